Background: an optimization exercise with open tools, aiming at small area and a short achievable clock period. Do not read the settings as production practice. Where RTL was checked, it was by simulation tests only, not by an equivalence proof against the original. Runs are listed by start time; runs that overlapped did not see each other's results, and the first one shown may already differ from the original design. Not every run is shown, and edits may drop behaviour that the tests do not exercise. No functional check of the RTL was part of runs 17, 20, 21 and 28 to 30. No driver is modelled on the clock port, so clocking that relies on it looks cheaper here than on a real chip. Power is estimated from default activity; no workload was simulated.

==> design.v <==
module fairArb (
	input logic [15:0] bids,
	output logic [15:0] wins,
	input logic get_next_win,
	input logic clk,
	input logic rst
		);
	parameter SIZE = 3;
	parameter S0=3'b000, S1=3'b001, S2=3'b010, S3=3'b011, S4=3'b100, S5=3'b101, S6=3'b110;
	logic [SIZE-1:0] state;
	logic [SIZE-1:0] next_state;
	logic [3:0] dec1;
	logic [3:0] dec2;
	logic [15:0] bid1;
	logic [15:0] bid2;
	logic [15:0] b [15:0];
	logic [15:0] d [15:0];
	logic [15:0] out_check;
	logic [3:0] new_priority;
	logic [3:0] pr_in;
	logic [15:0] bids_cycle_f;
	logic [3:0] priority_f;
	logic [3:0] priority_d;
	logic [15:0] wins_d;
	logic sB, sD;
	logic [1:0] sC;
	always @ (*) begin
		case (sC)
			2'b00: priority_d = dec2;
			2'b01: priority_d = priority_f;
			2'b10: priority_d = pr_in;
			2'b11: priority_d = 0;
		endcase
	end
	always @ (*) begin
		case (sB)
			1'b0: wins_d = bid1;
			1'b1: wins_d = bid2;
		endcase
	end
	always @ (*) begin
		case (sD)
			1'b0: begin
				bid2 = out_check;
				pr_in = new_priority + 1;
			end
			1'b1: begin
				bid2 = d[priority_f];
				pr_in = priority_f + 1;
			end
		endcase
	end
	always @ (*) begin
		bids_cycle_f = bids;
		next_state = S0;
		new_priority = 4'd0;
		out_check = 16'd0;
		if ((bids_cycle_f & 16'd1) != 16'b0) begin
			bid1 = 16'd1;
		end
		else if ((bids_cycle_f & 16'd2) != 16'b0) begin
			bid1 = 16'd2;
		end
		else if ((bids_cycle_f & 16'd4) != 16'b0) begin
			bid1 = 16'd4;
		end
		else if ((bids_cycle_f & 16'd8) != 16'b0) begin
			bid1 = 16'd8;
		end
		else if ((bids_cycle_f & 16'd16) != 16'b0) begin
			bid1 = 16'd16;
		end
		else if ((bids_cycle_f & 16'd32) != 16'b0) begin
			bid1 = 16'd32;
		end
		else if ((bids_cycle_f & 16'd64) != 16'b0) begin
			bid1 = 16'd64;
		end
		else if ((bids_cycle_f & 16'd128) != 16'b0) begin
			bid1 = 16'd128;
		end
		else if ((bids_cycle_f & 16'd256) != 16'b0) begin
			bid1 = 16'd256;
		end
		else if ((bids_cycle_f & 16'd512) != 16'b0) begin
			bid1 = 16'd512;
		end
		else if ((bids_cycle_f & 16'd1024) != 16'b0) begin
			bid1 = 16'd1024;
		end
		else if ((bids_cycle_f & 16'd2048) != 16'b0) begin
			bid1 = 16'd2048;
		end
		else if ((bids_cycle_f & 16'd4096) != 16'b0) begin
			bid1 = 16'd4096;
		end
		else if ((bids_cycle_f & 16'd8192) != 16'b0) begin
			bid1 = 16'd8192;
		end
		else if ((bids_cycle_f & 16'd16384) != 16'b0) begin
			bid1 = 16'd16384;
		end
		else if ((bids_cycle_f & 16'd32768) != 16'b0) begin
			bid1 = 16'd32768;
		end
		else begin
			bid1 = 0;
		end
		d[0] = bids_cycle_f & 16'd1;
		b[0] = (bids_cycle_f & 16'd1) >> 0;
		d[1] = bids_cycle_f & 16'd2;
		b[1] = (bids_cycle_f & 16'd2) >> 1;
		d[2] = bids_cycle_f & 16'd4;
		b[2] = (bids_cycle_f & 16'd4) >> 2;
		d[3] = bids_cycle_f & 16'd8;
		b[3] = (bids_cycle_f & 16'd8) >> 3;
		d[4] = bids_cycle_f & 16'd16;
		b[4] = (bids_cycle_f & 16'd16) >> 4;
		d[5] = bids_cycle_f & 16'd32;
		b[5] = (bids_cycle_f & 16'd32) >> 5;
		d[6] = bids_cycle_f & 16'd64;
		b[6] = (bids_cycle_f & 16'd64) >> 6;
		d[7] = bids_cycle_f & 16'd128;
		b[7] = (bids_cycle_f & 16'd128) >> 7;
		d[8] = bids_cycle_f & 16'd256;
		b[8] = (bids_cycle_f & 16'd256) >> 8;
		d[9] = bids_cycle_f & 16'd512;
		b[9] = (bids_cycle_f & 16'd512) >> 9;
		d[10] = bids_cycle_f & 16'd1024;
		b[10] = (bids_cycle_f & 16'd1024) >> 10;
		d[11] = bids_cycle_f & 16'd2048;
		b[11] = (bids_cycle_f & 16'd2048) >> 11;
		d[12] = bids_cycle_f & 16'd4096;
		b[12] = (bids_cycle_f & 16'd4096) >> 12;
		d[13] = bids_cycle_f & 16'd8192;
		b[13] = (bids_cycle_f & 16'd8192) >> 13;
		d[14] = bids_cycle_f & 16'd16384;
		b[14] = (bids_cycle_f & 16'd16384) >> 14;
		d[15] = bids_cycle_f & 16'd32768;
		b[15] = (bids_cycle_f & 16'd32768) >> 15;
                case (wins_d)
                16'd1: begin
                        dec1 = 0;
                end
                16'd2: begin
                        dec1 = 1;
                end
                16'd4: begin
                        dec1 = 2;
                end
                16'd8: begin
                        dec1 = 3;
                end
                16'd16: begin
                        dec1 = 4;
                end
                16'd32: begin
                        dec1 = 5;
                end
                16'd64: begin
                        dec1 = 6;
                end
                16'd128: begin
                        dec1 = 7;
                end
                16'd256: begin
                        dec1 = 8;
                end
                16'd512: begin
                        dec1 = 9;
                end
                16'd1024: begin
                        dec1 = 10;
                end
                16'd2048: begin
                        dec1 = 11;
                end
                16'd4096: begin
                        dec1 = 12;
                end
                16'd8192: begin
                        dec1 = 13;
                end
                16'd16384: begin
                        dec1 = 14;
                end
                16'd32768: begin
                        dec1 = 15;
                end
                default: begin
                        dec1 = 0;
                end
                endcase
		dec2 = dec1 + 1'b1;
		sD = b[priority_f] & 1'b1;
		if (bids_cycle_f == 16'b0) begin
			out_check = 16'b0;
			new_priority = new_priority;
		end
		else begin
			case (priority_f)
			5'd0: begin
			case (1'b1)
			b[1]: begin
			  new_priority = 1;
			  out_check = d[1];
			end
			b[2]: begin
			  new_priority = 2;
			  out_check = d[2];
			end
			b[3]: begin
			  new_priority = 3;
			  out_check = d[3];
			end
			b[4]: begin
			  new_priority = 4;
			  out_check = d[4];
			end
			b[5]: begin
			  new_priority = 5;
			  out_check = d[5];
			end
			b[6]: begin
			  new_priority = 6;
			  out_check = d[6];
			end
			b[7]: begin
			  new_priority = 7;
			  out_check = d[7];
			end
			b[8]: begin
			  new_priority = 8;
			  out_check = d[8];
			end
			b[9]: begin
			  new_priority = 9;
			  out_check = d[9];
			end
			b[10]: begin
			  new_priority = 10;
			  out_check = d[10];
			end
			b[11]: begin
			  new_priority = 11;
			  out_check = d[11];
			end
			b[12]: begin
			  new_priority = 12;
			  out_check = d[12];
			end
			b[13]: begin
			  new_priority = 13;
			  out_check = d[13];
			end
			b[14]: begin
			  new_priority = 14;
			  out_check = d[14];
			end
			b[15]: begin
			  new_priority = 15;
			  out_check = d[15];
			end
			endcase
			end
			5'd1: begin
			case (1'b1)
			b[2]: begin
			  new_priority = 2;
			  out_check = d[2];
			end
			b[3]: begin
			  new_priority = 3;
			  out_check = d[3];
			end
			b[4]: begin
			  new_priority = 4;
			  out_check = d[4];
			end
			b[5]: begin
			  new_priority = 5;
			  out_check = d[5];
			end
			b[6]: begin
			  new_priority = 6;
			  out_check = d[6];
			end
			b[7]: begin
			  new_priority = 7;
			  out_check = d[7];
			end
			b[8]: begin
			  new_priority = 8;
			  out_check = d[8];
			end
			b[9]: begin
			  new_priority = 9;
			  out_check = d[9];
			end
			b[10]: begin
			  new_priority = 10;
			  out_check = d[10];
			end
			b[11]: begin
			  new_priority = 11;
			  out_check = d[11];
			end
			b[12]: begin
			  new_priority = 12;
			  out_check = d[12];
			end
			b[13]: begin
			  new_priority = 13;
			  out_check = d[13];
			end
			b[14]: begin
			  new_priority = 14;
			  out_check = d[14];
			end
			b[15]: begin
			  new_priority = 15;
			  out_check = d[15];
			end
			b[0]: begin
			  new_priority = 0;
			  out_check = d[0];
			end
			endcase
			end
			5'd2: begin
			case (1'b1)
			b[3]: begin
			  new_priority = 3;
			  out_check = d[3];
			end
			b[4]: begin
			  new_priority = 4;
			  out_check = d[4];
			end
			b[5]: begin
			  new_priority = 5;
			  out_check = d[5];
			end
			b[6]: begin
			  new_priority = 6;
			  out_check = d[6];
			end
			b[7]: begin
			  new_priority = 7;
			  out_check = d[7];
			end
			b[8]: begin
			  new_priority = 8;
			  out_check = d[8];
			end
			b[9]: begin
			  new_priority = 9;
			  out_check = d[9];
			end
			b[10]: begin
			  new_priority = 10;
			  out_check = d[10];
			end
			b[11]: begin
			  new_priority = 11;
			  out_check = d[11];
			end
			b[12]: begin
			  new_priority = 12;
			  out_check = d[12];
			end
			b[13]: begin
			  new_priority = 13;
			  out_check = d[13];
			end
			b[14]: begin
			  new_priority = 14;
			  out_check = d[14];
			end
			b[15]: begin
			  new_priority = 15;
			  out_check = d[15];
			end
			b[0]: begin
			  new_priority = 0;
			  out_check = d[0];
			end
			b[1]: begin
			  new_priority = 1;
			  out_check = d[1];
			end
			endcase
			end
			5'd3: begin
			case (1'b1)
			b[4]: begin
			  new_priority = 4;
			  out_check = d[4];
			end
			b[5]: begin
			  new_priority = 5;
			  out_check = d[5];
			end
			b[6]: begin
			  new_priority = 6;
			  out_check = d[6];
			end
			b[7]: begin
			  new_priority = 7;
			  out_check = d[7];
			end
			b[8]: begin
			  new_priority = 8;
			  out_check = d[8];
			end
			b[9]: begin
			  new_priority = 9;
			  out_check = d[9];
			end
			b[10]: begin
			  new_priority = 10;
			  out_check = d[10];
			end
			b[11]: begin
			  new_priority = 11;
			  out_check = d[11];
			end
			b[12]: begin
			  new_priority = 12;
			  out_check = d[12];
			end
			b[13]: begin
			  new_priority = 13;
			  out_check = d[13];
			end
			b[14]: begin
			  new_priority = 14;
			  out_check = d[14];
			end
			b[15]: begin
			  new_priority = 15;
			  out_check = d[15];
			end
			b[0]: begin
			  new_priority = 0;
			  out_check = d[0];
			end
			b[1]: begin
			  new_priority = 1;
			  out_check = d[1];
			end
			b[2]: begin
			  new_priority = 2;
			  out_check = d[2];
			end
			endcase
			end
			5'd4: begin
			case (1'b1)
			b[5]: begin
			  new_priority = 5;
			  out_check = d[5];
			end
			b[6]: begin
			  new_priority = 6;
			  out_check = d[6];
			end
			b[7]: begin
			  new_priority = 7;
			  out_check = d[7];
			end
			b[8]: begin
			  new_priority = 8;
			  out_check = d[8];
			end
			b[9]: begin
			  new_priority = 9;
			  out_check = d[9];
			end
			b[10]: begin
			  new_priority = 10;
			  out_check = d[10];
			end
			b[11]: begin
			  new_priority = 11;
			  out_check = d[11];
			end
			b[12]: begin
			  new_priority = 12;
			  out_check = d[12];
			end
			b[13]: begin
			  new_priority = 13;
			  out_check = d[13];
			end
			b[14]: begin
			  new_priority = 14;
			  out_check = d[14];
			end
			b[15]: begin
			  new_priority = 15;
			  out_check = d[15];
			end
			b[0]: begin
			  new_priority = 0;
			  out_check = d[0];
			end
			b[1]: begin
			  new_priority = 1;
			  out_check = d[1];
			end
			b[2]: begin
			  new_priority = 2;
			  out_check = d[2];
			end
			b[3]: begin
			  new_priority = 3;
			  out_check = d[3];
			end
			endcase
			end
			5'd5: begin
			case (1'b1)
			b[6]: begin
			  new_priority = 6;
			  out_check = d[6];
			end
			b[7]: begin
			  new_priority = 7;
			  out_check = d[7];
			end
			b[8]: begin
			  new_priority = 8;
			  out_check = d[8];
			end
			b[9]: begin
			  new_priority = 9;
			  out_check = d[9];
			end
			b[10]: begin
			  new_priority = 10;
			  out_check = d[10];
			end
			b[11]: begin
			  new_priority = 11;
			  out_check = d[11];
			end
			b[12]: begin
			  new_priority = 12;
			  out_check = d[12];
			end
			b[13]: begin
			  new_priority = 13;
			  out_check = d[13];
			end
			b[14]: begin
			  new_priority = 14;
			  out_check = d[14];
			end
			b[15]: begin
			  new_priority = 15;
			  out_check = d[15];
			end
			b[0]: begin
			  new_priority = 0;
			  out_check = d[0];
			end
			b[1]: begin
			  new_priority = 1;
			  out_check = d[1];
			end
			b[2]: begin
			  new_priority = 2;
			  out_check = d[2];
			end
			b[3]: begin
			  new_priority = 3;
			  out_check = d[3];
			end
			b[4]: begin
			  new_priority = 4;
			  out_check = d[4];
			end
			endcase
			end
			5'd6: begin
			case (1'b1)
			b[7]: begin
			  new_priority = 7;
			  out_check = d[7];
			end
			b[8]: begin
			  new_priority = 8;
			  out_check = d[8];
			end
			b[9]: begin
			  new_priority = 9;
			  out_check = d[9];
			end
			b[10]: begin
			  new_priority = 10;
			  out_check = d[10];
			end
			b[11]: begin
			  new_priority = 11;
			  out_check = d[11];
			end
			b[12]: begin
			  new_priority = 12;
			  out_check = d[12];
			end
			b[13]: begin
			  new_priority = 13;
			  out_check = d[13];
			end
			b[14]: begin
			  new_priority = 14;
			  out_check = d[14];
			end
			b[15]: begin
			  new_priority = 15;
			  out_check = d[15];
			end
			b[0]: begin
			  new_priority = 0;
			  out_check = d[0];
			end
			b[1]: begin
			  new_priority = 1;
			  out_check = d[1];
			end
			b[2]: begin
			  new_priority = 2;
			  out_check = d[2];
			end
			b[3]: begin
			  new_priority = 3;
			  out_check = d[3];
			end
			b[4]: begin
			  new_priority = 4;
			  out_check = d[4];
			end
			b[5]: begin
			  new_priority = 5;
			  out_check = d[5];
			end
			endcase
			end
			5'd7: begin
			case (1'b1)
			b[8]: begin
			  new_priority = 8;
			  out_check = d[8];
			end
			b[9]: begin
			  new_priority = 9;
			  out_check = d[9];
			end
			b[10]: begin
			  new_priority = 10;
			  out_check = d[10];
			end
			b[11]: begin
			  new_priority = 11;
			  out_check = d[11];
			end
			b[12]: begin
			  new_priority = 12;
			  out_check = d[12];
			end
			b[13]: begin
			  new_priority = 13;
			  out_check = d[13];
			end
			b[14]: begin
			  new_priority = 14;
			  out_check = d[14];
			end
			b[15]: begin
			  new_priority = 15;
			  out_check = d[15];
			end
			b[0]: begin
			  new_priority = 0;
			  out_check = d[0];
			end
			b[1]: begin
			  new_priority = 1;
			  out_check = d[1];
			end
			b[2]: begin
			  new_priority = 2;
			  out_check = d[2];
			end
			b[3]: begin
			  new_priority = 3;
			  out_check = d[3];
			end
			b[4]: begin
			  new_priority = 4;
			  out_check = d[4];
			end
			b[5]: begin
			  new_priority = 5;
			  out_check = d[5];
			end
			b[6]: begin
			  new_priority = 6;
			  out_check = d[6];
			end
			endcase
			end
			5'd8: begin
			case (1'b1)
			b[9]: begin
			  new_priority = 9;
			  out_check = d[9];
			end
			b[10]: begin
			  new_priority = 10;
			  out_check = d[10];
			end
			b[11]: begin
			  new_priority = 11;
			  out_check = d[11];
			end
			b[12]: begin
			  new_priority = 12;
			  out_check = d[12];
			end
			b[13]: begin
			  new_priority = 13;
			  out_check = d[13];
			end
			b[14]: begin
			  new_priority = 14;
			  out_check = d[14];
			end
			b[15]: begin
			  new_priority = 15;
			  out_check = d[15];
			end
			b[0]: begin
			  new_priority = 0;
			  out_check = d[0];
			end
			b[1]: begin
			  new_priority = 1;
			  out_check = d[1];
			end
			b[2]: begin
			  new_priority = 2;
			  out_check = d[2];
			end
			b[3]: begin
			  new_priority = 3;
			  out_check = d[3];
			end
			b[4]: begin
			  new_priority = 4;
			  out_check = d[4];
			end
			b[5]: begin
			  new_priority = 5;
			  out_check = d[5];
			end
			b[6]: begin
			  new_priority = 6;
			  out_check = d[6];
			end
			b[7]: begin
			  new_priority = 7;
			  out_check = d[7];
			end
			endcase
			end
			5'd9: begin
			case (1'b1)
			b[10]: begin
			  new_priority = 10;
			  out_check = d[10];
			end
			b[11]: begin
			  new_priority = 11;
			  out_check = d[11];
			end
			b[12]: begin
			  new_priority = 12;
			  out_check = d[12];
			end
			b[13]: begin
			  new_priority = 13;
			  out_check = d[13];
			end
			b[14]: begin
			  new_priority = 14;
			  out_check = d[14];
			end
			b[15]: begin
			  new_priority = 15;
			  out_check = d[15];
			end
			b[0]: begin
			  new_priority = 0;
			  out_check = d[0];
			end
			b[1]: begin
			  new_priority = 1;
			  out_check = d[1];
			end
			b[2]: begin
			  new_priority = 2;
			  out_check = d[2];
			end
			b[3]: begin
			  new_priority = 3;
			  out_check = d[3];
			end
			b[4]: begin
			  new_priority = 4;
			  out_check = d[4];
			end
			b[5]: begin
			  new_priority = 5;
			  out_check = d[5];
			end
			b[6]: begin
			  new_priority = 6;
			  out_check = d[6];
			end
			b[7]: begin
			  new_priority = 7;
			  out_check = d[7];
			end
			b[8]: begin
			  new_priority = 8;
			  out_check = d[8];
			end
			endcase
			end
			5'd10: begin
			case (1'b1)
			b[11]: begin
			  new_priority = 11;
			  out_check = d[11];
			end
			b[12]: begin
			  new_priority = 12;
			  out_check = d[12];
			end
			b[13]: begin
			  new_priority = 13;
			  out_check = d[13];
			end
			b[14]: begin
			  new_priority = 14;
			  out_check = d[14];
			end
			b[15]: begin
			  new_priority = 15;
			  out_check = d[15];
			end
			b[0]: begin
			  new_priority = 0;
			  out_check = d[0];
			end
			b[1]: begin
			  new_priority = 1;
			  out_check = d[1];
			end
			b[2]: begin
			  new_priority = 2;
			  out_check = d[2];
			end
			b[3]: begin
			  new_priority = 3;
			  out_check = d[3];
			end
			b[4]: begin
			  new_priority = 4;
			  out_check = d[4];
			end
			b[5]: begin
			  new_priority = 5;
			  out_check = d[5];
			end
			b[6]: begin
			  new_priority = 6;
			  out_check = d[6];
			end
			b[7]: begin
			  new_priority = 7;
			  out_check = d[7];
			end
			b[8]: begin
			  new_priority = 8;
			  out_check = d[8];
			end
			b[9]: begin
			  new_priority = 9;
			  out_check = d[9];
			end
			endcase
			end
			5'd11: begin
			case (1'b1)
			b[12]: begin
			  new_priority = 12;
			  out_check = d[12];
			end
			b[13]: begin
			  new_priority = 13;
			  out_check = d[13];
			end
			b[14]: begin
			  new_priority = 14;
			  out_check = d[14];
			end
			b[15]: begin
			  new_priority = 15;
			  out_check = d[15];
			end
			b[0]: begin
			  new_priority = 0;
			  out_check = d[0];
			end
			b[1]: begin
			  new_priority = 1;
			  out_check = d[1];
			end
			b[2]: begin
			  new_priority = 2;
			  out_check = d[2];
			end
			b[3]: begin
			  new_priority = 3;
			  out_check = d[3];
			end
			b[4]: begin
			  new_priority = 4;
			  out_check = d[4];
			end
			b[5]: begin
			  new_priority = 5;
			  out_check = d[5];
			end
			b[6]: begin
			  new_priority = 6;
			  out_check = d[6];
			end
			b[7]: begin
			  new_priority = 7;
			  out_check = d[7];
			end
			b[8]: begin
			  new_priority = 8;
			  out_check = d[8];
			end
			b[9]: begin
			  new_priority = 9;
			  out_check = d[9];
			end
			b[10]: begin
			  new_priority = 10;
			  out_check = d[10];
			end
			endcase
			end
			5'd12: begin
			case (1'b1)
			b[13]: begin
			  new_priority = 13;
			  out_check = d[13];
			end
			b[14]: begin
			  new_priority = 14;
			  out_check = d[14];
			end
			b[15]: begin
			  new_priority = 15;
			  out_check = d[15];
			end
			b[0]: begin
			  new_priority = 0;
			  out_check = d[0];
			end
			b[1]: begin
			  new_priority = 1;
			  out_check = d[1];
			end
			b[2]: begin
			  new_priority = 2;
			  out_check = d[2];
			end
			b[3]: begin
			  new_priority = 3;
			  out_check = d[3];
			end
			b[4]: begin
			  new_priority = 4;
			  out_check = d[4];
			end
			b[5]: begin
			  new_priority = 5;
			  out_check = d[5];
			end
			b[6]: begin
			  new_priority = 6;
			  out_check = d[6];
			end
			b[7]: begin
			  new_priority = 7;
			  out_check = d[7];
			end
			b[8]: begin
			  new_priority = 8;
			  out_check = d[8];
			end
			b[9]: begin
			  new_priority = 9;
			  out_check = d[9];
			end
			b[10]: begin
			  new_priority = 10;
			  out_check = d[10];
			end
			b[11]: begin
			  new_priority = 11;
			  out_check = d[11];
			end
			endcase
			end
			5'd13: begin
			case (1'b1)
			b[14]: begin
			  new_priority = 14;
			  out_check = d[14];
			end
			b[15]: begin
			  new_priority = 15;
			  out_check = d[15];
			end
			b[0]: begin
			  new_priority = 0;
			  out_check = d[0];
			end
			b[1]: begin
			  new_priority = 1;
			  out_check = d[1];
			end
			b[2]: begin
			  new_priority = 2;
			  out_check = d[2];
			end
			b[3]: begin
			  new_priority = 3;
			  out_check = d[3];
			end
			b[4]: begin
			  new_priority = 4;
			  out_check = d[4];
			end
			b[5]: begin
			  new_priority = 5;
			  out_check = d[5];
			end
			b[6]: begin
			  new_priority = 6;
			  out_check = d[6];
			end
			b[7]: begin
			  new_priority = 7;
			  out_check = d[7];
			end
			b[8]: begin
			  new_priority = 8;
			  out_check = d[8];
			end
			b[9]: begin
			  new_priority = 9;
			  out_check = d[9];
			end
			b[10]: begin
			  new_priority = 10;
			  out_check = d[10];
			end
			b[11]: begin
			  new_priority = 11;
			  out_check = d[11];
			end
			b[12]: begin
			  new_priority = 12;
			  out_check = d[12];
			end
			endcase
			end
			5'd14: begin
			case (1'b1)
			b[15]: begin
			  new_priority = 15;
			  out_check = d[15];
			end
			b[0]: begin
			  new_priority = 0;
			  out_check = d[0];
			end
			b[1]: begin
			  new_priority = 1;
			  out_check = d[1];
			end
			b[2]: begin
			  new_priority = 2;
			  out_check = d[2];
			end
			b[3]: begin
			  new_priority = 3;
			  out_check = d[3];
			end
			b[4]: begin
			  new_priority = 4;
			  out_check = d[4];
			end
			b[5]: begin
			  new_priority = 5;
			  out_check = d[5];
			end
			b[6]: begin
			  new_priority = 6;
			  out_check = d[6];
			end
			b[7]: begin
			  new_priority = 7;
			  out_check = d[7];
			end
			b[8]: begin
			  new_priority = 8;
			  out_check = d[8];
			end
			b[9]: begin
			  new_priority = 9;
			  out_check = d[9];
			end
			b[10]: begin
			  new_priority = 10;
			  out_check = d[10];
			end
			b[11]: begin
			  new_priority = 11;
			  out_check = d[11];
			end
			b[12]: begin
			  new_priority = 12;
			  out_check = d[12];
			end
			b[13]: begin
			  new_priority = 13;
			  out_check = d[13];
			end
			endcase
			end
			5'd15: begin
			case (1'b1)
			b[0]: begin
			  new_priority = 0;
			  out_check = d[0];
			end
			b[1]: begin
			  new_priority = 1;
			  out_check = d[1];
			end
			b[2]: begin
			  new_priority = 2;
			  out_check = d[2];
			end
			b[3]: begin
			  new_priority = 3;
			  out_check = d[3];
			end
			b[4]: begin
			  new_priority = 4;
			  out_check = d[4];
			end
			b[5]: begin
			  new_priority = 5;
			  out_check = d[5];
			end
			b[6]: begin
			  new_priority = 6;
			  out_check = d[6];
			end
			b[7]: begin
			  new_priority = 7;
			  out_check = d[7];
			end
			b[8]: begin
			  new_priority = 8;
			  out_check = d[8];
			end
			b[9]: begin
			  new_priority = 9;
			  out_check = d[9];
			end
			b[10]: begin
			  new_priority = 10;
			  out_check = d[10];
			end
			b[11]: begin
			  new_priority = 11;
			  out_check = d[11];
			end
			b[12]: begin
			  new_priority = 12;
			  out_check = d[12];
			end
			b[13]: begin
			  new_priority = 13;
			  out_check = d[13];
			end
			b[14]: begin
			  new_priority = 14;
			  out_check = d[14];
			end
			endcase
			end
			endcase
		end
        case (state)
        S0: begin
			sB = 0;
			sC = 2'b11;
			next_state = S1;
        end
        S1: begin
			sB = 0;
			sC = 2'b00;
			next_state = S2;
		end
		S2: begin
			sB = 1;
			if (get_next_win == 1)  begin
				if (bids_cycle_f == 16'b0) begin
					sC = 2'b01;
				end
				else begin
					sC = 2'b10;
				end
			end
			else begin
				sC = 2'b01;
			end
			next_state = S2;
		end
		default: begin
			sC = 2'b11;
			sB = 0;
		end
		endcase
	end
	always @ (posedge clk) begin
		if (~rst) begin
			wins <= 0;
		end
		else begin
			wins <= wins_d;
		end
	end
	always @ (posedge clk) begin
		if (~rst) begin
			priority_f <= 0;
		end
		else begin
			priority_f <= priority_d;
		end
	end
	always @ (posedge clk) begin
		if (~rst) begin
			state <= S0;
		end
		else begin
			state <= next_state;
		end
	end
endmodule
==> run.sh <==
#!/bin/bash
# synth_recipe.tcl (not shown) runs the flow's synth.tcl, then flattens the netlist and writes it again
# the make line also repeats each setting of config.mk as NAME=value (left out here)
make -C /OpenROAD-flow-scripts/flow DESIGN_CONFIG=/design/flow/config.mk WORK_HOME=/design/flow/orfs CLKGATE_MAP_FILE= SYNTH_SCRIPT=/design/flow/synth_recipe.tcl finish
==> config.mk <==
export PLATFORM = sky130hd
export DESIGN_NAME = fairArb
export DESIGN_NICKNAME = fairArb
export VERILOG_FILES = /design/flow/design.v
export SDC_FILE = /design/flow/constraint.sdc
export NUM_CORES = 4
export LEC_CHECK = 0
export CAP_MARGIN = 20
export CORE_MARGIN = 2
export CORE_UTILIZATION = 40
export SLEW_MARGIN = 20
==> constraint.sdc <==
create_clock -name core_clock -period 4.0 [get_ports {clk}]
set_input_delay 0.8000 -clock core_clock [delete_from_list [all_inputs] [get_ports {clk}]]
set_output_delay 0.8000 -clock core_clock [all_outputs]
set_load 0.01 [all_outputs]
==> out/results.tsv, run 1 <==
stage	metric	value	unit
sta	Tcrit/Tclk final	0.9667	
logic_synthesis	synthesized flop and latch total	22	
logic_synthesis	most frequent cell after synthesis	nor2_1	
logic_synthesis	Ys Warns	3	
power	worst vdd ir	162.6	uV
final_layout	fin nets	560	
logic_synthesis	post-synth top area cell	dfxtp_1	
worst_hold_path	hold depth	3	
placement	# port buffers	34	
placement	GPL Wtd Cong	1.072	
clock_network	depth of the CTS H-tree	1	
worst_setup_path	r2r endpoint	priority_f[1]$_SDFFE_PN0P_	
global_routing	first-pass GRT wire length	22760	um
power	PwrDens	273.1	nW/um^2
global_routing	vias in the first global route	4077	
detailed_routing	WL met2	6291	um
detailed_routing	antenna-violating nets left	0	
worst_setup_path	Crit path depth	12	
detailed_routing	met3 wire length	1713	um
worst_setup_path	CP delay by family, top	simple AND/OR/NAND/NOR gates	
final_layout	area delta synth->final	38.02	%
worst_setup_path	CP Capture Type	flop	
worst_setup_path	Setup Crit Path Kind	input pin to flop	
final_layout	final instance area	4210	um^2
detailed_routing	Pre-Repair DR Iteration Count	5	
sta	RSZ-0062 raised after global routing	false	
sta	worst hold margin	661.4	ps
logic_synthesis	share of flip-flops with an asynchronous set or reset	0	
placement	placed wire-length estimate	11420	um
logic_synthesis	most frequent cells after synthesis	nor2_1, nand2_1, a21oi_1	
clock_network	clock slew at reported path FFs	80	ps
placement	dpl cell area	4124	um^2
logic_synthesis	Mapped Avg Cell Area	7.144	um^2
logic_synthesis	Syn Std Cell Area	3050	um^2
clock_network	clk sinks	22	
detailed_routing	DR iter-0 viols	498	
detailed_routing	vias per cell	6.587	
sta	Slew Limit Fails	0	
worst_setup_path	Worst EP required	4150	ps
global_routing	gr usage total	0.3495	
detailed_routing	Post-Route WL	14440	um
global_routing	largest net degree at the start of global routing	23	
sta	worst-margin pin slew	1067	ps
worst_setup_path	worst reg2reg startpoint	priority_f[1]$_SDFFE_PN0P_	
placement	Setup WS pre-CTS	-79.63	ps
clock_network	Clock Tree Buf Depth	2	
worst_hold_path	Hold Path Class	flop to flop	
final_layout	Ant. Diodes	0	
logic_synthesis	Synth cell types	84	
worst_setup_path	CP max stage delay	680	ps
power	LEAKAGE	1.638	nW
worst_setup_path	type of origin of the critical path	input pin	
worst_setup_path	Critical Path AT	4020	ps
die	Core Area	7331	um^2
detailed_routing	wire length per cell	22.74	um
final_layout	layout cells sized above 1	0.2575	
die	Die Height	91.33	um
sta	setup slack after layout	133.3	ps
placement	# placed instances	631	
logic_synthesis	ys flop type	dfxtp_1	
worst_setup_path	worst path bufs/invs	2	
worst_hold_path	WHS Endpoint	state[1]$_SDFF_PN0_	
die	DIE AREA	8340	um^2
die	initial core utilization	0.4161	
logic_synthesis	post-synthesis sequential area ratio	0.1444	
die	I/O pin count	35	
final_layout	non-filler cells, final	635	
logic_synthesis	largest cells by area after synthesis	dfxtp_1, nor2_1, a21oi_1, nand2_1, o21ai_0	
clock_network	CTS tree	built	
status	outcome	finished clean	
sta	Final Hold Vio Count	0	
detailed_routing	vias	4183	
worst_setup_path	Worst path slowest cell	or4_1	
clock_network	Root Buffer	clkbuf_8	
detailed_routing	Routed met1 length	5739	um
worst_setup_path	Worst Path Max Fanout	7	
clock_network	clock latency on the worst-skew pair	260	ps
global_routing	initial antenna violation count	0	
worst_hold_path	Hold Startpoint	state[1]$_SDFF_PN0_	
logic_synthesis	Post-synth EDFFs	0	
sta	Final setup violation count	0	
logic_synthesis	share of the synthesized area in the top cell type	0.1444	
power	total power	0.001150	W
die	Cell Rows	31	
detailed_routing	uppermost layer routed	met4	
detailed_routing	Post-route DRC	0	
worst_setup_path	Reg2Reg Setup Slack	240	ps
logic_synthesis	instance count of the mapped netlist	427	
global_routing	Overflow after GRT	0	
sta	Tmin final	3867	ps
sta	Setup Skew	0.7895	ps
sta	Rel. slew slack	0.2878	
die	Die W	91.33	um
clock_network	TritonCTS buffer count	3	
job	Max-Cap Viols	0	
sta	fmax	258.6	MHz
worst_setup_path	worst path cell trace	clkdlybuf4s50_1, buf_4, or4_1, or3_4, o22ai_1, nor2_1, and3_1, a22oi_1, or3_1, ha_1, a22oi_1, nor2_1	
clock_network	Hold Buf Count CTS	0	
worst_setup_path	R2R cell count	11	
-- area by class of cell --
class	count	area, um^2
Fill cell	696	3120
Multi-Input combinational cell	356	2351
Timing Repair Buffer	142	1179
Sequential cell	22	440.4
Tap cell	99	123.9
Inverter	12	45.04
Clock buffer	3	41.29
Clock inverter	1	30.03
-- power by group --
group	internal [W]	switching (W)	leakage (nW)
Sequential	0.000232	0.0000355	0.179
Combinational	0.000295	0.000383	1.42
Clock	0.000134	0.0000700	0.0357
Total	0.000661	0.000489	1.64
-- routing by layer --
layer,up-vias,GRT usage
met2,309,0.5469
met1,1957,0.4540
met5,-,0
li1,1853,-
met3,64,0.08465
met4,0,0.1553
-- kinds of logic after synthesis --
group,after synthesis,synth area share
muxes,4,0.01477
adders and majority gates,4,0.01641
buffers and inverters,49,0.08901
xor gates and xnor gates,1,0.002872
DFF,22,0.1444
AOI/OAI and AO/OA,145,0.3482
and+or+nand+nor,202,0.3843
-- sequential cells by signal (all words and copies together), names as in the netlist --
register    flops
state           2
priority_f      4
wins           16
-- per-stage QoR --
stage	TNS, ps	util
2_1_floorplan	0	-
3_3_place_gp	-85.17	0.5626
3_5_place_dp	-151.3	0.5626
4_1_cts	0	0.5723
5_1_grt	0	0.5743
6_report	0	0.5743
-- placed cells by master (no fill, tap or decap), drive strengths merged, types with 3 or more instances in the layout --
| master | synthesis | layout |
|---|---|---|
| o21bai | 3 | 3 |
| o22ai | 5 | 5 |
| nor4b | 4 | 4 |
| a31oi | 11 | 11 |
| a221oi | 3 | 3 |
| o311ai | 4 | 4 |
| clkbuf | 10 | 3 |
| or4 | 3 | 3 |
| a21oi | 29 | 29 |
| dfxtp | 22 | 22 |
| o2111ai | 3 | 3 |
| nor3b | 6 | 6 |
| nand3b | 5 | 5 |
| o32ai | 5 | 5 |
| nor2b | 12 | 12 |
| mux2i | 3 | 3 |
| nand2 | 39 | 39 |
| nor4 | 11 | 11 |
| clkdlybuf4s50 | 0 | 33 |
| nand4 | 7 | 7 |
| o211ai | 6 | 6 |
| a211oi | 6 | 6 |
| and2 | 13 | 13 |
| o31ai | 9 | 9 |
| o21ai | 23 | 23 |
| nand3 | 12 | 12 |
| nand2b | 8 | 8 |
| ha | 4 | 4 |
| nor3 | 12 | 12 |
| nor2 | 46 | 46 |
| inv | 11 | 11 |
| a22oi | 3 | 3 |
| or3 | 6 | 6 |
| a32oi | 7 | 7 |
| and3 | 10 | 10 |
| a2111oi | 4 | 4 |
| buf | 27 | 108 |
-- what timing repair did --
item	CTS	global route
buffers inserted	0	0
endpoints found under the setup margin	0	3
gates resized for setup	0	3
-- worst min-delay path: cells and delay by family (launching register included) --
kind / cells / cell delay [ps]
adders and majority gates: 1 / 120
buffers and inverters: 1 / 80
DFF: 1 / 330
and+or+nand+nor: 1 / 110
-- worst max-delay path by stage --
stage                 start                         end
CTS                 bids[1]  priority_f[3]$_SDFFE_PN0P_
finish              bids[7]  priority_f[1]$_SDFFE_PN0P_
detailed placement  bids[1]  priority_f[3]$_SDFFE_PN0P_
floorplan           bids[3]  priority_f[1]$_SDFFE_PN0P_
global placement    bids[1]  priority_f[3]$_SDFFE_PN0P_
global route        bids[5]  priority_f[1]$_SDFFE_PN0P_
==> run 2: changes to the inputs <==
==> design.v (replaced) <==
module fairArb (
	input  logic [15:0] bids,
	output logic [15:0] wins,
	input  logic        get_next_win,
	input  logic        clk,
	input  logic        rst
);
	logic [3:0]  p;
	logic        a, b;
	logic [15:0] m;       
	logic [15:0] bm;      
	logic [15:0] g;       
	logic [3:0]  pn;      
	always_comb begin
		for (int i = 0; i < 16; i++)
			m[i] = (i[3:0] >= p);
	end
	assign bm = bids & m;
	assign g  = (|bm) ? (bm & (~bm + 16'd1)) : (bids & (~bids + 16'd1));
	always_comb begin
		pn = 4'd0;
		for (int i = 0; i < 16; i++)
			if (g[i]) pn = pn | (i[3:0] + 4'd1);
		if (g == 16'd0) pn = 4'd1;
	end
	always_ff @(posedge clk) begin
		if (~rst) begin
			wins <= 16'd0;
			p    <= 4'd0;
			a    <= 1'b0;
			b    <= 1'b0;
		end else begin
			wins <= g;
			a    <= 1'b1;
			b    <= a;
			if ((a & ~b) | (b & get_next_win & (|bids)))
				p <= pn;
		end
	end
endmodule
==> run 2 against run 1 <==
Net effect:
- still clean
- global-route usage shrank 15 points
- clock skew grew 4.5 ps
- setup slack gained 830 ps
- sequential share of layout area grew 12 points
- non-clock buffer count shrank 107
- synthesized cell count shrank 56%
- count of clock-buffer cells in the layout is the same
- combinational power shrank 78%
- critical endpoint is now p[0]$_SDFFE_PN0P_
- largest power group is now sequential cells
- highest routed layer unchanged
==> out/results.tsv, run 2 <==
stage	metric	value	unit	change
logic_synthesis	instance count of the mapped netlist	190		was 427
final_layout	Ant. Diodes	0		unchanged
sta	Final setup violation count	0		unchanged
global_routing	vias in the first global route	1408		was 4077
detailed_routing	wire length per cell	15.74	um	was 22.74 um
sta	Rel. slew slack	0.5472		was 0.2878
power	worst vdd ir	116.3	uV	was 162.6 uV
logic_synthesis	Post-synth EDFFs	0		unchanged
die	Cell Rows	22		was 31
clock_network	clock latency on the worst-skew pair	260	ps	about the same
clock_network	Hold Buf Count CTS	0		unchanged
detailed_routing	Post-Route WL	4218	um	was 14440 um
sta	RSZ-0062 raised after global routing	false		unchanged
logic_synthesis	Synth cell types	53		was 84
power	LEAKAGE	0.6521	nW	was 1.638 nW
die	initial core utilization	0.4156		was 0.4161
worst_setup_path	Worst EP required	4190	ps	was 4150 ps
sta	Final Hold Vio Count	0		unchanged
die	Die Height	65.68	um	was 91.33 um
clock_network	depth of the CTS H-tree	1		unchanged
worst_setup_path	Critical Path AT	3230	ps	was 4020 ps
worst_setup_path	CP Capture Type	flop		unchanged
detailed_routing	DR iter-0 viols	118		was 498
logic_synthesis	Syn Std Cell Area	1521	um^2	was 3050 um^2
worst_setup_path	Worst Path Max Fanout	11		was 7
final_layout	commonest non-fill, non-tap cell in the layout	clkdlybuf4s50_1		was buf_4
clock_network	clk sinks	22		unchanged
global_routing	largest net degree at the start of global routing	19		was 23
sta	Setup Skew	5.272	ps	was 0.7895 ps
power	PwrDens	309.1	nW/um^2	was 273.1 nW/um^2
placement	# port buffers	34		unchanged
logic_synthesis	largest cells by area after synthesis	dfxtp_1, nor2_1, and2_1, o21ai_0, nand3_1		was dfxtp_1, nor2_1, a21oi_1, nand2_1, o21ai_0
clock_network	post_cts resized	0		unchanged
logic_synthesis	synthesized flop and latch total	22		unchanged
clock_network	Clock Tree Buf Depth	2		unchanged
logic_synthesis	most frequent cell after synthesis	nor2_1		unchanged
detailed_routing	vias	1603		was 4183
global_routing	first-pass GRT wire length	6796	um	was 22760 um
logic_synthesis	post-synth top area cell	dfxtp_1		unchanged
status	outcome	finished clean		unchanged
final_layout	most frequent cells in the layout	clkdlybuf4s50_1, nor2_1, dfxtp_1		was buf_4, nor2_1, nand2_1
logic_synthesis	most frequent cells after synthesis	nor2_1, dfxtp_1, nand2_1		was nor2_1, nand2_1, a21oi_1
logic_synthesis	Mapped Avg Cell Area	8.008	um^2	was 7.144 um^2
sta	Slew Limit Fails	0		unchanged
final_layout	Final Util	0.5335		was 0.5743
global_routing	initial antenna violation count	0		unchanged
final_layout	Largest regs	wins (16), p (4)		was wins (16), priority_f (4), state (2)
detailed_routing	Pre-Repair DR Iteration Count	4		was 5
logic_synthesis	share of the synthesized area in the top cell type	0.2895		was 0.1444
logic_synthesis	Ys Warns	1		was 3
clock_network	clock slew at reported path FFs	80	ps	about the same
worst_setup_path	type of origin of the critical path	input pin		unchanged
sta	worst-margin pin slew	678.2	ps	was 1067 ps
clock_network	CTS tree	built		unchanged
sta	Tcrit/Tclk final	0.7603		was 0.9667
sta	Tmin final	3041	ps	was 3867 ps
clock_network	TritonCTS buffer count	3		unchanged
placement	GPL Wtd Cong	0.8535		was 1.072
worst_setup_path	Setup Crit Path Kind	input pin to flop		unchanged
worst_setup_path	Worst path slowest cell	o31ai_1		was or4_1
global_routing	gr usage total	0.2015		was 0.3495
logic_synthesis	ys flop type	dfxtp_1		unchanged
placement	placed wire-length estimate	3178	um	was 11420 um
worst_setup_path	worst path cell trace	clkdlybuf4s50_1, a21boi_1, o21ai_1, nand4_1, o31ai_1, nor2_1, a41oi_2		was clkdlybuf4s50_1, buf_4, or4_1, or3_4, o22ai_1, nor2_1, and3_1, a22oi_1, or3_1, ha_1, a22oi_1, nor2_1
final_layout	area delta synth->final	28.37	%	was 38.02%
sta	fmax	328.8	MHz	was 258.6 MHz
job	Max-Cap Viols	0		unchanged
die	Die W	65.68	um	was 91.33 um
final_layout	max reg flops	16		unchanged
clock_network	Root Buffer	clkbuf_8		unchanged
die	I/O pin count	35		unchanged
logic_synthesis	share of flip-flops with an asynchronous set or reset	0		unchanged
final_layout	layout cells sized above 1	0.1136		was 0.2575
final_layout	fin nets	240		was 560
global_routing	Overflow after GRT	0		unchanged
final_layout	non-filler cells, final	268		was 635
detailed_routing	antenna-violating nets left	0		unchanged
die	DIE AREA	4313	um^2	was 8340 um^2
detailed_routing	Post-route DRC	0		unchanged
final_layout	Reg with most FFs	wins		unchanged
logic_synthesis	post-synthesis sequential area ratio	0.2895		was 0.1444
placement	# placed instances	264		was 631
worst_hold_path	Hold Path Class	flop to flop		unchanged
detailed_routing	vias per cell	5.981		was 6.587
worst_setup_path	CP max stage delay	590	ps	was 680 ps
sta	final setup TNS	0	ps	unchanged
clock_network	Post-CTS Setup Inserts	0		unchanged
die	Core Area	3661	um^2	was 7331 um^2
## run 2: routing by layer
layer  global-route usage  part of all wire  wire length, um
met3              0.01541             0.068              288
met1               0.2742              0.43             1827
met4              0.09896             0.025              106
met2               0.3194              0.47             1995
met5                    0                 0                0
## run 2: path summary, 6_finish.rpt
kind,cells after the start,slack (ps),startpoint,endpoint
worst max-delay path,7,960,bids[2],p[0]$_SDFFE_PN0P_
worst min-delay path,2,480,a$_DFF_P_,b$_SDFF_PN0_
worst max register to register,6,1240,p[1]$_SDFFE_PN0P_,p[0]$_SDFFE_PN0P_
worst min register to register,2,480,a$_DFF_P_,b$_SDFF_PN0_
## run 2: worst max-delay path: cells and delay by family
| family | cells | cell delay, ps |
|---|---|---|
| simple gates | 2 | 570 |
| buf+inv | 1 | 500 |
| compound gates | 4 | 1360 |
## run 2: kinds of logic after synthesis
| family | after synthesis | synth area share |
|---|---|---|
| fa+ha+maj | 1 | 0.006579 |
| buf+inv | 17 | 0.05098 |
| flops | 22 | 0.2895 |
| mux | 1 | 0.007401 |
| compound gates | 49 | 0.2533 |
| simple gates | 100 | 0.3923 |
## run 2: layout make-up
type / count / area, um^2
clock buffer: 3 / 41.29
clock inverter: 1 / 30.03
fill: 351 / 1708
inverter: 8 / 30.03
multi-input combinational: 151 / 1003
sequential: 22 / 440.4
tap: 48 / 60.06
timing repair buffer: 35 / 347.8
## run 2: power breakdown
group	switching [W]	total (W)	internal, W	leakage (nW)
registers	0.0000247	0.000254	0.000229	0.179
logic	0.0000826	0.000149	0.0000661	0.437
clock network	0.0000675	0.000201	0.000134	0.0357
total	0.000175	0.000604	0.000429	0.652
## run 2: through the flow
stage	cell area (um^2)	hold WS (ps)	setup slack (ps)	power, W
detailed placement	1882	473.9	695.8	0.0004055
floorplan	1521	434.2	1613	0.0003478
global placement	1882	454.6	785.8	0.0004023
CTS	1953	485.6	980.5	0.0006043
global route	1953	496.4	669.1	0.0006303
finish	1953	481.1	958.9	0.0006037
==> run 3: changes to the inputs <==
--- a/config.mk
+++ b/config.mk
@@ -5,7 +5,9 @@
 export SDC_FILE = /design/flow/constraint.sdc
 export NUM_CORES = 4
 export LEC_CHECK = 0
+export ABC_CLOCK_PERIOD_IN_PS = 1500
 export CAP_MARGIN = 20
 export CORE_MARGIN = 2
 export CORE_UTILIZATION = 40
+export SETUP_SLACK_MARGIN = 2.2
 export SLEW_MARGIN = 20
==> run 3 against run 2 <==
Net effect:
- combinational power rose by 75%
- highest routed layer unchanged
- via count rose by 22%
- sequential power rose by 3%
- setup slack improved by 600 ps
- sequential cell count did not move
- count of clock-buffer cells in the layout did not move
- design area rose by 40%
- non-clock buffer count rose by 42
==> out/results.tsv, run 3 <==
stage	metric	value	unit	change
detailed_routing	vias	1955		was 1603
clock_network	Root Buffer	clkbuf_8		unchanged
detailed_routing	vias per cell	6.306		was 5.981
logic_synthesis	share of the synthesized area in the top cell type	0.2895		unchanged
sta	Final setup violation count	0		unchanged
worst_setup_path	cell repeated most along the worst path	buf_4		
power	clock share of power	0.284		was 0.333
power	Gate power share	0.358		was 0.246
worst_setup_path	r2r endpoint	p[1]$_SDFFE_PN0P_		was p[0]$_SDFFE_PN0P_
logic_synthesis	most frequent cell after synthesis	nor2_1		unchanged
die	Die W	65.68	um	unchanged
global_routing	gr usage total	0.2876		was 0.2015
worst_setup_path	CP Capture Type	flop		unchanged
power	worst vdd ir	160.9	uV	was 116.3 uV
logic_synthesis	Ys Warns	1		unchanged
final_layout	most frequent cells in the layout	buf_4, nor2_1, dfxtp_1		was clkdlybuf4s50_1, nor2_1, dfxtp_1
power	total power	0.0007293	W	was 0.0006037 W
final_layout	max reg flops	16		unchanged
clock_network	clock slew at reported path FFs	80	ps	about the same
worst_hold_path	Hold Path Class	flop to flop		unchanged
worst_setup_path	CP max stage delay	260	ps	was 590 ps
logic_synthesis	most frequent cells after synthesis	nor2_1, dfxtp_1, nand2_1		unchanged
logic_synthesis	Synth cell types	53		unchanged
power	Internal	0.0004855	W	was 0.0004288 W
detailed_routing	wire length per cell	20.68	um	was 15.74 um
clock_network	Hold Buf Count CTS	0		unchanged
die	Die Height	65.68	um	unchanged
job	Max-Cap Viols	0		unchanged
detailed_routing	Pre-Repair DR Iteration Count	7		was 4
logic_synthesis	Post-synth EDFFs	0		unchanged
worst_setup_path	worst path bufs/invs	6		was 1
worst_setup_path	Setup Crit Path Kind	input pin to flop		unchanged
placement	Setup WS pre-CTS	668.9	ps	was 695.8 ps
placement	GPL Wtd Cong	0.9798		was 0.8535
detailed_routing	antenna-violating nets left	0		unchanged
die	DIE AREA	4313	um^2	unchanged
sta	setup slack after layout	1561	ps	was 958.9 ps
worst_setup_path	type of origin of the critical path	input pin		unchanged
final_layout	layout cells sized above 1	0.4847		was 0.1136
logic_synthesis	Syn Std Cell Area	1521	um^2	unchanged
final_layout	Ant. Diodes	0		unchanged
logic_synthesis	ys flop type	dfxtp_1		unchanged
detailed_routing	Post-route DRC	0		unchanged
power	switching pwr	0.0002438	W	was 0.0001748 W
detailed_routing	DR iter-0 viols	135		was 118
sta	RSZ-0062 raised after global routing	true		was false
logic_synthesis	instance count of the mapped netlist	190		unchanged
sta	Final Hold Vio Count	0		unchanged
final_layout	Reg with most FFs	wins		unchanged
worst_setup_path	worst path cell trace	buf_8, buf_4, buf_6, nor2b_4, o211ai_4, nand4_1, buf_4, buf_4, buf_6, o31ai_4, nor2_1, a31oi_1		was clkdlybuf4s50_1, a21boi_1, o21ai_1, nand4_1, o31ai_1, nor2_1, a41oi_2
final_layout	fin nets	282		was 240
worst_setup_path	worst reg2reg startpoint	p[0]$_SDFFE_PN0P_		was p[1]$_SDFFE_PN0P_
final_layout	non-filler cells, final	310		was 268
final_layout	Fillers	233		was 351
die	Cell Rows	22		unchanged
clock_network	CTS tree	built		unchanged
sta	Slew Limit Fails	0		unchanged
die	initial core utilization	0.4156		unchanged
worst_setup_path	Worst path slowest cell	o31ai_4		was o31ai_1
sta	fmax	410.1	MHz	was 328.8 MHz
logic_synthesis	post-synth top area cell	dfxtp_1		unchanged
logic_synthesis	Mapped Avg Cell Area	8.008	um^2	unchanged
worst_setup_path	R2R cell count	9		was 6
global_routing	first-pass GRT wire length	9480	um	was 6796 um
final_layout	area delta synth->final	79.11	%	was 28.37%
clock_network	clk sinks	22		unchanged
detailed_routing	Post-Route WL	6410	um	was 4218 um
logic_synthesis	share of flip-flops with an asynchronous set or reset	0		unchanged
placement	placed wire-length estimate	3413	um	was 3178 um
final_layout	Final Util	0.7444		was 0.5335
worst_setup_path	Reg2Reg Setup Slack	1730	ps	was 1240 ps
logic_synthesis	largest cells by area after synthesis	dfxtp_1, nor2_1, and2_1, o21ai_0, nand3_1		unchanged
global_routing	vias in the first global route	1929		was 1408
global_routing	initial antenna violation count	0		unchanged
clock_network	Clock Tree Buf Depth	2		unchanged
worst_setup_path	Worst EP required	4190	ps	about the same
sta	Rel. slew slack	0.6739		was 0.5472
worst_hold_path	WHS Endpoint	b$_SDFF_PN0_		unchanged
worst_setup_path	Critical Path AT	2630	ps	was 3230 ps
clock_network	clock latency on the worst-skew pair	270	ps	was 260 ps
power	LEAKAGE	1.084	nW	was 0.6521 nW
die	I/O pin count	35		unchanged
worst_setup_path	Worst Path Max Fanout	3		was 11
power	PwrDens	267.6	nW/um^2	was 309.1 nW/um^2
final_layout	Largest regs	wins (16), p (4)		unchanged
final_layout	multi-input logic area	1424	um^2	was 1003 um^2
global_routing	largest net degree at the start of global routing	19		unchanged
placement	# placed instances	265		was 264
placement	# port buffers	34		unchanged
clock_network	depth of the CTS H-tree	1		unchanged
power	sw frac	0.3343		was 0.2896
worst_setup_path	CP delay by family, top	buffers and inverters		was compound AO/OA/AOI/OAI gates
final_layout	commonest non-fill, non-tap cell in the layout	buf_4		was clkdlybuf4s50_1
sta	final setup TNS	0	ps	unchanged
die	Core Area	3661	um^2	unchanged
global_routing	Overflow after GRT	0		unchanged
worst_hold_path	hold depth	2		unchanged
worst_hold_path	Hold Startpoint	a$_DFF_P_		unchanged
sta	Tmin final	2439	ps	was 3041 ps
power	Sequential Power Share	0.358		was 0.420
final_layout	Seq. cell area	445.4	um^2	was 440.4 um^2
clock_network	TritonCTS buffer count	3		unchanged
sta	worst-margin pin slew	484.6	ps	was 678.2 ps
sta	Setup Skew	2.291	ps	was 5.272 ps
sta	Tcrit/Tclk final	0.6096		was 0.7603
logic_synthesis	post-synthesis sequential area ratio	0.2895		unchanged
logic_synthesis	synthesized flop and latch total	22		unchanged
status	outcome	finished clean		unchanged
## run 3: cell counts after synthesis
No cell type changed its count.
## run 3: timing repair
item,CTS,global route
resized for setup,151,20
gates cloned,2,0
setup buffers,25,14
endpoints found under the hold margin,0,0
setup endpoints to repair,36,20
pin swaps,38,22
## run 3: stage by stage
step	hold WS (ps)	instance area, um^2
after floorplan	434.2	1603
after global placement	464.8	1964
after detailed placement	459.4	1964
after CTS	470.8	2534
after global routing	510.8	2725
final	470.4	2725
## run 3: how the worst max path moves through the flow
stage	from	to	slack (ps)	depth (start not counted)
floorplan	bids[0]	p[0]$_SDFFE_PN0P_	1610	6
global placement	bids[2]	p[0]$_SDFFE_PN0P_	560	7
detailed placement	bids[2]	p[0]$_SDFFE_PN0P_	670	7
CTS	bids[0]	p[0]$_SDFFE_PN0P_	1620	8
global route	bids[0]	p[2]$_SDFFE_PN0P_	1510	11
finish	bids[0]	p[1]$_SDFFE_PN0P_	1560	12
## run 3: worst reg2reg max path: cells and delay by family (launching register included)
kind                   cells  cell delay [ps]
AOI/OAI and AO/OA          4              870
DFF                        1              630
buffers and inverters      3              420
and+or+nand+nor            2              280
## run 3: layer usage
| layer | wire (um) | track usage |
|---|---|---|
| met3 | 496 | 0.04281 |
| met4 | 343 | 0.1276 |
| met1 | 2428 | 0.3463 |
| met2 | 3142 | 0.5013 |
| met5 | 0 | 0 |
## run 3: kinds of logic after synthesis
| logic type | after synthesis | share of synthesized area |
|---|---|---|
| buffers and inverters | 17 | 0.05098 |
| DFF | 22 | 0.2895 |
| and+or+nand+nor | 100 | 0.3923 |
| AOI/OAI and AO/OA | 49 | 0.2533 |
| adders and majority gates | 1 | 0.006579 |
| muxes | 1 | 0.007401 |
## run 3: layout make-up
class | count | share of cell area
clock buffer | 3 | 0.01515
multi-input combinational | 151 | 0.5225
clock inverter | 1 | 0.01102
timing repair buffer | 77 | 0.2548
inverter | 8 | 0.01102
sequential | 22 | 0.1635
tap | 48 | 0.02204
## run 3: power by group through the flow
stage	registers, W	clock network (W)	logic (W)
after global routing	0.000262	0.000219	0.000275
after global placement	0.000259	0	0.000162
final	0.000261	0.000207	0.000261
after detailed placement	0.000260	0	0.000164
after CTS	0.000259	0.000207	0.000224
after floorplan	0.000242	0	0.000119
==> run 4: changes to the inputs <==
--- a/config.mk
+++ b/config.mk
@@ -5,7 +5,6 @@
 export SDC_FILE = /design/flow/constraint.sdc
 export NUM_CORES = 4
 export LEC_CHECK = 0
-export ABC_CLOCK_PERIOD_IN_PS = 1500
 export CAP_MARGIN = 20
 export CORE_MARGIN = 2
 export CORE_UTILIZATION = 40
==> run 4 against run 3 <==
Net effect:
- clock power hardly changed
- combinational power about the same
- sequential share of layout area unchanged
- first-iteration DRC count did not move
- die area did not move
- critical endpoint unchanged
- largest cell class unchanged
- largest power group unchanged
==> out/results.tsv, run 4 <==
stage	metric	value	unit	change
logic_synthesis	instance count of the mapped netlist	190		unchanged
clock_network	clock latency on the worst-skew pair	270	ps	about the same
clock_network	clock slew at reported path FFs	80	ps	about the same
final_layout	Ant. Diodes	0		unchanged
clock_network	Clock Tree Buf Depth	2		unchanged
final_layout	Fillers	233		unchanged
worst_hold_path	Hold Path Class	flop to flop		unchanged
logic_synthesis	Mapped Avg Cell Area	8.008	um^2	unchanged
detailed_routing	DR iter-0 viols	135		unchanged
sta	Slew Limit Fails	0		unchanged
worst_setup_path	Setup crit start	bids[0]		unchanged
clock_network	clk sinks	22		unchanged
final_layout	commonest non-fill, non-tap cell in the layout	buf_4		unchanged
logic_synthesis	largest cells by area after synthesis	dfxtp_1, nor2_1, and2_1, o21ai_0, nand3_1		unchanged
logic_synthesis	Syn Std Cell Area	1521	um^2	unchanged
global_routing	first-pass GRT wire length	9480	um	unchanged
die	Die W	65.68	um	unchanged
logic_synthesis	post-synth top area cell	dfxtp_1		unchanged
logic_synthesis	most frequent cells after synthesis	nor2_1, dfxtp_1, nand2_1		unchanged
final_layout	Largest regs	wins (16), p (4)		unchanged
detailed_routing	Pre-Repair DR Iteration Count	7		unchanged
die	Core Area	3661	um^2	unchanged
final_layout	layout cells sized above 1	0.4847		unchanged
worst_setup_path	R2R cell count	9		unchanged
worst_hold_path	hold depth	2		unchanged
final_layout	fin nets	282		unchanged
worst_setup_path	CP Capture Type	flop		unchanged
clock_network	depth of the CTS H-tree	1		unchanged
logic_synthesis	share of the synthesized area in the top cell type	0.2895		unchanged
logic_synthesis	synthesized flop and latch total	22		unchanged
final_layout	area delta synth->final	79.11	%	unchanged
logic_synthesis	Post-synth EDFFs	0		unchanged
global_routing	gr usage total	0.2876		unchanged
sta	Tmin final	2439	ps	unchanged
worst_setup_path	Reg2Reg Setup Slack	1730	ps	about the same
worst_setup_path	Critical Path AT	2630	ps	about the same
logic_synthesis	Synth cell types	53		unchanged
final_layout	Seq. cell area	445.4	um^2	unchanged
sta	Tcrit/Tclk final	0.6096		unchanged
logic_synthesis	ys flop type	dfxtp_1		unchanged
worst_setup_path	r2r endpoint	p[1]$_SDFFE_PN0P_		unchanged
sta	final setup TNS	0	ps	unchanged
global_routing	initial antenna violation count	0		unchanged
placement	placed wire-length estimate	3413	um	unchanged
worst_setup_path	Worst EP required	4190	ps	about the same
sta	Setup Skew	2.291	ps	unchanged
final_layout	Reg with most FFs	wins		unchanged
logic_synthesis	share of flip-flops with an asynchronous set or reset	0		unchanged
worst_hold_path	Hold Startpoint	a$_DFF_P_		unchanged
global_routing	Overflow after GRT	0		unchanged
final_layout	max reg flops	16		unchanged
logic_synthesis	post-synthesis sequential area ratio	0.2895		unchanged
sta	worst-margin pin slew	484.6	ps	unchanged
detailed_routing	vias	1955		unchanged
global_routing	largest net degree at the start of global routing	19		unchanged
placement	GPL Wtd Cong	0.9798		unchanged
worst_hold_path	WHS Endpoint	b$_SDFF_PN0_		unchanged
die	DIE AREA	4313	um^2	unchanged
sta	Final setup violation count	0		unchanged
clock_network	TritonCTS buffer count	3		unchanged
final_layout	multi-input logic area	1424	um^2	unchanged
power	LEAKAGE	1.084	nW	unchanged
status	outcome	finished clean		unchanged
die	initial core utilization	0.4156		unchanged
final_layout	most frequent cells in the layout	buf_4, nor2_1, dfxtp_1		unchanged
die	I/O pin count	35		unchanged
clock_network	Hold Buf Count CTS	0		unchanged
worst_setup_path	Worst Path Max Fanout	3		unchanged
logic_synthesis	most frequent cell after synthesis	nor2_1		unchanged
die	Cell Rows	22		unchanged
job	Max-Cap Viols	0		unchanged
detailed_routing	Post-Route WL	6410	um	unchanged
detailed_routing	antenna-violating nets left	0		unchanged
placement	dpl cell area	1964	um^2	unchanged
detailed_routing	Post-route DRC	0		unchanged
sta	Final Hold Vio Count	0		unchanged
logic_synthesis	Ys Warns	1		unchanged
sta	RSZ-0062 raised after global routing	true		unchanged
global_routing	vias in the first global route	1929		unchanged
worst_setup_path	Setup Crit Path Kind	input pin to flop		unchanged
clock_network	CTS tree	built		unchanged
die	Die Height	65.68	um	unchanged
detailed_routing	wire length per cell	20.68	um	unchanged
power	worst vdd ir	160.9	uV	unchanged
final_layout	final instance area	2725	um^2	unchanged
sta	Rel. slew slack	0.6739		unchanged
power	PwrDens	267.6	nW/um^2	unchanged
worst_setup_path	worst reg2reg startpoint	p[0]$_SDFFE_PN0P_		unchanged
placement	# port buffers	34		unchanged
clock_network	Root Buffer	clkbuf_8		unchanged
detailed_routing	vias per cell	6.306		unchanged
sta	fmax	410.1	MHz	unchanged
worst_setup_path	type of origin of the critical path	input pin		unchanged
## run 4: metrics by stage
step                hold slack, ps    util  setup slack (ps)  power [W]  instances
finish                       470.4  0.7444              1561  0.0007293        310
global route                 510.8  0.7444              1506  0.0007557        310
CTS                          470.8  0.6921              1620  0.0006890        296
detailed placement           459.4  0.5366             668.9  0.0004241        265
global placement             464.8  0.5366             558.3  0.0004216        265
floorplan                    434.2       -              1615  0.0003616        190
## run 4: what timing repair did
action	CTS	global route
resized for setup	151	20
pin swaps	38	22
setup endpoints to repair	36	20
setup buffers	25	14
gates cloned	2	0
## run 4: logic make-up (layout without fill, tap and decap cells)
family | Yosys count | count (layout) | synth area share
muxes | 1 | 1 | 0.007401
DFF | 22 | 22 | 0.2895
AOI/OAI and AO/OA | 49 | 49 | 0.2533
adders and majority gates | 1 | 1 | 0.006579
and+or+nand+nor | 100 | 100 | 0.3923
buffers and inverters | 17 | 89 | 0.05098
## run 4: worst max path at each step
stage,to,slack (ps),cells after the start
2_1_floorplan,p[0]$_SDFFE_PN0P_,1610,6
3_3_place_gp,p[0]$_SDFFE_PN0P_,560,7
3_5_place_dp,p[0]$_SDFFE_PN0P_,670,7
4_1_cts,p[0]$_SDFFE_PN0P_,1620,8
5_1_grt,p[2]$_SDFFE_PN0P_,1510,11
6_report,p[1]$_SDFFE_PN0P_,1560,12
## run 4: report_power, final
part	total [W]	leakage, nW	switching [W]	internal (W)
sequential	0.000261	0.181	0.0000313	0.000230
clock	0.000207	0.0357	0.0000733	0.000134
combinational	0.000261	0.867	0.000139	0.000122
## run 4: worst max-delay path, stage by stage
cell and delay [ps]:
buf_8 90, buf_4 120, buf_6 110, nor2b_4 120, o211ai_4 240, nand4_1 160, buf_4 180, buf_4 130
buf_6 110, o31ai_4 260, nor2_1 120, a31oi_1 180
## run 4: final cells by class
cell class | count | share of cell area
tap | 48 | 0.02204
timing repair buffer | 77 | 0.2548
inverter | 8 | 0.01102
clock inverter | 1 | 0.01102
clock buffer | 3 | 0.01515
multi-input combinational | 151 | 0.5225
sequential | 22 | 0.1635
## run 4: layer usage
| metal | global-route usage | vias to the layer above | share of wire |
|---|---|---|---|
| met5 | 0 | - | 0 |
| met4 | 0.1276 | 0 | 0.054 |
| met3 | 0.04281 | 34 | 0.077 |
| met2 | 0.5013 | 129 | 0.49 |
| met1 | 0.3463 | 926 | 0.38 |
| li1 | - | 866 | - |
==> run 5: changes to the inputs <==
==> flow/run.sh (new file) <==
#!/bin/bash
# Layout flow: the standard synthesis unchanged, then the standard ORFS
# steps with buf_2 port buffers and the timing-repair settings in vars.sh.
set -euo pipefail
here=$(cd "$(dirname "$0")" && pwd)
source "$here/vars.sh"
bash standard.sh synth > synth.log 2>&1
bash standard.sh "${EXTRA[@]}" finish > layout.log 2>&1
==> flow/vars.sh (new file) <==
EXTRA=(BUFFER_PORTS_ARGS="-buffer_cell sky130_fd_sc_hd__buf_2")
==> standard.sh (new file) <==
#!/bin/bash
# synth_recipe.tcl (not shown) runs the flow's synth.tcl, then flattens the netlist and writes it again
# the make line also repeats each setting of config.mk as NAME=value (left out here)
make -C /OpenROAD-flow-scripts/flow DESIGN_CONFIG=/design/flow/config.mk WORK_HOME=/design/flow/orfs CLKGATE_MAP_FILE= SYNTH_SCRIPT=/design/flow/synth_recipe.tcl "${@:-finish}"
--- a/config.mk
+++ b/config.mk
@@ -8,5 +8,4 @@
 export CAP_MARGIN = 20
 export CORE_MARGIN = 2
 export CORE_UTILIZATION = 40
-export SETUP_SLACK_MARGIN = 2.2
 export SLEW_MARGIN = 20
removed: run.sh
==> run 5 against run 4 <==
Net effect:
- sequential power shrank 3%
- register-to-register slack lost 620 ps
- die area is the same
- first-iteration DRC count grew 0.74%
- hold slack lost 15 ps
- global-route usage shrank 10 points
==> out/results.tsv, run 5 <==
stage	metric	value	unit	change
status	outcome	finished clean		unchanged
detailed_routing	uppermost layer routed	met4		unchanged
placement	dpl cell area	1712	um^2	was 1964 um^2
clock_network	Hold Buf Count CTS	0		unchanged
detailed_routing	met3 wire length	254	um	was 496 um
clock_network	clk sinks	22		unchanged
logic_synthesis	instance count of the mapped netlist	190		unchanged
detailed_routing	WL met2	1746	um	was 3142 um
logic_synthesis	Syn Std Cell Area	1521	um^2	unchanged
worst_setup_path	CP Capture Type	flop		unchanged
sta	worst-margin pin slew	690.8	ps	was 484.6 ps
logic_synthesis	Synth cell types	53		unchanged
sta	RSZ-0062 raised after global routing	false		was true
sta	Tcrit/Tclk final	0.7225		was 0.6096
final_layout	Reg with most FFs	wins		unchanged
logic_synthesis	Ys Warns	1		unchanged
final_layout	Seq. cell area	440.4	um^2	was 445.4 um^2
job	Max-Cap Viols	0		unchanged
worst_hold_path	WHS Endpoint	b$_SDFF_PN0_		unchanged
die	Core Area	3661	um^2	unchanged
global_routing	initial antenna violation count	0		unchanged
worst_setup_path	Setup Crit Path Kind	flop to flop		was input pin to flop
final_layout	layout cells sized above 1	0.2682		was 0.4847
worst_setup_path	worst path cell trace	a21boi_1, o21ai_1, nand4_1, o31ai_1, nor2_1, a41oi_2		was buf_8, buf_4, buf_6, nor2b_4, o211ai_4, nand4_1, buf_4, buf_4, buf_6, o31ai_4, nor2_1, a31oi_1
logic_synthesis	post-synth top area cell	dfxtp_1		unchanged
clock_network	clock slew at reported path FFs	70	ps	was 80 ps
clock_network	Root Buffer	clkbuf_8		unchanged
final_layout	multi-input logic area	1003	um^2	was 1424 um^2
clock_network	post_cts resized	0		was 151
worst_setup_path	Worst EP required	4190	ps	about the same
final_layout	most frequent cells in the layout	buf_2, nor2_1, dfxtp_1		was buf_4, nor2_1, dfxtp_1
final_layout	Ant. Diodes	0		unchanged
placement	# placed instances	264		was 265
logic_synthesis	most frequent cells after synthesis	nor2_1, dfxtp_1, nand2_1		unchanged
die	Die Height	65.68	um	unchanged
detailed_routing	wire length per cell	14.82	um	was 20.68 um
die	Cell Rows	22		unchanged
detailed_routing	Pre-Repair DR Iteration Count	4		was 7
final_layout	Largest regs	wins (16), p (4)		unchanged
final_layout	Fillers	392		was 233
final_layout	fin nets	240		was 282
sta	Slew Limit Fails	0		unchanged
final_layout	Final Util	0.4826		was 0.7444
logic_synthesis	share of the synthesized area in the top cell type	0.2895		unchanged
final_layout	max reg flops	16		unchanged
worst_setup_path	R2R cell count	6		was 9
sta	setup slack after layout	1110	ps	was 1561 ps
placement	GPL Wtd Cong	0.8900		was 0.9798
logic_synthesis	largest cells by area after synthesis	dfxtp_1, nor2_1, and2_1, o21ai_0, nand3_1		unchanged
final_layout	non-filler cells, final	268		was 310
global_routing	largest net degree at the start of global routing	19		unchanged
placement	# port buffers	34		unchanged
clock_network	depth of the CTS H-tree	1		unchanged
worst_setup_path	type of origin of the critical path	flop		was input pin
sta	final setup TNS	0	ps	unchanged
detailed_routing	vias per cell	5.769		was 6.306
worst_hold_path	Hold Path Class	flop to flop		unchanged
placement	placed wire-length estimate	2952	um	was 3413 um
detailed_routing	DR iter-0 viols	136		was 135
logic_synthesis	Mapped Avg Cell Area	8.008	um^2	unchanged
detailed_routing	Post-route DRC	0		unchanged
global_routing	vias in the first global route	1288		was 1929
clock_network	Post-CTS Setup Inserts	0		was 25
global_routing	first-pass GRT wire length	6299	um	was 9480 um
logic_synthesis	share of flip-flops with an asynchronous set or reset	0		unchanged
worst_setup_path	worst reg2reg startpoint	p[1]$_SDFFE_PN0P_		was p[0]$_SDFFE_PN0P_
clock_network	CTS tree	built		unchanged
global_routing	gr usage total	0.1860		was 0.2876
final_layout	commonest non-fill, non-tap cell in the layout	buf_2		was buf_4
logic_synthesis	most frequent cell after synthesis	nor2_1		unchanged
global_routing	Overflow after GRT	0		unchanged
logic_synthesis	synthesized flop and latch total	22		unchanged
die	initial core utilization	0.4156		unchanged
logic_synthesis	post-synthesis sequential area ratio	0.2895		unchanged
worst_setup_path	Worst path slowest cell	dfxtp_1		was o31ai_4
die	Die W	65.68	um	unchanged
worst_setup_path	Reg2Reg Setup Slack	1110	ps	was 1730 ps
sta	Setup Skew	0.6113	ps	was 2.291 ps
sta	fmax	346.0	MHz	was 410.1 MHz
final_layout	final instance area	1767	um^2	was 2725 um^2
clock_network	clock latency on the worst-skew pair	260	ps	was 270 ps
worst_hold_path	hold depth	2		unchanged
detailed_routing	antenna-violating nets left	0		unchanged
final_layout	area delta synth->final	16.12	%	was 79.11%
power	worst vdd ir	112.4	uV	was 160.9 uV
power	PwrDens	307.2	nW/um^2	was 267.6 nW/um^2
worst_setup_path	Critical Path AT	3080	ps	was 2630 ps
power	LEAKAGE	0.6787	nW	was 1.084 nW
die	DIE AREA	4313	um^2	unchanged
sta	Tmin final	2890	ps	was 2439 ps
sta	Final Hold Vio Count	0		unchanged
detailed_routing	Post-Route WL	3972	um	was 6410 um
die	I/O pin count	35		unchanged
placement	Setup WS pre-CTS	1061	ps	was 668.9 ps
worst_setup_path	r2r endpoint	p[0]$_SDFFE_PN0P_		was p[1]$_SDFFE_PN0P_
detailed_routing	vias	1546		was 1955
clock_network	TritonCTS buffer count	3		unchanged
worst_setup_path	Worst Path Max Fanout	18		was 3
worst_setup_path	CP max stage delay	770	ps	was 260 ps
detailed_routing	Routed met1 length	1923	um	was 2428 um
sta	Final setup violation count	0		unchanged
clock_network	Clock Tree Buf Depth	2		unchanged
logic_synthesis	ys flop type	dfxtp_1		unchanged
logic_synthesis	Post-synth EDFFs	0		unchanged
sta	Rel. slew slack	0.5388		was 0.6739
worst_hold_path	Hold Startpoint	a$_DFF_P_		unchanged
-- run 5: area by class of cell --
| type | instances | area share |
|---|---|---|
| sequential | 22 | 0.2493 |
| multi-input combinational | 151 | 0.5680 |
| clock buffer | 4 | 0.03116 |
| inverter | 8 | 0.01700 |
| timing repair buffer | 35 | 0.1006 |
| tap | 48 | 0.03399 |
-- run 5: how the worst max path moves through the flow --
stage	start	end	slack (ps)	depth (start not counted)
global route	p[1]$_SDFFE_PN0P_	p[0]$_SDFFE_PN0P_	910	6
floorplan	bids[0]	p[0]$_SDFFE_PN0P_	1610	6
finish	p[1]$_SDFFE_PN0P_	p[0]$_SDFFE_PN0P_	1110	6
CTS	p[1]$_SDFFE_PN0P_	p[0]$_SDFFE_PN0P_	1230	6
detailed placement	bids[2]	p[0]$_SDFFE_PN0P_	1060	7
global placement	bids[2]	p[0]$_SDFFE_PN0P_	1100	7
-- run 5: per-layer routing --
| layer | global-route usage | up-vias |
|---|---|---|
| li1 | - | 773 |
| met1 | 0.2760 | 713 |
| met2 | 0.2727 | 56 |
| met3 | 0.01370 | 4 |
| met4 | 0.08073 | 0 |
| met5 | 0 | - |
-- run 5: kinds of logic (layout without fill, tap and decap cells) --
family / Yosys count / count (layout) / share of synthesized area
buffers and inverters: 17 / 47 / 0.05098
multiplexers: 1 / 1 / 0.007401
AO/OA/AOI/OAI: 49 / 49 / 0.2533
flip-flops: 22 / 22 / 0.2895
adder cells (fa/ha/maj): 1 / 1 / 0.006579
AND/OR/NAND/NOR: 100 / 100 / 0.3923
-- run 5: report_power, final --
group	internal (W)	total [W]	switching [W]
sequential	0.000229	0.000253	0.0000240
clock	0.0000877	0.000156	0.0000679
combinational	0.0000525	0.000134	0.0000817
-- run 5: stage by stage --
step	hold WS [ps]	total power [W]
final	454.9	0.0005428
after global placement	453.0	0.0003911
after global routing	477.7	0.0005688
after detailed placement	443.1	0.0003904
after CTS	456.2	0.0005408
after floorplan	434.2	0.0003478
-- run 5: worst max-delay path: cells and delay by family, from the launching register on --
family | cells | cell delay (ps)
compound gates | 4 | 1430
flops | 1 | 770
simple gates | 2 | 620
==> run 6: changes to the inputs <==
==> flow/vars.sh (replaced) <==
EXTRA=(BUFFER_PORTS_ARGS="-buffer_cell sky130_fd_sc_hd__buf_2" SETUP_SLACK_MARGIN=2.4 SETUP_MOVE_SEQUENCE=sizeup,swap SKIP_GATE_CLONING=1)
==> run 6 against run 5 <==
Net effect:
- synthesized cell count did not move
- design area rose by 15%
- clock power fell by 3%
- register-to-register slack improved by 240 ps
- area after synthesis did not move
==> out/results.tsv, run 6 <==
stage	metric	value	unit	change
status	outcome	finished clean		unchanged
clock_network	Hold Buf Count CTS	0		unchanged
sta	fmax	368.4	MHz	was 346.0 MHz
global_routing	vias in the first global route	1537		was 1288
logic_synthesis	instance count of the mapped netlist	190		unchanged
clock_network	TritonCTS buffer count	3		unchanged
detailed_routing	wire length per cell	16.81	um	was 14.82 um
final_layout	Fillers	359		was 392
final_layout	commonest non-fill, non-tap cell in the layout	buf_2		unchanged
die	Core Area	3661	um^2	unchanged
sta	worst-margin pin slew	893.3	ps	was 690.8 ps
die	Cell Rows	22		unchanged
final_layout	final instance area	2029	um^2	was 1767 um^2
final_layout	multi-input logic area	1235	um^2	was 1003 um^2
logic_synthesis	share of flip-flops with an asynchronous set or reset	0		unchanged
global_routing	initial antenna violation count	0		unchanged
placement	dpl cell area	1787	um^2	was 1712 um^2
placement	GPL Wtd Cong	0.9042		was 0.8900
die	DIE AREA	4313	um^2	unchanged
worst_setup_path	worst path bufs/invs	1		was 0
worst_setup_path	Worst EP required	4180	ps	was 4190 ps
sta	worst hold margin	462.8	ps	was 454.9 ps
worst_setup_path	Setup Crit Path Kind	input pin to flop		was flop to flop
final_layout	Final Util	0.5543		was 0.4826
detailed_routing	DR iter-0 viols	58		was 136
worst_setup_path	type of origin of the critical path	input pin		was flop
sta	Rel. slew slack	0.4027		was 0.5388
worst_hold_path	hold depth	2		unchanged
final_layout	most frequent cells in the layout	buf_2, nor2_1, dfxtp_1		unchanged
sta	Final Hold Vio Count	0		unchanged
sta	Setup Skew	3.808	ps	was 0.6113 ps
clock_network	Clock Tree Buf Depth	2		unchanged
placement	# placed instances	264		unchanged
logic_synthesis	ys flop type	dfxtp_1		unchanged
power	LEAKAGE	0.7486	nW	was 0.6787 nW
clock_network	Root Buffer	clkbuf_8		unchanged
worst_setup_path	Critical Path AT	2900	ps	was 3080 ps
logic_synthesis	synthesized flop and latch total	22		unchanged
worst_setup_path	r2r endpoint	wins[11]$_SDFF_PN0_		was p[0]$_SDFFE_PN0P_
sta	Tmin final	2714	ps	was 2890 ps
detailed_routing	Post-Route WL	4506	um	was 3972 um
final_layout	Reg with most FFs	wins		unchanged
worst_hold_path	Hold Path Class	flop to flop		unchanged
logic_synthesis	share of the synthesized area in the top cell type	0.2895		unchanged
worst_setup_path	Worst path slowest cell	nand4_1		was dfxtp_1
sta	RSZ-0062 raised after global routing	true		was false
clock_network	clock latency on the worst-skew pair	260	ps	about the same
logic_synthesis	post-synthesis sequential area ratio	0.2895		unchanged
global_routing	first-pass GRT wire length	7355	um	was 6299 um
global_routing	Overflow after GRT	0		unchanged
final_layout	Largest regs	wins (16), p (4)		unchanged
worst_setup_path	CP delay by family, top	simple AND/OR/NAND/NOR gates		was compound AO/OA/AOI/OAI gates
clock_network	clock slew at reported path FFs	70	ps	about the same
sta	Slew Limit Fails	0		unchanged
logic_synthesis	Mapped Avg Cell Area	8.008	um^2	unchanged
global_routing	gr usage total	0.2199		was 0.1860
worst_setup_path	CP Capture Type	flop		unchanged
logic_synthesis	largest cells by area after synthesis	dfxtp_1, nor2_1, and2_1, o21ai_0, nand3_1		unchanged
clock_network	depth of the CTS H-tree	1		unchanged
final_layout	layout cells sized above 1	0.3864		was 0.2682
logic_synthesis	Synth cell types	53		unchanged
detailed_routing	vias per cell	5.981		was 5.769
detailed_routing	vias	1603		was 1546
die	I/O pin count	35		unchanged
worst_setup_path	Reg2Reg Setup Slack	1350	ps	was 1110 ps
final_layout	Ant. Diodes	0		unchanged
logic_synthesis	Post-synth EDFFs	0		unchanged
worst_setup_path	worst reg2reg startpoint	p[1]$_SDFFE_PN0P_		unchanged
final_layout	area delta synth->final	33.39	%	was 16.12%
final_layout	max reg flops	16		unchanged
power	worst vdd ir	173.7	uV	was 112.4 uV
final_layout	fin nets	240		unchanged
clock_network	CTS tree	built		unchanged
detailed_routing	Pre-Repair DR Iteration Count	4		unchanged
die	initial core utilization	0.4156		unchanged
global_routing	largest net degree at the start of global routing	19		unchanged
placement	placed wire-length estimate	3276	um	was 2952 um
worst_hold_path	WHS Endpoint	b$_SDFF_PN0_		unchanged
die	Die W	65.68	um	unchanged
logic_synthesis	most frequent cells after synthesis	nor2_1, dfxtp_1, nand2_1		unchanged
sta	Final setup violation count	0		unchanged
detailed_routing	antenna-violating nets left	0		unchanged
worst_setup_path	CP max stage delay	750	ps	was 770 ps
worst_setup_path	Worst Path Max Fanout	11		was 18
job	Max-Cap Viols	0		unchanged
logic_synthesis	Syn Std Cell Area	1521	um^2	unchanged
logic_synthesis	post-synth top area cell	dfxtp_1		unchanged
final_layout	Seq. cell area	450.4	um^2	was 440.4 um^2
sta	Tcrit/Tclk final	0.6786		was 0.7225
worst_setup_path	worst path cell trace	buf_8, nor2b_4, o211ai_4, nand4_1, or3_4, nor3b_2		was a21boi_1, o21ai_1, nand4_1, o31ai_1, nor2_1, a41oi_2
sta	final setup TNS	0	ps	unchanged
worst_hold_path	Hold Startpoint	a$_DFF_P_		unchanged
power	PwrDens	285.1	nW/um^2	was 307.2 nW/um^2
final_layout	non-filler cells, final	268		unchanged
logic_synthesis	most frequent cell after synthesis	nor2_1		unchanged
logic_synthesis	Ys Warns	1		unchanged
clock_network	clk sinks	22		unchanged
placement	# port buffers	34		unchanged
worst_setup_path	Crit path depth	6		unchanged
die	Die Height	65.68	um	unchanged
detailed_routing	Post-route DRC	0		unchanged
worst_setup_path	R2R cell count	5		was 6
## run 6: area by class of cell
| type | count | share of cell area |
|---|---|---|
| clock buffers | 4 | 0.02713 |
| repair buffers | 35 | 0.09803 |
| multi-input cells | 151 | 0.6085 |
| flip-flops and latches | 22 | 0.2219 |
| inverters | 8 | 0.01480 |
| well taps | 48 | 0.02959 |
## run 6: what timing repair did
item,in CTS,in global routing
setup endpoints to repair,20,20
pin swaps,27,5
gates cloned,0,0
setup buffers,0,0
gates resized for setup,32,6
## run 6: worst register-to-register path: cells and delay by family (launching register included)
family / cells / cell delay (ps)
and+or+nand+nor: 4 / 1730
DFF: 1 / 600
AOI/OAI and AO/OA: 1 / 250
## run 6: cell families after synthesis
| family | Yosys count | synth area share |
|---|---|---|
| compound gates | 49 | 0.2533 |
| mux | 1 | 0.007401 |
| flops | 22 | 0.2895 |
| simple gates | 100 | 0.3923 |
| fa+ha+maj | 1 | 0.006579 |
| buf+inv | 17 | 0.05098 |
## run 6: how the worst max path moves through the flow
stage,from,slack (ps),end
2_1_floorplan,bids[0],1610,p[0]$_SDFFE_PN0P_
5_1_grt,bids[0],1180,p[3]$_SDFFE_PN0P_
3_5_place_dp,bids[4],1000,p[0]$_SDFFE_PN0P_
4_1_cts,bids[0],1400,wins[11]$_SDFF_PN0_
6_report,bids[0],1290,wins[11]$_SDFF_PN0_
3_3_place_gp,bids[4],1080,p[0]$_SDFFE_PN0P_
## run 6: power breakdown
part	switching [W]	internal [W]
clock	0.0000634	0.0000875
sequential	0.0000290	0.000230
combinational	0.000101	0.0000676
## run 6: routing by layer
metal | track usage | wire length, um | up-vias
li1 | - | - | 774
met4 | 0.08594 | 47 | 0
met1 | 0.2854 | 1950 | 758
met5 | 0 | 0 | -
met2 | 0.3611 | 2206 | 63
met3 | 0.03767 | 301 | 8
## run 6: per-stage QoR
| stage | power (W) | setup WS, ps |
|---|---|---|
| floorplan | 0.0003616 | 1615 |
| global placement | 0.0004039 | 1081 |
| detailed placement | 0.0004083 | 1005 |
| CTS | 0.0005778 | 1403 |
| global route | 0.0006076 | 1178 |
| finish | 0.0005786 | 1286 |
==> run 7: changes to the inputs <==
==> flow/vars.sh (replaced) <==
EXTRA=(BUFFER_PORTS_ARGS="-buffer_cell sky130_fd_sc_hd__buf_2")
--- a/config.mk
+++ b/config.mk
@@ -5,6 +5,7 @@
 export SDC_FILE = /design/flow/constraint.sdc
 export NUM_CORES = 4
 export LEC_CHECK = 0
+export ABC_AREA = 1
 export CAP_MARGIN = 20
 export CORE_MARGIN = 2
 export CORE_UTILIZATION = 40
==> run 7 against run 6 <==
Net effect:
- critical path depth rose by 7
- count of clock-buffer cells in the layout did not move
- setup slack improved by 140 ps
- critical path type is now flop to flop
- critical endpoint is now p[2]$_SDFFE_PN0P_
- highest routed layer unchanged
==> out/results.tsv, run 7 <==
stage	metric	value	unit	change
status	outcome	finished clean		unchanged
placement	Setup WS pre-CTS	1307	ps	was 1005 ps
worst_setup_path	Critical Path AT	2730	ps	was 2900 ps
logic_synthesis	synthesized flop and latch total	22		unchanged
logic_synthesis	post-synth top area cell	dfxtp_1		unchanged
logic_synthesis	most frequent cells after synthesis	nand2_1, nor2_1, inv_1		was nor2_1, dfxtp_1, nand2_1
die	Cell Rows	23		was 22
final_layout	Reg with most FFs	wins		unchanged
logic_synthesis	largest cells by area after synthesis	dfxtp_1, nand2_1, nor2_1, inv_1, nand3_1		was dfxtp_1, nor2_1, and2_1, o21ai_0, nand3_1
detailed_routing	vias per cell	4.913		was 5.981
final_layout	area delta synth->final	13.05	%	was 33.39%
sta	worst hold margin	427.9	ps	was 462.8 ps
job	Max-Cap Viols	0		unchanged
sta	setup slack after layout	1423	ps	was 1286 ps
final_layout	Seq. cell area	440.4	um^2	was 450.4 um^2
clock_network	Clock Tree Buf Depth	2		unchanged
clock_network	depth of the CTS H-tree	1		unchanged
worst_setup_path	type of origin of the critical path	flop		was input pin
worst_setup_path	Setup Crit Path Kind	flop to flop		was input pin to flop
clock_network	post_cts resized	0		was 32
final_layout	layout cells sized above 1	0.2226		was 0.3864
sta	RSZ-0062 raised after global routing	false		was true
final_layout	commonest non-fill, non-tap cell in the layout	nand2_1		was buf_2
logic_synthesis	Post-synth EDFFs	0		unchanged
logic_synthesis	share of flip-flops with an asynchronous set or reset	0		unchanged
die	initial core utilization	0.4222		was 0.4156
worst_setup_path	Worst EP required	4160	ps	was 4180 ps
final_layout	multi-input logic area	1065	um^2	was 1235 um^2
worst_hold_path	hold depth	2		unchanged
sta	Rel. slew slack	0.6414		was 0.4027
logic_synthesis	ys flop type	dfxtp_1		unchanged
global_routing	Overflow after GRT	0		unchanged
worst_setup_path	R2R cell count	13		was 5
logic_synthesis	share of the synthesized area in the top cell type	0.2553		was 0.2895
worst_setup_path	r2r endpoint	p[2]$_SDFFE_PN0P_		was wins[11]$_SDFF_PN0_
die	Core Area	4086	um^2	was 3661 um^2
placement	GPL Wtd Cong	0.8903		was 0.9042
clock_network	Root Buffer	clkbuf_8		unchanged
detailed_routing	vias	1813		was 1603
global_routing	largest net degree at the start of global routing	17		was 19
die	I/O pin count	35		unchanged
final_layout	fin nets	339		was 240
logic_synthesis	Ys Warns	1		unchanged
global_routing	vias in the first global route	1665		was 1537
placement	# port buffers	34		unchanged
logic_synthesis	Syn Std Cell Area	1725	um^2	was 1521 um^2
sta	Final setup violation count	0		unchanged
clock_network	Hold Buf Count CTS	0		unchanged
global_routing	first-pass GRT wire length	7748	um	was 7355 um
final_layout	Largest regs	wins (16), p (4)		unchanged
detailed_routing	Post-Route WL	4531	um	was 4506 um
worst_setup_path	CP Capture Type	flop		unchanged
detailed_routing	Post-route DRC	0		unchanged
worst_hold_path	Hold Startpoint	a$_DFF_P_		unchanged
sta	worst-margin pin slew	537.1	ps	was 893.3 ps
detailed_routing	DR iter-0 viols	113		was 58
detailed_routing	antenna-violating nets left	0		unchanged
power	PwrDens	281.6	nW/um^2	was 285.1 nW/um^2
sta	Final Hold Vio Count	0		unchanged
die	DIE AREA	4855	um^2	was 4313 um^2
sta	final setup TNS	0	ps	unchanged
global_routing	initial antenna violation count	0		unchanged
logic_synthesis	Synth cell types	31		was 53
logic_synthesis	most frequent cell after synthesis	nand2_1		was nor2_1
die	Die W	69.68	um	was 65.68 um
sta	Tmin final	2577	ps	was 2714 ps
logic_synthesis	Mapped Avg Cell Area	6.012	um^2	was 8.008 um^2
sta	Slew Limit Fails	0		unchanged
clock_network	clock latency on the worst-skew pair	250	ps	was 260 ps
clock_network	TritonCTS buffer count	3		unchanged
worst_hold_path	WHS Endpoint	b$_SDFF_PN0_		unchanged
worst_setup_path	Reg2Reg Setup Slack	1420	ps	was 1350 ps
global_routing	gr usage total	0.1945		was 0.2199
final_layout	Fillers	467		was 359
logic_synthesis	post-synthesis sequential area ratio	0.2553		was 0.2895
power	worst vdd ir	157.8	uV	was 173.7 uV
detailed_routing	wire length per cell	12.28	um	was 16.81 um
detailed_routing	Pre-Repair DR Iteration Count	4		unchanged
sta	Tcrit/Tclk final	0.6441		was 0.6786
sta	fmax	388.1	MHz	was 368.4 MHz
clock_network	clk sinks	22		unchanged
clock_network	CTS tree	built		unchanged
clock_network	clock slew at reported path FFs	70	ps	about the same
sta	Setup Skew	2.786	ps	was 3.808 ps
worst_setup_path	worst reg2reg startpoint	p[1]$_SDFFE_PN0P_		unchanged
placement	placed wire-length estimate	3754	um	was 3276 um
die	Die Height	69.68	um	was 65.68 um
logic_synthesis	instance count of the mapped netlist	287		was 190
worst_hold_path	Hold Path Class	flop to flop		unchanged
power	LEAKAGE	1.136	nW	was 0.7486 nW
worst_setup_path	Worst Path Max Fanout	14		was 11
final_layout	max reg flops	16		unchanged
clock_network	Post-CTS Setup Inserts	0		unchanged
final_layout	Ant. Diodes	0		unchanged
final_layout	most frequent cells in the layout	nand2_1, nor2_1, inv_1		was buf_2, nor2_1, dfxtp_1
## run 7: worst max-delay path by stage
stage | start | endpoint | slack [ps] | cells after the start
floorplan | bids[6] | p[2]$_SDFFE_PN0P_ | 1940 | 16
global placement | bids[6] | p[2]$_SDFFE_PN0P_ | 1280 | 15
detailed placement | bids[6] | p[2]$_SDFFE_PN0P_ | 1310 | 15
CTS | p[1]$_SDFFE_PN0P_ | p[2]$_SDFFE_PN0P_ | 1460 | 13
global route | p[1]$_SDFFE_PN0P_ | p[2]$_SDFFE_PN0P_ | 1180 | 13
finish | p[1]$_SDFFE_PN0P_ | p[2]$_SDFFE_PN0P_ | 1420 | 13
## run 7: cell type report
class / instances / area share
repair buffers: 34 / 0.08724
multi-input cells: 217 / 0.5459
well taps: 50 / 0.03207
clock buffers: 4 / 0.02822
inverters: 42 / 0.08082
flip-flops and latches: 22 / 0.2258
## run 7: report_power, final
part	total, W	internal [W]	switching [W]
combinational	0.000151	0.0000507	0.000101
clock	0.000152	0.0000875	0.0000649
sequential	0.000245	0.000230	0.0000160
## run 7: logic make-up after synthesis
group	Yosys count	share of synthesized area
flops	22	0.2553
simple gates	204	0.5685
buf+inv	48	0.1276
compound gates	13	0.04859
## run 7: critical path, cell delays in order (launching register included)
cell and delay [ps]:
dfxtp_1 570, nand2_1 230, o21ai_2 260, nand2_1 120, clkinv_1 60, nand2_1 70, nor2_4 360, nand2_4 190
o21ai_1 280, nand2_1 80, nor2_1 100, nand3_1 70, nand2_1 60, inv_1 30
## run 7: layer usage
layer  GRT usage  wire length, um
met1      0.2716             2082
met5           0                0
met3     0.03779              288
met2      0.3162             2082
met4     0.03205               78
## run 7: metrics by stage
stage          total power (W)  area [um^2]  utilization  instances
3_5_place_dp         0.0004001         1896       0.4639        365
3_3_place_gp         0.0004008         1896       0.4639        365
5_1_grt              0.0005825         1951       0.4773        369
4_1_cts              0.0005526         1951       0.4773        369
6_report             0.0005492         1951       0.4773        369
2_1_floorplan        0.0003555         1725            -        287
==> run 8: changes to the inputs <==
==> flow/vars.sh (replaced) <==
EXTRA=(BUFFER_PORTS_ARGS="-buffer_cell sky130_fd_sc_hd__buf_2" MATCH_CELL_FOOTPRINT=0 SETUP_SLACK_MARGIN=2.3)
--- a/config.mk
+++ b/config.mk
@@ -5,7 +5,6 @@
 export SDC_FILE = /design/flow/constraint.sdc
 export NUM_CORES = 4
 export LEC_CHECK = 0
-export ABC_AREA = 1
 export CAP_MARGIN = 20
 export CORE_MARGIN = 2
 export CORE_UTILIZATION = 40
==> run 8 against run 7 <==
Net effect:
- hold slack better by 35 ps
- sequential share of layout area is 4.4 points lower
- largest power group unchanged
- highest routed layer unchanged
- sequential power rose by 7%
==> out/results.tsv, run 8 <==
stage	metric	value	unit	change
logic_synthesis	Synth cell types	53		was 31
job	Max-Cap Viols	0		unchanged
sta	RSZ-0062 raised after global routing	true		was false
power	Gate power share	0.356		was 0.276
logic_synthesis	share of the synthesized area in the top cell type	0.2895		was 0.2553
placement	placed wire-length estimate	3276	um	was 3754 um
worst_setup_path	Critical Path AT	2590	ps	was 2730 ps
detailed_routing	vias per cell	5.940		was 4.913
sta	Tcrit/Tclk final	0.6040		was 0.6441
worst_setup_path	Worst Path Max Fanout	5		was 14
clock_network	CTS tree	built		unchanged
placement	GPL Wtd Cong	0.9042		was 0.8903
worst_setup_path	CP Capture Type	flop		unchanged
final_layout	layout cells sized above 1	0.5276		was 0.2226
logic_synthesis	ys flop type	dfxtp_1		unchanged
final_layout	area delta synth->final	63.40	%	was 13.05%
clock_network	clock latency on the worst-skew pair	260	ps	was 250 ps
final_layout	Largest regs	wins (16), p (4)		unchanged
power	LEAKAGE	0.9919	nW	was 1.136 nW
sta	Final Hold Vio Count	0		unchanged
sta	Final setup violation count	0		unchanged
logic_synthesis	Ys Warns	1		unchanged
worst_hold_path	Hold Path Class	flop to flop		unchanged
placement	Setup WS pre-CTS	1005	ps	was 1307 ps
logic_synthesis	most frequent cell after synthesis	nor2_1		was nand2_1
final_layout	commonest non-fill, non-tap cell in the layout	buf_4		was nand2_1
final_layout	Reg with most FFs	wins		unchanged
global_routing	first-pass GRT wire length	8238	um	was 7748 um
logic_synthesis	Mapped Avg Cell Area	8.008	um^2	was 6.012 um^2
sta	worst-margin pin slew	610.0	ps	was 537.1 ps
logic_synthesis	Post-synth EDFFs	0		unchanged
final_layout	Final Util	0.6791		was 0.4773
clock_network	Clock Tree Buf Depth	2		unchanged
logic_synthesis	most frequent cells after synthesis	nor2_1, dfxtp_1, nand2_1		was nand2_1, nor2_1, inv_1
sta	final setup TNS	0	ps	unchanged
global_routing	largest net degree at the start of global routing	19		was 17
die	Die W	65.68	um	was 69.68 um
logic_synthesis	instance count of the mapped netlist	190		was 287
sta	setup slack after layout	1584	ps	was 1423 ps
die	Cell Rows	22		was 23
global_routing	gr usage total	0.2461		was 0.1945
clock_network	clk sinks	22		unchanged
worst_setup_path	Worst path slowest cell	or4_4		was dfxtp_1
power	Sequential Power Share	0.405		was 0.447
final_layout	fin nets	274		was 339
detailed_routing	Pre-Repair DR Iteration Count	5		was 4
global_routing	Overflow after GRT	0		unchanged
die	Core Area	3661	um^2	was 4086 um^2
sta	Setup Skew	5.399	ps	was 2.786 ps
detailed_routing	wire length per cell	17.35	um	was 12.28 um
power	clock share of power	0.238		was 0.277
placement	# port buffers	34		unchanged
worst_setup_path	type of origin of the critical path	input pin		was flop
logic_synthesis	share of flip-flops with an asynchronous set or reset	0		unchanged
detailed_routing	Post-Route WL	5240	um	was 4531 um
die	initial core utilization	0.4156		was 0.4222
worst_hold_path	Hold Startpoint	a$_DFF_P_		unchanged
worst_setup_path	Worst EP required	4180	ps	was 4160 ps
global_routing	initial antenna violation count	0		unchanged
sta	Rel. slew slack	0.5896		was 0.6414
sta	fmax	413.9	MHz	was 388.1 MHz
final_layout	most frequent cells in the layout	buf_4, buf_2, nor2_1		was nand2_1, nor2_1, inv_1
clock_network	clock slew at reported path FFs	70	ps	about the same
worst_setup_path	Setup crit start	bids[0]		was p[1]$_SDFFE_PN0P_
worst_setup_path	Setup Crit Path Kind	input pin to flop		was flop to flop
die	Die Height	65.68	um	was 69.68 um
worst_setup_path	worst path cell trace	buf_8, or4_4, nor4_4, nand4_2, a211oi_2, a311oi_1, a31oi_1		was nand2_1, o21ai_2, nand2_1, clkinv_1, nand2_1, nor2_4, nand2_4, o21ai_1, nand2_1, nor2_1, nand3_1, nand2_1, inv_1
power	sw frac	0.3405		was 0.3305
detailed_routing	vias	1794		was 1813
global_routing	vias in the first global route	1724		was 1665
clock_network	Hold Buf Count CTS	0		unchanged
worst_setup_path	CP max stage delay	600	ps	was 570 ps
power	PwrDens	260.1	nW/um^2	was 281.6 nW/um^2
power	worst vdd ir	183.6	uV	was 157.8 uV
detailed_routing	DR iter-0 viols	141		was 113
clock_network	depth of the CTS H-tree	1		unchanged
detailed_routing	antenna-violating nets left	0		unchanged
clock_network	TritonCTS buffer count	3		unchanged
detailed_routing	Post-route DRC	0		unchanged
logic_synthesis	synthesized flop and latch total	22		unchanged
status	outcome	finished clean		unchanged
final_layout	max reg flops	16		unchanged
sta	Slew Limit Fails	0		unchanged
logic_synthesis	largest cells by area after synthesis	dfxtp_1, nor2_1, and2_1, o21ai_0, nand3_1		was dfxtp_1, nand2_1, nor2_1, inv_1, nand3_1
logic_synthesis	Syn Std Cell Area	1521	um^2	was 1725 um^2
sta	Tmin final	2416	ps	was 2577 ps
worst_setup_path	worst reg2reg startpoint	p[3]$_SDFFE_PN0P_		was p[1]$_SDFFE_PN0P_
die	I/O pin count	35		unchanged
final_layout	Ant. Diodes	0		unchanged
power	Internal	0.0004264	W	was 0.0003677 W
logic_synthesis	post-synthesis sequential area ratio	0.2895		was 0.2553
clock_network	Root Buffer	clkbuf_8		unchanged
power	switching pwr	0.0002202	W	was 0.0001815 W
logic_synthesis	post-synth top area cell	dfxtp_1		unchanged
die	DIE AREA	4313	um^2	was 4855 um^2
[run 8: cell types whose count changed after synthesis, moves of 5 or more]
| cell | previous run | this run |
|---|---|---|
| nand2_2 | 13 | 0 |
| nor2b_1 | 0 | 5 |
| nand2_1 | 81 | 11 |
| and2_1 | 1 | 10 |
| or3_1 | 0 | 6 |
| nand3_1 | 21 | 9 |
| nor2_1 | 53 | 25 |
| a21oi_1 | 1 | 7 |
| nand3_2 | 7 | 1 |
| inv_1 | 39 | 8 |
[run 8: kinds of logic after synthesis]
group | synth area share
AOI/OAI and AO/OA | 0.2533
adders and majority gates | 0.006579
buffers and inverters | 0.05098
DFF | 0.2895
muxes | 0.007401
and+or+nand+nor | 0.3923
[run 8: layout make-up]
cell class,count,area (um^2)
sequential,22,452.9
clock buffer,4,55.05
inverter,8,30.03
tap,48,60.06
timing repair buffer,69,499.2
fill,279,1175
multi-input combinational,151,1389
[run 8: worst max-delay path: cells and delay by family]
family          cells  cell delay [ps]
simple gates        3             1050
compound gates      3              650
buf+inv             1               90
[run 8: path summary, 6_finish.rpt]
check	depth (start not counted)	slack, ps	end
min reg2reg	2	460	b$_SDFF_PN0_
max reg2reg	7	1780	p[3]$_SDFFE_PN0P_
min	2	460	b$_SDFF_PN0_
max	7	1580	p[3]$_SDFFE_PN0P_
[run 8: per-layer routing]
layer,share of wire,vias up,global-route usage
met4,0.031,0,0.1146
met3,0.076,20,0.03253
li1,-,845,-
met5,0,-,0
met2,0.49,93,0.4066
met1,0.40,836,0.3160
[run 8: power by group through the flow]
stage                     clock network, W  logic, W  registers, W
after global routing              0.000164  0.000246      0.000264
final                             0.000154  0.000230      0.000262
after floorplan                          0  0.000119      0.000242
after detailed placement                 0  0.000148      0.000260
after global placement                   0  0.000145      0.000259
after CTS                         0.000154  0.000206      0.000261
[run 8: through the flow]
step | cell area [um^2] | instances | power [W] | hold WS, ps
after floorplan | 1603 | 190 | 0.0003616 | 434.2
after global placement | 1787 | 264 | 0.0004039 | 443.0
after detailed placement | 1787 | 264 | 0.0004083 | 457.6
after CTS | 2349 | 296 | 0.0006221 | 468.3
after global routing | 2486 | 302 | 0.0006732 | 493.4
final | 2486 | 302 | 0.0006466 | 462.8
[run 8: timing repair]
action | 4_1_cts | 5_1_grt
resized for setup | 66 | 15
setup buffers | 28 | 6
pin swaps | 27 | 18
endpoints found under the setup margin | 20 | 20
==> run 9: changes to the inputs <==
==> design.v (replaced) <==
module fairArb (
	input  logic [15:0] bids,
	output logic [15:0] wins,
	input  logic        get_next_win,
	input  logic        clk,
	input  logic        rst
);
	logic [3:0]  p;
	logic        a, b;
	logic [15:0] m, nm, g;
	logic [3:0]  pn;
	logic        anyb, upd;
	logic nbm_1;
	logic nbm_2;
	logic nbm_3;
	logic nbm_4;
	logic nbm_5;
	logic nbm_6;
	logic nbm_7;
	logic nbm_8;
	logic nbm_9;
	logic nbm_10;
	logic nbm_11;
	logic nbm_12;
	logic nbm_13;
	logic nbm_14;
	logic nbm_15;
	logic nbm_16;
	logic n_17;
	logic n_18;
	logic n_19;
	logic n_20;
	logic n_21;
	logic n_22;
	logic n_23;
	logic n_24;
	logic n_25;
	logic n_26;
	logic n_27;
	logic n_28;
	logic n_29;
	logic n_30;
	logic n_31;
	logic n_32;
	logic n_33;
	logic n_34;
	logic n_35;
	logic n_36;
	logic n_37;
	logic n_38;
	logic n_39;
	logic n_40;
	logic n_41;
	logic n_42;
	logic n_43;
	logic n_44;
	logic n_45;
	logic n_46;
	logic n_47;
	logic n_48;
	logic n_49;
	logic n_50;
	logic n_51;
	logic n_52;
	logic n_53;
	logic n_54;
	logic n_55;
	logic n_56;
	logic n_57;
	logic n_58;
	logic n_59;
	logic n_60;
	logic n_61;
	logic n_62;
	logic n_63;
	logic n_64;
	logic n_65;
	logic n_66;
	logic n_67;
	logic n_68;
	logic n_69;
	logic n_70;
	logic n_71;
	logic n_72;
	logic n_73;
	logic n_74;
	logic n_75;
	logic n_76;
	logic n_77;
	logic n_78;
	logic n_79;
	logic n_80;
	logic nrb_81;
	logic n_82;
	logic nrb_83;
	logic n_84;
	logic n_85;
	logic nrb_86;
	logic n_87;
	logic nrb_88;
	logic n_89;
	logic n_90;
	logic nrb_91;
	logic n_92;
	logic n_93;
	logic nrb_94;
	logic n_95;
	logic nrb_96;
	logic n_97;
	logic nrb_98;
	logic n_99;
	logic nrb_100;
	logic n_101;
	logic nrb_102;
	logic n_103;
	logic n_104;
	logic nrb_105;
	logic n_106;
	logic n_107;
	logic nrb_108;
	logic n_109;
	logic n_110;
	logic nrb_111;
	logic n_112;
	logic n_113;
	logic nrb_114;
	logic n_115;
	logic n_116;
	logic nrb_117;
	logic n_118;
	logic n_119;
	logic nrb_120;
	logic n_121;
	logic n_122;
	always @(*) begin
		for (int i = 0; i < 16; i++) begin
			m[i]  = (i[3:0] >= p);
			nm[i] = ~(i[3:0] >= p);
		end
	end
	g_nand2 u_nbm_1 (.a(bids[0]), .b(m[0]), .y(nbm_1));
	g_nand2 u_nbm_2 (.a(bids[1]), .b(m[1]), .y(nbm_2));
	g_nand2 u_nbm_3 (.a(bids[2]), .b(m[2]), .y(nbm_3));
	g_nand2 u_nbm_4 (.a(bids[3]), .b(m[3]), .y(nbm_4));
	g_nand2 u_nbm_5 (.a(bids[4]), .b(m[4]), .y(nbm_5));
	g_nand2 u_nbm_6 (.a(bids[5]), .b(m[5]), .y(nbm_6));
	g_nand2 u_nbm_7 (.a(bids[6]), .b(m[6]), .y(nbm_7));
	g_nand2 u_nbm_8 (.a(bids[7]), .b(m[7]), .y(nbm_8));
	g_nand2 u_nbm_9 (.a(bids[8]), .b(m[8]), .y(nbm_9));
	g_nand2 u_nbm_10 (.a(bids[9]), .b(m[9]), .y(nbm_10));
	g_nand2 u_nbm_11 (.a(bids[10]), .b(m[10]), .y(nbm_11));
	g_nand2 u_nbm_12 (.a(bids[11]), .b(m[11]), .y(nbm_12));
	g_nand2 u_nbm_13 (.a(bids[12]), .b(m[12]), .y(nbm_13));
	g_nand2 u_nbm_14 (.a(bids[13]), .b(m[13]), .y(nbm_14));
	g_nand2 u_nbm_15 (.a(bids[14]), .b(m[14]), .y(nbm_15));
	g_nand2 u_nbm_16 (.a(bids[15]), .b(m[15]), .y(nbm_16));
	g_nand2 u_n_17 (.a(nbm_2), .b(nbm_1), .y(n_17));
	g_nand2 u_n_18 (.a(nbm_4), .b(nbm_3), .y(n_18));
	g_nand2 u_n_19 (.a(nbm_6), .b(nbm_5), .y(n_19));
	g_nand2 u_n_20 (.a(nbm_8), .b(nbm_7), .y(n_20));
	g_nand2 u_n_21 (.a(nbm_10), .b(nbm_9), .y(n_21));
	g_nand2 u_n_22 (.a(nbm_12), .b(nbm_11), .y(n_22));
	g_nand2 u_n_23 (.a(nbm_14), .b(nbm_13), .y(n_23));
	g_nand2 u_n_24 (.a(nbm_16), .b(nbm_15), .y(n_24));
	g_nor2b u_n_25 (.a(n_17), .bn(nbm_3), .y(n_25));
	g_nor2 u_n_26 (.a(n_18), .b(n_17), .y(n_26));
	g_nor2b u_n_27 (.a(n_19), .bn(nbm_7), .y(n_27));
	g_nor2 u_n_28 (.a(n_20), .b(n_19), .y(n_28));
	g_nor2b u_n_29 (.a(n_21), .bn(nbm_11), .y(n_29));
	g_nor2 u_n_30 (.a(n_22), .b(n_21), .y(n_30));
	g_nor2b u_n_31 (.a(n_23), .bn(nbm_15), .y(n_31));
	g_nor2 u_n_32 (.a(n_24), .b(n_23), .y(n_32));
	g_nand2 u_n_33 (.a(nbm_5), .b(n_26), .y(n_33));
	g_nand2b u_n_34 (.an(n_19), .b(n_26), .y(n_34));
	g_nand2 u_n_35 (.a(n_27), .b(n_26), .y(n_35));
	g_nand2 u_n_36 (.a(n_28), .b(n_26), .y(n_36));
	g_nand2 u_n_37 (.a(nbm_13), .b(n_30), .y(n_37));
	g_nand2b u_n_38 (.an(n_23), .b(n_30), .y(n_38));
	g_nand2 u_n_39 (.a(n_31), .b(n_30), .y(n_39));
	g_nand2 u_n_40 (.a(n_32), .b(n_30), .y(n_40));
	g_nor2b u_n_41 (.a(n_36), .bn(nbm_9), .y(n_41));
	g_nor2 u_n_42 (.a(n_21), .b(n_36), .y(n_42));
	g_nor2b u_n_43 (.a(n_36), .bn(n_29), .y(n_43));
	g_nor2b u_n_44 (.a(n_36), .bn(n_30), .y(n_44));
	g_nor2 u_n_45 (.a(n_37), .b(n_36), .y(n_45));
	g_nor2 u_n_46 (.a(n_38), .b(n_36), .y(n_46));
	g_nor2 u_n_47 (.a(n_39), .b(n_36), .y(n_47));
	g_nor2 u_n_48 (.a(n_40), .b(n_36), .y(n_48));
	g_nor2 u_n_49 (.a(bids[1]), .b(bids[0]), .y(n_49));
	g_nor2 u_n_50 (.a(bids[3]), .b(bids[2]), .y(n_50));
	g_nor2 u_n_51 (.a(bids[5]), .b(bids[4]), .y(n_51));
	g_nor2 u_n_52 (.a(bids[7]), .b(bids[6]), .y(n_52));
	g_nor2 u_n_53 (.a(bids[9]), .b(bids[8]), .y(n_53));
	g_nor2 u_n_54 (.a(bids[11]), .b(bids[10]), .y(n_54));
	g_nor2 u_n_55 (.a(bids[13]), .b(bids[12]), .y(n_55));
	g_nor2 u_n_56 (.a(bids[15]), .b(bids[14]), .y(n_56));
	g_nand2b u_n_57 (.an(bids[2]), .b(n_49), .y(n_57));
	g_nand2 u_n_58 (.a(n_50), .b(n_49), .y(n_58));
	g_nand2b u_n_59 (.an(bids[6]), .b(n_51), .y(n_59));
	g_nand2 u_n_60 (.a(n_52), .b(n_51), .y(n_60));
	g_nand2b u_n_61 (.an(bids[10]), .b(n_53), .y(n_61));
	g_nand2 u_n_62 (.a(n_54), .b(n_53), .y(n_62));
	g_nand2b u_n_63 (.an(bids[14]), .b(n_55), .y(n_63));
	g_nand2 u_n_64 (.a(n_56), .b(n_55), .y(n_64));
	g_nor2 u_n_65 (.a(bids[4]), .b(n_58), .y(n_65));
	g_nor2b u_n_66 (.a(n_58), .bn(n_51), .y(n_66));
	g_nor2 u_n_67 (.a(n_59), .b(n_58), .y(n_67));
	g_nor2 u_n_68 (.a(n_60), .b(n_58), .y(n_68));
	g_nor2 u_n_69 (.a(bids[12]), .b(n_62), .y(n_69));
	g_nor2b u_n_70 (.a(n_62), .bn(n_55), .y(n_70));
	g_nor2 u_n_71 (.a(n_63), .b(n_62), .y(n_71));
	g_nor2 u_n_72 (.a(n_64), .b(n_62), .y(n_72));
	g_nand2b u_n_73 (.an(bids[8]), .b(n_68), .y(n_73));
	g_nand2 u_n_74 (.a(n_53), .b(n_68), .y(n_74));
	g_nand2b u_n_75 (.an(n_61), .b(n_68), .y(n_75));
	g_nand2b u_n_76 (.an(n_62), .b(n_68), .y(n_76));
	g_nand2 u_n_77 (.a(n_69), .b(n_68), .y(n_77));
	g_nand2 u_n_78 (.a(n_70), .b(n_68), .y(n_78));
	g_nand2 u_n_79 (.a(n_71), .b(n_68), .y(n_79));
	g_nand2 u_n_80 (.a(n_72), .b(n_68), .y(n_80));
	g_nand2 u_nrb_81 (.a(bids[0]), .b(rst), .y(nrb_81));
	g_inv u_n_82 (.a(n_48), .y(n_82));
	g_a211oi u_g0 (.a1(nm[0]), .a2(n_82), .b1(1'b0), .c1(nrb_81), .y(g[0]));
	g_nand2 u_nrb_83 (.a(bids[1]), .b(rst), .y(nrb_83));
	g_nand2b u_n_84 (.an(bids[0]), .b(n_48), .y(n_84));
	g_inv u_n_85 (.a(nbm_1), .y(n_85));
	g_a211oi u_g1 (.a1(nm[1]), .a2(n_84), .b1(n_85), .c1(nrb_83), .y(g[1]));
	g_nand2 u_nrb_86 (.a(bids[2]), .b(rst), .y(nrb_86));
	g_nand2 u_n_87 (.a(n_48), .b(n_49), .y(n_87));
	g_a211oi u_g2 (.a1(nm[2]), .a2(n_87), .b1(n_17), .c1(nrb_86), .y(g[2]));
	g_nand2 u_nrb_88 (.a(bids[3]), .b(rst), .y(nrb_88));
	g_nand2b u_n_89 (.an(n_57), .b(n_48), .y(n_89));
	g_inv u_n_90 (.a(n_25), .y(n_90));
	g_a211oi u_g3 (.a1(nm[3]), .a2(n_89), .b1(n_90), .c1(nrb_88), .y(g[3]));
	g_nand2 u_nrb_91 (.a(bids[4]), .b(rst), .y(nrb_91));
	g_nand2b u_n_92 (.an(n_58), .b(n_48), .y(n_92));
	g_inv u_n_93 (.a(n_26), .y(n_93));
	g_a211oi u_g4 (.a1(nm[4]), .a2(n_92), .b1(n_93), .c1(nrb_91), .y(g[4]));
	g_nand2 u_nrb_94 (.a(bids[5]), .b(rst), .y(nrb_94));
	g_nand2 u_n_95 (.a(n_48), .b(n_65), .y(n_95));
	g_a211oi u_g5 (.a1(nm[5]), .a2(n_95), .b1(n_33), .c1(nrb_94), .y(g[5]));
	g_nand2 u_nrb_96 (.a(bids[6]), .b(rst), .y(nrb_96));
	g_nand2 u_n_97 (.a(n_48), .b(n_66), .y(n_97));
	g_a211oi u_g6 (.a1(nm[6]), .a2(n_97), .b1(n_34), .c1(nrb_96), .y(g[6]));
	g_nand2 u_nrb_98 (.a(bids[7]), .b(rst), .y(nrb_98));
	g_nand2 u_n_99 (.a(n_48), .b(n_67), .y(n_99));
	g_a211oi u_g7 (.a1(nm[7]), .a2(n_99), .b1(n_35), .c1(nrb_98), .y(g[7]));
	g_nand2 u_nrb_100 (.a(bids[8]), .b(rst), .y(nrb_100));
	g_nand2 u_n_101 (.a(n_48), .b(n_68), .y(n_101));
	g_a211oi u_g8 (.a1(nm[8]), .a2(n_101), .b1(n_36), .c1(nrb_100), .y(g[8]));
	g_nand2 u_nrb_102 (.a(bids[9]), .b(rst), .y(nrb_102));
	g_nand2b u_n_103 (.an(n_73), .b(n_48), .y(n_103));
	g_inv u_n_104 (.a(n_41), .y(n_104));
	g_a211oi u_g9 (.a1(nm[9]), .a2(n_103), .b1(n_104), .c1(nrb_102), .y(g[9]));
	g_nand2 u_nrb_105 (.a(bids[10]), .b(rst), .y(nrb_105));
	g_nand2b u_n_106 (.an(n_74), .b(n_48), .y(n_106));
	g_inv u_n_107 (.a(n_42), .y(n_107));
	g_a211oi u_g10 (.a1(nm[10]), .a2(n_106), .b1(n_107), .c1(nrb_105), .y(g[10]));
	g_nand2 u_nrb_108 (.a(bids[11]), .b(rst), .y(nrb_108));
	g_nand2b u_n_109 (.an(n_75), .b(n_48), .y(n_109));
	g_inv u_n_110 (.a(n_43), .y(n_110));
	g_a211oi u_g11 (.a1(nm[11]), .a2(n_109), .b1(n_110), .c1(nrb_108), .y(g[11]));
	g_nand2 u_nrb_111 (.a(bids[12]), .b(rst), .y(nrb_111));
	g_nand2b u_n_112 (.an(n_76), .b(n_48), .y(n_112));
	g_inv u_n_113 (.a(n_44), .y(n_113));
	g_a211oi u_g12 (.a1(nm[12]), .a2(n_112), .b1(n_113), .c1(nrb_111), .y(g[12]));
	g_nand2 u_nrb_114 (.a(bids[13]), .b(rst), .y(nrb_114));
	g_nand2b u_n_115 (.an(n_77), .b(n_48), .y(n_115));
	g_inv u_n_116 (.a(n_45), .y(n_116));
	g_a211oi u_g13 (.a1(nm[13]), .a2(n_115), .b1(n_116), .c1(nrb_114), .y(g[13]));
	g_nand2 u_nrb_117 (.a(bids[14]), .b(rst), .y(nrb_117));
	g_nand2b u_n_118 (.an(n_78), .b(n_48), .y(n_118));
	g_inv u_n_119 (.a(n_46), .y(n_119));
	g_a211oi u_g14 (.a1(nm[14]), .a2(n_118), .b1(n_119), .c1(nrb_117), .y(g[14]));
	g_nand2 u_nrb_120 (.a(bids[15]), .b(rst), .y(nrb_120));
	g_nand2b u_n_121 (.an(n_79), .b(n_48), .y(n_121));
	g_inv u_n_122 (.a(n_47), .y(n_122));
	g_a211oi u_g15 (.a1(nm[15]), .a2(n_121), .b1(n_122), .c1(nrb_120), .y(g[15]));
	assign anyb = n_80;
	assign pn[0] = ~(g[1] | g[3] | g[5] | g[7] | g[9] | g[11] | g[13] | g[15]);
	assign pn[1] = g[1] | g[2] | g[5] | g[6] | g[9] | g[10] | g[13] | g[14];
	assign pn[2] = g[3] | g[4] | g[5] | g[6] | g[11] | g[12] | g[13] | g[14];
	assign pn[3] = g[7] | g[8] | g[9] | g[10] | g[11] | g[12] | g[13] | g[14];
	assign upd = (a & ~b) | (b & get_next_win & anyb);
	always_ff @(posedge clk) begin
		if (~rst) begin
			wins <= 16'd0;
			p    <= 4'd0;
			a    <= 1'b0;
			b    <= 1'b0;
		end else begin
			wins <= g;
			a    <= 1'b1;
			b    <= a;
			if (upd)
				p <= pn;
		end
	end
endmodule
module g_inv (input logic a, output logic y);
	assign y = ~a;
endmodule
module g_nand2 (input logic a, input logic b, output logic y);
	assign y = ~(a & b);
endmodule
module g_nor2 (input logic a, input logic b, output logic y);
	assign y = ~(a | b);
endmodule
module g_nand2b (input logic an, input logic b, output logic y);
	assign y = ~(~an & b);
endmodule
module g_nor2b (input logic a, input logic bn, output logic y);
	assign y = ~(a | ~bn);
endmodule
module g_a211oi (input logic a1, input logic a2, input logic b1, input logic c1, output logic y);
	assign y = ~((a1 & a2) | b1 | c1);
endmodule
module g_o211ai (input logic a1, input logic a2, input logic b1, input logic c1, output logic y);
	assign y = ~((a1 | a2) & b1 & c1);
endmodule
module g_nor3 (input logic a, input logic b, input logic c, output logic y);
	assign y = ~(a | b | c);
endmodule
module g_nand3 (input logic a, input logic b, input logic c, output logic y);
	assign y = ~(a & b & c);
endmodule
module g_nor4 (input logic a, input logic b, input logic c, input logic d, output logic y);
	assign y = ~(a | b | c | d);
endmodule
module g_nand4 (input logic a, input logic b, input logic c, input logic d, output logic y);
	assign y = ~(a & b & c & d);
endmodule
==> flow/vars.sh (replaced) <==
EXTRA=(BUFFER_PORTS_ARGS="-buffer_cell sky130_fd_sc_hd__buf_2")
--- a/config.mk
+++ b/config.mk
@@ -9,3 +9,4 @@
 export CORE_MARGIN = 2
 export CORE_UTILIZATION = 40
 export SLEW_MARGIN = 20
+export SYNTH_HIERARCHICAL = 1
==> run 9 against run 8 <==
Net effect:
- still clean on timing, DRC and antenna
- non-clock buffer count shrank 33
- register-to-register slack lost 900 ps
- cell count grew 6.3%
- combinational power shrank 51%
- clock power is essentially flat
- via count shrank 15%
- critical path depth grew 8
- wire length shrank 29%
- global-route usage shrank 7.2 points
- sequential power shrank 9.5%
- core utilization shrank 20 points
- design area shrank 22%
- critical path type is now flop to flop
- largest power group unchanged
- highest routed layer unchanged
==> out/results.tsv, run 9 <==
stage	metric	value	unit	change
sta	Tmin final	3118	ps	was 2416 ps
sta	worst-margin pin slew	591.8	ps	was 610.0 ps
worst_setup_path	type of origin of the critical path	flop		was input pin
sta	fmax	320.7	MHz	was 413.9 MHz
worst_setup_path	cell repeated most along the worst path	nand2_1		
power	LEAKAGE	0.8569	nW	was 0.9919 nW
logic_synthesis	post-synth top area cell	dfxtp_1		unchanged
worst_setup_path	Worst path slowest cell	dfxtp_1		was or4_4
worst_setup_path	R2R cell count	15		was 7
die	initial core utilization	0.4189		was 0.4156
status	outcome	finished clean		unchanged
die	Core Area	4029	um^2	was 3661 um^2
logic_synthesis	Post-synth EDFFs	0		unchanged
sta	worst hold margin	450.3	ps	was 462.8 ps
logic_synthesis	synthesized flop and latch total	22		unchanged
die	Cell Rows	23		was 22
worst_setup_path	Setup Crit Path Kind	flop to flop		was input pin to flop
power	worst vdd ir	99.39	uV	was 183.6 uV
final_layout	Largest regs	wins (16), p (4)		unchanged
placement	GPL Wtd Cong	0.8523		was 0.9042
power	Sequential Power Share	0.470		was 0.405
clock_network	clock latency on the worst-skew pair	260	ps	about the same
power	switching pwr	0.0001431	W	was 0.0002202 W
worst_setup_path	CP max stage delay	590	ps	was 600 ps
placement	placed wire-length estimate	2944	um	was 3276 um
clock_network	clk sinks	22		unchanged
logic_synthesis	Mapped Avg Cell Area	7.092	um^2	was 8.008 um^2
final_layout	final instance area	1947	um^2	was 2486 um^2
global_routing	largest net degree at the start of global routing	39		was 19
detailed_routing	DR iter-0 viols	66		was 141
sta	Tcrit/Tclk final	0.7795		was 0.6040
detailed_routing	Post-route DRC	0		unchanged
worst_setup_path	CP delay by family, top	simple AND/OR/NAND/NOR gates		unchanged
clock_network	TritonCTS buffer count	3		unchanged
sta	RSZ-0062 raised after global routing	false		was true
power	PwrDens	258.9	nW/um^2	was 260.1 nW/um^2
worst_hold_path	hold depth	1		was 2
sta	Final setup violation count	0		unchanged
final_layout	most frequent cells in the layout	nand2_1, buf_2, nor2_1		was buf_4, buf_2, nor2_1
final_layout	layout cells sized above 1	0.2620		was 0.5276
logic_synthesis	Synth cell types	26		was 53
worst_setup_path	worst path cell trace	nor3_2, nand2b_1, inv_2, nand2_1, nand2_1, nor2_1, nand2_1, buf_4, nor2_1, buf_4, nand2b_1, a211oi_2, nor4_1, o211ai_1, o311a_1		was buf_8, or4_4, nor4_4, nand4_2, a211oi_2, a311oi_1, a31oi_1
logic_synthesis	Syn Std Cell Area	1688	um^2	was 1521 um^2
final_layout	Reg with most FFs	wins		unchanged
sta	Setup Skew	1.541	ps	was 5.399 ps
sta	Slew Limit Fails	0		unchanged
worst_setup_path	worst reg2reg startpoint	p[3]$_SDFFE_PN0P_		unchanged
worst_setup_path	Reg2Reg Setup Slack	880	ps	was 1780 ps
detailed_routing	vias	1530		was 1794
detailed_routing	Post-Route WL	3696	um	was 5240 um
die	DIE AREA	4755	um^2	was 4313 um^2
worst_setup_path	Worst EP required	4210	ps	was 4180 ps
final_layout	commonest non-fill, non-tap cell in the layout	nand2_1		was buf_4
placement	# port buffers	34		unchanged
sta	final setup TNS	0	ps	unchanged
power	Internal	0.0003610	W	was 0.0004264 W
placement	dpl cell area	1892	um^2	was 1787 um^2
logic_synthesis	ys flop type	dfxtp_1		unchanged
logic_synthesis	largest cells by area after synthesis	dfxtp_1, nand2_1, a211oi_2, nand2b_1, nor2b_4		was dfxtp_1, nor2_1, and2_1, o21ai_0, nand3_1
sta	Rel. slew slack	0.6040		was 0.5896
worst_hold_path	Hold Path Class	flop to flop		unchanged
clock_network	CTS tree	built		unchanged
clock_network	post_cts resized	0		was 66
clock_network	Clock Tree Buf Depth	2		unchanged
logic_synthesis	post-synthesis sequential area ratio	0.2609		was 0.2895
worst_setup_path	CP Capture Type	flop		unchanged
global_routing	Overflow after GRT	0		unchanged
detailed_routing	vias per cell	4.766		was 5.940
power	clock share of power	0.306		was 0.238
die	Die W	68.96	um	was 65.68 um
sta	Final Hold Vio Count	0		unchanged
final_layout	fin nets	291		was 274
worst_setup_path	Critical Path AT	3320	ps	was 2590 ps
worst_setup_path	worst path bufs/invs	3		was 1
detailed_routing	wire length per cell	11.51	um	was 17.35 um
worst_setup_path	Crit path depth	15		was 7
global_routing	vias in the first global route	1367		was 1724
global_routing	first-pass GRT wire length	6223	um	was 8238 um
die	I/O pin count	35		unchanged
final_layout	Ant. Diodes	0		unchanged
clock_network	Hold Buf Count CTS	0		unchanged
clock_network	clock slew at reported path FFs	70	ps	about the same
logic_synthesis	most frequent cell after synthesis	nand2_1		was nor2_1
job	Max-Cap Viols	0		unchanged
worst_setup_path	Setup crit start	p[3]$_SDFFE_PN0P_		was bids[0]
worst_setup_path	Worst Path Max Fanout	13		was 5
power	Gate power share	0.223		was 0.356
logic_synthesis	most frequent cells after synthesis	nand2_1, nor2_1, dfxtp_1, inv_1, nand2b_1		was nor2_1, dfxtp_1, nand2_1
clock_network	depth of the CTS H-tree	1		unchanged
logic_synthesis	Ys Warns	7		was 1
detailed_routing	Pre-Repair DR Iteration Count	4		was 5
worst_hold_path	Hold Startpoint	a$_DFF_P_		unchanged
power	sw frac	0.2839		was 0.3405
die	Die Height	68.96	um	was 65.68 um
logic_synthesis	instance count of the mapped netlist	238		was 190
logic_synthesis	share of the synthesized area in the top cell type	0.2609		was 0.2895
clock_network	Root Buffer	clkbuf_8		unchanged
global_routing	gr usage total	0.1740		was 0.2461
global_routing	initial antenna violation count	0		unchanged
clock_network	Post-CTS Setup Inserts	0		was 28
logic_synthesis	share of flip-flops with an asynchronous set or reset	0		unchanged
final_layout	max reg flops	16		unchanged
detailed_routing	antenna-violating nets left	0		unchanged
final_layout	area delta synth->final	15.34	%	was 63.40%
==> run 9: metal layers <==
layer,share of wire,vias to the layer above,GRT usage,routed length (um)
li1,-,818,-,-
met1,0.51,665,0.2522,1881
met2,0.42,41,0.2572,1552
met3,0.051,6,0.01461,187
met4,0.020,0,0.08333,74
met5,0,-,0,0
==> run 9: kinds of logic (layout without fill, tap and decap cells) <==
group | after synthesis | count (layout) | synth area share
AND/OR/NAND/NOR | 151 | 151 | 0.4752
buffers and inverters | 34 | 66 | 0.08598
AO/OA/AOI/OAI | 29 | 29 | 0.1735
flip-flops | 22 | 22 | 0.2609
other | 2 | 3 | 0.004449
==> run 9: final cells by class <==
class | count | area [um^2]
Fill cell | 445 | 2082
Multi-Input combinational cell | 183 | 1106
Sequential cell | 22 | 440.4
Timing Repair Buffer | 36 | 185.2
Inverter | 26 | 97.59
Tap cell | 50 | 62.56
Clock buffer | 4 | 55.05
==> run 9: per-stage QoR <==
stage / total power (W) / utilization / setup slack [ps] / std cells
5_1_grt: 0.0005327 / 0.4832 / 549.0 / 321
6_report: 0.0005041 / 0.4832 / 882.0 / 321
3_3_place_gp: 0.0003550 / 0.4696 / 916.3 / 317
3_5_place_dp: 0.0003540 / 0.4696 / 892.0 / 317
4_1_cts: 0.0005072 / 0.4832 / 918.4 / 321
2_1_floorplan: 0.0003251 / - / 1045 / 239
==> run 9: final timing paths <==
| path | end |
|---|---|
| worst max-delay path | p[1]$_SDFFE_PN0P_ |
| worst max register to register | p[1]$_SDFFE_PN0P_ |
| worst min-delay path | b$_SDFF_PN0_ |
| worst min register to register | b$_SDFF_PN0_ |
==> run 9: Yosys stat by module (local to each module, per instance) <==
module,copies in the design,area [um^2],cells inside
g_nand2b,19,6.256,1
g_inv,11,3.754,1
g_nand2,60,3.754,1
g_nor2,23,3.754,1
fairArb,1,892.1,100
g_a211oi,16,12.51,1
g_nor2b,9,13.76,1
==> run 9: power groups by stage <==
stage	combinational (W)	sequential (W)	clock, W
floorplan	0.0000898	0.000235	0
finish	0.000112	0.000237	0.000154
detailed placement	0.000112	0.000242	0
global route	0.000127	0.000239	0.000167
CTS	0.000112	0.000237	0.000158
global placement	0.000113	0.000242	0
==> run 9: worst reg2reg max path: stages (launching register included) <==
cell and delay [ps]:
dfxtp_1 590, nor3_2 130, nand2b_1 140, inv_2 40
nand2_1 70, nand2_1 130, nor2_1 290, nand2_1 100
buf_4 200, nor2_1 300, buf_4 240, nand2b_1 80
a211oi_2 320, nor4_1 140, o211ai_1 120, o311a_1 180
==> run 10: changes to the inputs <==
==> flow/vars.sh (replaced) <==
EXTRA=(BUFFER_PORTS_ARGS="-buffer_cell sky130_fd_sc_hd__buf_2" SETUP_SLACK_MARGIN=2.3)
==> run 10 against run 9 <==
Net effect:
- fmax is 32% higher
- still clean
- area after synthesis stayed put
- synthesized cell count stayed put
- setup slack better by 750 ps
- sequential power hardly changed
- combinational power is 120% higher
- sequential share of layout area is 6.5 points lower
- core utilization is 22 points higher
- wire length is 37% higher
- first-iteration DRC count is 4.5% lower
==> out/results.tsv, run 10 <==
stage	metric	value	unit	change
logic_synthesis	most frequent cells after synthesis	nand2_1, nor2_1, dfxtp_1, inv_1, nand2b_1		unchanged
global_routing	first-pass GRT wire length	7969	um	was 6223 um
worst_setup_path	Worst Path Max Fanout	6		was 13
global_routing	Overflow after GRT	0		unchanged
worst_setup_path	CP Capture Type	flop		unchanged
logic_synthesis	post-synthesis sequential area ratio	0.2609		unchanged
final_layout	commonest non-fill, non-tap cell in the layout	nand2_1		unchanged
global_routing	vias in the first global route	1680		was 1367
sta	Rel. slew slack	0.5864		was 0.6040
placement	placed wire-length estimate	3052	um	was 2944 um
final_layout	Reg with most FFs	wins		unchanged
die	DIE AREA	4755	um^2	unchanged
die	Die W	68.96	um	unchanged
detailed_routing	vias	1786		was 1530
final_layout	most frequent cells in the layout	nand2_1, buf_2, buf_4		was nand2_1, buf_2, nor2_1
clock_network	Clock Tree Buf Depth	2		unchanged
sta	Tmin final	2369	ps	was 3118 ps
final_layout	layout cells sized above 1	0.5466		was 0.2620
logic_synthesis	Mapped Avg Cell Area	7.092	um^2	unchanged
detailed_routing	antenna-violating nets left	0		unchanged
final_layout	area delta synth->final	67.46	%	was 15.34%
final_layout	fin nets	332		was 291
detailed_routing	DR iter-0 viols	63		was 66
die	I/O pin count	35		unchanged
die	Die Height	68.96	um	unchanged
logic_synthesis	share of flip-flops with an asynchronous set or reset	0		unchanged
die	Core Area	4029	um^2	unchanged
worst_setup_path	CP max stage delay	390	ps	was 590 ps
sta	Final Hold Vio Count	0		unchanged
sta	fmax	422.2	MHz	was 320.7 MHz
die	initial core utilization	0.4189		unchanged
placement	GPL Wtd Cong	0.8318		was 0.8523
worst_setup_path	Worst path slowest cell	dfxtp_4		was dfxtp_1
worst_setup_path	worst path bufs/invs	2		was 3
placement	Setup WS pre-CTS	1143	ps	was 892.0 ps
clock_network	clock slew at reported path FFs	80	ps	was 70 ps
worst_hold_path	Hold Path Class	flop to flop		unchanged
job	Max-Cap Viols	0		unchanged
final_layout	Largest regs	wins (16), p (4)		unchanged
sta	Tcrit/Tclk final	0.5922		was 0.7795
worst_setup_path	type of origin of the critical path	flop		unchanged
sta	worst-margin pin slew	620.4	ps	was 591.8 ps
sta	final setup TNS	0	ps	unchanged
worst_setup_path	worst path cell trace	or2_4, a21oi_4, nand2_4, nand2_4, nor2_4, nand2_4, nor2_4, buf_12, buf_12, nand2b_4, a211oi_4, nor4_1, o211ai_1, a21boi_1		was nor3_2, nand2b_1, inv_2, nand2_1, nand2_1, nor2_1, nand2_1, buf_4, nor2_1, buf_4, nand2b_1, a211oi_2, nor4_1, o211ai_1, o311a_1
sta	RSZ-0062 raised after global routing	true		was false
detailed_routing	vias per cell	4.947		was 4.766
worst_setup_path	cell repeated most along the worst path	nand2_4		was nand2_1
power	worst vdd ir	98.23	uV	was 99.39 uV
status	outcome	finished clean		unchanged
worst_setup_path	Worst EP required	4170	ps	was 4210 ps
final_layout	Final Util	0.7016		was 0.4832
logic_synthesis	ys flop type	dfxtp_1		unchanged
global_routing	gr usage total	0.2218		was 0.1740
sta	Slew Limit Fails	0		unchanged
detailed_routing	Post-route DRC	0		unchanged
logic_synthesis	synthesized flop and latch total	22		unchanged
logic_synthesis	Synth cell types	26		unchanged
worst_setup_path	Setup Crit Path Kind	flop to flop		unchanged
global_routing	initial antenna violation count	0		unchanged
logic_synthesis	most frequent cell after synthesis	nand2_1		unchanged
logic_synthesis	Syn Std Cell Area	1688	um^2	unchanged
final_layout	Ant. Diodes	0		unchanged
detailed_routing	wire length per cell	14.02	um	was 11.51 um
clock_network	Root Buffer	clkbuf_8		unchanged
logic_synthesis	Post-synth EDFFs	0		unchanged
clock_network	clk sinks	22		unchanged
final_layout	max reg flops	16		unchanged
sta	Setup Skew	3.463	ps	was 1.541 ps
logic_synthesis	instance count of the mapped netlist	238		unchanged
power	PwrDens	219.8	nW/um^2	was 258.9 nW/um^2
worst_setup_path	Critical Path AT	2540	ps	was 3320 ps
power	LEAKAGE	1.288	nW	was 0.8569 nW
global_routing	largest net degree at the start of global routing	39		unchanged
logic_synthesis	Ys Warns	7		unchanged
detailed_routing	Pre-Repair DR Iteration Count	4		unchanged
die	Cell Rows	23		unchanged
clock_network	clock latency on the worst-skew pair	250	ps	was 260 ps
clock_network	TritonCTS buffer count	3		unchanged
clock_network	depth of the CTS H-tree	1		unchanged
sta	setup slack after layout	1631	ps	was 882.0 ps
worst_setup_path	CP delay by family, top	simple AND/OR/NAND/NOR gates		unchanged
logic_synthesis	largest cells by area after synthesis	dfxtp_1, nand2_1, a211oi_2, nand2b_1, nor2b_4		unchanged
placement	# port buffers	34		unchanged
detailed_routing	Post-Route WL	5062	um	was 3696 um
sta	Final setup violation count	0		unchanged
logic_synthesis	post-synth top area cell	dfxtp_1		unchanged
logic_synthesis	share of the synthesized area in the top cell type	0.2609		unchanged
clock_network	Hold Buf Count CTS	0		unchanged
clock_network	CTS tree	built		unchanged
[run 10: cell types whose count changed in the layout (fill, tap and decap cells not counted), sizes merged]
| cell | previous run | this run |
|---|---|---|
| buf | 36 | 77 |
| clkbuf | 4 | 3 |
[run 10: kinds of logic after synthesis]
logic type	share of synthesized area
simple gates	0.4752
buf+inv	0.08598
compound gates	0.1735
flops	0.2609
other cells	0.004449
[run 10: worst register-to-register path, cell delays in order (launching register included)]
cell      delay [ps]
dfxtp_4          390
or2_4            280
a21oi_4          180
nand2_4           80
nand2_4           70
nor2_4            40
nand2_4           90
nor2_4            50
buf_12           130
buf_12           140
nand2b_4          70
a211oi_4          70
nor4_1           370
o211ai_1         150
a21boi_1         180
[run 10: repair_timing]
action	CTS	global route
setup endpoints to repair	20	20
buffers inserted	39	4
gates resized for setup	79	25
pin swaps	32	21
[run 10: final cells by class]
type | count | area (um^2)
flip-flops and latches | 22 | 455.4
well taps | 50 | 62.56
multi-input cells | 183 | 1544
inverters | 26 | 97.59
repair buffers | 77 | 625.6
fillers | 322 | 1202
clock buffers | 3 | 41.29
[run 10: report_power, final]
part	switching [W]	total (W)	leakage, nW	internal [W]
registers	0.0000121	0.000238	0.182	0.000226
logic	0.000125	0.000249	1.08	0.000124
clock network	0.0000670	0.000134	0.0216	0.0000670
[run 10: worst paths after layout]
path                     start                 to  slack [ps]  depth (start not counted)
max reg2reg  p[1]$_SDFFE_PN0P_  p[0]$_SDFFE_PN0P_        1630                         14
max          p[1]$_SDFFE_PN0P_  p[0]$_SDFFE_PN0P_        1630                         14
min                  a$_DFF_P_       b$_SDFF_PN0_         450                          1
min reg2reg          a$_DFF_P_       b$_SDFF_PN0_         450                          1
[run 10: metrics by stage]
step	total power, W	cell area (um^2)	instances	hold WS (ps)
floorplan	0.0003488	1822	239	421.4
global placement	0.0003796	2003	315	425.9
detailed placement	0.0003800	2003	315	436.5
CTS	0.0005953	2643	357	451.3
global route	0.0006522	2826	361	480.9
finish	0.0006212	2826	361	449.7
[run 10: metal layers]
layer | global-route usage | share of wire | vias to the layer above
met3 | 0.01786 | 0.033 | 4
li1 | - | - | 895
met2 | 0.3834 | 0.51 | 41
met4 | 0.06127 | 0.0099 | 0
met1 | 0.2952 | 0.45 | 846
met5 | 0 | 0 | -
[run 10: modules after synthesis, one instance, submodules excluded]
module,cell area [um^2],flip-flops and latches
g_a211oi,12.51,0
g_nand2b,6.256,0
fairArb,892.1,22
g_inv,3.754,0
g_nand2,3.754,0
g_nor2b,13.76,0
g_nor2,3.754,0
==> run 11: changes to the inputs <==
==> design.v (replaced) <==
module fairArb (
	input  logic [15:0] bids,
	output logic [15:0] wins,
	input  logic        get_next_win,
	input  logic        clk,
	input  logic        rst
);
	logic [3:0]  p;
	logic        a, b;
	logic [15:0] m;       
	logic [15:0] bm;      
	logic [15:0] g;       
	logic [3:0]  pn;      
	always_comb begin
		for (int i = 0; i < 16; i++)
			m[i] = (i[3:0] >= p);
	end
	assign bm = bids & m;
	logic [31:0] dv, dg;
	assign dv = {bids, bm};
	assign dg = dv & (~dv + 32'd1);
	assign g  = dg[15:0] | dg[31:16];
	always_comb begin
		pn = 4'd0;
		for (int i = 0; i < 16; i++)
			if (g[i]) pn = pn | (i[3:0] + 4'd1);
		if (g == 16'd0) pn = 4'd1;
	end
	always_ff @(posedge clk) begin
		if (~rst) begin
			wins <= 16'd0;
			p    <= 4'd0;
			a    <= 1'b0;
			b    <= 1'b0;
		end else begin
			wins <= g;
			a    <= 1'b1;
			b    <= a;
			if ((a & ~b) | (b & get_next_win & (|bids)))
				p <= pn;
		end
	end
endmodule
==> flow/run.sh (replaced) <==
#!/bin/bash
set -euo pipefail
here=$(cd "$(dirname "$0")" && pwd)
source "$here/vars.sh"
bash standard.sh synth > synth.log 2>&1
bash standard.sh "${EXTRA[@]}" PRE_DETAIL_PLACE_TCL="$here/size.tcl" POST_CTS_TCL="$here/size_cts.tcl" finish > layout.log 2>&1
==> flow/size.tcl (new file) <==
source $::env(PLATFORM_DIR)/setRC.tcl
set ::size_stage [expr {[info exists ::env(SIZE_STAGE)] ? $::env(SIZE_STAGE) : "place"}]
set ::size_per [get_property [get_clocks core_clock] period]
set ::size_in [delete_from_list [all_inputs] [get_ports clk]]
set ::size_dly [expr {0.2 * $::size_per}]
if {$::size_stage eq "cts"} {
  set_propagated_clock [all_clocks]
} else {
  set ::size_lat [expr {[info exists ::env(SIZE_CLK_LATENCY)] ? $::env(SIZE_CLK_LATENCY) : 0.26}]
  set_input_delay [expr {$::size_dly - $::size_lat}] -clock core_clock $::size_in
  set_output_delay [expr {$::size_dly + $::size_lat}] -clock core_clock [all_outputs]
}
estimate_parasitics -placement
sta::make_equiv_cells [get_libs *]

# the period is a soft maximum over all endpoints, so that paths close to the
# worst one also count and ties between near-critical paths do not stall it
proc size_obj {} {
  estimate_parasitics -placement
  set k $::size_k
  set sum 0.0
  foreach p $::size_eps {
    set d [expr {$::size_per - [get_property $p slack_max]}]
    set sum [expr {$sum + exp($k * ($d - 2.0))}]
  }
  set ps [expr {2.0 + log($sum) / $k}]
  return [expr {log([rsz::design_area]) + log($ps)}]
}
set ::size_k [expr {[info exists ::env(SIZE_K)] ? $::env(SIZE_K) : 25.0}]
set ::size_eps [concat [all_registers -data_pins] [all_outputs]]

set cands {}
foreach inst [get_cells *] {
  set ref [get_property $inst ref_name]
  set name [get_full_name $inst]
  if {[string match "*tapvpwrvgnd*" $ref] || [string match "*fill*" $ref] || [string match "*conb*" $ref]} { continue }
  if {[string match "clkbuf_*" $name] || [string match "clkload*" $name] || [string match "clkinv*" $name]} { continue }
  set lc [get_lib_cells $ref]
  set alts {}
  foreach c [sta::find_equiv_cells $lc] {
    set n [get_name $c]
    if {[string match "*lpflow*" $n] || [string match "*probe*" $n]} { continue }
    lappend alts $n
  }
  if {[llength $alts] > 1} { lappend cands [list $inst $alts] }
}
set best [size_obj]
puts "size($::size_stage): start obj [format %.5f $best] ws [worst_slack -max] area [expr {[rsz::design_area]*1e12}] cands [llength $cands]"
set maxpass [expr {[info exists ::env(SIZE_PASSES)] ? $::env(SIZE_PASSES) : 10}]
for {set pass 0} {$pass < $maxpass} {incr pass} {
  set changed 0
  foreach c $cands {
    lassign $c inst alts
    set cur [get_property $inst ref_name]
    set pick $cur
    foreach n $alts {
      if {$n eq $cur} { continue }
      replace_cell $inst $n
      set o [size_obj]
      if {$o < $best - 1e-7} { set best $o; set pick $n }
    }
    if {[get_property $inst ref_name] ne $pick} { replace_cell $inst $pick }
    if {$pick ne $cur} { incr changed }
  }
  set best [size_obj]
  puts "size($::size_stage): pass $pass changed $changed obj [format %.5f $best] ws [worst_slack -max] area [expr {[rsz::design_area]*1e12}]"
  if {$changed == 0} { break }
}
if {$::size_stage eq "cts"} {
  detailed_placement
  check_placement -verbose
  estimate_parasitics -placement
  puts "size($::size_stage): legalised ws [worst_slack -max] hold [worst_slack -min]"
} else {
  set_input_delay $::size_dly -clock core_clock $::size_in
  set_output_delay $::size_dly -clock core_clock [all_outputs]
  estimate_parasitics -placement
}
==> flow/size_cts.tcl (new file) <==
# second sizing pass, after clock tree synthesis (see size.tcl)
set ::env(SIZE_STAGE) cts
source [file join [file dirname [info script]] size.tcl]
==> flow/vars.sh (replaced) <==
EXTRA=(BUFFER_PORTS_ARGS="-buffer_cell sky130_fd_sc_hd__buf_2" CTS_ARGS="-sink_clustering_enable -repair_clock_nets -dont_use_dummy_load")
--- a/config.mk
+++ b/config.mk
@@ -5,8 +5,9 @@
 export SDC_FILE = /design/flow/constraint.sdc
 export NUM_CORES = 4
 export LEC_CHECK = 0
+export ABC_AREA = 1
 export CAP_MARGIN = 20
 export CORE_MARGIN = 2
-export CORE_UTILIZATION = 40
+export CORE_UTILIZATION = 65
+export PLACE_DENSITY = 0.8
 export SLEW_MARGIN = 20
-export SYNTH_HIERARCHICAL = 1
==> run 11 against run 10 <==
Net effect:
- die area fell by 39%
- largest cell class unchanged
- highest routed layer unchanged
- sequential power grew 3%
- first-iteration DRC count rose to 2.6 times the previous value
- core utilization up 1.6 points
- register-to-register slack improved by 360 ps
- critical path type unchanged
==> out/results.tsv, run 11 <==
stage	metric	value	unit	change
logic_synthesis	adder-cell share of the synthesized area	0		unchanged
die	Cell Rows	18		was 23
die	Die W	53.95	um	was 68.96 um
logic_synthesis	Mapped Avg Cell Area	5.771	um^2	was 7.092 um^2
global_routing	largest net degree at the start of global routing	17		was 39
detailed_routing	Post-Route WL	4843	um	was 5062 um
die	DIE AREA	2910	um^2	was 4755 um^2
detailed_routing	vias per cell	5.657		was 4.947
worst_setup_path	Worst EP required	4210	ps	was 4170 ps
clock_network	clk sinks	22		unchanged
logic_synthesis	share of flip-flops with an asynchronous set or reset	0		unchanged
worst_hold_path	hold depth	2		was 1
worst_hold_path	Hold Startpoint	a$_DFF_P_		unchanged
worst_setup_path	Critical Path AT	2220	ps	was 2540 ps
die	initial core utilization	0.6729		was 0.4189
placement	# port buffers	34		unchanged
final_layout	final instance area	1729	um^2	was 2826 um^2
detailed_routing	wire length per cell	14.08	um	was 14.02 um
final_layout	Largest regs	wins (16), p (4)		unchanged
logic_synthesis	Synth cell types	25		was 26
global_routing	first-pass GRT wire length	7596	um	was 7969 um
worst_setup_path	worst reg2reg startpoint	p[0]$_SDFFE_PN0P_		was p[1]$_SDFFE_PN0P_
logic_synthesis	Post-synth EDFFs	0		unchanged
sta	Final setup violation count	0		unchanged
clock_network	CTS tree	built		unchanged
die	Die Height	53.95	um	was 68.96 um
power	PwrDens	282.2	nW/um^2	was 219.8 nW/um^2
global_routing	gr usage total	0.3701		was 0.2218
placement	GPL Wtd Cong	1.083		was 0.8318
final_layout	fin nets	335		was 332
logic_synthesis	post-synth top area cell	dfxtp_1		unchanged
logic_synthesis	ys flop type	dfxtp_1		unchanged
worst_hold_path	Hold Path Class	flop to flop		unchanged
logic_synthesis	instance count of the mapped netlist	281		was 238
status	outcome	finished clean		unchanged
logic_synthesis	compound-gate portion of the synthesized area	0.08565		was 0.1735
worst_setup_path	Reg2Reg Setup Slack	1990	ps	was 1630 ps
final_layout	Seq. cell area	444.2	um^2	was 455.4 um^2
worst_hold_path	WHS Endpoint	b$_SDFF_PN0_		unchanged
logic_synthesis	share of the synthesized area in the top cell type	0.2716		was 0.2609
sta	Rel. slew slack	0.6671		was 0.5864
sta	setup slack after layout	1990	ps	was 1631 ps
sta	Tmin final	2010	ps	was 2369 ps
global_routing	Overflow after GRT	0		unchanged
final_layout	most frequent cells in the layout	nor2_1, nand2_1, nand3_1		was nand2_1, buf_2, buf_4
power	Internal	0.0003081	W	was 0.0004175 W
detailed_routing	Pre-Repair DR Iteration Count	5		was 4
global_routing	initial antenna violation count	0		unchanged
worst_setup_path	CP Capture Type	flop		unchanged
sta	final setup TNS	0	ps	unchanged
final_layout	non-filler cells, final	344		was 361
worst_setup_path	R2R cell count	12		was 14
sta	Tcrit/Tclk final	0.5025		was 0.5922
sta	Final Hold Vio Count	0		unchanged
logic_synthesis	synthesized flop and latch total	22		unchanged
final_layout	Ant. Diodes	0		unchanged
worst_setup_path	worst path cell trace	nor2_1, nand3_1, nand2_1, nor2_1, nand2_1, nor2_1, nand2_1, nand3_1, nor2_1, nand4_1, nor2_1, nor2_1		was or2_4, a21oi_4, nand2_4, nand2_4, nor2_4, nand2_4, nor2_4, buf_12, buf_12, nand2b_4, a211oi_4, nor4_1, o211ai_1, a21boi_1
detailed_routing	DR iter-0 viols	163		was 63
clock_network	clock slew at reported path FFs	110	ps	was 80 ps
worst_setup_path	Worst path slowest cell	dfxtp_1		was dfxtp_4
final_layout	max reg flops	16		unchanged
final_layout	commonest non-fill, non-tap cell in the layout	nor2_1		was nand2_1
worst_setup_path	Worst Path Max Fanout	6		unchanged
power	worst vdd ir	287.6	uV	was 98.23 uV
logic_synthesis	largest cells by area after synthesis	dfxtp_1, nor2_1, nand2_1, nand3_1, inv_1		was dfxtp_1, nand2_1, a211oi_2, nand2b_1, nor2b_4
detailed_routing	vias	1946		was 1786
logic_synthesis	Synth Area in Simple Gates	0.5316		was 0.4752
die	I/O pin count	35		unchanged
worst_setup_path	worst path bufs/invs	0		was 2
job	Max-Cap Viols	0		unchanged
power	Sequential Power Share	0.504		was 0.384
logic_synthesis	main combinational cell family by area after synthesis	simple AND/OR/NAND/NOR gates		unchanged
sta	fmax	497.5	MHz	was 422.2 MHz
power	sw frac	0.3688		was 0.3278
power	clock share of power	0.200		was 0.216
clock_network	clock latency on the worst-skew pair	310	ps	was 250 ps
worst_setup_path	type of origin of the critical path	flop		unchanged
final_layout	Fillers	241		was 322
worst_setup_path	Setup Crit Path Kind	flop to flop		unchanged
global_routing	vias in the first global route	1679		was 1680
final_layout	layout cells sized above 1	0.09554		was 0.5466
worst_setup_path	cell repeated most along the worst path	nor2_1		was nand2_4
worst_setup_path	CP max stage delay	410	ps	was 390 ps
logic_synthesis	mux cell area share after synthesis	0		unchanged
worst_setup_path	CP delay by family, top	simple AND/OR/NAND/NOR gates		unchanged
placement	Setup WS pre-CTS	1754	ps	was 1143 ps
final_layout	Reg with most FFs	wins		unchanged
detailed_routing	Post-route DRC	0		unchanged
detailed_routing	antenna-violating nets left	0		unchanged
logic_synthesis	post-synthesis sequential area ratio	0.2716		was 0.2609
sta	RSZ-0062 raised after global routing	false		was true
power	LEAKAGE	0.8349	nW	was 1.288 nW
logic_synthesis	Post-Synth XOR/XNOR Area	0		unchanged
die	Core Area	2410	um^2	was 4029 um^2
power	Gate power share	0.297		was 0.401
sta	Setup Skew	5.918	ps	was 3.463 ps
worst_setup_path	r2r endpoint	p[0]$_SDFFE_PN0P_		unchanged
sta	Slew Limit Fails	0		unchanged
power	switching pwr	0.0001800	W	was 0.0002037 W
logic_synthesis	most frequent cells after synthesis	nor2_1, nand2_1, inv_1		was nand2_1, nor2_1, dfxtp_1, inv_1, nand2b_1
logic_synthesis	most frequent cell after synthesis	nor2_1		was nand2_1
final_layout	area delta synth->final	6.636	%	was 67.46%
placement	# placed instances	341		was 315
final_layout	multi-input logic area	942.2	um^2	was 1544 um^2
logic_synthesis	Syn Std Cell Area	1622	um^2	was 1688 um^2
logic_synthesis	Ys Warns	1		was 7
sta	worst-margin pin slew	494.8	ps	was 620.4 ps
placement	dpl cell area	1708	um^2	was 2003 um^2
placement	placed wire-length estimate	3971	um	was 3052 um
==> run 11: final cells by class <==
class,instances,share of cell area
Sequential cell,22,0.2569
Timing Repair Buffer,34,0.07670
Multi-Input combinational cell,215,0.5449
Inverter,40,0.08683
Tap cell,30,0.02171
Clock buffer,3,0.01302
==> run 11: routing by layer <==
| layer | vias to the layer above | part of all wire | GRT usage |
|---|---|---|---|
| met5 | - | 0 | 0 |
| met4 | 0 | 0.034 | 0.1282 |
| met3 | 23 | 0.13 | 0.07500 |
| met2 | 137 | 0.43 | 0.5772 |
| met1 | 826 | 0.40 | 0.5034 |
| li1 | 960 | - | - |
==> run 11: power groups by stage <==
stage | logic [W] | clock network (W) | registers [W]
3_5_place_dp | 0.000139 | 0 | 0.000249
6_report | 0.000145 | 0.0000974 | 0.000246
2_1_floorplan | 0.000113 | 0 | 0.000241
5_1_grt | 0.000162 | 0.000104 | 0.000246
3_3_place_gp | 0.000149 | 0 | 0.000251
==> run 11: worst min-delay path: stages (launching register included) <==
cell and delay [ps]:
dfxtp_1 330, nand2_1 50, inv_1 40
==> run 11: cell families (layout without fill, tap and decap cells) <==
kind of cell | count (synthesis) | in the layout
flip-flops | 22 | 22
buffers and inverters | 44 | 77
AO/OA/AOI/OAI | 26 | 26
AND/OR/NAND/NOR | 189 | 189
==> run 11: stage by stage <==
step,utilization,hold WS [ps],power [W]
finish,0.7175,457.7,0.0004881
global route,0.7175,487.8,0.0005124
detailed placement,0.7087,447.7,0.0003887
global placement,0.7466,418.7,0.0003995
floorplan,-,407.1,0.0003539
==> run 11: worst max-delay path by stage <==
stage               slack (ps)  cells after the start         startpoint           endpoint
detailed placement        1750                     12           bids[11]  p[1]$_SDFFE_PN0P_
floorplan                 2150                     13            bids[7]  p[2]$_SDFFE_PN0P_
global route              1790                     12  p[0]$_SDFFE_PN0P_  p[0]$_SDFFE_PN0P_
finish                    1990                     12  p[0]$_SDFFE_PN0P_  p[0]$_SDFFE_PN0P_
global placement          1690                      9            bids[0]  p[2]$_SDFFE_PN0P_
==> run 12: changes to the inputs <==
==> flow/vars.sh (replaced) <==
EXTRA=(BUFFER_PORTS_ARGS="-buffer_cell sky130_fd_sc_hd__buf_2")
--- a/config.mk
+++ b/config.mk
@@ -8,6 +8,5 @@
 export ABC_AREA = 1
 export CAP_MARGIN = 20
 export CORE_MARGIN = 2
-export CORE_UTILIZATION = 65
-export PLACE_DENSITY = 0.8
+export CORE_UTILIZATION = 40
 export SLEW_MARGIN = 20
==> run 12 against run 11 <==
Net effect:
- combinational power about the same
- clock power rose by 61%
- clock skew up 2.4 ps
- critical endpoint is now p[2]$_SDFFE_PN0P_
==> out/results.tsv, run 12 <==
stage	metric	value	unit	change
global_routing	first-pass GRT wire length	8086	um	was 7596 um
clock_network	CTS tree	built		unchanged
sta	Final setup violation count	0		unchanged
logic_synthesis	post-synth top area cell	dfxtp_1		unchanged
sta	setup slack after layout	1986	ps	was 1990 ps
sta	Rel. slew slack	0.7138		was 0.6671
power	Internal	0.0003612	W	was 0.0003081 W
sta	worst-margin pin slew	425.3	ps	was 494.8 ps
logic_synthesis	Mapped Avg Cell Area	5.771	um^2	unchanged
die	DIE AREA	4579	um^2	was 2910 um^2
worst_setup_path	Worst EP required	4160	ps	was 4210 ps
power	worst vdd ir	164.3	uV	was 287.6 uV
final_layout	most frequent cells in the layout	nor2_1, nand2_1, nand3_1		unchanged
die	Core Area	3943	um^2	was 2410 um^2
detailed_routing	antenna-violating nets left	0		unchanged
logic_synthesis	share of the synthesized area in the top cell type	0.2716		unchanged
placement	# placed instances	361		was 341
die	initial core utilization	0.4113		was 0.6729
final_layout	Ant. Diodes	0		unchanged
worst_hold_path	Hold Path Class	flop to flop		unchanged
logic_synthesis	Ys Warns	1		unchanged
worst_setup_path	CP Capture Type	flop		unchanged
detailed_routing	Post-Route WL	5034	um	was 4843 um
worst_setup_path	Critical Path AT	2170	ps	was 2220 ps
power	LEAKAGE	0.8651	nW	was 0.8349 nW
logic_synthesis	most frequent cells after synthesis	nor2_1, nand2_1, inv_1		unchanged
sta	final setup TNS	0	ps	unchanged
worst_setup_path	Worst Path Max Fanout	4		was 6
status	outcome	finished clean		unchanged
placement	Setup WS pre-CTS	1738	ps	was 1754 ps
sta	Final Hold Vio Count	0		unchanged
logic_synthesis	largest cells by area after synthesis	dfxtp_1, nor2_1, nand2_1, nand3_1, inv_1		unchanged
detailed_routing	Pre-Repair DR Iteration Count	5		unchanged
final_layout	max reg flops	16		unchanged
die	Die W	67.67	um	was 53.95 um
placement	placed wire-length estimate	4119	um	was 3971 um
global_routing	initial antenna violation count	0		unchanged
detailed_routing	Post-route DRC	0		unchanged
logic_synthesis	ys flop type	dfxtp_1		unchanged
power	Gate power share	0.269		was 0.297
global_routing	vias in the first global route	1711		was 1679
final_layout	area delta synth->final	10.57	%	was 6.636%
power	switching pwr	0.0001880	W	was 0.0001800 W
logic_synthesis	synthesized flop and latch total	22		unchanged
final_layout	Largest regs	wins (16), p (4)		unchanged
logic_synthesis	instance count of the mapped netlist	281		unchanged
sta	fmax	496.5	MHz	was 497.5 MHz
final_layout	commonest non-fill, non-tap cell in the layout	nor2_1		unchanged
sta	RSZ-0062 raised after global routing	false		unchanged
detailed_routing	DR iter-0 viols	143		was 163
global_routing	gr usage total	0.2370		was 0.3701
die	Cell Rows	23		was 18
power	total power	0.0005492	W	was 0.0004881 W
logic_synthesis	post-synthesis sequential area ratio	0.2716		unchanged
sta	Tcrit/Tclk final	0.5035		was 0.5025
final_layout	fin nets	335		unchanged
power	clock share of power	0.285		was 0.200
sta	Slew Limit Fails	0		unchanged
worst_setup_path	Setup Crit Path Kind	input pin to flop		was flop to flop
logic_synthesis	share of flip-flops with an asynchronous set or reset	0		unchanged
clock_network	clock slew at reported path FFs	80	ps	was 110 ps
final_layout	Reg with most FFs	wins		unchanged
sta	Setup Skew	8.285	ps	was 5.918 ps
logic_synthesis	most frequent cell after synthesis	nor2_1		unchanged
global_routing	largest net degree at the start of global routing	17		unchanged
final_layout	non-filler cells, final	365		was 344
logic_synthesis	Syn Std Cell Area	1622	um^2	unchanged
detailed_routing	vias	1923		was 1946
detailed_routing	vias per cell	5.268		was 5.657
clock_network	clk sinks	22		unchanged
global_routing	Overflow after GRT	0		unchanged
logic_synthesis	Synth cell types	25		unchanged
power	sw frac	0.3423		was 0.3688
placement	# port buffers	34		unchanged
final_layout	layout cells sized above 1	0.1111		was 0.09554
power	Sequential Power Share	0.445		was 0.504
power	PwrDens	306.3	nW/um^2	was 282.2 nW/um^2
worst_setup_path	type of origin of the critical path	input pin		was flop
die	I/O pin count	35		unchanged
sta	Tmin final	2014	ps	was 2010 ps
job	Max-Cap Viols	0		unchanged
die	Die Height	67.67	um	was 53.95 um
placement	GPL Wtd Cong	1.029		was 1.083
clock_network	clock latency on the worst-skew pair	260	ps	was 310 ps
logic_synthesis	Post-synth EDFFs	0		unchanged
detailed_routing	wire length per cell	13.79	um	was 14.08 um
-- run 12: cell types whose count changed in the layout (fill, tap and decap cells not counted), sizes merged --
cell	change
clkbuf	+8
clkinv	-1
inv	+1
buf	-7
-- run 12: kinds of logic after synthesis --
group                  Yosys count  synth area share
and+or+nand+nor                189            0.5316
buffers and inverters           44            0.1111
DFF                             22            0.2716
AOI/OAI and AO/OA               26           0.08565
-- run 12: path summary, 6_finish.rpt --
kind / from / endpoint / slack, ps / depth (start not counted)
hold / removal: a$_DFF_P_ / b$_SDFF_PN0_ / 430 / 2
setup / recovery: bids[11] / p[2]$_SDFFE_PN0P_ / 1990 / 10
hold reg to reg: a$_DFF_P_ / b$_SDFF_PN0_ / 430 / 2
setup reg to reg: p[1]$_SDFFE_PN0P_ / p[3]$_SDFFE_PN0P_ / 2030 / 12
-- run 12: layout make-up --
type / instances / area (um^2)
inverters: 40 / 150.1
repair buffers: 34 / 140.1
multi-input cells: 215 / 942.2
well taps: 50 / 62.56
fillers: 415 / 2150
flip-flops and latches: 22 / 442.9
clock buffers: 4 / 55.05
-- run 12: power groups by stage --
stage	clock [W]	combinational, W	sequential [W]
floorplan	0	0.000113	0.000241
global placement	0	0.000155	0.000251
detailed placement	0	0.000142	0.000249
global route	0.000170	0.000166	0.000245
finish	0.000157	0.000148	0.000245
-- run 12: metrics by stage --
stage,util,area [um^2],hold WS (ps)
2_1_floorplan,-,1622,407.1
3_3_place_gp,0.4627,1824,415.3
3_5_place_dp,0.4389,1730,420.1
5_1_grt,0.4548,1793,458.6
6_report,0.4548,1793,425.0
-- run 12: worst max-delay path: stages --
cell and delay [ps]:
buf_4 110, inv_2 40, a21oi_1 300, nor2_1 130, nand2_1 100, nor2_1 70, a31oi_1 300, nand3_1 130
nor2_1 120, a21oi_1 70
-- run 12: metal layers --
layer  wire length [um]  vias to the layer above  GRT usage
li1                   -                      966          -
met1               2176                      824     0.3101
met2               2292                      113     0.3885
met3                443                       20    0.04333
met4                122                        0    0.08163
met5                  0                        -          0
==> run 13: changes to the inputs <==
--- a/flow/size.tcl
+++ b/flow/size.tcl
@@ -11,6 +11,11 @@
   set_output_delay [expr {$::size_dly + $::size_lat}] -clock core_clock [all_outputs]
 }
 estimate_parasitics -placement
+if {[info exists ::env(SIZE_REPAIR_MARGIN)] && $::size_stage ne "cts"} {
+  set_dont_use $::env(DONT_USE_CELLS)
+  repair_timing -setup -setup_margin $::env(SIZE_REPAIR_MARGIN) -repair_tns 100 -verbose
+  estimate_parasitics -placement
+}
 sta::make_equiv_cells [get_libs *]
 
 # the period is a soft maximum over all endpoints, so that paths close to the
--- a/config.mk
+++ b/config.mk
@@ -5,7 +5,6 @@
 export SDC_FILE = /design/flow/constraint.sdc
 export NUM_CORES = 4
 export LEC_CHECK = 0
-export ABC_AREA = 1
 export CAP_MARGIN = 20
 export CORE_MARGIN = 2
 export CORE_UTILIZATION = 40
==> run 13 against run 12 <==
Net effect:
- fmax shrank 25%
- area after synthesis shrank 15%
- cell count fell by 33%
- critical path type is now flop to flop
- setup slack got worse by 670 ps
- clock skew decreased by 3.2 ps
- sequential cell count unchanged
- hold slack gained 72 ps
- core utilization rose by 0.98 points
- clock power is about 40% lower
- power is 15% lower
- still clean
- first-iteration DRC count fell by 23%
- sequential power up 2%
==> out/results.tsv, run 13 <==
stage	metric	value	unit	change
die	Cell Rows	21		was 23
global_routing	vias in the first global route	1429		was 1711
final_layout	layout cells sized above 1	0.1000		was 0.1111
worst_setup_path	CP delay by family, top	compound AO/OA/AOI/OAI gates		unchanged
detailed_routing	uppermost layer routed	met4		unchanged
power	LEAKAGE	0.5261	nW	was 0.8651 nW
sta	Tcrit/Tclk final	0.6713		was 0.5035
power	PwrDens	301.9	nW/um^2	was 306.3 nW/um^2
clock_network	clock slew at reported path FFs	110	ps	was 80 ps
placement	placed wire-length estimate	3007	um	was 4119 um
worst_setup_path	Critical Path AT	2910	ps	was 2170 ps
sta	Final setup violation count	0		unchanged
logic_synthesis	Mapped Avg Cell Area	8.188	um^2	was 5.771 um^2
worst_setup_path	worst path bufs/invs	0		was 2
final_layout	Ant. Diodes	0		unchanged
worst_hold_path	Hold Startpoint	a$_DFF_P_		unchanged
power	total power	0.0004680	W	was 0.0005492 W
sta	Setup Skew	5.126	ps	was 8.285 ps
detailed_routing	antenna-violating nets left	0		unchanged
global_routing	initial antenna violation count	0		unchanged
logic_synthesis	share of flip-flops with an asynchronous set or reset	0		unchanged
worst_hold_path	Hold Path Class	flop to flop		unchanged
logic_synthesis	Ys Warns	1		unchanged
final_layout	max reg flops	16		unchanged
worst_setup_path	Setup Crit Path Kind	flop to flop		was input pin to flop
logic_synthesis	largest cells by area after synthesis	dfxtp_1, o21ai_0, nand2_1, nor2_1, a2111oi_4		was dfxtp_1, nor2_1, nand2_1, nand3_1, inv_1
die	Core Area	3337	um^2	was 3943 um^2
worst_setup_path	type of origin of the critical path	flop		was input pin
final_layout	most frequent cells in the layout	clkbuf_1, dfxtp_1, nor2_1		was nor2_1, nand2_1, nand3_1
die	I/O pin count	35		unchanged
detailed_routing	wire length per cell	16.22	um	was 13.79 um
clock_network	clock latency on the worst-skew pair	300	ps	was 260 ps
placement	Setup WS pre-CTS	1042	ps	was 1738 ps
power	worst vdd ir	120.5	uV	was 164.3 uV
worst_setup_path	Setup crit start	p[2]$_SDFFE_PN0P_		was bids[11]
job	Max-Cap Viols	0		unchanged
status	outcome	finished clean		unchanged
logic_synthesis	post-synthesis sequential area ratio	0.3183		was 0.2716
clock_network	clk sinks	22		unchanged
sta	final setup TNS	0	ps	unchanged
worst_hold_path	hold depth	2		unchanged
detailed_routing	Routed met1 length	1677	um	was 2176 um
worst_setup_path	worst reg2reg startpoint	p[2]$_SDFFE_PN0P_		was p[1]$_SDFFE_PN0P_
sta	worst-margin pin slew	797.7	ps	was 425.3 ps
placement	# port buffers	34		unchanged
logic_synthesis	post-synth top area cell	dfxtp_1		unchanged
die	initial core utilization	0.4147		was 0.4113
detailed_routing	WL met2	1932	um	was 2292 um
final_layout	area delta synth->final	12.03	%	was 10.57%
sta	Tmin final	2685	ps	was 2014 ps
detailed_routing	vias per cell	6.016		was 5.268
logic_synthesis	ys flop type	dfxtp_1		unchanged
worst_setup_path	Worst Path Max Fanout	15		was 4
worst_setup_path	worst path cell trace	nor2_1, and3_1, a2111oi_4, nand2_4, o41ai_1, nor4_1, a41oi_1		was buf_4, inv_2, a21oi_1, nor2_1, nand2_1, nor2_1, a31oi_1, nand3_1, nor2_1, a21oi_1
global_routing	largest net degree at the start of global routing	17		unchanged
logic_synthesis	Post-synth EDFFs	0		unchanged
logic_synthesis	mux cell area share after synthesis	0		unchanged
final_layout	Largest regs	wins (16), p (4)		unchanged
final_layout	Final Util	0.4646		was 0.4548
final_layout	commonest non-fill, non-tap cell in the layout	clkbuf_1		was nor2_1
logic_synthesis	most frequent cells after synthesis	dfxtp_1, nand2_1, nor2_1		was nor2_1, nand2_1, inv_1
logic_synthesis	compound-gate portion of the synthesized area	0.3228		was 0.08565
logic_synthesis	Syn Std Cell Area	1384	um^2	was 1622 um^2
final_layout	fin nets	221		was 335
detailed_routing	Pre-Repair DR Iteration Count	4		was 5
logic_synthesis	Post-Synth XOR/XNOR Area	0		unchanged
worst_setup_path	Worst path slowest cell	o41ai_1		was a21oi_1
global_routing	Overflow after GRT	0		unchanged
final_layout	Reg with most FFs	wins		unchanged
die	DIE AREA	3946	um^2	was 4579 um^2
logic_synthesis	main combinational cell family by area after synthesis	compound AO/OA/AOI/OAI gates		was simple AND/OR/NAND/NOR gates
clock_network	CTS tree	built		unchanged
logic_synthesis	Synth cell types	48		was 25
sta	RSZ-0062 raised after global routing	false		unchanged
die	Die Height	62.82	um	was 67.67 um
sta	Slew Limit Fails	0		unchanged
logic_synthesis	adder-cell share of the synthesized area	0		unchanged
worst_setup_path	Crit path depth	7		was 10
die	Die W	62.82	um	was 67.67 um
sta	setup slack after layout	1315	ps	was 1986 ps
sta	Rel. slew slack	0.4669		was 0.7138
worst_setup_path	CP max stage delay	580	ps	was 300 ps
logic_synthesis	Synth Area in Simple Gates	0.3128		was 0.5316
worst_setup_path	CP Capture Type	flop		unchanged
logic_synthesis	share of the synthesized area in the top cell type	0.3183		was 0.2716
detailed_routing	vias	1480		was 1923
detailed_routing	DR iter-0 viols	110		was 143
detailed_routing	met3 wire length	282	um	was 443 um
detailed_routing	Post-route DRC	0		unchanged
sta	fmax	372.4	MHz	was 496.5 MHz
global_routing	first-pass GRT wire length	6679	um	was 8086 um
logic_synthesis	instance count of the mapped netlist	169		was 281
worst_setup_path	Worst EP required	4220	ps	was 4160 ps
global_routing	gr usage total	0.2116		was 0.2370
logic_synthesis	most frequent cell after synthesis	dfxtp_1		was nor2_1
placement	GPL Wtd Cong	0.8655		was 1.029
detailed_routing	Post-Route WL	3991	um	was 5034 um
sta	Final Hold Vio Count	0		unchanged
worst_setup_path	R2R cell count	7		was 12
logic_synthesis	synthesized flop and latch total	22		unchanged
[run 13: cell count changes in the layout (fill, tap and decap cells not counted), sizes merged, moves of 7 or more]
cell	previous run	this run
nor2	76	16
nand2	65	16
inv	37	8
nand3	33	7
a21oi	17	5
and2	1	8
[run 13: report_power, final]
| part | total (W) | internal [W] | switching, W | leakage (nW) |
|---|---|---|---|---|
| Combinational | 0.000124 | 0.0000444 | 0.0000792 | 0.331 |
| Sequential | 0.000250 | 0.000230 | 0.0000203 | 0.181 |
| Clock | 0.0000939 | 0.0000351 | 0.0000588 | 0.0138 |
[run 13: logic make-up (layout without fill, tap and decap cells)]
family          count (synthesis)  in the layout
compound gates                 56             56
simple gates                   77             77
buf+inv                        14             45
flops                          22             22
[run 13: layout make-up]
cell class                 instances  area, um^2
inverter                           8       30.03
fill                             361        1787
sequential                        22       447.9
multi-input combinational        133       863.3
timing repair buffer              34       128.9
clock buffer                       3       22.52
tap                               46       57.56
[run 13: layer usage]
layer | vias to the layer above | global-route usage
li1 | 714 | -
met1 | 674 | 0.2726
met2 | 79 | 0.3481
met3 | 13 | 0.02523
met4 | 0 | 0.1056
met5 | - | 0
[run 13: stage by stage]
step	hold slack, ps	cells	instance area (um^2)
after detailed placement	477.1	243	1516
after global placement	474.2	243	1578
after global routing	532.2	246	1550
after floorplan	436.8	169	1384
final	496.7	246	1550
[run 13: final timing paths]
check,to,slack (ps)
setup / recovery,p[1]$_SDFFE_PN0P_,1310
hold / removal,b$_SDFF_PN0_,500
setup reg to reg,p[1]$_SDFFE_PN0P_,1310
hold reg to reg,b$_SDFF_PN0_,500
[run 13: worst reg2reg max path, cell delays in order (launching register included)]
cell and delay [ps]:
dfxtp_2 530, nor2_1 170, and3_1 260, a2111oi_4 470
nand2_4 180, o41ai_1 580, nor4_1 180, a41oi_1 240
==> run 14: changes to the inputs <==
==> flow/vars.sh (replaced) <==
EXTRA=(BUFFER_PORTS_ARGS="-buffer_cell sky130_fd_sc_hd__buf_2" CTS_ARGS="-sink_clustering_enable -repair_clock_nets -dont_use_dummy_load")
export SIZE_REPAIR_MARGIN=2.1
--- a/config.mk
+++ b/config.mk
@@ -5,7 +5,9 @@
 export SDC_FILE = /design/flow/constraint.sdc
 export NUM_CORES = 4
 export LEC_CHECK = 0
+export ABC_AREA = 1
 export CAP_MARGIN = 20
 export CORE_MARGIN = 2
-export CORE_UTILIZATION = 40
+export CORE_UTILIZATION = 65
+export PLACE_DENSITY = 0.8
 export SLEW_MARGIN = 20
==> run 14 against run 13 <==
Net effect:
- via count up 32%
- clock skew up 1.6 ps
- power rose by 5.1%
- critical endpoint unchanged
==> out/results.tsv, run 14 <==
stage	metric	value	unit	change
clock_network	CTS tree	built		unchanged
sta	Rel. slew slack	0.6569		was 0.4669
detailed_routing	vias	1948		was 1480
sta	Tmin final	1985	ps	was 2685 ps
sta	Slew Limit Fails	0		unchanged
logic_synthesis	ys flop type	dfxtp_1		unchanged
logic_synthesis	most frequent cells after synthesis	nor2_1, nand2_1, inv_1		was dfxtp_1, nand2_1, nor2_1
worst_hold_path	hold depth	2		unchanged
final_layout	layout cells sized above 1	0.1234		was 0.1000
sta	Setup Skew	6.719	ps	was 5.126 ps
die	I/O pin count	35		unchanged
final_layout	Fillers	226		was 361
sta	fmax	503.8	MHz	was 372.4 MHz
worst_hold_path	Hold Path Class	flop to flop		unchanged
logic_synthesis	Synth cell types	25		was 48
logic_synthesis	Syn Std Cell Area	1622	um^2	was 1384 um^2
worst_hold_path	Hold Startpoint	a$_DFF_P_		unchanged
final_layout	Largest regs	wins (16), p (4)		unchanged
worst_setup_path	R2R cell count	12		was 7
final_layout	fin nets	337		was 221
status	outcome	finished clean		unchanged
die	Die W	53.95	um	was 62.82 um
worst_setup_path	CP Capture Type	flop		unchanged
job	Max-Cap Viols	0		unchanged
detailed_routing	Post-route DRC	0		unchanged
final_layout	commonest non-fill, non-tap cell in the layout	nor2_1		was clkbuf_1
final_layout	area delta synth->final	8.256	%	was 12.03%
power	PwrDens	280.3	nW/um^2	was 301.9 nW/um^2
worst_hold_path	WHS Endpoint	b$_SDFF_PN0_		unchanged
worst_setup_path	Reg2Reg Setup Slack	2020	ps	was 1310 ps
worst_setup_path	CP max stage delay	460	ps	was 580 ps
detailed_routing	Post-Route WL	4832	um	was 3991 um
worst_setup_path	worst reg2reg startpoint	p[2]$_SDFFE_PN0P_		unchanged
logic_synthesis	synthesized flop and latch total	22		unchanged
worst_setup_path	cell repeated most along the worst path	nor2_1		
clock_network	clk sinks	22		unchanged
global_routing	met2 usage	0.5610		was 0.3481
detailed_routing	vias per cell	5.630		was 6.016
logic_synthesis	post-synth top area cell	dfxtp_1		unchanged
worst_setup_path	Critical Path AT	2220	ps	was 2910 ps
logic_synthesis	post-synthesis sequential area ratio	0.2716		was 0.3183
worst_setup_path	worst path cell trace	nand2_2, nand2_1, nor2_1, nor2_1, nand2_1, nor2_1, nand3_1, o21ai_1, nor2_1, nand2_1, nor2_1, a21oi_1		was nor2_1, and3_1, a2111oi_4, nand2_4, o41ai_1, nor4_1, a41oi_1
die	Die Height	53.95	um	was 62.82 um
die	DIE AREA	2910	um^2	was 3946 um^2
final_layout	most frequent cells in the layout	nor2_1, nand2_1, nand3_1		was clkbuf_1, dfxtp_1, nor2_1
placement	dpl cell area	1748	um^2	was 1516 um^2
worst_setup_path	Setup Crit Path Kind	flop to flop		unchanged
logic_synthesis	Ys Warns	1		unchanged
worst_setup_path	worst path bufs/invs	0		unchanged
detailed_routing	Pre-Repair DR Iteration Count	5		was 4
global_routing	largest net degree at the start of global routing	17		unchanged
logic_synthesis	most frequent cell after synthesis	nor2_1		was dfxtp_1
global_routing	Overflow after GRT	0		unchanged
final_layout	Reg with most FFs	wins		unchanged
sta	RSZ-0062 raised after global routing	false		unchanged
power	LEAKAGE	0.8678	nW	was 0.5261 nW
detailed_routing	antenna-violating nets left	0		unchanged
die	Core Area	2410	um^2	was 3337 um^2
detailed_routing	DR iter-0 viols	162		was 110
global_routing	initial antenna violation count	0		unchanged
logic_synthesis	share of the synthesized area in the top cell type	0.2716		was 0.3183
placement	GPL Wtd Cong	1.083		was 0.8655
logic_synthesis	Post-synth EDFFs	0		unchanged
worst_setup_path	Worst path slowest cell	dfxtp_2		was o41ai_1
final_layout	final instance area	1755	um^2	was 1550 um^2
global_routing	gr usage total	0.3676		was 0.2116
logic_synthesis	instance count of the mapped netlist	281		was 169
final_layout	Ant. Diodes	0		unchanged
worst_setup_path	CP delay by family, top	simple AND/OR/NAND/NOR gates		was compound AO/OA/AOI/OAI gates
clock_network	clock latency on the worst-skew pair	310	ps	was 300 ps
worst_setup_path	type of origin of the critical path	flop		unchanged
worst_setup_path	Worst Path Max Fanout	8		was 15
global_routing	gr busiest metal	met2		unchanged
logic_synthesis	share of flip-flops with an asynchronous set or reset	0		unchanged
placement	placed wire-length estimate	3937	um	was 3007 um
die	initial core utilization	0.6729		was 0.4147
sta	Final Hold Vio Count	0		unchanged
clock_network	clock slew at reported path FFs	110	ps	about the same
sta	worst-margin pin slew	509.9	ps	was 797.7 ps
global_routing	first-pass GRT wire length	7590	um	was 6679 um
detailed_routing	wire length per cell	13.97	um	was 16.22 um
logic_synthesis	Mapped Avg Cell Area	5.771	um^2	was 8.188 um^2
logic_synthesis	largest cells by area after synthesis	dfxtp_1, nor2_1, nand2_1, nand3_1, inv_1		was dfxtp_1, o21ai_0, nand2_1, nor2_1, a2111oi_4
die	Cell Rows	18		was 21
final_layout	Final Util	0.7285		was 0.4646
global_routing	met1 GRT Util	0.5136		was 0.2726
power	worst vdd ir	417.0	uV	was 120.5 uV
worst_setup_path	Worst EP required	4240	ps	was 4220 ps
final_layout	max reg flops	16		unchanged
sta	Final setup violation count	0		unchanged
worst_setup_path	r2r endpoint	p[1]$_SDFFE_PN0P_		unchanged
sta	Tcrit/Tclk final	0.4962		was 0.6713
global_routing	met3 usage	0.08333		was 0.02523
global_routing	vias in the first global route	1615		was 1429
placement	# port buffers	34		unchanged
sta	final setup TNS	0	ps	unchanged
-- run 14: layer usage --
layer  routed length, um  vias up  part of all wire
met5                   0        -                 0
met4                 133        0             0.028
met3                 649       17              0.13
met2                2117      156              0.44
met1                1931      813              0.40
li1                    -      962                 -
-- run 14: per-stage QoR --
| step | power (W) | hold slack [ps] | worst slack [ps] | cells |
|---|---|---|---|---|
| finish | 0.0004920 | 448.6 | 2015 | 346 |
| global route | 0.0005196 | 483.9 | 1902 | 346 |
| detailed placement | 0.0003937 | 437.7 | 1809 | 343 |
| global placement | 0.0003995 | 418.7 | 1688 | 341 |
| floorplan | 0.0003539 | 407.1 | 2149 | 281 |
-- run 14: report_power, final --
part / leakage [nW] / internal (W) / total [W] / switching, W
clock network: 0.0138 / 0.0000352 / 0.0000989 / 0.0000637
registers: 0.181 / 0.000230 / 0.000245 / 0.0000146
logic: 0.673 / 0.0000445 / 0.000148 / 0.000104
total: 0.868 / 0.000310 / 0.000492 / 0.000182
-- run 14: worst register-to-register path: cells and delay by family (launching register included) --
kind             cells  cell delay, ps
flip-flops           1             460
AND/OR/NAND/NOR     10            1190
AO/OA/AOI/OAI        2             280
-- run 14: layout make-up --
cell class / count / area, um^2 / area share
clock buffer: 3 / 22.52 / 0.01283
inverter: 40 / 150.1 / 0.08553
multi-input combinational: 215 / 949.7 / 0.5410
sequential: 22 / 447.9 / 0.2552
tap: 30 / 37.54 / 0.02138
timing repair buffer: 36 / 147.6 / 0.08411
-- run 14: cells by family after synthesis --
logic type | Yosys count | share of synthesized area
AO/OA/AOI/OAI | 26 | 0.08565
buffers and inverters | 44 | 0.1111
flip-flops | 22 | 0.2716
AND/OR/NAND/NOR | 189 | 0.5316
-- run 14: worst max path at each step --
stage                                  from           endpoint  slack (ps)  depth (start not counted)
after detailed placement           bids[11]  p[0]$_SDFFE_PN0P_        1810                         12
final                     p[2]$_SDFFE_PN0P_  p[1]$_SDFFE_PN0P_        2020                         12
after global routing      p[1]$_SDFFE_PN0P_  p[0]$_SDFFE_PN0P_        1900                         12
after global placement              bids[0]  p[2]$_SDFFE_PN0P_        1690                          9
after floorplan                     bids[7]  p[2]$_SDFFE_PN0P_        2150                         13
==> run 15: changes to the inputs <==
==> flow/vars.sh (replaced) <==
EXTRA=(BUFFER_PORTS_ARGS="-buffer_cell sky130_fd_sc_hd__buf_2")
export SIZE_REPAIR_MARGIN=2.1
--- a/config.mk
+++ b/config.mk
@@ -8,6 +8,5 @@
 export ABC_AREA = 1
 export CAP_MARGIN = 20
 export CORE_MARGIN = 2
-export CORE_UTILIZATION = 65
-export PLACE_DENSITY = 0.8
+export CORE_UTILIZATION = 40
 export SLEW_MARGIN = 20
==> run 15 against run 14 <==
Net effect:
- critical path depth unchanged
- largest cell class unchanged
- sequential power about the same
- still clean
- sequential share of layout area decreased by 0.93 points
==> out/results.tsv, run 15 <==
stage	metric	value	unit	change
status	outcome	finished clean		unchanged
sta	Tcrit/Tclk final	0.4864		was 0.4962
global_routing	met2 usage	0.3860		was 0.5610
worst_setup_path	Critical Path AT	2090	ps	was 2220 ps
worst_setup_path	worst path cell trace	buf_1, inv_2, a21oi_1, inv_2, nand2_1, nor2_1, nand3_1, nand2_1, nor2_2, nand2_1, nor2_1, a21oi_1		was nand2_2, nand2_1, nor2_1, nor2_1, nand2_1, nor2_1, nand3_1, o21ai_1, nor2_1, nand2_1, nor2_1, a21oi_1
logic_synthesis	Mapped Avg Cell Area	5.771	um^2	unchanged
detailed_routing	Pre-Repair DR Iteration Count	4		was 5
sta	Slew Limit Fails	0		unchanged
global_routing	met3 usage	0.03833		was 0.08333
worst_hold_path	Hold Path Class	flop to flop		unchanged
worst_setup_path	Worst EP required	4150	ps	was 4240 ps
placement	placed wire-length estimate	4278	um	was 3937 um
global_routing	Overflow after GRT	0		unchanged
logic_synthesis	Synth cell types	25		unchanged
clock_network	clk sinks	22		unchanged
clock_network	clock slew at reported path FFs	80	ps	was 110 ps
worst_setup_path	worst reg2reg startpoint	p[3]$_SDFFE_PN0P_		was p[2]$_SDFFE_PN0P_
logic_synthesis	synthesized flop and latch total	22		unchanged
global_routing	met1 GRT Util	0.3283		was 0.5136
sta	Rel. slew slack	0.6672		was 0.6569
worst_setup_path	worst path bufs/invs	3		was 0
die	Die W	67.67	um	was 53.95 um
detailed_routing	Post-route DRC	0		unchanged
worst_setup_path	CP Capture Type	flop		unchanged
final_layout	layout cells sized above 1	0.1429		was 0.1234
worst_setup_path	Worst Path Max Fanout	3		was 8
power	total power	0.0005464	W	was 0.0004920 W
die	initial core utilization	0.4113		was 0.6729
detailed_routing	vias per cell	5.279		was 5.630
die	Cell Rows	23		was 18
job	Max-Cap Viols	0		unchanged
worst_hold_path	hold depth	2		unchanged
final_layout	commonest non-fill, non-tap cell in the layout	nor2_1		unchanged
power	PwrDens	300.7	nW/um^2	was 280.3 nW/um^2
detailed_routing	Post-Route WL	5107	um	was 4832 um
global_routing	gr busiest metal	met2		unchanged
final_layout	Largest regs	wins (16), p (4)		unchanged
clock_network	CTS tree	built		unchanged
detailed_routing	DR iter-0 viols	155		was 162
placement	GPL Wtd Cong	1.029		was 1.083
placement	# port buffers	34		unchanged
global_routing	initial antenna violation count	0		unchanged
logic_synthesis	Syn Std Cell Area	1622	um^2	unchanged
global_routing	largest net degree at the start of global routing	17		unchanged
global_routing	first-pass GRT wire length	8176	um	was 7590 um
worst_setup_path	CP max stage delay	270	ps	was 460 ps
logic_synthesis	share of the synthesized area in the top cell type	0.2716		unchanged
final_layout	most frequent cells in the layout	nor2_1, nand2_1, nand3_1		unchanged
clock_network	clock latency on the worst-skew pair	250	ps	was 310 ps
sta	Setup Skew	7.371	ps	was 6.719 ps
logic_synthesis	most frequent cell after synthesis	nor2_1		unchanged
sta	final setup TNS	0	ps	unchanged
power	LEAKAGE	0.8711	nW	was 0.8678 nW
logic_synthesis	instance count of the mapped netlist	281		unchanged
final_layout	Reg with most FFs	wins		unchanged
sta	setup slack after layout	2055	ps	was 2015 ps
worst_setup_path	R2R cell count	12		unchanged
worst_setup_path	Reg2Reg Setup Slack	2070	ps	was 2020 ps
detailed_routing	wire length per cell	13.99	um	was 13.97 um
sta	worst-margin pin slew	494.7	ps	was 509.9 ps
logic_synthesis	Post-synth EDFFs	0		unchanged
power	worst vdd ir	192.4	uV	was 417.0 uV
worst_setup_path	cell repeated most along the worst path	nand2_1		was nor2_1
logic_synthesis	largest cells by area after synthesis	dfxtp_1, nor2_1, nand2_1, nand3_1, inv_1		unchanged
detailed_routing	antenna-violating nets left	0		unchanged
final_layout	area delta synth->final	12.04	%	was 8.256%
die	DIE AREA	4579	um^2	was 2910 um^2
placement	Setup WS pre-CTS	1795	ps	was 1809 ps
worst_hold_path	WHS Endpoint	b$_SDFF_PN0_		unchanged
logic_synthesis	post-synthesis sequential area ratio	0.2716		unchanged
sta	Final Hold Vio Count	0		unchanged
sta	fmax	514.0	MHz	was 503.8 MHz
final_layout	Ant. Diodes	0		unchanged
worst_setup_path	CP delay by family, top	simple AND/OR/NAND/NOR gates		unchanged
final_layout	fin nets	335		was 337
die	I/O pin count	35		unchanged
global_routing	vias in the first global route	1712		was 1615
global_routing	gr usage total	0.2391		was 0.3676
logic_synthesis	share of flip-flops with an asynchronous set or reset	0		unchanged
sta	Tmin final	1945	ps	was 1985 ps
worst_setup_path	type of origin of the critical path	input pin		was flop
logic_synthesis	Ys Warns	1		unchanged
sta	RSZ-0062 raised after global routing	false		unchanged
final_layout	max reg flops	16		unchanged
logic_synthesis	ys flop type	dfxtp_1		unchanged
die	Die Height	67.67	um	was 53.95 um
sta	Final setup violation count	0		unchanged
worst_setup_path	r2r endpoint	p[0]$_SDFFE_PN0P_		was p[1]$_SDFFE_PN0P_
detailed_routing	vias	1927		was 1948
worst_hold_path	Hold Startpoint	a$_DFF_P_		unchanged
logic_synthesis	most frequent cells after synthesis	nor2_1, nand2_1, inv_1		unchanged
logic_synthesis	post-synth top area cell	dfxtp_1		unchanged
die	Core Area	3943	um^2	was 2410 um^2
sta	worst hold margin	425.4	ps	was 448.6 ps
worst_setup_path	Setup Crit Path Kind	input pin to flop		was flop to flop
worst_setup_path	Worst path slowest cell	a21oi_1		was dfxtp_2
run 15: cell counts after synthesis:
Identical to the previous run, type by type.
run 15: kinds of logic after synthesis:
| group | share of synthesized area |
|---|---|
| AO/OA/AOI/OAI | 0.08565 |
| flip-flops | 0.2716 |
| buffers and inverters | 0.1111 |
| AND/OR/NAND/NOR | 0.5316 |
run 15: area by class of cell:
cell class | count | area [um^2]
clock buffers | 4 | 55.05
fillers | 424 | 2126
inverters | 40 | 150.1
multi-input cells | 215 | 958.4
flip-flops and latches | 22 | 446.7
well taps | 50 | 62.56
repair buffers | 34 | 143.9
run 15: worst register-to-register path, stage by stage (launching register included):
cell	delay, ps
dfxtp_4	400
nor2_1	250
nand3_1	200
nand2_1	170
nor2_1	80
nand2_1	100
inv_2	60
nand3_1	140
nand2_1	80
nor2_1	130
nand4_1	90
nor2_1	90
nor2_1	40
run 15: per-stage QoR:
| stage | cells | area (um^2) | util |
|---|---|---|---|
| after floorplan | 281 | 1622 | - |
| final | 365 | 1817 | 0.4608 |
| after global placement | 361 | 1824 | 0.4627 |
| after global routing | 365 | 1817 | 0.4608 |
| after detailed placement | 361 | 1785 | 0.4529 |
run 15: how the worst max path moves through the flow:
stage                           start           endpoint  slack (ps)  depth (start not counted)
floorplan                     bids[7]  p[2]$_SDFFE_PN0P_        2150                         13
global route        p[2]$_SDFFE_PN0P_  p[1]$_SDFFE_PN0P_        1820                         12
detailed placement            bids[0]  p[0]$_SDFFE_PN0P_        1790                          9
finish                        bids[9]  p[2]$_SDFFE_PN0P_        2050                         12
global placement              bids[7]  p[1]$_SDFFE_PN0P_        1630                         14
run 15: routing by layer:
metal,vias to the layer above,wire length (um)
li1,963,-
met1,847,2246
met2,105,2315
met3,12,430
met4,0,114
met5,-,0
run 15: where the power goes:
part           switching, W  internal, W
logic              0.000104    0.0000450
clock network     0.0000644    0.0000875
registers         0.0000156     0.000230
total              0.000184     0.000362
==> run 16: changes to the inputs <==
==> flow/size.tcl (replaced) <==
source $::env(PLATFORM_DIR)/setRC.tcl
set ::size_stage [expr {[info exists ::env(SIZE_STAGE)] ? $::env(SIZE_STAGE) : "place"}]
set ::size_per [get_property [get_clocks core_clock] period]
set ::size_in [delete_from_list [all_inputs] [get_ports clk]]
set ::size_dly [expr {0.2 * $::size_per}]
if {$::size_stage eq "cts"} {
  set_propagated_clock [all_clocks]
} else {
  set ::size_lat [expr {[info exists ::env(SIZE_CLK_LATENCY)] ? $::env(SIZE_CLK_LATENCY) : 0.26}]
  set_input_delay [expr {$::size_dly - $::size_lat}] -clock core_clock $::size_in
  set_output_delay [expr {$::size_dly + $::size_lat}] -clock core_clock [all_outputs]
}
set_dont_use $::env(DONT_USE_CELLS)
estimate_parasitics -placement
sta::make_equiv_cells [get_libs *]

# the period is a soft maximum over all endpoints, so that paths close to the
# worst one also count and ties between near-critical paths do not stall it
proc size_obj {} {
  estimate_parasitics -placement
  set k $::size_k
  set sum 0.0
  foreach p $::size_eps {
    set d [expr {$::size_per - [get_property $p slack_max]}]
    set sum [expr {$sum + exp($k * ($d - 2.0))}]
  }
  set ps [expr {2.0 + log($sum) / $k}]
  return [expr {log([rsz::design_area]) + log($ps)}]
}
set ::size_k [expr {[info exists ::env(SIZE_K)] ? $::env(SIZE_K) : 25.0}]
set ::size_eps [concat [all_registers -data_pins] [all_outputs]]

set ::size_cands {}
foreach inst [get_cells *] {
  set ref [get_property $inst ref_name]
  set name [get_full_name $inst]
  if {[string match "*tapvpwrvgnd*" $ref] || [string match "*fill*" $ref] || [string match "*conb*" $ref]} { continue }
  if {[string match "clkbuf_*" $name] || [string match "clkload*" $name] || [string match "clkinv*" $name]} { continue }
  set lc [get_lib_cells $ref]
  set alts {}
  foreach c [sta::find_equiv_cells $lc] {
    set n [get_name $c]
    if {[string match "*lpflow*" $n] || [string match "*probe*" $n]} { continue }
    lappend alts $n
  }
  if {[llength $alts] > 1} { lappend ::size_cands [list $inst $alts] }
}

proc size_state {} {
  set st {}
  foreach c $::size_cands { lappend st [get_property [lindex $c 0] ref_name] }
  return $st
}
proc size_restore {st} {
  foreach c $::size_cands n $st {
    set inst [lindex $c 0]
    if {[get_property $inst ref_name] ne $n} { replace_cell $inst $n }
  }
}
proc size_report {tag obj} {
  puts "size($::size_stage): $tag obj [format %.5f $obj] ws [format %.4f [worst_slack -max]] area [format %.2f [expr {[rsz::design_area]*1e12}]]"
}

proc size_greedy {maxpass} {
  set best [size_obj]
  size_report "greedy start" $best
  for {set pass 0} {$pass < $maxpass} {incr pass} {
    set changed 0
    foreach c $::size_cands {
      lassign $c inst alts
      set cur [get_property $inst ref_name]
      set pick $cur
      foreach n $alts {
        if {$n eq $cur} { continue }
        replace_cell $inst $n
        set o [size_obj]
        if {$o < $best - 1e-7} { set best $o; set pick $n }
      }
      if {[get_property $inst ref_name] ne $pick} { replace_cell $inst $pick }
      if {$pick ne $cur} { incr changed }
    }
    set best [size_obj]
    size_report "pass $pass changed $changed" $best
    if {$changed == 0} { break }
  }
  return $best
}

set maxpass [expr {[info exists ::env(SIZE_PASSES)] ? $::env(SIZE_PASSES) : 8}]
if {$::size_stage eq "cts"} {
  size_greedy $maxpass
  detailed_placement
  check_placement -verbose
  estimate_parasitics -placement
  puts "size($::size_stage): legalised ws [worst_slack -max] hold [worst_slack -min]"
} else {
  set margins [expr {[info exists ::env(SIZE_MARGINS)] ? $::env(SIZE_MARGINS) : "none"}]
  set start [size_state]
  set best_obj 1e9
  set best_st $start
  foreach m $margins {
    size_restore $start
    estimate_parasitics -placement
    if {$m ne "none"} {
      repair_timing -setup -setup_margin $m -sequence "sizeup,swap" -repair_tns 100
    }
    set o [size_greedy $maxpass]
    puts "size($::size_stage): margin $m final obj [format %.5f $o]"
    if {$o < $best_obj} { set best_obj $o; set best_st [size_state] }
  }
  size_restore $best_st
  size_report "chosen" [size_obj]
  set_input_delay $::size_dly -clock core_clock $::size_in
  set_output_delay $::size_dly -clock core_clock [all_outputs]
  estimate_parasitics -placement
}
==> flow/vars.sh (replaced) <==
EXTRA=(BUFFER_PORTS_ARGS="-buffer_cell sky130_fd_sc_hd__buf_2")
export SIZE_MARGINS="none 2.05 2.15 2.25"
==> run 16 against run 15 <==
Net effect:
- still clean
- sequential share of layout area decreased by 0.20 points
- clock power increased by 5%
- count of clock-buffer cells in the layout unchanged
- critical path depth unchanged
- sequential power about the same
- highest routed layer unchanged
==> out/results.tsv, run 16 <==
stage	metric	value	unit	change
sta	Tmin final	2002	ps	was 1945 ps
logic_synthesis	Mapped Avg Cell Area	5.771	um^2	unchanged
global_routing	initial antenna violation count	0		unchanged
worst_setup_path	type of origin of the critical path	input pin		unchanged
clock_network	clk sinks	22		unchanged
die	Die Height	67.67	um	unchanged
placement	placed wire-length estimate	4244	um	was 4278 um
final_layout	multi-input logic area	965.9	um^2	was 958.4 um^2
detailed_routing	vias per cell	5.258		was 5.279
logic_synthesis	ys flop type	dfxtp_1		unchanged
clock_network	clock slew at reported path FFs	80	ps	about the same
worst_setup_path	Worst EP required	4160	ps	was 4150 ps
placement	# port buffers	34		unchanged
sta	Slew Limit Fails	0		unchanged
logic_synthesis	synthesized flop and latch total	22		unchanged
worst_setup_path	worst path cell trace	buf_4, inv_2, nor2_1, nand2_1, nand2_1, inv_2, nand2_1, nor2_1, a31oi_1, nand3_1, nor2_1, a21oi_1		was buf_1, inv_2, a21oi_1, inv_2, nand2_1, nor2_1, nand3_1, nand2_1, nor2_2, nand2_1, nor2_1, a21oi_1
die	I/O pin count	35		unchanged
detailed_routing	DR iter-0 viols	176		was 155
sta	worst-margin pin slew	439.0	ps	was 494.7 ps
logic_synthesis	mux cell area share after synthesis	0		unchanged
detailed_routing	Pre-Repair DR Iteration Count	5		was 4
logic_synthesis	compound-gate portion of the synthesized area	0.08565		unchanged
final_layout	max reg flops	16		unchanged
die	Core Area	3943	um^2	unchanged
power	sw frac	0.3483		was 0.3370
final_layout	commonest non-fill, non-tap cell in the layout	nor2_1		unchanged
final_layout	Fillers	433		was 424
logic_synthesis	post-synthesis sequential area ratio	0.2716		unchanged
final_layout	layout cells sized above 1	0.1524		was 0.1429
detailed_routing	antenna-violating nets left	0		unchanged
power	LEAKAGE	0.8708	nW	was 0.8711 nW
worst_setup_path	Setup Crit Path Kind	input pin to flop		unchanged
worst_setup_path	CP Capture Type	flop		unchanged
die	DIE AREA	4579	um^2	unchanged
logic_synthesis	most frequent cell after synthesis	nor2_1		unchanged
logic_synthesis	Syn Std Cell Area	1622	um^2	unchanged
worst_setup_path	Worst Path Max Fanout	4		was 3
final_layout	non-filler cells, final	365		unchanged
logic_synthesis	most frequent cells after synthesis	nor2_1, nand2_1, inv_1		unchanged
die	Cell Rows	23		unchanged
placement	# placed instances	361		unchanged
placement	GPL Wtd Cong	1.029		unchanged
sta	Final setup violation count	0		unchanged
worst_setup_path	Reg2Reg Setup Slack	2020	ps	was 2070 ps
sta	Final Hold Vio Count	0		unchanged
logic_synthesis	post-synth top area cell	dfxtp_1		unchanged
worst_setup_path	Worst path slowest cell	a31oi_1		was a21oi_1
die	initial core utilization	0.4113		unchanged
final_layout	Ant. Diodes	0		unchanged
global_routing	gr usage total	0.2389		was 0.2391
logic_synthesis	share of the synthesized area in the top cell type	0.2716		unchanged
detailed_routing	Post-Route WL	5146	um	was 5107 um
sta	Rel. slew slack	0.7047		was 0.6672
logic_synthesis	Synth Area in Simple Gates	0.5316		unchanged
final_layout	area delta synth->final	12.35	%	was 12.04%
logic_synthesis	Ys Warns	1		unchanged
logic_synthesis	adder-cell share of the synthesized area	0		unchanged
logic_synthesis	Synth cell types	25		unchanged
sta	final setup TNS	0	ps	unchanged
clock_network	clock latency on the worst-skew pair	260	ps	was 250 ps
sta	fmax	499.5	MHz	was 514.0 MHz
global_routing	first-pass GRT wire length	8121	um	was 8176 um
global_routing	vias in the first global route	1708		was 1712
clock_network	CTS tree	built		unchanged
final_layout	Seq. cell area	444.2	um^2	was 446.7 um^2
logic_synthesis	Post-synth EDFFs	0		unchanged
sta	Setup Skew	4.892	ps	was 7.371 ps
global_routing	largest net degree at the start of global routing	17		unchanged
detailed_routing	wire length per cell	14.10	um	was 13.99 um
logic_synthesis	instance count of the mapped netlist	281		unchanged
final_layout	Largest regs	wins (16), p (4)		unchanged
detailed_routing	Post-route DRC	0		unchanged
power	PwrDens	306.4	nW/um^2	was 300.7 nW/um^2
detailed_routing	vias	1919		was 1927
logic_synthesis	main combinational cell family by area after synthesis	simple AND/OR/NAND/NOR gates		unchanged
final_layout	most frequent cells in the layout	nor2_1, nand2_1, nand3_1		unchanged
global_routing	Overflow after GRT	0		unchanged
sta	Tcrit/Tclk final	0.5005		was 0.4864
final_layout	fin nets	335		unchanged
worst_hold_path	Hold Path Class	flop to flop		unchanged
power	Gate power share	0.274		was 0.273
power	Sequential Power Share	0.440		was 0.449
power	switching pwr	0.0001944	W	was 0.0001841 W
final_layout	Reg with most FFs	wins		unchanged
status	outcome	finished clean		unchanged
job	Max-Cap Viols	0		unchanged
logic_synthesis	largest cells by area after synthesis	dfxtp_1, nor2_1, nand2_1, nand3_1, inv_1		unchanged
logic_synthesis	Post-Synth XOR/XNOR Area	0		unchanged
worst_setup_path	CP max stage delay	270	ps	about the same
power	worst vdd ir	138.4	uV	was 192.4 uV
power	Internal	0.0003638	W	was 0.0003622 W
worst_setup_path	Critical Path AT	2160	ps	was 2090 ps
die	Die W	67.67	um	unchanged
logic_synthesis	share of flip-flops with an asynchronous set or reset	0		unchanged
sta	RSZ-0062 raised after global routing	false		unchanged
power	clock share of power	0.286		was 0.278
## run 16: stage by stage
stage	hold slack [ps]	power, W	instance area [um^2]	utilization	worst slack, ps
6_report	424.4	0.0005582	1822	0.4621	1998
5_1_grt	458.6	0.0005898	1822	0.4621	1870
3_5_place_dp	417.8	0.0004008	1779	0.4513	1791
3_3_place_gp	415.3	0.0004063	1824	0.4627	1632
2_1_floorplan	407.1	0.0003539	1622	-	2149
## run 16: path summary, 6_finish.rpt
| path | start | to | cells past startpoint |
|---|---|---|---|
| worst max-delay path | bids[6] | p[2]$_SDFFE_PN0P_ | 12 |
| worst min register to register | a$_DFF_P_ | b$_SDFF_PN0_ | 2 |
| worst max register to register | p[0]$_SDFFE_PN0P_ | p[3]$_SDFFE_PN0P_ | 12 |
| worst min-delay path | a$_DFF_P_ | b$_SDFF_PN0_ | 2 |
## run 16: area by class of cell
class | count | share of cell area
Multi-Input combinational cell | 215 | 0.5302
Sequential cell | 22 | 0.2438
Inverter | 40 | 0.08242
Timing Repair Buffer | 34 | 0.07898
Tap cell | 50 | 0.03434
Clock buffer | 4 | 0.03022
## run 16: layer usage
layer,vias up,track usage,wire length (um),share of wire
met4,0,0.08673,148,0.029
met1,813,0.3226,2260,0.44
met3,18,0.03667,488,0.095
met5,-,0,0,0
met2,124,0.3824,2248,0.44
li1,964,-,-,-
## run 16: critical path, delay by kind of cell
family / cells / cell delay (ps)
AND/OR/NAND/NOR: 7 / 830
AO/OA/AOI/OAI: 2 / 330
buffers and inverters: 3 / 210
## run 16: logic make-up after synthesis
family / after synthesis
flip-flops: 22
buffers and inverters: 44
AND/OR/NAND/NOR: 189
AO/OA/AOI/OAI: 26
## run 16: power groups by stage
stage | logic (W) | registers (W) | clock network, W
after floorplan | 0.000113 | 0.000241 | 0
after global placement | 0.000155 | 0.000251 | 0
after detailed placement | 0.000150 | 0.000251 | 0
after global routing | 0.000170 | 0.000246 | 0.000173
final | 0.000153 | 0.000245 | 0.000160
==> run 17: changes to the inputs <==
==> design.v (replaced) <==
module fairArb (
	input  logic [15:0] bids,
	output logic [15:0] wins,
	input  logic        get_next_win,
	input  logic        clk,
	input  logic        rst
);
	logic [3:0]  p;
	logic        a, b;
	logic [15:0] m, nm, g;
	logic [3:0]  pn;
	logic        anyb, upd;
	logic nbm_1;
	logic nbm_2;
	logic nbm_3;
	logic nbm_4;
	logic nbm_5;
	logic nbm_6;
	logic nbm_7;
	logic nbm_8;
	logic nbm_9;
	logic nbm_10;
	logic nbm_11;
	logic nbm_12;
	logic nbm_13;
	logic nbm_14;
	logic nbm_15;
	logic nbm_16;
	logic n_17;
	logic n_18;
	logic n_19;
	logic n_20;
	logic n_21;
	logic n_22;
	logic n_23;
	logic n_24;
	logic n_25;
	logic n_26;
	logic n_27;
	logic n_28;
	logic n_29;
	logic n_30;
	logic n_31;
	logic n_32;
	logic n_33;
	logic n_34;
	logic n_35;
	logic n_36;
	logic n_37;
	logic n_38;
	logic n_39;
	logic n_40;
	logic n_41;
	logic n_42;
	logic n_43;
	logic n_44;
	logic n_45;
	logic n_46;
	logic n_47;
	logic n_48;
	logic n_49;
	logic n_50;
	logic n_51;
	logic n_52;
	logic n_53;
	logic n_54;
	logic n_55;
	logic n_56;
	logic n_57;
	logic n_58;
	logic n_59;
	logic n_60;
	logic n_61;
	logic n_62;
	logic n_63;
	logic n_64;
	logic n_65;
	logic n_66;
	logic n_67;
	logic n_68;
	logic n_69;
	logic n_70;
	logic n_71;
	logic n_72;
	logic n_73;
	logic n_74;
	logic n_75;
	logic n_76;
	logic n_77;
	logic n_78;
	logic n_79;
	logic n_80;
	logic n_81;
	logic n_82;
	logic n_83;
	logic n_84;
	logic n_85;
	logic n_86;
	logic n_87;
	logic n_88;
	logic n_89;
	logic n_90;
	logic n_91;
	logic n_92;
	logic n_93;
	logic n_94;
	logic n_95;
	logic n_96;
	logic n_97;
	logic n_98;
	logic n_99;
	logic n_100;
	logic n_101;
	logic n_102;
	logic n_103;
	logic n_104;
	logic n_105;
	logic n_106;
	logic n_107;
	logic n_108;
	logic n_109;
	logic n_110;
	logic n_111;
	logic n_112;
	logic n_113;
	logic n_114;
	logic nrb_115;
	logic n_116;
	logic nrb_117;
	logic n_118;
	logic n_119;
	logic nrb_120;
	logic n_121;
	logic nrb_122;
	logic n_123;
	logic n_124;
	logic nrb_125;
	logic n_126;
	logic n_127;
	logic nrb_128;
	logic n_129;
	logic nrb_130;
	logic n_131;
	logic nrb_132;
	logic n_133;
	logic nrb_134;
	logic n_135;
	logic nrb_136;
	logic n_137;
	logic n_138;
	logic nrb_139;
	logic n_140;
	logic n_141;
	logic nrb_142;
	logic n_143;
	logic n_144;
	logic nrb_145;
	logic n_146;
	logic n_147;
	logic nrb_148;
	logic n_149;
	logic n_150;
	logic nrb_151;
	logic n_152;
	logic n_153;
	logic nrb_154;
	logic n_155;
	logic n_156;
	always @(*) begin
		for (int i = 0; i < 16; i++) begin
			m[i]  = (i[3:0] >= p);
			nm[i] = ~(i[3:0] >= p);
		end
	end
	g_nand2 u_nbm_1 (.a(bids[0]), .b(m[0]), .y(nbm_1));
	g_nand2 u_nbm_2 (.a(bids[1]), .b(m[1]), .y(nbm_2));
	g_nand2 u_nbm_3 (.a(bids[2]), .b(m[2]), .y(nbm_3));
	g_nand2 u_nbm_4 (.a(bids[3]), .b(m[3]), .y(nbm_4));
	g_nand2 u_nbm_5 (.a(bids[4]), .b(m[4]), .y(nbm_5));
	g_nand2 u_nbm_6 (.a(bids[5]), .b(m[5]), .y(nbm_6));
	g_nand2 u_nbm_7 (.a(bids[6]), .b(m[6]), .y(nbm_7));
	g_nand2 u_nbm_8 (.a(bids[7]), .b(m[7]), .y(nbm_8));
	g_nand2 u_nbm_9 (.a(bids[8]), .b(m[8]), .y(nbm_9));
	g_nand2 u_nbm_10 (.a(bids[9]), .b(m[9]), .y(nbm_10));
	g_nand2 u_nbm_11 (.a(bids[10]), .b(m[10]), .y(nbm_11));
	g_nand2 u_nbm_12 (.a(bids[11]), .b(m[11]), .y(nbm_12));
	g_nand2 u_nbm_13 (.a(bids[12]), .b(m[12]), .y(nbm_13));
	g_nand2 u_nbm_14 (.a(bids[13]), .b(m[13]), .y(nbm_14));
	g_nand2 u_nbm_15 (.a(bids[14]), .b(m[14]), .y(nbm_15));
	g_nand2 u_nbm_16 (.a(bids[15]), .b(m[15]), .y(nbm_16));
	g_nand2 u_n_17 (.a(nbm_2), .b(nbm_1), .y(n_17));
	g_nand2 u_n_18 (.a(nbm_3), .b(nbm_2), .y(n_18));
	g_nand2 u_n_19 (.a(nbm_4), .b(nbm_3), .y(n_19));
	g_nand2 u_n_20 (.a(nbm_5), .b(nbm_4), .y(n_20));
	g_nand2 u_n_21 (.a(nbm_6), .b(nbm_5), .y(n_21));
	g_nand2 u_n_22 (.a(nbm_7), .b(nbm_6), .y(n_22));
	g_nand2 u_n_23 (.a(nbm_8), .b(nbm_7), .y(n_23));
	g_nand2 u_n_24 (.a(nbm_9), .b(nbm_8), .y(n_24));
	g_nand2 u_n_25 (.a(nbm_10), .b(nbm_9), .y(n_25));
	g_nand2 u_n_26 (.a(nbm_11), .b(nbm_10), .y(n_26));
	g_nand2 u_n_27 (.a(nbm_12), .b(nbm_11), .y(n_27));
	g_nand2 u_n_28 (.a(nbm_13), .b(nbm_12), .y(n_28));
	g_nand2 u_n_29 (.a(nbm_14), .b(nbm_13), .y(n_29));
	g_nand2 u_n_30 (.a(nbm_15), .b(nbm_14), .y(n_30));
	g_nand2 u_n_31 (.a(nbm_16), .b(nbm_15), .y(n_31));
	g_nor2b u_n_32 (.a(n_18), .bn(nbm_1), .y(n_32));
	g_nor2 u_n_33 (.a(n_19), .b(n_17), .y(n_33));
	g_nor2 u_n_34 (.a(n_20), .b(n_18), .y(n_34));
	g_nor2 u_n_35 (.a(n_21), .b(n_19), .y(n_35));
	g_nor2 u_n_36 (.a(n_22), .b(n_20), .y(n_36));
	g_nor2 u_n_37 (.a(n_23), .b(n_21), .y(n_37));
	g_nor2 u_n_38 (.a(n_24), .b(n_22), .y(n_38));
	g_nor2 u_n_39 (.a(n_25), .b(n_23), .y(n_39));
	g_nor2 u_n_40 (.a(n_26), .b(n_24), .y(n_40));
	g_nor2 u_n_41 (.a(n_27), .b(n_25), .y(n_41));
	g_nor2 u_n_42 (.a(n_28), .b(n_26), .y(n_42));
	g_nor2 u_n_43 (.a(n_29), .b(n_27), .y(n_43));
	g_nor2 u_n_44 (.a(n_30), .b(n_28), .y(n_44));
	g_nor2 u_n_45 (.a(n_31), .b(n_29), .y(n_45));
	g_nand2 u_n_46 (.a(n_34), .b(nbm_1), .y(n_46));
	g_nand2b u_n_47 (.an(n_17), .b(n_35), .y(n_47));
	g_nand2 u_n_48 (.a(n_36), .b(n_32), .y(n_48));
	g_nand2 u_n_49 (.a(n_37), .b(n_33), .y(n_49));
	g_nand2 u_n_50 (.a(n_38), .b(n_34), .y(n_50));
	g_nand2 u_n_51 (.a(n_39), .b(n_35), .y(n_51));
	g_nand2 u_n_52 (.a(n_40), .b(n_36), .y(n_52));
	g_nand2 u_n_53 (.a(n_41), .b(n_37), .y(n_53));
	g_nand2 u_n_54 (.a(n_42), .b(n_38), .y(n_54));
	g_nand2 u_n_55 (.a(n_43), .b(n_39), .y(n_55));
	g_nand2 u_n_56 (.a(n_44), .b(n_40), .y(n_56));
	g_nand2 u_n_57 (.a(n_45), .b(n_41), .y(n_57));
	g_nor2b u_n_58 (.a(n_50), .bn(nbm_1), .y(n_58));
	g_nor2 u_n_59 (.a(n_51), .b(n_17), .y(n_59));
	g_nor2b u_n_60 (.a(n_52), .bn(n_32), .y(n_60));
	g_nor2b u_n_61 (.a(n_53), .bn(n_33), .y(n_61));
	g_nor2 u_n_62 (.a(n_54), .b(n_46), .y(n_62));
	g_nor2 u_n_63 (.a(n_55), .b(n_47), .y(n_63));
	g_nor2 u_n_64 (.a(n_56), .b(n_48), .y(n_64));
	g_nor2 u_n_65 (.a(n_57), .b(n_49), .y(n_65));
	g_nor2 u_n_66 (.a(bids[1]), .b(bids[0]), .y(n_66));
	g_nor2 u_n_67 (.a(bids[2]), .b(bids[1]), .y(n_67));
	g_nor2 u_n_68 (.a(bids[3]), .b(bids[2]), .y(n_68));
	g_nor2 u_n_69 (.a(bids[4]), .b(bids[3]), .y(n_69));
	g_nor2 u_n_70 (.a(bids[5]), .b(bids[4]), .y(n_70));
	g_nor2 u_n_71 (.a(bids[6]), .b(bids[5]), .y(n_71));
	g_nor2 u_n_72 (.a(bids[7]), .b(bids[6]), .y(n_72));
	g_nor2 u_n_73 (.a(bids[8]), .b(bids[7]), .y(n_73));
	g_nor2 u_n_74 (.a(bids[9]), .b(bids[8]), .y(n_74));
	g_nor2 u_n_75 (.a(bids[10]), .b(bids[9]), .y(n_75));
	g_nor2 u_n_76 (.a(bids[11]), .b(bids[10]), .y(n_76));
	g_nor2 u_n_77 (.a(bids[12]), .b(bids[11]), .y(n_77));
	g_nor2 u_n_78 (.a(bids[13]), .b(bids[12]), .y(n_78));
	g_nor2 u_n_79 (.a(bids[14]), .b(bids[13]), .y(n_79));
	g_nor2 u_n_80 (.a(bids[15]), .b(bids[14]), .y(n_80));
	g_nand2b u_n_81 (.an(bids[0]), .b(n_67), .y(n_81));
	g_nand2 u_n_82 (.a(n_68), .b(n_66), .y(n_82));
	g_nand2 u_n_83 (.a(n_69), .b(n_67), .y(n_83));
	g_nand2 u_n_84 (.a(n_70), .b(n_68), .y(n_84));
	g_nand2 u_n_85 (.a(n_71), .b(n_69), .y(n_85));
	g_nand2 u_n_86 (.a(n_72), .b(n_70), .y(n_86));
	g_nand2 u_n_87 (.a(n_73), .b(n_71), .y(n_87));
	g_nand2 u_n_88 (.a(n_74), .b(n_72), .y(n_88));
	g_nand2 u_n_89 (.a(n_75), .b(n_73), .y(n_89));
	g_nand2 u_n_90 (.a(n_76), .b(n_74), .y(n_90));
	g_nand2 u_n_91 (.a(n_77), .b(n_75), .y(n_91));
	g_nand2 u_n_92 (.a(n_78), .b(n_76), .y(n_92));
	g_nand2 u_n_93 (.a(n_79), .b(n_77), .y(n_93));
	g_nand2 u_n_94 (.a(n_80), .b(n_78), .y(n_94));
	g_nor2 u_n_95 (.a(n_83), .b(bids[0]), .y(n_95));
	g_nor2b u_n_96 (.a(n_84), .bn(n_66), .y(n_96));
	g_nor2 u_n_97 (.a(n_85), .b(n_81), .y(n_97));
	g_nor2 u_n_98 (.a(n_86), .b(n_82), .y(n_98));
	g_nor2 u_n_99 (.a(n_87), .b(n_83), .y(n_99));
	g_nor2 u_n_100 (.a(n_88), .b(n_84), .y(n_100));
	g_nor2 u_n_101 (.a(n_89), .b(n_85), .y(n_101));
	g_nor2 u_n_102 (.a(n_90), .b(n_86), .y(n_102));
	g_nor2 u_n_103 (.a(n_91), .b(n_87), .y(n_103));
	g_nor2 u_n_104 (.a(n_92), .b(n_88), .y(n_104));
	g_nor2 u_n_105 (.a(n_93), .b(n_89), .y(n_105));
	g_nor2 u_n_106 (.a(n_94), .b(n_90), .y(n_106));
	g_nand2b u_n_107 (.an(bids[0]), .b(n_99), .y(n_107));
	g_nand2 u_n_108 (.a(n_100), .b(n_66), .y(n_108));
	g_nand2b u_n_109 (.an(n_81), .b(n_101), .y(n_109));
	g_nand2b u_n_110 (.an(n_82), .b(n_102), .y(n_110));
	g_nand2 u_n_111 (.a(n_103), .b(n_95), .y(n_111));
	g_nand2 u_n_112 (.a(n_104), .b(n_96), .y(n_112));
	g_nand2 u_n_113 (.a(n_105), .b(n_97), .y(n_113));
	g_nand2 u_n_114 (.a(n_106), .b(n_98), .y(n_114));
	g_nand2 u_nrb_115 (.a(bids[0]), .b(rst), .y(nrb_115));
	g_inv u_n_116 (.a(n_65), .y(n_116));
	g_a211oi u_g0 (.a1(nm[0]), .a2(n_116), .b1(1'b0), .c1(nrb_115), .y(g[0]));
	g_nand2 u_nrb_117 (.a(bids[1]), .b(rst), .y(nrb_117));
	g_nand2b u_n_118 (.an(bids[0]), .b(n_65), .y(n_118));
	g_inv u_n_119 (.a(nbm_1), .y(n_119));
	g_a211oi u_g1 (.a1(nm[1]), .a2(n_118), .b1(n_119), .c1(nrb_117), .y(g[1]));
	g_nand2 u_nrb_120 (.a(bids[2]), .b(rst), .y(nrb_120));
	g_nand2 u_n_121 (.a(n_65), .b(n_66), .y(n_121));
	g_a211oi u_g2 (.a1(nm[2]), .a2(n_121), .b1(n_17), .c1(nrb_120), .y(g[2]));
	g_nand2 u_nrb_122 (.a(bids[3]), .b(rst), .y(nrb_122));
	g_nand2b u_n_123 (.an(n_81), .b(n_65), .y(n_123));
	g_inv u_n_124 (.a(n_32), .y(n_124));
	g_a211oi u_g3 (.a1(nm[3]), .a2(n_123), .b1(n_124), .c1(nrb_122), .y(g[3]));
	g_nand2 u_nrb_125 (.a(bids[4]), .b(rst), .y(nrb_125));
	g_nand2b u_n_126 (.an(n_82), .b(n_65), .y(n_126));
	g_inv u_n_127 (.a(n_33), .y(n_127));
	g_a211oi u_g4 (.a1(nm[4]), .a2(n_126), .b1(n_127), .c1(nrb_125), .y(g[4]));
	g_nand2 u_nrb_128 (.a(bids[5]), .b(rst), .y(nrb_128));
	g_nand2 u_n_129 (.a(n_65), .b(n_95), .y(n_129));
	g_a211oi u_g5 (.a1(nm[5]), .a2(n_129), .b1(n_46), .c1(nrb_128), .y(g[5]));
	g_nand2 u_nrb_130 (.a(bids[6]), .b(rst), .y(nrb_130));
	g_nand2 u_n_131 (.a(n_65), .b(n_96), .y(n_131));
	g_a211oi u_g6 (.a1(nm[6]), .a2(n_131), .b1(n_47), .c1(nrb_130), .y(g[6]));
	g_nand2 u_nrb_132 (.a(bids[7]), .b(rst), .y(nrb_132));
	g_nand2 u_n_133 (.a(n_65), .b(n_97), .y(n_133));
	g_a211oi u_g7 (.a1(nm[7]), .a2(n_133), .b1(n_48), .c1(nrb_132), .y(g[7]));
	g_nand2 u_nrb_134 (.a(bids[8]), .b(rst), .y(nrb_134));
	g_nand2 u_n_135 (.a(n_65), .b(n_98), .y(n_135));
	g_a211oi u_g8 (.a1(nm[8]), .a2(n_135), .b1(n_49), .c1(nrb_134), .y(g[8]));
	g_nand2 u_nrb_136 (.a(bids[9]), .b(rst), .y(nrb_136));
	g_nand2b u_n_137 (.an(n_107), .b(n_65), .y(n_137));
	g_inv u_n_138 (.a(n_58), .y(n_138));
	g_a211oi u_g9 (.a1(nm[9]), .a2(n_137), .b1(n_138), .c1(nrb_136), .y(g[9]));
	g_nand2 u_nrb_139 (.a(bids[10]), .b(rst), .y(nrb_139));
	g_nand2b u_n_140 (.an(n_108), .b(n_65), .y(n_140));
	g_inv u_n_141 (.a(n_59), .y(n_141));
	g_a211oi u_g10 (.a1(nm[10]), .a2(n_140), .b1(n_141), .c1(nrb_139), .y(g[10]));
	g_nand2 u_nrb_142 (.a(bids[11]), .b(rst), .y(nrb_142));
	g_nand2b u_n_143 (.an(n_109), .b(n_65), .y(n_143));
	g_inv u_n_144 (.a(n_60), .y(n_144));
	g_a211oi u_g11 (.a1(nm[11]), .a2(n_143), .b1(n_144), .c1(nrb_142), .y(g[11]));
	g_nand2 u_nrb_145 (.a(bids[12]), .b(rst), .y(nrb_145));
	g_nand2b u_n_146 (.an(n_110), .b(n_65), .y(n_146));
	g_inv u_n_147 (.a(n_61), .y(n_147));
	g_a211oi u_g12 (.a1(nm[12]), .a2(n_146), .b1(n_147), .c1(nrb_145), .y(g[12]));
	g_nand2 u_nrb_148 (.a(bids[13]), .b(rst), .y(nrb_148));
	g_nand2b u_n_149 (.an(n_111), .b(n_65), .y(n_149));
	g_inv u_n_150 (.a(n_62), .y(n_150));
	g_a211oi u_g13 (.a1(nm[13]), .a2(n_149), .b1(n_150), .c1(nrb_148), .y(g[13]));
	g_nand2 u_nrb_151 (.a(bids[14]), .b(rst), .y(nrb_151));
	g_nand2b u_n_152 (.an(n_112), .b(n_65), .y(n_152));
	g_inv u_n_153 (.a(n_63), .y(n_153));
	g_a211oi u_g14 (.a1(nm[14]), .a2(n_152), .b1(n_153), .c1(nrb_151), .y(g[14]));
	g_nand2 u_nrb_154 (.a(bids[15]), .b(rst), .y(nrb_154));
	g_nand2b u_n_155 (.an(n_113), .b(n_65), .y(n_155));
	g_inv u_n_156 (.a(n_64), .y(n_156));
	g_a211oi u_g15 (.a1(nm[15]), .a2(n_155), .b1(n_156), .c1(nrb_154), .y(g[15]));
	assign anyb = n_114;
	assign pn[0] = ~(g[1] | g[3] | g[5] | g[7] | g[9] | g[11] | g[13] | g[15]);
	assign pn[1] = g[1] | g[2] | g[5] | g[6] | g[9] | g[10] | g[13] | g[14];
	assign pn[2] = g[3] | g[4] | g[5] | g[6] | g[11] | g[12] | g[13] | g[14];
	assign pn[3] = g[7] | g[8] | g[9] | g[10] | g[11] | g[12] | g[13] | g[14];
	assign upd = (a & ~b) | (b & get_next_win & anyb);
	always_ff @(posedge clk) begin
		if (~rst) begin
			wins <= 16'd0;
			p    <= 4'd0;
			a    <= 1'b0;
			b    <= 1'b0;
		end else begin
			wins <= g;
			a    <= 1'b1;
			b    <= a;
			if (upd)
				p <= pn;
		end
	end
endmodule
module g_inv (input logic a, output logic y);
	assign y = ~a;
endmodule
module g_nand2 (input logic a, input logic b, output logic y);
	assign y = ~(a & b);
endmodule
module g_nor2 (input logic a, input logic b, output logic y);
	assign y = ~(a | b);
endmodule
module g_nand2b (input logic an, input logic b, output logic y);
	assign y = ~(~an & b);
endmodule
module g_nor2b (input logic a, input logic bn, output logic y);
	assign y = ~(a | ~bn);
endmodule
module g_a211oi (input logic a1, input logic a2, input logic b1, input logic c1, output logic y);
	assign y = ~((a1 & a2) | b1 | c1);
endmodule
module g_o211ai (input logic a1, input logic a2, input logic b1, input logic c1, output logic y);
	assign y = ~((a1 | a2) & b1 & c1);
endmodule
module g_nor3 (input logic a, input logic b, input logic c, output logic y);
	assign y = ~(a | b | c);
endmodule
module g_nand3 (input logic a, input logic b, input logic c, output logic y);
	assign y = ~(a & b & c);
endmodule
module g_nor4 (input logic a, input logic b, input logic c, input logic d, output logic y);
	assign y = ~(a | b | c | d);
endmodule
module g_nand4 (input logic a, input logic b, input logic c, input logic d, output logic y);
	assign y = ~(a & b & c & d);
endmodule
==> flow/vars.sh (replaced) <==
EXTRA=(BUFFER_PORTS_ARGS="-buffer_cell sky130_fd_sc_hd__buf_2")
==> run 17 against run 16 <==
Net effect:
- via count fell by 12%
- fmax fell by 6.4%
- clock power decreased by 16%
- critical path type unchanged
- critical endpoint is now p[3]$_SDFFE_PN0P_
==> out/results.tsv, run 17 <==
stage	metric	value	unit	change
worst_hold_path	WHS Endpoint	b$_SDFF_PN0_		unchanged
die	I/O pin count	35		unchanged
global_routing	first-pass GRT wire length	6837	um	was 8121 um
clock_network	clock slew at reported path FFs	70	ps	was 80 ps
logic_synthesis	Ys Warns	1		unchanged
logic_synthesis	most frequent cells after synthesis	nand2_1, inv_1, nand3_1		was nor2_1, nand2_1, inv_1
sta	Slew Limit Fails	0		unchanged
worst_setup_path	worst reg2reg startpoint	p[3]$_SDFFE_PN0P_		was p[0]$_SDFFE_PN0P_
worst_setup_path	type of origin of the critical path	input pin		unchanged
final_layout	fin nets	310		was 335
detailed_routing	DR iter-0 viols	153		was 176
logic_synthesis	Syn Std Cell Area	1560	um^2	was 1622 um^2
sta	Final Hold Vio Count	0		unchanged
die	Die W	66.46	um	was 67.67 um
placement	GPL Wtd Cong	0.9362		was 1.029
sta	Tmin final	2139	ps	was 2002 ps
logic_synthesis	most frequent cell after synthesis	nand2_1		was nor2_1
clock_network	clock latency on the worst-skew pair	250	ps	was 260 ps
clock_network	clk sinks	22		unchanged
final_layout	Fillers	411		was 433
logic_synthesis	share of flip-flops with an asynchronous set or reset	0		unchanged
detailed_routing	Post-route DRC	0		unchanged
power	LEAKAGE	0.8485	nW	was 0.8708 nW
global_routing	largest net degree at the start of global routing	17		unchanged
logic_synthesis	share of the synthesized area in the top cell type	0.2823		was 0.2716
detailed_routing	antenna-violating nets left	0		unchanged
final_layout	final instance area	1737	um^2	was 1822 um^2
power	worst vdd ir	113.3	uV	was 138.4 uV
final_layout	layout cells sized above 1	0.1345		was 0.1524
detailed_routing	Pre-Repair DR Iteration Count	5		unchanged
placement	# port buffers	34		unchanged
logic_synthesis	post-synth top area cell	dfxtp_1		unchanged
worst_hold_path	Hold Path Class	flop to flop		unchanged
sta	RSZ-0062 raised after global routing	false		unchanged
worst_hold_path	hold depth	2		unchanged
sta	Tcrit/Tclk final	0.5347		was 0.5005
logic_synthesis	Mapped Avg Cell Area	6.071	um^2	was 5.771 um^2
worst_setup_path	r2r endpoint	p[3]$_SDFFE_PN0P_		unchanged
die	DIE AREA	4416	um^2	was 4579 um^2
global_routing	gr usage total	0.2018		was 0.2389
logic_synthesis	ys flop type	dfxtp_1		unchanged
worst_hold_path	Hold Startpoint	a$_DFF_P_		unchanged
sta	Final setup violation count	0		unchanged
final_layout	area delta synth->final	11.31	%	was 12.35%
final_layout	Largest regs	wins (16), p (4)		unchanged
final_layout	most frequent cells in the layout	nand2_1, nand3_1, inv_1, nor2_1, clkbuf_1		was nor2_1, nand2_1, nand3_1
power	PwrDens	280.5	nW/um^2	was 306.4 nW/um^2
global_routing	vias in the first global route	1527		was 1708
worst_setup_path	Reg2Reg Setup Slack	1880	ps	was 2020 ps
job	Max-Cap Viols	0		unchanged
sta	Rel. slew slack	0.7116		was 0.7047
detailed_routing	wire length per cell	12.23	um	was 14.10 um
worst_setup_path	CP Capture Type	flop		unchanged
sta	fmax	467.5	MHz	was 499.5 MHz
sta	setup slack after layout	1861	ps	was 1998 ps
worst_setup_path	Worst Path Max Fanout	16		was 4
status	outcome	finished clean		unchanged
die	Core Area	3716	um^2	was 3943 um^2
logic_synthesis	Post-synth EDFFs	0		unchanged
logic_synthesis	instance count of the mapped netlist	257		was 281
global_routing	Overflow after GRT	0		unchanged
placement	placed wire-length estimate	3346	um	was 4244 um
logic_synthesis	largest cells by area after synthesis	dfxtp_1, nand2_1, inv_1, nand3_1, nor2_1		was dfxtp_1, nor2_1, nand2_1, nand3_1, inv_1
worst_setup_path	Worst EP required	4190	ps	was 4160 ps
logic_synthesis	synthesized flop and latch total	22		unchanged
global_routing	initial antenna violation count	0		unchanged
worst_setup_path	Setup Crit Path Kind	input pin to flop		unchanged
worst_setup_path	Critical Path AT	2320	ps	was 2160 ps
placement	dpl cell area	1707	um^2	was 1779 um^2
final_layout	commonest non-fill, non-tap cell in the layout	nand2_1		was nor2_1
detailed_routing	vias	1689		was 1919
worst_setup_path	R2R cell count	12		unchanged
logic_synthesis	post-synthesis sequential area ratio	0.2823		was 0.2716
clock_network	CTS tree	built		unchanged
final_layout	Reg with most FFs	wins		unchanged
sta	Setup Skew	3.216	ps	was 4.892 ps
final_layout	max reg flops	16		unchanged
sta	final setup TNS	0	ps	unchanged
placement	Setup WS pre-CTS	1647	ps	was 1791 ps
power	total power	0.0004871	W	was 0.0005582 W
die	Die Height	66.46	um	was 67.67 um
die	Cell Rows	22		was 23
logic_synthesis	Synth cell types	30		was 25
detailed_routing	vias per cell	4.997		was 5.258
final_layout	Ant. Diodes	0		unchanged
detailed_routing	Post-Route WL	4135	um	was 5146 um
sta	worst-margin pin slew	428.6	ps	was 439.0 ps
die	initial core utilization	0.4199		was 0.4113
run 17: changes by cell type after synthesis, sizes merged, moves of 2 or more:
cell and change:
nor2 -37, nand3 +4, nand2 -5, nor4 -2, a21oi -8, nor3 +8, buf +2, inv +13
run 17: power by group:
group	internal [W]	switching [W]	total (W)
combinational	0.0000360	0.0000750	0.000111
clock	0.0000708	0.0000644	0.000135
sequential	0.000229	0.0000122	0.000241
run 17: worst max-delay path by stage:
stage | cells after the start | endpoint | start
after global routing | 14 | p[1]$_SDFFE_PN0P_ | bids[1]
after detailed placement | 12 | p[3]$_SDFFE_PN0P_ | bids[1]
after global placement | 12 | p[2]$_SDFFE_PN0P_ | bids[9]
final | 12 | p[3]$_SDFFE_PN0P_ | bids[0]
after floorplan | 12 | p[0]$_SDFFE_PN0P_ | bids[0]
run 17: cell families after synthesis:
family                 Yosys count  share of synthesized area
flip-flops                      22                     0.2823
AO/OA/AOI/OAI                   21                    0.08100
AND/OR/NAND/NOR                156                     0.4820
buffers and inverters           58                     0.1548
run 17: stage by stage:
step | hold WS [ps] | util | std cells
2_1_floorplan | 413.3 | - | 257
3_3_place_gp | 420.8 | 0.4704 | 334
3_5_place_dp | 434.7 | 0.4593 | 334
5_1_grt | 467.9 | 0.4673 | 338
6_report | 438.2 | 0.4673 | 338
run 17: worst max-delay path, stage by stage:
cell and delay [ps]:
buf_6 100, nand3_1 110, nand2_2 90, nor2_2 160
nand2_2 130, nor2_8 230, nand2_2 150, nor2_1 120
nor2_1 60, nor3_2 190, nor2_1 60, a21oi_1 130
run 17: final cells by class:
class / count / area (um^2) / area share
multi-input cells: 177 / 845.8 / 0.4870
flip-flops and latches: 22 / 447.9 / 0.2579
inverters: 53 / 198.9 / 0.1146
repair buffers: 34 / 138.9 / 0.07997
well taps: 48 / 60.06 / 0.03458
clock buffers: 4 / 45.04 / 0.02594
run 17: per-layer routing:
layer	global-route usage	routed length [um]	vias to the layer above
li1	-	-	875
met1	0.2816	1957	742
met2	0.3063	1806	66
met3	0.02703	306	6
met4	0.09184	65	0
met5	0	0	-
==> run 18: changes to the inputs <==
==> design.v (replaced) <==
module fairArb (
	input  logic [15:0] bids,
	output logic [15:0] wins,
	input  logic        get_next_win,
	input  logic        clk,
	input  logic        rst
);
	logic [3:0]  p;
	logic        a, b;
	logic [15:0] m;       
	logic [15:0] bm;      
	logic [15:0] g;       
	logic [3:0]  pn;      
	always_comb begin
		for (int i = 0; i < 16; i++)
			m[i] = (i[3:0] >= p);
	end
	assign bm = bids & m;
	logic [31:0] dv, dg;
	assign dv = {bids, bm};
	assign dg = dv & (~dv + 32'd1);
	assign g  = dg[15:0] | dg[31:16];
	always_comb begin
		pn = 4'd0;
		for (int i = 0; i < 16; i++)
			if (g[i]) pn = pn | (i[3:0] + 4'd1);
		if (g == 16'd0) pn = 4'd1;
	end
	always_ff @(posedge clk) begin
		if (~rst) begin
			wins <= 16'd0;
			p    <= 4'd0;
			a    <= 1'b0;
			b    <= 1'b0;
		end else begin
			wins <= g;
			a    <= 1'b1;
			b    <= a;
			if ((a & ~b) | (b & get_next_win & (|bids)))
				p <= pn;
		end
	end
endmodule
--- a/flow/size.tcl
+++ b/flow/size.tcl
@@ -36,6 +36,9 @@
   set name [get_full_name $inst]
   if {[string match "*tapvpwrvgnd*" $ref] || [string match "*fill*" $ref] || [string match "*conb*" $ref]} { continue }
   if {[string match "clkbuf_*" $name] || [string match "clkload*" $name] || [string match "clkinv*" $name]} { continue }
+  # after the clock tree is built, flip-flops keep their size: a larger one
+  # loads the clock net more and slows its slew
+  if {$::size_stage eq "cts" && [string match "*__df*" $ref]} { continue }
   set lc [get_lib_cells $ref]
   set alts {}
   foreach c [sta::find_equiv_cells $lc] {
@@ -86,9 +89,43 @@
   return $best
 }
 
+# keep the slew at every flip-flop clock pin under SIZE_CLK_SLEW (ns) by
+# moving the clock buffers that drive slow pins to the next larger size
+proc size_clk_slew {} {
+  set lim [expr {[info exists ::env(SIZE_CLK_SLEW)] ? $::env(SIZE_CLK_SLEW) : 0.105}]
+  for {set it 0} {$it < 6} {incr it} {
+    estimate_parasitics -placement
+    set drivers {}
+    set worst 0.0
+    foreach pin [all_registers -clock_pins -edge_triggered] {
+      foreach e {rise fall} {
+        set s [get_property $pin slew_max_$e]
+        if {$s > $worst} { set worst $s }
+        if {$s > $lim} {
+          foreach d [get_pins -of_objects [get_nets -of_objects $pin] -filter "direction==output"] {
+            lappend drivers [get_full_name [get_cells -of_objects $d]]
+          }
+        }
+      }
+    }
+    puts "size(clk): worst clock pin slew $worst"
+    if {[llength $drivers] == 0} { return }
+    foreach n [lsort -unique $drivers] {
+      set inst [get_cells $n]
+      set ref [get_property $inst ref_name]
+      if {[regexp {^(.*clkbuf_)([0-9]+)$} $ref -> base sz] && $sz < 16} {
+        set nsz [expr {$sz * 2}]
+        replace_cell $inst $base$nsz
+        puts "size(clk): $n $ref -> $base$nsz"
+      }
+    }
+  }
+}
+
 set maxpass [expr {[info exists ::env(SIZE_PASSES)] ? $::env(SIZE_PASSES) : 8}]
 if {$::size_stage eq "cts"} {
   size_greedy $maxpass
+  size_clk_slew
   detailed_placement
   check_placement -verbose
   estimate_parasitics -placement
==> flow/vars.sh (replaced) <==
EXTRA=(BUFFER_PORTS_ARGS="-buffer_cell sky130_fd_sc_hd__buf_2")
export SIZE_MARGINS="2.1"
==> run 18 against run 17 <==
Net effect:
- still clean
- clock power up 13%
- sequential share of layout area decreased by 1.2 points
- non-clock buffer count stayed put
- global-route usage up 3.7 points
- fmax rose by 9.9%
- synthesized cell count rose by 9.3%
- die area increased by 3.7%
- critical path type unchanged
- critical endpoint is now p[2]$_SDFFE_PN0P_
- largest cell class unchanged
- highest routed layer unchanged
==> out/results.tsv, run 18 <==
stage	metric	value	unit	change
clock_network	clk sinks	22		unchanged
sta	worst-margin pin slew	494.7	ps	was 428.6 ps
worst_setup_path	type of origin of the critical path	input pin		unchanged
global_routing	largest net degree at the start of global routing	17		unchanged
worst_setup_path	worst reg2reg startpoint	p[3]$_SDFFE_PN0P_		unchanged
detailed_routing	Pre-Repair DR Iteration Count	4		was 5
final_layout	fin nets	335		was 310
detailed_routing	antenna-violating nets left	0		unchanged
detailed_routing	DR iter-0 viols	155		was 153
sta	fmax	514.0	MHz	was 467.5 MHz
die	Core Area	3943	um^2	was 3716 um^2
power	LEAKAGE	0.8711	nW	was 0.8485 nW
logic_synthesis	Syn Std Cell Area	1622	um^2	was 1560 um^2
sta	Slew Limit Fails	0		unchanged
placement	placed wire-length estimate	4278	um	was 3346 um
clock_network	clock latency on the worst-skew pair	250	ps	about the same
power	clock share of power	0.278		about the same
power	Gate power share	0.273		was 0.228
sta	Tcrit/Tclk final	0.4864		was 0.5347
worst_setup_path	r2r endpoint	p[0]$_SDFFE_PN0P_		was p[3]$_SDFFE_PN0P_
logic_synthesis	post-synthesis sequential area ratio	0.2716		was 0.2823
worst_setup_path	Reg2Reg Setup Slack	2070	ps	was 1880 ps
die	DIE AREA	4579	um^2	was 4416 um^2
detailed_routing	vias per cell	5.279		was 4.997
worst_setup_path	Setup crit start	bids[9]		was bids[0]
die	Die Height	67.67	um	was 66.46 um
sta	Final setup violation count	0		unchanged
logic_synthesis	largest cells by area after synthesis	dfxtp_1, nor2_1, nand2_1, nand3_1, inv_1		was dfxtp_1, nand2_1, inv_1, nand3_1, nor2_1
logic_synthesis	post-synth top area cell	dfxtp_1		unchanged
detailed_routing	Post-Route WL	5107	um	was 4135 um
power	Internal	0.0003622	W	was 0.0003355 W
power	PwrDens	300.7	nW/um^2	was 280.5 nW/um^2
clock_network	clock slew at reported path FFs	80	ps	was 70 ps
final_layout	Ant. Diodes	0		unchanged
final_layout	Largest regs	wins (16), p (4)		unchanged
global_routing	gr usage total	0.2391		was 0.2018
logic_synthesis	Mapped Avg Cell Area	5.771	um^2	was 6.071 um^2
worst_setup_path	Worst Path Max Fanout	3		was 16
worst_setup_path	Setup crit end	p[2]$_SDFFE_PN0P_		was p[3]$_SDFFE_PN0P_
die	Cell Rows	23		was 22
placement	# port buffers	34		unchanged
sta	Final Hold Vio Count	0		unchanged
sta	Tmin final	1945	ps	was 2139 ps
global_routing	Overflow after GRT	0		unchanged
worst_setup_path	Critical Path AT	2090	ps	was 2320 ps
logic_synthesis	share of the synthesized area in the top cell type	0.2716		was 0.2823
final_layout	Final Util	0.4608		was 0.4673
die	I/O pin count	35		unchanged
worst_setup_path	Setup Crit Path Kind	input pin to flop		unchanged
sta	Setup Skew	7.371	ps	was 3.216 ps
detailed_routing	wire length per cell	13.99	um	was 12.23 um
final_layout	layout cells sized above 1	0.1429		was 0.1345
worst_hold_path	Hold Path Class	flop to flop		unchanged
detailed_routing	Post-route DRC	0		unchanged
clock_network	CTS tree	built		unchanged
worst_setup_path	Worst EP required	4150	ps	was 4190 ps
sta	RSZ-0062 raised after global routing	false		unchanged
die	initial core utilization	0.4113		was 0.4199
sta	final setup TNS	0	ps	unchanged
power	switching pwr	0.0001841	W	was 0.0001515 W
logic_synthesis	Synth cell types	25		was 30
die	Die W	67.67	um	was 66.46 um
final_layout	commonest non-fill, non-tap cell in the layout	nor2_1		was nand2_1
logic_synthesis	instance count of the mapped netlist	281		was 257
worst_setup_path	CP Capture Type	flop		unchanged
logic_synthesis	ys flop type	dfxtp_1		unchanged
final_layout	max reg flops	16		unchanged
logic_synthesis	Ys Warns	1		unchanged
final_layout	area delta synth->final	12.04	%	was 11.31%
final_layout	most frequent cells in the layout	nor2_1, nand2_1, nand3_1		was nand2_1, nand3_1, inv_1, nor2_1, clkbuf_1
job	Max-Cap Viols	0		unchanged
logic_synthesis	most frequent cell after synthesis	nor2_1		was nand2_1
power	sw frac	0.3370		was 0.3111
global_routing	first-pass GRT wire length	8176	um	was 6837 um
global_routing	initial antenna violation count	0		unchanged
placement	GPL Wtd Cong	1.029		was 0.9362
detailed_routing	vias	1927		was 1689
final_layout	Reg with most FFs	wins		unchanged
worst_setup_path	R2R cell count	12		unchanged
logic_synthesis	synthesized flop and latch total	22		unchanged
logic_synthesis	most frequent cells after synthesis	nor2_1, nand2_1, inv_1		was nand2_1, inv_1, nand3_1
sta	Rel. slew slack	0.6672		was 0.7116
power	worst vdd ir	192.4	uV	was 113.3 uV
logic_synthesis	share of flip-flops with an asynchronous set or reset	0		unchanged
logic_synthesis	Post-synth EDFFs	0		unchanged
status	outcome	finished clean		unchanged
global_routing	vias in the first global route	1712		was 1527
power	Sequential Power Share	0.449		was 0.495
[run 18: changes by cell type in the layout (fill, tap and decap cells not counted), sizes merged, moves of 5 or more]
cell / change
nor3: -8
buf: +8
inv: -7
clkinv: -6
a21oi: +8
nand2: +5
clkbuf: -8
nor2: +37
[run 18: logic make-up after synthesis]
| family | after synthesis | synth area share |
|---|---|---|
| AOI/OAI and AO/OA | 26 | 0.08565 |
| buffers and inverters | 44 | 0.1111 |
| DFF | 22 | 0.2716 |
| and+or+nand+nor | 189 | 0.5316 |
[run 18: worst min-delay path by stage]
stage	cells past startpoint	from	to
2_1_floorplan	2	a$_DFF_P_	b$_SDFF_PN0_
6_report	2	a$_DFF_P_	b$_SDFF_PN0_
3_3_place_gp	2	a$_DFF_P_	b$_SDFF_PN0_
5_1_grt	2	a$_DFF_P_	b$_SDFF_PN0_
3_5_place_dp	2	a$_DFF_P_	b$_SDFF_PN0_
[run 18: worst max-delay path: stages]
cell and delay, ps:
buf_1 140, inv_2 60, a21oi_1 270, inv_2 70, nand2_1 120, nor2_1 60
nand3_1 110, nand2_1 80, nor2_2 140, nand2_1 80, nor2_1 100, a21oi_1 60
[run 18: metal layers]
layer | track usage | part of all wire | up-vias
li1 | - | - | 963
met1 | 0.3283 | 0.44 | 847
met2 | 0.3860 | 0.45 | 105
met3 | 0.03833 | 0.084 | 12
met4 | 0.06378 | 0.022 | 0
met5 | 0 | 0 | -
[run 18: cell type report]
type	instances	area, um^2
timing repair buffer	34	143.9
multi-input combinational	215	958.4
inverter	40	150.1
tap	50	62.56
clock buffer	4	55.05
fill	424	2126
sequential	22	446.7
[run 18: stage by stage]
| step | instance area, um^2 | std cells | hold WS, ps | setup slack, ps | total power [W] |
|---|---|---|---|---|---|
| after global routing | 1817 | 365 | 458.4 | 1824 | 0.0005810 |
| after detailed placement | 1785 | 361 | 420.1 | 1795 | 0.0004008 |
| final | 1817 | 365 | 425.4 | 2055 | 0.0005464 |
| after global placement | 1824 | 361 | 415.3 | 1632 | 0.0004063 |
| after floorplan | 1622 | 281 | 407.1 | 2149 | 0.0003539 |
[run 18: power groups by stage]
stage               logic (W)  registers [W]  clock network (W)
finish               0.000149       0.000245           0.000152
global route         0.000167       0.000246           0.000167
detailed placement   0.000150       0.000251                  0
global placement     0.000155       0.000251                  0
floorplan            0.000113       0.000241                  0
==> run 19: changes to the inputs <==
==> design.v: back to that of run 9 <==
==> flow/vars.sh (replaced) <==
EXTRA=(BUFFER_PORTS_ARGS="-buffer_cell sky130_fd_sc_hd__buf_2")
--- a/config.mk
+++ b/config.mk
@@ -5,7 +5,6 @@
 export SDC_FILE = /design/flow/constraint.sdc
 export NUM_CORES = 4
 export LEC_CHECK = 0
-export ABC_AREA = 1
 export CAP_MARGIN = 20
 export CORE_MARGIN = 2
 export CORE_UTILIZATION = 40
==> run 19 against run 18 <==
Net effect:
- sequential share of layout area grew 5.1 points
- power shrank 9.7%
- critical path type unchanged
- count of clock-buffer cells in the layout unchanged
- sequential cell count unchanged
- highest routed layer unchanged
- non-clock buffer count stayed put
- register-to-register slack lost 640 ps
- clock power down 4%
- sequential power grew 2%
==> out/results.tsv, run 19 <==
stage	metric	value	unit	change
status	outcome	finished clean		unchanged
final_layout	Fillers	367		was 424
job	Max-Cap Viols	0		unchanged
logic_synthesis	post-synth top area cell	dfxtp_1		unchanged
worst_setup_path	Reg2Reg Setup Slack	1430	ps	was 2070 ps
sta	Tmin final	2573	ps	was 1945 ps
placement	GPL Wtd Cong	0.9102		was 1.029
global_routing	first-pass GRT wire length	5775	um	was 8176 um
final_layout	fin nets	207		was 335
detailed_routing	wire length per cell	15.50	um	was 13.99 um
final_layout	Reg with most FFs	wins		unchanged
placement	Setup WS pre-CTS	1139	ps	was 1795 ps
worst_setup_path	r2r endpoint	p[2]$_SDFFE_PN0P_		was p[0]$_SDFFE_PN0P_
clock_network	clock latency on the worst-skew pair	290	ps	was 250 ps
worst_setup_path	CP Capture Type	flop		unchanged
die	Die W	63.35	um	was 67.67 um
clock_network	clock slew at reported path FFs	80	ps	about the same
sta	Setup Skew	4.523	ps	was 7.371 ps
placement	# port buffers	34		unchanged
final_layout	Final Util	0.4442		was 0.4608
worst_setup_path	R2R cell count	7		was 12
logic_synthesis	most frequent cell after synthesis	dfxtp_1		was nor2_1
final_layout	max reg flops	16		unchanged
logic_synthesis	Synth cell types	60		was 25
global_routing	largest net degree at the start of global routing	20		was 17
logic_synthesis	Mapped Avg Cell Area	9.031	um^2	was 5.771 um^2
final_layout	most frequent cells in the layout	clkbuf_1, dfxtp_1, nand2_1		was nor2_1, nand2_1, nand3_1
logic_synthesis	ys flop type	dfxtp_1		unchanged
logic_synthesis	most frequent cells after synthesis	dfxtp_1, nand2_1, nand3_1, nor2_1, a21oi_1		was nor2_1, nand2_1, inv_1
power	LEAKAGE	0.5453	nW	was 0.8711 nW
logic_synthesis	Ys Warns	1		unchanged
logic_synthesis	instance count of the mapped netlist	156		was 281
sta	Tcrit/Tclk final	0.6432		was 0.4864
detailed_routing	vias	1353		was 1927
clock_network	clk sinks	22		unchanged
global_routing	vias in the first global route	1229		was 1712
sta	Final setup violation count	0		unchanged
clock_network	CTS tree	built		unchanged
final_layout	layout cells sized above 1	0.09091		was 0.1429
worst_setup_path	Critical Path AT	2760	ps	was 2090 ps
logic_synthesis	Post-synth EDFFs	0		unchanged
die	Die Height	63.35	um	was 67.67 um
sta	fmax	388.7	MHz	was 514.0 MHz
logic_synthesis	largest cells by area after synthesis	dfxtp_1, buf_6, nand3_1, nand2_1, nor2_1		was dfxtp_1, nor2_1, nand2_1, nand3_1, inv_1
worst_setup_path	Worst Path Max Fanout	7		was 3
placement	placed wire-length estimate	2757	um	was 4278 um
logic_synthesis	post-synthesis sequential area ratio	0.3126		was 0.2716
sta	Slew Limit Fails	0		unchanged
worst_hold_path	Hold Startpoint	a$_DFF_P_		unchanged
worst_setup_path	Setup Crit Path Kind	input pin to flop		unchanged
final_layout	Largest regs	wins (16), p (4)		unchanged
power	PwrDens	330.2	nW/um^2	was 300.7 nW/um^2
final_layout	area delta synth->final	6.039	%	was 12.04%
final_layout	Seq. cell area	442.9	um^2	was 446.7 um^2
final_layout	Ant. Diodes	0		unchanged
detailed_routing	Post-route DRC	0		unchanged
logic_synthesis	synthesized flop and latch total	22		unchanged
sta	Rel. slew slack	0.6229		was 0.6672
logic_synthesis	share of flip-flops with an asynchronous set or reset	0		unchanged
sta	Final Hold Vio Count	0		unchanged
die	Core Area	3363	um^2	was 3943 um^2
detailed_routing	DR iter-0 viols	76		was 155
sta	worst-margin pin slew	564.9	ps	was 494.7 ps
die	I/O pin count	35		unchanged
worst_setup_path	type of origin of the critical path	input pin		unchanged
power	total power	0.0004933	W	was 0.0005464 W
worst_hold_path	WHS Endpoint	b$_SDFF_PN0_		unchanged
detailed_routing	Pre-Repair DR Iteration Count	4		unchanged
global_routing	initial antenna violation count	0		unchanged
worst_setup_path	worst reg2reg startpoint	p[3]$_SDFFE_PN0P_		unchanged
sta	RSZ-0062 raised after global routing	false		unchanged
die	initial core utilization	0.4189		was 0.4113
detailed_routing	antenna-violating nets left	0		unchanged
die	Cell Rows	21		was 23
sta	setup slack after layout	1427	ps	was 2055 ps
global_routing	gr usage total	0.1815		was 0.2391
worst_hold_path	Hold Path Class	flop to flop		unchanged
logic_synthesis	Syn Std Cell Area	1409	um^2	was 1622 um^2
detailed_routing	Post-Route WL	3611	um	was 5107 um
final_layout	commonest non-fill, non-tap cell in the layout	clkbuf_1		was nor2_1
global_routing	Overflow after GRT	0		unchanged
worst_hold_path	hold depth	1		was 2
power	worst vdd ir	137.3	uV	was 192.4 uV
detailed_routing	vias per cell	5.807		was 5.279
sta	final setup TNS	0	ps	unchanged
die	DIE AREA	4013	um^2	was 4579 um^2
final_layout	multi-input logic area	798.3	um^2	was 958.4 um^2
logic_synthesis	share of the synthesized area in the top cell type	0.3126		was 0.2716
worst_setup_path	Worst EP required	4180	ps	was 4150 ps
-- run 19: report_power, final --
group	switching (W)	internal, W
Combinational	0.0000583	0.0000390
Sequential	0.0000208	0.000229
Clock	0.0000690	0.0000773
Total	0.000148	0.000345
-- run 19: area by class of cell --
class / count / share of cell area
Multi-Input combinational cell: 122 / 0.5343
Sequential cell: 22 / 0.2965
Timing Repair Buffer: 34 / 0.08543
Tap cell: 46 / 0.03853
Clock buffer: 4 / 0.03266
Inverter: 5 / 0.01256
-- run 19: cells by family (layout without fill, tap and decap cells) --
| kind of cell | count (synthesis) | in the layout | share of synthesized area |
|---|---|---|---|
| compound gates | 44 | 44 | 0.2718 |
| flops | 22 | 22 | 0.3126 |
| simple gates | 78 | 78 | 0.3490 |
| buf+inv | 12 | 43 | 0.06660 |
-- run 19: critical path, stage by stage --
cell,delay [ps]
clkbuf_1,180
or2_2,170
o211ai_2,160
nand4_4,170
nor2b_1,80
o311a_1,370
or4_4,500
o311a_1,330
-- run 19: layer usage --
layer	part of all wire	up-vias	track usage
met1	0.46	634	0.2572
met4	0.014	0	0.07609
li1	-	655	-
met2	0.46	59	0.2776
met3	0.063	5	0.02143
met5	0	-	0
-- run 19: worst max path at each step --
stage / startpoint / endpoint / slack [ps] / cells past startpoint
final: bids[3] / p[3]$_SDFFE_PN0P_ / 1430 / 8
after global routing: p[3]$_SDFFE_PN0P_ / p[0]$_SDFFE_PN0P_ / 1210 / 7
after detailed placement: bids[2] / p[0]$_SDFFE_PN0P_ / 1140 / 8
after global placement: bids[2] / p[3]$_SDFFE_PN0P_ / 1210 / 8
after floorplan: rst / p[0]$_SDFFE_PN0P_ / 1490 / 6
-- run 19: through the flow --
stage	hold slack, ps	instances	instance area (um^2)
2_1_floorplan	426.9	156	1409
3_3_place_gp	441.4	229	1562
3_5_place_dp	444.4	229	1440
5_1_grt	498.1	233	1494
6_report	461.3	233	1494
==> run 20: changes to the inputs <==
==> design.v (replaced) <==
module fairArb (
	input  logic [15:0] bids,
	output logic [15:0] wins,
	input  logic        get_next_win,
	input  logic        clk,
	input  logic        rst
);
	logic [3:0]  p;
	logic        a, b;
	logic [15:0] m, nm, g;
	logic [3:0]  p_d, pb;
	logic        anyb, upd, ne1, ne0;
	logic nbm_1;
	logic nbm_2;
	logic nbm_3;
	logic nbm_4;
	logic nbm_5;
	logic nbm_6;
	logic nbm_7;
	logic nbm_8;
	logic nbm_9;
	logic nbm_10;
	logic nbm_11;
	logic nbm_12;
	logic nbm_13;
	logic nbm_14;
	logic nbm_15;
	logic nbm_16;
	logic n_17;
	logic n_18;
	logic n_19;
	logic n_20;
	logic n_21;
	logic n_22;
	logic n_23;
	logic n_24;
	logic n_25;
	logic n_26;
	logic n_27;
	logic n_28;
	logic n_29;
	logic n_30;
	logic n_31;
	logic n_32;
	logic n_33;
	logic n_34;
	logic n_35;
	logic n_36;
	logic n_37;
	logic n_38;
	logic n_39;
	logic n_40;
	logic n_41;
	logic n_42;
	logic n_43;
	logic n_44;
	logic n_45;
	logic n_46;
	logic n_47;
	logic n_48;
	logic n_49;
	logic n_50;
	logic n_51;
	logic n_52;
	logic n_53;
	logic n_54;
	logic n_55;
	logic n_56;
	logic n_57;
	logic n_58;
	logic n_59;
	logic n_60;
	logic n_61;
	logic n_62;
	logic n_63;
	logic n_64;
	logic n_65;
	logic n_66;
	logic n_67;
	logic n_68;
	logic n_69;
	logic n_70;
	logic n_71;
	logic n_72;
	logic n_73;
	logic n_74;
	logic n_75;
	logic n_76;
	logic n_77;
	logic n_78;
	logic n_79;
	logic n_80;
	logic nrb_81;
	logic n_82;
	logic nrb_83;
	logic n_84;
	logic n_85;
	logic nrb_86;
	logic n_87;
	logic nrb_88;
	logic n_89;
	logic n_90;
	logic nrb_91;
	logic n_92;
	logic n_93;
	logic nrb_94;
	logic n_95;
	logic nrb_96;
	logic n_97;
	logic nrb_98;
	logic n_99;
	logic nrb_100;
	logic n_101;
	logic nrb_102;
	logic n_103;
	logic n_104;
	logic nrb_105;
	logic n_106;
	logic n_107;
	logic nrb_108;
	logic n_109;
	logic n_110;
	logic nrb_111;
	logic n_112;
	logic n_113;
	logic nrb_114;
	logic n_115;
	logic n_116;
	logic nrb_117;
	logic n_118;
	logic n_119;
	logic nrb_120;
	logic n_121;
	logic n_122;
	logic enc_123;
	logic enc_124;
	logic enc_125;
	logic pd_126;
	logic enc_127;
	logic enc_128;
	logic enc_129;
	logic enc_130;
	logic enc_131;
	logic enc_132;
	logic enc_133;
	logic pd_134;
	logic enc_135;
	logic enc_136;
	logic enc_137;
	logic enc_138;
	logic enc_139;
	logic enc_140;
	logic enc_141;
	logic pd_142;
	logic enc_143;
	logic enc_144;
	logic enc_145;
	logic enc_146;
	logic enc_147;
	logic enc_148;
	logic enc_149;
	logic pd_150;
	always @(*) begin
		for (int i = 0; i < 16; i++) begin
			m[i]  = (i[3:0] >= p);
			nm[i] = ~(i[3:0] >= p);
		end
	end
	assign nbm_1 = ~(bids[0] & m[0]);
	assign nbm_2 = ~(bids[1] & m[1]);
	assign nbm_3 = ~(bids[2] & m[2]);
	assign nbm_4 = ~(bids[3] & m[3]);
	assign nbm_5 = ~(bids[4] & m[4]);
	assign nbm_6 = ~(bids[5] & m[5]);
	assign nbm_7 = ~(bids[6] & m[6]);
	assign nbm_8 = ~(bids[7] & m[7]);
	assign nbm_9 = ~(bids[8] & m[8]);
	assign nbm_10 = ~(bids[9] & m[9]);
	assign nbm_11 = ~(bids[10] & m[10]);
	assign nbm_12 = ~(bids[11] & m[11]);
	assign nbm_13 = ~(bids[12] & m[12]);
	assign nbm_14 = ~(bids[13] & m[13]);
	assign nbm_15 = ~(bids[14] & m[14]);
	assign nbm_16 = ~(bids[15] & m[15]);
	assign n_17 = ~(nbm_2 & nbm_1);
	assign n_18 = ~(nbm_4 & nbm_3);
	assign n_19 = ~(nbm_6 & nbm_5);
	assign n_20 = ~(nbm_8 & nbm_7);
	assign n_21 = ~(nbm_10 & nbm_9);
	assign n_22 = ~(nbm_12 & nbm_11);
	assign n_23 = ~(nbm_14 & nbm_13);
	assign n_24 = ~(nbm_16 & nbm_15);
	assign n_25 = ~(n_17 | ~nbm_3);
	assign n_26 = ~(n_18 | n_17);
	assign n_27 = ~(n_19 | ~nbm_7);
	assign n_28 = ~(n_20 | n_19);
	assign n_29 = ~(n_21 | ~nbm_11);
	assign n_30 = ~(n_22 | n_21);
	assign n_31 = ~(n_23 | ~nbm_15);
	assign n_32 = ~(n_24 | n_23);
	assign n_33 = ~(nbm_5 & n_26);
	assign n_34 = ~(~n_19 & n_26);
	assign n_35 = ~(n_27 & n_26);
	assign n_36 = ~(n_28 & n_26);
	assign n_37 = ~(nbm_13 & n_30);
	assign n_38 = ~(~n_23 & n_30);
	assign n_39 = ~(n_31 & n_30);
	assign n_40 = ~(n_32 & n_30);
	assign n_41 = ~(n_36 | ~nbm_9);
	assign n_42 = ~(n_21 | n_36);
	assign n_43 = ~(n_36 | ~n_29);
	assign n_44 = ~(n_36 | ~n_30);
	assign n_45 = ~(n_37 | n_36);
	assign n_46 = ~(n_38 | n_36);
	assign n_47 = ~(n_39 | n_36);
	assign n_48 = ~(n_40 | n_36);
	assign n_49 = ~(bids[1] | bids[0]);
	assign n_50 = ~(bids[3] | bids[2]);
	assign n_51 = ~(bids[5] | bids[4]);
	assign n_52 = ~(bids[7] | bids[6]);
	assign n_53 = ~(bids[9] | bids[8]);
	assign n_54 = ~(bids[11] | bids[10]);
	assign n_55 = ~(bids[13] | bids[12]);
	assign n_56 = ~(bids[15] | bids[14]);
	assign n_57 = ~(~bids[2] & n_49);
	assign n_58 = ~(n_50 & n_49);
	assign n_59 = ~(~bids[6] & n_51);
	assign n_60 = ~(n_52 & n_51);
	assign n_61 = ~(~bids[10] & n_53);
	assign n_62 = ~(n_54 & n_53);
	assign n_63 = ~(~bids[14] & n_55);
	assign n_64 = ~(n_56 & n_55);
	assign n_65 = ~(bids[4] | n_58);
	assign n_66 = ~(n_58 | ~n_51);
	assign n_67 = ~(n_59 | n_58);
	assign n_68 = ~(n_60 | n_58);
	assign n_69 = ~(bids[12] | n_62);
	assign n_70 = ~(n_62 | ~n_55);
	assign n_71 = ~(n_63 | n_62);
	assign n_72 = ~(n_64 | n_62);
	assign n_73 = ~(~bids[8] & n_68);
	assign n_74 = ~(n_53 & n_68);
	assign n_75 = ~(~n_61 & n_68);
	assign n_76 = ~(~n_62 & n_68);
	assign n_77 = ~(n_69 & n_68);
	assign n_78 = ~(n_70 & n_68);
	assign n_79 = ~(n_71 & n_68);
	assign n_80 = ~(n_72 & n_68);
	assign nrb_81 = ~(bids[0] & rst);
	assign n_82 = ~n_48;
	assign g[0] = ~((nm[0] & n_82) | nrb_81);
	assign nrb_83 = ~(bids[1] & rst);
	assign n_84 = ~(~bids[0] & n_48);
	assign n_85 = ~nbm_1;
	assign g[1] = ~((nm[1] & n_84) | n_85 | nrb_83);
	assign nrb_86 = ~(bids[2] & rst);
	assign n_87 = ~(n_48 & n_49);
	assign g[2] = ~((nm[2] & n_87) | n_17 | nrb_86);
	assign nrb_88 = ~(bids[3] & rst);
	assign n_89 = ~(~n_57 & n_48);
	assign n_90 = ~n_25;
	assign g[3] = ~((nm[3] & n_89) | n_90 | nrb_88);
	assign nrb_91 = ~(bids[4] & rst);
	assign n_92 = ~(~n_58 & n_48);
	assign n_93 = ~n_26;
	assign g[4] = ~((nm[4] & n_92) | n_93 | nrb_91);
	assign nrb_94 = ~(bids[5] & rst);
	assign n_95 = ~(n_48 & n_65);
	assign g[5] = ~((nm[5] & n_95) | n_33 | nrb_94);
	assign nrb_96 = ~(bids[6] & rst);
	assign n_97 = ~(n_48 & n_66);
	assign g[6] = ~((nm[6] & n_97) | n_34 | nrb_96);
	assign nrb_98 = ~(bids[7] & rst);
	assign n_99 = ~(n_48 & n_67);
	assign g[7] = ~((nm[7] & n_99) | n_35 | nrb_98);
	assign nrb_100 = ~(bids[8] & rst);
	assign n_101 = ~(n_48 & n_68);
	assign g[8] = ~((nm[8] & n_101) | n_36 | nrb_100);
	assign nrb_102 = ~(bids[9] & rst);
	assign n_103 = ~(~n_73 & n_48);
	assign n_104 = ~n_41;
	assign g[9] = ~((nm[9] & n_103) | n_104 | nrb_102);
	assign nrb_105 = ~(bids[10] & rst);
	assign n_106 = ~(~n_74 & n_48);
	assign n_107 = ~n_42;
	assign g[10] = ~((nm[10] & n_106) | n_107 | nrb_105);
	assign nrb_108 = ~(bids[11] & rst);
	assign n_109 = ~(~n_75 & n_48);
	assign n_110 = ~n_43;
	assign g[11] = ~((nm[11] & n_109) | n_110 | nrb_108);
	assign nrb_111 = ~(bids[12] & rst);
	assign n_112 = ~(~n_76 & n_48);
	assign n_113 = ~n_44;
	assign g[12] = ~((nm[12] & n_112) | n_113 | nrb_111);
	assign nrb_114 = ~(bids[13] & rst);
	assign n_115 = ~(~n_77 & n_48);
	assign n_116 = ~n_45;
	assign g[13] = ~((nm[13] & n_115) | n_116 | nrb_114);
	assign nrb_117 = ~(bids[14] & rst);
	assign n_118 = ~(~n_78 & n_48);
	assign n_119 = ~n_46;
	assign g[14] = ~((nm[14] & n_118) | n_119 | nrb_117);
	assign nrb_120 = ~(bids[15] & rst);
	assign n_121 = ~(~n_79 & n_48);
	assign n_122 = ~n_47;
	assign g[15] = ~((nm[15] & n_121) | n_122 | nrb_120);
	g_nor4 u_enc_123 (.a(g[1]), .b(g[3]), .c(g[5]), .d(g[7]), .y(enc_123));
	g_nor4 u_enc_124 (.a(g[9]), .b(g[11]), .c(g[13]), .d(g[15]), .y(enc_124));
	g_nand2 u_enc_125 (.a(enc_123), .b(enc_124), .y(enc_125));
	g_o22ai u_pd_126 (.a1(ne1), .a2(enc_125), .b1(ne0), .b2(pb[0]), .y(pd_126));
	assign p_d[0] = pd_126;
	g_nor2 u_enc_127 (.a(g[1]), .b(g[2]), .y(enc_127));
	g_nor2 u_enc_128 (.a(g[5]), .b(g[6]), .y(enc_128));
	g_nor2 u_enc_129 (.a(g[9]), .b(g[10]), .y(enc_129));
	g_nor2 u_enc_130 (.a(g[13]), .b(g[14]), .y(enc_130));
	g_nand2 u_enc_131 (.a(enc_127), .b(enc_128), .y(enc_131));
	g_nand2 u_enc_132 (.a(enc_129), .b(enc_130), .y(enc_132));
	g_nor2 u_enc_133 (.a(enc_131), .b(enc_132), .y(enc_133));
	g_o22ai u_pd_134 (.a1(ne1), .a2(enc_133), .b1(ne0), .b2(pb[1]), .y(pd_134));
	assign p_d[1] = pd_134;
	g_nor2 u_enc_135 (.a(g[3]), .b(g[4]), .y(enc_135));
	g_nor2 u_enc_136 (.a(g[5]), .b(g[6]), .y(enc_136));
	g_nor2 u_enc_137 (.a(g[11]), .b(g[12]), .y(enc_137));
	g_nor2 u_enc_138 (.a(g[13]), .b(g[14]), .y(enc_138));
	g_nand2 u_enc_139 (.a(enc_135), .b(enc_136), .y(enc_139));
	g_nand2 u_enc_140 (.a(enc_137), .b(enc_138), .y(enc_140));
	g_nor2 u_enc_141 (.a(enc_139), .b(enc_140), .y(enc_141));
	g_o22ai u_pd_142 (.a1(ne1), .a2(enc_141), .b1(ne0), .b2(pb[2]), .y(pd_142));
	assign p_d[2] = pd_142;
	g_nor2 u_enc_143 (.a(g[7]), .b(g[8]), .y(enc_143));
	g_nor2 u_enc_144 (.a(g[9]), .b(g[10]), .y(enc_144));
	g_nor2 u_enc_145 (.a(g[11]), .b(g[12]), .y(enc_145));
	g_nor2 u_enc_146 (.a(g[13]), .b(g[14]), .y(enc_146));
	g_nand2 u_enc_147 (.a(enc_143), .b(enc_144), .y(enc_147));
	g_nand2 u_enc_148 (.a(enc_145), .b(enc_146), .y(enc_148));
	g_nor2 u_enc_149 (.a(enc_147), .b(enc_148), .y(enc_149));
	g_o22ai u_pd_150 (.a1(ne1), .a2(enc_149), .b1(ne0), .b2(pb[3]), .y(pd_150));
	assign p_d[3] = pd_150;
	assign anyb = n_80;
	assign upd = (a & ~b) | (b & get_next_win & anyb);
	assign ne1 = ~(rst & upd);
	assign ne0 = ~(rst & ~upd);
	assign pb  = ~p;
	always_ff @(posedge clk) begin
		wins <= g;
		p    <= p_d;
		if (~rst) begin
			a <= 1'b0;
			b <= 1'b0;
		end else begin
			a <= 1'b1;
			b <= a;
		end
	end
endmodule
module g_inv (input logic a, output logic y);
	assign y = ~a;
endmodule
module g_nand2 (input logic a, input logic b, output logic y);
	assign y = ~(a & b);
endmodule
module g_nor2 (input logic a, input logic b, output logic y);
	assign y = ~(a | b);
endmodule
module g_nand2b (input logic an, input logic b, output logic y);
	assign y = ~(~an & b);
endmodule
module g_nor2b (input logic a, input logic bn, output logic y);
	assign y = ~(a | ~bn);
endmodule
module g_a211oi (input logic a1, input logic a2, input logic b1, input logic c1, output logic y);
	assign y = ~((a1 & a2) | b1 | c1);
endmodule
module g_o211ai (input logic a1, input logic a2, input logic b1, input logic c1, output logic y);
	assign y = ~((a1 | a2) & b1 & c1);
endmodule
module g_nor3 (input logic a, input logic b, input logic c, output logic y);
	assign y = ~(a | b | c);
endmodule
module g_nand3 (input logic a, input logic b, input logic c, output logic y);
	assign y = ~(a & b & c);
endmodule
module g_nor4 (input logic a, input logic b, input logic c, input logic d, output logic y);
	assign y = ~(a | b | c | d);
endmodule
module g_nand4 (input logic a, input logic b, input logic c, input logic d, output logic y);
	assign y = ~(a & b & c & d);
endmodule
module g_o22ai (input logic a1, input logic a2, input logic b1, input logic b2, output logic y);
	assign y = ~((a1 | a2) & (b1 | b2));
endmodule
--- a/config.mk
+++ b/config.mk
@@ -9,3 +9,4 @@
 export CORE_MARGIN = 2
 export CORE_UTILIZATION = 40
 export SLEW_MARGIN = 20
+export SYNTH_HIERARCHICAL = 1
==> run 20 against run 19 <==
Net effect:
- still clean
- area after synthesis shrank 7.3%
- first-iteration DRC count grew 1.3%
- hold slack gained 0.67 ps
- sequential power shrank 6%
- highest routed layer unchanged
==> out/results.tsv, run 20 <==
stage	metric	value	unit	change
worst_setup_path	worst path bufs/invs	1		unchanged
sta	Slew Limit Fails	0		unchanged
power	Internal	0.0003734	W	was 0.0003451 W
sta	worst hold margin	461.9	ps	was 461.3 ps
die	I/O pin count	35		unchanged
final_layout	non-filler cells, final	237		was 233
logic_synthesis	share of the synthesized area in the top cell type	0.3372		was 0.3126
final_layout	fin nets	213		was 207
final_layout	final instance area	1494	um^2	unchanged
final_layout	Fillers	324		was 367
sta	Rel. slew slack	0.5988		was 0.6229
clock_network	CTS tree	built		unchanged
placement	# port buffers	34		unchanged
final_layout	layout cells sized above 1	0.08808		was 0.09091
logic_synthesis	mux cell area share after synthesis	0		unchanged
logic_synthesis	Synth Area in Simple Gates	0.3515		was 0.3490
logic_synthesis	adder-cell share of the synthesized area	0		unchanged
sta	Setup Skew	0.9058	ps	was 4.523 ps
power	LEAKAGE	0.5553	nW	was 0.5453 nW
power	switching pwr	0.0001288	W	was 0.0001482 W
logic_synthesis	most frequent cell after synthesis	nor2_1		was dfxtp_1
logic_synthesis	Ys Warns	7		was 1
sta	Final Hold Vio Count	0		unchanged
placement	# placed instances	233		was 229
final_layout	Final Util	0.4854		was 0.4442
logic_synthesis	ys flop type	dfxtp_1		unchanged
worst_setup_path	Setup crit start	bids[14]		was bids[3]
detailed_routing	DR iter-0 viols	77		was 76
global_routing	Overflow after GRT	0		unchanged
logic_synthesis	Post-synth EDFFs	0		unchanged
power	PwrDens	336.2	nW/um^2	was 330.2 nW/um^2
logic_synthesis	Syn Std Cell Area	1306	um^2	was 1409 um^2
global_routing	largest net degree at the start of global routing	14		was 20
job	Max-Cap Viols	0		unchanged
status	outcome	finished clean		unchanged
worst_setup_path	Worst path slowest cell	o32ai_1		was or4_4
detailed_routing	antenna-violating nets left	0		unchanged
logic_synthesis	most frequent cells after synthesis	nor2_1, nand2_1, dfxtp_1		was dfxtp_1, nand2_1, nand3_1, nor2_1, a21oi_1
worst_setup_path	Worst Path Max Fanout	9		was 7
sta	RSZ-0062 raised after global routing	false		unchanged
global_routing	initial antenna violation count	0		unchanged
power	sw frac	0.2565		was 0.3003
die	DIE AREA	3739	um^2	was 4013 um^2
detailed_routing	Pre-Repair DR Iteration Count	4		unchanged
power	Sequential Power Share	0.467		was 0.506
logic_synthesis	Synth cell types	50		was 60
detailed_routing	vias	1359		was 1353
worst_setup_path	CP Capture Type	flop		unchanged
clock_network	clock latency on the worst-skew pair	290	ps	about the same
logic_synthesis	share of flip-flops with an asynchronous set or reset	0		unchanged
detailed_routing	Post-Route WL	3718	um	was 3611 um
power	clock share of power	0.398		was 0.297
final_layout	commonest non-fill, non-tap cell in the layout	clkbuf_1		unchanged
logic_synthesis	post-synthesis sequential area ratio	0.3372		was 0.3126
worst_setup_path	type of origin of the critical path	input pin		unchanged
logic_synthesis	Post-Synth XOR/XNOR Area	0		unchanged
clock_network	clk sinks	22		unchanged
clock_network	clock slew at reported path FFs	80	ps	about the same
sta	fmax	379.4	MHz	was 388.7 MHz
die	Core Area	3078	um^2	was 3363 um^2
detailed_routing	wire length per cell	15.69	um	was 15.50 um
worst_setup_path	worst reg2reg startpoint	p[2]$_DFF_P_		was p[3]$_SDFFE_PN0P_
worst_hold_path	Hold Path Class	flop to flop		unchanged
power	Gate power share	0.135		was 0.197
power	worst vdd ir	203.4	uV	was 137.3 uV
global_routing	vias in the first global route	1256		was 1229
sta	Tcrit/Tclk final	0.6590		was 0.6432
logic_synthesis	instance count of the mapped netlist	160		was 156
logic_synthesis	Mapped Avg Cell Area	8.164	um^2	was 9.031 um^2
die	Die W	61.15	um	was 63.35 um
final_layout	Seq. cell area	444.2	um^2	was 442.9 um^2
final_layout	area delta synth->final	14.37	%	was 6.039%
sta	worst-margin pin slew	599.9	ps	was 564.9 ps
final_layout	Largest regs	wins (16), p (4)		unchanged
sta	Final setup violation count	0		unchanged
detailed_routing	vias per cell	5.734		was 5.807
worst_setup_path	Critical Path AT	2850	ps	was 2760 ps
logic_synthesis	compound-gate portion of the synthesized area	0.2672		was 0.2718
worst_setup_path	Worst EP required	4210	ps	was 4180 ps
worst_setup_path	cell repeated most along the worst path	nor2_1		was o311a_1
placement	GPL Wtd Cong	0.9213		was 0.9102
sta	Tmin final	2636	ps	was 2573 ps
final_layout	multi-input logic area	782.0	um^2	was 798.3 um^2
global_routing	gr usage total	0.2141		was 0.1815
worst_setup_path	CP max stage delay	580	ps	was 500 ps
placement	placed wire-length estimate	2681	um	was 2757 um
logic_synthesis	largest cells by area after synthesis	dfxtp_1, nor2_1, nand2_1, o22ai_1, or3_1		was dfxtp_1, buf_6, nand3_1, nand2_1, nor2_1
detailed_routing	Post-route DRC	0		unchanged
logic_synthesis	main combinational cell family by area after synthesis	simple AND/OR/NAND/NOR gates		unchanged
die	Die Height	61.15	um	was 63.35 um
final_layout	Ant. Diodes	0		unchanged
die	Cell Rows	20		was 21
logic_synthesis	synthesized flop and latch total	22		unchanged
final_layout	most frequent cells in the layout	clkbuf_1, nand2_1, nor2_1		was clkbuf_1, dfxtp_1, nand2_1
logic_synthesis	post-synth top area cell	dfxtp_1		unchanged
worst_hold_path	Hold Startpoint	a$_DFF_P_		unchanged
sta	final setup TNS	0	ps	unchanged
die	initial core utilization	0.4244		was 0.4189
worst_setup_path	CP delay by family, top	compound AO/OA/AOI/OAI gates		was simple AND/OR/NAND/NOR gates
final_layout	max reg flops	16		unchanged
worst_setup_path	worst path cell trace	clkbuf_1, o32ai_1, nand4_4, or2_4, o31ai_1, nor2_1, nand2_1, nor2_1, o22ai_1		was clkbuf_1, or2_2, o211ai_2, nand4_4, nor2b_1, o311a_1, or4_4, o311a_1
final_layout	Reg with most FFs	wins		unchanged
worst_setup_path	Setup Crit Path Kind	input pin to flop		unchanged
global_routing	first-pass GRT wire length	5947	um	was 5775 um
placement	dpl cell area	1410	um^2	was 1440 um^2
-- run 20: cell count changes after synthesis, sizes merged, moves of 4 or more --
cell	delta
nand2	+11
nor2	+13
o22ai	+4
a21oi	-4
nand3	-9
-- run 20: cell type report --
type | instances | share of cell area
Clock inverter | 1 | 0.02010
Tap cell | 44 | 0.03685
Timing Repair Buffer | 34 | 0.08627
Sequential cell | 22 | 0.2973
Multi-Input combinational cell | 128 | 0.5235
Inverter | 5 | 0.01256
Clock buffer | 3 | 0.02345
-- run 20: path summary, 6_finish.rpt --
check | to | slack [ps] | depth (start not counted)
worst max register to register | p[1]$_DFF_P_ | 1390 | 9
worst max-delay path | p[1]$_DFF_P_ | 1360 | 9
worst min register to register | b$_SDFF_PN0_ | 460 | 1
worst min-delay path | b$_SDFF_PN0_ | 460 | 1
-- run 20: per-stage QoR --
stage / total power (W) / worst slack [ps]
3_5_place_dp: 0.0003033 / 1132
2_1_floorplan: 0.0002812 / 1475
6_report: 0.0005022 / 1364
3_3_place_gp: 0.0003091 / 919.4
5_1_grt: 0.0005221 / 1229
-- run 20: cells by family (layout without fill, tap and decap cells) --
logic type             Yosys count  in the layout
and+or+nand+nor                 86             86
AOI/OAI and AO/OA               42             42
DFF                             22             22
buffers and inverters           10             43
-- run 20: metal layers --
layer  vias up  wire [um]  GRT usage  share of wire
li1        658          -          -              -
met4         0         15     0.1025         0.0040
met5         -          0          0              0
met2        60       1836     0.3328           0.49
met3         2        255    0.03992          0.069
met1       639       1610     0.2857           0.43
-- run 20: power groups by stage --
stage / Sequential, W / Combinational [W] / Clock [W]
finish: 0.000235 / 0.0000676 / 0.000200
global route: 0.000235 / 0.0000755 / 0.000212
detailed placement: 0.000239 / 0.0000642 / 0
global placement: 0.000239 / 0.0000699 / 0
floorplan: 0.000234 / 0.0000472 / 0
-- run 20: modules after synthesis (local to each module, per instance) --
module,flops+latches,cells
g_o22ai,0,1
fairArb,22,132
g_nor4,0,1
g_nand2,0,1
g_nor2,0,1
==> run 21: changes to the inputs <==
--- a/config.mk
+++ b/config.mk
@@ -5,6 +5,7 @@
 export SDC_FILE = /design/flow/constraint.sdc
 export NUM_CORES = 4
 export LEC_CHECK = 0
+export ABC_AREA = 1
 export CAP_MARGIN = 20
 export CORE_MARGIN = 2
 export CORE_UTILIZATION = 40
==> run 21 against run 20 <==
Net effect:
- non-clock buffer count unchanged
- cell count grew 44%
- via count up 23%
- hold slack lost 35 ps
==> out/results.tsv, run 21 <==
stage	metric	value	unit	change
status	outcome	finished clean		unchanged
power	PwrDens	253.1	nW/um^2	was 336.2 nW/um^2
logic_synthesis	share of flip-flops with an asynchronous set or reset	0		unchanged
detailed_routing	vias per cell	4.889		was 5.734
logic_synthesis	most frequent cell after synthesis	nand2_1		was nor2_1
job	Max-Cap Viols	0		unchanged
sta	RSZ-0062 raised after global routing	false		unchanged
clock_network	clock latency on the worst-skew pair	260	ps	was 290 ps
final_layout	Largest regs	wins (16), p (4)		unchanged
logic_synthesis	Post-Synth XOR/XNOR Area	0		unchanged
worst_setup_path	type of origin of the critical path	input pin		unchanged
final_layout	Seq. cell area	444.2	um^2	unchanged
sta	Tmin final	2187	ps	was 2636 ps
logic_synthesis	Ys Warns	7		unchanged
final_layout	area delta synth->final	15.31	%	was 14.37%
global_routing	largest net degree at the start of global routing	19		was 14
die	Cell Rows	22		was 20
power	worst vdd ir	158.8	uV	was 203.4 uV
worst_setup_path	CP Capture Type	flop		unchanged
logic_synthesis	Syn Std Cell Area	1504	um^2	was 1306 um^2
sta	Setup Skew	6.413	ps	was 0.9058 ps
placement	# port buffers	34		unchanged
sta	Slew Limit Fails	0		unchanged
logic_synthesis	post-synthesis sequential area ratio	0.2928		was 0.3372
worst_setup_path	R2R cell count	13		was 9
global_routing	Overflow after GRT	0		unchanged
detailed_routing	Pre-Repair DR Iteration Count	4		unchanged
logic_synthesis	Synth cell types	21		was 50
sta	final setup TNS	0	ps	unchanged
die	I/O pin count	35		unchanged
worst_setup_path	Worst EP required	4160	ps	was 4210 ps
global_routing	initial antenna violation count	0		unchanged
die	Die Height	65.32	um	was 61.15 um
sta	fmax	457.2	MHz	was 379.4 MHz
final_layout	final instance area	1734	um^2	was 1494 um^2
worst_hold_path	Hold Path Class	flop to flop		unchanged
placement	placed wire-length estimate	3159	um	was 2681 um
logic_synthesis	instance count of the mapped netlist	260		was 160
detailed_routing	Post-Route WL	4008	um	was 3718 um
die	DIE AREA	4266	um^2	was 3739 um^2
clock_network	CTS tree	built		unchanged
placement	GPL Wtd Cong	0.8475		was 0.9213
logic_synthesis	synthesized flop and latch total	22		unchanged
detailed_routing	Post-route DRC	0		unchanged
detailed_routing	vias	1667		was 1359
logic_synthesis	largest cells by area after synthesis	dfxtp_1, nand2_1, inv_1, nor2_1, nand4_1		was dfxtp_1, nor2_1, nand2_1, o22ai_1, or3_1
global_routing	gr usage total	0.2082		was 0.2141
logic_synthesis	most frequent cells after synthesis	nand2_1, inv_1, nor2_1		was nor2_1, nand2_1, dfxtp_1
final_layout	Ant. Diodes	0		unchanged
final_layout	Reg with most FFs	wins		unchanged
logic_synthesis	post-synth top area cell	dfxtp_1		unchanged
die	Core Area	3633	um^2	was 3078 um^2
logic_synthesis	share of the synthesized area in the top cell type	0.2928		was 0.3372
sta	worst hold margin	427.4	ps	was 461.9 ps
die	initial core utilization	0.4139		was 0.4244
logic_synthesis	compound-gate portion of the synthesized area	0.06739		was 0.2672
final_layout	fin nets	314		was 213
sta	worst-margin pin slew	390.1	ps	was 599.9 ps
final_layout	max reg flops	16		unchanged
worst_hold_path	hold depth	2		was 1
placement	dpl cell area	1692	um^2	was 1410 um^2
global_routing	vias in the first global route	1446		was 1256
final_layout	layout cells sized above 1	0.1229		was 0.08808
final_layout	most frequent cells in the layout	nand2_1, nor2_1, inv_1		was clkbuf_1, nand2_1, nor2_1
detailed_routing	wire length per cell	11.75	um	was 15.69 um
sta	Tcrit/Tclk final	0.5468		was 0.6590
logic_synthesis	main combinational cell family by area after synthesis	simple AND/OR/NAND/NOR gates		unchanged
detailed_routing	antenna-violating nets left	0		unchanged
clock_network	clock slew at reported path FFs	70	ps	was 80 ps
logic_synthesis	Mapped Avg Cell Area	5.784	um^2	was 8.164 um^2
detailed_routing	DR iter-0 viols	155		was 77
logic_synthesis	Post-synth EDFFs	0		unchanged
worst_setup_path	Worst Path Max Fanout	15		was 9
power	total power	0.0004389	W	was 0.0005022 W
sta	Rel. slew slack	0.7390		was 0.5988
clock_network	clk sinks	22		unchanged
logic_synthesis	mux cell area share after synthesis	0		unchanged
power	LEAKAGE	0.9070	nW	was 0.5553 nW
worst_setup_path	Reg2Reg Setup Slack	1830	ps	was 1390 ps
final_layout	commonest non-fill, non-tap cell in the layout	nand2_1		was clkbuf_1
logic_synthesis	Synth Area in Simple Gates	0.4875		was 0.3515
placement	# placed instances	338		was 233
sta	Final setup violation count	0		unchanged
logic_synthesis	adder-cell share of the synthesized area	0		unchanged
sta	Final Hold Vio Count	0		unchanged
global_routing	first-pass GRT wire length	6768	um	was 5947 um
final_layout	non-filler cells, final	341		was 237
final_layout	multi-input logic area	864.6	um^2	was 782.0 um^2
worst_setup_path	Setup Crit Path Kind	input pin to flop		unchanged
final_layout	Fillers	402		was 324
worst_setup_path	Critical Path AT	2340	ps	was 2850 ps
logic_synthesis	ys flop type	dfxtp_1		unchanged
die	Die W	65.32	um	was 61.15 um
## run 21: changes by cell type in the layout (fill, tap and decap cells not counted), moves of 5 or more
cell and change:
nor2_1 +21, clkinv_1 +9, inv_1 +25, nand2_2 +6, inv_2 +13, nand3_1 +14, o22ai_1 -6, nand4_1 +17
or3_1 -5, nand2_1 +42
## run 21: layer usage
layer	part of all wire	track usage
met5	0	0
met4	0.029	0.08594
met3	0.051	0.04281
met2	0.45	0.3202
met1	0.47	0.2831
## run 21: worst paths after layout
path / from / to
min: a$_DFF_P_ / b$_SDFF_PN0_
max: bids[7] / p[0]$_DFF_P_
max reg2reg: p[3]$_DFF_P_ / p[0]$_DFF_P_
min reg2reg: a$_DFF_P_ / b$_SDFF_PN0_
## run 21: cell type report
type | instances | share of cell area
clock buffers | 3 | 0.02381
inverters | 52 | 0.1126
multi-input cells | 182 | 0.4986
flip-flops and latches | 22 | 0.2561
well taps | 48 | 0.03463
repair buffers | 34 | 0.07431
## run 21: cell families (layout without fill, tap and decap cells)
kind of cell	after synthesis	in the layout
AND/OR/NAND/NOR	163	163
flip-flops	22	22
buffers and inverters	56	89
AO/OA/AOI/OAI	19	19
## run 21: where the power goes
part	total [W]	switching (W)	internal [W]	leakage [nW]
sequential	0.000230	0.00000489	0.000225	0.180
combinational	0.0000761	0.0000535	0.0000226	0.705
clock	0.000132	0.0000653	0.0000671	0.0216
## run 21: per-module statistics from Yosys, one instance, submodules excluded
| module | flops+latches | cells | cell area (um^2) |
|---|---|---|---|
| fairArb | 22 | 196 | 1264 |
| g_nor4 | 0 | 7 | 26.28 |
| g_o22ai | 0 | 7 | 26.28 |
| g_nand2 | 0 | 1 | 3.754 |
| g_nor2 | 0 | 1 | 3.754 |
## run 21: stage by stage
stage | setup WS (ps) | utilization
after floorplan | 1881 | -
after global placement | 1291 | 0.4680
after detailed placement | 1532 | 0.4656
after global routing | 1556 | 0.4773
final | 1813 | 0.4773
## run 21: critical path, cell delays in order
cell	delay (ps)
buf_1	100
nand2_2	100
inv_2	40
nor2_1	70
nand4_1	220
nor2_8	280
nand4_1	130
a21oi_2	260
inv_2	40
nand2_1	60
nor2_1	60
nand2_1	50
inv_1	30
nand2_1	40
nand2_1	40
==> run 22: changes to the inputs <==
==> design.v: back to that of run 9 <==
==> flow/vars.sh (replaced) <==
EXTRA=(BUFFER_PORTS_ARGS="-buffer_cell sky130_fd_sc_hd__buf_2")
export SIZE_MARGINS="2.0"
--- a/config.mk
+++ b/config.mk
@@ -10,4 +10,3 @@
 export CORE_MARGIN = 2
 export CORE_UTILIZATION = 40
 export SLEW_MARGIN = 20
-export SYNTH_HIERARCHICAL = 1
==> run 22 against run 21 <==
Net effect:
- still clean
- sequential cell count did not move
- power increased by 18%
- sequential share of layout area rose by 0.81 points
- die area decreased by 4.4%
- clock power up 33%
- design area decreased by 2.5%
- core utilization rose by 2.1 points
- register-to-register slack improved by 120 ps
- hold slack improved by 11 ps
- via count decreased by 6.7%
- largest cell class unchanged
==> out/results.tsv, run 22 <==
stage	metric	value	unit	change
placement	placed wire-length estimate	2918	um	was 3159 um
global_routing	gr usage total	0.1964		was 0.2082
sta	Final Hold Vio Count	0		unchanged
logic_synthesis	compound-gate portion of the synthesized area	0.07504		was 0.06739
global_routing	vias in the first global route	1456		was 1446
die	Die Height	63.87	um	was 65.32 um
logic_synthesis	Post-Synth XOR/XNOR Area	0		unchanged
job	Max-Cap Viols	0		unchanged
sta	Final setup violation count	0		unchanged
clock_network	clock latency on the worst-skew pair	280	ps	was 260 ps
die	initial core utilization	0.4230		was 0.4139
logic_synthesis	Synth cell types	21		unchanged
detailed_routing	Post-route DRC	0		unchanged
die	Die W	63.87	um	was 65.32 um
sta	Rel. slew slack	0.5946		was 0.7390
final_layout	layout cells sized above 1	0.08741		was 0.1229
global_routing	largest net degree at the start of global routing	14		was 19
final_layout	Final Util	0.4987		was 0.4773
sta	fmax	484.2	MHz	was 457.2 MHz
logic_synthesis	Syn Std Cell Area	1434	um^2	was 1504 um^2
final_layout	Reg with most FFs	wins		unchanged
global_routing	Overflow after GRT	0		unchanged
placement	# port buffers	34		unchanged
die	Cell Rows	21		was 22
final_layout	commonest non-fill, non-tap cell in the layout	nand2_1		unchanged
worst_setup_path	CP max stage delay	210	ps	was 280 ps
worst_setup_path	Critical Path AT	2250	ps	was 2340 ps
worst_setup_path	CP Capture Type	flop		unchanged
die	I/O pin count	35		unchanged
detailed_routing	antenna-violating nets left	0		unchanged
sta	Slew Limit Fails	0		unchanged
logic_synthesis	mux cell area share after synthesis	0		unchanged
worst_setup_path	Worst Path Max Fanout	5		was 15
sta	worst-margin pin slew	608.0	ps	was 390.1 ps
die	DIE AREA	4079	um^2	was 4266 um^2
detailed_routing	Routed met1 length	1611	um	was 1892 um
worst_setup_path	cell repeated most along the worst path	inv_1		was nand2_1
placement	GPL Wtd Cong	0.9192		was 0.8475
logic_synthesis	share of flip-flops with an asynchronous set or reset	0		unchanged
clock_network	clock slew at reported path FFs	90	ps	was 70 ps
worst_setup_path	Worst EP required	4180	ps	was 4160 ps
logic_synthesis	Post-synth EDFFs	0		unchanged
status	outcome	finished clean		unchanged
worst_setup_path	worst path cell trace	buf_1, inv_1, nand2_1, nor2_1, inv_2, nor2_4, nand4_1, a21oi_2, inv_1, o21ai_0, inv_1, nand2_1, clkinv_1		was buf_1, nand2_2, inv_2, nor2_1, nand4_1, nor2_8, nand4_1, a21oi_2, inv_2, nand2_1, nor2_1, nand2_1, inv_1, nand2_1, nand2_1
final_layout	fin nets	306		was 314
clock_network	CTS tree	built		unchanged
detailed_routing	WL met2	1694	um	was 1792 um
detailed_routing	uppermost layer routed	met4		unchanged
logic_synthesis	Ys Warns	1		was 7
sta	Tmin final	2065	ps	was 2187 ps
power	PwrDens	306.1	nW/um^2	was 253.1 nW/um^2
worst_setup_path	Setup Crit Path Kind	input pin to flop		unchanged
logic_synthesis	Mapped Avg Cell Area	5.736	um^2	was 5.784 um^2
detailed_routing	vias	1556		was 1667
logic_synthesis	post-synth top area cell	dfxtp_1		unchanged
logic_synthesis	adder-cell share of the synthesized area	0		unchanged
die	Core Area	3390	um^2	was 3633 um^2
sta	final setup TNS	0	ps	unchanged
final_layout	area delta synth->final	17.89	%	was 15.31%
logic_synthesis	largest cells by area after synthesis	dfxtp_1, nand2_1, inv_1, nor2_1, nand3_1		was dfxtp_1, nand2_1, inv_1, nor2_1, nand4_1
global_routing	first-pass GRT wire length	6389	um	was 6768 um
clock_network	clk sinks	22		unchanged
logic_synthesis	ys flop type	dfxtp_1		unchanged
final_layout	Largest regs	wins (16), p (4)		unchanged
final_layout	Ant. Diodes	0		unchanged
logic_synthesis	instance count of the mapped netlist	250		was 260
detailed_routing	wire length per cell	11.02	um	was 11.75 um
sta	Setup Skew	1.516	ps	was 6.413 ps
detailed_routing	met3 wire length	331	um	was 205 um
detailed_routing	Post-Route WL	3660	um	was 4008 um
logic_synthesis	most frequent cells after synthesis	nand2_1, inv_1, nor2_1		unchanged
logic_synthesis	Synth Area in Simple Gates	0.4756		was 0.4875
worst_setup_path	Worst path slowest cell	a21oi_2		was nor2_8
final_layout	most frequent cells in the layout	nand2_1, inv_1, nor2_1		was nand2_1, nor2_1, inv_1
logic_synthesis	most frequent cell after synthesis	nand2_1		unchanged
detailed_routing	Pre-Repair DR Iteration Count	5		was 4
sta	RSZ-0062 raised after global routing	false		unchanged
logic_synthesis	main combinational cell family by area after synthesis	simple AND/OR/NAND/NOR gates		unchanged
detailed_routing	DR iter-0 viols	71		was 155
logic_synthesis	synthesized flop and latch total	22		unchanged
logic_synthesis	share of the synthesized area in the top cell type	0.3072		was 0.2928
worst_hold_path	Hold Path Class	flop to flop		unchanged
final_layout	max reg flops	16		unchanged
worst_setup_path	type of origin of the critical path	input pin		unchanged
detailed_routing	vias per cell	4.687		was 4.889
global_routing	initial antenna violation count	0		unchanged
sta	Tcrit/Tclk final	0.5164		was 0.5468
power	worst vdd ir	133.0	uV	was 158.8 uV
logic_synthesis	post-synthesis sequential area ratio	0.3072		was 0.2928
power	LEAKAGE	0.8964	nW	was 0.9070 nW
sta	worst hold margin	438.0	ps	was 427.4 ps
## run 22: logic make-up (layout without fill, tap and decap cells)
logic type | after synthesis | after routing
buffers and inverters | 54 | 90
flip-flops | 22 | 22
AO/OA/AOI/OAI | 17 | 17
AND/OR/NAND/NOR | 157 | 157
## run 22: path summary, 6_finish.rpt
kind	slack, ps	to	start	depth (start not counted)
setup / recovery	1930	p[1]$_SDFFE_PN0P_	bids[0]	13
setup reg to reg	1950	p[1]$_SDFFE_PN0P_	p[1]$_SDFFE_PN0P_	14
hold reg to reg	440	b$_SDFF_PN0_	a$_DFF_P_	2
hold / removal	440	b$_SDFF_PN0_	a$_DFF_P_	2
## run 22: routing by layer
layer / up-vias / global-route usage
met4: 0 / 0.05435
met2: 62 / 0.3281
met5: - / 0
met3: 2 / 0.03169
li1: 828 / -
met1: 664 / 0.2600
## run 22: through the flow
stage / worst slack [ps] / cell area (um^2) / instances / power [W]
3_3_place_gp: 1537 / 1653 / 328 / 0.0003458
5_1_grt: 1707 / 1690 / 332 / 0.0005464
6_report: 1935 / 1690 / 332 / 0.0005175
2_1_floorplan: 1863 / 1434 / 250 / 0.0003129
3_5_place_dp: 1678 / 1644 / 328 / 0.0003496
## run 22: critical path: cells and delay by family
kind,cells,cell delay [ps]
compound gates,2,360
simple gates,5,610
buf+inv,6,470
## run 22: area by class of cell
class                   count  area, um^2
inverters                  52       195.2
well taps                  46       57.56
repair buffers             34       127.6
clock buffers               4       60.06
fillers                   375        1699
multi-input cells         174       803.3
flip-flops and latches     22       446.7
## run 22: report_power, final
group / switching [W] / total, W / internal, W
clock network: 0.0000773 / 0.000176 / 0.0000983
logic: 0.0000682 / 0.000103 / 0.0000347
registers: 0.0000106 / 0.000239 / 0.000228
==> run 23: changes to the inputs <==
==> flow/vars.sh (replaced) <==
EXTRA=(BUFFER_PORTS_ARGS="-buffer_cell sky130_fd_sc_hd__buf_2")
export SIZE_MARGINS="1.95 2.05"
--- a/config.mk
+++ b/config.mk
@@ -8,5 +8,6 @@
 export ABC_AREA = 1
 export CAP_MARGIN = 20
 export CORE_MARGIN = 2
-export CORE_UTILIZATION = 40
+export CORE_UTILIZATION = 60
+export PLACE_DENSITY = 0.75
 export SLEW_MARGIN = 20
==> run 23 against run 22 <==
Net effect:
- clock skew grew 4.0 ps
- critical path depth grew 1
- sequential power is essentially flat
- clock power shrank 6%
- power shrank 1.2%
- fmax shrank 1.5%
- synthesized cell count is the same
- critical path type unchanged
- core utilization grew 25 points
- first-iteration DRC count grew 13%
==> out/results.tsv, run 23 <==
stage	metric	value	unit	change
global_routing	gr usage total	0.3060		was 0.1964
worst_setup_path	worst path bufs/invs	3		was 6
logic_synthesis	synthesized flop and latch total	22		unchanged
die	initial core utilization	0.6420		was 0.4230
status	outcome	finished clean		unchanged
detailed_routing	wire length per cell	12.04	um	was 11.02 um
die	DIE AREA	2797	um^2	was 4079 um^2
die	Cell Rows	17		was 21
worst_setup_path	CP Capture Type	flop		unchanged
worst_setup_path	Critical Path AT	2320	ps	was 2250 ps
worst_setup_path	worst reg2reg startpoint	p[0]$_SDFFE_PN0P_		was p[1]$_SDFFE_PN0P_
job	Max-Cap Viols	0		unchanged
worst_setup_path	Worst path slowest cell	nor2_4		was a21oi_2
final_layout	most frequent cells in the layout	nand2_1, nor2_1, inv_1		was nand2_1, inv_1, nor2_1
worst_setup_path	R2R cell count	14		unchanged
sta	RSZ-0062 raised after global routing	false		unchanged
worst_setup_path	CP delay by family, top	simple AND/OR/NAND/NOR gates		unchanged
detailed_routing	vias per cell	5.204		was 4.687
global_routing	Overflow after GRT	0		unchanged
die	Die W	52.89	um	was 63.87 um
placement	# placed instances	310		was 328
logic_synthesis	Syn Std Cell Area	1434	um^2	unchanged
worst_setup_path	r2r endpoint	p[1]$_SDFFE_PN0P_		unchanged
logic_synthesis	most frequent cell after synthesis	nand2_1		unchanged
die	I/O pin count	35		unchanged
final_layout	Reg with most FFs	wins		unchanged
power	sw frac	0.2926		was 0.3017
logic_synthesis	instance count of the mapped netlist	250		unchanged
logic_synthesis	post-synthesis sequential area ratio	0.3072		unchanged
final_layout	final instance area	1668	um^2	was 1690 um^2
worst_setup_path	Worst EP required	4230	ps	was 4180 ps
clock_network	clock slew at reported path FFs	80	ps	was 90 ps
logic_synthesis	Mapped Avg Cell Area	5.736	um^2	unchanged
logic_synthesis	share of flip-flops with an asynchronous set or reset	0		unchanged
detailed_routing	Post-Route WL	3782	um	was 3660 um
power	Sequential Power Share	0.467		was 0.462
placement	# port buffers	34		unchanged
logic_synthesis	Ys Warns	1		unchanged
sta	Slew Limit Fails	0		unchanged
detailed_routing	Pre-Repair DR Iteration Count	5		unchanged
power	Gate power share	0.210		was 0.199
logic_synthesis	Synth cell types	21		unchanged
placement	dpl cell area	1672	um^2	was 1644 um^2
clock_network	clk sinks	22		unchanged
worst_setup_path	worst path cell trace	clkbuf_1, nand3_1, nand2_2, nor2_4, nand2_2, nor2_4, nand2_4, o21bai_2, nand2_1, nand2_1, inv_1, nand3_1, nand2_1, inv_1		was buf_1, inv_1, nand2_1, nor2_1, inv_2, nor2_4, nand4_1, a21oi_2, inv_1, o21ai_0, inv_1, nand2_1, clkinv_1
final_layout	Largest regs	wins (16), p (4)		unchanged
worst_setup_path	CP max stage delay	250	ps	was 210 ps
clock_network	clock latency on the worst-skew pair	280	ps	about the same
logic_synthesis	Post-Synth XOR/XNOR Area	0		unchanged
final_layout	multi-input logic area	800.8	um^2	was 803.3 um^2
final_layout	layout cells sized above 1	0.1084		was 0.08741
sta	Setup Skew	5.516	ps	was 1.516 ps
detailed_routing	DR iter-0 viols	80		was 71
placement	placed wire-length estimate	2920	um	was 2918 um
worst_setup_path	type of origin of the critical path	input pin		unchanged
power	clock share of power	0.323		was 0.339
final_layout	Ant. Diodes	0		unchanged
final_layout	area delta synth->final	16.32	%	was 17.89%
sta	Final setup violation count	0		unchanged
logic_synthesis	most frequent cells after synthesis	nand2_1, inv_1, nor2_1		unchanged
power	worst vdd ir	225.7	uV	was 133.0 uV
detailed_routing	Post-route DRC	0		unchanged
sta	worst hold margin	458.4	ps	was 438.0 ps
final_layout	commonest non-fill, non-tap cell in the layout	nand2_1		unchanged
worst_setup_path	Reg2Reg Setup Slack	1940	ps	was 1950 ps
logic_synthesis	Post-synth EDFFs	0		unchanged
sta	Rel. slew slack	0.6283		was 0.5946
global_routing	initial antenna violation count	0		unchanged
clock_network	CTS tree	built		unchanged
sta	Tcrit/Tclk final	0.5241		was 0.5164
detailed_routing	vias	1634		was 1556
worst_hold_path	hold depth	2		unchanged
worst_setup_path	Worst Path Max Fanout	10		was 5
global_routing	first-pass GRT wire length	6265	um	was 6389 um
final_layout	non-filler cells, final	314		was 332
worst_setup_path	Setup Crit Path Kind	input pin to flop		unchanged
final_layout	fin nets	306		unchanged
power	LEAKAGE	0.8579	nW	was 0.8964 nW
placement	GPL Wtd Cong	0.9197		was 0.9192
final_layout	Final Util	0.7468		was 0.4987
logic_synthesis	main combinational cell family by area after synthesis	simple AND/OR/NAND/NOR gates		unchanged
worst_hold_path	Hold Startpoint	a$_DFF_P_		unchanged
worst_setup_path	cell repeated most along the worst path	nand2_1		was inv_1
global_routing	largest net degree at the start of global routing	14		unchanged
worst_setup_path	Crit path depth	14		was 13
power	switching pwr	0.0001496	W	was 0.0001561 W
logic_synthesis	mux cell area share after synthesis	0		unchanged
logic_synthesis	largest cells by area after synthesis	dfxtp_1, nand2_1, inv_1, nor2_1, nand3_1		unchanged
global_routing	vias in the first global route	1443		was 1456
worst_hold_path	WHS Endpoint	b$_SDFF_PN0_		unchanged
logic_synthesis	adder-cell share of the synthesized area	0		unchanged
sta	worst-margin pin slew	557.6	ps	was 608.0 ps
logic_synthesis	Synth Area in Simple Gates	0.4756		unchanged
sta	final setup TNS	0	ps	unchanged
worst_hold_path	Hold Path Class	flop to flop		unchanged
sta	Tmin final	2097	ps	was 2065 ps
sta	fmax	477.0	MHz	was 484.2 MHz
logic_synthesis	post-synth top area cell	dfxtp_1		unchanged
final_layout	max reg flops	16		unchanged
logic_synthesis	ys flop type	dfxtp_1		unchanged
power	PwrDens	306.6	nW/um^2	was 306.1 nW/um^2
logic_synthesis	compound-gate portion of the synthesized area	0.07504		unchanged
die	Die Height	52.89	um	was 63.87 um
die	Core Area	2233	um^2	was 3390 um^2
logic_synthesis	share of the synthesized area in the top cell type	0.3072		unchanged
final_layout	Fillers	201		was 375
final_layout	Seq. cell area	446.7	um^2	unchanged
detailed_routing	antenna-violating nets left	0		unchanged
power	Internal	0.0003617	W	was 0.0003614 W
sta	Final Hold Vio Count	0		unchanged
[run 23: stage by stage]
| stage | total power (W) | setup slack, ps |
|---|---|---|
| global route | 0.0005404 | 1685 |
| floorplan | 0.0003129 | 1863 |
| finish | 0.0005113 | 1903 |
| global placement | 0.0003431 | 1579 |
| detailed placement | 0.0003546 | 1602 |
[run 23: tightest hold or removal path, stage by stage, from the launching register on]
cell     delay [ps]
dfxtp_1         320
nand2_1          70
inv_1            40
[run 23: worst max path at each step]
stage	start	endpoint	slack, ps
after floorplan	bids[0]	p[3]$_SDFFE_PN0P_	1860
after global placement	bids[0]	p[3]$_SDFFE_PN0P_	1580
after detailed placement	bids[0]	p[3]$_SDFFE_PN0P_	1600
after global routing	p[0]$_SDFFE_PN0P_	p[1]$_SDFFE_PN0P_	1690
final	bids[1]	p[1]$_SDFFE_PN0P_	1900
[run 23: cell families after synthesis]
kind of cell | count (synthesis)
flip-flops | 22
AO/OA/AOI/OAI | 17
AND/OR/NAND/NOR | 157
buffers and inverters | 54
[run 23: power groups by stage]
stage               logic (W)  registers (W)  clock network [W]
floorplan           0.0000718       0.000241                  0
finish               0.000107       0.000239           0.000165
global route         0.000122       0.000240           0.000179
detailed placement   0.000112       0.000243                  0
global placement     0.000101       0.000243                  0
[run 23: cell type report]
cell class / instances / share of cell area
Sequential cell: 22 / 0.2678
Tap cell: 28 / 0.02101
Inverter: 52 / 0.1178
Multi-Input combinational cell: 174 / 0.4801
Clock buffer: 4 / 0.03601
Timing Repair Buffer: 34 / 0.07727
[run 23: metal layers]
metal,part of all wire,GRT usage
met2,0.48,0.5146
met3,0.077,0.03107
met5,0,0
met1,0.43,0.3958
met4,0.019,0.1282
==> run 24: changes to the inputs <==
==> flow/run.sh (replaced) <==
#!/bin/bash
set -euo pipefail
here=$(cd "$(dirname "$0")" && pwd)
source "$here/vars.sh"
bash standard.sh synth > synth.log 2>&1
bash standard.sh "${EXTRA[@]}" PRE_DETAIL_PLACE_TCL="$here/size.tcl" POST_CTS_TCL="$here/size_cts.tcl" ${SIZE_GRT:+POST_GLOBAL_ROUTE_TCL="$here/size_grt.tcl"} finish > layout.log 2>&1
--- a/flow/size.tcl
+++ b/flow/size.tcl
@@ -3,7 +3,8 @@
 set ::size_per [get_property [get_clocks core_clock] period]
 set ::size_in [delete_from_list [all_inputs] [get_ports clk]]
 set ::size_dly [expr {0.2 * $::size_per}]
-if {$::size_stage eq "cts"} {
+set ::size_est [expr {$::size_stage eq "grt" ? "-global_routing" : "-placement"}]
+if {$::size_stage ne "place"} {
   set_propagated_clock [all_clocks]
 } else {
   set ::size_lat [expr {[info exists ::env(SIZE_CLK_LATENCY)] ? $::env(SIZE_CLK_LATENCY) : 0.26}]
@@ -11,13 +12,13 @@
   set_output_delay [expr {$::size_dly + $::size_lat}] -clock core_clock [all_outputs]
 }
 set_dont_use $::env(DONT_USE_CELLS)
-estimate_parasitics -placement
+estimate_parasitics $::size_est
 sta::make_equiv_cells [get_libs *]
 
 # the period is a soft maximum over all endpoints, so that paths close to the
 # worst one also count and ties between near-critical paths do not stall it
 proc size_obj {} {
-  estimate_parasitics -placement
+  estimate_parasitics $::size_est
   set k $::size_k
   set sum 0.0
   foreach p $::size_eps {
@@ -38,7 +39,7 @@
   if {[string match "clkbuf_*" $name] || [string match "clkload*" $name] || [string match "clkinv*" $name]} { continue }
   # after the clock tree is built, flip-flops keep their size: a larger one
   # loads the clock net more and slows its slew
-  if {$::size_stage eq "cts" && [string match "*__df*" $ref]} { continue }
+  if {$::size_stage ne "place" && [string match "*__df*" $ref]} { continue }
   set lc [get_lib_cells $ref]
   set alts {}
   foreach c [sta::find_equiv_cells $lc] {
@@ -94,7 +95,7 @@
 proc size_clk_slew {} {
   set lim [expr {[info exists ::env(SIZE_CLK_SLEW)] ? $::env(SIZE_CLK_SLEW) : 0.105}]
   for {set it 0} {$it < 6} {incr it} {
-    estimate_parasitics -placement
+    estimate_parasitics $::size_est
     set drivers {}
     set worst 0.0
     foreach pin [all_registers -clock_pins -edge_triggered] {
@@ -123,12 +124,22 @@
 }
 
 set maxpass [expr {[info exists ::env(SIZE_PASSES)] ? $::env(SIZE_PASSES) : 8}]
-if {$::size_stage eq "cts"} {
+if {$::size_stage eq "grt"} {
+  size_greedy $maxpass
+  size_clk_slew
+  global_route -start_incremental
+  detailed_placement
+  global_route -end_incremental
+  check_placement -verbose
+  estimate_parasitics $::size_est
+  write_guides $::env(RESULTS_DIR)/route.guide
+  puts "size($::size_stage): legalised ws [worst_slack -max] hold [worst_slack -min]"
+} elseif {$::size_stage eq "cts"} {
   size_greedy $maxpass
   size_clk_slew
   detailed_placement
   check_placement -verbose
-  estimate_parasitics -placement
+  estimate_parasitics $::size_est
   puts "size($::size_stage): legalised ws [worst_slack -max] hold [worst_slack -min]"
 } else {
   set margins [expr {[info exists ::env(SIZE_MARGINS)] ? $::env(SIZE_MARGINS) : "none"}]
@@ -137,7 +148,7 @@
   set best_st $start
   foreach m $margins {
     size_restore $start
-    estimate_parasitics -placement
+    estimate_parasitics $::size_est
     if {$m ne "none"} {
       repair_timing -setup -setup_margin $m -sequence "sizeup,swap" -repair_tns 100
     }
@@ -149,5 +160,5 @@
   size_report "chosen" [size_obj]
   set_input_delay $::size_dly -clock core_clock $::size_in
   set_output_delay $::size_dly -clock core_clock [all_outputs]
-  estimate_parasitics -placement
+  estimate_parasitics $::size_est
 }
==> flow/size_grt.tcl (new file) <==
# third sizing pass, after global routing (see size.tcl)
set ::env(SIZE_STAGE) grt
source [file join [file dirname [info script]] size.tcl]
==> flow/vars.sh (replaced) <==
EXTRA=(BUFFER_PORTS_ARGS="-buffer_cell sky130_fd_sc_hd__buf_2")
export SIZE_MARGINS="2.0"
export SIZE_GRT=1
--- a/config.mk
+++ b/config.mk
@@ -8,6 +8,5 @@
 export ABC_AREA = 1
 export CAP_MARGIN = 20
 export CORE_MARGIN = 2
-export CORE_UTILIZATION = 60
-export PLACE_DENSITY = 0.75
+export CORE_UTILIZATION = 40
 export SLEW_MARGIN = 20
==> run 24 against run 23 <==
Net effect:
- global-route usage decreased by 11 points
- hold slack got worse by 20 ps
- synthesized cell count unchanged
- combinational power decreased by 4%
- wire length decreased by 3.4%
- still clean on timing, DRC and antenna
- non-clock buffer count unchanged
- register-to-register slack about the same
- largest power group unchanged
- critical path type unchanged
- core utilization decreased by 25 points
==> out/results.tsv, run 24 <==
stage	metric	value	unit	change
global_routing	first-pass GRT wire length	6389	um	was 6265 um
final_layout	Final Util	0.4998		was 0.7468
final_layout	most frequent cells in the layout	nand2_1, nor2_1, inv_1		unchanged
power	LEAKAGE	0.8842	nW	was 0.8579 nW
clock_network	clock slew at reported path FFs	90	ps	was 80 ps
sta	worst hold margin	438.2	ps	was 458.4 ps
power	total power	0.0005170	W	was 0.0005113 W
power	worst vdd ir	131.8	uV	was 225.7 uV
global_routing	vias in the first global route	1456		was 1443
final_layout	Largest regs	wins (16), p (4)		unchanged
sta	Tmin final	2090	ps	was 2097 ps
final_layout	commonest non-fill, non-tap cell in the layout	nand2_1		unchanged
sta	Final Hold Vio Count	0		unchanged
final_layout	Reg with most FFs	wins		unchanged
global_routing	Overflow after GRT	0		unchanged
logic_synthesis	most frequent cell after synthesis	nand2_1		unchanged
sta	Rel. slew slack	0.5787		was 0.6283
power	Internal	0.0003615	W	was 0.0003617 W
logic_synthesis	largest cells by area after synthesis	dfxtp_1, nand2_1, inv_1, nor2_1, nand3_1		unchanged
worst_setup_path	Critical Path AT	2330	ps	was 2320 ps
logic_synthesis	most frequent cells after synthesis	nand2_1, inv_1, nor2_1		unchanged
die	Cell Rows	21		was 17
clock_network	clk sinks	22		unchanged
global_routing	largest net degree at the start of global routing	14		unchanged
worst_setup_path	CP Capture Type	flop		unchanged
final_layout	layout cells sized above 1	0.09790		was 0.1084
worst_setup_path	Setup crit start	bids[0]		was bids[1]
logic_synthesis	Mapped Avg Cell Area	5.736	um^2	unchanged
global_routing	gr usage total	0.1964		was 0.3060
die	Die W	63.87	um	was 52.89 um
power	Sequential Power Share	0.462		was 0.467
logic_synthesis	post-synthesis sequential area ratio	0.3072		unchanged
placement	placed wire-length estimate	2918	um	was 2920 um
worst_setup_path	Setup Crit Path Kind	input pin to flop		unchanged
worst_setup_path	Worst EP required	4240	ps	was 4230 ps
clock_network	CTS tree	built		unchanged
power	switching pwr	0.0001555	W	was 0.0001496 W
die	I/O pin count	35		unchanged
logic_synthesis	instance count of the mapped netlist	250		unchanged
clock_network	clock latency on the worst-skew pair	280	ps	about the same
logic_synthesis	Post-synth EDFFs	0		unchanged
job	Max-Cap Viols	0		unchanged
power	PwrDens	305.1	nW/um^2	was 306.6 nW/um^2
logic_synthesis	ys flop type	dfxtp_1		unchanged
logic_synthesis	Synth cell types	21		unchanged
logic_synthesis	synthesized flop and latch total	22		unchanged
power	Gate power share	0.199		was 0.210
placement	GPL Wtd Cong	0.9192		was 0.9197
detailed_routing	Pre-Repair DR Iteration Count	4		was 5
logic_synthesis	Syn Std Cell Area	1434	um^2	unchanged
final_layout	fin nets	306		unchanged
logic_synthesis	share of flip-flops with an asynchronous set or reset	0		unchanged
detailed_routing	vias per cell	4.717		was 5.204
worst_hold_path	Hold Path Class	flop to flop		unchanged
sta	final setup TNS	0	ps	unchanged
sta	Slew Limit Fails	0		unchanged
final_layout	area delta synth->final	18.15	%	was 16.32%
worst_hold_path	Hold Startpoint	a$_DFF_P_		unchanged
power	clock share of power	0.338		was 0.323
sta	Setup Skew	2.361	ps	was 5.516 ps
placement	# port buffers	34		unchanged
die	Die Height	63.87	um	was 52.89 um
logic_synthesis	post-synth top area cell	dfxtp_1		unchanged
die	Core Area	3390	um^2	was 2233 um^2
detailed_routing	Post-route DRC	0		unchanged
detailed_routing	wire length per cell	11.00	um	was 12.04 um
worst_setup_path	Worst Path Max Fanout	10		unchanged
global_routing	initial antenna violation count	0		unchanged
sta	fmax	478.5	MHz	was 477.0 MHz
worst_setup_path	worst reg2reg startpoint	p[0]$_SDFFE_PN0P_		unchanged
die	DIE AREA	4079	um^2	was 2797 um^2
detailed_routing	DR iter-0 viols	92		was 80
logic_synthesis	share of the synthesized area in the top cell type	0.3072		unchanged
status	outcome	finished clean		unchanged
detailed_routing	vias	1566		was 1634
detailed_routing	antenna-violating nets left	0		unchanged
sta	Final setup violation count	0		unchanged
sta	worst-margin pin slew	632.0	ps	was 557.6 ps
sta	Tcrit/Tclk final	0.5225		was 0.5241
detailed_routing	Post-Route WL	3653	um	was 3782 um
die	initial core utilization	0.4230		was 0.6420
logic_synthesis	Ys Warns	1		unchanged
final_layout	max reg flops	16		unchanged
final_layout	Ant. Diodes	0		unchanged
power	sw frac	0.3007		was 0.2926
worst_setup_path	type of origin of the critical path	input pin		unchanged
## run 24: cell counts after synthesis
Identical to the previous run, type by type.
## run 24: layout make-up
class	count	area, um^2
repair buffers	34	128.9
inverters	52	195.2
multi-input cells	174	805.8
fillers	375	1695
clock buffers	4	60.06
flip-flops and latches	22	446.7
well taps	46	57.56
## run 24: final timing paths
| path | end | slack (ps) | cells past startpoint |
|---|---|---|---|
| setup reg to reg | p[1]$_SDFFE_PN0P_ | 1950 | 14 |
| hold / removal | b$_SDFF_PN0_ | 440 | 2 |
| setup / recovery | p[1]$_SDFFE_PN0P_ | 1910 | 14 |
| hold reg to reg | b$_SDFF_PN0_ | 440 | 2 |
## run 24: metal layers
metal | track usage | vias up | share of wire | wire length, um
li1 | - | 830 | - | -
met2 | 0.3281 | 53 | 0.46 | 1671
met4 | 0.05435 | 0 | 0.010 | 38
met3 | 0.03169 | 4 | 0.069 | 252
met1 | 0.2600 | 679 | 0.46 | 1691
met5 | 0 | - | 0 | 0
## run 24: power groups by stage
stage	logic (W)	registers [W]	clock network (W)
after floorplan	0.0000718	0.000241	0
after global placement	0.000103	0.000243	0
after detailed placement	0.000106	0.000243	0
final	0.000103	0.000239	0.000175
## run 24: critical path: stages
cell	delay (ps)
clkbuf_2	90
nand3_1	120
nand2_1	110
nor2_2	150
nand2_1	140
nor2_8	220
nand2_4	110
o21ai_0	170
nand2_1	130
nand2_1	90
nor2_1	40
nand3_1	60
nand2_1	60
clkinv_1	40
## run 24: stage by stage
stage                     setup slack (ps)  area [um^2]  instances
after floorplan                       1863         1434        250
after global placement                1537         1653        328
after detailed placement              1678         1644        328
final                                 1910         1694        332
## run 24: logic make-up (layout without fill, tap and decap cells)
| logic type | after synthesis | in the layout | synth area share |
|---|---|---|---|
| flops | 22 | 22 | 0.3072 |
| compound gates | 17 | 17 | 0.07504 |
| simple gates | 157 | 157 | 0.4756 |
| buf+inv | 54 | 90 | 0.1422 |
==> run 25: changes to the inputs <==
==> flow/vars.sh (replaced) <==
EXTRA=(BUFFER_PORTS_ARGS="-buffer_cell sky130_fd_sc_hd__buf_2")
export SIZE_MARGINS="2.0"
export SIZE_CLK_LATENCY=0.28
==> run 25 against run 24 <==
Net effect:
- sequential share of layout area about the same
- sequential power barely moved
- cell count unchanged
- die area did not move
- critical path type unchanged
==> out/results.tsv, run 25 <==
stage	metric	value	unit	change
detailed_routing	Post-route DRC	0		unchanged
sta	Slew Limit Fails	0		unchanged
logic_synthesis	Post-synth EDFFs	0		unchanged
job	Max-Cap Viols	0		unchanged
detailed_routing	Pre-Repair DR Iteration Count	4		unchanged
clock_network	clock slew at reported path FFs	80	ps	was 90 ps
sta	Tmin final	2052	ps	was 2090 ps
power	PwrDens	305.3	nW/um^2	was 305.1 nW/um^2
worst_setup_path	CP max stage delay	210	ps	was 220 ps
worst_setup_path	worst path cell trace	buf_1, nand3_1, nand2_1, nor2_2, nand2_2, nor2_8, nand2_4, o21bai_1, nand2_1, nand2_1, inv_1, nand3_1, nand2_1, clkinv_1		was clkbuf_2, nand3_1, nand2_1, nor2_2, nand2_1, nor2_8, nand2_4, o21ai_0, nand2_1, nand2_1, nor2_1, nand3_1, nand2_1, clkinv_1
sta	setup slack after layout	1948	ps	was 1910 ps
power	LEAKAGE	0.8733	nW	was 0.8842 nW
sta	Rel. slew slack	0.5918		was 0.5787
die	DIE AREA	4079	um^2	unchanged
sta	final setup TNS	0	ps	unchanged
detailed_routing	vias per cell	4.684		was 4.717
global_routing	initial antenna violation count	0		unchanged
placement	GPL Wtd Cong	0.9192		unchanged
placement	placed wire-length estimate	2888	um	was 2918 um
clock_network	clock latency on the worst-skew pair	280	ps	about the same
worst_setup_path	Worst EP required	4230	ps	was 4240 ps
logic_synthesis	share of flip-flops with an asynchronous set or reset	0		unchanged
detailed_routing	vias	1555		was 1566
worst_hold_path	Hold Path Class	flop to flop		unchanged
clock_network	CTS tree	built		unchanged
final_layout	max reg flops	16		unchanged
worst_setup_path	Setup Crit Path Kind	input pin to flop		unchanged
worst_setup_path	type of origin of the critical path	input pin		unchanged
global_routing	gr usage total	0.1930		was 0.1964
power	total power	0.0005168	W	was 0.0005170 W
global_routing	largest net degree at the start of global routing	14		unchanged
final_layout	layout cells sized above 1	0.08741		was 0.09790
sta	Tcrit/Tclk final	0.5129		was 0.5225
die	initial core utilization	0.4230		unchanged
die	Core Area	3390	um^2	unchanged
global_routing	Overflow after GRT	0		unchanged
die	I/O pin count	35		unchanged
detailed_routing	DR iter-0 viols	77		was 92
worst_setup_path	Worst Path Max Fanout	10		unchanged
logic_synthesis	Mapped Avg Cell Area	5.736	um^2	unchanged
logic_synthesis	ys flop type	dfxtp_1		unchanged
detailed_routing	wire length per cell	10.85	um	was 11.00 um
die	Die W	63.87	um	unchanged
logic_synthesis	Ys Warns	1		unchanged
logic_synthesis	largest cells by area after synthesis	dfxtp_1, nand2_1, inv_1, nor2_1, nand3_1		unchanged
worst_setup_path	Critical Path AT	2290	ps	was 2330 ps
logic_synthesis	synthesized flop and latch total	22		unchanged
logic_synthesis	Syn Std Cell Area	1434	um^2	unchanged
final_layout	commonest non-fill, non-tap cell in the layout	nand2_1		unchanged
sta	Final setup violation count	0		unchanged
final_layout	fin nets	306		unchanged
logic_synthesis	share of the synthesized area in the top cell type	0.3072		unchanged
final_layout	area delta synth->final	18.06	%	was 18.15%
power	worst vdd ir	109.1	uV	was 131.8 uV
sta	Final Hold Vio Count	0		unchanged
worst_setup_path	Worst path slowest cell	nor2_8		unchanged
global_routing	first-pass GRT wire length	6258	um	was 6389 um
final_layout	multi-input logic area	805.8	um^2	unchanged
logic_synthesis	most frequent cells after synthesis	nand2_1, inv_1, nor2_1		unchanged
worst_setup_path	CP Capture Type	flop		unchanged
logic_synthesis	post-synthesis sequential area ratio	0.3072		unchanged
detailed_routing	antenna-violating nets left	0		unchanged
global_routing	vias in the first global route	1457		was 1456
final_layout	Seq. cell area	446.7	um^2	unchanged
worst_setup_path	worst path bufs/invs	3		was 2
die	Die Height	63.87	um	unchanged
placement	# port buffers	34		unchanged
logic_synthesis	instance count of the mapped netlist	250		unchanged
detailed_routing	Post-Route WL	3602	um	was 3653 um
clock_network	clk sinks	22		unchanged
final_layout	Reg with most FFs	wins		unchanged
placement	Setup WS pre-CTS	1720	ps	was 1678 ps
final_layout	most frequent cells in the layout	nand2_1, nor2_1, inv_1		unchanged
logic_synthesis	most frequent cell after synthesis	nand2_1		unchanged
die	Cell Rows	21		unchanged
sta	Setup Skew	2.047	ps	was 2.361 ps
final_layout	Largest regs	wins (16), p (4)		unchanged
status	outcome	finished clean		unchanged
final_layout	Ant. Diodes	0		unchanged
worst_setup_path	CP delay by family, top	simple AND/OR/NAND/NOR gates		unchanged
sta	fmax	487.4	MHz	was 478.5 MHz
logic_synthesis	post-synth top area cell	dfxtp_1		unchanged
worst_setup_path	cell repeated most along the worst path	nand2_1		unchanged
logic_synthesis	Synth cell types	21		unchanged
sta	worst-margin pin slew	612.2	ps	was 632.0 ps
final_layout	Fillers	394		was 375
run 25: cell counts after synthesis:
Identical to the previous run, type by type.
run 25: routing by layer:
layer | share of wire | track usage | vias up
met5 | 0 | 0 | -
met4 | 0.013 | 0.07609 | 0
met3 | 0.042 | 0.02993 | 6
met2 | 0.45 | 0.3112 | 38
met1 | 0.49 | 0.2565 | 681
li1 | - | - | 830
run 25: final timing paths:
path / startpoint / to / slack (ps) / cells past startpoint
worst max register to register: p[2]$_SDFFE_PN0P_ / p[1]$_SDFFE_PN0P_ / 1950 / 14
worst min-delay path: a$_DFF_P_ / b$_SDFF_PN0_ / 440 / 2
worst max-delay path: bids[0] / p[1]$_SDFFE_PN0P_ / 1950 / 14
worst min register to register: a$_DFF_P_ / b$_SDFF_PN0_ / 440 / 2
run 25: cell families (layout without fill, tap and decap cells):
kind of cell | count (synthesis) | count (layout) | share of synthesized area
AOI/OAI and AO/OA | 17 | 17 | 0.07504
buffers and inverters | 54 | 90 | 0.1422
DFF | 22 | 22 | 0.3072
and+or+nand+nor | 157 | 157 | 0.4756
run 25: through the flow:
step | hold slack [ps] | instance area, um^2 | utilization | instances
6_report | 438.6 | 1693 | 0.4994 | 332
3_5_place_dp | 428.2 | 1670 | 0.4928 | 328
3_3_place_gp | 421.3 | 1653 | 0.4876 | 328
2_1_floorplan | 413.3 | 1434 | - | 250
run 25: power breakdown:
part           switching, W  internal (W)  leakage, nW
Clock             0.0000763     0.0000983       0.0313
Combinational     0.0000688     0.0000350        0.661
Sequential        0.0000100      0.000228        0.181
run 25: layout make-up:
| cell class | instances | share of cell area |
|---|---|---|
| multi-input combinational | 174 | 0.4760 |
| timing repair buffer | 34 | 0.07539 |
| clock buffer | 4 | 0.03548 |
| inverter | 52 | 0.1153 |
| sequential | 22 | 0.2639 |
| tap | 46 | 0.03400 |
run 25: worst register-to-register path, cell delays in order, from the launching register on:
cell	delay (ps)
dfxtp_2	430
nand2_2	120
nor2_1	210
nor2_1	100
nor2_4	100
nand2_1	90
nor2_4	230
nand2_4	120
o21bai_1	150
nand2_1	120
nand2_1	100
inv_1	50
nand3_1	80
nand2_1	60
clkinv_1	40
==> run 26: changes to the inputs <==
==> flow/vars.sh (replaced) <==
EXTRA=(BUFFER_PORTS_ARGS="-buffer_cell sky130_fd_sc_hd__buf_2")
export SIZE_MARGINS="2.0"
export SIZE_K=50
==> run 26 against run 25 <==
Net effect:
- sequential cell count unchanged
- power up 0.24%
- area after synthesis unchanged
- sequential share of layout area down 0.14 points
- first-iteration DRC count down 2.6%
- wire length up 0.25%
- clock power about the same
- non-clock buffer count unchanged
- setup slack better by 17 ps
- combinational power about the same
- fmax up 0.82%
==> out/results.tsv, run 26 <==
stage	metric	value	unit	change
clock_network	CTS tree	built		unchanged
die	DIE AREA	4079	um^2	unchanged
sta	Final Hold Vio Count	0		unchanged
sta	worst hold margin	438.9	ps	was 438.6 ps
sta	final setup TNS	0	ps	unchanged
power	PwrDens	304.4	nW/um^2	was 305.3 nW/um^2
logic_synthesis	Synth Area in Simple Gates	0.4756		unchanged
worst_setup_path	Worst Path Max Fanout	5		was 10
logic_synthesis	share of flip-flops with an asynchronous set or reset	0		unchanged
power	worst vdd ir	109.3	uV	was 109.1 uV
worst_setup_path	R2R cell count	12		was 14
global_routing	vias in the first global route	1409		was 1457
placement	# port buffers	34		unchanged
die	Core Area	3390	um^2	unchanged
detailed_routing	vias	1568		was 1555
logic_synthesis	Post-synth EDFFs	0		unchanged
detailed_routing	antenna-violating nets left	0		unchanged
global_routing	gr usage total	0.1949		was 0.1930
worst_setup_path	Critical Path AT	2220	ps	was 2290 ps
logic_synthesis	compound-gate portion of the synthesized area	0.07504		unchanged
detailed_routing	Post-Route WL	3611	um	was 3602 um
final_layout	Largest regs	wins (16), p (4)		unchanged
logic_synthesis	Syn Std Cell Area	1434	um^2	unchanged
worst_setup_path	Setup crit end	p[1]$_SDFFE_PN0P_		unchanged
sta	Tmin final	2035	ps	was 2052 ps
logic_synthesis	adder-cell share of the synthesized area	0		unchanged
final_layout	Fillers	369		was 394
worst_setup_path	Worst EP required	4190	ps	was 4230 ps
sta	Setup Skew	2.321	ps	was 2.047 ps
logic_synthesis	Ys Warns	1		unchanged
logic_synthesis	ys flop type	dfxtp_1		unchanged
sta	fmax	491.4	MHz	was 487.4 MHz
final_layout	area delta synth->final	18.67	%	was 18.06%
final_layout	Reg with most FFs	wins		unchanged
logic_synthesis	most frequent cell after synthesis	nand2_1		unchanged
die	initial core utilization	0.4230		unchanged
clock_network	clk sinks	22		unchanged
sta	worst-margin pin slew	623.1	ps	was 612.2 ps
logic_synthesis	share of the synthesized area in the top cell type	0.3072		unchanged
detailed_routing	Pre-Repair DR Iteration Count	4		unchanged
sta	Final setup violation count	0		unchanged
logic_synthesis	post-synth top area cell	dfxtp_1		unchanged
logic_synthesis	mux cell area share after synthesis	0		unchanged
sta	setup slack after layout	1965	ps	was 1948 ps
die	Die W	63.87	um	unchanged
logic_synthesis	synthesized flop and latch total	22		unchanged
die	I/O pin count	35		unchanged
die	Cell Rows	21		unchanged
sta	Tcrit/Tclk final	0.5087		was 0.5129
job	Max-Cap Viols	0		unchanged
final_layout	most frequent cells in the layout	nand2_1, inv_1, nor2_1		was nand2_1, nor2_1, inv_1
detailed_routing	wire length per cell	10.88	um	was 10.85 um
sta	Slew Limit Fails	0		unchanged
global_routing	largest net degree at the start of global routing	14		unchanged
worst_setup_path	worst reg2reg startpoint	p[1]$_SDFFE_PN0P_		was p[2]$_SDFFE_PN0P_
detailed_routing	vias per cell	4.723		was 4.684
global_routing	initial antenna violation count	0		unchanged
worst_setup_path	CP Capture Type	flop		unchanged
power	LEAKAGE	0.9612	nW	was 0.8733 nW
logic_synthesis	Mapped Avg Cell Area	5.736	um^2	unchanged
logic_synthesis	Synth cell types	21		unchanged
worst_setup_path	Setup Crit Path Kind	input pin to flop		unchanged
worst_hold_path	Hold Path Class	flop to flop		unchanged
logic_synthesis	Post-Synth XOR/XNOR Area	0		unchanged
worst_setup_path	Reg2Reg Setup Slack	2010	ps	was 1950 ps
detailed_routing	DR iter-0 viols	75		was 77
logic_synthesis	post-synthesis sequential area ratio	0.3072		unchanged
detailed_routing	Post-route DRC	0		unchanged
worst_setup_path	r2r endpoint	p[2]$_SDFFE_PN0P_		was p[1]$_SDFFE_PN0P_
die	Die Height	63.87	um	unchanged
final_layout	fin nets	306		unchanged
sta	Rel. slew slack	0.5846		was 0.5918
logic_synthesis	largest cells by area after synthesis	dfxtp_1, nand2_1, inv_1, nor2_1, nand3_1		unchanged
placement	GPL Wtd Cong	0.9192		unchanged
power	total power	0.0005180	W	was 0.0005168 W
logic_synthesis	main combinational cell family by area after synthesis	simple AND/OR/NAND/NOR gates		unchanged
placement	Setup WS pre-CTS	1680	ps	was 1720 ps
global_routing	Overflow after GRT	0		unchanged
final_layout	max reg flops	16		unchanged
status	outcome	finished clean		unchanged
final_layout	commonest non-fill, non-tap cell in the layout	nand2_1		unchanged
logic_synthesis	instance count of the mapped netlist	250		unchanged
clock_network	clock latency on the worst-skew pair	290	ps	was 280 ps
final_layout	final instance area	1702	um^2	was 1693 um^2
clock_network	clock slew at reported path FFs	80	ps	about the same
placement	dpl cell area	1654	um^2	was 1670 um^2
global_routing	first-pass GRT wire length	6285	um	was 6258 um
worst_setup_path	type of origin of the critical path	input pin		unchanged
final_layout	layout cells sized above 1	0.1014		was 0.08741
placement	placed wire-length estimate	2944	um	was 2888 um
final_layout	Ant. Diodes	0		unchanged
worst_setup_path	Setup crit start	bids[0]		unchanged
logic_synthesis	most frequent cells after synthesis	nand2_1, inv_1, nor2_1		unchanged
## run 26: cell families after synthesis
| group | after synthesis |
|---|---|
| AND/OR/NAND/NOR | 157 |
| buffers and inverters | 54 |
| flip-flops | 22 |
| AO/OA/AOI/OAI | 17 |
## run 26: routing by layer
layer | GRT usage | vias up | part of all wire
met4 | 0.07337 | 0 | 0.020
met2 | 0.3151 | 42 | 0.45
met5 | 0 | - | 0
met3 | 0.03169 | 9 | 0.056
li1 | - | 833 | -
met1 | 0.2589 | 684 | 0.48
## run 26: critical path, cell delays in order
cell,delay (ps)
clkbuf_1,80
inv_1,80
nand2_1,100
nor2_2,130
inv_2,70
nor2_4,160
nand4_1,140
a21oi_2,220
inv_1,110
o21ai_0,150
inv_1,50
nand2_1,70
clkinv_1,60
## run 26: worst min path at each step
stage	depth (start not counted)	endpoint	slack, ps	startpoint
final	2	b$_SDFF_PN0_	440	a$_DFF_P_
after detailed placement	2	b$_SDFF_PN0_	430	a$_DFF_P_
after global placement	2	b$_SDFF_PN0_	420	a$_DFF_P_
after floorplan	2	b$_SDFF_PN0_	410	a$_DFF_P_
## run 26: final cells by class
type,instances,area (um^2),area share
Multi-Input combinational cell,174,814.5,0.4787
Tap cell,46,57.56,0.03382
Clock buffer,4,60.06,0.03529
Inverter,52,195.2,0.1147
Timing Repair Buffer,34,127.6,0.07500
Sequential cell,22,446.7,0.2625
## run 26: metrics by stage
stage	utilization	cells
2_1_floorplan	-	250
3_3_place_gp	0.4876	328
3_5_place_dp	0.4880	328
6_report	0.5020	332
## run 26: power by group
group | internal, W | switching, W
sequential | 0.000228 | 0.00000962
combinational | 0.0000349 | 0.0000693
clock | 0.0000983 | 0.0000775
total | 0.000362 | 0.000156
==> run 27: changes to the inputs <==
==> flow/run.sh (replaced) <==
#!/bin/bash
set -euo pipefail
here=$(cd "$(dirname "$0")" && pwd)
source "$here/vars.sh"
bash standard.sh synth > synth.log 2>&1
bash standard.sh "${EXTRA[@]}" PRE_DETAIL_PLACE_TCL="$here/size.tcl" POST_CTS_TCL="$here/size_cts.tcl" ${SIZE_GRT:+POST_GLOBAL_ROUTE_TCL="$here/size_grt.tcl"} ${RESTRUCTURE:+POST_FLOORPLAN_TCL="$here/restructure.tcl"} finish > layout.log 2>&1
==> flow/restructure.tcl (new file) <==
set_dont_use $::env(DONT_USE_CELLS)
set rmp_dir [file join $::env(OBJECTS_DIR) rmp]
file mkdir $rmp_dir
set lib [lindex $::env(LIB_FILES) 0]
restructure -target area -liberty_file $lib \
  -tielo_port sky130_fd_sc_hd__conb_1/LO -tiehi_port sky130_fd_sc_hd__conb_1/HI \
  -work_dir $rmp_dir
puts "restructure: [llength [get_cells *]] instances, area [format %.2f [expr {[rsz::design_area]*1e12}]]"
--- a/flow/size.tcl
+++ b/flow/size.tcl
@@ -150,7 +150,7 @@
     size_restore $start
     estimate_parasitics $::size_est
     if {$m ne "none"} {
-      repair_timing -setup -setup_margin $m -sequence "sizeup,swap" -repair_tns 100
+      repair_timing -setup -setup_margin $m -sequence "sizeup" -repair_tns 100
     }
     set o [size_greedy $maxpass]
     puts "size($::size_stage): margin $m final obj [format %.5f $o]"
==> flow/vars.sh (replaced) <==
EXTRA=(BUFFER_PORTS_ARGS="-buffer_cell sky130_fd_sc_hd__buf_2")
export SIZE_MARGINS="2.0"
export SIZE_K=100
export SIZE_CLK_LATENCY=0.28
==> run 27 against run 26 <==
Net effect:
- critical path type unchanged
- setup slack got worse by 15 ps
- critical path depth did not move
- highest routed layer unchanged
- still clean
- clock power about the same
- first-iteration DRC count grew 4.0%
- wire length is 1.9% higher
- global-route usage is 0.16 points lower
- sequential cell count is the same
- largest cell class unchanged
- clock skew shrank 0.87 ps
- core utilization shrank 0.30 points
- die area is the same
==> out/results.tsv, run 27 <==
stage	metric	value	unit	change
placement	# port buffers	34		unchanged
logic_synthesis	largest cells by area after synthesis	dfxtp_1, nand2_1, inv_1, nor2_1, nand3_1		unchanged
sta	worst-margin pin slew	603.3	ps	was 623.1 ps
logic_synthesis	post-synthesis sequential area ratio	0.3072		unchanged
power	Sequential Power Share	0.460		was 0.459
power	LEAKAGE	0.9093	nW	was 0.9612 nW
final_layout	Largest regs	wins (16), p (4)		unchanged
logic_synthesis	Mapped Avg Cell Area	5.736	um^2	unchanged
detailed_routing	antenna-violating nets left	0		unchanged
power	Gate power share	0.201		about the same
power	clock share of power	0.340		was 0.339
sta	Setup Skew	1.452	ps	was 2.321 ps
sta	worst hold margin	440.0	ps	was 438.9 ps
global_routing	initial antenna violation count	0		unchanged
logic_synthesis	synthesized flop and latch total	22		unchanged
global_routing	met1 GRT Util	0.2457		was 0.2589
logic_synthesis	most frequent cells after synthesis	nand2_1, inv_1, nor2_1		unchanged
sta	Final setup violation count	0		unchanged
worst_setup_path	Worst Path Max Fanout	5		unchanged
logic_synthesis	share of flip-flops with an asynchronous set or reset	0		unchanged
worst_setup_path	Critical Path AT	2240	ps	was 2220 ps
final_layout	Final Util	0.4991		was 0.5020
detailed_routing	Post-route DRC	0		unchanged
logic_synthesis	share of the synthesized area in the top cell type	0.3072		unchanged
die	Core Area	3390	um^2	unchanged
sta	Tmin final	2050	ps	was 2035 ps
power	worst vdd ir	112.1	uV	was 109.3 uV
detailed_routing	DR iter-0 viols	78		was 75
die	initial core utilization	0.4230		unchanged
status	outcome	finished clean		unchanged
worst_hold_path	Hold Path Class	flop to flop		unchanged
final_layout	layout cells sized above 1	0.1049		was 0.1014
clock_network	clk sinks	22		unchanged
job	Max-Cap Viols	0		unchanged
final_layout	area delta synth->final	17.98	%	was 18.67%
power	PwrDens	307.7	nW/um^2	was 304.4 nW/um^2
logic_synthesis	Ys Warns	1		unchanged
global_routing	gr busiest metal	met2		unchanged
worst_setup_path	worst reg2reg startpoint	p[2]$_SDFFE_PN0P_		was p[1]$_SDFFE_PN0P_
die	DIE AREA	4079	um^2	unchanged
logic_synthesis	Post-synth EDFFs	0		unchanged
sta	Rel. slew slack	0.5978		was 0.5846
clock_network	clock latency on the worst-skew pair	300	ps	was 290 ps
final_layout	max reg flops	16		unchanged
worst_setup_path	r2r endpoint	p[2]$_SDFFE_PN0P_		unchanged
final_layout	fin nets	306		unchanged
logic_synthesis	instance count of the mapped netlist	250		unchanged
die	Die Height	63.87	um	unchanged
placement	placed wire-length estimate	2926	um	was 2944 um
clock_network	CTS tree	built		unchanged
power	sw frac	0.3043		was 0.3019
detailed_routing	wire length per cell	11.08	um	was 10.88 um
sta	fmax	487.8	MHz	was 491.4 MHz
worst_setup_path	type of origin of the critical path	input pin		unchanged
die	Die W	63.87	um	unchanged
clock_network	clock slew at reported path FFs	80	ps	about the same
global_routing	met3 usage	0.02817		was 0.03169
sta	Tcrit/Tclk final	0.5125		was 0.5087
worst_setup_path	Setup Crit Path Kind	input pin to flop		unchanged
worst_setup_path	R2R cell count	14		was 12
detailed_routing	vias	1576		was 1568
logic_synthesis	Synth cell types	21		unchanged
die	Cell Rows	21		unchanged
global_routing	first-pass GRT wire length	6223	um	was 6285 um
worst_setup_path	Setup crit start	bids[0]		unchanged
global_routing	met2 usage	0.3229		was 0.3151
worst_setup_path	Setup crit end	p[1]$_SDFFE_PN0P_		unchanged
final_layout	Ant. Diodes	0		unchanged
final_layout	Reg with most FFs	wins		unchanged
die	I/O pin count	35		unchanged
detailed_routing	vias per cell	4.747		was 4.723
sta	final setup TNS	0	ps	unchanged
global_routing	largest net degree at the start of global routing	14		unchanged
global_routing	vias in the first global route	1474		was 1409
final_layout	most frequent cells in the layout	nand2_1, inv_1, nor2_1		unchanged
logic_synthesis	post-synth top area cell	dfxtp_1		unchanged
sta	Slew Limit Fails	0		unchanged
sta	Final Hold Vio Count	0		unchanged
logic_synthesis	most frequent cell after synthesis	nand2_1		unchanged
detailed_routing	Pre-Repair DR Iteration Count	4		unchanged
worst_setup_path	Worst EP required	4190	ps	about the same
placement	dpl cell area	1660	um^2	was 1654 um^2
power	switching pwr	0.0001584	W	was 0.0001564 W
logic_synthesis	Syn Std Cell Area	1434	um^2	unchanged
power	Internal	0.0003621	W	was 0.0003616 W
global_routing	Overflow after GRT	0		unchanged
detailed_routing	Post-Route WL	3680	um	was 3611 um
worst_setup_path	Reg2Reg Setup Slack	1970	ps	was 2010 ps
global_routing	gr usage total	0.1933		was 0.1949
final_layout	final instance area	1692	um^2	was 1702 um^2
final_layout	commonest non-fill, non-tap cell in the layout	nand2_1		unchanged
placement	GPL Wtd Cong	0.9192		unchanged
logic_synthesis	ys flop type	dfxtp_1		unchanged
worst_setup_path	CP Capture Type	flop		unchanged
[run 27: cell counts after synthesis]
No cell type changed its count.
[run 27: how the worst min path moves through the flow]
stage | depth (start not counted) | slack, ps | endpoint | start
6_report | 2 | 440 | b$_SDFF_PN0_ | a$_DFF_P_
3_5_place_dp | 2 | 440 | b$_SDFF_PN0_ | a$_DFF_P_
3_3_place_gp | 2 | 420 | b$_SDFF_PN0_ | a$_DFF_P_
2_1_floorplan | 2 | 410 | b$_SDFF_PN0_ | a$_DFF_P_
[run 27: critical path, cell delays in order]
cell and delay (ps):
clkbuf_1 80, clkinv_1 70, nand2_1 80, nor2_1 190, inv_2 80, nor2_4 150, nand4_1 130, a21oi_2 220
inv_1 100, o21ai_0 160, inv_1 60, nand2_1 60, clkinv_1 60
[run 27: final cells by class]
class                           instances  area, um^2
Clock buffer                            4       60.06
Fill cell                             401        1698
Inverter                               52       195.2
Multi-Input combinational cell        174       804.5
Sequential cell                        22       446.7
Tap cell                               46       57.56
Timing Repair Buffer                   34       127.6
[run 27: routing by layer]
| metal | up-vias | part of all wire |
|---|---|---|
| met5 | - | 0 |
| met4 | 0 | 0.023 |
| met3 | 9 | 0.068 |
| met2 | 58 | 0.45 |
| met1 | 678 | 0.46 |
| li1 | 831 | - |
[run 27: power by group through the flow]
stage          clock, W  sequential [W]  combinational (W)
3_3_place_gp          0        0.000243           0.000103
2_1_floorplan         0        0.000241          0.0000718
3_5_place_dp          0        0.000244           0.000108
6_report       0.000177        0.000239           0.000104
[run 27: through the flow]
stage | power [W] | setup WS (ps) | cells
finish | 0.0005205 | 1950 | 332
detailed placement | 0.0003514 | 1651 | 328
global placement | 0.0003458 | 1537 | 328
floorplan | 0.0003129 | 1863 | 250
[run 27: logic make-up after synthesis]
kind of cell	share of synthesized area
simple gates	0.4756
buf+inv	0.1422
flops	0.3072
compound gates	0.07504
==> run 28: changes to the inputs <==
==> design.v (replaced) <==
module fairArb (
	input  logic [15:0] bids,
	output logic [15:0] wins,
	input  logic        get_next_win,
	input  logic        clk,
	input  logic        rst
);
	logic [3:0]  p;
	logic        a, b;
	logic [15:0] m, nm, g;
	logic [3:0]  p_d, t0;
	logic        anyb, upd, e1, ne1;
	logic nbm_1;
	logic nbm_2;
	logic nbm_3;
	logic nbm_4;
	logic nbm_5;
	logic nbm_6;
	logic nbm_7;
	logic nbm_8;
	logic nbm_9;
	logic nbm_10;
	logic nbm_11;
	logic nbm_12;
	logic nbm_13;
	logic nbm_14;
	logic nbm_15;
	logic nbm_16;
	logic n_17;
	logic n_18;
	logic n_19;
	logic n_20;
	logic n_21;
	logic n_22;
	logic n_23;
	logic n_24;
	logic n_25;
	logic n_26;
	logic n_27;
	logic n_28;
	logic n_29;
	logic n_30;
	logic n_31;
	logic n_32;
	logic n_33;
	logic n_34;
	logic n_35;
	logic n_36;
	logic n_37;
	logic n_38;
	logic n_39;
	logic n_40;
	logic n_41;
	logic n_42;
	logic n_43;
	logic n_44;
	logic n_45;
	logic n_46;
	logic n_47;
	logic n_48;
	logic n_49;
	logic n_50;
	logic n_51;
	logic n_52;
	logic n_53;
	logic n_54;
	logic n_55;
	logic n_56;
	logic n_57;
	logic n_58;
	logic n_59;
	logic n_60;
	logic n_61;
	logic n_62;
	logic n_63;
	logic n_64;
	logic n_65;
	logic n_66;
	logic n_67;
	logic n_68;
	logic n_69;
	logic n_70;
	logic n_71;
	logic n_72;
	logic n_73;
	logic n_74;
	logic n_75;
	logic n_76;
	logic n_77;
	logic n_78;
	logic n_79;
	logic n_80;
	logic nrb_81;
	logic n_82;
	logic nrb_83;
	logic n_84;
	logic n_85;
	logic nrb_86;
	logic n_87;
	logic nrb_88;
	logic n_89;
	logic n_90;
	logic nrb_91;
	logic n_92;
	logic n_93;
	logic nrb_94;
	logic n_95;
	logic nrb_96;
	logic n_97;
	logic nrb_98;
	logic n_99;
	logic nrb_100;
	logic n_101;
	logic nrb_102;
	logic n_103;
	logic n_104;
	logic nrb_105;
	logic n_106;
	logic n_107;
	logic nrb_108;
	logic n_109;
	logic n_110;
	logic nrb_111;
	logic n_112;
	logic n_113;
	logic nrb_114;
	logic n_115;
	logic n_116;
	logic nrb_117;
	logic n_118;
	logic n_119;
	logic nrb_120;
	logic n_121;
	logic n_122;
	logic enc_123;
	logic enc_124;
	logic enc_125;
	logic enc_126;
	logic enc_127;
	logic enc_128;
	logic enc_129;
	logic pd_130;
	logic pd_131;
	logic enc_132;
	logic enc_133;
	logic enc_134;
	logic enc_135;
	logic enc_136;
	logic enc_137;
	logic enc_138;
	logic pd_139;
	logic enc_140;
	logic enc_141;
	logic enc_142;
	logic enc_143;
	logic enc_144;
	logic enc_145;
	logic enc_146;
	logic pd_147;
	logic enc_148;
	logic enc_149;
	logic enc_150;
	logic enc_151;
	logic enc_152;
	logic enc_153;
	logic enc_154;
	logic pd_155;
	always @(*) begin
		for (int i = 0; i < 16; i++) begin
			m[i]  = (i[3:0] >= p);
			nm[i] = ~(i[3:0] >= p);
		end
	end
	assign nbm_1 = ~(bids[0] & m[0]);
	assign nbm_2 = ~(bids[1] & m[1]);
	assign nbm_3 = ~(bids[2] & m[2]);
	assign nbm_4 = ~(bids[3] & m[3]);
	assign nbm_5 = ~(bids[4] & m[4]);
	assign nbm_6 = ~(bids[5] & m[5]);
	assign nbm_7 = ~(bids[6] & m[6]);
	assign nbm_8 = ~(bids[7] & m[7]);
	assign nbm_9 = ~(bids[8] & m[8]);
	assign nbm_10 = ~(bids[9] & m[9]);
	assign nbm_11 = ~(bids[10] & m[10]);
	assign nbm_12 = ~(bids[11] & m[11]);
	assign nbm_13 = ~(bids[12] & m[12]);
	assign nbm_14 = ~(bids[13] & m[13]);
	assign nbm_15 = ~(bids[14] & m[14]);
	assign nbm_16 = ~(bids[15] & m[15]);
	assign n_17 = ~(nbm_2 & nbm_1);
	assign n_18 = ~(nbm_4 & nbm_3);
	assign n_19 = ~(nbm_6 & nbm_5);
	assign n_20 = ~(nbm_8 & nbm_7);
	assign n_21 = ~(nbm_10 & nbm_9);
	assign n_22 = ~(nbm_12 & nbm_11);
	assign n_23 = ~(nbm_14 & nbm_13);
	assign n_24 = ~(nbm_16 & nbm_15);
	assign n_25 = ~(n_17 | ~nbm_3);
	assign n_26 = ~(n_18 | n_17);
	assign n_27 = ~(n_19 | ~nbm_7);
	assign n_28 = ~(n_20 | n_19);
	assign n_29 = ~(n_21 | ~nbm_11);
	assign n_30 = ~(n_22 | n_21);
	assign n_31 = ~(n_23 | ~nbm_15);
	assign n_32 = ~(n_24 | n_23);
	assign n_33 = ~(nbm_5 & n_26);
	assign n_34 = ~(~n_19 & n_26);
	assign n_35 = ~(n_27 & n_26);
	assign n_36 = ~(n_28 & n_26);
	assign n_37 = ~(nbm_13 & n_30);
	assign n_38 = ~(~n_23 & n_30);
	assign n_39 = ~(n_31 & n_30);
	assign n_40 = ~(n_32 & n_30);
	assign n_41 = ~(n_36 | ~nbm_9);
	assign n_42 = ~(n_21 | n_36);
	assign n_43 = ~(n_36 | ~n_29);
	assign n_44 = ~(n_36 | ~n_30);
	assign n_45 = ~(n_37 | n_36);
	assign n_46 = ~(n_38 | n_36);
	assign n_47 = ~(n_39 | n_36);
	assign n_48 = ~(n_40 | n_36);
	assign n_49 = ~(bids[1] | bids[0]);
	assign n_50 = ~(bids[3] | bids[2]);
	assign n_51 = ~(bids[5] | bids[4]);
	assign n_52 = ~(bids[7] | bids[6]);
	assign n_53 = ~(bids[9] | bids[8]);
	assign n_54 = ~(bids[11] | bids[10]);
	assign n_55 = ~(bids[13] | bids[12]);
	assign n_56 = ~(bids[15] | bids[14]);
	assign n_57 = ~(~bids[2] & n_49);
	assign n_58 = ~(n_50 & n_49);
	assign n_59 = ~(~bids[6] & n_51);
	assign n_60 = ~(n_52 & n_51);
	assign n_61 = ~(~bids[10] & n_53);
	assign n_62 = ~(n_54 & n_53);
	assign n_63 = ~(~bids[14] & n_55);
	assign n_64 = ~(n_56 & n_55);
	assign n_65 = ~(bids[4] | n_58);
	assign n_66 = ~(n_58 | ~n_51);
	assign n_67 = ~(n_59 | n_58);
	assign n_68 = ~(n_60 | n_58);
	assign n_69 = ~(bids[12] | n_62);
	assign n_70 = ~(n_62 | ~n_55);
	assign n_71 = ~(n_63 | n_62);
	assign n_72 = ~(n_64 | n_62);
	assign n_73 = ~(~bids[8] & n_68);
	assign n_74 = ~(n_53 & n_68);
	assign n_75 = ~(~n_61 & n_68);
	assign n_76 = ~(~n_62 & n_68);
	assign n_77 = ~(n_69 & n_68);
	assign n_78 = ~(n_70 & n_68);
	assign n_79 = ~(n_71 & n_68);
	assign n_80 = ~(n_72 & n_68);
	assign nrb_81 = ~(bids[0] & rst);
	assign n_82 = ~n_48;
	assign g[0] = ~((nm[0] & n_82) | nrb_81);
	assign nrb_83 = ~(bids[1] & rst);
	assign n_84 = ~(~bids[0] & n_48);
	assign n_85 = ~nbm_1;
	assign g[1] = ~((nm[1] & n_84) | n_85 | nrb_83);
	assign nrb_86 = ~(bids[2] & rst);
	assign n_87 = ~(n_48 & n_49);
	assign g[2] = ~((nm[2] & n_87) | n_17 | nrb_86);
	assign nrb_88 = ~(bids[3] & rst);
	assign n_89 = ~(~n_57 & n_48);
	assign n_90 = ~n_25;
	assign g[3] = ~((nm[3] & n_89) | n_90 | nrb_88);
	assign nrb_91 = ~(bids[4] & rst);
	assign n_92 = ~(~n_58 & n_48);
	assign n_93 = ~n_26;
	assign g[4] = ~((nm[4] & n_92) | n_93 | nrb_91);
	assign nrb_94 = ~(bids[5] & rst);
	assign n_95 = ~(n_48 & n_65);
	assign g[5] = ~((nm[5] & n_95) | n_33 | nrb_94);
	assign nrb_96 = ~(bids[6] & rst);
	assign n_97 = ~(n_48 & n_66);
	assign g[6] = ~((nm[6] & n_97) | n_34 | nrb_96);
	assign nrb_98 = ~(bids[7] & rst);
	assign n_99 = ~(n_48 & n_67);
	assign g[7] = ~((nm[7] & n_99) | n_35 | nrb_98);
	assign nrb_100 = ~(bids[8] & rst);
	assign n_101 = ~(n_48 & n_68);
	assign g[8] = ~((nm[8] & n_101) | n_36 | nrb_100);
	assign nrb_102 = ~(bids[9] & rst);
	assign n_103 = ~(~n_73 & n_48);
	assign n_104 = ~n_41;
	assign g[9] = ~((nm[9] & n_103) | n_104 | nrb_102);
	assign nrb_105 = ~(bids[10] & rst);
	assign n_106 = ~(~n_74 & n_48);
	assign n_107 = ~n_42;
	assign g[10] = ~((nm[10] & n_106) | n_107 | nrb_105);
	assign nrb_108 = ~(bids[11] & rst);
	assign n_109 = ~(~n_75 & n_48);
	assign n_110 = ~n_43;
	assign g[11] = ~((nm[11] & n_109) | n_110 | nrb_108);
	assign nrb_111 = ~(bids[12] & rst);
	assign n_112 = ~(~n_76 & n_48);
	assign n_113 = ~n_44;
	assign g[12] = ~((nm[12] & n_112) | n_113 | nrb_111);
	assign nrb_114 = ~(bids[13] & rst);
	assign n_115 = ~(~n_77 & n_48);
	assign n_116 = ~n_45;
	assign g[13] = ~((nm[13] & n_115) | n_116 | nrb_114);
	assign nrb_117 = ~(bids[14] & rst);
	assign n_118 = ~(~n_78 & n_48);
	assign n_119 = ~n_46;
	assign g[14] = ~((nm[14] & n_118) | n_119 | nrb_117);
	assign nrb_120 = ~(bids[15] & rst);
	assign n_121 = ~(~n_79 & n_48);
	assign n_122 = ~n_47;
	assign g[15] = ~((nm[15] & n_121) | n_122 | nrb_120);
	g_nor2 u_enc_123 (.a(g[1]), .b(g[3]), .y(enc_123));
	g_nor2 u_enc_124 (.a(g[5]), .b(g[7]), .y(enc_124));
	g_nor2 u_enc_125 (.a(g[9]), .b(g[11]), .y(enc_125));
	g_nor2 u_enc_126 (.a(g[13]), .b(g[15]), .y(enc_126));
	g_nand2 u_enc_127 (.a(enc_123), .b(enc_124), .y(enc_127));
	g_nand2 u_enc_128 (.a(enc_125), .b(enc_126), .y(enc_128));
	g_nor2 u_enc_129 (.a(enc_127), .b(enc_128), .y(enc_129));
	g_nand2 u_pd_130 (.a(e1), .b(enc_129), .y(pd_130));
	g_nand2 u_pd_131 (.a(pd_130), .b(t0[0]), .y(pd_131));
	assign p_d[0] = pd_131;
	g_nor2 u_enc_132 (.a(g[1]), .b(g[2]), .y(enc_132));
	g_nor2 u_enc_133 (.a(g[5]), .b(g[6]), .y(enc_133));
	g_nor2 u_enc_134 (.a(g[9]), .b(g[10]), .y(enc_134));
	g_nor2 u_enc_135 (.a(g[13]), .b(g[14]), .y(enc_135));
	g_nand2 u_enc_136 (.a(enc_132), .b(enc_133), .y(enc_136));
	g_nand2 u_enc_137 (.a(enc_134), .b(enc_135), .y(enc_137));
	g_nor2 u_enc_138 (.a(enc_136), .b(enc_137), .y(enc_138));
	g_o21ai u_pd_139 (.a1(ne1), .a2(enc_138), .b1(t0[1]), .y(pd_139));
	assign p_d[1] = pd_139;
	g_nor2 u_enc_140 (.a(g[3]), .b(g[4]), .y(enc_140));
	g_nor2 u_enc_141 (.a(g[5]), .b(g[6]), .y(enc_141));
	g_nor2 u_enc_142 (.a(g[11]), .b(g[12]), .y(enc_142));
	g_nor2 u_enc_143 (.a(g[13]), .b(g[14]), .y(enc_143));
	g_nand2 u_enc_144 (.a(enc_140), .b(enc_141), .y(enc_144));
	g_nand2 u_enc_145 (.a(enc_142), .b(enc_143), .y(enc_145));
	g_nor2 u_enc_146 (.a(enc_144), .b(enc_145), .y(enc_146));
	g_o21ai u_pd_147 (.a1(ne1), .a2(enc_146), .b1(t0[2]), .y(pd_147));
	assign p_d[2] = pd_147;
	g_nor2 u_enc_148 (.a(g[7]), .b(g[8]), .y(enc_148));
	g_nor2 u_enc_149 (.a(g[9]), .b(g[10]), .y(enc_149));
	g_nor2 u_enc_150 (.a(g[11]), .b(g[12]), .y(enc_150));
	g_nor2 u_enc_151 (.a(g[13]), .b(g[14]), .y(enc_151));
	g_nand2 u_enc_152 (.a(enc_148), .b(enc_149), .y(enc_152));
	g_nand2 u_enc_153 (.a(enc_150), .b(enc_151), .y(enc_153));
	g_nor2 u_enc_154 (.a(enc_152), .b(enc_153), .y(enc_154));
	g_o21ai u_pd_155 (.a1(ne1), .a2(enc_154), .b1(t0[3]), .y(pd_155));
	assign p_d[3] = pd_155;
	assign anyb = n_80;
	assign upd = (a & ~b) | (b & get_next_win & anyb);
	assign e1  = rst & upd;
	assign ne1 = ~e1;
	assign t0  = ~({4{rst & ~upd}} & p);
	always_ff @(posedge clk) begin
		wins <= g;
		p    <= p_d;
		if (~rst) begin
			a <= 1'b0;
			b <= 1'b0;
		end else begin
			a <= 1'b1;
			b <= a;
		end
	end
endmodule
module g_inv (input logic a, output logic y);
	assign y = ~a;
endmodule
module g_nand2 (input logic a, input logic b, output logic y);
	assign y = ~(a & b);
endmodule
module g_nor2 (input logic a, input logic b, output logic y);
	assign y = ~(a | b);
endmodule
module g_nand2b (input logic an, input logic b, output logic y);
	assign y = ~(~an & b);
endmodule
module g_nor2b (input logic a, input logic bn, output logic y);
	assign y = ~(a | ~bn);
endmodule
module g_a211oi (input logic a1, input logic a2, input logic b1, input logic c1, output logic y);
	assign y = ~((a1 & a2) | b1 | c1);
endmodule
module g_o211ai (input logic a1, input logic a2, input logic b1, input logic c1, output logic y);
	assign y = ~((a1 | a2) & b1 & c1);
endmodule
module g_nor3 (input logic a, input logic b, input logic c, output logic y);
	assign y = ~(a | b | c);
endmodule
module g_nand3 (input logic a, input logic b, input logic c, output logic y);
	assign y = ~(a & b & c);
endmodule
module g_nor4 (input logic a, input logic b, input logic c, input logic d, output logic y);
	assign y = ~(a | b | c | d);
endmodule
module g_nand4 (input logic a, input logic b, input logic c, input logic d, output logic y);
	assign y = ~(a & b & c & d);
endmodule
module g_o22ai (input logic a1, input logic a2, input logic b1, input logic b2, output logic y);
	assign y = ~((a1 | a2) & (b1 | b2));
endmodule
module g_o21ai (input logic a1, input logic a2, input logic b1, output logic y);
	assign y = ~((a1 | a2) & b1);
endmodule
==> flow/vars.sh (replaced) <==
EXTRA=(BUFFER_PORTS_ARGS="-buffer_cell sky130_fd_sc_hd__buf_2")
export SIZE_MARGINS="2.0"
export SIZE_K=50
--- a/config.mk
+++ b/config.mk
@@ -10,3 +10,4 @@
 export CORE_MARGIN = 2
 export CORE_UTILIZATION = 40
 export SLEW_MARGIN = 20
+export SYNTH_HIERARCHICAL = 1
==> run 28 against run 27 <==
Net effect:
- via count about the same
- largest power group unchanged
- clock skew about the same
- die area up 2.8%
- design area up 1.6%
- synthesized cell count unchanged
- area after synthesis up 3.0%
- sequential share of layout area down 0.50 points
- critical endpoint is now p[0]$_DFF_P_
- hold slack better by 0.51 ps
- core utilization down 2.2 points
==> out/results.tsv, run 28 <==
stage	metric	value	unit	change
worst_hold_path	Hold Path Class	flop to flop		unchanged
power	clock share of power	0.336		was 0.340
detailed_routing	antenna-violating nets left	0		unchanged
detailed_routing	wire length per cell	11.22	um	was 11.08 um
detailed_routing	DR iter-0 viols	99		was 78
die	Cell Rows	22		was 21
detailed_routing	Post-route DRC	0		unchanged
worst_setup_path	Setup Crit Path Kind	flop to flop		was input pin to flop
global_routing	Overflow after GRT	0		unchanged
worst_setup_path	type of origin of the critical path	flop		was input pin
logic_synthesis	Post-synth EDFFs	0		unchanged
logic_synthesis	Syn Std Cell Area	1476	um^2	was 1434 um^2
status	outcome	finished clean		unchanged
die	initial core utilization	0.4094		was 0.4230
die	Die Height	64.76	um	was 63.87 um
final_layout	Largest regs	wins (16), p (4)		unchanged
sta	Final setup violation count	0		unchanged
placement	placed wire-length estimate	2964	um	was 2926 um
job	Max-Cap Viols	0		unchanged
global_routing	largest net degree at the start of global routing	19		was 14
clock_network	CTS tree	built		unchanged
worst_setup_path	Worst EP required	4160	ps	was 4190 ps
logic_synthesis	instance count of the mapped netlist	250		unchanged
worst_setup_path	Critical Path AT	2310	ps	was 2240 ps
final_layout	Seq. cell area	445.4	um^2	was 446.7 um^2
clock_network	clock latency on the worst-skew pair	260	ps	was 300 ps
detailed_routing	Post-Route WL	3703	um	was 3680 um
final_layout	commonest non-fill, non-tap cell in the layout	nand2_1		unchanged
die	Die W	64.76	um	was 63.87 um
logic_synthesis	Mapped Avg Cell Area	5.906	um^2	was 5.736 um^2
sta	worst-margin pin slew	539.9	ps	was 603.3 ps
detailed_routing	vias	1577		was 1576
final_layout	max reg flops	16		unchanged
global_routing	vias in the first global route	1367		was 1474
worst_setup_path	Worst Path Max Fanout	15		was 5
power	worst vdd ir	107.3	uV	was 112.1 uV
power	LEAKAGE	0.8862	nW	was 0.9093 nW
sta	Setup Skew	1.390	ps	was 1.452 ps
sta	Tmin final	2151	ps	was 2050 ps
placement	GPL Wtd Cong	0.8464		was 0.9192
power	total power	0.0004524	W	was 0.0005205 W
logic_synthesis	share of flip-flops with an asynchronous set or reset	0		unchanged
detailed_routing	Pre-Repair DR Iteration Count	4		unchanged
global_routing	gr usage total	0.1871		was 0.1933
final_layout	Final Util	0.4768		was 0.4991
logic_synthesis	synthesized flop and latch total	22		unchanged
placement	dpl cell area	1697	um^2	was 1660 um^2
sta	Slew Limit Fails	0		unchanged
final_layout	layout cells sized above 1	0.1099		was 0.1049
worst_setup_path	Reg2Reg Setup Slack	1850	ps	was 1970 ps
logic_synthesis	Synth cell types	26		was 21
logic_synthesis	post-synth top area cell	dfxtp_1		unchanged
placement	Setup WS pre-CTS	1602	ps	was 1651 ps
final_layout	multi-input logic area	897.1	um^2	was 804.5 um^2
power	Sequential Power Share	0.510		was 0.460
power	switching pwr	0.0001178	W	was 0.0001584 W
final_layout	Ant. Diodes	0		unchanged
sta	setup slack after layout	1849	ps	was 1950 ps
die	I/O pin count	35		unchanged
final_layout	Reg with most FFs	wins		unchanged
power	sw frac	0.2604		was 0.3043
final_layout	most frequent cells in the layout	nand2_1, nor2_1, clkbuf_1		was nand2_1, inv_1, nor2_1
sta	Tcrit/Tclk final	0.5377		was 0.5125
clock_network	clock slew at reported path FFs	70	ps	was 80 ps
sta	final setup TNS	0	ps	unchanged
power	PwrDens	263.2	nW/um^2	was 307.7 nW/um^2
clock_network	clk sinks	22		unchanged
power	Internal	0.0003346	W	was 0.0003621 W
global_routing	first-pass GRT wire length	6154	um	was 6223 um
die	Core Area	3606	um^2	was 3390 um^2
final_layout	Fillers	435		was 401
logic_synthesis	largest cells by area after synthesis	dfxtp_1, nand2_1, nor2_1, nand3_1, inv_1		was dfxtp_1, nand2_1, inv_1, nor2_1, nand3_1
sta	Rel. slew slack	0.6387		was 0.5978
sta	fmax	464.9	MHz	was 487.8 MHz
power	Gate power share	0.154		was 0.201
final_layout	fin nets	302		was 306
logic_synthesis	ys flop type	dfxtp_1		unchanged
worst_setup_path	CP Capture Type	flop		unchanged
logic_synthesis	share of the synthesized area in the top cell type	0.2983		was 0.3072
logic_synthesis	post-synthesis sequential area ratio	0.2983		was 0.3072
logic_synthesis	most frequent cell after synthesis	nand2_1		unchanged
final_layout	area delta synth->final	16.44	%	was 17.98%
logic_synthesis	Ys Warns	7		was 1
placement	# port buffers	34		unchanged
sta	Final Hold Vio Count	0		unchanged
final_layout	final instance area	1719	um^2	was 1692 um^2
die	DIE AREA	4193	um^2	was 4079 um^2
detailed_routing	vias per cell	4.779		was 4.747
logic_synthesis	most frequent cells after synthesis	nand2_1, nor2_1, inv_1		was nand2_1, inv_1, nor2_1
global_routing	initial antenna violation count	0		unchanged
==> run 28: per-module statistics from Yosys (local to each module, per instance) <==
module   cells inside  area, um^2
g_o21ai             1       5.005
fairArb           217        1349
g_nand2             1       3.754
g_nor2              1       3.754
==> run 28: cells by family after synthesis <==
logic type,after synthesis,synth area share
DFF,22,0.2983
and+or+nand+nor,170,0.5237
AOI/OAI and AO/OA,17,0.06017
buffers and inverters,41,0.1178
==> run 28: per-stage QoR <==
step / instances / hold WS [ps]
after detailed placement: 326 / 434.4
final: 330 / 440.6
after global placement: 326 / 425.0
after floorplan: 250 / 413.7
==> run 28: power by group through the flow <==
| stage | sequential, W | clock, W | combinational, W |
|---|---|---|---|
| after floorplan | 0.000235 | 0 | 0.0000479 |
| final | 0.000231 | 0.000152 | 0.0000699 |
| after detailed placement | 0.000235 | 0 | 0.0000720 |
| after global placement | 0.000235 | 0 | 0.0000717 |
==> run 28: worst paths after layout <==
| kind | from | end | depth (start not counted) |
|---|---|---|---|
| max reg2reg | p[0]$_DFF_P_ | p[0]$_DFF_P_ | 13 |
| min | a$_DFF_P_ | b$_SDFF_PN0_ | 2 |
| max | p[0]$_DFF_P_ | p[0]$_DFF_P_ | 13 |
| min reg2reg | a$_DFF_P_ | b$_SDFF_PN0_ | 2 |
==> run 28: final cells by class <==
class	count	share of cell area
clock buffer	4	0.03202
inverter	35	0.07642
multi-input combinational	187	0.5218
sequential	22	0.2591
tap	48	0.03493
timing repair buffer	34	0.07569
==> run 28: per-layer routing <==
layer,track usage,up-vias,share of wire
met4,0.07979,0,0.019
met3,0.01042,5,0.036
li1,-,849,-
met2,0.2848,38,0.43
met5,0,-,0
met1,0.2721,685,0.52
==> run 28: critical path, stage by stage (launching register included) <==
cell and delay (ps):
dfxtp_1 440, nand2_2 140, nor2_2 180, nor2_1 70, nor2_1 90, nand2_1 110
nor2_4 340, nand3_1 190, a21oi_4 210, nor2_1 80, nand2_2 70, nor2_1 40
nand2_1 50, nand2_1 40
==> run 29: changes to the inputs <==
==> flow/vars.sh (replaced) <==
EXTRA=(BUFFER_PORTS_ARGS="-buffer_cell sky130_fd_sc_hd__buf_2")
export SIZE_MARGINS="2.15"
export SIZE_K=50
==> run 29 against run 28 <==
Net effect:
- largest cell class unchanged
- global-route usage unchanged
- die area unchanged
- first-iteration DRC count stayed put
- synthesized cell count stayed put
- wire length unchanged
- core utilization unchanged
- clock power barely moved
- sequential cell count unchanged
- still clean
- critical endpoint unchanged
==> out/results.tsv, run 29 <==
stage	metric	value	unit	change
clock_network	clock slew at reported path FFs	70	ps	about the same
logic_synthesis	instance count of the mapped netlist	250		unchanged
global_routing	gr usage total	0.1871		unchanged
worst_setup_path	cell repeated most along the worst path	nor2_1		unchanged
worst_setup_path	Worst path slowest cell	dfxtp_1		unchanged
die	DIE AREA	4193	um^2	unchanged
power	LEAKAGE	0.8862	nW	unchanged
logic_synthesis	most frequent cells after synthesis	nand2_1, nor2_1, inv_1		unchanged
global_routing	Overflow after GRT	0		unchanged
worst_hold_path	hold depth	2		unchanged
sta	Slew Limit Fails	0		unchanged
power	PwrDens	263.2	nW/um^2	unchanged
detailed_routing	Post-route DRC	0		unchanged
logic_synthesis	adder-cell share of the synthesized area	0		unchanged
detailed_routing	antenna-violating nets left	0		unchanged
logic_synthesis	largest cells by area after synthesis	dfxtp_1, nand2_1, nor2_1, nand3_1, inv_1		unchanged
worst_setup_path	CP Capture Type	flop		unchanged
sta	final setup TNS	0	ps	unchanged
worst_hold_path	Hold Path Class	flop to flop		unchanged
global_routing	met3 usage	0.01042		unchanged
die	Die Height	64.76	um	unchanged
logic_synthesis	Synth Area in Simple Gates	0.5237		unchanged
logic_synthesis	ys flop type	dfxtp_1		unchanged
final_layout	Largest regs	wins (16), p (4)		unchanged
logic_synthesis	share of flip-flops with an asynchronous set or reset	0		unchanged
detailed_routing	vias per cell	4.779		unchanged
final_layout	area delta synth->final	16.44	%	unchanged
placement	GPL Wtd Cong	0.8464		unchanged
global_routing	largest net degree at the start of global routing	19		unchanged
detailed_routing	Pre-Repair DR Iteration Count	4		unchanged
detailed_routing	wire length per cell	11.22	um	unchanged
logic_synthesis	Synth cell types	26		unchanged
power	clock share of power	0.336		about the same
final_layout	most frequent cells in the layout	nand2_1, nor2_1, clkbuf_1		unchanged
clock_network	clock latency on the worst-skew pair	260	ps	about the same
status	outcome	finished clean		unchanged
die	Core Area	3606	um^2	unchanged
global_routing	vias in the first global route	1367		unchanged
placement	placed wire-length estimate	2964	um	unchanged
logic_synthesis	Post-synth EDFFs	0		unchanged
sta	Tcrit/Tclk final	0.5377		unchanged
placement	dpl cell area	1697	um^2	unchanged
final_layout	layout cells sized above 1	0.1099		unchanged
worst_setup_path	Setup Crit Path Kind	flop to flop		unchanged
worst_hold_path	Hold Startpoint	a$_DFF_P_		unchanged
final_layout	max reg flops	16		unchanged
logic_synthesis	Ys Warns	7		unchanged
logic_synthesis	post-synth top area cell	dfxtp_1		unchanged
sta	worst-margin pin slew	539.9	ps	unchanged
final_layout	commonest non-fill, non-tap cell in the layout	nand2_1		unchanged
logic_synthesis	Syn Std Cell Area	1476	um^2	unchanged
worst_hold_path	WHS Endpoint	b$_SDFF_PN0_		unchanged
logic_synthesis	share of the synthesized area in the top cell type	0.2983		unchanged
sta	Tmin final	2151	ps	unchanged
global_routing	met1 GRT Util	0.2721		unchanged
clock_network	clk sinks	22		unchanged
worst_setup_path	CP max stage delay	440	ps	about the same
power	Gate power share	0.154		about the same
sta	Final setup violation count	0		unchanged
final_layout	Reg with most FFs	wins		unchanged
logic_synthesis	most frequent cell after synthesis	nand2_1		unchanged
final_layout	Ant. Diodes	0		unchanged
logic_synthesis	Mapped Avg Cell Area	5.906	um^2	unchanged
sta	worst hold margin	440.6	ps	unchanged
global_routing	first-pass GRT wire length	6154	um	unchanged
die	I/O pin count	35		unchanged
power	worst vdd ir	107.3	uV	unchanged
worst_setup_path	R2R cell count	13		unchanged
clock_network	CTS tree	built		unchanged
job	Max-Cap Viols	0		unchanged
worst_setup_path	Worst Path Max Fanout	15		unchanged
logic_synthesis	Post-Synth XOR/XNOR Area	0		unchanged
worst_setup_path	Critical Path AT	2310	ps	about the same
logic_synthesis	main combinational cell family by area after synthesis	simple AND/OR/NAND/NOR gates		unchanged
die	Cell Rows	22		unchanged
worst_setup_path	r2r endpoint	p[0]$_DFF_P_		unchanged
global_routing	initial antenna violation count	0		unchanged
power	total power	0.0004524	W	unchanged
worst_setup_path	Worst EP required	4160	ps	about the same
power	switching pwr	0.0001178	W	unchanged
worst_setup_path	worst reg2reg startpoint	p[0]$_DFF_P_		unchanged
detailed_routing	Post-Route WL	3703	um	unchanged
worst_setup_path	Reg2Reg Setup Slack	1850	ps	about the same
final_layout	final instance area	1719	um^2	unchanged
logic_synthesis	post-synthesis sequential area ratio	0.2983		unchanged
logic_synthesis	synthesized flop and latch total	22		unchanged
global_routing	gr busiest metal	met2		unchanged
placement	# port buffers	34		unchanged
logic_synthesis	compound-gate portion of the synthesized area	0.06017		unchanged
die	Die W	64.76	um	unchanged
detailed_routing	DR iter-0 viols	99		unchanged
final_layout	fin nets	302		unchanged
worst_setup_path	worst path cell trace	nand2_2, nor2_2, nor2_1, nor2_1, nand2_1, nor2_4, nand3_1, a21oi_4, nor2_1, nand2_2, nor2_1, nand2_1, nand2_1		unchanged
worst_setup_path	type of origin of the critical path	flop		unchanged
detailed_routing	vias	1577		unchanged
die	initial core utilization	0.4094		unchanged
sta	Final Hold Vio Count	0		unchanged
power	sw frac	0.2604		unchanged
power	Internal	0.0003346	W	unchanged
global_routing	met2 usage	0.2848		unchanged
sta	fmax	464.9	MHz	unchanged
power	Sequential Power Share	0.510		about the same
logic_synthesis	mux cell area share after synthesis	0		unchanged
sta	Setup Skew	1.390	ps	unchanged
sta	Rel. slew slack	0.6387		unchanged
final_layout	Fillers	435		unchanged
[run 29: cell counts after synthesis]
Identical to the previous run, type by type.
[run 29: power groups by stage]
stage          clock, W  combinational [W]  sequential, W
3_3_place_gp          0          0.0000717       0.000235
2_1_floorplan         0          0.0000479       0.000235
3_5_place_dp          0          0.0000720       0.000235
6_report       0.000152          0.0000699       0.000231
[run 29: worst max path at each step]
| stage | start | end | slack [ps] |
|---|---|---|---|
| floorplan | bids[5] | p[0]$_DFF_P_ | 1890 |
| global placement | bids[1] | p[0]$_DFF_P_ | 1330 |
| detailed placement | bids[2] | p[0]$_DFF_P_ | 1600 |
| finish | p[0]$_DFF_P_ | p[0]$_DFF_P_ | 1850 |
[run 29: cell type report]
type	instances	area, um^2	area share
multi-input combinational	187	897.1	0.5218
sequential	22	445.4	0.2591
inverter	35	131.4	0.07642
timing repair buffer	34	130.1	0.07569
tap	48	60.06	0.03493
clock buffer	4	55.05	0.03202
[run 29: kinds of logic after synthesis]
family / count (synthesis)
compound gates: 17
buf+inv: 41
flops: 22
simple gates: 170
[run 29: worst max-delay path, delay by kind of cell (launching register included)]
family / cells / cell delay, ps
DFF: 1 / 440
and+or+nand+nor: 12 / 1400
AOI/OAI and AO/OA: 1 / 210
[run 29: metal layers]
layer	up-vias	routed length (um)
met5	-	0
met4	0	70
met3	5	133
met2	38	1578
met1	685	1921
li1	849	-
[run 29: Yosys stat by module, one instance, submodules excluded]
module | cells | flip-flops and latches | copies in the design
g_nand2 | 1 | 0 | 10
g_nor2 | 1 | 0 | 20
g_o21ai | 1 | 0 | 3
fairArb | 217 | 22 | 1
[run 29: stage by stage]
step	instances	worst slack (ps)	utilization
after floorplan	250	1886	-
after global placement	326	1334	0.4615
after detailed placement	326	1602	0.4705
final	330	1849	0.4768
==> run 30: changes to the inputs <==
==> design.v (replaced) <==
module fairArb (
	input  logic [15:0] bids,
	output logic [15:0] wins,
	input  logic        get_next_win,
	input  logic        clk,
	input  logic        rst
);
	logic [3:0]  p;
	logic        a, b;
	logic [15:0] nm, g;
	logic [3:0]  p_d, t0;
	logic        anyb, upd, e1, ne1;
	logic pb_1;
	logic pb_2;
	logic pb_3;
	logic pb_4;
	logic he_5;
	logic he_6;
	logic he_7;
	logic he_8;
	logic hl_9;
	logic ll_10;
	logic ll_11;
	logic nm_12;
	logic nm_13;
	logic nm_14;
	logic nm_15;
	logic nm_16;
	logic nm_17;
	logic nm_18;
	logic nm_19;
	logic nm_20;
	logic nm_21;
	logic nm_22;
	logic nm_23;
	logic nm_24;
	logic nm_25;
	logic nm_26;
	logic nbm_27;
	logic nbm_28;
	logic nbm_29;
	logic nbm_30;
	logic nbm_31;
	logic nbm_32;
	logic nbm_33;
	logic nbm_34;
	logic nbm_35;
	logic nbm_36;
	logic nbm_37;
	logic nbm_38;
	logic nbm_39;
	logic nbm_40;
	logic nbm_41;
	logic nbm_42;
	logic n_43;
	logic n_44;
	logic n_45;
	logic n_46;
	logic n_47;
	logic n_48;
	logic n_49;
	logic n_50;
	logic n_51;
	logic n_52;
	logic n_53;
	logic n_54;
	logic n_55;
	logic n_56;
	logic n_57;
	logic n_58;
	logic n_59;
	logic n_60;
	logic n_61;
	logic n_62;
	logic n_63;
	logic n_64;
	logic n_65;
	logic n_66;
	logic n_67;
	logic n_68;
	logic n_69;
	logic n_70;
	logic n_71;
	logic n_72;
	logic n_73;
	logic n_74;
	logic n_75;
	logic n_76;
	logic n_77;
	logic n_78;
	logic n_79;
	logic n_80;
	logic n_81;
	logic n_82;
	logic n_83;
	logic n_84;
	logic n_85;
	logic n_86;
	logic n_87;
	logic n_88;
	logic n_89;
	logic n_90;
	logic n_91;
	logic n_92;
	logic n_93;
	logic n_94;
	logic n_95;
	logic n_96;
	logic n_97;
	logic n_98;
	logic n_99;
	logic n_100;
	logic n_101;
	logic n_102;
	logic n_103;
	logic n_104;
	logic n_105;
	logic n_106;
	logic nrb_107;
	logic n_108;
	logic nrb_109;
	logic n_110;
	logic n_111;
	logic nrb_112;
	logic n_113;
	logic nrb_114;
	logic n_115;
	logic n_116;
	logic nrb_117;
	logic n_118;
	logic n_119;
	logic nrb_120;
	logic n_121;
	logic nrb_122;
	logic n_123;
	logic nrb_124;
	logic n_125;
	logic nrb_126;
	logic n_127;
	logic nrb_128;
	logic n_129;
	logic n_130;
	logic nrb_131;
	logic n_132;
	logic n_133;
	logic nrb_134;
	logic n_135;
	logic n_136;
	logic nrb_137;
	logic n_138;
	logic n_139;
	logic nrb_140;
	logic n_141;
	logic n_142;
	logic nrb_143;
	logic n_144;
	logic n_145;
	logic nrb_146;
	logic n_147;
	logic n_148;
	logic enc_149;
	logic enc_150;
	logic enc_151;
	logic enc_152;
	logic enc_153;
	logic enc_154;
	logic enc_155;
	logic pd_156;
	logic pd_157;
	logic enc_158;
	logic enc_159;
	logic enc_160;
	logic enc_161;
	logic enc_162;
	logic enc_163;
	logic enc_164;
	logic pd_165;
	logic enc_166;
	logic enc_167;
	logic enc_168;
	logic enc_169;
	logic enc_170;
	logic enc_171;
	logic enc_172;
	logic pd_173;
	logic enc_174;
	logic enc_175;
	logic enc_176;
	logic enc_177;
	logic enc_178;
	logic enc_179;
	logic enc_180;
	logic pd_181;
	g_inv u_pb_1 (.a(p[0]), .y(pb_1));
	g_inv u_pb_2 (.a(p[1]), .y(pb_2));
	g_inv u_pb_3 (.a(p[2]), .y(pb_3));
	g_inv u_pb_4 (.a(p[3]), .y(pb_4));
	g_nor2 u_he_5 (.a(p[3]), .b(p[2]), .y(he_5));
	g_nor2 u_he_6 (.a(p[3]), .b(pb_3), .y(he_6));
	g_nor2 u_he_7 (.a(pb_4), .b(p[2]), .y(he_7));
	g_nor2 u_he_8 (.a(pb_4), .b(pb_3), .y(he_8));
	g_nand2 u_hl_9 (.a(p[3]), .b(p[2]), .y(hl_9));
	g_nor2 u_ll_10 (.a(p[1]), .b(p[0]), .y(ll_10));
	g_nand2 u_ll_11 (.a(p[1]), .b(p[0]), .y(ll_11));
	g_nand2 u_nm_12 (.a(he_5), .b(ll_10), .y(nm_12));
	assign nm[0] = nm_12;
	g_nand2 u_nm_13 (.a(he_5), .b(pb_2), .y(nm_13));
	assign nm[1] = nm_13;
	g_nand2 u_nm_14 (.a(he_5), .b(ll_11), .y(nm_14));
	assign nm[2] = nm_14;
	g_nand2 u_nm_15 (.a(pb_4), .b(pb_3), .y(nm_15));
	assign nm[3] = nm_15;
	g_a21oi u_nm_16 (.a1(he_6), .a2(ll_10), .b1(he_5), .y(nm_16));
	assign nm[4] = nm_16;
	g_a21oi u_nm_17 (.a1(he_6), .a2(pb_2), .b1(he_5), .y(nm_17));
	assign nm[5] = nm_17;
	g_a21oi u_nm_18 (.a1(he_6), .a2(ll_11), .b1(he_5), .y(nm_18));
	assign nm[6] = nm_18;
	g_nor2 u_nm_19 (.a(he_5), .b(he_6), .y(nm_19));
	assign nm[7] = nm_19;
	g_a21oi u_nm_20 (.a1(he_7), .a2(ll_10), .b1(pb_4), .y(nm_20));
	assign nm[8] = nm_20;
	g_a21oi u_nm_21 (.a1(he_7), .a2(pb_2), .b1(pb_4), .y(nm_21));
	assign nm[9] = nm_21;
	g_a21oi u_nm_22 (.a1(he_7), .a2(ll_11), .b1(pb_4), .y(nm_22));
	assign nm[10] = nm_22;
	g_nor2 u_nm_23 (.a(pb_4), .b(he_7), .y(nm_23));
	assign nm[11] = nm_23;
	g_a21oi u_nm_24 (.a1(he_8), .a2(ll_10), .b1(hl_9), .y(nm_24));
	assign nm[12] = nm_24;
	g_a21oi u_nm_25 (.a1(he_8), .a2(pb_2), .b1(hl_9), .y(nm_25));
	assign nm[13] = nm_25;
	g_a21oi u_nm_26 (.a1(he_8), .a2(ll_11), .b1(hl_9), .y(nm_26));
	assign nm[14] = nm_26;
	assign nm[15] = 1'b0;
	assign nbm_27 = ~(~nm[0] & bids[0]);
	assign nbm_28 = ~(~nm[1] & bids[1]);
	assign nbm_29 = ~(~nm[2] & bids[2]);
	assign nbm_30 = ~(~nm[3] & bids[3]);
	assign nbm_31 = ~(~nm[4] & bids[4]);
	assign nbm_32 = ~(~nm[5] & bids[5]);
	assign nbm_33 = ~(~nm[6] & bids[6]);
	assign nbm_34 = ~(~nm[7] & bids[7]);
	assign nbm_35 = ~(~nm[8] & bids[8]);
	assign nbm_36 = ~(~nm[9] & bids[9]);
	assign nbm_37 = ~(~nm[10] & bids[10]);
	assign nbm_38 = ~(~nm[11] & bids[11]);
	assign nbm_39 = ~(~nm[12] & bids[12]);
	assign nbm_40 = ~(~nm[13] & bids[13]);
	assign nbm_41 = ~(~nm[14] & bids[14]);
	assign nbm_42 = ~(~nm[15] & bids[15]);
	assign n_43 = ~(nbm_28 & nbm_27);
	assign n_44 = ~(nbm_30 & nbm_29);
	assign n_45 = ~(nbm_32 & nbm_31);
	assign n_46 = ~(nbm_34 & nbm_33);
	assign n_47 = ~(nbm_36 & nbm_35);
	assign n_48 = ~(nbm_38 & nbm_37);
	assign n_49 = ~(nbm_40 & nbm_39);
	assign n_50 = ~(nbm_42 & nbm_41);
	assign n_51 = ~(n_43 | ~nbm_29);
	assign n_52 = ~(n_44 | n_43);
	assign n_53 = ~(n_45 | ~nbm_33);
	assign n_54 = ~(n_46 | n_45);
	assign n_55 = ~(n_47 | ~nbm_37);
	assign n_56 = ~(n_48 | n_47);
	assign n_57 = ~(n_49 | ~nbm_41);
	assign n_58 = ~(n_50 | n_49);
	assign n_59 = ~(nbm_31 & n_52);
	assign n_60 = ~(~n_45 & n_52);
	assign n_61 = ~(n_53 & n_52);
	assign n_62 = ~(n_54 & n_52);
	assign n_63 = ~(nbm_39 & n_56);
	assign n_64 = ~(~n_49 & n_56);
	assign n_65 = ~(n_57 & n_56);
	assign n_66 = ~(n_58 & n_56);
	assign n_67 = ~(n_62 | ~nbm_35);
	assign n_68 = ~(n_47 | n_62);
	assign n_69 = ~(n_62 | ~n_55);
	assign n_70 = ~(n_62 | ~n_56);
	assign n_71 = ~(n_63 | n_62);
	assign n_72 = ~(n_64 | n_62);
	assign n_73 = ~(n_65 | n_62);
	assign n_74 = ~(n_66 | n_62);
	assign n_75 = ~(bids[1] | bids[0]);
	assign n_76 = ~(bids[3] | bids[2]);
	assign n_77 = ~(bids[5] | bids[4]);
	assign n_78 = ~(bids[7] | bids[6]);
	assign n_79 = ~(bids[9] | bids[8]);
	assign n_80 = ~(bids[11] | bids[10]);
	assign n_81 = ~(bids[13] | bids[12]);
	assign n_82 = ~(bids[15] | bids[14]);
	assign n_83 = ~(~bids[2] & n_75);
	assign n_84 = ~(n_76 & n_75);
	assign n_85 = ~(~bids[6] & n_77);
	assign n_86 = ~(n_78 & n_77);
	assign n_87 = ~(~bids[10] & n_79);
	assign n_88 = ~(n_80 & n_79);
	assign n_89 = ~(~bids[14] & n_81);
	assign n_90 = ~(n_82 & n_81);
	assign n_91 = ~(bids[4] | n_84);
	assign n_92 = ~(n_84 | ~n_77);
	assign n_93 = ~(n_85 | n_84);
	assign n_94 = ~(n_86 | n_84);
	assign n_95 = ~(bids[12] | n_88);
	assign n_96 = ~(n_88 | ~n_81);
	assign n_97 = ~(n_89 | n_88);
	assign n_98 = ~(n_90 | n_88);
	assign n_99 = ~(~bids[8] & n_94);
	assign n_100 = ~(n_79 & n_94);
	assign n_101 = ~(~n_87 & n_94);
	assign n_102 = ~(~n_88 & n_94);
	assign n_103 = ~(n_95 & n_94);
	assign n_104 = ~(n_96 & n_94);
	assign n_105 = ~(n_97 & n_94);
	assign n_106 = ~(n_98 & n_94);
	assign nrb_107 = ~(bids[0] & rst);
	assign n_108 = ~n_74;
	assign g[0] = ~((nm[0] & n_108) | nrb_107);
	assign nrb_109 = ~(bids[1] & rst);
	assign n_110 = ~(~bids[0] & n_74);
	assign n_111 = ~nbm_27;
	assign g[1] = ~((nm[1] & n_110) | n_111 | nrb_109);
	assign nrb_112 = ~(bids[2] & rst);
	assign n_113 = ~(n_74 & n_75);
	assign g[2] = ~((nm[2] & n_113) | n_43 | nrb_112);
	assign nrb_114 = ~(bids[3] & rst);
	assign n_115 = ~(~n_83 & n_74);
	assign n_116 = ~n_51;
	assign g[3] = ~((nm[3] & n_115) | n_116 | nrb_114);
	assign nrb_117 = ~(bids[4] & rst);
	assign n_118 = ~(~n_84 & n_74);
	assign n_119 = ~n_52;
	assign g[4] = ~((nm[4] & n_118) | n_119 | nrb_117);
	assign nrb_120 = ~(bids[5] & rst);
	assign n_121 = ~(n_74 & n_91);
	assign g[5] = ~((nm[5] & n_121) | n_59 | nrb_120);
	assign nrb_122 = ~(bids[6] & rst);
	assign n_123 = ~(n_74 & n_92);
	assign g[6] = ~((nm[6] & n_123) | n_60 | nrb_122);
	assign nrb_124 = ~(bids[7] & rst);
	assign n_125 = ~(n_74 & n_93);
	assign g[7] = ~((nm[7] & n_125) | n_61 | nrb_124);
	assign nrb_126 = ~(bids[8] & rst);
	assign n_127 = ~(n_74 & n_94);
	assign g[8] = ~((nm[8] & n_127) | n_62 | nrb_126);
	assign nrb_128 = ~(bids[9] & rst);
	assign n_129 = ~(~n_99 & n_74);
	assign n_130 = ~n_67;
	assign g[9] = ~((nm[9] & n_129) | n_130 | nrb_128);
	assign nrb_131 = ~(bids[10] & rst);
	assign n_132 = ~(~n_100 & n_74);
	assign n_133 = ~n_68;
	assign g[10] = ~((nm[10] & n_132) | n_133 | nrb_131);
	assign nrb_134 = ~(bids[11] & rst);
	assign n_135 = ~(~n_101 & n_74);
	assign n_136 = ~n_69;
	assign g[11] = ~((nm[11] & n_135) | n_136 | nrb_134);
	assign nrb_137 = ~(bids[12] & rst);
	assign n_138 = ~(~n_102 & n_74);
	assign n_139 = ~n_70;
	assign g[12] = ~((nm[12] & n_138) | n_139 | nrb_137);
	assign nrb_140 = ~(bids[13] & rst);
	assign n_141 = ~(~n_103 & n_74);
	assign n_142 = ~n_71;
	assign g[13] = ~((nm[13] & n_141) | n_142 | nrb_140);
	assign nrb_143 = ~(bids[14] & rst);
	assign n_144 = ~(~n_104 & n_74);
	assign n_145 = ~n_72;
	assign g[14] = ~((nm[14] & n_144) | n_145 | nrb_143);
	assign nrb_146 = ~(bids[15] & rst);
	assign n_147 = ~(~n_105 & n_74);
	assign n_148 = ~n_73;
	assign g[15] = ~((nm[15] & n_147) | n_148 | nrb_146);
	g_nor2 u_enc_149 (.a(g[1]), .b(g[3]), .y(enc_149));
	g_nor2 u_enc_150 (.a(g[5]), .b(g[7]), .y(enc_150));
	g_nor2 u_enc_151 (.a(g[9]), .b(g[11]), .y(enc_151));
	g_nor2 u_enc_152 (.a(g[13]), .b(g[15]), .y(enc_152));
	g_nand2 u_enc_153 (.a(enc_149), .b(enc_150), .y(enc_153));
	g_nand2 u_enc_154 (.a(enc_151), .b(enc_152), .y(enc_154));
	g_nor2 u_enc_155 (.a(enc_153), .b(enc_154), .y(enc_155));
	g_nand2 u_pd_156 (.a(e1), .b(enc_155), .y(pd_156));
	g_nand2 u_pd_157 (.a(pd_156), .b(t0[0]), .y(pd_157));
	assign p_d[0] = pd_157;
	g_nor2 u_enc_158 (.a(g[1]), .b(g[2]), .y(enc_158));
	g_nor2 u_enc_159 (.a(g[5]), .b(g[6]), .y(enc_159));
	g_nor2 u_enc_160 (.a(g[9]), .b(g[10]), .y(enc_160));
	g_nor2 u_enc_161 (.a(g[13]), .b(g[14]), .y(enc_161));
	g_nand2 u_enc_162 (.a(enc_158), .b(enc_159), .y(enc_162));
	g_nand2 u_enc_163 (.a(enc_160), .b(enc_161), .y(enc_163));
	g_nor2 u_enc_164 (.a(enc_162), .b(enc_163), .y(enc_164));
	g_o21ai u_pd_165 (.a1(ne1), .a2(enc_164), .b1(t0[1]), .y(pd_165));
	assign p_d[1] = pd_165;
	g_nor2 u_enc_166 (.a(g[3]), .b(g[4]), .y(enc_166));
	g_nor2 u_enc_167 (.a(g[5]), .b(g[6]), .y(enc_167));
	g_nor2 u_enc_168 (.a(g[11]), .b(g[12]), .y(enc_168));
	g_nor2 u_enc_169 (.a(g[13]), .b(g[14]), .y(enc_169));
	g_nand2 u_enc_170 (.a(enc_166), .b(enc_167), .y(enc_170));
	g_nand2 u_enc_171 (.a(enc_168), .b(enc_169), .y(enc_171));
	g_nor2 u_enc_172 (.a(enc_170), .b(enc_171), .y(enc_172));
	g_o21ai u_pd_173 (.a1(ne1), .a2(enc_172), .b1(t0[2]), .y(pd_173));
	assign p_d[2] = pd_173;
	g_nor2 u_enc_174 (.a(g[7]), .b(g[8]), .y(enc_174));
	g_nor2 u_enc_175 (.a(g[9]), .b(g[10]), .y(enc_175));
	g_nor2 u_enc_176 (.a(g[11]), .b(g[12]), .y(enc_176));
	g_nor2 u_enc_177 (.a(g[13]), .b(g[14]), .y(enc_177));
	g_nand2 u_enc_178 (.a(enc_174), .b(enc_175), .y(enc_178));
	g_nand2 u_enc_179 (.a(enc_176), .b(enc_177), .y(enc_179));
	g_nor2 u_enc_180 (.a(enc_178), .b(enc_179), .y(enc_180));
	g_o21ai u_pd_181 (.a1(ne1), .a2(enc_180), .b1(t0[3]), .y(pd_181));
	assign p_d[3] = pd_181;
	assign anyb = n_106;
	assign upd = (a & ~b) | (b & get_next_win & anyb);
	assign e1  = rst & upd;
	assign ne1 = ~e1;
	assign t0  = ~({4{rst & ~upd}} & p);
	always_ff @(posedge clk) begin
		wins <= g;
		p    <= p_d;
		if (~rst) begin
			a <= 1'b0;
			b <= 1'b0;
		end else begin
			a <= 1'b1;
			b <= a;
		end
	end
endmodule
module g_inv (input logic a, output logic y);
	assign y = ~a;
endmodule
module g_nand2 (input logic a, input logic b, output logic y);
	assign y = ~(a & b);
endmodule
module g_nor2 (input logic a, input logic b, output logic y);
	assign y = ~(a | b);
endmodule
module g_nand2b (input logic an, input logic b, output logic y);
	assign y = ~(~an & b);
endmodule
module g_nor2b (input logic a, input logic bn, output logic y);
	assign y = ~(a | ~bn);
endmodule
module g_a211oi (input logic a1, input logic a2, input logic b1, input logic c1, output logic y);
	assign y = ~((a1 & a2) | b1 | c1);
endmodule
module g_o211ai (input logic a1, input logic a2, input logic b1, input logic c1, output logic y);
	assign y = ~((a1 | a2) & b1 & c1);
endmodule
module g_nor3 (input logic a, input logic b, input logic c, output logic y);
	assign y = ~(a | b | c);
endmodule
module g_nand3 (input logic a, input logic b, input logic c, output logic y);
	assign y = ~(a & b & c);
endmodule
module g_nor4 (input logic a, input logic b, input logic c, input logic d, output logic y);
	assign y = ~(a | b | c | d);
endmodule
module g_nand4 (input logic a, input logic b, input logic c, input logic d, output logic y);
	assign y = ~(a & b & c & d);
endmodule
module g_o22ai (input logic a1, input logic a2, input logic b1, input logic b2, output logic y);
	assign y = ~((a1 | a2) & (b1 | b2));
endmodule
module g_o21ai (input logic a1, input logic a2, input logic b1, output logic y);
	assign y = ~((a1 | a2) & b1);
endmodule
module g_a21oi (input logic a1, input logic a2, input logic b1, output logic y);
	assign y = ~((a1 & a2) | b1);
endmodule
==> flow/vars.sh (replaced) <==
EXTRA=(BUFFER_PORTS_ARGS="-buffer_cell sky130_fd_sc_hd__buf_2")
export SIZE_MARGINS="none"
export SIZE_K=50
==> run 30 against run 29 <==
Net effect:
- still clean on timing, DRC and antenna
- clock power grew 35%
- first-iteration DRC count decreased by 27%
- register-to-register slack worse by 80 ps
- clock skew rose by 1.1 ps
- fmax fell by 3.4%
- via count down 4.9%
- sequential cell count unchanged
- count of clock-buffer cells in the layout decreased by 1
- critical endpoint unchanged
==> out/results.tsv, run 30 <==
stage	metric	value	unit	change
status	outcome	finished clean		unchanged
power	Internal	0.0003797	W	was 0.0003346 W
logic_synthesis	most frequent cell after synthesis	nand2_1		unchanged
power	clock share of power	0.408		was 0.336
power	worst vdd ir	219.8	uV	was 107.3 uV
detailed_routing	Pre-Repair DR Iteration Count	4		unchanged
logic_synthesis	Ys Warns	7		unchanged
global_routing	met3 usage	0.03748		was 0.01042
die	Die W	65.88	um	was 64.76 um
logic_synthesis	Synth Area in Simple Gates	0.4583		was 0.5237
sta	final setup TNS	0	ps	unchanged
worst_setup_path	Setup Crit Path Kind	flop to flop		unchanged
final_layout	layout cells sized above 1	0.07581		was 0.1099
logic_synthesis	adder-cell share of the synthesized area	0		unchanged
detailed_routing	vias	1500		was 1577
die	Cell Rows	22		unchanged
worst_setup_path	Worst Path Max Fanout	15		unchanged
logic_synthesis	largest cells by area after synthesis	dfxtp_1, nand2_1, nor2_1, a21oi_2, inv_1		was dfxtp_1, nand2_1, nor2_1, nand3_1, inv_1
global_routing	gr usage total	0.1724		was 0.1871
logic_synthesis	post-synthesis sequential area ratio	0.2876		was 0.2983
power	PwrDens	304.0	nW/um^2	was 263.2 nW/um^2
final_layout	Reg with most FFs	wins		unchanged
global_routing	gr busiest metal	met2		unchanged
detailed_routing	wire length per cell	10.90	um	was 11.22 um
sta	worst-margin pin slew	597.8	ps	was 539.9 ps
placement	GPL Wtd Cong	0.8620		was 0.8464
global_routing	vias in the first global route	1303		was 1367
sta	Rel. slew slack	0.5978		was 0.6387
sta	Tmin final	2227	ps	was 2151 ps
sta	Tcrit/Tclk final	0.5568		was 0.5377
placement	placed wire-length estimate	2894	um	was 2964 um
final_layout	Final Util	0.4515		was 0.4768
worst_setup_path	type of origin of the critical path	flop		unchanged
logic_synthesis	compound-gate portion of the synthesized area	0.1454		was 0.06017
logic_synthesis	Syn Std Cell Area	1531	um^2	was 1476 um^2
worst_setup_path	Critical Path AT	2390	ps	was 2310 ps
final_layout	Ant. Diodes	0		unchanged
logic_synthesis	Synth cell types	23		was 26
power	sw frac	0.2442		was 0.2604
detailed_routing	DR iter-0 viols	72		was 99
sta	Setup Skew	2.510	ps	was 1.390 ps
detailed_routing	Post-Route WL	3543	um	was 3703 um
power	Sequential Power Share	0.455		was 0.510
logic_synthesis	share of flip-flops with an asynchronous set or reset	0		unchanged
logic_synthesis	post-synth top area cell	dfxtp_1		unchanged
global_routing	met1 GRT Util	0.2435		was 0.2721
global_routing	first-pass GRT wire length	5768	um	was 6154 um
die	I/O pin count	35		unchanged
logic_synthesis	main combinational cell family by area after synthesis	simple AND/OR/NAND/NOR gates		unchanged
clock_network	CTS tree	built		unchanged
final_layout	most frequent cells in the layout	nand2_1, nor2_1, inv_1		was nand2_1, nor2_1, clkbuf_1
logic_synthesis	ys flop type	dfxtp_1		unchanged
sta	fmax	449.0	MHz	was 464.9 MHz
final_layout	Largest regs	wins (16), p (4)		unchanged
detailed_routing	Post-route DRC	0		unchanged
logic_synthesis	Post-synth EDFFs	0		unchanged
clock_network	clock latency on the worst-skew pair	260	ps	about the same
detailed_routing	antenna-violating nets left	0		unchanged
final_layout	max reg flops	16		unchanged
logic_synthesis	share of the synthesized area in the top cell type	0.2876		was 0.2983
worst_hold_path	Hold Path Class	flop to flop		unchanged
clock_network	clock slew at reported path FFs	80	ps	was 70 ps
sta	Final setup violation count	0		unchanged
power	Gate power share	0.137		was 0.154
sta	worst hold margin	437.8	ps	was 440.6 ps
final_layout	commonest non-fill, non-tap cell in the layout	nand2_1		unchanged
die	DIE AREA	4340	um^2	was 4193 um^2
placement	# placed instances	321		was 326
placement	# port buffers	34		unchanged
logic_synthesis	instance count of the mapped netlist	241		was 250
logic_synthesis	synthesized flop and latch total	22		unchanged
logic_synthesis	Post-Synth XOR/XNOR Area	0		unchanged
die	initial core utilization	0.4183		was 0.4094
detailed_routing	vias per cell	4.615		was 4.779
worst_setup_path	CP Capture Type	flop		unchanged
global_routing	met2 usage	0.2740		was 0.2848
power	switching pwr	0.0001227	W	was 0.0001178 W
die	Core Area	3661	um^2	was 3606 um^2
final_layout	Fillers	426		was 435
sta	Final Hold Vio Count	0		unchanged
worst_setup_path	Worst EP required	4160	ps	about the same
global_routing	initial antenna violation count	0		unchanged
logic_synthesis	mux cell area share after synthesis	0		unchanged
final_layout	non-filler cells, final	325		was 330
placement	dpl cell area	1579	um^2	was 1697 um^2
clock_network	clk sinks	22		unchanged
global_routing	Overflow after GRT	0		unchanged
logic_synthesis	Mapped Avg Cell Area	6.355	um^2	was 5.906 um^2
power	LEAKAGE	0.8059	nW	was 0.8862 nW
final_layout	fin nets	297		was 302
die	Die Height	65.88	um	was 64.76 um
sta	Slew Limit Fails	0		unchanged
job	Max-Cap Viols	0		unchanged
logic_synthesis	most frequent cells after synthesis	nand2_1, nor2_1, inv_1		unchanged
global_routing	largest net degree at the start of global routing	16		was 19
final_layout	final instance area	1653	um^2	was 1719 um^2
final_layout	area delta synth->final	7.925	%	was 16.44%
-- run 30: changes by cell type after synthesis, moves of 2 or more --
cell / change
a21oi_1: -10
a21oi_2: +18
buf_4: -3
inv_1: +5
inv_2: -2
nand2_1: -4
nand2_2: +14
nand3_1: -18
nand3b_1: -3
nand4_1: -2
nor2_1: -4
nor2_2: -2
or2_2: +2
-- run 30: critical path, cell delays in order, from the launching register on --
cell and delay (ps):
dfxtp_2 390, nor2_1 130, a21oi_1 220, inv_1 60, nand2_1 60, nand2_1 90
nor2_4 140, nand2_2 130, nor2_8 220, nand2_1 90, a21oi_2 270, nor2_1 70
nand2_1 90, nor2_1 60, nand2_1 60, nand2_1 50
-- run 30: modules after synthesis (local to each module, per instance) --
module / copies in the design / area [um^2]
fairArb: 1 / 1265
g_nor2: 27 / 3.754
g_nand2: 16 / 3.754
g_inv: 3 / 3.754
g_a21oi: 9 / 8.758
g_o21ai: 3 / 5.005
-- run 30: power groups by stage --
stage,Clock [W],Sequential [W],Combinational [W]
floorplan,0,0.000235,0.0000497
global placement,0,0.000233,0.0000794
detailed placement,0,0.000234,0.0000685
finish,0.000205,0.000229,0.0000689
-- run 30: layer usage --
metal | wire length [um] | up-vias | part of all wire
met4 | 21 | 0 | 0.0059
met3 | 197 | 2 | 0.056
met5 | 0 | - | 0
li1 | - | 813 | -
met1 | 1795 | 650 | 0.51
met2 | 1528 | 35 | 0.43
-- run 30: worst paths after layout --
kind / from / endpoint / slack [ps] / depth (start not counted)
worst max register to register: p[3]$_DFF_P_ / p[0]$_DFF_P_ / 1770 / 15
worst min register to register: a$_DFF_P_ / b$_SDFF_PN0_ / 440 / 2
worst max-delay path: p[3]$_DFF_P_ / p[0]$_DFF_P_ / 1770 / 15
worst min-delay path: a$_DFF_P_ / b$_SDFF_PN0_ / 440 / 2
-- run 30: area by class of cell --
type	instances	area (um^2)	area share
multi-input cells	179	804.5	0.4868
clock buffers	3	41.29	0.02498
inverters	38	145.1	0.08781
repair buffers	34	128.9	0.07797
well taps	48	60.06	0.03634
flip-flops and latches	22	442.9	0.2680
clock inverters	1	30.03	0.01817
-- run 30: per-stage QoR --
stage	power, W	setup slack, ps
detailed placement	0.0003023	1541
floorplan	0.0002843	1961
finish	0.0005024	1773
global placement	0.0003127	1443
-- run 30: cell families (layout without fill, tap and decap cells) --
kind of cell / Yosys count / after routing
AOI/OAI and AO/OA: 27 / 27
DFF: 22 / 22
buffers and inverters: 40 / 76
and+or+nand+nor: 152 / 152
==> run 31: changes to the inputs <==
==> design.v: back to that of run 9 <==
==> flow/vars.sh (replaced) <==
EXTRA=(BUFFER_PORTS_ARGS="-buffer_cell sky130_fd_sc_hd__buf_2")
export SIZE_MARGINS="2.0"
export SIZE_K=50
--- a/config.mk
+++ b/config.mk
@@ -9,5 +9,5 @@
 export CAP_MARGIN = 20
 export CORE_MARGIN = 2
 export CORE_UTILIZATION = 40
+export GPL_TIMING_DRIVEN = 1
 export SLEW_MARGIN = 20
-export SYNTH_HIERARCHICAL = 1
==> run 31 against run 30 <==
Net effect:
- clock skew is 4.6 ps higher
- sequential cell count unchanged
- critical path depth fell by 1
- register-to-register slack improved by 190 ps
- combinational power grew 48%
- non-clock buffer count is the same
- setup slack gained 170 ps
- area after synthesis shrank 6.4%
- highest routed layer unchanged
==> out/results.tsv, run 31 <==
stage	metric	value	unit	change
status	outcome	finished clean		unchanged
logic_synthesis	Ys Warns	1		was 7
sta	fmax	485.8	MHz	was 449.0 MHz
final_layout	commonest non-fill, non-tap cell in the layout	nand2_1		unchanged
detailed_routing	vias	1577		was 1500
sta	Setup Skew	7.135	ps	was 2.510 ps
sta	Tmin final	2059	ps	was 2227 ps
sta	Final Hold Vio Count	0		unchanged
final_layout	Largest regs	wins (16), p (4)		unchanged
worst_setup_path	Setup Crit Path Kind	input pin to flop		was flop to flop
detailed_routing	vias per cell	4.750		was 4.615
die	Core Area	3390	um^2	was 3661 um^2
sta	Rel. slew slack	0.5873		was 0.5978
global_routing	vias in the first global route	1406		was 1303
clock_network	clock slew at reported path FFs	80	ps	about the same
die	DIE AREA	4079	um^2	was 4340 um^2
final_layout	max reg flops	16		unchanged
final_layout	Fillers	393		was 426
worst_setup_path	CP max stage delay	260	ps	was 390 ps
logic_synthesis	share of flip-flops with an asynchronous set or reset	0		unchanged
placement	placed wire-length estimate	2961	um	was 2894 um
logic_synthesis	Synth cell types	21		was 23
global_routing	first-pass GRT wire length	6210	um	was 5768 um
logic_synthesis	Post-synth EDFFs	0		unchanged
sta	Slew Limit Fails	0		unchanged
final_layout	area delta synth->final	16.75	%	was 7.925%
worst_hold_path	Hold Startpoint	a$_DFF_P_		unchanged
logic_synthesis	Mapped Avg Cell Area	5.736	um^2	was 6.355 um^2
final_layout	Ant. Diodes	0		unchanged
final_layout	final instance area	1674	um^2	was 1653 um^2
logic_synthesis	share of the synthesized area in the top cell type	0.3072		was 0.2876
global_routing	Overflow after GRT	0		unchanged
final_layout	Reg with most FFs	wins		unchanged
global_routing	initial antenna violation count	0		unchanged
placement	GPL Wtd Cong	0.9192		was 0.8620
sta	Tcrit/Tclk final	0.5146		was 0.5568
clock_network	clock latency on the worst-skew pair	300	ps	was 260 ps
die	Die Height	63.87	um	was 65.88 um
worst_hold_path	Hold Path Class	flop to flop		unchanged
power	worst vdd ir	104.8	uV	was 219.8 uV
final_layout	layout cells sized above 1	0.1084		was 0.07581
logic_synthesis	most frequent cell after synthesis	nand2_1		unchanged
worst_setup_path	worst path cell trace	clkbuf_2, nand3_1, nand2_1, nor2_2, nand2_2, nor2_4, nand2_4, o21bai_1, nand2_1, nand2_1, nor2_1, nand3_1, nand2_1, inv_1		was nor2_1, a21oi_1, inv_1, nand2_1, nand2_1, nor2_4, nand2_2, nor2_8, nand2_1, a21oi_2, nor2_1, nand2_1, nor2_1, nand2_1, nand2_1
logic_synthesis	post-synthesis sequential area ratio	0.3072		was 0.2876
detailed_routing	Post-Route WL	3689	um	was 3543 um
die	I/O pin count	35		unchanged
power	PwrDens	295.1	nW/um^2	was 304.0 nW/um^2
placement	dpl cell area	1669	um^2	was 1579 um^2
job	Max-Cap Viols	0		unchanged
worst_setup_path	worst reg2reg startpoint	p[3]$_SDFFE_PN0P_		was p[3]$_DFF_P_
worst_setup_path	CP Capture Type	flop		unchanged
sta	final setup TNS	0	ps	unchanged
final_layout	fin nets	306		was 297
power	LEAKAGE	0.9075	nW	was 0.8059 nW
detailed_routing	Pre-Repair DR Iteration Count	4		unchanged
worst_setup_path	cell repeated most along the worst path	nand2_1		unchanged
worst_setup_path	Critical Path AT	2290	ps	was 2390 ps
detailed_routing	wire length per cell	11.11	um	was 10.90 um
worst_setup_path	Worst EP required	4240	ps	was 4160 ps
die	Die W	63.87	um	was 65.88 um
sta	Final setup violation count	0		unchanged
logic_synthesis	most frequent cells after synthesis	nand2_1, inv_1, nor2_1		was nand2_1, nor2_1, inv_1
sta	worst-margin pin slew	619.0	ps	was 597.8 ps
worst_setup_path	Worst path slowest cell	nor2_4		was dfxtp_2
detailed_routing	Post-route DRC	0		unchanged
final_layout	most frequent cells in the layout	nand2_1, inv_1, nor2_1		was nand2_1, nor2_1, inv_1
worst_setup_path	Worst Path Max Fanout	10		was 15
clock_network	clk sinks	22		unchanged
placement	# port buffers	34		unchanged
global_routing	largest net degree at the start of global routing	13		was 16
die	Cell Rows	21		was 22
logic_synthesis	ys flop type	dfxtp_1		unchanged
logic_synthesis	post-synth top area cell	dfxtp_1		unchanged
detailed_routing	antenna-violating nets left	0		unchanged
logic_synthesis	synthesized flop and latch total	22		unchanged
logic_synthesis	largest cells by area after synthesis	dfxtp_1, nand2_1, inv_1, nor2_1, nand3_1		was dfxtp_1, nand2_1, nor2_1, a21oi_2, inv_1
die	initial core utilization	0.4230		was 0.4183
logic_synthesis	Syn Std Cell Area	1434	um^2	was 1531 um^2
logic_synthesis	instance count of the mapped netlist	250		was 241
detailed_routing	DR iter-0 viols	62		was 72
clock_network	CTS tree	built		unchanged
worst_setup_path	Setup crit start	bids[2]		was p[3]$_DFF_P_
worst_setup_path	type of origin of the critical path	input pin		was flop
global_routing	gr usage total	0.1922		was 0.1724
## run 31: cell types whose count changed after synthesis, sizes merged
cell / delta
a21boi: -1
a21oi: -16
inv: +14
nand3: +17
nand4: -6
nor2: -12
nor3: +9
nor4: -1
o2111ai: +1
o21ai: +4
o21bai: +2
or2: -2
## run 31: final cells by class
cell class	instances	area, um^2	share of cell area
Multi-Input combinational cell	174	794.5	0.4746
Clock buffer	4	48.80	0.02915
Inverter	52	195.2	0.1166
Tap cell	46	57.56	0.03438
Timing Repair Buffer	34	128.9	0.07698
Sequential cell	22	449.2	0.2683
## run 31: power breakdown
group          total, W  internal [W]  switching [W]
logic          0.000102     0.0000344      0.0000680
clock network  0.000154     0.0000775      0.0000762
registers      0.000238      0.000228     0.00000966
total          0.000494      0.000340       0.000154
## run 31: worst paths after layout
check                      endpoint  slack [ps]  cells past startpoint
setup / recovery  p[1]$_SDFFE_PN0P_        1940                     14
hold / removal         b$_SDFF_PN0_         440                      2
setup reg to reg  p[1]$_SDFFE_PN0P_        1960                     14
hold reg to reg        b$_SDFF_PN0_         440                      2
## run 31: cells by family (layout without fill, tap and decap cells)
family / Yosys count / after routing / synth area share
compound gates: 17 / 17 / 0.07504
buf+inv: 54 / 90 / 0.1422
simple gates: 157 / 157 / 0.4756
flops: 22 / 22 / 0.3072
## run 31: critical path: cells and delay by family
family / cells / cell delay, ps
compound gates: 1 / 160
simple gates: 11 / 1160
buf+inv: 2 / 160
## run 31: per-stage QoR
step | total power (W) | setup slack (ps) | hold slack [ps] | instances | utilization
2_1_floorplan | 0.0003129 | 1863 | 413.3 | 250 | -
3_3_place_gp | 0.0003458 | 1537 | 421.3 | 328 | 0.4876
6_report | 0.0004940 | 1941 | 437.8 | 332 | 0.4939
3_5_place_dp | 0.0003517 | 1702 | 430.9 | 328 | 0.4924
## run 31: metal layers
metal,track usage,part of all wire,vias up
met5,0,0,-
met4,0.06522,0.012,0
met3,0.03169,0.065,6
met2,0.3112,0.44,52
met1,0.2573,0.48,688
li1,-,-,831
==> run 32: changes to the inputs <==
--- a/flow/size.tcl
+++ b/flow/size.tcl
@@ -150,7 +150,7 @@
     size_restore $start
     estimate_parasitics $::size_est
     if {$m ne "none"} {
-      repair_timing -setup -setup_margin $m -sequence "sizeup" -repair_tns 100
+      repair_timing -setup -setup_margin $m -sequence [expr {[info exists ::env(SIZE_REPAIR_SEQ)] ? $::env(SIZE_REPAIR_SEQ) : "sizeup"}] -repair_tns 100
     }
     set o [size_greedy $maxpass]
     puts "size($::size_stage): margin $m final obj [format %.5f $o]"
==> flow/vars.sh (replaced) <==
EXTRA=(BUFFER_PORTS_ARGS="-buffer_cell sky130_fd_sc_hd__buf_2")
export SIZE_MARGINS="2.05"
export SIZE_K=50
export SIZE_REPAIR_SEQ="sizeup,swap,buffer,clone"
--- a/config.mk
+++ b/config.mk
@@ -9,5 +9,4 @@
 export CAP_MARGIN = 20
 export CORE_MARGIN = 2
 export CORE_UTILIZATION = 40
-export GPL_TIMING_DRIVEN = 1
 export SLEW_MARGIN = 20
==> run 32 against run 31 <==
Net effect:
- clock skew shrank 4.3 ps
- wire length grew 1.1%
- core utilization grew 2.0 points
- still clean
- cell count grew 3.6%
- synthesized cell count is the same
- sequential power is essentially flat
- critical path depth is the same
==> out/results.tsv, run 32 <==
stage	metric	value	unit	change
logic_synthesis	Mapped Avg Cell Area	5.736	um^2	unchanged
global_routing	largest net degree at the start of global routing	14		was 13
final_layout	Fillers	391		was 393
detailed_routing	antenna-violating nets left	0		unchanged
power	worst vdd ir	120.7	uV	was 104.8 uV
global_routing	Overflow after GRT	0		unchanged
detailed_routing	Pre-Repair DR Iteration Count	5		was 4
die	initial core utilization	0.4230		unchanged
sta	worst-margin pin slew	264.7	ps	was 619.0 ps
power	LEAKAGE	0.9318	nW	was 0.9075 nW
sta	Tcrit/Tclk final	0.5025		was 0.5146
sta	Tmin final	2010	ps	was 2059 ps
final_layout	Largest regs	wins (16), p (4)		unchanged
detailed_routing	vias	1652		was 1577
sta	Rel. slew slack	0.8229		was 0.5873
worst_setup_path	r2r endpoint	p[1]$_SDFFE_PN0P_		unchanged
die	DIE AREA	4079	um^2	unchanged
final_layout	most frequent cells in the layout	nand2_1, inv_1, nor2_1		unchanged
worst_setup_path	Reg2Reg Setup Slack	2020	ps	was 1960 ps
worst_setup_path	Setup Crit Path Kind	input pin to flop		unchanged
final_layout	layout cells sized above 1	0.1174		was 0.1084
sta	Final setup violation count	0		unchanged
global_routing	gr usage total	0.1960		was 0.1922
power	PwrDens	312.4	nW/um^2	was 295.1 nW/um^2
final_layout	commonest non-fill, non-tap cell in the layout	nand2_1		unchanged
worst_setup_path	Setup crit start	bids[2]		unchanged
detailed_routing	Post-Route WL	3728	um	was 3689 um
clock_network	clock latency on the worst-skew pair	290	ps	was 300 ps
logic_synthesis	Ys Warns	1		unchanged
worst_setup_path	Critical Path AT	2230	ps	was 2290 ps
detailed_routing	DR iter-0 viols	57		was 62
logic_synthesis	Post-synth EDFFs	0		unchanged
logic_synthesis	post-synth top area cell	dfxtp_1		unchanged
detailed_routing	vias per cell	4.802		was 4.750
worst_setup_path	worst reg2reg startpoint	p[0]$_SDFFE_PN0P_		was p[3]$_SDFFE_PN0P_
logic_synthesis	share of the synthesized area in the top cell type	0.3072		unchanged
detailed_routing	Post-route DRC	0		unchanged
job	Max-Cap Viols	0		unchanged
global_routing	first-pass GRT wire length	6348	um	was 6210 um
detailed_routing	wire length per cell	10.84	um	was 11.11 um
logic_synthesis	most frequent cells after synthesis	nand2_1, inv_1, nor2_1		unchanged
power	total power	0.0005444	W	was 0.0004940 W
final_layout	fin nets	318		was 306
die	Cell Rows	21		unchanged
worst_setup_path	Worst EP required	4220	ps	was 4240 ps
logic_synthesis	share of flip-flops with an asynchronous set or reset	0		unchanged
sta	Setup Skew	2.850	ps	was 7.135 ps
placement	GPL Wtd Cong	0.9192		unchanged
status	outcome	finished clean		unchanged
worst_setup_path	Worst Path Max Fanout	5		was 10
die	Core Area	3390	um^2	unchanged
clock_network	CTS tree	built		unchanged
placement	# port buffers	34		unchanged
sta	worst hold margin	438.8	ps	was 437.8 ps
worst_setup_path	type of origin of the critical path	input pin		unchanged
final_layout	Final Util	0.5142		was 0.4939
logic_synthesis	instance count of the mapped netlist	250		unchanged
worst_setup_path	R2R cell count	15		was 14
logic_synthesis	Synth cell types	21		unchanged
die	Die Height	63.87	um	unchanged
worst_hold_path	Hold Path Class	flop to flop		unchanged
placement	Setup WS pre-CTS	1753	ps	was 1702 ps
worst_setup_path	Setup crit end	p[2]$_SDFFE_PN0P_		was p[1]$_SDFFE_PN0P_
sta	Final Hold Vio Count	0		unchanged
logic_synthesis	most frequent cell after synthesis	nand2_1		unchanged
placement	placed wire-length estimate	3041	um	was 2961 um
sta	setup slack after layout	1990	ps	was 1941 ps
sta	fmax	497.5	MHz	was 485.8 MHz
sta	final setup TNS	0	ps	unchanged
die	I/O pin count	35		unchanged
logic_synthesis	Syn Std Cell Area	1434	um^2	unchanged
final_layout	Reg with most FFs	wins		unchanged
clock_network	clock slew at reported path FFs	80	ps	about the same
logic_synthesis	post-synthesis sequential area ratio	0.3072		unchanged
worst_setup_path	CP Capture Type	flop		unchanged
logic_synthesis	synthesized flop and latch total	22		unchanged
die	Die W	63.87	um	unchanged
logic_synthesis	largest cells by area after synthesis	dfxtp_1, nand2_1, inv_1, nor2_1, nand3_1		unchanged
clock_network	clk sinks	22		unchanged
global_routing	initial antenna violation count	0		unchanged
global_routing	vias in the first global route	1494		was 1406
final_layout	Ant. Diodes	0		unchanged
final_layout	area delta synth->final	21.55	%	was 16.75%
logic_synthesis	ys flop type	dfxtp_1		unchanged
final_layout	max reg flops	16		unchanged
sta	Slew Limit Fails	0		unchanged
run 32: cell type report:
class	instances	area (um^2)	share of cell area
clock buffer	3	35.03	0.02010
clock inverter	1	30.03	0.01723
inverter	52	195.2	0.1120
multi-input combinational	174	785.8	0.4508
sequential	22	444.2	0.2548
tap	46	57.56	0.03302
timing repair buffer	46	195.2	0.1120
run 32: metrics by stage:
step	std cells	area [um^2]
finish	344	1743
floorplan	250	1434
global placement	328	1653
detailed placement	340	1763
run 32: per-layer routing:
metal | up-vias | track usage | share of wire
met4 | 0 | 0.09783 | 0.019
met1 | 735 | 0.2492 | 0.45
li1 | 859 | - | -
met3 | 8 | 0.03345 | 0.065
met5 | - | 0 | 0
met2 | 50 | 0.3177 | 0.46
run 32: worst min path at each step:
| stage | from | to | slack, ps | cells after the start |
|---|---|---|---|---|
| after floorplan | a$_DFF_P_ | b$_SDFF_PN0_ | 410 | 2 |
| after global placement | a$_DFF_P_ | b$_SDFF_PN0_ | 420 | 2 |
| after detailed placement | a$_DFF_P_ | b$_SDFF_PN0_ | 430 | 2 |
| final | a$_DFF_P_ | b$_SDFF_PN0_ | 440 | 2 |
run 32: where the power goes:
| group | leakage (nW) | internal (W) | switching [W] |
|---|---|---|---|
| combinational | 0.718 | 0.0000379 | 0.0000682 |
| clock | 0.0331 | 0.000123 | 0.0000764 |
| sequential | 0.180 | 0.000229 | 0.00000993 |
| total | 0.932 | 0.000390 | 0.000155 |
run 32: logic make-up (layout without fill, tap and decap cells):
kind of cell / Yosys count / in the layout / share of synthesized area
buffers and inverters: 54 / 102 / 0.1422
AOI/OAI and AO/OA: 17 / 17 / 0.07504
DFF: 22 / 22 / 0.3072
and+or+nand+nor: 157 / 157 / 0.4756
run 32: worst max-delay path, stage by stage:
cell and delay [ps]:
buf_1 110, clkinv_1 60, nand2_1 50, nor2_1 180, inv_2 70, nor2_4 160, inv_2 60, nor2_1 140
nand2_1 60, o21ai_1 120, nand2_1 130, nand3_1 110, nor2_1 40, a21oi_1 110
==> run 33: changes to the inputs <==
==> flow/vars.sh (replaced) <==
EXTRA=(BUFFER_PORTS_ARGS="-buffer_cell sky130_fd_sc_hd__buf_2")
export SIZE_MARGINS="none 1.95 2.05 2.15"
export SIZE_K=50
--- a/config.mk
+++ b/config.mk
@@ -9,4 +9,5 @@
 export CAP_MARGIN = 20
 export CORE_MARGIN = 2
 export CORE_UTILIZATION = 40
+export GPL_TIMING_DRIVEN = 1
 export SLEW_MARGIN = 20
==> run 33 against run 32 <==
Net effect:
- still clean on timing, DRC and antenna
- first-iteration DRC count rose by 26%
- sequential power about the same
- register-to-register slack about the same
- core utilization is 1.1 points lower
- critical path depth decreased by 2
- non-clock buffer count decreased by 12
- design area decreased by 2.2%
- largest cell class unchanged
- largest power group unchanged
==> out/results.tsv, run 33 <==
stage	metric	value	unit	change
status	outcome	finished clean		unchanged
detailed_routing	wire length per cell	11.05	um	was 10.84 um
sta	Final Hold Vio Count	0		unchanged
worst_setup_path	worst path cell trace	clkbuf_1, nand3_1, nand2_1, nor2_2, nand2_2, nor2_8, nand2_1, nor3_1, nand2_2, nand3_1, nor2_1, a21oi_1		was buf_1, clkinv_1, nand2_1, nor2_1, inv_2, nor2_4, inv_2, nor2_1, nand2_1, o21ai_1, nand2_1, nand3_1, nor2_1, a21oi_1
sta	final setup TNS	0	ps	unchanged
global_routing	gr usage total	0.1930		was 0.1960
worst_setup_path	worst path bufs/invs	1		was 4
detailed_routing	Post-route DRC	0		unchanged
worst_setup_path	Worst path slowest cell	nor2_8		was nor2_1
detailed_routing	Pre-Repair DR Iteration Count	4		was 5
global_routing	largest net degree at the start of global routing	14		unchanged
logic_synthesis	share of the synthesized area in the top cell type	0.3072		unchanged
sta	Final setup violation count	0		unchanged
detailed_routing	DR iter-0 viols	72		was 57
logic_synthesis	instance count of the mapped netlist	250		unchanged
worst_setup_path	Setup crit start	bids[1]		was bids[2]
clock_network	CTS tree	built		unchanged
logic_synthesis	ys flop type	dfxtp_1		unchanged
die	DIE AREA	4079	um^2	unchanged
detailed_routing	Post-Route WL	3669	um	was 3728 um
logic_synthesis	most frequent cell after synthesis	nand2_1		unchanged
sta	Rel. slew slack	0.5947		was 0.8229
final_layout	commonest non-fill, non-tap cell in the layout	nand2_1		unchanged
worst_setup_path	Worst Path Max Fanout	10		was 5
logic_synthesis	Post-synth EDFFs	0		unchanged
clock_network	clk sinks	22		unchanged
placement	# port buffers	34		unchanged
die	Die W	63.87	um	unchanged
placement	placed wire-length estimate	2908	um	was 3041 um
worst_setup_path	Worst EP required	4220	ps	about the same
power	PwrDens	303.6	nW/um^2	was 312.4 nW/um^2
global_routing	met2 usage	0.3294		was 0.3177
die	initial core utilization	0.4230		unchanged
worst_setup_path	worst reg2reg startpoint	p[3]$_SDFFE_PN0P_		was p[0]$_SDFFE_PN0P_
final_layout	Ant. Diodes	0		unchanged
sta	worst-margin pin slew	607.9	ps	was 264.7 ps
worst_hold_path	Hold Path Class	flop to flop		unchanged
worst_setup_path	Setup Crit Path Kind	input pin to flop		unchanged
placement	Setup WS pre-CTS	1752	ps	was 1753 ps
final_layout	layout cells sized above 1	0.1119		was 0.1174
logic_synthesis	Syn Std Cell Area	1434	um^2	unchanged
sta	Tcrit/Tclk final	0.5001		was 0.5025
final_layout	Final Util	0.5028		was 0.5142
die	Core Area	3390	um^2	unchanged
final_layout	max reg flops	16		unchanged
global_routing	gr busiest metal	met2		unchanged
logic_synthesis	post-synth top area cell	dfxtp_1		unchanged
logic_synthesis	Synth cell types	21		unchanged
final_layout	fin nets	306		was 318
worst_setup_path	Critical Path AT	2220	ps	was 2230 ps
worst_setup_path	R2R cell count	12		was 15
die	I/O pin count	35		unchanged
detailed_routing	vias	1586		was 1652
worst_setup_path	Crit path depth	12		was 14
global_routing	vias in the first global route	1462		was 1494
placement	GPL Wtd Cong	0.9192		unchanged
logic_synthesis	synthesized flop and latch total	22		unchanged
logic_synthesis	share of flip-flops with an asynchronous set or reset	0		unchanged
logic_synthesis	Ys Warns	1		unchanged
worst_setup_path	CP Capture Type	flop		unchanged
sta	Setup Skew	1.812	ps	was 2.850 ps
worst_setup_path	Setup crit end	p[2]$_SDFFE_PN0P_		unchanged
global_routing	first-pass GRT wire length	6292	um	was 6348 um
job	Max-Cap Viols	0		unchanged
detailed_routing	vias per cell	4.777		was 4.802
sta	Slew Limit Fails	0		unchanged
logic_synthesis	largest cells by area after synthesis	dfxtp_1, nand2_1, inv_1, nor2_1, nand3_1		unchanged
worst_setup_path	CP delay by family, top	simple AND/OR/NAND/NOR gates		unchanged
final_layout	area delta synth->final	18.85	%	was 21.55%
worst_setup_path	type of origin of the critical path	input pin		unchanged
global_routing	met3 usage	0.02817		was 0.03345
logic_synthesis	post-synthesis sequential area ratio	0.3072		unchanged
worst_setup_path	Reg2Reg Setup Slack	2020	ps	about the same
final_layout	Reg with most FFs	wins		unchanged
clock_network	clock latency on the worst-skew pair	290	ps	about the same
worst_setup_path	r2r endpoint	p[2]$_SDFFE_PN0P_		was p[1]$_SDFFE_PN0P_
die	Die Height	63.87	um	unchanged
final_layout	most frequent cells in the layout	nand2_1, inv_1, nor2_1		unchanged
clock_network	clock slew at reported path FFs	80	ps	about the same
logic_synthesis	most frequent cells after synthesis	nand2_1, inv_1, nor2_1		unchanged
sta	Tmin final	2001	ps	was 2010 ps
global_routing	Overflow after GRT	0		unchanged
power	LEAKAGE	0.9314	nW	was 0.9318 nW
global_routing	initial antenna violation count	0		unchanged
final_layout	Largest regs	wins (16), p (4)		unchanged
power	worst vdd ir	108.8	uV	was 120.7 uV
sta	setup slack after layout	1999	ps	was 1990 ps
detailed_routing	antenna-violating nets left	0		unchanged
logic_synthesis	Mapped Avg Cell Area	5.736	um^2	unchanged
sta	fmax	499.9	MHz	was 497.5 MHz
worst_setup_path	CP max stage delay	190	ps	was 180 ps
die	Cell Rows	21		unchanged
global_routing	met1 GRT Util	0.2503		was 0.2492
[run 33: cell counts after synthesis]
Identical to the previous run, type by type.
[run 33: cells by family (layout without fill, tap and decap cells)]
group | Yosys count | count (layout) | share of synthesized area
AND/OR/NAND/NOR | 157 | 157 | 0.4756
buffers and inverters | 54 | 90 | 0.1422
flip-flops | 22 | 22 | 0.3072
AO/OA/AOI/OAI | 17 | 17 | 0.07504
[run 33: metrics by stage]
| stage | instances | hold WS (ps) | total power [W] | instance area (um^2) |
|---|---|---|---|---|
| 2_1_floorplan | 250 | 413.3 | 0.0003129 | 1434 |
| 3_3_place_gp | 328 | 421.3 | 0.0003458 | 1653 |
| 3_5_place_dp | 328 | 435.2 | 0.0003531 | 1679 |
| 6_report | 332 | 443.1 | 0.0005173 | 1704 |
[run 33: worst min path at each step]
| stage | startpoint | end | slack [ps] | depth (start not counted) |
|---|---|---|---|---|
| finish | a$_DFF_P_ | b$_SDFF_PN0_ | 440 | 2 |
| detailed placement | a$_DFF_P_ | b$_SDFF_PN0_ | 440 | 2 |
| global placement | a$_DFF_P_ | b$_SDFF_PN0_ | 420 | 2 |
| floorplan | a$_DFF_P_ | b$_SDFF_PN0_ | 410 | 2 |
[run 33: worst reg2reg max path: stages (launching register included)]
cell     delay (ps)
dfxtp_4         420
inv_1           130
nand2_1          90
nand2_1          50
nand2_1          70
nand3_1         200
nor2_8          270
nand2_1         110
nor3_1          190
nand2_2         120
nand3_1          90
nor2_1           40
a21oi_1         110
[run 33: area by class of cell]
| cell class | instances | area (um^2) |
|---|---|---|
| flip-flops and latches | 22 | 446.7 |
| well taps | 46 | 57.56 |
| multi-input cells | 174 | 815.8 |
| repair buffers | 34 | 128.9 |
| fillers | 386 | 1685 |
| inverters | 52 | 195.2 |
| clock buffers | 4 | 60.06 |
[run 33: layer usage]
layer	wire length, um	share of wire
met3	210	0.057
met1	1739	0.47
met5	0	0
met4	42	0.011
met2	1676	0.46
[run 33: power breakdown]
| part | leakage (nW) | internal (W) | switching (W) |
|---|---|---|---|
| Combinational | 0.719 | 0.0000352 | 0.0000701 |
| Clock | 0.0313 | 0.0000982 | 0.0000750 |
| Sequential | 0.181 | 0.000228 | 0.0000103 |
==> run 34: changes to the inputs <==
==> flow/vars.sh (replaced) <==
EXTRA=(BUFFER_PORTS_ARGS="-buffer_cell sky130_fd_sc_hd__buf_2")
export SIZE_MARGINS="2.05 2.3 2.5"
export SIZE_K=50
==> run 34 against run 33 <==
Net effect:
- still clean on timing, DRC and antenna
- cell count unchanged
- first-iteration DRC count did not move
- sequential cell count did not move
- setup slack did not move
- sequential share of layout area stayed put
- critical endpoint unchanged
==> out/results.tsv, run 34 <==
stage	metric	value	unit	change
worst_setup_path	CP max stage delay	190	ps	about the same
die	I/O pin count	35		unchanged
die	Cell Rows	21		unchanged
final_layout	Reg with most FFs	wins		unchanged
die	initial core utilization	0.4230		unchanged
detailed_routing	uppermost layer routed	met4		unchanged
sta	Final Hold Vio Count	0		unchanged
clock_network	clock latency on the worst-skew pair	290	ps	about the same
sta	Tmin final	2001	ps	unchanged
logic_synthesis	Synth cell types	21		unchanged
worst_setup_path	CP Capture Type	flop		unchanged
worst_setup_path	type of origin of the critical path	input pin		unchanged
worst_setup_path	Worst path slowest cell	nor2_8		unchanged
die	Die W	63.87	um	unchanged
logic_synthesis	most frequent cell after synthesis	nand2_1		unchanged
logic_synthesis	most frequent cells after synthesis	nand2_1, inv_1, nor2_1		unchanged
sta	Tcrit/Tclk final	0.5001		unchanged
final_layout	max reg flops	16		unchanged
final_layout	commonest non-fill, non-tap cell in the layout	nand2_1		unchanged
detailed_routing	met3 wire length	210	um	unchanged
detailed_routing	Routed met1 length	1739	um	unchanged
power	switching pwr	0.0001555	W	unchanged
global_routing	first-pass GRT wire length	6292	um	unchanged
clock_network	clock slew at reported path FFs	80	ps	about the same
placement	Setup WS pre-CTS	1752	ps	unchanged
sta	Rel. slew slack	0.5947		unchanged
detailed_routing	antenna-violating nets left	0		unchanged
power	clock share of power	0.335		about the same
placement	# port buffers	34		unchanged
final_layout	layout cells sized above 1	0.1119		unchanged
final_layout	most frequent cells in the layout	nand2_1, inv_1, nor2_1		unchanged
worst_setup_path	Setup Crit Path Kind	input pin to flop		unchanged
final_layout	Largest regs	wins (16), p (4)		unchanged
power	Sequential Power Share	0.461		about the same
clock_network	clk sinks	22		unchanged
global_routing	vias in the first global route	1462		unchanged
detailed_routing	Post-route DRC	0		unchanged
detailed_routing	Post-Route WL	3669	um	unchanged
sta	fmax	499.9	MHz	unchanged
power	total power	0.0005173	W	unchanged
detailed_routing	vias	1586		unchanged
global_routing	initial antenna violation count	0		unchanged
status	outcome	finished clean		unchanged
logic_synthesis	share of flip-flops with an asynchronous set or reset	0		unchanged
die	Core Area	3390	um^2	unchanged
worst_setup_path	Worst EP required	4220	ps	about the same
power	worst vdd ir	108.8	uV	unchanged
worst_setup_path	Worst Path Max Fanout	10		unchanged
logic_synthesis	synthesized flop and latch total	22		unchanged
final_layout	Ant. Diodes	0		unchanged
placement	GPL Wtd Cong	0.9192		unchanged
worst_setup_path	worst path cell trace	clkbuf_1, nand3_1, nand2_1, nor2_2, nand2_2, nor2_8, nand2_1, nor3_1, nand2_2, nand3_1, nor2_1, a21oi_1		unchanged
logic_synthesis	ys flop type	dfxtp_1		unchanged
placement	placed wire-length estimate	2908	um	unchanged
power	Gate power share	0.204		about the same
sta	worst hold margin	443.1	ps	unchanged
sta	Final setup violation count	0		unchanged
global_routing	largest net degree at the start of global routing	14		unchanged
detailed_routing	wire length per cell	11.05	um	unchanged
logic_synthesis	Syn Std Cell Area	1434	um^2	unchanged
logic_synthesis	Ys Warns	1		unchanged
job	Max-Cap Viols	0		unchanged
detailed_routing	vias per cell	4.777		unchanged
global_routing	gr usage total	0.1930		unchanged
detailed_routing	WL met2	1676	um	unchanged
worst_setup_path	Critical Path AT	2220	ps	about the same
final_layout	Final Util	0.5028		unchanged
power	sw frac	0.3006		unchanged
logic_synthesis	share of the synthesized area in the top cell type	0.3072		unchanged
sta	Slew Limit Fails	0		unchanged
sta	worst-margin pin slew	607.9	ps	unchanged
worst_setup_path	CP delay by family, top	simple AND/OR/NAND/NOR gates		unchanged
worst_hold_path	Hold Path Class	flop to flop		unchanged
logic_synthesis	instance count of the mapped netlist	250		unchanged
global_routing	Overflow after GRT	0		unchanged
logic_synthesis	post-synthesis sequential area ratio	0.3072		unchanged
die	Die Height	63.87	um	unchanged
logic_synthesis	largest cells by area after synthesis	dfxtp_1, nand2_1, inv_1, nor2_1, nand3_1		unchanged
final_layout	area delta synth->final	18.85	%	unchanged
detailed_routing	Pre-Repair DR Iteration Count	4		unchanged
power	LEAKAGE	0.9314	nW	unchanged
power	PwrDens	303.6	nW/um^2	unchanged
sta	Setup Skew	1.812	ps	unchanged
die	DIE AREA	4079	um^2	unchanged
logic_synthesis	Post-synth EDFFs	0		unchanged
sta	final setup TNS	0	ps	unchanged
detailed_routing	DR iter-0 viols	72		unchanged
power	Internal	0.0003618	W	unchanged
logic_synthesis	Mapped Avg Cell Area	5.736	um^2	unchanged
worst_setup_path	worst path bufs/invs	1		unchanged
clock_network	CTS tree	built		unchanged
final_layout	fin nets	306		unchanged
sta	setup slack after layout	1999	ps	unchanged
logic_synthesis	post-synth top area cell	dfxtp_1		unchanged
## run 34: cell counts after synthesis
No cell type changed its count.
## run 34: layer usage
layer	global-route usage	up-vias
met2	0.3294	38
li1	-	832
met5	0	-
met4	0.05707	0
met3	0.02817	5
met1	0.2503	711
## run 34: area by class of cell
type,instances,area [um^2]
tap,46,57.56
clock buffer,4,60.06
inverter,52,195.2
fill,386,1685
multi-input combinational,174,815.8
timing repair buffer,34,128.9
sequential,22,446.7
## run 34: worst paths after layout
kind / from / to / slack, ps / depth (start not counted)
min reg2reg: a$_DFF_P_ / b$_SDFF_PN0_ / 440 / 2
max: bids[1] / p[2]$_SDFFE_PN0P_ / 2000 / 12
max reg2reg: p[3]$_SDFFE_PN0P_ / p[2]$_SDFFE_PN0P_ / 2020 / 12
min: a$_DFF_P_ / b$_SDFF_PN0_ / 440 / 2
## run 34: through the flow
stage	instances	area (um^2)
6_report	332	1704
3_5_place_dp	328	1679
3_3_place_gp	328	1653
2_1_floorplan	250	1434
## run 34: worst register-to-register path, delay by kind of cell, from the launching register on
kind            cells  cell delay [ps]
compound gates      1              110
buf+inv             1              130
flops               1              420
simple gates       10             1230
## run 34: logic make-up (layout without fill, tap and decap cells)
group / Yosys count / in the layout / synth area share
and+or+nand+nor: 157 / 157 / 0.4756
AOI/OAI and AO/OA: 17 / 17 / 0.07504
buffers and inverters: 54 / 90 / 0.1422
DFF: 22 / 22 / 0.3072
## run 34: power groups by stage
stage                     sequential, W  combinational [W]  clock (W)
after floorplan                0.000241          0.0000718          0
after global placement         0.000243           0.000103          0
after detailed placement       0.000243           0.000110          0
final                          0.000239           0.000105   0.000173
==> run 35: changes to the inputs <==
==> design.v (replaced) <==
module fairArb (
	input  logic [15:0] bids,
	output logic [15:0] wins,
	input  logic        get_next_win,
	input  logic        clk,
	input  logic        rst
);
	logic [3:0]  p;
	logic        a, b;
	logic [15:0] m;       
	logic [15:0] bm;      
	logic [15:0] g;       
	logic [3:0]  pn;      
	always_comb begin
		for (int i = 0; i < 16; i++)
			m[i] = (i[3:0] >= p);
	end
	assign bm = bids & m;
	logic [31:0] dv, dg;
	assign dv = {bids, bm};
	assign dg = dv & (~dv + 32'd1);
	assign g  = dg[15:0] | dg[31:16];
	always_comb begin
		pn = 4'd0;
		for (int i = 0; i < 16; i++)
			if (g[i]) pn = pn | (i[3:0] + 4'd1);
		if (g == 16'd0) pn = 4'd1;
	end
	always_ff @(posedge clk) begin
		if (~rst) begin
			wins <= 16'd0;
			p    <= 4'd0;
			a    <= 1'b0;
			b    <= 1'b0;
		end else begin
			wins <= g;
			a    <= 1'b1;
			b    <= a;
			if ((a & ~b) | (b & get_next_win & (|bids)))
				p <= pn;
		end
	end
endmodule
==> flow/vars.sh (replaced) <==
EXTRA=(BUFFER_PORTS_ARGS="-buffer_cell sky130_fd_sc_hd__buf_2")
export SIZE_MARGINS="none 2.05 2.15"
export SIZE_K=50
==> run 35 against run 34 <==
Net effect:
- setup slack better by 48 ps
- critical path depth unchanged
- design area up 6.5%
- register-to-register slack better by 30 ps
- largest cell class unchanged
- still clean
==> out/results.tsv, run 35 <==
stage	metric	value	unit	change
logic_synthesis	most frequent cells after synthesis	nor2_1, nand2_1, inv_1		was nand2_1, inv_1, nor2_1
worst_setup_path	Worst Path Max Fanout	8		was 10
logic_synthesis	most frequent cell after synthesis	nor2_1		was nand2_1
power	worst vdd ir	172.1	uV	was 108.8 uV
worst_setup_path	Setup Crit Path Kind	flop to flop		was input pin to flop
global_routing	Overflow after GRT	0		unchanged
logic_synthesis	share of flip-flops with an asynchronous set or reset	0		unchanged
sta	Tcrit/Tclk final	0.4883		was 0.5001
sta	Final Hold Vio Count	0		unchanged
clock_network	CTS tree	built		unchanged
final_layout	Final Util	0.4602		was 0.5028
worst_setup_path	CP max stage delay	550	ps	was 190 ps
die	I/O pin count	35		unchanged
job	Max-Cap Viols	0		unchanged
logic_synthesis	adder-cell share of the synthesized area	0		unchanged
logic_synthesis	ys flop type	dfxtp_1		unchanged
detailed_routing	Post-route DRC	0		unchanged
final_layout	Largest regs	wins (16), p (4)		unchanged
logic_synthesis	Synth Area in Simple Gates	0.5316		was 0.4756
logic_synthesis	Post-synth EDFFs	0		unchanged
sta	Tmin final	1953	ps	was 2001 ps
logic_synthesis	Ys Warns	1		unchanged
sta	fmax	512.0	MHz	was 499.9 MHz
sta	final setup TNS	0	ps	unchanged
logic_synthesis	main combinational cell family by area after synthesis	simple AND/OR/NAND/NOR gates		unchanged
final_layout	commonest non-fill, non-tap cell in the layout	nor2_1		was nand2_1
worst_setup_path	Setup crit start	p[1]$_SDFFE_PN0P_		was bids[1]
sta	Rel. slew slack	0.6877		was 0.5947
worst_setup_path	r2r endpoint	p[3]$_SDFFE_PN0P_		was p[2]$_SDFFE_PN0P_
logic_synthesis	Synth cell types	25		was 21
logic_synthesis	instance count of the mapped netlist	281		was 250
detailed_routing	antenna-violating nets left	0		unchanged
logic_synthesis	compound-gate portion of the synthesized area	0.08565		was 0.07504
logic_synthesis	Syn Std Cell Area	1622	um^2	was 1434 um^2
worst_setup_path	Worst path slowest cell	dfxtp_1		was nor2_8
global_routing	initial antenna violation count	0		unchanged
final_layout	most frequent cells in the layout	nor2_1, nand2_1, nand3_1		was nand2_1, inv_1, nor2_1
global_routing	vias in the first global route	1741		was 1462
clock_network	clock latency on the worst-skew pair	260	ps	was 290 ps
power	PwrDens	303.1	nW/um^2	was 303.6 nW/um^2
clock_network	clk sinks	22		unchanged
logic_synthesis	mux cell area share after synthesis	0		unchanged
die	Die W	67.67	um	was 63.87 um
worst_setup_path	cell repeated most along the worst path	nor2_1		
worst_setup_path	CP Capture Type	flop		unchanged
final_layout	Ant. Diodes	0		unchanged
die	Core Area	3943	um^2	was 3390 um^2
detailed_routing	vias	1899		was 1586
global_routing	first-pass GRT wire length	8211	um	was 6292 um
sta	worst-margin pin slew	467.9	ps	was 607.9 ps
clock_network	clock slew at reported path FFs	80	ps	about the same
final_layout	max reg flops	16		unchanged
detailed_routing	DR iter-0 viols	159		was 72
placement	placed wire-length estimate	4192	um	was 2908 um
detailed_routing	Pre-Repair DR Iteration Count	5		was 4
placement	# port buffers	34		unchanged
placement	GPL Wtd Cong	1.029		was 0.9192
die	DIE AREA	4579	um^2	was 4079 um^2
global_routing	largest net degree at the start of global routing	17		was 14
status	outcome	finished clean		unchanged
final_layout	area delta synth->final	11.88	%	was 18.85%
logic_synthesis	synthesized flop and latch total	22		unchanged
worst_setup_path	Reg2Reg Setup Slack	2050	ps	was 2020 ps
logic_synthesis	Post-Synth XOR/XNOR Area	0		unchanged
final_layout	layout cells sized above 1	0.1397		was 0.1119
detailed_routing	Post-Route WL	5004	um	was 3669 um
die	initial core utilization	0.4113		was 0.4230
sta	Slew Limit Fails	0		unchanged
logic_synthesis	share of the synthesized area in the top cell type	0.2716		was 0.3072
worst_setup_path	worst path cell trace	nand2_2, nor2_1, nor2_1, nor2_1, nand2_1, nor2_1, nand4_1, nand2_1, nor2_1, nand2_1, nor2_1, a21oi_1		was clkbuf_1, nand3_1, nand2_1, nor2_2, nand2_2, nor2_8, nand2_1, nor3_1, nand2_2, nand3_1, nor2_1, a21oi_1
power	LEAKAGE	0.8807	nW	was 0.9314 nW
logic_synthesis	largest cells by area after synthesis	dfxtp_1, nor2_1, nand2_1, nand3_1, inv_1		was dfxtp_1, nand2_1, inv_1, nor2_1, nand3_1
detailed_routing	wire length per cell	13.71	um	was 11.05 um
worst_setup_path	type of origin of the critical path	flop		was input pin
logic_synthesis	post-synth top area cell	dfxtp_1		unchanged
worst_setup_path	R2R cell count	12		unchanged
worst_setup_path	Critical Path AT	2140	ps	was 2220 ps
sta	Final setup violation count	0		unchanged
worst_setup_path	worst reg2reg startpoint	p[1]$_SDFFE_PN0P_		was p[3]$_SDFFE_PN0P_
die	Cell Rows	23		was 21
final_layout	Reg with most FFs	wins		unchanged
logic_synthesis	Mapped Avg Cell Area	5.771	um^2	was 5.736 um^2
worst_setup_path	Worst EP required	4190	ps	was 4220 ps
final_layout	fin nets	335		was 306
sta	Setup Skew	7.005	ps	was 1.812 ps
global_routing	gr usage total	0.2425		was 0.1930
detailed_routing	vias per cell	5.203		was 4.777
logic_synthesis	post-synthesis sequential area ratio	0.2716		was 0.3072
worst_setup_path	Setup crit end	p[3]$_SDFFE_PN0P_		was p[2]$_SDFFE_PN0P_
die	Die Height	67.67	um	was 63.87 um
worst_hold_path	Hold Path Class	flop to flop		unchanged
## run 35: kinds of logic after synthesis
kind of cell / count (synthesis)
AND/OR/NAND/NOR: 189
flip-flops: 22
AO/OA/AOI/OAI: 26
buffers and inverters: 44
## run 35: per-layer routing
layer	vias to the layer above	part of all wire	global-route usage
met3	22	0.073	0.03667
li1	962	-	-
met1	820	0.44	0.3222
met2	95	0.44	0.3922
met5	-	0	0
met4	0	0.041	0.09439
## run 35: worst min path at each step
| stage | startpoint | to | slack (ps) | cells past startpoint |
|---|---|---|---|---|
| detailed placement | a$_DFF_P_ | b$_SDFF_PN0_ | 420 | 2 |
| global placement | a$_DFF_P_ | b$_SDFF_PN0_ | 420 | 2 |
| finish | a$_DFF_P_ | b$_SDFF_PN0_ | 420 | 2 |
| floorplan | a$_DFF_P_ | b$_SDFF_PN0_ | 410 | 2 |
## run 35: worst max-delay path, delay by kind of cell (launching register included)
kind | cells | cell delay (ps)
flip-flops | 1 | 550
AND/OR/NAND/NOR | 11 | 1210
AO/OA/AOI/OAI | 1 | 100
## run 35: final cells by class
type	instances	area (um^2)
flip-flops and latches	22	442.9
repair buffers	34	138.9
well taps	50	62.56
multi-input cells	215	964.7
inverters	40	150.1
clock buffers	4	55.05
fillers	435	2128
## run 35: through the flow
stage | worst slack, ps | hold slack (ps) | power (W) | cell area, um^2 | cells
6_report | 2047 | 423.3 | 0.0005499 | 1814 | 365
3_5_place_dp | 1807 | 419.2 | 0.0003980 | 1777 | 361
3_3_place_gp | 1632 | 415.3 | 0.0004063 | 1824 | 361
2_1_floorplan | 2149 | 407.1 | 0.0003539 | 1622 | 281
## run 35: power by group
group          total, W  switching, W  internal, W
Sequential     0.000246     0.0000161     0.000230
Clock          0.000156     0.0000682    0.0000877
Combinational  0.000148      0.000103    0.0000448

## static timing again, ports no longer ideal
Ports are ideal in the flow. The routed layouts listed here were re-timed in OpenROAD. Step 1, drivers: a clkbuf_16 drives clk and a buf_2 each remaining input, both assumed. Step 2 times the ports against the registers' clock, not the clock port: input delays grow and output delays shrink by t, the midpoint of the rising clock arrivals with the driver on. Three values: ideal, step 1, step 2; two values: the first two.
| run | shift t [ns] | setup WS [ns] | hold WS [ns] | clock arrival spread, ns | cell pins on the clock port's net |
|---|---|---|---|---|---|
| run 1 | 0.285 | 0.133 / 0.139 / -0.147 | 0.661 / 0.661 / 0.661 | 0.000 / 0.001 | 1 |
| run 2 | 0.282 | 0.959 / 0.962 / 0.680 | 0.481 / 0.481 / 0.481 | 0.005 / 0.006 | 1 |
| run 3 | 0.289 | 1.561 / 1.547 / 1.258 | 0.470 / 0.470 / 0.470 | 0.003 / 0.002 | 1 |
| run 4 | 0.289 | 1.561 / 1.547 / 1.258 | 0.470 / 0.470 / 0.470 | 0.003 / 0.002 | 1 |
| run 5 | 0.283 | 1.110 / 1.110 / 0.975 | 0.455 / 0.455 / 0.455 | 0.000 / 0.001 | 1 |
| run 6 | 0.278 | 1.286 / 1.265 / 0.987 | 0.463 / 0.463 / 0.463 | 0.004 / 0.004 | 1 |
| run 7 | 0.275 | 1.423 / 1.423 / 1.290 | 0.428 / 0.428 / 0.428 | 0.003 / 0.003 | 1 |
| run 8 | 0.284 | 1.584 / 1.565 / 1.281 | 0.463 / 0.463 / 0.463 | 0.006 / 0.006 | 1 |
| run 9 | 0.283 | 0.882 / 0.882 / 0.828 | 0.450 / 0.450 / 0.450 | 0.001 / 0.002 | 1 |
| run 10 | 0.278 | 1.631 / 1.631 / 1.458 | 0.450 / 0.450 / 0.450 | 0.004 / 0.003 | 1 |
| run 11 | 0.328 | 1.990 / 1.990 / 1.690 | 0.458 / 0.458 / 0.458 | 0.006 / 0.006 | 1 |
| run 12 | 0.281 | 1.986 / 1.984 / 1.703 | 0.425 / 0.425 / 0.425 | 0.008 / 0.009 | 1 |
| run 13 | 0.319 | 1.315 / 1.315 / 1.003 | 0.497 / 0.497 / 0.497 | 0.005 / 0.006 | 1 |
| run 14 | 0.322 | 2.015 / 2.015 / 1.719 | 0.449 / 0.449 / 0.449 | 0.007 / 0.007 | 1 |
| run 15 | 0.275 | 2.055 / 2.055 / 1.780 | 0.425 / 0.425 / 0.425 | 0.008 / 0.007 | 1 |
| run 16 | 0.284 | 1.998 / 1.997 / 1.713 | 0.424 / 0.424 / 0.424 | 0.005 / 0.005 | 1 |
| run 17 | 0.279 | 1.861 / 1.851 / 1.573 | 0.438 / 0.438 / 0.438 | 0.004 / 0.003 | 1 |
| run 18 | 0.275 | 2.055 / 2.055 / 1.780 | 0.425 / 0.425 / 0.425 | 0.008 / 0.007 | 1 |
| run 19 | 0.308 | 1.427 / 1.429 / 1.120 | 0.461 / 0.461 / 0.461 | 0.005 / 0.005 | 1 |
| run 20 | 0.308 | 1.364 / 1.363 / 1.054 | 0.462 / 0.462 / 0.462 | 0.001 / 0.001 | 1 |
| run 21 | 0.280 | 1.813 / 1.817 / 1.537 | 0.427 / 0.427 / 0.427 | 0.006 / 0.006 | 1 |
| run 22 | 0.306 | 1.935 / 1.938 / 1.632 | 0.438 / 0.438 / 0.438 | 0.002 / 0.002 | 1 |
| run 23 | 0.299 | 1.903 / 1.907 / 1.608 | 0.458 / 0.458 / 0.458 | 0.005 / 0.006 | 1 |
| run 24 | 0.307 | 1.910 / 1.912 / 1.604 | 0.438 / 0.438 / 0.438 | 0.003 / 0.003 | 1 |
| run 25 | 0.308 | 1.948 / 1.950 / 1.642 | 0.439 / 0.439 / 0.439 | 0.002 / 0.002 | 1 |
| run 26 | 0.310 | 1.965 / 1.966 / 1.656 | 0.439 / 0.439 / 0.439 | 0.003 / 0.003 | 1 |
| run 27 | 0.321 | 1.950 / 1.955 / 1.634 | 0.440 / 0.440 / 0.440 | 0.002 / 0.002 | 1 |
| run 28 | 0.281 | 1.849 / 1.849 / 1.574 | 0.441 / 0.441 / 0.441 | 0.001 / 0.002 | 1 |
| run 29 | 0.281 | 1.849 / 1.849 / 1.574 | 0.441 / 0.441 / 0.441 | 0.001 / 0.002 | 1 |
| run 30 | 0.287 | 1.773 / 1.773 / 1.503 | 0.438 / 0.438 / 0.438 | 0.003 / 0.002 | 1 |
| run 31 | 0.317 | 1.941 / 1.946 / 1.630 | 0.438 / 0.438 / 0.438 | 0.007 / 0.007 | 1 |
| run 32 | 0.312 | 1.990 / 1.996 / 1.684 | 0.439 / 0.439 / 0.439 | 0.003 / 0.003 | 1 |
| run 33 | 0.309 | 1.999 / 2.003 / 1.694 | 0.443 / 0.443 / 0.443 | 0.002 / 0.002 | 1 |
| run 34 | 0.309 | 1.999 / 2.003 / 1.694 | 0.443 / 0.443 / 0.443 | 0.002 / 0.002 | 1 |
| run 35 | 0.282 | 2.047 / 2.047 / 1.773 | 0.423 / 0.423 / 0.423 | 0.007 / 0.007 | 1 |
Met with ideal ports but missed after step 2: setup timing in run 1. For run 27, which loses most, drivers alone change the setup slack by +0.005 ns; drivers and shift together by -0.316 ns.
